What follows belongs to an exercise in optimizing a design on an open flow for small area and a short achievable clock period; a production flow would make more cautious choices. RTL that was checked went through simulation tests only; none was proved equivalent to the original. The runs stand in the order in which they began. Some may have run side by side, so a run need not build on the results above it, and the first need not be the original design. Not every run is shown, and edits may drop behaviour that the tests do not exercise. Only the layout flow was run in runs 6, 8 to 11, 14 to 16, 19, 21, 25 to 27 and 31; the RTL was not checked for function there. Power is estimated from default activity; no workload was simulated.

## run.sh

```bash
#!/bin/bash
# synth_recipe.tcl (not shown) runs the flow's synth.tcl, then flattens the netlist and writes it again
# the make line also repeats each setting of config.mk as NAME=value (left out here)
make -C /OpenROAD-flow-scripts/flow DESIGN_CONFIG=/design/flow/config.mk WORK_HOME=/design/flow/orfs CLKGATE_MAP_FILE= SYNTH_SCRIPT=/design/flow/synth_recipe.tcl finish
```

## config.mk

```make
export PLATFORM = sky130hd
export DESIGN_NAME = FloatingPointMultiplierSingle
export DESIGN_NICKNAME = FloatingPointMultiplierSingle
export VERILOG_FILES = /design/flow/design.v
export SDC_FILE = /design/flow/constraint.sdc
export NUM_CORES = 4
export LEC_CHECK = 0
export CAP_MARGIN = 20
export CORE_MARGIN = 2
export CORE_UTILIZATION = 45
export SLEW_MARGIN = 20
```

## constraint.sdc

```tcl
create_clock -name core_clock -period 11.0 [get_ports {clk}]
set_input_delay 2.2000 -clock core_clock [delete_from_list [all_inputs] [get_ports {clk}]]
set_output_delay 2.2000 -clock core_clock [all_outputs]
set_load 0.01 [all_outputs]
```

## design.v

```verilog
module registerNbits #(parameter N = 32) (clk,reset,en, inp, out);
	input clk,reset,en;
	output reg [N-1:0] out;
	input [N-1:0] inp;
	always @(posedge clk)
		begin
			if (reset) 
				out <= 'b0;
			else if(en)
				out <= inp;
		end
endmodule
module FloatingPointMultiplierSingle (clk,reset,en,inputA,inputB,result, OF);
input clk,reset,en;
input [32-1:0] inputA, inputB;
output [32-1:0] result;
output OF;
wire [32-1:0] A_reg;
wire [32-1:0] B_reg;
wire [32-1:0] out;
registerNbits #(32) regA (clk,reset,en,inputA, A_reg);
registerNbits #(32) regB (clk,reset,en,inputB, B_reg);
FloatingPointMultiplier 
FloatingPointMultiplier_dut (
  .A (A_reg),
  . B (B_reg),
  .O (out),
  .OF  ( OF)
);
registerNbits #(32) outReg (clk,reset,en,out,result);
endmodule
module FloatingPointMultiplier (A, B, O, OF);
  input [31:0] A, B;
  output [31:0] O;
  output OF;
  wire [7:0] a_exponent;
  wire [23:0] a_mantissa;
  wire [7:0] b_exponent;
  wire [23:0] b_mantissa;
  wire isNormalised;
  wire [47:0] o_mantissa_normalised;
  wire [23:0] O_final_mantessa;
  wire o_sign;
  wire [7:0]  o_exponent; 
  wire o_carry_exponent;
  wire [47:0] o_mantissa;
  wire zf;
  wire inf;
  wire nan;
  wire a_sign;
  wire b_sign;
  assign a_sign = A[31];
  assign a_exponent = A[30:23]; 
  assign a_mantissa = {1'b1,A[22:0]};
  assign b_sign = B[31];
  assign b_exponent = B[30:23];
  assign b_mantissa = {1'b1,B[22:0]};
  assign round = |o_mantissa[22:0];
  assign o_mantissa = a_mantissa * b_mantissa;
  assign {o_carry_exponent,o_exponent} = a_exponent + b_exponent - 8'd127 + isNormalised;
  assign o_sign = A[31] ^ B[31];
  assign isNormalised = o_mantissa[47] ? 1'b1 : 1'b0;
  assign o_mantissa_normalised = isNormalised ? o_mantissa : o_mantissa << 1;
  assign O_final_mantessa = o_mantissa_normalised[46:24] + (o_mantissa_normalised[23] & round); 					 
  assign zf = ((a_mantissa[22:0] == 23'b0 && a_exponent==8'b0) || (b_mantissa[22:0] == 23'b0 && b_exponent==8'b0)) ? 1'b1 :  1'b0;
  assign inf = ((a_mantissa[22:0] == 23'b0 && a_exponent==8'hff) || (b_mantissa[22:0] == 23'b0 && b_exponent==8'hff)) ? 1'b1 :  1'b0;
  assign nan = (zf & inf)||((a_mantissa[22:0] != 23'b0 && a_exponent==8'hff) || (b_mantissa[22:0] != 23'b0 && b_exponent==8'hff)) ;
  assign O[31] = o_sign;
  assign O[30:23] = nan?8'hff:
         zf ? 0 :
         inf ? 8'hff:
         o_exponent;
  assign O[22:0] = nan ? 23'b1111_1111_1111_1111_1111_111:
         zf ? 0 :
         inf ? 23'b0:
         O_final_mantessa[22:0];
  assign OF = (inf|zf|nan)?0: o_carry_exponent;
endmodule
```

==> results of run 1 <==
worst max path at each step:
stage,endpoint,slack [ns]
2_1_floorplan,OF,0.03
3_3_place_gp,OF,-0.13
3_5_place_dp,OF,-0.22
4_1_cts,OF,0.05
5_1_grt,OF,0.03
6_report,OF,0.43
stage by stage:
| stage | TNS [ns] | power [uW] | instance area, sq um | instances |
|---|---|---|---|---|
| finish | 0 | 2810 | 27600 | 3673 |
| global route | 0 | 3070 | 27600 | 3673 |
| CTS | 0 | 2790 | 27300 | 3664 |
| detailed placement | -0.223 | 2410 | 27000 | 3648 |
| global placement | -0.129 | 2400 | 27000 | 3648 |
| floorplan | 0 | 1700 | 24300 | 2822 |
layer usage:
| metal | track usage | up-vias | wire length [microns] |
|---|---|---|---|
| li1 | - | 8969 | - |
| met1 | 0.346 | 9980 | 30400 |
| met2 | 0.453 | 560 | 35100 |
| met3 | 0.0515 | 145 | 4050 |
| met4 | 0.106 | 0 | 3080 |
| met5 | 0 | - | 0 |
state kept, by name (all words and copies together) (netlist names):
name and cells:
regB.out 32, outReg.out 32, regA.out 32
report_power, final:
| group | switching (uW) | internal (uW) | total, uW | leakage [uW] |
|---|---|---|---|---|
| Combinational | 1180 | 844 | 2020 | 0.0125 |
| Clock | 194 | 161 | 355 | 0.000143 |
| Sequential | 47.9 | 386 | 434 | 0.000808 |
| Total | 1420 | 1390 | 2810 | 0.0135 |
worst max-delay path: cells and delay by family (launching register included):
family          cells  cell delay [ns]
xor+xnor            1             0.15
flops               1             0.36
simple gates        6             1.02
compound gates     10             1.08
buf+inv            10             0.97
fa+ha+maj          10             4.37
synthesized netlist by cell type (all sizes together), types with 6 or more instances:
cell	number
a211o	6
a211oi	22
a21o	14
a21oi	72
a311oi	7
a31oi	11
and2	231
and3	13
and4	6
buf	27
clkbuf	129
dfxtp	96
fa	483
ha	190
inv	585
mux2i	76
nand2	355
nand3	26
nand4	20
nor2	165
nor3	30
nor4	27
o211ai	8
o21a	6
o21ai	61
o21bai	10
or2	7
or3	6
xnor2	33
xor2	18
cell families after synthesis:
family / synth area share
AOI/OAI and AO/OA: 0.0753
xor gates and xnor gates: 0.0187
adders and majority gates: 0.496
buffers and inverters: 0.118
DFF: 0.0792
muxes: 0.0318
and+or+nand+nor: 0.181
final cells by class:
cell class,instances,share of cell area
well taps,696,0.0315
inverters,588,0.0803
repair buffers,295,0.0935
multi-input cells,1982,0.712
clock inverters,7,0.00272
clock buffers,9,0.00816
flip-flops and latches,96,0.0719
what timing repair did:
item	CTS	global route
pin swaps	5	35
buffers inserted	0	9
gates resized for setup	25	67
endpoints found under the hold margin	0	0
setup endpoints to repair	1	1
gates cloned	0	0
==> results.json, run 1 <==
{
  "ir_drop_v": 0.000102,
  "drc": 0,
  "core_sq_um": 53600,
  "power_density_nw_per_um2": 102,
  "drt_iter0_drc": 1254,
  "synth_top_area_frac": 0.398,
  "endpoint_kind": "output pin",
  "mappedNetlistArea_sq_um": 24300,
  "fin_ws_ns": 0.432,
  "hp-class": "flop to flop",
  "cts_htree_levels": 3,
  "clockRootBuffer": "clkbuf_16",
  "drt_pre_antenna_iters": 5,
  "min_from": "outReg.out[7]",
  "timing.hold.ws_ns": 0.476,
  "period_share": 0.961,
  "finalSetupViolations": 0,
  "rows": 85,
  "wl_per_cell_microns": 19.8,
  "slew_viol_final": 0,
  "hold_buffers": 0,
  "grt-ovfl-total": 0,
  "die_w_microns": 236,
  "cp_max_fo": 7,
  "synth.avg_cell_area_sq_um": 8.60,
  "worst_path_largest_cell_delay_ns": 0.55,
  "startpoint_type": "flop",
  "grt_max_degree": 73,
  "yosys-top-cells-area": "fa_1 40%, ha_1 9.8%, inv_1 9.0%",
  "antenna_found_initial": 1,
  "antenna_left": 0,
  "worstMarginPinSlew_ns": 1.06,
  "crit_path_start": "regA.out[10]",
  "yosysWarnings": 2,
  "grt_pass1_vias": 21300,
  "dieArea_sq_um": 55800,
  "vias": 19700,
  "antenna_cells": 0,
  "io_pins": 100,
  "clock_latency_ns": 0.40,
  "synth.net_count": 3562,
  "synth.distinct_cells": 88,
  "synthArstFlopShare": 0,
  "num-nets-final": 3712,
  "multi_input_area_sq_um": 19700,
  "cp.required_ns": 8.80,
  "slew_headroom": 0.289,
  "max_cap_violations": 0,
  "cts.sinks": 96,
  "syn2layout_area_growth_pct": 13.7,
  "fin_skew_ns": 0.0217,
  "synth_edf_count": 0,
  "cp_data_arrival_time_ns": 8.37,
  "grtUsageTotal": 0.270,
  "place_ws_ns": -0.223,
  "hold_violations": 0,
  "final_cell_mix": "582 x inv_1, 481 x fa_1, 352 x nand2_1",
  "p_leak_uw": 0.0135,
  "regArea_sq_um": 1980,
  "cts_buffer_depth": 2,
  "hold_path_depth": 2,
  "worst_path_most_repeated_cell": "fa_1",
  "r2r.worst_path.cells": 31,
  "die_h_microns": 236,
  "ys_ff_latch": 96,
  "drive_above_1_share": 0.103,
  "grt_pass1_wl_microns": 116000,
  "grt_setup_unrepaired": "false",
  "hpwl_microns": 61500,
  "wl_microns": 72600,
  "seq_area_frac_synth": 0.0792,
  "yosys_most_used_dff": "dfxtp_1",
  "viasPerCell": 5.35,
  "r2r-start": "regA.out[5]",
  "crit_path_top_delay_cell": "fa_1",
  "start_util": 0.453,
  "fill_cells": 5153,
  "post-route-util": 0.515,
  "r2r-end": "outReg.out[22]",
  "fmax_mhz": 94.6,
  "final_common_cell": "inv_1",
  "rrSetupSlack_ns": 1.86,
  "cts_tree": "built",
  "min_to": "outReg.out[7]",
  "fin_crit_ns": 10.57,
  "synthCells": 2822,
  "gp_congestion": 0.918,
  "crit_type": "flop to output pin",
  "synth.largest_area_cell": "fa_1",
  "cts_buffers": 9,
  "status": "timing/DRC/antenna clean",
  "cts.reportedPaths.clkPinSlew_ns": 0.09,
  "io_buffers": 99
}
==> run 2: changes to the inputs <==
==> design.v (replaced) <==
module FloatingPointMultiplierSingle (clk,reset,en,inputA,inputB,result, OF);
input clk,reset,en;
input [31:0] inputA, inputB;
output reg [31:0] result;
output OF;
wire [31:0] A = inputA;
wire [31:0] B = inputB;
wire [23:0] ma = {1'b1, A[22:0]};
wire [23:0] mb = {1'b1, B[22:0]};
wire pp1 = ma[0] & mb[0];
wire pp2 = ma[0] & mb[1];
wire pp3 = ma[0] & mb[2];
wire pp4 = ma[0] & mb[3];
wire pp5 = ma[0] & mb[4];
wire pp6 = ma[0] & mb[5];
wire pp7 = ma[0] & mb[6];
wire pp8 = ma[0] & mb[7];
wire pp9 = ma[0] & mb[8];
wire pp10 = ma[0] & mb[9];
wire pp11 = ma[0] & mb[10];
wire pp12 = ma[0] & mb[11];
wire pp13 = ma[0] & mb[12];
wire pp14 = ma[0] & mb[13];
wire pp15 = ma[0] & mb[14];
wire pp16 = ma[0] & mb[15];
wire pp17 = ma[0] & mb[16];
wire pp18 = ma[0] & mb[17];
wire pp19 = ma[0] & mb[18];
wire pp20 = ma[0] & mb[19];
wire pp21 = ma[0] & mb[20];
wire pp22 = ma[0] & mb[21];
wire pp23 = ma[0] & mb[22];
wire pp24 = ma[1] & mb[0];
wire pp25 = ma[1] & mb[1];
wire pp26 = ma[1] & mb[2];
wire pp27 = ma[1] & mb[3];
wire pp28 = ma[1] & mb[4];
wire pp29 = ma[1] & mb[5];
wire pp30 = ma[1] & mb[6];
wire pp31 = ma[1] & mb[7];
wire pp32 = ma[1] & mb[8];
wire pp33 = ma[1] & mb[9];
wire pp34 = ma[1] & mb[10];
wire pp35 = ma[1] & mb[11];
wire pp36 = ma[1] & mb[12];
wire pp37 = ma[1] & mb[13];
wire pp38 = ma[1] & mb[14];
wire pp39 = ma[1] & mb[15];
wire pp40 = ma[1] & mb[16];
wire pp41 = ma[1] & mb[17];
wire pp42 = ma[1] & mb[18];
wire pp43 = ma[1] & mb[19];
wire pp44 = ma[1] & mb[20];
wire pp45 = ma[1] & mb[21];
wire pp46 = ma[1] & mb[22];
wire pp47 = ma[2] & mb[0];
wire pp48 = ma[2] & mb[1];
wire pp49 = ma[2] & mb[2];
wire pp50 = ma[2] & mb[3];
wire pp51 = ma[2] & mb[4];
wire pp52 = ma[2] & mb[5];
wire pp53 = ma[2] & mb[6];
wire pp54 = ma[2] & mb[7];
wire pp55 = ma[2] & mb[8];
wire pp56 = ma[2] & mb[9];
wire pp57 = ma[2] & mb[10];
wire pp58 = ma[2] & mb[11];
wire pp59 = ma[2] & mb[12];
wire pp60 = ma[2] & mb[13];
wire pp61 = ma[2] & mb[14];
wire pp62 = ma[2] & mb[15];
wire pp63 = ma[2] & mb[16];
wire pp64 = ma[2] & mb[17];
wire pp65 = ma[2] & mb[18];
wire pp66 = ma[2] & mb[19];
wire pp67 = ma[2] & mb[20];
wire pp68 = ma[2] & mb[21];
wire pp69 = ma[2] & mb[22];
wire pp70 = ma[3] & mb[0];
wire pp71 = ma[3] & mb[1];
wire pp72 = ma[3] & mb[2];
wire pp73 = ma[3] & mb[3];
wire pp74 = ma[3] & mb[4];
wire pp75 = ma[3] & mb[5];
wire pp76 = ma[3] & mb[6];
wire pp77 = ma[3] & mb[7];
wire pp78 = ma[3] & mb[8];
wire pp79 = ma[3] & mb[9];
wire pp80 = ma[3] & mb[10];
wire pp81 = ma[3] & mb[11];
wire pp82 = ma[3] & mb[12];
wire pp83 = ma[3] & mb[13];
wire pp84 = ma[3] & mb[14];
wire pp85 = ma[3] & mb[15];
wire pp86 = ma[3] & mb[16];
wire pp87 = ma[3] & mb[17];
wire pp88 = ma[3] & mb[18];
wire pp89 = ma[3] & mb[19];
wire pp90 = ma[3] & mb[20];
wire pp91 = ma[3] & mb[21];
wire pp92 = ma[3] & mb[22];
wire pp93 = ma[4] & mb[0];
wire pp94 = ma[4] & mb[1];
wire pp95 = ma[4] & mb[2];
wire pp96 = ma[4] & mb[3];
wire pp97 = ma[4] & mb[4];
wire pp98 = ma[4] & mb[5];
wire pp99 = ma[4] & mb[6];
wire pp100 = ma[4] & mb[7];
wire pp101 = ma[4] & mb[8];
wire pp102 = ma[4] & mb[9];
wire pp103 = ma[4] & mb[10];
wire pp104 = ma[4] & mb[11];
wire pp105 = ma[4] & mb[12];
wire pp106 = ma[4] & mb[13];
wire pp107 = ma[4] & mb[14];
wire pp108 = ma[4] & mb[15];
wire pp109 = ma[4] & mb[16];
wire pp110 = ma[4] & mb[17];
wire pp111 = ma[4] & mb[18];
wire pp112 = ma[4] & mb[19];
wire pp113 = ma[4] & mb[20];
wire pp114 = ma[4] & mb[21];
wire pp115 = ma[4] & mb[22];
wire pp116 = ma[5] & mb[0];
wire pp117 = ma[5] & mb[1];
wire pp118 = ma[5] & mb[2];
wire pp119 = ma[5] & mb[3];
wire pp120 = ma[5] & mb[4];
wire pp121 = ma[5] & mb[5];
wire pp122 = ma[5] & mb[6];
wire pp123 = ma[5] & mb[7];
wire pp124 = ma[5] & mb[8];
wire pp125 = ma[5] & mb[9];
wire pp126 = ma[5] & mb[10];
wire pp127 = ma[5] & mb[11];
wire pp128 = ma[5] & mb[12];
wire pp129 = ma[5] & mb[13];
wire pp130 = ma[5] & mb[14];
wire pp131 = ma[5] & mb[15];
wire pp132 = ma[5] & mb[16];
wire pp133 = ma[5] & mb[17];
wire pp134 = ma[5] & mb[18];
wire pp135 = ma[5] & mb[19];
wire pp136 = ma[5] & mb[20];
wire pp137 = ma[5] & mb[21];
wire pp138 = ma[5] & mb[22];
wire pp139 = ma[6] & mb[0];
wire pp140 = ma[6] & mb[1];
wire pp141 = ma[6] & mb[2];
wire pp142 = ma[6] & mb[3];
wire pp143 = ma[6] & mb[4];
wire pp144 = ma[6] & mb[5];
wire pp145 = ma[6] & mb[6];
wire pp146 = ma[6] & mb[7];
wire pp147 = ma[6] & mb[8];
wire pp148 = ma[6] & mb[9];
wire pp149 = ma[6] & mb[10];
wire pp150 = ma[6] & mb[11];
wire pp151 = ma[6] & mb[12];
wire pp152 = ma[6] & mb[13];
wire pp153 = ma[6] & mb[14];
wire pp154 = ma[6] & mb[15];
wire pp155 = ma[6] & mb[16];
wire pp156 = ma[6] & mb[17];
wire pp157 = ma[6] & mb[18];
wire pp158 = ma[6] & mb[19];
wire pp159 = ma[6] & mb[20];
wire pp160 = ma[6] & mb[21];
wire pp161 = ma[6] & mb[22];
wire pp162 = ma[7] & mb[0];
wire pp163 = ma[7] & mb[1];
wire pp164 = ma[7] & mb[2];
wire pp165 = ma[7] & mb[3];
wire pp166 = ma[7] & mb[4];
wire pp167 = ma[7] & mb[5];
wire pp168 = ma[7] & mb[6];
wire pp169 = ma[7] & mb[7];
wire pp170 = ma[7] & mb[8];
wire pp171 = ma[7] & mb[9];
wire pp172 = ma[7] & mb[10];
wire pp173 = ma[7] & mb[11];
wire pp174 = ma[7] & mb[12];
wire pp175 = ma[7] & mb[13];
wire pp176 = ma[7] & mb[14];
wire pp177 = ma[7] & mb[15];
wire pp178 = ma[7] & mb[16];
wire pp179 = ma[7] & mb[17];
wire pp180 = ma[7] & mb[18];
wire pp181 = ma[7] & mb[19];
wire pp182 = ma[7] & mb[20];
wire pp183 = ma[7] & mb[21];
wire pp184 = ma[7] & mb[22];
wire pp185 = ma[8] & mb[0];
wire pp186 = ma[8] & mb[1];
wire pp187 = ma[8] & mb[2];
wire pp188 = ma[8] & mb[3];
wire pp189 = ma[8] & mb[4];
wire pp190 = ma[8] & mb[5];
wire pp191 = ma[8] & mb[6];
wire pp192 = ma[8] & mb[7];
wire pp193 = ma[8] & mb[8];
wire pp194 = ma[8] & mb[9];
wire pp195 = ma[8] & mb[10];
wire pp196 = ma[8] & mb[11];
wire pp197 = ma[8] & mb[12];
wire pp198 = ma[8] & mb[13];
wire pp199 = ma[8] & mb[14];
wire pp200 = ma[8] & mb[15];
wire pp201 = ma[8] & mb[16];
wire pp202 = ma[8] & mb[17];
wire pp203 = ma[8] & mb[18];
wire pp204 = ma[8] & mb[19];
wire pp205 = ma[8] & mb[20];
wire pp206 = ma[8] & mb[21];
wire pp207 = ma[8] & mb[22];
wire pp208 = ma[9] & mb[0];
wire pp209 = ma[9] & mb[1];
wire pp210 = ma[9] & mb[2];
wire pp211 = ma[9] & mb[3];
wire pp212 = ma[9] & mb[4];
wire pp213 = ma[9] & mb[5];
wire pp214 = ma[9] & mb[6];
wire pp215 = ma[9] & mb[7];
wire pp216 = ma[9] & mb[8];
wire pp217 = ma[9] & mb[9];
wire pp218 = ma[9] & mb[10];
wire pp219 = ma[9] & mb[11];
wire pp220 = ma[9] & mb[12];
wire pp221 = ma[9] & mb[13];
wire pp222 = ma[9] & mb[14];
wire pp223 = ma[9] & mb[15];
wire pp224 = ma[9] & mb[16];
wire pp225 = ma[9] & mb[17];
wire pp226 = ma[9] & mb[18];
wire pp227 = ma[9] & mb[19];
wire pp228 = ma[9] & mb[20];
wire pp229 = ma[9] & mb[21];
wire pp230 = ma[9] & mb[22];
wire pp231 = ma[10] & mb[0];
wire pp232 = ma[10] & mb[1];
wire pp233 = ma[10] & mb[2];
wire pp234 = ma[10] & mb[3];
wire pp235 = ma[10] & mb[4];
wire pp236 = ma[10] & mb[5];
wire pp237 = ma[10] & mb[6];
wire pp238 = ma[10] & mb[7];
wire pp239 = ma[10] & mb[8];
wire pp240 = ma[10] & mb[9];
wire pp241 = ma[10] & mb[10];
wire pp242 = ma[10] & mb[11];
wire pp243 = ma[10] & mb[12];
wire pp244 = ma[10] & mb[13];
wire pp245 = ma[10] & mb[14];
wire pp246 = ma[10] & mb[15];
wire pp247 = ma[10] & mb[16];
wire pp248 = ma[10] & mb[17];
wire pp249 = ma[10] & mb[18];
wire pp250 = ma[10] & mb[19];
wire pp251 = ma[10] & mb[20];
wire pp252 = ma[10] & mb[21];
wire pp253 = ma[10] & mb[22];
wire pp254 = ma[11] & mb[0];
wire pp255 = ma[11] & mb[1];
wire pp256 = ma[11] & mb[2];
wire pp257 = ma[11] & mb[3];
wire pp258 = ma[11] & mb[4];
wire pp259 = ma[11] & mb[5];
wire pp260 = ma[11] & mb[6];
wire pp261 = ma[11] & mb[7];
wire pp262 = ma[11] & mb[8];
wire pp263 = ma[11] & mb[9];
wire pp264 = ma[11] & mb[10];
wire pp265 = ma[11] & mb[11];
wire pp266 = ma[11] & mb[12];
wire pp267 = ma[11] & mb[13];
wire pp268 = ma[11] & mb[14];
wire pp269 = ma[11] & mb[15];
wire pp270 = ma[11] & mb[16];
wire pp271 = ma[11] & mb[17];
wire pp272 = ma[11] & mb[18];
wire pp273 = ma[11] & mb[19];
wire pp274 = ma[11] & mb[20];
wire pp275 = ma[11] & mb[21];
wire pp276 = ma[11] & mb[22];
wire pp277 = ma[12] & mb[0];
wire pp278 = ma[12] & mb[1];
wire pp279 = ma[12] & mb[2];
wire pp280 = ma[12] & mb[3];
wire pp281 = ma[12] & mb[4];
wire pp282 = ma[12] & mb[5];
wire pp283 = ma[12] & mb[6];
wire pp284 = ma[12] & mb[7];
wire pp285 = ma[12] & mb[8];
wire pp286 = ma[12] & mb[9];
wire pp287 = ma[12] & mb[10];
wire pp288 = ma[12] & mb[11];
wire pp289 = ma[12] & mb[12];
wire pp290 = ma[12] & mb[13];
wire pp291 = ma[12] & mb[14];
wire pp292 = ma[12] & mb[15];
wire pp293 = ma[12] & mb[16];
wire pp294 = ma[12] & mb[17];
wire pp295 = ma[12] & mb[18];
wire pp296 = ma[12] & mb[19];
wire pp297 = ma[12] & mb[20];
wire pp298 = ma[12] & mb[21];
wire pp299 = ma[12] & mb[22];
wire pp300 = ma[13] & mb[0];
wire pp301 = ma[13] & mb[1];
wire pp302 = ma[13] & mb[2];
wire pp303 = ma[13] & mb[3];
wire pp304 = ma[13] & mb[4];
wire pp305 = ma[13] & mb[5];
wire pp306 = ma[13] & mb[6];
wire pp307 = ma[13] & mb[7];
wire pp308 = ma[13] & mb[8];
wire pp309 = ma[13] & mb[9];
wire pp310 = ma[13] & mb[10];
wire pp311 = ma[13] & mb[11];
wire pp312 = ma[13] & mb[12];
wire pp313 = ma[13] & mb[13];
wire pp314 = ma[13] & mb[14];
wire pp315 = ma[13] & mb[15];
wire pp316 = ma[13] & mb[16];
wire pp317 = ma[13] & mb[17];
wire pp318 = ma[13] & mb[18];
wire pp319 = ma[13] & mb[19];
wire pp320 = ma[13] & mb[20];
wire pp321 = ma[13] & mb[21];
wire pp322 = ma[13] & mb[22];
wire pp323 = ma[14] & mb[0];
wire pp324 = ma[14] & mb[1];
wire pp325 = ma[14] & mb[2];
wire pp326 = ma[14] & mb[3];
wire pp327 = ma[14] & mb[4];
wire pp328 = ma[14] & mb[5];
wire pp329 = ma[14] & mb[6];
wire pp330 = ma[14] & mb[7];
wire pp331 = ma[14] & mb[8];
wire pp332 = ma[14] & mb[9];
wire pp333 = ma[14] & mb[10];
wire pp334 = ma[14] & mb[11];
wire pp335 = ma[14] & mb[12];
wire pp336 = ma[14] & mb[13];
wire pp337 = ma[14] & mb[14];
wire pp338 = ma[14] & mb[15];
wire pp339 = ma[14] & mb[16];
wire pp340 = ma[14] & mb[17];
wire pp341 = ma[14] & mb[18];
wire pp342 = ma[14] & mb[19];
wire pp343 = ma[14] & mb[20];
wire pp344 = ma[14] & mb[21];
wire pp345 = ma[14] & mb[22];
wire pp346 = ma[15] & mb[0];
wire pp347 = ma[15] & mb[1];
wire pp348 = ma[15] & mb[2];
wire pp349 = ma[15] & mb[3];
wire pp350 = ma[15] & mb[4];
wire pp351 = ma[15] & mb[5];
wire pp352 = ma[15] & mb[6];
wire pp353 = ma[15] & mb[7];
wire pp354 = ma[15] & mb[8];
wire pp355 = ma[15] & mb[9];
wire pp356 = ma[15] & mb[10];
wire pp357 = ma[15] & mb[11];
wire pp358 = ma[15] & mb[12];
wire pp359 = ma[15] & mb[13];
wire pp360 = ma[15] & mb[14];
wire pp361 = ma[15] & mb[15];
wire pp362 = ma[15] & mb[16];
wire pp363 = ma[15] & mb[17];
wire pp364 = ma[15] & mb[18];
wire pp365 = ma[15] & mb[19];
wire pp366 = ma[15] & mb[20];
wire pp367 = ma[15] & mb[21];
wire pp368 = ma[15] & mb[22];
wire pp369 = ma[16] & mb[0];
wire pp370 = ma[16] & mb[1];
wire pp371 = ma[16] & mb[2];
wire pp372 = ma[16] & mb[3];
wire pp373 = ma[16] & mb[4];
wire pp374 = ma[16] & mb[5];
wire pp375 = ma[16] & mb[6];
wire pp376 = ma[16] & mb[7];
wire pp377 = ma[16] & mb[8];
wire pp378 = ma[16] & mb[9];
wire pp379 = ma[16] & mb[10];
wire pp380 = ma[16] & mb[11];
wire pp381 = ma[16] & mb[12];
wire pp382 = ma[16] & mb[13];
wire pp383 = ma[16] & mb[14];
wire pp384 = ma[16] & mb[15];
wire pp385 = ma[16] & mb[16];
wire pp386 = ma[16] & mb[17];
wire pp387 = ma[16] & mb[18];
wire pp388 = ma[16] & mb[19];
wire pp389 = ma[16] & mb[20];
wire pp390 = ma[16] & mb[21];
wire pp391 = ma[16] & mb[22];
wire pp392 = ma[17] & mb[0];
wire pp393 = ma[17] & mb[1];
wire pp394 = ma[17] & mb[2];
wire pp395 = ma[17] & mb[3];
wire pp396 = ma[17] & mb[4];
wire pp397 = ma[17] & mb[5];
wire pp398 = ma[17] & mb[6];
wire pp399 = ma[17] & mb[7];
wire pp400 = ma[17] & mb[8];
wire pp401 = ma[17] & mb[9];
wire pp402 = ma[17] & mb[10];
wire pp403 = ma[17] & mb[11];
wire pp404 = ma[17] & mb[12];
wire pp405 = ma[17] & mb[13];
wire pp406 = ma[17] & mb[14];
wire pp407 = ma[17] & mb[15];
wire pp408 = ma[17] & mb[16];
wire pp409 = ma[17] & mb[17];
wire pp410 = ma[17] & mb[18];
wire pp411 = ma[17] & mb[19];
wire pp412 = ma[17] & mb[20];
wire pp413 = ma[17] & mb[21];
wire pp414 = ma[17] & mb[22];
wire pp415 = ma[18] & mb[0];
wire pp416 = ma[18] & mb[1];
wire pp417 = ma[18] & mb[2];
wire pp418 = ma[18] & mb[3];
wire pp419 = ma[18] & mb[4];
wire pp420 = ma[18] & mb[5];
wire pp421 = ma[18] & mb[6];
wire pp422 = ma[18] & mb[7];
wire pp423 = ma[18] & mb[8];
wire pp424 = ma[18] & mb[9];
wire pp425 = ma[18] & mb[10];
wire pp426 = ma[18] & mb[11];
wire pp427 = ma[18] & mb[12];
wire pp428 = ma[18] & mb[13];
wire pp429 = ma[18] & mb[14];
wire pp430 = ma[18] & mb[15];
wire pp431 = ma[18] & mb[16];
wire pp432 = ma[18] & mb[17];
wire pp433 = ma[18] & mb[18];
wire pp434 = ma[18] & mb[19];
wire pp435 = ma[18] & mb[20];
wire pp436 = ma[18] & mb[21];
wire pp437 = ma[18] & mb[22];
wire pp438 = ma[19] & mb[0];
wire pp439 = ma[19] & mb[1];
wire pp440 = ma[19] & mb[2];
wire pp441 = ma[19] & mb[3];
wire pp442 = ma[19] & mb[4];
wire pp443 = ma[19] & mb[5];
wire pp444 = ma[19] & mb[6];
wire pp445 = ma[19] & mb[7];
wire pp446 = ma[19] & mb[8];
wire pp447 = ma[19] & mb[9];
wire pp448 = ma[19] & mb[10];
wire pp449 = ma[19] & mb[11];
wire pp450 = ma[19] & mb[12];
wire pp451 = ma[19] & mb[13];
wire pp452 = ma[19] & mb[14];
wire pp453 = ma[19] & mb[15];
wire pp454 = ma[19] & mb[16];
wire pp455 = ma[19] & mb[17];
wire pp456 = ma[19] & mb[18];
wire pp457 = ma[19] & mb[19];
wire pp458 = ma[19] & mb[20];
wire pp459 = ma[19] & mb[21];
wire pp460 = ma[19] & mb[22];
wire pp461 = ma[20] & mb[0];
wire pp462 = ma[20] & mb[1];
wire pp463 = ma[20] & mb[2];
wire pp464 = ma[20] & mb[3];
wire pp465 = ma[20] & mb[4];
wire pp466 = ma[20] & mb[5];
wire pp467 = ma[20] & mb[6];
wire pp468 = ma[20] & mb[7];
wire pp469 = ma[20] & mb[8];
wire pp470 = ma[20] & mb[9];
wire pp471 = ma[20] & mb[10];
wire pp472 = ma[20] & mb[11];
wire pp473 = ma[20] & mb[12];
wire pp474 = ma[20] & mb[13];
wire pp475 = ma[20] & mb[14];
wire pp476 = ma[20] & mb[15];
wire pp477 = ma[20] & mb[16];
wire pp478 = ma[20] & mb[17];
wire pp479 = ma[20] & mb[18];
wire pp480 = ma[20] & mb[19];
wire pp481 = ma[20] & mb[20];
wire pp482 = ma[20] & mb[21];
wire pp483 = ma[20] & mb[22];
wire pp484 = ma[21] & mb[0];
wire pp485 = ma[21] & mb[1];
wire pp486 = ma[21] & mb[2];
wire pp487 = ma[21] & mb[3];
wire pp488 = ma[21] & mb[4];
wire pp489 = ma[21] & mb[5];
wire pp490 = ma[21] & mb[6];
wire pp491 = ma[21] & mb[7];
wire pp492 = ma[21] & mb[8];
wire pp493 = ma[21] & mb[9];
wire pp494 = ma[21] & mb[10];
wire pp495 = ma[21] & mb[11];
wire pp496 = ma[21] & mb[12];
wire pp497 = ma[21] & mb[13];
wire pp498 = ma[21] & mb[14];
wire pp499 = ma[21] & mb[15];
wire pp500 = ma[21] & mb[16];
wire pp501 = ma[21] & mb[17];
wire pp502 = ma[21] & mb[18];
wire pp503 = ma[21] & mb[19];
wire pp504 = ma[21] & mb[20];
wire pp505 = ma[21] & mb[21];
wire pp506 = ma[21] & mb[22];
wire pp507 = ma[22] & mb[0];
wire pp508 = ma[22] & mb[1];
wire pp509 = ma[22] & mb[2];
wire pp510 = ma[22] & mb[3];
wire pp511 = ma[22] & mb[4];
wire pp512 = ma[22] & mb[5];
wire pp513 = ma[22] & mb[6];
wire pp514 = ma[22] & mb[7];
wire pp515 = ma[22] & mb[8];
wire pp516 = ma[22] & mb[9];
wire pp517 = ma[22] & mb[10];
wire pp518 = ma[22] & mb[11];
wire pp519 = ma[22] & mb[12];
wire pp520 = ma[22] & mb[13];
wire pp521 = ma[22] & mb[14];
wire pp522 = ma[22] & mb[15];
wire pp523 = ma[22] & mb[16];
wire pp524 = ma[22] & mb[17];
wire pp525 = ma[22] & mb[18];
wire pp526 = ma[22] & mb[19];
wire pp527 = ma[22] & mb[20];
wire pp528 = ma[22] & mb[21];
wire pp529 = ma[22] & mb[22];
wire s530 = pp3 ^ pp25;
wire c531 = pp3 & pp25;
wire s532 = pp4 ^ pp26 ^ pp48;
wire c533 = (pp4 & pp26) | (pp4 & pp48) | (pp26 & pp48);
wire s534 = pp70 ^ c531;
wire c535 = pp70 & c531;
wire s536 = pp5 ^ pp27 ^ pp49;
wire c537 = (pp5 & pp27) | (pp5 & pp49) | (pp27 & pp49);
wire s538 = pp71 ^ pp93 ^ c533;
wire c539 = (pp71 & pp93) | (pp71 & c533) | (pp93 & c533);
wire s540 = c535 ^ s536;
wire c541 = c535 & s536;
wire s542 = pp6 ^ pp28 ^ pp50;
wire c543 = (pp6 & pp28) | (pp6 & pp50) | (pp28 & pp50);
wire s544 = pp72 ^ pp94 ^ pp116;
wire c545 = (pp72 & pp94) | (pp72 & pp116) | (pp94 & pp116);
wire s546 = c537 ^ s542 ^ s544;
wire c547 = (c537 & s542) | (c537 & s544) | (s542 & s544);
wire s548 = c541 ^ c539;
wire c549 = c541 & c539;
wire s550 = pp7 ^ pp29 ^ pp51;
wire c551 = (pp7 & pp29) | (pp7 & pp51) | (pp29 & pp51);
wire s552 = pp73 ^ pp95 ^ pp117;
wire c553 = (pp73 & pp95) | (pp73 & pp117) | (pp95 & pp117);
wire s554 = pp139 ^ c543 ^ c545;
wire c555 = (pp139 & c543) | (pp139 & c545) | (c543 & c545);
wire s556 = s550 ^ s552 ^ c547;
wire c557 = (s550 & s552) | (s550 & c547) | (s552 & c547);
wire s558 = s554 ^ c549;
wire c559 = s554 & c549;
wire s560 = pp8 ^ pp30 ^ pp52;
wire c561 = (pp8 & pp30) | (pp8 & pp52) | (pp30 & pp52);
wire s562 = pp74 ^ pp96 ^ pp118;
wire c563 = (pp74 & pp96) | (pp74 & pp118) | (pp96 & pp118);
wire s564 = pp140 ^ pp162 ^ c551;
wire c565 = (pp140 & pp162) | (pp140 & c551) | (pp162 & c551);
wire s566 = c553 ^ s560 ^ s562;
wire c567 = (c553 & s560) | (c553 & s562) | (s560 & s562);
wire s568 = c555 ^ s564 ^ s566;
wire c569 = (c555 & s564) | (c555 & s566) | (s564 & s566);
wire s570 = c559 ^ c557;
wire c571 = c559 & c557;
wire s572 = pp9 ^ pp31 ^ pp53;
wire c573 = (pp9 & pp31) | (pp9 & pp53) | (pp31 & pp53);
wire s574 = pp75 ^ pp97 ^ pp119;
wire c575 = (pp75 & pp97) | (pp75 & pp119) | (pp97 & pp119);
wire s576 = pp141 ^ pp163 ^ pp185;
wire c577 = (pp141 & pp163) | (pp141 & pp185) | (pp163 & pp185);
wire s578 = c561 ^ c563 ^ s572;
wire c579 = (c561 & c563) | (c561 & s572) | (c563 & s572);
wire s580 = s574 ^ s576 ^ c565;
wire c581 = (s574 & s576) | (s574 & c565) | (s576 & c565);
wire s582 = c567 ^ s578 ^ s580;
wire c583 = (c567 & s578) | (c567 & s580) | (s578 & s580);
wire s584 = c569 ^ c571;
wire c585 = c569 & c571;
wire s586 = pp10 ^ pp32 ^ pp54;
wire c587 = (pp10 & pp32) | (pp10 & pp54) | (pp32 & pp54);
wire s588 = pp76 ^ pp98 ^ pp120;
wire c589 = (pp76 & pp98) | (pp76 & pp120) | (pp98 & pp120);
wire s590 = pp142 ^ pp164 ^ pp186;
wire c591 = (pp142 & pp164) | (pp142 & pp186) | (pp164 & pp186);
wire s592 = pp208 ^ c573 ^ c575;
wire c593 = (pp208 & c573) | (pp208 & c575) | (c573 & c575);
wire s594 = c577 ^ s586 ^ s588;
wire c595 = (c577 & s586) | (c577 & s588) | (s586 & s588);
wire s596 = s590 ^ c579 ^ s592;
wire c597 = (s590 & c579) | (s590 & s592) | (c579 & s592);
wire s598 = s594 ^ c581 ^ s596;
wire c599 = (s594 & c581) | (s594 & s596) | (c581 & s596);
wire s600 = c585 ^ c583;
wire c601 = c585 & c583;
wire s602 = pp11 ^ pp33 ^ pp55;
wire c603 = (pp11 & pp33) | (pp11 & pp55) | (pp33 & pp55);
wire s604 = pp77 ^ pp99 ^ pp121;
wire c605 = (pp77 & pp99) | (pp77 & pp121) | (pp99 & pp121);
wire s606 = pp143 ^ pp165 ^ pp187;
wire c607 = (pp143 & pp165) | (pp143 & pp187) | (pp165 & pp187);
wire s608 = pp209 ^ pp231 ^ c587;
wire c609 = (pp209 & pp231) | (pp209 & c587) | (pp231 & c587);
wire s610 = c589 ^ c591 ^ s602;
wire c611 = (c589 & c591) | (c589 & s602) | (c591 & s602);
wire s612 = s604 ^ s606 ^ c593;
wire c613 = (s604 & s606) | (s604 & c593) | (s606 & c593);
wire s614 = c595 ^ s608 ^ s610;
wire c615 = (c595 & s608) | (c595 & s610) | (s608 & s610);
wire s616 = c597 ^ s612 ^ s614;
wire c617 = (c597 & s612) | (c597 & s614) | (s612 & s614);
wire s618 = c599 ^ s616;
wire c619 = c599 & s616;
wire s620 = pp12 ^ pp34 ^ pp56;
wire c621 = (pp12 & pp34) | (pp12 & pp56) | (pp34 & pp56);
wire s622 = pp78 ^ pp100 ^ pp122;
wire c623 = (pp78 & pp100) | (pp78 & pp122) | (pp100 & pp122);
wire s624 = pp144 ^ pp166 ^ pp188;
wire c625 = (pp144 & pp166) | (pp144 & pp188) | (pp166 & pp188);
wire s626 = pp210 ^ pp232 ^ pp254;
wire c627 = (pp210 & pp232) | (pp210 & pp254) | (pp232 & pp254);
wire s628 = c603 ^ c605 ^ c607;
wire c629 = (c603 & c605) | (c603 & c607) | (c605 & c607);
wire s630 = s620 ^ s622 ^ s624;
wire c631 = (s620 & s622) | (s620 & s624) | (s622 & s624);
wire s632 = s626 ^ c609 ^ c611;
wire c633 = (s626 & c609) | (s626 & c611) | (c609 & c611);
wire s634 = s628 ^ s630 ^ c613;
wire c635 = (s628 & s630) | (s628 & c613) | (s630 & c613);
wire s636 = s632 ^ c615 ^ s634;
wire c637 = (s632 & c615) | (s632 & s634) | (c615 & s634);
wire s638 = c617 ^ c619;
wire c639 = c617 & c619;
wire s640 = pp13 ^ pp35 ^ pp57;
wire c641 = (pp13 & pp35) | (pp13 & pp57) | (pp35 & pp57);
wire s642 = pp79 ^ pp101 ^ pp123;
wire c643 = (pp79 & pp101) | (pp79 & pp123) | (pp101 & pp123);
wire s644 = pp145 ^ pp167 ^ pp189;
wire c645 = (pp145 & pp167) | (pp145 & pp189) | (pp167 & pp189);
wire s646 = pp211 ^ pp233 ^ pp255;
wire c647 = (pp211 & pp233) | (pp211 & pp255) | (pp233 & pp255);
wire s648 = pp277 ^ c621 ^ c623;
wire c649 = (pp277 & c621) | (pp277 & c623) | (c621 & c623);
wire s650 = c625 ^ c627 ^ s640;
wire c651 = (c625 & c627) | (c625 & s640) | (c627 & s640);
wire s652 = s642 ^ s644 ^ s646;
wire c653 = (s642 & s644) | (s642 & s646) | (s644 & s646);
wire s654 = c629 ^ c631 ^ s648;
wire c655 = (c629 & c631) | (c629 & s648) | (c631 & s648);
wire s656 = s650 ^ s652 ^ c633;
wire c657 = (s650 & s652) | (s650 & c633) | (s652 & c633);
wire s658 = s654 ^ c635 ^ s656;
wire c659 = (s654 & c635) | (s654 & s656) | (c635 & s656);
wire s660 = c637 ^ s658;
wire c661 = c637 & s658;
wire s662 = pp14 ^ pp36 ^ pp58;
wire c663 = (pp14 & pp36) | (pp14 & pp58) | (pp36 & pp58);
wire s664 = pp80 ^ pp102 ^ pp124;
wire c665 = (pp80 & pp102) | (pp80 & pp124) | (pp102 & pp124);
wire s666 = pp146 ^ pp168 ^ pp190;
wire c667 = (pp146 & pp168) | (pp146 & pp190) | (pp168 & pp190);
wire s668 = pp212 ^ pp234 ^ pp256;
wire c669 = (pp212 & pp234) | (pp212 & pp256) | (pp234 & pp256);
wire s670 = pp278 ^ pp300 ^ c641;
wire c671 = (pp278 & pp300) | (pp278 & c641) | (pp300 & c641);
wire s672 = c643 ^ c645 ^ c647;
wire c673 = (c643 & c645) | (c643 & c647) | (c645 & c647);
wire s674 = s662 ^ s664 ^ s666;
wire c675 = (s662 & s664) | (s662 & s666) | (s664 & s666);
wire s676 = s668 ^ c649 ^ c651;
wire c677 = (s668 & c649) | (s668 & c651) | (c649 & c651);
wire s678 = c653 ^ s670 ^ s672;
wire c679 = (c653 & s670) | (c653 & s672) | (s670 & s672);
wire s680 = s674 ^ c655 ^ s676;
wire c681 = (s674 & c655) | (s674 & s676) | (c655 & s676);
wire s682 = s678 ^ c657 ^ s680;
wire c683 = (s678 & c657) | (s678 & s680) | (c657 & s680);
wire s684 = c659 ^ s682;
wire c685 = c659 & s682;
wire s686 = pp15 ^ pp37 ^ pp59;
wire c687 = (pp15 & pp37) | (pp15 & pp59) | (pp37 & pp59);
wire s688 = pp81 ^ pp103 ^ pp125;
wire c689 = (pp81 & pp103) | (pp81 & pp125) | (pp103 & pp125);
wire s690 = pp147 ^ pp169 ^ pp191;
wire c691 = (pp147 & pp169) | (pp147 & pp191) | (pp169 & pp191);
wire s692 = pp213 ^ pp235 ^ pp257;
wire c693 = (pp213 & pp235) | (pp213 & pp257) | (pp235 & pp257);
wire s694 = pp279 ^ pp301 ^ pp323;
wire c695 = (pp279 & pp301) | (pp279 & pp323) | (pp301 & pp323);
wire s696 = c663 ^ c665 ^ c667;
wire c697 = (c663 & c665) | (c663 & c667) | (c665 & c667);
wire s698 = c669 ^ s686 ^ s688;
wire c699 = (c669 & s686) | (c669 & s688) | (s686 & s688);
wire s700 = s690 ^ s692 ^ s694;
wire c701 = (s690 & s692) | (s690 & s694) | (s692 & s694);
wire s702 = c671 ^ c673 ^ c675;
wire c703 = (c671 & c673) | (c671 & c675) | (c673 & c675);
wire s704 = s696 ^ s698 ^ s700;
wire c705 = (s696 & s698) | (s696 & s700) | (s698 & s700);
wire s706 = c677 ^ c679 ^ s702;
wire c707 = (c677 & c679) | (c677 & s702) | (c679 & s702);
wire s708 = s704 ^ c681 ^ s706;
wire c709 = (s704 & c681) | (s704 & s706) | (c681 & s706);
wire s710 = c683 ^ s708;
wire c711 = c683 & s708;
wire s712 = pp16 ^ pp38 ^ pp60;
wire c713 = (pp16 & pp38) | (pp16 & pp60) | (pp38 & pp60);
wire s714 = pp82 ^ pp104 ^ pp126;
wire c715 = (pp82 & pp104) | (pp82 & pp126) | (pp104 & pp126);
wire s716 = pp148 ^ pp170 ^ pp192;
wire c717 = (pp148 & pp170) | (pp148 & pp192) | (pp170 & pp192);
wire s718 = pp214 ^ pp236 ^ pp258;
wire c719 = (pp214 & pp236) | (pp214 & pp258) | (pp236 & pp258);
wire s720 = pp280 ^ pp302 ^ pp324;
wire c721 = (pp280 & pp302) | (pp280 & pp324) | (pp302 & pp324);
wire s722 = pp346 ^ c687 ^ c689;
wire c723 = (pp346 & c687) | (pp346 & c689) | (c687 & c689);
wire s724 = c691 ^ c693 ^ c695;
wire c725 = (c691 & c693) | (c691 & c695) | (c693 & c695);
wire s726 = s712 ^ s714 ^ s716;
wire c727 = (s712 & s714) | (s712 & s716) | (s714 & s716);
wire s728 = s718 ^ s720 ^ c697;
wire c729 = (s718 & s720) | (s718 & c697) | (s720 & c697);
wire s730 = c699 ^ c701 ^ s722;
wire c731 = (c699 & c701) | (c699 & s722) | (c701 & s722);
wire s732 = s724 ^ s726 ^ c703;
wire c733 = (s724 & s726) | (s724 & c703) | (s726 & c703);
wire s734 = s728 ^ s730 ^ c705;
wire c735 = (s728 & s730) | (s728 & c705) | (s730 & c705);
wire s736 = s732 ^ c707 ^ s734;
wire c737 = (s732 & c707) | (s732 & s734) | (c707 & s734);
wire s738 = c709 ^ s736;
wire c739 = c709 & s736;
wire s740 = pp17 ^ pp39 ^ pp61;
wire c741 = (pp17 & pp39) | (pp17 & pp61) | (pp39 & pp61);
wire s742 = pp83 ^ pp105 ^ pp127;
wire c743 = (pp83 & pp105) | (pp83 & pp127) | (pp105 & pp127);
wire s744 = pp149 ^ pp171 ^ pp193;
wire c745 = (pp149 & pp171) | (pp149 & pp193) | (pp171 & pp193);
wire s746 = pp215 ^ pp237 ^ pp259;
wire c747 = (pp215 & pp237) | (pp215 & pp259) | (pp237 & pp259);
wire s748 = pp281 ^ pp303 ^ pp325;
wire c749 = (pp281 & pp303) | (pp281 & pp325) | (pp303 & pp325);
wire s750 = pp347 ^ pp369 ^ c713;
wire c751 = (pp347 & pp369) | (pp347 & c713) | (pp369 & c713);
wire s752 = c715 ^ c717 ^ c719;
wire c753 = (c715 & c717) | (c715 & c719) | (c717 & c719);
wire s754 = c721 ^ s740 ^ s742;
wire c755 = (c721 & s740) | (c721 & s742) | (s740 & s742);
wire s756 = s744 ^ s746 ^ s748;
wire c757 = (s744 & s746) | (s744 & s748) | (s746 & s748);
wire s758 = c723 ^ c725 ^ c727;
wire c759 = (c723 & c725) | (c723 & c727) | (c725 & c727);
wire s760 = s750 ^ s752 ^ s754;
wire c761 = (s750 & s752) | (s750 & s754) | (s752 & s754);
wire s762 = s756 ^ c729 ^ c731;
wire c763 = (s756 & c729) | (s756 & c731) | (c729 & c731);
wire s764 = s758 ^ s760 ^ c733;
wire c765 = (s758 & s760) | (s758 & c733) | (s760 & c733);
wire s766 = s762 ^ c735 ^ s764;
wire c767 = (s762 & c735) | (s762 & s764) | (c735 & s764);
wire s768 = c737 ^ c739;
wire c769 = c737 & c739;
wire s770 = pp18 ^ pp40 ^ pp62;
wire c771 = (pp18 & pp40) | (pp18 & pp62) | (pp40 & pp62);
wire s772 = pp84 ^ pp106 ^ pp128;
wire c773 = (pp84 & pp106) | (pp84 & pp128) | (pp106 & pp128);
wire s774 = pp150 ^ pp172 ^ pp194;
wire c775 = (pp150 & pp172) | (pp150 & pp194) | (pp172 & pp194);
wire s776 = pp216 ^ pp238 ^ pp260;
wire c777 = (pp216 & pp238) | (pp216 & pp260) | (pp238 & pp260);
wire s778 = pp282 ^ pp304 ^ pp326;
wire c779 = (pp282 & pp304) | (pp282 & pp326) | (pp304 & pp326);
wire s780 = pp348 ^ pp370 ^ pp392;
wire c781 = (pp348 & pp370) | (pp348 & pp392) | (pp370 & pp392);
wire s782 = c741 ^ c743 ^ c745;
wire c783 = (c741 & c743) | (c741 & c745) | (c743 & c745);
wire s784 = c747 ^ c749 ^ s770;
wire c785 = (c747 & c749) | (c747 & s770) | (c749 & s770);
wire s786 = s772 ^ s774 ^ s776;
wire c787 = (s772 & s774) | (s772 & s776) | (s774 & s776);
wire s788 = s778 ^ s780 ^ c751;
wire c789 = (s778 & s780) | (s778 & c751) | (s780 & c751);
wire s790 = c753 ^ c755 ^ c757;
wire c791 = (c753 & c755) | (c753 & c757) | (c755 & c757);
wire s792 = s782 ^ s784 ^ s786;
wire c793 = (s782 & s784) | (s782 & s786) | (s784 & s786);
wire s794 = c759 ^ s788 ^ s790;
wire c795 = (c759 & s788) | (c759 & s790) | (s788 & s790);
wire s796 = c761 ^ s792 ^ c763;
wire c797 = (c761 & s792) | (c761 & c763) | (s792 & c763);
wire s798 = s794 ^ c765 ^ s796;
wire c799 = (s794 & c765) | (s794 & s796) | (c765 & s796);
wire s800 = c767 ^ s798;
wire c801 = c767 & s798;
wire s802 = pp19 ^ pp41 ^ pp63;
wire c803 = (pp19 & pp41) | (pp19 & pp63) | (pp41 & pp63);
wire s804 = pp85 ^ pp107 ^ pp129;
wire c805 = (pp85 & pp107) | (pp85 & pp129) | (pp107 & pp129);
wire s806 = pp151 ^ pp173 ^ pp195;
wire c807 = (pp151 & pp173) | (pp151 & pp195) | (pp173 & pp195);
wire s808 = pp217 ^ pp239 ^ pp261;
wire c809 = (pp217 & pp239) | (pp217 & pp261) | (pp239 & pp261);
wire s810 = pp283 ^ pp305 ^ pp327;
wire c811 = (pp283 & pp305) | (pp283 & pp327) | (pp305 & pp327);
wire s812 = pp349 ^ pp371 ^ pp393;
wire c813 = (pp349 & pp371) | (pp349 & pp393) | (pp371 & pp393);
wire s814 = pp415 ^ c771 ^ c773;
wire c815 = (pp415 & c771) | (pp415 & c773) | (c771 & c773);
wire s816 = c775 ^ c777 ^ c779;
wire c817 = (c775 & c777) | (c775 & c779) | (c777 & c779);
wire s818 = c781 ^ s802 ^ s804;
wire c819 = (c781 & s802) | (c781 & s804) | (s802 & s804);
wire s820 = s806 ^ s808 ^ s810;
wire c821 = (s806 & s808) | (s806 & s810) | (s808 & s810);
wire s822 = s812 ^ c783 ^ c785;
wire c823 = (s812 & c783) | (s812 & c785) | (c783 & c785);
wire s824 = c787 ^ s814 ^ s816;
wire c825 = (c787 & s814) | (c787 & s816) | (s814 & s816);
wire s826 = s818 ^ s820 ^ c789;
wire c827 = (s818 & s820) | (s818 & c789) | (s820 & c789);
wire s828 = c791 ^ s822 ^ s824;
wire c829 = (c791 & s822) | (c791 & s824) | (s822 & s824);
wire s830 = c793 ^ s826 ^ c795;
wire c831 = (c793 & s826) | (c793 & c795) | (s826 & c795);
wire s832 = s828 ^ c797 ^ s830;
wire c833 = (s828 & c797) | (s828 & s830) | (c797 & s830);
wire s834 = c799 ^ s832;
wire c835 = c799 & s832;
wire s836 = pp20 ^ pp42 ^ pp64;
wire c837 = (pp20 & pp42) | (pp20 & pp64) | (pp42 & pp64);
wire s838 = pp86 ^ pp108 ^ pp130;
wire c839 = (pp86 & pp108) | (pp86 & pp130) | (pp108 & pp130);
wire s840 = pp152 ^ pp174 ^ pp196;
wire c841 = (pp152 & pp174) | (pp152 & pp196) | (pp174 & pp196);
wire s842 = pp218 ^ pp240 ^ pp262;
wire c843 = (pp218 & pp240) | (pp218 & pp262) | (pp240 & pp262);
wire s844 = pp284 ^ pp306 ^ pp328;
wire c845 = (pp284 & pp306) | (pp284 & pp328) | (pp306 & pp328);
wire s846 = pp350 ^ pp372 ^ pp394;
wire c847 = (pp350 & pp372) | (pp350 & pp394) | (pp372 & pp394);
wire s848 = pp416 ^ pp438 ^ c803;
wire c849 = (pp416 & pp438) | (pp416 & c803) | (pp438 & c803);
wire s850 = c805 ^ c807 ^ c809;
wire c851 = (c805 & c807) | (c805 & c809) | (c807 & c809);
wire s852 = c811 ^ c813 ^ s836;
wire c853 = (c811 & c813) | (c811 & s836) | (c813 & s836);
wire s854 = s838 ^ s840 ^ s842;
wire c855 = (s838 & s840) | (s838 & s842) | (s840 & s842);
wire s856 = s844 ^ s846 ^ c815;
wire c857 = (s844 & s846) | (s844 & c815) | (s846 & c815);
wire s858 = c817 ^ c819 ^ c821;
wire c859 = (c817 & c819) | (c817 & c821) | (c819 & c821);
wire s860 = s848 ^ s850 ^ s852;
wire c861 = (s848 & s850) | (s848 & s852) | (s850 & s852);
wire s862 = s854 ^ c823 ^ c825;
wire c863 = (s854 & c823) | (s854 & c825) | (c823 & c825);
wire s864 = s856 ^ s858 ^ s860;
wire c865 = (s856 & s858) | (s856 & s860) | (s858 & s860);
wire s866 = c827 ^ s862 ^ c829;
wire c867 = (c827 & s862) | (c827 & c829) | (s862 & c829);
wire s868 = s864 ^ c831 ^ s866;
wire c869 = (s864 & c831) | (s864 & s866) | (c831 & s866);
wire s870 = c833 ^ s868;
wire c871 = c833 & s868;
wire s872 = pp21 ^ pp43 ^ pp65;
wire c873 = (pp21 & pp43) | (pp21 & pp65) | (pp43 & pp65);
wire s874 = pp87 ^ pp109 ^ pp131;
wire c875 = (pp87 & pp109) | (pp87 & pp131) | (pp109 & pp131);
wire s876 = pp153 ^ pp175 ^ pp197;
wire c877 = (pp153 & pp175) | (pp153 & pp197) | (pp175 & pp197);
wire s878 = pp219 ^ pp241 ^ pp263;
wire c879 = (pp219 & pp241) | (pp219 & pp263) | (pp241 & pp263);
wire s880 = pp285 ^ pp307 ^ pp329;
wire c881 = (pp285 & pp307) | (pp285 & pp329) | (pp307 & pp329);
wire s882 = pp351 ^ pp373 ^ pp395;
wire c883 = (pp351 & pp373) | (pp351 & pp395) | (pp373 & pp395);
wire s884 = pp417 ^ pp439 ^ pp461;
wire c885 = (pp417 & pp439) | (pp417 & pp461) | (pp439 & pp461);
wire s886 = c837 ^ c839 ^ c841;
wire c887 = (c837 & c839) | (c837 & c841) | (c839 & c841);
wire s888 = c843 ^ c845 ^ c847;
wire c889 = (c843 & c845) | (c843 & c847) | (c845 & c847);
wire s890 = s872 ^ s874 ^ s876;
wire c891 = (s872 & s874) | (s872 & s876) | (s874 & s876);
wire s892 = s878 ^ s880 ^ s882;
wire c893 = (s878 & s880) | (s878 & s882) | (s880 & s882);
wire s894 = s884 ^ c849 ^ c851;
wire c895 = (s884 & c849) | (s884 & c851) | (c849 & c851);
wire s896 = c853 ^ c855 ^ s886;
wire c897 = (c853 & c855) | (c853 & s886) | (c855 & s886);
wire s898 = s888 ^ s890 ^ s892;
wire c899 = (s888 & s890) | (s888 & s892) | (s890 & s892);
wire s900 = c857 ^ c859 ^ s894;
wire c901 = (c857 & c859) | (c857 & s894) | (c859 & s894);
wire s902 = s896 ^ c861 ^ s898;
wire c903 = (s896 & c861) | (s896 & s898) | (c861 & s898);
wire s904 = c863 ^ s900 ^ c865;
wire c905 = (c863 & s900) | (c863 & c865) | (s900 & c865);
wire s906 = s902 ^ c867 ^ s904;
wire c907 = (s902 & c867) | (s902 & s904) | (c867 & s904);
wire s908 = c869 ^ s906;
wire c909 = c869 & s906;
wire s910 = pp22 ^ pp44 ^ pp66;
wire c911 = (pp22 & pp44) | (pp22 & pp66) | (pp44 & pp66);
wire s912 = pp88 ^ pp110 ^ pp132;
wire c913 = (pp88 & pp110) | (pp88 & pp132) | (pp110 & pp132);
wire s914 = pp154 ^ pp176 ^ pp198;
wire c915 = (pp154 & pp176) | (pp154 & pp198) | (pp176 & pp198);
wire s916 = pp220 ^ pp242 ^ pp264;
wire c917 = (pp220 & pp242) | (pp220 & pp264) | (pp242 & pp264);
wire s918 = pp286 ^ pp308 ^ pp330;
wire c919 = (pp286 & pp308) | (pp286 & pp330) | (pp308 & pp330);
wire s920 = pp352 ^ pp374 ^ pp396;
wire c921 = (pp352 & pp374) | (pp352 & pp396) | (pp374 & pp396);
wire s922 = pp418 ^ pp440 ^ pp462;
wire c923 = (pp418 & pp440) | (pp418 & pp462) | (pp440 & pp462);
wire s924 = pp484 ^ c873 ^ c875;
wire c925 = (pp484 & c873) | (pp484 & c875) | (c873 & c875);
wire s926 = c877 ^ c879 ^ c881;
wire c927 = (c877 & c879) | (c877 & c881) | (c879 & c881);
wire s928 = c883 ^ c885 ^ s910;
wire c929 = (c883 & c885) | (c883 & s910) | (c885 & s910);
wire s930 = s912 ^ s914 ^ s916;
wire c931 = (s912 & s914) | (s912 & s916) | (s914 & s916);
wire s932 = s918 ^ s920 ^ s922;
wire c933 = (s918 & s920) | (s918 & s922) | (s920 & s922);
wire s934 = c887 ^ c889 ^ c891;
wire c935 = (c887 & c889) | (c887 & c891) | (c889 & c891);
wire s936 = c893 ^ s924 ^ s926;
wire c937 = (c893 & s924) | (c893 & s926) | (s924 & s926);
wire s938 = s928 ^ s930 ^ s932;
wire c939 = (s928 & s930) | (s928 & s932) | (s930 & s932);
wire s940 = c895 ^ c897 ^ s934;
wire c941 = (c895 & c897) | (c895 & s934) | (c897 & s934);
wire s942 = s936 ^ c899 ^ s938;
wire c943 = (s936 & c899) | (s936 & s938) | (c899 & s938);
wire s944 = c901 ^ c903 ^ s940;
wire c945 = (c901 & c903) | (c901 & s940) | (c903 & s940);
wire s946 = s942 ^ c905 ^ s944;
wire c947 = (s942 & c905) | (s942 & s944) | (c905 & s944);
wire s948 = c907 ^ s946;
wire c949 = c907 & s946;
wire s950 = pp23 ^ pp45 ^ pp67;
wire c951 = (pp23 & pp45) | (pp23 & pp67) | (pp45 & pp67);
wire s952 = pp89 ^ pp111 ^ pp133;
wire c953 = (pp89 & pp111) | (pp89 & pp133) | (pp111 & pp133);
wire s954 = pp155 ^ pp177 ^ pp199;
wire c955 = (pp155 & pp177) | (pp155 & pp199) | (pp177 & pp199);
wire s956 = pp221 ^ pp243 ^ pp265;
wire c957 = (pp221 & pp243) | (pp221 & pp265) | (pp243 & pp265);
wire s958 = pp287 ^ pp309 ^ pp331;
wire c959 = (pp287 & pp309) | (pp287 & pp331) | (pp309 & pp331);
wire s960 = pp353 ^ pp375 ^ pp397;
wire c961 = (pp353 & pp375) | (pp353 & pp397) | (pp375 & pp397);
wire s962 = pp419 ^ pp441 ^ pp463;
wire c963 = (pp419 & pp441) | (pp419 & pp463) | (pp441 & pp463);
wire s964 = pp485 ^ pp507 ^ c911;
wire c965 = (pp485 & pp507) | (pp485 & c911) | (pp507 & c911);
wire s966 = c913 ^ c915 ^ c917;
wire c967 = (c913 & c915) | (c913 & c917) | (c915 & c917);
wire s968 = c919 ^ c921 ^ c923;
wire c969 = (c919 & c921) | (c919 & c923) | (c921 & c923);
wire s970 = s950 ^ s952 ^ s954;
wire c971 = (s950 & s952) | (s950 & s954) | (s952 & s954);
wire s972 = s956 ^ s958 ^ s960;
wire c973 = (s956 & s958) | (s956 & s960) | (s958 & s960);
wire s974 = s962 ^ c925 ^ c927;
wire c975 = (s962 & c925) | (s962 & c927) | (c925 & c927);
wire s976 = c929 ^ c931 ^ c933;
wire c977 = (c929 & c931) | (c929 & c933) | (c931 & c933);
wire s978 = s964 ^ s966 ^ s968;
wire c979 = (s964 & s966) | (s964 & s968) | (s966 & s968);
wire s980 = s970 ^ s972 ^ c935;
wire c981 = (s970 & s972) | (s970 & c935) | (s972 & c935);
wire s982 = c937 ^ s974 ^ s976;
wire c983 = (c937 & s974) | (c937 & s976) | (s974 & s976);
wire s984 = s978 ^ c939 ^ s980;
wire c985 = (s978 & c939) | (s978 & s980) | (c939 & s980);
wire s986 = c941 ^ c943 ^ s982;
wire c987 = (c941 & c943) | (c941 & s982) | (c943 & s982);
wire s988 = c945 ^ s984 ^ s986;
wire c989 = (c945 & s984) | (c945 & s986) | (s984 & s986);
wire s990 = c947 ^ s988;
wire c991 = c947 & s988;
wire s992 = ma[0] ^ mb[0] ^ pp46;
wire c993 = (ma[0] & mb[0]) | (ma[0] & pp46) | (mb[0] & pp46);
wire s994 = pp68 ^ pp90 ^ pp112;
wire c995 = (pp68 & pp90) | (pp68 & pp112) | (pp90 & pp112);
wire s996 = pp134 ^ pp156 ^ pp178;
wire c997 = (pp134 & pp156) | (pp134 & pp178) | (pp156 & pp178);
wire s998 = pp200 ^ pp222 ^ pp244;
wire c999 = (pp200 & pp222) | (pp200 & pp244) | (pp222 & pp244);
wire s1000 = pp266 ^ pp288 ^ pp310;
wire c1001 = (pp266 & pp288) | (pp266 & pp310) | (pp288 & pp310);
wire s1002 = pp332 ^ pp354 ^ pp376;
wire c1003 = (pp332 & pp354) | (pp332 & pp376) | (pp354 & pp376);
wire s1004 = pp398 ^ pp420 ^ pp442;
wire c1005 = (pp398 & pp420) | (pp398 & pp442) | (pp420 & pp442);
wire s1006 = pp464 ^ pp486 ^ pp508;
wire c1007 = (pp464 & pp486) | (pp464 & pp508) | (pp486 & pp508);
wire s1008 = c951 ^ c953 ^ c955;
wire c1009 = (c951 & c953) | (c951 & c955) | (c953 & c955);
wire s1010 = c957 ^ c959 ^ c961;
wire c1011 = (c957 & c959) | (c957 & c961) | (c959 & c961);
wire s1012 = c963 ^ s992 ^ s994;
wire c1013 = (c963 & s992) | (c963 & s994) | (s992 & s994);
wire s1014 = s996 ^ s998 ^ s1000;
wire c1015 = (s996 & s998) | (s996 & s1000) | (s998 & s1000);
wire s1016 = s1002 ^ s1004 ^ s1006;
wire c1017 = (s1002 & s1004) | (s1002 & s1006) | (s1004 & s1006);
wire s1018 = c965 ^ c967 ^ c969;
wire c1019 = (c965 & c967) | (c965 & c969) | (c967 & c969);
wire s1020 = c971 ^ c973 ^ s1008;
wire c1021 = (c971 & c973) | (c971 & s1008) | (c973 & s1008);
wire s1022 = s1010 ^ s1012 ^ s1014;
wire c1023 = (s1010 & s1012) | (s1010 & s1014) | (s1012 & s1014);
wire s1024 = s1016 ^ c975 ^ c977;
wire c1025 = (s1016 & c975) | (s1016 & c977) | (c975 & c977);
wire s1026 = c979 ^ s1018 ^ s1020;
wire c1027 = (c979 & s1018) | (c979 & s1020) | (s1018 & s1020);
wire s1028 = s1022 ^ c981 ^ s1024;
wire c1029 = (s1022 & c981) | (s1022 & s1024) | (c981 & s1024);
wire s1030 = c983 ^ s1026 ^ c985;
wire c1031 = (c983 & s1026) | (c983 & c985) | (s1026 & c985);
wire s1032 = c987 ^ s1028 ^ s1030;
wire c1033 = (c987 & s1028) | (c987 & s1030) | (s1028 & s1030);
wire s1034 = c989 ^ c991;
wire c1035 = c989 & c991;
wire s1036 = ma[1] ^ mb[1] ^ pp69;
wire c1037 = (ma[1] & mb[1]) | (ma[1] & pp69) | (mb[1] & pp69);
wire s1038 = pp91 ^ pp113 ^ pp135;
wire c1039 = (pp91 & pp113) | (pp91 & pp135) | (pp113 & pp135);
wire s1040 = pp157 ^ pp179 ^ pp201;
wire c1041 = (pp157 & pp179) | (pp157 & pp201) | (pp179 & pp201);
wire s1042 = pp223 ^ pp245 ^ pp267;
wire c1043 = (pp223 & pp245) | (pp223 & pp267) | (pp245 & pp267);
wire s1044 = pp289 ^ pp311 ^ pp333;
wire c1045 = (pp289 & pp311) | (pp289 & pp333) | (pp311 & pp333);
wire s1046 = pp355 ^ pp377 ^ pp399;
wire c1047 = (pp355 & pp377) | (pp355 & pp399) | (pp377 & pp399);
wire s1048 = pp421 ^ pp443 ^ pp465;
wire c1049 = (pp421 & pp443) | (pp421 & pp465) | (pp443 & pp465);
wire s1050 = pp487 ^ pp509 ^ c993;
wire c1051 = (pp487 & pp509) | (pp487 & c993) | (pp509 & c993);
wire s1052 = c995 ^ c997 ^ c999;
wire c1053 = (c995 & c997) | (c995 & c999) | (c997 & c999);
wire s1054 = c1001 ^ c1003 ^ c1005;
wire c1055 = (c1001 & c1003) | (c1001 & c1005) | (c1003 & c1005);
wire s1056 = c1007 ^ s1036 ^ s1038;
wire c1057 = (c1007 & s1036) | (c1007 & s1038) | (s1036 & s1038);
wire s1058 = s1040 ^ s1042 ^ s1044;
wire c1059 = (s1040 & s1042) | (s1040 & s1044) | (s1042 & s1044);
wire s1060 = s1046 ^ s1048 ^ c1009;
wire c1061 = (s1046 & s1048) | (s1046 & c1009) | (s1048 & c1009);
wire s1062 = c1011 ^ c1013 ^ c1015;
wire c1063 = (c1011 & c1013) | (c1011 & c1015) | (c1013 & c1015);
wire s1064 = c1017 ^ s1050 ^ s1052;
wire c1065 = (c1017 & s1050) | (c1017 & s1052) | (s1050 & s1052);
wire s1066 = s1054 ^ s1056 ^ s1058;
wire c1067 = (s1054 & s1056) | (s1054 & s1058) | (s1056 & s1058);
wire s1068 = c1019 ^ c1021 ^ s1060;
wire c1069 = (c1019 & c1021) | (c1019 & s1060) | (c1021 & s1060);
wire s1070 = s1062 ^ s1064 ^ c1023;
wire c1071 = (s1062 & s1064) | (s1062 & c1023) | (s1064 & c1023);
wire s1072 = s1066 ^ c1025 ^ c1027;
wire c1073 = (s1066 & c1025) | (s1066 & c1027) | (c1025 & c1027);
wire s1074 = s1068 ^ s1070 ^ c1029;
wire c1075 = (s1068 & s1070) | (s1068 & c1029) | (s1070 & c1029);
wire s1076 = s1072 ^ c1031 ^ s1074;
wire c1077 = (s1072 & c1031) | (s1072 & s1074) | (c1031 & s1074);
wire s1078 = c1033 ^ s1076;
wire c1079 = c1033 & s1076;
wire s1080 = ma[2] ^ mb[2] ^ pp92;
wire c1081 = (ma[2] & mb[2]) | (ma[2] & pp92) | (mb[2] & pp92);
wire s1082 = pp114 ^ pp136 ^ pp158;
wire c1083 = (pp114 & pp136) | (pp114 & pp158) | (pp136 & pp158);
wire s1084 = pp180 ^ pp202 ^ pp224;
wire c1085 = (pp180 & pp202) | (pp180 & pp224) | (pp202 & pp224);
wire s1086 = pp246 ^ pp268 ^ pp290;
wire c1087 = (pp246 & pp268) | (pp246 & pp290) | (pp268 & pp290);
wire s1088 = pp312 ^ pp334 ^ pp356;
wire c1089 = (pp312 & pp334) | (pp312 & pp356) | (pp334 & pp356);
wire s1090 = pp378 ^ pp400 ^ pp422;
wire c1091 = (pp378 & pp400) | (pp378 & pp422) | (pp400 & pp422);
wire s1092 = pp444 ^ pp466 ^ pp488;
wire c1093 = (pp444 & pp466) | (pp444 & pp488) | (pp466 & pp488);
wire s1094 = pp510 ^ c1037 ^ c1039;
wire c1095 = (pp510 & c1037) | (pp510 & c1039) | (c1037 & c1039);
wire s1096 = c1041 ^ c1043 ^ c1045;
wire c1097 = (c1041 & c1043) | (c1041 & c1045) | (c1043 & c1045);
wire s1098 = c1047 ^ c1049 ^ s1080;
wire c1099 = (c1047 & c1049) | (c1047 & s1080) | (c1049 & s1080);
wire s1100 = s1082 ^ s1084 ^ s1086;
wire c1101 = (s1082 & s1084) | (s1082 & s1086) | (s1084 & s1086);
wire s1102 = s1088 ^ s1090 ^ s1092;
wire c1103 = (s1088 & s1090) | (s1088 & s1092) | (s1090 & s1092);
wire s1104 = c1051 ^ c1053 ^ c1055;
wire c1105 = (c1051 & c1053) | (c1051 & c1055) | (c1053 & c1055);
wire s1106 = c1057 ^ c1059 ^ s1094;
wire c1107 = (c1057 & c1059) | (c1057 & s1094) | (c1059 & s1094);
wire s1108 = s1096 ^ s1098 ^ s1100;
wire c1109 = (s1096 & s1098) | (s1096 & s1100) | (s1098 & s1100);
wire s1110 = s1102 ^ c1061 ^ c1063;
wire c1111 = (s1102 & c1061) | (s1102 & c1063) | (c1061 & c1063);
wire s1112 = c1065 ^ s1104 ^ s1106;
wire c1113 = (c1065 & s1104) | (c1065 & s1106) | (s1104 & s1106);
wire s1114 = c1067 ^ s1108 ^ c1069;
wire c1115 = (c1067 & s1108) | (c1067 & c1069) | (s1108 & c1069);
wire s1116 = s1110 ^ c1071 ^ s1112;
wire c1117 = (s1110 & c1071) | (s1110 & s1112) | (c1071 & s1112);
wire s1118 = c1073 ^ s1114 ^ s1116;
wire c1119 = (c1073 & s1114) | (c1073 & s1116) | (s1114 & s1116);
wire s1120 = c1075 ^ s1118 ^ c1077;
wire c1121 = (c1075 & s1118) | (c1075 & c1077) | (s1118 & c1077);
wire s1122 = ma[3] ^ mb[3] ^ pp115;
wire c1123 = (ma[3] & mb[3]) | (ma[3] & pp115) | (mb[3] & pp115);
wire s1124 = pp137 ^ pp159 ^ pp181;
wire c1125 = (pp137 & pp159) | (pp137 & pp181) | (pp159 & pp181);
wire s1126 = pp203 ^ pp225 ^ pp247;
wire c1127 = (pp203 & pp225) | (pp203 & pp247) | (pp225 & pp247);
wire s1128 = pp269 ^ pp291 ^ pp313;
wire c1129 = (pp269 & pp291) | (pp269 & pp313) | (pp291 & pp313);
wire s1130 = pp335 ^ pp357 ^ pp379;
wire c1131 = (pp335 & pp357) | (pp335 & pp379) | (pp357 & pp379);
wire s1132 = pp401 ^ pp423 ^ pp445;
wire c1133 = (pp401 & pp423) | (pp401 & pp445) | (pp423 & pp445);
wire s1134 = pp467 ^ pp489 ^ pp511;
wire c1135 = (pp467 & pp489) | (pp467 & pp511) | (pp489 & pp511);
wire s1136 = c1081 ^ c1083 ^ c1085;
wire c1137 = (c1081 & c1083) | (c1081 & c1085) | (c1083 & c1085);
wire s1138 = c1087 ^ c1089 ^ c1091;
wire c1139 = (c1087 & c1089) | (c1087 & c1091) | (c1089 & c1091);
wire s1140 = c1093 ^ s1122 ^ s1124;
wire c1141 = (c1093 & s1122) | (c1093 & s1124) | (s1122 & s1124);
wire s1142 = s1126 ^ s1128 ^ s1130;
wire c1143 = (s1126 & s1128) | (s1126 & s1130) | (s1128 & s1130);
wire s1144 = s1132 ^ s1134 ^ c1095;
wire c1145 = (s1132 & s1134) | (s1132 & c1095) | (s1134 & c1095);
wire s1146 = c1097 ^ c1099 ^ c1101;
wire c1147 = (c1097 & c1099) | (c1097 & c1101) | (c1099 & c1101);
wire s1148 = c1103 ^ s1136 ^ s1138;
wire c1149 = (c1103 & s1136) | (c1103 & s1138) | (s1136 & s1138);
wire s1150 = s1140 ^ s1142 ^ c1105;
wire c1151 = (s1140 & s1142) | (s1140 & c1105) | (s1142 & c1105);
wire s1152 = c1107 ^ s1144 ^ s1146;
wire c1153 = (c1107 & s1144) | (c1107 & s1146) | (s1144 & s1146);
wire s1154 = s1148 ^ c1109 ^ c1111;
wire c1155 = (s1148 & c1109) | (s1148 & c1111) | (c1109 & c1111);
wire s1156 = s1150 ^ c1113 ^ s1152;
wire c1157 = (s1150 & c1113) | (s1150 & s1152) | (c1113 & s1152);
wire s1158 = c1115 ^ s1154 ^ c1117;
wire c1159 = (c1115 & s1154) | (c1115 & c1117) | (s1154 & c1117);
wire s1160 = s1156 ^ c1119 ^ s1158;
wire c1161 = (s1156 & c1119) | (s1156 & s1158) | (c1119 & s1158);
wire s1162 = ma[4] ^ mb[4] ^ pp138;
wire c1163 = (ma[4] & mb[4]) | (ma[4] & pp138) | (mb[4] & pp138);
wire s1164 = pp160 ^ pp182 ^ pp204;
wire c1165 = (pp160 & pp182) | (pp160 & pp204) | (pp182 & pp204);
wire s1166 = pp226 ^ pp248 ^ pp270;
wire c1167 = (pp226 & pp248) | (pp226 & pp270) | (pp248 & pp270);
wire s1168 = pp292 ^ pp314 ^ pp336;
wire c1169 = (pp292 & pp314) | (pp292 & pp336) | (pp314 & pp336);
wire s1170 = pp358 ^ pp380 ^ pp402;
wire c1171 = (pp358 & pp380) | (pp358 & pp402) | (pp380 & pp402);
wire s1172 = pp424 ^ pp446 ^ pp468;
wire c1173 = (pp424 & pp446) | (pp424 & pp468) | (pp446 & pp468);
wire s1174 = pp490 ^ pp512 ^ c1123;
wire c1175 = (pp490 & pp512) | (pp490 & c1123) | (pp512 & c1123);
wire s1176 = c1125 ^ c1127 ^ c1129;
wire c1177 = (c1125 & c1127) | (c1125 & c1129) | (c1127 & c1129);
wire s1178 = c1131 ^ c1133 ^ c1135;
wire c1179 = (c1131 & c1133) | (c1131 & c1135) | (c1133 & c1135);
wire s1180 = s1162 ^ s1164 ^ s1166;
wire c1181 = (s1162 & s1164) | (s1162 & s1166) | (s1164 & s1166);
wire s1182 = s1168 ^ s1170 ^ s1172;
wire c1183 = (s1168 & s1170) | (s1168 & s1172) | (s1170 & s1172);
wire s1184 = c1137 ^ c1139 ^ c1141;
wire c1185 = (c1137 & c1139) | (c1137 & c1141) | (c1139 & c1141);
wire s1186 = c1143 ^ s1174 ^ s1176;
wire c1187 = (c1143 & s1174) | (c1143 & s1176) | (s1174 & s1176);
wire s1188 = s1178 ^ s1180 ^ s1182;
wire c1189 = (s1178 & s1180) | (s1178 & s1182) | (s1180 & s1182);
wire s1190 = c1145 ^ c1147 ^ c1149;
wire c1191 = (c1145 & c1147) | (c1145 & c1149) | (c1147 & c1149);
wire s1192 = s1184 ^ s1186 ^ s1188;
wire c1193 = (s1184 & s1186) | (s1184 & s1188) | (s1186 & s1188);
wire s1194 = c1151 ^ s1190 ^ c1153;
wire c1195 = (c1151 & s1190) | (c1151 & c1153) | (s1190 & c1153);
wire s1196 = s1192 ^ c1155 ^ c1157;
wire c1197 = (s1192 & c1155) | (s1192 & c1157) | (c1155 & c1157);
wire s1198 = s1194 ^ c1159 ^ s1196;
wire c1199 = (s1194 & c1159) | (s1194 & s1196) | (c1159 & s1196);
wire s1200 = ma[5] ^ mb[5] ^ pp161;
wire c1201 = (ma[5] & mb[5]) | (ma[5] & pp161) | (mb[5] & pp161);
wire s1202 = pp183 ^ pp205 ^ pp227;
wire c1203 = (pp183 & pp205) | (pp183 & pp227) | (pp205 & pp227);
wire s1204 = pp249 ^ pp271 ^ pp293;
wire c1205 = (pp249 & pp271) | (pp249 & pp293) | (pp271 & pp293);
wire s1206 = pp315 ^ pp337 ^ pp359;
wire c1207 = (pp315 & pp337) | (pp315 & pp359) | (pp337 & pp359);
wire s1208 = pp381 ^ pp403 ^ pp425;
wire c1209 = (pp381 & pp403) | (pp381 & pp425) | (pp403 & pp425);
wire s1210 = pp447 ^ pp469 ^ pp491;
wire c1211 = (pp447 & pp469) | (pp447 & pp491) | (pp469 & pp491);
wire s1212 = pp513 ^ c1163 ^ c1165;
wire c1213 = (pp513 & c1163) | (pp513 & c1165) | (c1163 & c1165);
wire s1214 = c1167 ^ c1169 ^ c1171;
wire c1215 = (c1167 & c1169) | (c1167 & c1171) | (c1169 & c1171);
wire s1216 = c1173 ^ s1200 ^ s1202;
wire c1217 = (c1173 & s1200) | (c1173 & s1202) | (s1200 & s1202);
wire s1218 = s1204 ^ s1206 ^ s1208;
wire c1219 = (s1204 & s1206) | (s1204 & s1208) | (s1206 & s1208);
wire s1220 = s1210 ^ c1175 ^ c1177;
wire c1221 = (s1210 & c1175) | (s1210 & c1177) | (c1175 & c1177);
wire s1222 = c1179 ^ c1181 ^ c1183;
wire c1223 = (c1179 & c1181) | (c1179 & c1183) | (c1181 & c1183);
wire s1224 = s1212 ^ s1214 ^ s1216;
wire c1225 = (s1212 & s1214) | (s1212 & s1216) | (s1214 & s1216);
wire s1226 = s1218 ^ c1185 ^ c1187;
wire c1227 = (s1218 & c1185) | (s1218 & c1187) | (c1185 & c1187);
wire s1228 = s1220 ^ s1222 ^ c1189;
wire c1229 = (s1220 & s1222) | (s1220 & c1189) | (s1222 & c1189);
wire s1230 = s1224 ^ c1191 ^ s1226;
wire c1231 = (s1224 & c1191) | (s1224 & s1226) | (c1191 & s1226);
wire s1232 = c1193 ^ s1228 ^ c1195;
wire c1233 = (c1193 & s1228) | (c1193 & c1195) | (s1228 & c1195);
wire s1234 = s1230 ^ c1197 ^ s1232;
wire c1235 = (s1230 & c1197) | (s1230 & s1232) | (c1197 & s1232);
wire s1236 = ma[6] ^ mb[6] ^ pp184;
wire c1237 = (ma[6] & mb[6]) | (ma[6] & pp184) | (mb[6] & pp184);
wire s1238 = pp206 ^ pp228 ^ pp250;
wire c1239 = (pp206 & pp228) | (pp206 & pp250) | (pp228 & pp250);
wire s1240 = pp272 ^ pp294 ^ pp316;
wire c1241 = (pp272 & pp294) | (pp272 & pp316) | (pp294 & pp316);
wire s1242 = pp338 ^ pp360 ^ pp382;
wire c1243 = (pp338 & pp360) | (pp338 & pp382) | (pp360 & pp382);
wire s1244 = pp404 ^ pp426 ^ pp448;
wire c1245 = (pp404 & pp426) | (pp404 & pp448) | (pp426 & pp448);
wire s1246 = pp470 ^ pp492 ^ pp514;
wire c1247 = (pp470 & pp492) | (pp470 & pp514) | (pp492 & pp514);
wire s1248 = c1201 ^ c1203 ^ c1205;
wire c1249 = (c1201 & c1203) | (c1201 & c1205) | (c1203 & c1205);
wire s1250 = c1207 ^ c1209 ^ c1211;
wire c1251 = (c1207 & c1209) | (c1207 & c1211) | (c1209 & c1211);
wire s1252 = s1236 ^ s1238 ^ s1240;
wire c1253 = (s1236 & s1238) | (s1236 & s1240) | (s1238 & s1240);
wire s1254 = s1242 ^ s1244 ^ s1246;
wire c1255 = (s1242 & s1244) | (s1242 & s1246) | (s1244 & s1246);
wire s1256 = c1213 ^ c1215 ^ c1217;
wire c1257 = (c1213 & c1215) | (c1213 & c1217) | (c1215 & c1217);
wire s1258 = c1219 ^ s1248 ^ s1250;
wire c1259 = (c1219 & s1248) | (c1219 & s1250) | (s1248 & s1250);
wire s1260 = s1252 ^ s1254 ^ c1221;
wire c1261 = (s1252 & s1254) | (s1252 & c1221) | (s1254 & c1221);
wire s1262 = c1223 ^ s1256 ^ s1258;
wire c1263 = (c1223 & s1256) | (c1223 & s1258) | (s1256 & s1258);
wire s1264 = c1225 ^ c1227 ^ s1260;
wire c1265 = (c1225 & c1227) | (c1225 & s1260) | (c1227 & s1260);
wire s1266 = c1229 ^ s1262 ^ c1231;
wire c1267 = (c1229 & s1262) | (c1229 & c1231) | (s1262 & c1231);
wire s1268 = s1264 ^ c1233 ^ s1266;
wire c1269 = (s1264 & c1233) | (s1264 & s1266) | (c1233 & s1266);
wire s1270 = ma[7] ^ mb[7] ^ pp207;
wire c1271 = (ma[7] & mb[7]) | (ma[7] & pp207) | (mb[7] & pp207);
wire s1272 = pp229 ^ pp251 ^ pp273;
wire c1273 = (pp229 & pp251) | (pp229 & pp273) | (pp251 & pp273);
wire s1274 = pp295 ^ pp317 ^ pp339;
wire c1275 = (pp295 & pp317) | (pp295 & pp339) | (pp317 & pp339);
wire s1276 = pp361 ^ pp383 ^ pp405;
wire c1277 = (pp361 & pp383) | (pp361 & pp405) | (pp383 & pp405);
wire s1278 = pp427 ^ pp449 ^ pp471;
wire c1279 = (pp427 & pp449) | (pp427 & pp471) | (pp449 & pp471);
wire s1280 = pp493 ^ pp515 ^ c1237;
wire c1281 = (pp493 & pp515) | (pp493 & c1237) | (pp515 & c1237);
wire s1282 = c1239 ^ c1241 ^ c1243;
wire c1283 = (c1239 & c1241) | (c1239 & c1243) | (c1241 & c1243);
wire s1284 = c1245 ^ c1247 ^ s1270;
wire c1285 = (c1245 & c1247) | (c1245 & s1270) | (c1247 & s1270);
wire s1286 = s1272 ^ s1274 ^ s1276;
wire c1287 = (s1272 & s1274) | (s1272 & s1276) | (s1274 & s1276);
wire s1288 = s1278 ^ c1249 ^ c1251;
wire c1289 = (s1278 & c1249) | (s1278 & c1251) | (c1249 & c1251);
wire s1290 = c1253 ^ c1255 ^ s1280;
wire c1291 = (c1253 & c1255) | (c1253 & s1280) | (c1255 & s1280);
wire s1292 = s1282 ^ s1284 ^ s1286;
wire c1293 = (s1282 & s1284) | (s1282 & s1286) | (s1284 & s1286);
wire s1294 = c1257 ^ c1259 ^ s1288;
wire c1295 = (c1257 & c1259) | (c1257 & s1288) | (c1259 & s1288);
wire s1296 = s1290 ^ s1292 ^ c1261;
wire c1297 = (s1290 & s1292) | (s1290 & c1261) | (s1292 & c1261);
wire s1298 = c1263 ^ s1294 ^ c1265;
wire c1299 = (c1263 & s1294) | (c1263 & c1265) | (s1294 & c1265);
wire s1300 = s1296 ^ c1267 ^ s1298;
wire c1301 = (s1296 & c1267) | (s1296 & s1298) | (c1267 & s1298);
wire s1302 = ma[8] ^ mb[8] ^ pp230;
wire c1303 = (ma[8] & mb[8]) | (ma[8] & pp230) | (mb[8] & pp230);
wire s1304 = pp252 ^ pp274 ^ pp296;
wire c1305 = (pp252 & pp274) | (pp252 & pp296) | (pp274 & pp296);
wire s1306 = pp318 ^ pp340 ^ pp362;
wire c1307 = (pp318 & pp340) | (pp318 & pp362) | (pp340 & pp362);
wire s1308 = pp384 ^ pp406 ^ pp428;
wire c1309 = (pp384 & pp406) | (pp384 & pp428) | (pp406 & pp428);
wire s1310 = pp450 ^ pp472 ^ pp494;
wire c1311 = (pp450 & pp472) | (pp450 & pp494) | (pp472 & pp494);
wire s1312 = pp516 ^ c1271 ^ c1273;
wire c1313 = (pp516 & c1271) | (pp516 & c1273) | (c1271 & c1273);
wire s1314 = c1275 ^ c1277 ^ c1279;
wire c1315 = (c1275 & c1277) | (c1275 & c1279) | (c1277 & c1279);
wire s1316 = s1302 ^ s1304 ^ s1306;
wire c1317 = (s1302 & s1304) | (s1302 & s1306) | (s1304 & s1306);
wire s1318 = s1308 ^ s1310 ^ c1281;
wire c1319 = (s1308 & s1310) | (s1308 & c1281) | (s1310 & c1281);
wire s1320 = c1283 ^ c1285 ^ c1287;
wire c1321 = (c1283 & c1285) | (c1283 & c1287) | (c1285 & c1287);
wire s1322 = s1312 ^ s1314 ^ s1316;
wire c1323 = (s1312 & s1314) | (s1312 & s1316) | (s1314 & s1316);
wire s1324 = c1289 ^ c1291 ^ s1318;
wire c1325 = (c1289 & c1291) | (c1289 & s1318) | (c1291 & s1318);
wire s1326 = s1320 ^ c1293 ^ s1322;
wire c1327 = (s1320 & c1293) | (s1320 & s1322) | (c1293 & s1322);
wire s1328 = c1295 ^ s1324 ^ s1326;
wire c1329 = (c1295 & s1324) | (c1295 & s1326) | (s1324 & s1326);
wire s1330 = c1297 ^ s1328 ^ c1299;
wire c1331 = (c1297 & s1328) | (c1297 & c1299) | (s1328 & c1299);
wire s1332 = ma[9] ^ mb[9] ^ pp253;
wire c1333 = (ma[9] & mb[9]) | (ma[9] & pp253) | (mb[9] & pp253);
wire s1334 = pp275 ^ pp297 ^ pp319;
wire c1335 = (pp275 & pp297) | (pp275 & pp319) | (pp297 & pp319);
wire s1336 = pp341 ^ pp363 ^ pp385;
wire c1337 = (pp341 & pp363) | (pp341 & pp385) | (pp363 & pp385);
wire s1338 = pp407 ^ pp429 ^ pp451;
wire c1339 = (pp407 & pp429) | (pp407 & pp451) | (pp429 & pp451);
wire s1340 = pp473 ^ pp495 ^ pp517;
wire c1341 = (pp473 & pp495) | (pp473 & pp517) | (pp495 & pp517);
wire s1342 = c1303 ^ c1305 ^ c1307;
wire c1343 = (c1303 & c1305) | (c1303 & c1307) | (c1305 & c1307);
wire s1344 = c1309 ^ c1311 ^ s1332;
wire c1345 = (c1309 & c1311) | (c1309 & s1332) | (c1311 & s1332);
wire s1346 = s1334 ^ s1336 ^ s1338;
wire c1347 = (s1334 & s1336) | (s1334 & s1338) | (s1336 & s1338);
wire s1348 = s1340 ^ c1313 ^ c1315;
wire c1349 = (s1340 & c1313) | (s1340 & c1315) | (c1313 & c1315);
wire s1350 = c1317 ^ s1342 ^ s1344;
wire c1351 = (c1317 & s1342) | (c1317 & s1344) | (s1342 & s1344);
wire s1352 = s1346 ^ c1319 ^ c1321;
wire c1353 = (s1346 & c1319) | (s1346 & c1321) | (c1319 & c1321);
wire s1354 = s1348 ^ c1323 ^ s1350;
wire c1355 = (s1348 & c1323) | (s1348 & s1350) | (c1323 & s1350);
wire s1356 = c1325 ^ s1352 ^ c1327;
wire c1357 = (c1325 & s1352) | (c1325 & c1327) | (s1352 & c1327);
wire s1358 = s1354 ^ c1329 ^ s1356;
wire c1359 = (s1354 & c1329) | (s1354 & s1356) | (c1329 & s1356);
wire s1360 = ma[10] ^ mb[10] ^ pp276;
wire c1361 = (ma[10] & mb[10]) | (ma[10] & pp276) | (mb[10] & pp276);
wire s1362 = pp298 ^ pp320 ^ pp342;
wire c1363 = (pp298 & pp320) | (pp298 & pp342) | (pp320 & pp342);
wire s1364 = pp364 ^ pp386 ^ pp408;
wire c1365 = (pp364 & pp386) | (pp364 & pp408) | (pp386 & pp408);
wire s1366 = pp430 ^ pp452 ^ pp474;
wire c1367 = (pp430 & pp452) | (pp430 & pp474) | (pp452 & pp474);
wire s1368 = pp496 ^ pp518 ^ c1333;
wire c1369 = (pp496 & pp518) | (pp496 & c1333) | (pp518 & c1333);
wire s1370 = c1335 ^ c1337 ^ c1339;
wire c1371 = (c1335 & c1337) | (c1335 & c1339) | (c1337 & c1339);
wire s1372 = c1341 ^ s1360 ^ s1362;
wire c1373 = (c1341 & s1360) | (c1341 & s1362) | (s1360 & s1362);
wire s1374 = s1364 ^ s1366 ^ c1343;
wire c1375 = (s1364 & s1366) | (s1364 & c1343) | (s1366 & c1343);
wire s1376 = c1345 ^ c1347 ^ s1368;
wire c1377 = (c1345 & c1347) | (c1345 & s1368) | (c1347 & s1368);
wire s1378 = s1370 ^ s1372 ^ c1349;
wire c1379 = (s1370 & s1372) | (s1370 & c1349) | (s1372 & c1349);
wire s1380 = s1374 ^ s1376 ^ c1351;
wire c1381 = (s1374 & s1376) | (s1374 & c1351) | (s1376 & c1351);
wire s1382 = c1353 ^ s1378 ^ c1355;
wire c1383 = (c1353 & s1378) | (c1353 & c1355) | (s1378 & c1355);
wire s1384 = s1380 ^ c1357 ^ s1382;
wire c1385 = (s1380 & c1357) | (s1380 & s1382) | (c1357 & s1382);
wire s1386 = ma[11] ^ mb[11] ^ pp299;
wire c1387 = (ma[11] & mb[11]) | (ma[11] & pp299) | (mb[11] & pp299);
wire s1388 = pp321 ^ pp343 ^ pp365;
wire c1389 = (pp321 & pp343) | (pp321 & pp365) | (pp343 & pp365);
wire s1390 = pp387 ^ pp409 ^ pp431;
wire c1391 = (pp387 & pp409) | (pp387 & pp431) | (pp409 & pp431);
wire s1392 = pp453 ^ pp475 ^ pp497;
wire c1393 = (pp453 & pp475) | (pp453 & pp497) | (pp475 & pp497);
wire s1394 = pp519 ^ c1361 ^ c1363;
wire c1395 = (pp519 & c1361) | (pp519 & c1363) | (c1361 & c1363);
wire s1396 = c1365 ^ c1367 ^ s1386;
wire c1397 = (c1365 & c1367) | (c1365 & s1386) | (c1367 & s1386);
wire s1398 = s1388 ^ s1390 ^ s1392;
wire c1399 = (s1388 & s1390) | (s1388 & s1392) | (s1390 & s1392);
wire s1400 = c1369 ^ c1371 ^ c1373;
wire c1401 = (c1369 & c1371) | (c1369 & c1373) | (c1371 & c1373);
wire s1402 = s1394 ^ s1396 ^ s1398;
wire c1403 = (s1394 & s1396) | (s1394 & s1398) | (s1396 & s1398);
wire s1404 = c1375 ^ c1377 ^ s1400;
wire c1405 = (c1375 & c1377) | (c1375 & s1400) | (c1377 & s1400);
wire s1406 = s1402 ^ c1379 ^ c1381;
wire c1407 = (s1402 & c1379) | (s1402 & c1381) | (c1379 & c1381);
wire s1408 = s1404 ^ c1383 ^ s1406;
wire c1409 = (s1404 & c1383) | (s1404 & s1406) | (c1383 & s1406);
wire s1410 = ma[12] ^ mb[12] ^ pp322;
wire c1411 = (ma[12] & mb[12]) | (ma[12] & pp322) | (mb[12] & pp322);
wire s1412 = pp344 ^ pp366 ^ pp388;
wire c1413 = (pp344 & pp366) | (pp344 & pp388) | (pp366 & pp388);
wire s1414 = pp410 ^ pp432 ^ pp454;
wire c1415 = (pp410 & pp432) | (pp410 & pp454) | (pp432 & pp454);
wire s1416 = pp476 ^ pp498 ^ pp520;
wire c1417 = (pp476 & pp498) | (pp476 & pp520) | (pp498 & pp520);
wire s1418 = c1387 ^ c1389 ^ c1391;
wire c1419 = (c1387 & c1389) | (c1387 & c1391) | (c1389 & c1391);
wire s1420 = c1393 ^ s1410 ^ s1412;
wire c1421 = (c1393 & s1410) | (c1393 & s1412) | (s1410 & s1412);
wire s1422 = s1414 ^ s1416 ^ c1395;
wire c1423 = (s1414 & s1416) | (s1414 & c1395) | (s1416 & c1395);
wire s1424 = c1397 ^ c1399 ^ s1418;
wire c1425 = (c1397 & c1399) | (c1397 & s1418) | (c1399 & s1418);
wire s1426 = s1420 ^ c1401 ^ s1422;
wire c1427 = (s1420 & c1401) | (s1420 & s1422) | (c1401 & s1422);
wire s1428 = s1424 ^ c1403 ^ c1405;
wire c1429 = (s1424 & c1403) | (s1424 & c1405) | (c1403 & c1405);
wire s1430 = s1426 ^ c1407 ^ s1428;
wire c1431 = (s1426 & c1407) | (s1426 & s1428) | (c1407 & s1428);
wire s1432 = ma[13] ^ mb[13] ^ pp345;
wire c1433 = (ma[13] & mb[13]) | (ma[13] & pp345) | (mb[13] & pp345);
wire s1434 = pp367 ^ pp389 ^ pp411;
wire c1435 = (pp367 & pp389) | (pp367 & pp411) | (pp389 & pp411);
wire s1436 = pp433 ^ pp455 ^ pp477;
wire c1437 = (pp433 & pp455) | (pp433 & pp477) | (pp455 & pp477);
wire s1438 = pp499 ^ pp521 ^ c1411;
wire c1439 = (pp499 & pp521) | (pp499 & c1411) | (pp521 & c1411);
wire s1440 = c1413 ^ c1415 ^ c1417;
wire c1441 = (c1413 & c1415) | (c1413 & c1417) | (c1415 & c1417);
wire s1442 = s1432 ^ s1434 ^ s1436;
wire c1443 = (s1432 & s1434) | (s1432 & s1436) | (s1434 & s1436);
wire s1444 = c1419 ^ c1421 ^ s1438;
wire c1445 = (c1419 & c1421) | (c1419 & s1438) | (c1421 & s1438);
wire s1446 = s1440 ^ s1442 ^ c1423;
wire c1447 = (s1440 & s1442) | (s1440 & c1423) | (s1442 & c1423);
wire s1448 = c1425 ^ s1444 ^ s1446;
wire c1449 = (c1425 & s1444) | (c1425 & s1446) | (s1444 & s1446);
wire s1450 = c1427 ^ c1429 ^ s1448;
wire c1451 = (c1427 & c1429) | (c1427 & s1448) | (c1429 & s1448);
wire s1452 = ma[14] ^ mb[14] ^ pp368;
wire c1453 = (ma[14] & mb[14]) | (ma[14] & pp368) | (mb[14] & pp368);
wire s1454 = pp390 ^ pp412 ^ pp434;
wire c1455 = (pp390 & pp412) | (pp390 & pp434) | (pp412 & pp434);
wire s1456 = pp456 ^ pp478 ^ pp500;
wire c1457 = (pp456 & pp478) | (pp456 & pp500) | (pp478 & pp500);
wire s1458 = pp522 ^ c1433 ^ c1435;
wire c1459 = (pp522 & c1433) | (pp522 & c1435) | (c1433 & c1435);
wire s1460 = c1437 ^ s1452 ^ s1454;
wire c1461 = (c1437 & s1452) | (c1437 & s1454) | (s1452 & s1454);
wire s1462 = s1456 ^ c1439 ^ c1441;
wire c1463 = (s1456 & c1439) | (s1456 & c1441) | (c1439 & c1441);
wire s1464 = c1443 ^ s1458 ^ s1460;
wire c1465 = (c1443 & s1458) | (c1443 & s1460) | (s1458 & s1460);
wire s1466 = c1445 ^ s1462 ^ s1464;
wire c1467 = (c1445 & s1462) | (c1445 & s1464) | (s1462 & s1464);
wire s1468 = c1447 ^ s1466 ^ c1449;
wire c1469 = (c1447 & s1466) | (c1447 & c1449) | (s1466 & c1449);
wire s1470 = ma[15] ^ mb[15] ^ pp391;
wire c1471 = (ma[15] & mb[15]) | (ma[15] & pp391) | (mb[15] & pp391);
wire s1472 = pp413 ^ pp435 ^ pp457;
wire c1473 = (pp413 & pp435) | (pp413 & pp457) | (pp435 & pp457);
wire s1474 = pp479 ^ pp501 ^ pp523;
wire c1475 = (pp479 & pp501) | (pp479 & pp523) | (pp501 & pp523);
wire s1476 = c1453 ^ c1455 ^ c1457;
wire c1477 = (c1453 & c1455) | (c1453 & c1457) | (c1455 & c1457);
wire s1478 = s1470 ^ s1472 ^ s1474;
wire c1479 = (s1470 & s1472) | (s1470 & s1474) | (s1472 & s1474);
wire s1480 = c1459 ^ c1461 ^ s1476;
wire c1481 = (c1459 & c1461) | (c1459 & s1476) | (c1461 & s1476);
wire s1482 = s1478 ^ c1463 ^ s1480;
wire c1483 = (s1478 & c1463) | (s1478 & s1480) | (c1463 & s1480);
wire s1484 = c1465 ^ c1467 ^ s1482;
wire c1485 = (c1465 & c1467) | (c1465 & s1482) | (c1467 & s1482);
wire s1486 = ma[16] ^ mb[16] ^ pp414;
wire c1487 = (ma[16] & mb[16]) | (ma[16] & pp414) | (mb[16] & pp414);
wire s1488 = pp436 ^ pp458 ^ pp480;
wire c1489 = (pp436 & pp458) | (pp436 & pp480) | (pp458 & pp480);
wire s1490 = pp502 ^ pp524 ^ c1471;
wire c1491 = (pp502 & pp524) | (pp502 & c1471) | (pp524 & c1471);
wire s1492 = c1473 ^ c1475 ^ s1486;
wire c1493 = (c1473 & c1475) | (c1473 & s1486) | (c1475 & s1486);
wire s1494 = s1488 ^ c1477 ^ c1479;
wire c1495 = (s1488 & c1477) | (s1488 & c1479) | (c1477 & c1479);
wire s1496 = s1490 ^ s1492 ^ c1481;
wire c1497 = (s1490 & s1492) | (s1490 & c1481) | (s1492 & c1481);
wire s1498 = s1494 ^ s1496 ^ c1483;
wire c1499 = (s1494 & s1496) | (s1494 & c1483) | (s1496 & c1483);
wire s1500 = ma[17] ^ mb[17] ^ pp437;
wire c1501 = (ma[17] & mb[17]) | (ma[17] & pp437) | (mb[17] & pp437);
wire s1502 = pp459 ^ pp481 ^ pp503;
wire c1503 = (pp459 & pp481) | (pp459 & pp503) | (pp481 & pp503);
wire s1504 = pp525 ^ c1487 ^ c1489;
wire c1505 = (pp525 & c1487) | (pp525 & c1489) | (c1487 & c1489);
wire s1506 = s1500 ^ s1502 ^ c1491;
wire c1507 = (s1500 & s1502) | (s1500 & c1491) | (s1502 & c1491);
wire s1508 = c1493 ^ s1504 ^ c1495;
wire c1509 = (c1493 & s1504) | (c1493 & c1495) | (s1504 & c1495);
wire s1510 = s1506 ^ c1497 ^ s1508;
wire c1511 = (s1506 & c1497) | (s1506 & s1508) | (c1497 & s1508);
wire s1512 = ma[18] ^ mb[18] ^ pp460;
wire c1513 = (ma[18] & mb[18]) | (ma[18] & pp460) | (mb[18] & pp460);
wire s1514 = pp482 ^ pp504 ^ pp526;
wire c1515 = (pp482 & pp504) | (pp482 & pp526) | (pp504 & pp526);
wire s1516 = c1501 ^ c1503 ^ s1512;
wire c1517 = (c1501 & c1503) | (c1501 & s1512) | (c1503 & s1512);
wire s1518 = s1514 ^ c1505 ^ s1516;
wire c1519 = (s1514 & c1505) | (s1514 & s1516) | (c1505 & s1516);
wire s1520 = c1507 ^ s1518 ^ c1509;
wire c1521 = (c1507 & s1518) | (c1507 & c1509) | (s1518 & c1509);
wire s1522 = ma[19] ^ mb[19] ^ pp483;
wire c1523 = (ma[19] & mb[19]) | (ma[19] & pp483) | (mb[19] & pp483);
wire s1524 = pp505 ^ pp527 ^ c1513;
wire c1525 = (pp505 & pp527) | (pp505 & c1513) | (pp527 & c1513);
wire s1526 = c1515 ^ s1522 ^ c1517;
wire c1527 = (c1515 & s1522) | (c1515 & c1517) | (s1522 & c1517);
wire s1528 = s1524 ^ s1526 ^ c1519;
wire c1529 = (s1524 & s1526) | (s1524 & c1519) | (s1526 & c1519);
wire s1530 = ma[20] ^ mb[20] ^ pp506;
wire c1531 = (ma[20] & mb[20]) | (ma[20] & pp506) | (mb[20] & pp506);
wire s1532 = pp528 ^ c1523 ^ s1530;
wire c1533 = (pp528 & c1523) | (pp528 & s1530) | (c1523 & s1530);
wire s1534 = c1525 ^ s1532 ^ c1527;
wire c1535 = (c1525 & s1532) | (c1525 & c1527) | (s1532 & c1527);
wire s1536 = ma[21] ^ mb[21] ^ pp529;
wire c1537 = (ma[21] & mb[21]) | (ma[21] & pp529) | (mb[21] & pp529);
wire s1538 = c1531 ^ s1536 ^ c1533;
wire c1539 = (c1531 & s1536) | (c1531 & c1533) | (s1536 & c1533);
wire s1540 = ma[22] ^ mb[22] ^ c1537;
wire c1541 = (ma[22] & mb[22]) | (ma[22] & c1537) | (mb[22] & c1537);
wire [31:0] row0 = {1'b0, 1'b1, c1539, c1535, c1529, c1521, c1511, c1499, c1485, c1469, c1451, c1431, c1409, c1385, c1359, c1331, c1301, c1269, c1235, c1199, c1161, c1121, c1079, c1035, s1032, c949, c909, c871, c835, c801, c769, s766};
wire [31:0] row1 = {1'b0, c1541, s1540, s1538, s1534, s1528, s1520, s1510, s1498, s1484, s1468, s1450, s1430, s1408, s1384, s1358, s1330, s1300, s1268, s1234, s1198, s1160, s1120, s1078, s1034, s990, s948, s908, s870, s834, s800, s768};
wire [15:0] low0 = {c711, c685, c661, c639, s636, c601, s598, s582, s568, s556, s546, s538, s532, pp47, pp2, pp1};
wire [15:0] low1 = {s738, s710, s684, s660, s638, s618, s600, s584, s570, s558, s548, s540, s534, s530, pp24, 1'b0};
wire [16:0] lowsum = low0 + low1;
wire cK = lowsum[16];
function [4:0] tz23; input [22:0] m; integer i; begin
  tz23 = 5'd23;
  for (i = 22; i >= 0; i = i - 1) if (m[i]) tz23 = i;
end endfunction
wire [5:0] tzsum = tz23(A[22:0]) + tz23(B[22:0]);
wire sticky = tzsum < 6'd23;
wire [8:0] e0 = {1'b0, A[30:23]} + {1'b0, B[30:23]} - 9'd127;
wire [8:0] e1 = e0 + 9'd1;
wire a_mz = A[22:0] == 23'd0, b_mz = B[22:0] == 23'd0;
wire a_ef = A[30:23] == 8'hff, b_ef = B[30:23] == 8'hff;
wire zf = (a_mz & A[30:23] == 8'h00) | (b_mz & B[30:23] == 8'h00);
wire inf = (a_mz & a_ef) | (b_mz & b_ef);
wire nan = (zf & inf) | (~a_mz & a_ef) | (~b_mz & b_ef);
wire [1:0] cls = nan ? 2'b10 : zf ? 2'b00 : inf ? 2'b01 : 2'b11;
reg [31:0] q_row0, q_row1;
reg q_cK, q_sticky, q_sign, q_of0, q_of1;
reg [7:0] q_e0;
reg [1:0] q_cls;
always @(posedge clk) begin
  if (reset) begin
    q_row0 <= 0; q_row1 <= 0; q_cK <= 1'b0; q_sticky <= 1'b0; q_sign <= 1'b0;
    q_of0 <= 1'b0; q_of1 <= 1'b0; q_e0 <= 8'd0; q_cls <= 2'b00;
  end else if (en) begin
    q_row0 <= row0; q_row1 <= row1; q_cK <= cK; q_sticky <= sticky;
    q_sign <= A[31] ^ B[31];
    q_of0 <= e0[8]; q_of1 <= e1[8]; q_e0 <= e0[7:0]; q_cls <= cls;
  end
end
wire [31:0] P = q_row0 + q_row1 + q_cK;   
wire n = P[31];
wire [22:0] m_hi = P[30:8] + (P[7] & q_sticky);
wire [22:0] m_lo = P[29:7] + P[6];
wire [22:0] mant = n ? m_hi : m_lo;
wire [7:0] expo = q_e0 + n;
wire normal = q_cls == 2'b11;
assign OF = normal & (n ? q_of1 : q_of0);
wire [31:0] O;
assign O[31] = q_sign;
assign O[30:23] = normal ? expo : (q_cls == 2'b00 ? 8'h00 : 8'hff);
assign O[22:0] = normal ? mant : (q_cls == 2'b10 ? 23'h7fffff : 23'h0);
always @(posedge clk) begin
  if (reset) result <= 32'd0;
  else if (en) result <= O;
end
endmodule
==> run 2 against run 1 <==
Still clean. Core utilization fell by 2.0 points. Register-to-register slack better by 4.7 ns. Sequential cell count grew 13. Global-route usage rose by 0.65 points. Cell count shrank 7.8%. First-iteration DRC count grew 7.2%. Total power grew 67%. Die area fell by 2.7%. Sequential share of layout area grew 1.3 points. Clock power down 5.6%. Setup slack improved by 3.0 ns. Highest routed layer unchanged.
==> results.json, run 2 <==
{
  "largest_reg_flops": 32,
  "seqPwrFrac": 0.114,
  "final_common_cell": "inv_1",
  "drt_iter0_drc": 1344,
  "cts_resized": 0,
  "gp_congestion": 0.917,
  "clockRootBuffer": "clkbuf_16",
  "wl_per_cell_microns": 21.5,
  "fin_skew_ns": 0.0178,
  "final_cell_mix": "534 x inv_1, 485 x fa_1, 329 x and2_1",
  "worstMarginPinSlew_ns": 0.975,
  "grtUsageTotal": 0.277,
  "synth.largest_area_cell": "fa_1",
  "antenna_found_initial": 1,
  "rrSetupSlack_ns": 6.52,
  "die_w_microns": 233,
  "switching_share": 0.518,
  "num-nets-final": 3368,
  "synth_edf_count": 0,
  "ir_drop_v": 0.000158,
  "status": "timing/DRC/antenna clean",
  "worst_path_largest_cell_delay_ns": 1.11,
  "crit_type": "input pin to flop",
  "core_sq_um": 51600,
  "cp_max_fo": 19,
  "grt_setup_unrepaired": "false",
  "fin_crit_ns": 7.58,
  "cts_buffer_depth": 2,
  "cp.required_ns": 11.24,
  "internal_power_uw": 2260,
  "mappedNetlistArea_sq_um": 23600,
  "synthCells": 2681,
  "grt_pass1_wl_microns": 114000,
  "seq_area_frac_synth": 0.0924,
  "switchingPower_uw": 2430,
  "r2r-start": "q_row0[12]",
  "yosysWarnings": 1,
  "synthArstFlopShare": 0,
  "ys_top_cells_by_count": "534 x inv_1, 485 x fa_1, 329 x and2_1",
  "grt_pass1_vias": 20000,
  "period_share": 0.689,
  "vias": 18800,
  "r2r-end": "result[30]",
  "io_pins": 100,
  "synth.net_count": 3349,
  "start_util": 0.457,
  "endpoint_kind": "flop",
  "grt_max_degree": 75,
  "synth_top_area_frac": 0.411,
  "yosysMostFrequentCell": "inv_1",
  "fmax_mhz": 132,
  "hold_buffers": 0,
  "worst_path_most_repeated_cell": "fa_1",
  "multi_input_area_sq_um": 18900,
  "top_regs": "result (32), q_row0 (31), q_row1 (31)",
  "hold_path_depth": 2,
  "synth.distinct_cells": 70,
  "finalSetupViolations": 0,
  "rows": 83,
  "fin_setup_tns_ns": 0,
  "drt_pre_antenna_iters": 5,
  "syn2layout_area_growth_pct": 8.27,
  "min_to": "result[5]",
  "power_uw": 4690,
  "hp-class": "flop to flop",
  "yosys_most_used_dff": "dfxtp_1",
  "io_buffers": 99,
  "crit_path_top_delay_cell": "clkdlybuf4s50_1",
  "grt-ovfl-total": 0,
  "yosys-top-cells-area": "fa_1 41%, dfxtp_1 9.2%, and2_1 8.7%",
  "hold_violations": 0,
  "drive_above_1_share": 0.0344,
  "cp_data_arrival_time_ns": 7.82,
  "dieArea_sq_um": 54300,
  "slew_headroom": 0.348,
  "comb_power_share": 0.815,
  "p_leak_uw": 0.0119,
  "antenna_cells": 0,
  "drc": 0,
  "cts.sinks": 109,
  "antenna_left": 0,
  "regArea_sq_um": 2180,
  "r2r.worst_path.cells": 15,
  "fill_cells": 4959,
  "power_density_nw_per_um2": 183,
  "viasPerCell": 5.55,
  "min_from": "result[5]",
  "cts_tree": "built",
  "place_inst": 3369,
  "critical_path.cell_chain": "clkdlybuf4s50_1 -> clkinv_1 -> nor2_1 -> fa_1 -> inv_1 -> fa_1 -> fa_1 -> fa_1 -> fa_1 -> fa_1 -> fa_1 -> inv_1 -> fa_1 -> mux2i_1 -> nor2_1",
  "wl_microns": 72600,
  "synth.avg_cell_area_sq_um": 8.81,
  "cts_buffers": 9,
  "cts_htree_levels": 3,
  "cts.reportedPaths.clkPinSlew_ns": 0.08,
  "stdcell_count": 3385,
  "largest_register": "result",
  "hpwl_microns": 52600,
  "startpoint_type": "input pin",
  "pwr-share-clk": 0.071,
  "die_h_microns": 233,
  "cts_setup_buffers": 0,
  "clock_latency_ns": 0.38,
  "ys_ff_latch": 109,
  "slew_viol_final": 0,
  "max_cap_violations": 0
}
## run 2: changes by cell type in the layout (fill, tap and decap cells not counted), sizes merged, moves of 6 or more
cell / delta
a21oi: +9
and2: +100
buf: -147
clkinv: +8
dfxtp: +13
ha: -74
inv: -49
nand2: -163
nand2b: +13
nand3: +6
nand4: +9
nor2: +20
o211ai: +9
o21ai: -14
## run 2: logic make-up after synthesis
group,count (synthesis),share of synthesized area
and+or+nand+nor,896,0.200
buffers and inverters,681,0.109
adders and majority gates,601,0.473
AOI/OAI and AO/OA,273,0.0771
DFF,109,0.0924
muxes,74,0.0314
xor gates and xnor gates,47,0.0178
## run 2: power groups by stage
stage | clock (uW) | sequential [uW] | combinational, uW
after floorplan | 0 | 528 | 2610
after global placement | 0 | 540 | 3690
after CTS | 344 | 533 | 3810
after global routing | 360 | 542 | 4350
final | 335 | 533 | 3820
after detailed placement | 0 | 541 | 3790
## run 2: layout make-up
class,instances,share of cell area
timing repair buffer,146,0.0520
clock inverter,7,0.00308
inverter,543,0.0797
tap,680,0.0333
clock buffer,9,0.00881
sequential,109,0.0854
multi-input combinational,1891,0.738
## run 2: worst max-delay path by stage
stage / startpoint / end / cells after the start
final: inputA[0] / q_row1[9] / 15
after global routing: inputA[0] / q_row1[7] / 15
after detailed placement: inputA[0] / q_row1[9] / 15
after floorplan: inputA[2] / q_cK / 16
after global placement: inputA[0] / q_row1[7] / 15
after CTS: inputA[0] / q_row1[9] / 15
## run 2: layer usage
metal	wire length (microns)	vias up	GRT usage	part of all wire
li1	-	8250	-	-
met1	30100	9554	0.366	0.41
met2	33900	799	0.461	0.47
met3	5950	170	0.0448	0.082
met4	2610	0	0.0961	0.036
met5	0	-	0	0
## run 2: critical path: cells and delay by family
kind | cells | cell delay, ns
adders and majority gates | 8 | 3.11
buffers and inverters | 4 | 1.96
and+or+nand+nor | 2 | 0.39
muxes | 1 | 0.14
## run 2: through the flow
| stage | worst slack, ns | utilization | area [sq um] | hold slack [ns] |
|---|---|---|---|---|
| 2_1_floorplan | 4.26 | - | 23600 | 0.441 |
| 4_1_cts | 3.49 | 0.495 | 25600 | 0.448 |
| 5_1_grt | 3.26 | 0.495 | 25600 | 0.468 |
| 6_report | 3.42 | 0.495 | 25600 | 0.444 |
| 3_5_place_dp | 3.10 | 0.489 | 25300 | 0.436 |
| 3_3_place_gp | 3.25 | 0.489 | 25300 | 0.437 |
==> run 3: changes to the inputs <==
--- a/config.mk
+++ b/config.mk
@@ -7,2 +7,3 @@
 export LEC_CHECK = 0
+export ABC_CLOCK_PERIOD_IN_PS = 4000
 export CAP_MARGIN = 20
==> run 3 against run 2 <==
Sequential power barely moved. Setup slack did not move. Still clean on timing, DRC and antenna. Combinational power barely moved. Largest cell class unchanged. Total power did not move. Global-route usage did not move. First-iteration DRC count did not move. Area after synthesis did not move. Sequential cell count did not move. Clock-buffer cell count did not move. Via count did not move. Register-to-register slack barely moved. Cell count did not move.
==> results.json, run 3 <==
{
  "status": "timing/DRC/antenna clean",
  "internal_power_uw": 2260,
  "grt_max_degree": 75,
  "switchingPower_uw": 2430,
  "start_util": 0.457,
  "synth.net_count": 3349,
  "antenna_found_initial": 1,
  "grt_setup_unrepaired": "false",
  "fin_setup_tns_ns": 0,
  "place_ws_ns": 3.10,
  "startpoint_type": "input pin",
  "syn2layout_area_growth_pct": 8.27,
  "fin_crit_ns": 7.58,
  "die_w_microns": 233,
  "cts_buffers": 9,
  "fmax_mhz": 132,
  "switching_share": 0.518,
  "yosysMostFrequentCell": "inv_1",
  "cp.required_ns": 11.24,
  "vias": 18800,
  "ys_ff_latch": 109,
  "largest_reg_flops": 32,
  "synthArstFlopShare": 0,
  "synth_edf_count": 0,
  "rows": 83,
  "top_regs": "result (32), q_row0 (31), q_row1 (31)",
  "hpwl_microns": 52600,
  "synthCells": 2681,
  "ir_drop_v": 0.000158,
  "cp_data_arrival_time_ns": 7.82,
  "final_cell_mix": "534 x inv_1, 485 x fa_1, 329 x and2_1",
  "cts_resized": 0,
  "grt-ovfl-total": 0,
  "wl_microns": 72600,
  "drt_pre_antenna_iters": 5,
  "synth.avg_cell_area_sq_um": 8.81,
  "hold_buffers": 0,
  "cts_tree": "built",
  "slew_headroom": 0.348,
  "synth_top_area_frac": 0.411,
  "slew_viol_final": 0,
  "cp_max_fo": 19,
  "cts_setup_buffers": 0,
  "period_share": 0.689,
  "p_leak_uw": 0.0119,
  "yosys-top-cells-area": "fa_1 41%, dfxtp_1 9.2%, and2_1 8.7%",
  "fill_cells": 4959,
  "gp_congestion": 0.917,
  "max_cap_violations": 0,
  "cts_htree_levels": 3,
  "synth.largest_area_cell": "fa_1",
  "crit_type": "input pin to flop",
  "power_density_nw_per_um2": 183,
  "worstMarginPinSlew_ns": 0.975,
  "crit_path_start": "inputA[0]",
  "comb_power_share": 0.815,
  "grt_pass1_vias": 20000,
  "finalSetupViolations": 0,
  "cts.reportedPaths.clkPinSlew_ns": 0.08,
  "hold_violations": 0,
  "synth.distinct_cells": 70,
  "cts.sinks": 109,
  "antenna_cells": 0,
  "grtUsageTotal": 0.277,
  "grt_pass1_wl_microns": 114000,
  "r2r-start": "q_row0[12]",
  "drc": 0,
  "largest_register": "result",
  "wl_per_cell_microns": 21.5,
  "power_uw": 4690,
  "mappedNetlistArea_sq_um": 23600,
  "seq_area_frac_synth": 0.0924,
  "viasPerCell": 5.55,
  "io_buffers": 99,
  "io_pins": 100,
  "min_from": "result[5]",
  "fin_skew_ns": 0.0178,
  "num-nets-final": 3368,
  "antenna_left": 0,
  "clock_latency_ns": 0.38,
  "final_common_cell": "inv_1",
  "die_h_microns": 233,
  "endpoint_kind": "flop",
  "core_sq_um": 51600,
  "fin_ws_ns": 3.42,
  "yosys_most_used_dff": "dfxtp_1",
  "ys_top_cells_by_count": "534 x inv_1, 485 x fa_1, 329 x and2_1",
  "hp-class": "flop to flop",
  "drive_above_1_share": 0.0344,
  "yosysWarnings": 1,
  "cts_buffer_depth": 2,
  "dieArea_sq_um": 54300,
  "drt_iter0_drc": 1344,
  "pwr-share-clk": 0.071,
  "seqPwrFrac": 0.114,
  "clockRootBuffer": "clkbuf_16"
}
-- run 3: critical path, stage by stage --
cell	delay, ns
clkdlybuf4s50_1	1.11
clkinv_1	0.72
nor2_1	0.34
fa_1	0.20
inv_1	0.06
fa_1	0.43
fa_1	0.42
fa_1	0.47
fa_1	0.40
fa_1	0.40
fa_1	0.39
inv_1	0.07
fa_1	0.40
mux2i_1	0.14
nor2_1	0.05
-- run 3: path summary, 6_finish.rpt --
path                     end  slack, ns  cells past startpoint
hold reg to reg    result[5]       0.44                      2
setup reg to reg  result[30]       6.52                     15
setup / recovery   q_row1[9]       3.42                     15
hold / removal     result[5]       0.44                      2
-- run 3: cell type report --
type	count	area (sq um)	share of cell area
inverter	543	2040	0.0797
tap	680	851	0.0333
clock buffer	9	225	0.00881
multi-input combinational	1891	18900	0.738
sequential	109	2180	0.0854
timing repair buffer	146	1330	0.0520
clock inverter	7	78.8	0.00308
-- run 3: kinds of logic (layout without fill, tap and decap cells) --
family,Yosys count,count (layout),share of synthesized area
buffers and inverters,681,705,0.109
AO/OA/AOI/OAI,273,273,0.0771
multiplexers,74,74,0.0314
XOR/XNOR,47,47,0.0178
flip-flops,109,109,0.0924
adder cells (fa/ha/maj),601,601,0.473
AND/OR/NAND/NOR,896,896,0.200
-- run 3: power by group through the flow --
stage,clock (uW),combinational (uW),sequential [uW]
floorplan,0,2610,528
global placement,0,3690,540
detailed placement,0,3790,541
CTS,344,3810,533
global route,360,4350,542
finish,335,3820,533
-- run 3: per-stage QoR --
stage	instances	cell area [sq um]	util	hold slack, ns
after global placement	3369	25300	0.489	0.437
final	3385	25600	0.495	0.444
after global routing	3385	25600	0.495	0.468
after detailed placement	3369	25300	0.489	0.436
after floorplan	2681	23600	-	0.441
after CTS	3385	25600	0.495	0.448
-- run 3: metal layers --
layer	part of all wire	vias to the layer above	GRT usage	routed length (microns)
met1	0.41	9554	0.366	30100
met2	0.47	799	0.461	33900
met3	0.082	170	0.0448	5950
met4	0.036	0	0.0961	2610
met5	0	-	0	0
li1	-	8250	-	-
==> run 4: changes to the inputs <==
--- a/config.mk
+++ b/config.mk
@@ -7,3 +7,2 @@
 export LEC_CHECK = 0
-export ABC_CLOCK_PERIOD_IN_PS = 4000
 export CAP_MARGIN = 20
@@ -11,2 +10,4 @@
 export CORE_UTILIZATION = 45
+export SETUP_SLACK_MARGIN = 4
 export SLEW_MARGIN = 20
+export TNS_END_PERCENT = 100
==> run 4 against run 3 <==
Global-route usage about the same. Synthesized cell count unchanged. Design area increased by 1.1%. Non-clock buffer count increased by 23. Clock skew increased by 0.00064 ns. Cell count increased by 0.68%. Maximum frequency increased by 9.5%. Via count increased by 0.79%. Total power increased by 0.34%. Clock-buffer cell count unchanged. Clock power about the same. Highest routed layer unchanged.
==> results.json, run 4 <==
{
  "status": "timing/DRC/antenna clean",
  "die_w_microns": 233,
  "worst_path_most_repeated_cell": "fa_1",
  "p_leak_uw": 0.0121,
  "hp-class": "flop to flop",
  "antenna_left": 0,
  "endpoint_kind": "flop",
  "fmax_mhz": 145,
  "cp.required_ns": 11.24,
  "cts_buffers": 9,
  "crit_path_top_delay_cell": "fa_1",
  "ys_top_cells_by_count": "534 x inv_1, 485 x fa_1, 329 x and2_1",
  "hold_buffers": 0,
  "largest_register": "result",
  "num-nets-final": 3391,
  "fin_ws_ns": 4.08,
  "hold_violations": 0,
  "synth_top_area_frac": 0.411,
  "crit_type": "input pin to flop",
  "viasPerCell": 5.55,
  "fin_crit_ns": 6.92,
  "die_h_microns": 233,
  "fill_cells": 4935,
  "gp_congestion": 0.917,
  "max_cap_violations": 0,
  "mappedNetlistArea_sq_um": 23600,
  "clock_latency_ns": 0.37,
  "start_util": 0.457,
  "wl_per_cell_microns": 21.5,
  "worst_path_largest_cell_delay_ns": 0.52,
  "top_regs": "result (32), q_row0 (31), q_row1 (31)",
  "vias": 18900,
  "grt_setup_unrepaired": "false",
  "largest_reg_flops": 32,
  "synthArstFlopShare": 0,
  "yosys_most_used_dff": "dfxtp_1",
  "synthCells": 2681,
  "wl_microns": 73200,
  "critical_path.cell_chain": "clkdlybuf4s50_1 -> buf_4 -> clkinvlp_4 -> nor2_1 -> fa_1 -> inv_1 -> fa_1 -> fa_1 -> fa_1 -> fa_1 -> fa_1 -> fa_1 -> inv_1 -> fa_1 -> mux2i_1 -> nor2_1",
  "synth_edf_count": 0,
  "slew_viol_final": 0,
  "cts_htree_levels": 3,
  "rows": 83,
  "cts_tree": "built",
  "grt_max_degree": 75,
  "antenna_found_initial": 1,
  "ir_drop_v": 0.000155,
  "grtUsageTotal": 0.277,
  "io_buffers": 99,
  "core_sq_um": 51600,
  "drive_above_1_share": 0.0480,
  "cts.reportedPaths.clkPinSlew_ns": 0.08,
  "drt_iter0_drc": 1384,
  "yosysMostFrequentCell": "inv_1",
  "fin_skew_ns": 0.0184,
  "finalSetupViolations": 0,
  "yosys-top-cells-area": "fa_1 41%, dfxtp_1 9.2%, and2_1 8.7%",
  "place_ws_ns": 3.10,
  "grt_pass1_vias": 20000,
  "ys_ff_latch": 109,
  "drc": 0,
  "clockRootBuffer": "clkbuf_16",
  "seq_area_frac_synth": 0.0924,
  "power_density_nw_per_um2": 182,
  "cp_data_arrival_time_ns": 7.16,
  "cts_buffer_depth": 2,
  "synth.avg_cell_area_sq_um": 8.81,
  "grt_pass1_wl_microns": 114000,
  "cts.sinks": 109,
  "syn2layout_area_growth_pct": 9.50,
  "io_pins": 100,
  "dieArea_sq_um": 54300,
  "synth.distinct_cells": 70,
  "period_share": 0.629,
  "final_common_cell": "inv_1",
  "yosysWarnings": 1,
  "fin_setup_tns_ns": 0,
  "drt_pre_antenna_iters": 6,
  "synth.largest_area_cell": "fa_1",
  "grt-ovfl-total": 0,
  "final_cell_mix": "528 x inv_1, 485 x fa_1, 329 x and2_1",
  "synth.net_count": 3349,
  "cp_max_fo": 21,
  "antenna_cells": 0,
  "hpwl_microns": 52600,
  "startpoint_type": "input pin",
  "slew_headroom": 0.349,
  "worstMarginPinSlew_ns": 0.976
}
run 4: cell types whose count changed in the layout (fill, tap and decap cells not counted), sizes merged:
cell and delta:
buf +22, clkinvlp +9, clkinv -6, clkdlybuf4s50 -5, dlygate4sd2 +3, inv -3
clkbuf +2, dlymetal6s2s +1
run 4: final timing paths:
path,start,endpoint,slack (ns),cells past startpoint
worst max-delay path,inputB[14],q_row1[9],4.08,16
worst min-delay path,result[5],result[5],0.44,2
worst min register to register,result[5],result[5],0.44,2
worst max register to register,q_row0[12],result[30],6.58,15
run 4: worst max-delay path, delay by kind of cell:
family / cells / cell delay, ns
adder cells (fa/ha/maj): 8 / 3.28
buffers and inverters: 5 / 1.27
AND/OR/NAND/NOR: 2 / 0.27
multiplexers: 1 / 0.14
run 4: kinds of logic (layout without fill, tap and decap cells):
| group | count (synthesis) | in the layout | share of synthesized area |
|---|---|---|---|
| flops | 109 | 109 | 0.0924 |
| xor+xnor | 47 | 47 | 0.0178 |
| simple gates | 896 | 896 | 0.200 |
| fa+ha+maj | 601 | 601 | 0.473 |
| mux | 74 | 74 | 0.0314 |
| compound gates | 273 | 273 | 0.0771 |
| buf+inv | 681 | 728 | 0.109 |
run 4: layer usage:
layer	global-route usage	share of wire
met5	0	0
met1	0.367	0.41
met4	0.0957	0.033
met3	0.0438	0.084
met2	0.461	0.47
run 4: layout make-up:
cell class	count	area, sq um	share of cell area
clock buffers	9	225	0.00871
clock inverters	7	78.8	0.00305
inverters	543	2080	0.0805
multi-input cells	1891	18900	0.729
flip-flops and latches	109	2180	0.0844
well taps	680	851	0.0329
repair buffers	169	1580	0.0609
run 4: where the power goes:
group	internal (uW)	switching (uW)	total, uW
clock network	162	173	335
logic	1620	2210	3830
registers	485	48.1	533
run 4: metrics by stage:
step           total power, uW  hold slack, ns  area [sq um]  cells  utilization
3_5_place_dp              4330           0.436         25300   3369        0.489
2_1_floorplan             3140           0.441         23600   2681            -
6_report                  4700           0.443         25900   3408        0.501
4_1_cts                   4690           0.448         25600   3385        0.495
5_1_grt                   5260           0.468         25900   3408        0.501
3_3_place_gp              4230           0.437         25300   3369        0.489
run 4: what timing repair did:
item | CTS | global route
endpoints found under the setup margin | 25 | 20
buffers inserted | 0 | 22
gates resized for setup | 9 | 32
cloned | 0 | 1
--- run 5: outline of the changes from run 4 ---
design.v: 1601 -> 995 lines; modules unchanged: 0
  FloatingPointMultiplierSingle: edited, 1601 -> 995 lines, shown in part
==> module FloatingPointMultiplierSingle as of run 5, first 36 of 995 lines <==
module FloatingPointMultiplierSingle (clk,reset,en,inputA,inputB,result, OF);
input clk,reset,en;
input [31:0] inputA, inputB;
output reg [31:0] result;
output OF;
wire [31:0] A = inputA;
wire [31:0] B = inputB;
wire [23:0] ma = {1'b1, A[22:0]};
wire [23:0] mb = {1'b1, B[22:0]};
wire [25:0] mbx = {2'b00, mb};
wire [24:0] max1 = {1'b0, ma};       
wire [24:0] max2 = {ma, 1'b0};       
wire one0 = mb[0] ^ 1'b0;
wire two0 = (mbx[1] & ~mb[0] & ~1'b0) | (~mbx[1] & mb[0] & 1'b0);
wire neg0 = mbx[1] & ~(mb[0] & 1'b0);
wire pp1 = ((one0 & max1[0]) | (two0 & max2[0])) ^ neg0;
wire pp2 = ((one0 & max1[1]) | (two0 & max2[1])) ^ neg0;
wire pp3 = ((one0 & max1[2]) | (two0 & max2[2])) ^ neg0;
wire pp4 = ((one0 & max1[3]) | (two0 & max2[3])) ^ neg0;
wire pp5 = ((one0 & max1[4]) | (two0 & max2[4])) ^ neg0;
wire pp6 = ((one0 & max1[5]) | (two0 & max2[5])) ^ neg0;
wire pp7 = ((one0 & max1[6]) | (two0 & max2[6])) ^ neg0;
wire pp8 = ((one0 & max1[7]) | (two0 & max2[7])) ^ neg0;
wire pp9 = ((one0 & max1[8]) | (two0 & max2[8])) ^ neg0;
wire pp10 = ((one0 & max1[9]) | (two0 & max2[9])) ^ neg0;
wire pp11 = ((one0 & max1[10]) | (two0 & max2[10])) ^ neg0;
wire pp12 = ((one0 & max1[11]) | (two0 & max2[11])) ^ neg0;
wire pp13 = ((one0 & max1[12]) | (two0 & max2[12])) ^ neg0;
wire pp14 = ((one0 & max1[13]) | (two0 & max2[13])) ^ neg0;
wire pp15 = ((one0 & max1[14]) | (two0 & max2[14])) ^ neg0;
wire pp16 = ((one0 & max1[15]) | (two0 & max2[15])) ^ neg0;
wire pp17 = ((one0 & max1[16]) | (two0 & max2[16])) ^ neg0;
wire pp18 = ((one0 & max1[17]) | (two0 & max2[17])) ^ neg0;
wire pp19 = ((one0 & max1[18]) | (two0 & max2[18])) ^ neg0;
wire pp20 = ((one0 & max1[19]) | (two0 & max2[19])) ^ neg0;
wire pp21 = ((one0 & max1[20]) | (two0 & max2[20])) ^ neg0;
==> run 5 against run 4 <==
Via count down 6.3%. Combinational power grew 16%. Core utilization down 0.60 points. Sequential power grew 4.3%. Design area decreased by 13%. Critical path type unchanged. Largest cell class unchanged. Critical endpoint is now q_row1[8]. Global-route usage fell by 0.58 points. Synthesized cell count is 10% lower.
==> results.json, run 5 <==
{
  "status": "timing/DRC/antenna clean",
  "ys_top_cells_by_count": "280 x xnor2_1, 263 x inv_1, 253 x fa_1",
  "ys_ff_latch": 111,
  "worst_path_most_repeated_cell": "fa_1",
  "seq_area_frac_synth": 0.107,
  "synthArstFlopShare": 0,
  "clockRootBuffer": "clkbuf_16",
  "synth_top_area_frac": 0.244,
  "yosys-top-cells-area": "fa_1 24%, xnor2_1 12%, dfxtp_1 11%",
  "switching_share": 0.509,
  "r2r-end": "result[6]",
  "synth_edf_count": 0,
  "timing.hold.ws_ns": 0.460,
  "num-nets-final": 2830,
  "fmax_mhz": 148,
  "drt_iter0_drc": 1682,
  "synth.avg_cell_area_sq_um": 8.61,
  "cp_data_arrival_time_ns": 7.00,
  "internal_power_uw": 2630,
  "grt_setup_unrepaired": "false",
  "max_cap_violations": 0,
  "fin_crit_ns": 6.74,
  "cts.reportedPaths.clkPinSlew_ns": 0.09,
  "synth.distinct_cells": 90,
  "seqPwrFrac": 0.104,
  "start_util": 0.457,
  "cts_buffer_depth": 2,
  "fin_ws_ns": 4.26,
  "mappedNetlistArea_sq_um": 20800,
  "cts_tree": "built",
  "viasPerCell": 5.94,
  "pwr-share-clk": 0.064,
  "synth.net_count": 2864,
  "cts.sinks": 111,
  "synth.largest_area_cell": "fa_1",
  "worst_path_largest_cell_delay_ns": 0.51,
  "top_regs": "q_row0 (32), q_row1 (32), result (32)",
  "io_pins": 100,
  "yosysWarnings": 1,
  "clock_latency_ns": 0.38,
  "drt_pre_antenna_iters": 6,
  "yosys_most_used_dff": "dfxtp_1",
  "startpoint_type": "input pin",
  "vias": 17700,
  "syn2layout_area_growth_pct": 8.33,
  "period_share": 0.612,
  "grt-ovfl-total": 0,
  "hold_buffers": 0,
  "yosysMostFrequentCell": "xnor2_1",
  "drive_above_1_share": 0.0553,
  "dpl_cell_area_sq_um": 22100,
  "min_from": "result[5]",
  "grt_pass1_vias": 18200,
  "critical_path.cell_chain": "clkdlybuf4s50_1 -> buf_6 -> ha_4 -> nor2b_4 -> buf_4 -> xor2_1 -> fa_1 -> fa_1 -> fa_1 -> fa_1 -> fa_1 -> inv_1 -> fa_1 -> mux2i_1 -> nor2_1",
  "finalSetupViolations": 0,
  "drc": 0,
  "crit_buf_inv": 4,
  "wl_microns": 64000,
  "dieArea_sq_um": 47900,
  "ir_drop_v": 0.000150,
  "cp_max_fo": 31,
  "place_inst": 2966,
  "r2r-start": "q_row0[0]",
  "grt_max_degree": 66,
  "io_buffers": 99,
  "die_w_microns": 219,
  "slew_viol_final": 0,
  "hold_path_depth": 1,
  "grt_pass1_wl_microns": 102000,
  "antenna_cells": 0,
  "p_leak_uw": 0.00942,
  "rows": 78,
  "antenna_found_initial": 1,
  "fin_setup_tns_ns": 0,
  "place_ws_ns": 3.17,
  "final_common_cell": "xnor2_1",
  "slew_headroom": 0.394,
  "wl_per_cell_microns": 21.5,
  "cts_htree_levels": 3,
  "critical-path-top-delay-family": "adder cells",
  "fin_skew_ns": 0.0147,
  "crit_type": "input pin to flop",
  "gp_congestion": 0.903,
  "final_cell_mix": "280 x xnor2_1, 262 x inv_1, 253 x fa_1",
  "crit_path_top_delay_cell": "fa_1",
  "rrSetupSlack_ns": 6.63,
  "cp.required_ns": 11.26,
  "core_sq_um": 45500,
  "switchingPower_uw": 2730,
  "grtUsageTotal": 0.271,
  "endpoint_kind": "flop",
  "synthCells": 2414,
  "final_area_sq_um": 22500,
  "comb_power_share": 0.833,
  "r2r.worst_path.cells": 13,
  "hpwl_microns": 45500,
  "power_density_nw_per_um2": 238,
  "worstMarginPinSlew_ns": 0.910,
  "min_to": "result[5]",
  "antenna_left": 0,
  "stdcell_count": 2985,
  "hp-class": "flop to flop",
  "hold_violations": 0,
  "die_h_microns": 219,
  "cts_buffers": 9
}
==> run 5: cell types whose count changed after synthesis, moves of 34 or more <==
| cell | previous run | this run |
|---|---|---|
| a22oi_1 | 0 | 241 |
| and2_1 | 329 | 14 |
| clkbuf_1 | 112 | 146 |
| fa_1 | 485 | 253 |
| inv_1 | 534 | 263 |
| nand2_1 | 192 | 124 |
| nor2_1 | 185 | 137 |
| xnor2_1 | 29 | 280 |
| xor2_1 | 17 | 73 |
==> run 5: cell type report <==
| class | instances | area [sq um] |
|---|---|---|
| clock buffers | 9 | 225 |
| multi-input cells | 1828 | 16800 |
| clock inverters | 7 | 85.1 |
| inverters | 271 | 1030 |
| fillers | 4423 | 23000 |
| repair inverters | 1 | 5.00 |
| flip-flops and latches | 111 | 2220 |
| repair buffers | 158 | 1420 |
| well taps | 600 | 751 |
==> run 5: what timing repair did <==
item,in CTS,in global routing
pin swaps,0,0
resized for setup,7,7
buffers inserted,0,2
endpoints found under the hold margin,0,0
setup endpoints to repair,30,17
cloned,1,0
==> run 5: routing by layer <==
metal	global-route usage	up-vias	part of all wire
met1	0.366	8564	0.43
met4	0.0923	0	0.029
li1	-	8098	-
met3	0.0561	156	0.095
met5	0	-	0
met2	0.432	905	0.45
==> run 5: worst max-delay path by stage <==
stage / startpoint / depth (start not counted) / endpoint / slack, ns
after floorplan: inputB[9] / 17 / q_row1[11] / 4.39
after global placement: inputB[9] / 16 / q_row1[11] / 3.28
after detailed placement: inputB[9] / 16 / q_row1[11] / 3.17
after CTS: inputB[3] / 16 / q_row1[11] / 4.06
after global routing: inputB[11] / 17 / q_row1[11] / 4.04
final: inputB[1] / 15 / q_row1[8] / 4.26
==> run 5: kinds of logic (layout without fill, tap and decap cells) <==
kind of cell | Yosys count | after routing | synth area share
compound gates | 569 | 569 | 0.193
xor+xnor | 353 | 353 | 0.149
fa+ha+maj | 383 | 383 | 0.322
buf+inv | 475 | 446 | 0.0879
flops | 111 | 111 | 0.107
mux | 78 | 78 | 0.0377
simple gates | 445 | 445 | 0.103
==> run 5: power by group through the flow <==
stage | logic, uW | clock network [uW] | registers [uW]
2_1_floorplan | 3280 | 0 | 549
3_3_place_gp | 4280 | 0 | 565
3_5_place_dp | 4430 | 0 | 565
4_1_cts | 4470 | 354 | 556
5_1_grt | 5150 | 369 | 566
6_report | 4460 | 341 | 556
==> run 5: per-stage QoR <==
step	total power, uW	util
floorplan	3830	-
global placement	4850	0.486
detailed placement	5000	0.486
CTS	5380	0.494
global route	6080	0.495
finish	5360	0.495
==> run 6: changes to the inputs <==
--- a/design.v
+++ b/design.v
@@ -980,5 +980,5 @@
 wire n = P[31];
-wire [22:0] m_hi = P[30:8] + (P[7] & q_sticky);
-wire [22:0] m_lo = P[29:7] + P[6];
-wire [22:0] mant = n ? m_hi : m_lo;
+wire [22:0] m_sel = n ? P[30:8] : P[29:7];
+wire m_inc = n ? (P[7] & q_sticky) : P[6];
+wire [22:0] mant = m_sel + m_inc;
 wire [7:0] expo = q_e0 + n;
==> flow/run.sh (new file) <==
#!/bin/bash
# Standard ORFS layout, except that Yosys's generic ABC pass before full-adder
# extraction is skipped (SYNTH_ARGS=-noabc), so the hand-written adder tree is
# mapped to full-adder cells without extra inverters. Registers are unchanged.
set -euo pipefail
bash standard.sh SYNTH_ARGS=-noabc finish > standard.log 2>&1
==> standard.sh (new file) <==
#!/bin/bash
# synth_recipe.tcl (not shown) runs the flow's synth.tcl, then flattens the netlist and writes it again
# the make line also repeats each setting of config.mk as NAME=value (left out here)
make -C /OpenROAD-flow-scripts/flow DESIGN_CONFIG=/design/flow/config.mk WORK_HOME=/design/flow/orfs CLKGATE_MAP_FILE= SYNTH_SCRIPT=/design/flow/synth_recipe.tcl "${@:-finish}"
--- a/config.mk
+++ b/config.mk
@@ -10,3 +10,3 @@
 export CORE_UTILIZATION = 45
-export SETUP_SLACK_MARGIN = 4
+export SETUP_SLACK_MARGIN = 5
 export SLEW_MARGIN = 20
removed: run.sh
==> run 6 against run 5 <==
First-iteration DRC count up 32%. Largest power group unchanged. Die area down 4.1%. Combinational power up about 10%. Sequential share of layout area down 0.92 points.
==> results.json, run 6 <==
{
  "io_pins": 100,
  "min_from": "result[4]",
  "cts.sinks": 111,
  "max_cap_violations": 0,
  "cp_max_fo": 5,
  "fmax_mhz": 166,
  "cp.required_ns": 11.23,
  "dieArea_sq_um": 46000,
  "r2r-end": "result[10]",
  "status": "timing/DRC/antenna clean",
  "synth.distinct_cells": 82,
  "antenna_found_initial": 0,
  "start_util": 0.453,
  "ys_ff_latch": 111,
  "synth-adder-area-share": 0.335,
  "synth.avg_cell_area_sq_um": 8.98,
  "cts_htree_levels": 3,
  "cts_buffer_depth": 2,
  "synth_compound_area_frac": 0.200,
  "synth_top_family_by_area": "adder cells",
  "fin_setup_tns_ns": 0,
  "startpoint_type": "input pin",
  "io_buffers": 99,
  "seqPwrFrac": 0.096,
  "yosys-top-cells-area": "fa_1 25%, xnor2_1 13%, dfxtp_1 11%",
  "synth-xor-area-share": 0.157,
  "clockRootBuffer": "clkbuf_16",
  "drt_pre_antenna_iters": 6,
  "core_sq_um": 43900,
  "gp_congestion": 0.913,
  "worstMarginPinSlew_ns": 0.909,
  "yosysWarnings": 1,
  "yosys.area_share.simple": 0.0966,
  "wl_per_cell_microns": 27.7,
  "ys_top_cells_by_count": "300 x xnor2_1, 253 x fa_1, 244 x a22oi_1",
  "die_w_microns": 214,
  "fill_cells": 3788,
  "hp-class": "flop to flop",
  "endpoint_kind": "flop",
  "num-nets-final": 2744,
  "cts_buffers": 9,
  "antenna_left": 0,
  "grtUsageTotal": 0.328,
  "synth.largest_area_cell": "fa_1",
  "post-route-util": 0.565,
  "ir_drop_v": 0.000184,
  "final_common_cell": "xnor2_1",
  "clock_latency_ns": 0.38,
  "grt_pass1_wl_microns": 115000,
  "power_density_nw_per_um2": 235,
  "period_share": 0.548,
  "grt_setup_unrepaired": "true",
  "vias": 18700,
  "cts.reportedPaths.clkPinSlew_ns": 0.09,
  "switchingPower_uw": 2860,
  "stdcell_count": 2893,
  "grt_pass1_vias": 18600,
  "yosysMostFrequentCell": "xnor2_1",
  "power_uw": 5820,
  "antenna_cells": 0,
  "pwr-share-clk": 0.062,
  "viasPerCell": 6.48,
  "synth.net_count": 2666,
  "finalSetupViolations": 0,
  "p_leak_uw": 0.00965,
  "hold_path_depth": 2,
  "rows": 77,
  "die_h_microns": 214,
  "grt_max_degree": 73,
  "synth_top_area_frac": 0.254,
  "place_ws_ns": 3.49,
  "fin_crit_ns": 6.02,
  "synth_edf_count": 0,
  "slew_headroom": 0.394,
  "synthCells": 2218,
  "hold_violations": 0,
  "crit_type": "input pin to flop",
  "seq_area_frac_synth": 0.112,
  "internal_power_uw": 2960,
  "syn2layout_area_growth_pct": 24.6,
  "drt_iter0_drc": 2216,
  "switching_share": 0.491,
  "min_to": "result[4]",
  "synthArstFlopShare": 0,
  "yosys_most_used_dff": "dfxtp_1",
  "comb_power_share": 0.843,
  "synth.area.mux_share": 0.0388,
  "r2r.worst_path.cells": 17,
  "multi_input_area_sq_um": 17400,
  "cts_tree": "built",
  "fin_ws_ns": 4.98,
  "rrSetupSlack_ns": 5.79,
  "slew_viol_final": 0,
  "grt-ovfl-total": 0,
  "top_regs": "q_row0 (32), q_row1 (32), result (32)",
  "place_inst": 2757,
  "cp_data_arrival_time_ns": 6.26,
  "hpwl_microns": 45900,
  "drc": 0,
  "drive_above_1_share": 0.178,
  "mappedNetlistArea_sq_um": 19900,
  "final_cell_mix": "291 x xnor2_1, 223 x a22oi_1, 175 x fa_1",
  "r2r-start": "q_row0[24]",
  "wl_microns": 80100,
  "regArea_sq_um": 2220,
  "fin_skew_ns": 0.0160
}
run 6: cell types whose count changed in the layout (fill, tap and decap cells not counted), moves of 17 or more:
cell,previous run,this run
fa_2,0,78
a22oi_2,0,21
clkdlybuf4s50_1,94,56
nor2_1,137,115
a22oi_1,241,223
xor2_1,73,56
inv_1,262,93
bufbuf_16,0,19
fa_1,253,175
a21oi_1,96,122
buf_12,0,51
run 6: area by class of cell:
class	instances	area share
repair inverters	10	0.00353
clock buffers	9	0.00908
inverters	110	0.0242
flip-flops and latches	111	0.0895
repair buffers	255	0.141
multi-input cells	1799	0.699
clock inverters	7	0.00378
well taps	592	0.0298
run 6: layer usage:
| layer | vias to the layer above | track usage | part of all wire |
|---|---|---|---|
| li1 | 7930 | - | - |
| met1 | 9057 | 0.406 | 0.37 |
| met5 | - | 0 | 0 |
| met3 | 414 | 0.0843 | 0.12 |
| met4 | 0 | 0.206 | 0.078 |
| met2 | 1336 | 0.510 | 0.43 |
run 6: what timing repair did:
action / in CTS / in global routing
endpoints found under the setup margin: 52 / 38
gates resized for setup: 327 / 152
cloned: 35 / 10
hold buffers: 0 / 0
setup buffers: 57 / 18
pin swaps: 32 / 93
run 6: worst max-delay path, cell delays in order:
cell and delay (ns):
buf_12 0.09, inv_4 0.03, or3_4 0.38, o21ai_4 0.09, buf_12 0.16, buf_4 0.11, buf_8 0.13, a22oi_1 0.09
xnor2_1 0.18, fa_2 0.40, fa_1 0.51, fa_2 0.37, fa_1 0.47, fa_2 0.61, ha_4 0.21, mux2i_1 0.15
nor2_1 0.06
run 6: cell families (layout without fill, tap and decap cells):
kind of cell    count (synthesis)  count (layout)
compound gates                577             578
fa+ha+maj                     381             381
mux                            77              77
simple gates                  405             405
flops                         111             111
xor+xnor                      358             358
buf+inv                       309             391
run 6: worst max path at each step:
stage / from / end / slack (ns) / cells after the start
finish: inputB[9] / q_row1[16] / 4.98 / 17
global route: inputB[9] / q_row1[16] / 4.90 / 17
CTS: inputB[21] / q_row1[11] / 4.96 / 15
detailed placement: inputB[9] / q_row1[11] / 3.49 / 12
global placement: inputB[9] / q_row1[11] / 3.56 / 12
floorplan: inputB[8] / q_cK / 4.89 / 15
run 6: through the flow:
step                instance area [sq um]  hold slack, ns
finish                              24800           0.471
global route                        24800           0.490
CTS                                 23900           0.471
detailed placement                  21300           0.457
floorplan                           20200           0.441
global placement                    21300           0.444
run 6: power by group through the flow:
stage	combinational [uW]	sequential (uW)	clock, uW
after floorplan	3190	544	0
after global placement	4290	562	0
after detailed placement	4410	563	0
after CTS	4600	555	370
after global routing	5420	564	384
final	4910	556	358
==> run 7: changes to the inputs <==
--- a/design.v
+++ b/design.v
@@ -980,5 +980,5 @@
 wire n = P[31];
-wire [22:0] m_sel = n ? P[30:8] : P[29:7];
-wire m_inc = n ? (P[7] & q_sticky) : P[6];
-wire [22:0] mant = m_sel + m_inc;
+wire [22:0] m_hi = P[30:8] + (P[7] & q_sticky);
+wire [22:0] m_lo = P[29:7] + P[6];
+wire [22:0] mant = n ? m_hi : m_lo;
 wire [7:0] expo = q_e0 + n;
--- a/config.mk
+++ b/config.mk
@@ -10,3 +10,3 @@
 export CORE_UTILIZATION = 45
-export SETUP_SLACK_MARGIN = 5
+export SETUP_SLACK_MARGIN = 4
 export SLEW_MARGIN = 20
==> run 7 against run 6 <==
Total power fell by 9.6%. Critical path depth fell by 1. Cell count is 3.6% lower. Design area down 12%. Global-route usage fell by 5.6 points. Clock skew grew 0.0057 ns. Die area up 1.1%. Synthesized cell count is 0.77% higher. Maximum frequency down 12%. First-iteration DRC count down 37%. Via count down 9.1%. Critical endpoint is now q_cK. Largest cell class unchanged.
==> results.json, run 7 <==
{
  "status": "timing/DRC/antenna clean",
  "wl_per_cell_microns": 22.7,
  "die_w_microns": 216,
  "die_h_microns": 216,
  "start_util": 0.455,
  "cts_tree": "built",
  "drc": 0,
  "mappedNetlistArea_sq_um": 20100,
  "fin_crit_ns": 6.84,
  "fin_setup_tns_ns": 0,
  "yosys_most_used_dff": "dfxtp_1",
  "finalSetupViolations": 0,
  "stdcell_count": 2790,
  "power_density_nw_per_um2": 241,
  "synthArstFlopShare": 0,
  "max_cap_violations": 0,
  "io_buffers": 99,
  "io_pins": 100,
  "hold_path_depth": 2,
  "clockRootBuffer": "clkbuf_16",
  "slew_headroom": 0.326,
  "synthCells": 2235,
  "drt_iter0_drc": 1397,
  "viasPerCell": 6.10,
  "grt_setup_unrepaired": "true",
  "cts.sinks": 111,
  "startpoint_type": "input pin",
  "antenna_cells": 0,
  "cp_data_arrival_time_ns": 7.10,
  "cts_buffers": 9,
  "yosysWarnings": 1,
  "cts_buffer_depth": 2,
  "wl_microns": 63400,
  "grt-ovfl-total": 0,
  "vias": 17000,
  "core_sq_um": 44200,
  "crit_type": "input pin to flop",
  "ys_ff_latch": 111,
  "synth.largest_area_cell": "fa_1",
  "synth_edf_count": 0,
  "antenna_left": 0,
  "rows": 77,
  "period_share": 0.622,
  "worstMarginPinSlew_ns": 1.01,
  "synth_top_area_frac": 0.252,
  "slew_viol_final": 0,
  "clock_latency_ns": 0.40,
  "grt_pass1_wl_microns": 98800,
  "antenna_found_initial": 0,
  "dieArea_sq_um": 46500,
  "place_inst": 2774,
  "syn2layout_area_growth_pct": 8.30,
  "fmax_mhz": 146,
  "synth.net_count": 2685,
  "num-nets-final": 2643,
  "synth.distinct_cells": 79,
  "drive_above_1_share": 0.0505,
  "ys_top_cells_by_count": "301 x xnor2_1, 253 x fa_1, 244 x a22oi_1",
  "top_regs": "q_row0 (32), q_row1 (32), result (32)",
  "hp-class": "flop to flop",
  "p_leak_uw": 0.00846,
  "hold_violations": 0,
  "seq_area_frac_synth": 0.110,
  "gp_congestion": 0.908,
  "rrSetupSlack_ns": 6.37,
  "grtUsageTotal": 0.271,
  "cp_max_fo": 25,
  "yosysMostFrequentCell": "xnor2_1",
  "grt_pass1_vias": 17400,
  "grt_max_degree": 68,
  "fin_skew_ns": 0.0217,
  "yosys-top-cells-area": "fa_1 25%, xnor2_1 13%, dfxtp_1 11%",
  "cts_htree_levels": 3,
  "r2r.worst_path.cells": 16,
  "final_common_cell": "xnor2_1",
  "synth.avg_cell_area_sq_um": 9.01,
  "cp.required_ns": 11.26,
  "hpwl_microns": 45600,
  "endpoint_kind": "flop",
  "final_cell_mix": "301 x xnor2_1, 253 x fa_1, 244 x a22oi_1",
  "ir_drop_v": 0.000149,
  "cts.reportedPaths.clkPinSlew_ns": 0.09,
  "hold_buffers": 0,
  "drt_pre_antenna_iters": 6
}
## run 7: changes by cell type after synthesis, moves of 6 or more
cell,previous run,this run
nand2_1,117,91
nand2b_1,21,33
nand4_1,11,23
a221oi_1,11,0
buf_1,41,50
buf_2,10,2
mux2i_1,76,83
nor2_1,116,123
nand3_1,28,22
## run 7: area by class of cell
cell class / count / area [sq um]
Inverter: 104 / 413
Clock inverter: 7 / 88.8
Timing Repair Buffer: 147 / 1350
Tap cell: 592 / 741
Multi-Input combinational cell: 1820 / 16800
Sequential cell: 111 / 2220
Clock buffer: 9 / 225
Fill cell: 4177 / 22400
## run 7: worst max-delay path, stage by stage
cell,delay (ns)
clkdlybuf4s50_1,0.58
ha_4,0.24
nand2b_1,0.22
inv_4,0.42
xnor2_1,0.18
fa_1,0.43
fa_1,0.40
fa_1,0.56
fa_1,0.42
ha_1,0.29
ha_1,0.29
a21o_1,0.18
a21oi_1,0.21
nand3b_1,0.12
a311oi_2,0.26
nor3_1,0.08
## run 7: final timing paths
| check | start | endpoint |
|---|---|---|
| worst max-delay path | inputB[5] | q_cK |
| worst min-delay path | result[10] | result[10] |
| worst max register to register | q_row0[0] | result[20] |
| worst min register to register | result[10] | result[10] |
## run 7: per-stage QoR
stage	utilization	hold WS, ns	total power, uW	setup WS [ns]	cell area [sq um]
finish	0.493	0.446	5260	4.16	21800
global route	0.493	0.465	5880	3.94	21800
CTS	0.492	0.448	5240	4.02	21800
detailed placement	0.484	0.434	4840	3.37	21400
global placement	0.484	0.433	4740	3.53	21400
floorplan	-	0.442	3670	4.37	20100
## run 7: routing by layer
| metal | share of wire | wire, microns | track usage |
|---|---|---|---|
| met2 | 0.45 | 28700 | 0.429 |
| met5 | 0 | 0 | 0 |
| met1 | 0.43 | 27600 | 0.368 |
| met3 | 0.073 | 4630 | 0.0427 |
| met4 | 0.039 | 2450 | 0.120 |
## run 7: repair_timing
action / in CTS / in global routing
gates resized for setup: 11 / 15
endpoints found under the hold margin: 0 / 0
setup endpoints to repair: 3 / 13
buffers inserted: 0 / 0
## run 7: kinds of logic after synthesis
| family | after synthesis | synth area share |
|---|---|---|
| adder cells (fa/ha/maj) | 383 | 0.332 |
| XOR/XNOR | 358 | 0.156 |
| AO/OA/AOI/OAI | 571 | 0.193 |
| multiplexers | 84 | 0.0418 |
| buffers and inverters | 304 | 0.0596 |
| AND/OR/NAND/NOR | 424 | 0.107 |
| flip-flops | 111 | 0.110 |
## run 7: power by group
group          total, uW  switching (uW)  internal [uW]
Clock                361             196            166
Sequential           548            47.2            501
Combinational       4350            2370           1990
==> run 8: changes to the inputs <==
--- a/design.v
+++ b/design.v
@@ -970,8 +970,11 @@
   if (reset) begin
-    q_row0 <= 0; q_row1 <= 0; q_cK <= 1'b0; q_sticky <= 1'b0; q_sign <= 1'b0;
-    q_of0 <= 1'b0; q_of1 <= 1'b0; q_e0 <= 8'd0; q_cls <= 2'b00;
+    q_sign <= 1'b0; q_cls <= 2'b00;
   end else if (en) begin
+    q_sign <= A[31] ^ B[31]; q_cls <= cls;
+  end
+end
+always @(posedge clk) begin
+  if (en) begin
     q_row0 <= row0; q_row1 <= row1; q_cK <= cK; q_sticky <= sticky;
-    q_sign <= A[31] ^ B[31];
-    q_of0 <= e0[8]; q_of1 <= e1[8]; q_e0 <= e0[7:0]; q_cls <= cls;
+    q_of0 <= e0[8]; q_of1 <= e1[8]; q_e0 <= e0[7:0];
   end
@@ -980,5 +983,5 @@
 wire n = P[31];
-wire [22:0] m_hi = P[30:8] + (P[7] & q_sticky);
-wire [22:0] m_lo = P[29:7] + P[6];
-wire [22:0] mant = n ? m_hi : m_lo;
+wire [22:0] m_sel = n ? P[30:8] : P[29:7];
+wire m_inc = n ? (P[7] & q_sticky) : P[6];
+wire [22:0] mant = m_sel + m_inc;
 wire [7:0] expo = q_e0 + n;
==> run 8 against run 7 <==
Largest power group unchanged. Highest routed layer is now met5. Wire length is 4.1% lower. Sequential share of layout area is 3.8 points higher. Still clean on timing, DRC and antenna. Total power is 29% higher.
==> results.json, run 8 <==
{
  "status": "timing/DRC/antenna clean",
  "io_buffers": 99,
  "viasPerCell": 6.09,
  "final_area_sq_um": 21400,
  "post-route-util": 0.495,
  "fill_cells": 4159,
  "slew_viol_final": 0,
  "dieArea_sq_um": 45500,
  "grt_max_degree": 66,
  "antenna_left": 0,
  "mappedNetlistArea_sq_um": 19700,
  "clockRootBuffer": "clkbuf_16",
  "start_util": 0.457,
  "cp.required_ns": 11.10,
  "finalSetupViolations": 0,
  "core_sq_um": 43200,
  "wl_per_cell_microns": 23.2,
  "place_ws_ns": 3.46,
  "die_h_microns": 213,
  "yosysMostFrequentCell": "xnor2_1",
  "synth.avg_cell_area_sq_um": 9.58,
  "dpl_cell_area_sq_um": 21000,
  "yosysWarnings": 1,
  "worstMarginPinSlew_ns": 0.927,
  "regArea_sq_um": 2980,
  "grtUsageTotal": 0.271,
  "period_share": 0.631,
  "synth_top_area_frac": 0.257,
  "cts.reportedPaths.clkPinSlew_ns": 0.07,
  "grt-ovfl-total": 0,
  "startpoint_type": "input pin",
  "synth.largest_area_cell": "fa_1",
  "grt_setup_unrepaired": "true",
  "hpwl_microns": 42900,
  "ys_top_cells_by_count": "288 x xnor2_1, 253 x fa_1, 244 x a22oi_1",
  "wl_microns": 60800,
  "crit_type": "input pin to flop",
  "fin_crit_ns": 6.94,
  "synth_edf_count": 76,
  "final_cell_mix": "288 x xnor2_1, 253 x fa_1, 244 x a22oi_1",
  "power_density_nw_per_um2": 318,
  "top_regs": "q_row0 (32), q_row1 (32), result (32)",
  "synth.distinct_cells": 89,
  "hp-class": "flop to flop",
  "cts_htree_levels": 3,
  "yosys-top-cells-area": "fa_1 26%, xnor2_1 13%, edfxtp_1 12%",
  "cts.sinks": 111,
  "io_pins": 100,
  "max_cap_violations": 0,
  "cts_buffers": 9,
  "ir_drop_v": 0.000180,
  "ys_ff_latch": 111,
  "grt_pass1_vias": 16500,
  "hold_buffers": 0,
  "drc": 0,
  "slew_headroom": 0.379,
  "stdcell_count": 2620,
  "min_from": "result[0]",
  "vias": 15900,
  "gp_congestion": 0.889,
  "grtUsageMet3": 0.0353,
  "fin_ws_ns": 4.06,
  "drive_above_1_share": 0.0585,
  "cp_max_fo": 25,
  "p_leak_uw": 0.00788,
  "clock_latency_ns": 0.37,
  "grt_use_met2": 0.454,
  "grt-busiest-layer": "met2",
  "fin_setup_tns_ns": 0,
  "rows": 76,
  "grt_pass1_wl_microns": 95100,
  "met1_usage": 0.356,
  "drt_iter0_drc": 1401,
  "cts_buffer_depth": 2,
  "fmax_mhz": 144,
  "drt_pre_antenna_iters": 6,
  "synthCells": 2060,
  "synthArstFlopShare": 0,
  "crit_path_start": "inputB[17]",
  "syn2layout_area_growth_pct": 8.23,
  "r2r-start": "q_row0[10]",
  "final_common_cell": "xnor2_1",
  "seq_area_frac_synth": 0.151,
  "fin_skew_ns": 0.0138,
  "cts_tree": "built",
  "place_inst": 2603,
  "num-nets-final": 2477,
  "die_w_microns": 213,
  "synth.net_count": 2508,
  "multi_input_area_sq_um": 15600,
  "antenna_found_initial": 2,
  "cp_data_arrival_time_ns": 7.04,
  "yosys_most_used_dff": "edfxtp_1",
  "hold_violations": 0,
  "endpoint_kind": "flop"
}
run 8: cell count changes after synthesis, sizes merged, moves of 10 or more:
cell / change
o211ai: -13
dfxtp: -76
buf: -10
mux2i: -65
edfxtp: +76
nor2: -58
xor2: +12
nand2: +17
xnor2: -12
nand2b: -12
run 8: cell families after synthesis:
logic type,after synthesis,synth area share
and+or+nand+nor,342,0.0875
muxes,21,0.0110
AOI/OAI and AO/OA,555,0.195
buffers and inverters,292,0.0575
xor gates and xnor gates,358,0.160
adders and majority gates,381,0.338
DFF,111,0.151
run 8: final timing paths:
path              cells after the start  slack, ns          to
hold reg to reg                       2       0.46   result[0]
hold / removal                        2       0.46   result[0]
setup reg to reg                     19       5.42  result[16]
setup / recovery                     11       4.06  q_row1[11]
run 8: cell type report:
type | count | share of cell area
diodes | 1 | 0.000117
clock buffers | 9 | 0.0105
flip-flops and latches | 111 | 0.140
repair buffers | 140 | 0.0606
multi-input cells | 1657 | 0.732
well taps | 585 | 0.0343
inverters | 110 | 0.0202
clock inverters | 7 | 0.00217
run 8: stage by stage:
stage               power [uW]  hold slack [ns]
CTS                       6790            0.467
floorplan                 4950            0.463
finish                    6800            0.463
detailed placement        6440            0.455
global placement          6280            0.453
global route              7530            0.492
run 8: routing by layer:
metal	share of wire	up-vias
met1	0.42	7891
met2	0.47	734
met4	0.038	2
met3	0.072	128
li1	-	7189
met5	0.00020	-
run 8: power breakdown:
group	internal, uW	total, uW	switching (uW)
logic	2330	5510	3180
registers	912	974	61.7
clock network	155	318	164
run 8: timing repair:
item | CTS | global route
gates resized for setup | 6 | 15
setup endpoints to repair | 4 | 14
buffers inserted | 0 | 0
run 8: critical path, stage by stage:
cell	delay, ns
clkdlybuf4s50_1	0.57
ha_2	0.26
nand2b_1	0.21
inv_2	0.70
xnor2_1	0.23
fa_1	0.47
fa_1	0.46
fa_1	0.49
fa_1	0.48
fa_1	0.46
fa_1	0.48
==> run 9: changes to the inputs <==
==> flow/run.sh (replaced) <==
#!/bin/bash
# Standard ORFS layout with two changes: Yosys's generic ABC pass before
# full-adder extraction is skipped (SYNTH_ARGS=-noabc), so the hand-written
# adder tree maps to full-adder cells without extra inverters; and the port
# buffers are buf_4 cells instead of the default delay-buffer choice.
# Registers are unchanged. ORFS writes each tool's log under orfs/logs.
set -euo pipefail
bash standard.sh SYNTH_ARGS=-noabc "BUFFER_PORTS_ARGS=-buffer_cell sky130_fd_sc_hd__buf_4" finish > standard.log 2>&1
==> run 9 against run 8 <==
Critical endpoint is now q_cK. Global-route usage down 0.13 points. Still clean on timing, DRC and antenna. Sequential cell count unchanged. Via count up 0.34%. Critical path depth up 4. Sequential power about the same.
==> results.json, run 9 <==
{
  "status": "timing/DRC/antenna clean",
  "clockRootBuffer": "clkbuf_16",
  "grt_max_degree": 51,
  "grtUsageTotal": 0.270,
  "worst_path_largest_cell_delay_ns": 1.00,
  "rrSetupSlack_ns": 5.42,
  "cp-endpoint": "q_cK",
  "cts_buffers": 9,
  "crit_type": "input pin to flop",
  "max_cap_violations": 0,
  "cp_data_arrival_time_ns": 6.83,
  "ys_ff_latch": 111,
  "fmax_mhz": 149,
  "worst_path_most_repeated_cell": "ha_1",
  "fin_crit_ns": 6.70,
  "cp_max_fo": 24,
  "r2r-end": "result[16]",
  "rows": 76,
  "cts.reportedPaths.clkPinSlew_ns": 0.08,
  "period_share": 0.609,
  "ir_drop_v": 0.000187,
  "synth_top_area_frac": 0.257,
  "antenna_found_initial": 1,
  "synth.net_count": 2508,
  "hold_violations": 0,
  "synth.distinct_cells": 89,
  "cts_buffer_depth": 2,
  "ys_top_cells_by_count": "288 x xnor2_1, 253 x fa_1, 244 x a22oi_1",
  "grt_setup_unrepaired": "false",
  "core_sq_um": 43200,
  "drt_pre_antenna_iters": 6,
  "start_util": 0.457,
  "timing.hold.ws_ns": 0.468,
  "r2r-start": "q_row1[10]",
  "wl_per_cell_microns": 23.4,
  "crit_path_top_delay_cell": "ha_1",
  "die_w_microns": 213,
  "min_from": "result[0]",
  "synth_edf_count": 76,
  "cp.required_ns": 11.13,
  "num-nets-final": 2454,
  "worstMarginPinSlew_ns": 1.08,
  "seq_area_frac_synth": 0.151,
  "grt-ovfl-total": 0,
  "dieArea_sq_um": 45500,
  "syn2layout_area_growth_pct": 6.30,
  "fill_cells": 4109,
  "p_leak_uw": 0.00792,
  "final_common_cell": "xnor2_1",
  "power_uw": 6860,
  "cts.sinks": 111,
  "synth.largest_area_cell": "fa_1",
  "power_density_nw_per_um2": 327,
  "mappedNetlistArea_sq_um": 19700,
  "drc": 0,
  "hpwl_microns": 42700,
  "grt_pass1_wl_microns": 94400,
  "yosysMostFrequentCell": "xnor2_1",
  "yosysWarnings": 1,
  "viasPerCell": 6.16,
  "gp_congestion": 0.890,
  "cts_htree_levels": 3,
  "antenna_left": 0,
  "fin_skew_ns": 0.0128,
  "drive_above_1_share": 0.0940,
  "startpoint_type": "input pin",
  "critical_path.cell_chain": "buf_4 -> ha_1 -> a22oi_1 -> xnor2_1 -> fa_1 -> fa_1 -> fa_1 -> ha_1 -> ha_1 -> ha_1 -> a21o_1 -> a21o_1 -> a21oi_1 -> nand2_1 -> o21a_1",
  "slew_viol_final": 0,
  "yosys-top-cells-area": "fa_1 26%, xnor2_1 13%, edfxtp_1 12%",
  "yosys_most_used_dff": "edfxtp_1",
  "io_buffers": 99,
  "drt_iter0_drc": 1455,
  "vias": 16000,
  "die_h_microns": 213,
  "clock_latency_ns": 0.37,
  "top_regs": "q_row0 (32), q_row1 (32), result (32)",
  "cts_setup_buffers": 0,
  "grt_pass1_vias": 16300,
  "synth.avg_cell_area_sq_um": 9.58,
  "synthCells": 2060,
  "cts_tree": "built",
  "hp-class": "flop to flop",
  "endpoint_kind": "flop",
  "io_pins": 100,
  "slew_headroom": 0.278,
  "fin_setup_tns_ns": 0,
  "r2r.worst_path.cells": 19,
  "synthArstFlopShare": 0,
  "finalSetupViolations": 0,
  "wl_microns": 60900,
  "crit_path_start": "inputB[7]",
  "final_cell_mix": "288 x xnor2_1, 253 x fa_1, 244 x a22oi_1"
}
-- run 9: per-stage QoR --
stage               utilization  setup slack [ns]  area, sq um  instances
CTS                       0.486              4.22        21000       2596
detailed placement        0.478              3.82        20600       2580
finish                    0.486              4.30        21000       2597
floorplan                     -              4.50        19700       2060
global route              0.486              4.14        21000       2596
global placement          0.478              3.87        20600       2580
-- run 9: timing repair --
action	CTS	global route
hold buffers	0	0
setup endpoints to repair	0	1
gates resized for setup	0	1
-- run 9: cells by family after synthesis --
| kind of cell | after synthesis | synth area share |
|---|---|---|
| multiplexers | 21 | 0.0110 |
| buffers and inverters | 292 | 0.0575 |
| adder cells (fa/ha/maj) | 381 | 0.338 |
| flip-flops | 111 | 0.151 |
| AND/OR/NAND/NOR | 342 | 0.0875 |
| AO/OA/AOI/OAI | 555 | 0.195 |
| XOR/XNOR | 358 | 0.160 |
-- run 9: final cells by class --
cell class	instances	area [sq um]	area share
multi-input cells	1657	15600	0.745
flip-flops and latches	111	2980	0.142
repair buffers	117	878	0.0419
well taps	585	732	0.0349
inverters	110	415	0.0198
clock buffers	9	225	0.0107
clock inverters	7	104	0.00495
diodes	1	2.50	0.000119
-- run 9: worst max-delay path, delay by kind of cell --
family	cells	cell delay, ns
adders and majority gates	7	3.24
buffers and inverters	1	0.14
and+or+nand+nor	1	0.07
xor gates and xnor gates	1	0.20
AOI/OAI and AO/OA	5	0.94
-- run 9: worst min path at each step --
stage / cells after the start / slack, ns / to
after global routing: 2 / 0.49 / result[0]
after global placement: 2 / 0.45 / result[1]
after floorplan: 2 / 0.46 / q_sign
after CTS: 2 / 0.47 / result[0]
final: 2 / 0.47 / result[0]
after detailed placement: 2 / 0.46 / result[0]
-- run 9: routing by layer --
layer	vias up	share of wire	global-route usage
met3	134	0.081	0.0391
met2	768	0.47	0.444
met4	0	0.033	0.105
met5	-	0	0
li1	7129	-	-
met1	7967	0.42	0.361
-- run 9: power by group --
group / internal, uW / switching, uW
Sequential: 912 / 61.8
Clock: 203 / 166
Combinational: 2320 / 3190
Total: 3440 / 3420
==> run 10: changes to the inputs <==
--- a/config.mk
+++ b/config.mk
@@ -10,3 +10,3 @@
 export CORE_UTILIZATION = 45
-export SETUP_SLACK_MARGIN = 4
+export SETUP_SLACK_MARGIN = 4.5
 export SLEW_MARGIN = 20
==> run 10 against run 9 <==
Highest routed layer unchanged. Via count up 0.38%. Wire length grew 1.2%. Still clean. Synthesized cell count stayed put. Combinational power hardly changed. Setup slack better by 0.36 ns. Critical endpoint unchanged. Core utilization about the same.
==> results.json, run 10 <==
{
  "cp_max_fo": 24,
  "grt_pass1_wl_microns": 95600,
  "dieArea_sq_um": 45500,
  "crit_type": "input pin to flop",
  "period_share": 0.576,
  "antenna_cells": 0,
  "grtUsageTotal": 0.275,
  "wl_microns": 61600,
  "die_h_microns": 213,
  "worstMarginPinSlew_ns": 0.916,
  "hp-class": "flop to flop",
  "ys_ff_latch": 111,
  "fin_skew_ns": 0.0139,
  "fill_cells": 4130,
  "grt-ovfl-total": 0,
  "antenna_left": 0,
  "cts_tree": "built",
  "pwr-share-clk": 0.047,
  "cp.required_ns": 11.14,
  "drt_iter0_drc": 1462,
  "seq_area_frac_synth": 0.151,
  "fin_setup_tns_ns": 0,
  "grt_setup_unrepaired": "false",
  "cts.sinks": 111,
  "fmax_mhz": 158,
  "synth_top_area_frac": 0.257,
  "ys_top_cells_by_count": "288 x xnor2_1, 253 x fa_1, 244 x a22oi_1",
  "grt_pass1_vias": 16700,
  "synth_edf_count": 76,
  "hpwl_microns": 43100,
  "start_util": 0.457,
  "mappedNetlistArea_sq_um": 19700,
  "yosys_most_used_dff": "edfxtp_1",
  "hold_violations": 0,
  "drc": 0,
  "top_regs": "q_row0 (32), q_row1 (32), result (32)",
  "cts_buffer_depth": 2,
  "grt_max_degree": 53,
  "switching_share": 0.503,
  "rows": 76,
  "drive_above_1_share": 0.0959,
  "endpoint_kind": "flop",
  "yosys-top-cells-area": "fa_1 26%, xnor2_1 13%, edfxtp_1 12%",
  "cp_data_arrival_time_ns": 6.48,
  "cts.reportedPaths.clkPinSlew_ns": 0.09,
  "p_leak_uw": 0.00790,
  "internal_power_uw": 3400,
  "switchingPower_uw": 3440,
  "finalSetupViolations": 0,
  "io_buffers": 99,
  "wl_per_cell_microns": 23.7,
  "clock_latency_ns": 0.38,
  "syn2layout_area_growth_pct": 6.27,
  "synthCells": 2060,
  "cts_buffers": 9,
  "viasPerCell": 6.18,
  "fin_ws_ns": 4.66,
  "final_cell_mix": "288 x xnor2_1, 253 x fa_1, 244 x a22oi_1",
  "synth.avg_cell_area_sq_um": 9.58,
  "ir_drop_v": 0.000145,
  "core_sq_um": 43200,
  "place_ws_ns": 3.83,
  "seqPwrFrac": 0.142,
  "stdcell_count": 2597,
  "max_cap_violations": 0,
  "status": "timing/DRC/antenna clean",
  "synth.net_count": 2508,
  "final_common_cell": "xnor2_1",
  "synthArstFlopShare": 0,
  "place_inst": 2581,
  "drt_pre_antenna_iters": 6,
  "synth.distinct_cells": 89,
  "die_w_microns": 213,
  "yosysMostFrequentCell": "xnor2_1",
  "slew_headroom": 0.387,
  "slew_viol_final": 0,
  "synth.largest_area_cell": "fa_1",
  "power_uw": 6830,
  "yosysWarnings": 1,
  "antenna_found_initial": 0,
  "num-nets-final": 2455,
  "power_density_nw_per_um2": 326,
  "clockRootBuffer": "clkbuf_16",
  "io_pins": 100,
  "gp_congestion": 0.884,
  "comb_power_share": 0.811,
  "startpoint_type": "input pin",
  "cts_setup_buffers": 0,
  "vias": 16100,
  "cts_htree_levels": 3,
  "fin_crit_ns": 6.34
}
[run 10: cell counts after synthesis]
No cell type changed its count.
[run 10: metal layers]
metal  global-route usage  part of all wire  vias to the layer above
met4                0.108             0.032                        0
li1                     -                 -                     7154
met1                0.363              0.42                     7987
met2                0.455              0.47                      782
met3               0.0429             0.083                      135
met5                    0                 0                        -
[run 10: stage by stage]
step	hold WS [ns]	utilization	area, sq um
CTS	0.468	0.485	20900
global route	0.495	0.486	21000
finish	0.469	0.486	21000
detailed placement	0.457	0.478	20600
floorplan	0.463	-	19700
global placement	0.454	0.478	20600
[run 10: cell families (layout without fill, tap and decap cells)]
group                      after synthesis  count (layout)  share of synthesized area
muxes                                   21              21                     0.0110
xor gates and xnor gates               358             358                      0.160
and+or+nand+nor                        342             342                     0.0875
adders and majority gates              381             381                      0.338
AOI/OAI and AO/OA                      555             555                      0.195
buffers and inverters                  292             244                     0.0575
DFF                                    111             111                      0.151
[run 10: what timing repair did]
item | in CTS | in global routing
setup endpoints to repair | 9 | 10
endpoints found under the hold margin | 0 | 0
resized for setup | 7 | 18
hold buffers | 0 | 0
[run 10: worst paths after layout]
path           endpoint  slack (ns)        from  cells past startpoint
max                q_cK        4.66   inputB[5]                     15
min          result[24]        0.47  result[24]                      2
max reg2reg  result[12]        5.42  q_row0[16]                     19
min reg2reg  result[24]        0.47  result[24]                      2
[run 10: critical path, cell delays in order]
cell and delay (ns):
buf_4 0.14, ha_2 0.72, a22oi_1 0.22, xnor2_1 0.19
fa_1 0.49, fa_1 0.57, fa_1 0.42, ha_1 0.20
ha_1 0.27, ha_1 0.30, a21o_1 0.16, a21o_1 0.17
a21oi_1 0.17, nand2_1 0.07, o21a_1 0.18
[run 10: final cells by class]
cell class,count,area [sq um],area share
multi-input combinational,1657,15600,0.746
inverter,110,440,0.0210
clock inverter,7,55.1,0.00263
clock buffer,9,225,0.0107
tap,585,732,0.0349
timing repair buffer,118,890,0.0424
sequential,111,2980,0.142
[run 10: power groups by stage]
stage	Sequential (uW)	Clock [uW]	Combinational (uW)
floorplan	966	0	3980
global placement	981	0	5330
detailed placement	982	0	5480
CTS	973	332	5510
global route	985	345	6240
finish	971	322	5540
--- run 11: outline of the changes from run 10 ---
design.v: 998 -> 1029 lines; modules unchanged: 0
  FloatingPointMultiplierSingle: edited, 998 -> 1029 lines, shown in part
==> module FloatingPointMultiplierSingle as of run 11, first 36 of 1029 lines <==
module FloatingPointMultiplierSingle (clk,reset,en,inputA,inputB,result, OF);
input clk,reset,en;
input [31:0] inputA, inputB;
output reg [31:0] result;
output OF;
wire [31:0] A = inputA;
wire [31:0] B = inputB;
wire [23:0] ma = {1'b1, A[22:0]};
wire [23:0] mb = {1'b1, B[22:0]};
wire [25:0] mbx = {2'b00, mb};
wire [24:0] max1 = {1'b0, ma};       
wire [24:0] max2 = {ma, 1'b0};       
wire one0 = mb[0] ^ 1'b0;
wire two0 = (mbx[1] & ~mb[0] & ~1'b0) | (~mbx[1] & mb[0] & 1'b0);
wire neg0 = mbx[1] & ~(mb[0] & 1'b0);
wire pp1 = ((one0 & max1[0]) | (two0 & max2[0])) ^ neg0;
wire pp2 = ((one0 & max1[1]) | (two0 & max2[1])) ^ neg0;
wire pp3 = ((one0 & max1[2]) | (two0 & max2[2])) ^ neg0;
wire pp4 = ((one0 & max1[3]) | (two0 & max2[3])) ^ neg0;
wire pp5 = ((one0 & max1[4]) | (two0 & max2[4])) ^ neg0;
wire pp6 = ((one0 & max1[5]) | (two0 & max2[5])) ^ neg0;
wire pp7 = ((one0 & max1[6]) | (two0 & max2[6])) ^ neg0;
wire pp8 = ((one0 & max1[7]) | (two0 & max2[7])) ^ neg0;
wire pp9 = ((one0 & max1[8]) | (two0 & max2[8])) ^ neg0;
wire pp10 = ((one0 & max1[9]) | (two0 & max2[9])) ^ neg0;
wire pp11 = ((one0 & max1[10]) | (two0 & max2[10])) ^ neg0;
wire pp12 = ((one0 & max1[11]) | (two0 & max2[11])) ^ neg0;
wire pp13 = ((one0 & max1[12]) | (two0 & max2[12])) ^ neg0;
wire pp14 = ((one0 & max1[13]) | (two0 & max2[13])) ^ neg0;
wire pp15 = ((one0 & max1[14]) | (two0 & max2[14])) ^ neg0;
wire pp16 = ((one0 & max1[15]) | (two0 & max2[15])) ^ neg0;
wire pp17 = ((one0 & max1[16]) | (two0 & max2[16])) ^ neg0;
wire pp18 = ((one0 & max1[17]) | (two0 & max2[17])) ^ neg0;
wire pp19 = ((one0 & max1[18]) | (two0 & max2[18])) ^ neg0;
wire pp20 = ((one0 & max1[19]) | (two0 & max2[19])) ^ neg0;
wire pp21 = ((one0 & max1[20]) | (two0 & max2[20])) ^ neg0;
--- a/config.mk
+++ b/config.mk
@@ -10,3 +10,3 @@
 export CORE_UTILIZATION = 45
-export SETUP_SLACK_MARGIN = 4.5
+export SETUP_SLACK_MARGIN = 4
 export SLEW_MARGIN = 20
==> run 11 against run 10 <==
Global-route usage decreased by 1.3 points. Synthesized cell count increased by 0.19%. Maximum frequency decreased by 3.6%. Largest power group unchanged. Design area increased by 2.8%. Register-to-register slack got worse by 0.49 ns. First-iteration DRC count increased by 0.96%. Sequential power decreased by 3.0%. Still clean.
==> results.json, run 11 <==
{
  "status": "timing/DRC/antenna clean",
  "wl_per_cell_microns": 22.9,
  "grtUsageTotal": 0.262,
  "final_cell_mix": "280 x xnor2_1, 252 x fa_1, 243 x a22oi_1",
  "critical_path.cell_chain": "buf_4 -> ha_1 -> a22oi_1 -> xnor2_1 -> fa_1 -> fa_1 -> fa_1 -> fa_1 -> ha_1 -> ha_1 -> a2111oi_0 -> a21oi_1",
  "ys_ff_latch": 117,
  "ir_drop_v": 0.000186,
  "grt_pass1_wl_microns": 95300,
  "power_uw": 7580,
  "final_common_cell": "xnor2_1",
  "cts_buffer_depth": 2,
  "seq_area_frac_synth": 0.158,
  "synthCells": 2064,
  "rows": 77,
  "antenna_found_initial": 2,
  "num-nets-final": 2492,
  "cp-endpoint": "q_cK",
  "synthArstFlopShare": 0,
  "fin_setup_tns_ns": 0,
  "fin_crit_ns": 6.58,
  "grt-ovfl-total": 0,
  "antenna_left": 0,
  "cts_buffers": 17,
  "wl_microns": 60200,
  "cp_max_fo": 44,
  "worstMarginPinSlew_ns": 1.18,
  "yosys-top-cells-area": "fa_1 25%, edfxtp_1 12%, xnor2_1 12%",
  "dieArea_sq_um": 46200,
  "cts.sinks": 117,
  "drt_pre_antenna_iters": 6,
  "place_ws_ns": 4.06,
  "cts.reportedPaths.clkPinSlew_ns": 0.06,
  "crit_buf_inv": 1,
  "hp-class": "flop to flop",
  "yosysWarnings": 1,
  "finalSetupViolations": 0,
  "power_density_nw_per_um2": 352,
  "grt_setup_unrepaired": "false",
  "drc": 0,
  "antenna_cells": 0,
  "synth.distinct_cells": 89,
  "slew_headroom": 0.217,
  "largest_reg_flops": 70,
  "p_leak_uw": 0.00822,
  "synth.avg_cell_area_sq_um": 9.70,
  "rrSetupSlack_ns": 4.93,
  "io_pins": 100,
  "clock_latency_ns": 0.43,
  "die_w_microns": 215,
  "worst_path_largest_cell_delay_ns": 0.78,
  "viasPerCell": 6.10,
  "fin_ws_ns": 4.42,
  "die_h_microns": 215,
  "timing.hold.ws_ns": 0.462,
  "cp.required_ns": 11.17,
  "cts_setup_buffers": 0,
  "start_util": 0.455,
  "cts_htree_levels": 4,
  "yosysMostFrequentCell": "xnor2_1",
  "fill_cells": 4156,
  "stdcell_count": 2634,
  "crit_path_top_delay_cell": "ha_1",
  "synth_edf_count": 82,
  "fin_skew_ns": 0.0115,
  "hold_violations": 0,
  "synth.net_count": 2526,
  "mappedNetlistArea_sq_um": 20000,
  "ys_top_cells_by_count": "280 x xnor2_1, 252 x fa_1, 243 x a22oi_1",
  "yosys_most_used_dff": "edfxtp_1",
  "crit_type": "input pin to flop",
  "drive_above_1_share": 0.103,
  "core_sq_um": 44000,
  "cp_data_arrival_time_ns": 6.75,
  "io_buffers": 99,
  "largest_register": "q_pp",
  "drt_iter0_drc": 1476,
  "worst_path_most_repeated_cell": "fa_1",
  "hpwl_microns": 42900,
  "cts_tree": "built",
  "clockRootBuffer": "clkbuf_16",
  "slew_viol_final": 0,
  "synth.largest_area_cell": "fa_1",
  "r2r.worst_path.cells": 18,
  "synth_top_area_frac": 0.252,
  "grt_pass1_vias": 16800,
  "endpoint_kind": "flop",
  "syn2layout_area_growth_pct": 7.62,
  "fmax_mhz": 152,
  "r2r-end": "result[21]",
  "max_cap_violations": 0,
  "period_share": 0.598,
  "r2r-start": "q_pp[22]",
  "gp_congestion": 0.898,
  "place_inst": 2603,
  "top_regs": "q_pp (70), result (32), q_e0 (8)",
  "startpoint_type": "input pin",
  "critical-path-top-delay-family": "adder cells",
  "vias": 16100,
  "grt_max_degree": 72,
  "crit_path_start": "inputB[1]",
  "critical_path_depth": 12
}
[run 11: cell types whose count changed in the layout (fill, tap and decap cells not counted), moves of 6 or more]
cell       change
inv_4         -10
inv_2         +11
ha_1          +20
clkbuf_16      +8
mux2i_1       -10
xnor2_1        -8
edfxtp_1       +6
[run 11: layout make-up]
type	instances	area (sq um)	area share
multi-input cells	1661	15700	0.730
clock inverters	14	161	0.00749
repair buffers	122	916	0.0425
flip-flops and latches	117	3160	0.147
inverters	111	419	0.0195
clock buffers	17	425	0.0197
well taps	592	741	0.0344
[run 11: stage by stage]
stage               cell area (sq um)  utilization
detailed placement              21000        0.476
global route                    21500        0.489
global placement                21000        0.476
CTS                             21500        0.489
finish                          21500        0.489
floorplan                       20000            -
[run 11: worst min-delay path by stage]
stage          cells after the start    endpoint  startpoint
2_1_floorplan                      2      q_sign      q_sign
3_3_place_gp                       2  result[24]  result[24]
3_5_place_dp                       2  result[24]  result[24]
4_1_cts                            2  result[24]  result[24]
5_1_grt                            2   result[0]   result[0]
6_report                           2  result[24]  result[24]
[run 11: cells by family after synthesis]
logic type	count (synthesis)	synth area share
AO/OA/AOI/OAI	564	0.197
XOR/XNOR	350	0.154
adder cells (fa/ha/maj)	395	0.341
buffers and inverters	286	0.0571
flip-flops	117	0.158
multiplexers	7	0.00350
AND/OR/NAND/NOR	345	0.0889
[run 11: power by group]
group	total (uW)	leakage [uW]	internal, uW	switching [uW]
registers	942	0.00109	877	64.8
logic	6080	0.00687	2400	3670
clock network	557	0.000268	352	205
[run 11: per-layer routing]
metal  vias up  global-route usage  share of wire  wire, microns
li1       7236                   -              -              -
met1      7937               0.350           0.43          25900
met2       768               0.419           0.45          27400
met3       139              0.0495          0.079           4740
met4         0               0.107          0.037           2240
met5         -                   0              0              0
[run 11: tightest hold or removal path, delay by kind of cell (launching register included)]
family / cells / cell delay [ns]
AND/OR/NAND/NOR: 1 / 0.06
flip-flops: 1 / 0.30
AO/OA/AOI/OAI: 1 / 0.05
[run 11: timing repair]
action	in CTS	in global routing
setup endpoints to repair	0	2
hold buffers	0	0
resized for setup	0	3
--- run 12: outline of the changes from run 11 ---
design.v: 1029 -> 1153 lines; modules unchanged: 0
  FloatingPointMultiplierSingle: edited, 1029 -> 1153 lines, shown in part
==> module FloatingPointMultiplierSingle as of run 12, first 36 of 1153 lines <==
module FloatingPointMultiplierSingle (clk,reset,en,inputA,inputB,result, OF);
input clk,reset,en;
input [31:0] inputA, inputB;
output reg [31:0] result;
output OF;
wire [31:0] A = inputA;
wire [31:0] B = inputB;
wire [23:0] ma = {1'b1, A[22:0]};
wire [23:0] mb = {1'b1, B[22:0]};
wire [25:0] mbx = {2'b00, mb};
wire [24:0] max1 = {1'b0, ma};       
wire [24:0] max2 = {ma, 1'b0};       
wire one0 = mb[0] ^ 1'b0;
wire two0 = (mbx[1] & ~mb[0] & ~1'b0) | (~mbx[1] & mb[0] & 1'b0);
wire neg0 = mbx[1] & ~(mb[0] & 1'b0);
wire pp1 = ((one0 & max1[0]) | (two0 & max2[0])) ^ neg0;
wire pp2 = ((one0 & max1[1]) | (two0 & max2[1])) ^ neg0;
wire pp3 = ((one0 & max1[2]) | (two0 & max2[2])) ^ neg0;
wire pp4 = ((one0 & max1[3]) | (two0 & max2[3])) ^ neg0;
wire pp5 = ((one0 & max1[4]) | (two0 & max2[4])) ^ neg0;
wire pp6 = ((one0 & max1[5]) | (two0 & max2[5])) ^ neg0;
wire pp7 = ((one0 & max1[6]) | (two0 & max2[6])) ^ neg0;
wire pp8 = ((one0 & max1[7]) | (two0 & max2[7])) ^ neg0;
wire pp9 = ((one0 & max1[8]) | (two0 & max2[8])) ^ neg0;
wire pp10 = ((one0 & max1[9]) | (two0 & max2[9])) ^ neg0;
wire pp11 = ((one0 & max1[10]) | (two0 & max2[10])) ^ neg0;
wire pp12 = ((one0 & max1[11]) | (two0 & max2[11])) ^ neg0;
wire pp13 = ((one0 & max1[12]) | (two0 & max2[12])) ^ neg0;
wire pp14 = ((one0 & max1[13]) | (two0 & max2[13])) ^ neg0;
wire pp15 = ((one0 & max1[14]) | (two0 & max2[14])) ^ neg0;
wire pp16 = ((one0 & max1[15]) | (two0 & max2[15])) ^ neg0;
wire pp17 = ((one0 & max1[16]) | (two0 & max2[16])) ^ neg0;
wire pp18 = ((one0 & max1[17]) | (two0 & max2[17])) ^ neg0;
wire pp19 = ((one0 & max1[18]) | (two0 & max2[18])) ^ neg0;
wire pp20 = ((one0 & max1[19]) | (two0 & max2[19])) ^ neg0;
wire pp21 = ((one0 & max1[20]) | (two0 & max2[20])) ^ neg0;
--- a/config.mk
+++ b/config.mk
@@ -10,3 +10,3 @@
 export CORE_UTILIZATION = 45
-export SETUP_SLACK_MARGIN = 4
+export SETUP_SLACK_MARGIN = 5
 export SLEW_MARGIN = 20
==> run 12 against run 11 <==
Still clean. Design area shrank 1.2%. Sequential cell count shrank 6. Setup slack gained 0.55 ns. Sequential power grew 5.9%. Global-route usage grew 0.71 points. Total power shrank 14%. Via count shrank 4.3%. Synthesized cell count shrank 7.5%. Register-to-register slack gained 0.62 ns. Clock skew grew 0.0022 ns.
==> results.json, run 12 <==
{
  "grt-ovfl-total": 0,
  "hold_buffers": 0,
  "viasPerCell": 6.30,
  "ir_drop_v": 0.000204,
  "start_util": 0.455,
  "drive_above_1_share": 0.153,
  "finalSetupViolations": 0,
  "cp_max_fo": 8,
  "fin_skew_ns": 0.0137,
  "hp-class": "flop to flop",
  "crit_type": "input pin to flop",
  "final_cell_mix": "257 x xnor2_1, 238 x a22oi_1, 223 x fa_1",
  "grtUsageTotal": 0.269,
  "ys_top_cells_by_count": "265 x fa_1, 264 x xnor2_1, 243 x a22oi_1",
  "io_pins": 100,
  "endpoint_kind": "flop",
  "final_common_cell": "xnor2_1",
  "clock_latency_ns": 0.36,
  "cts.reportedPaths.clkPinSlew_ns": 0.07,
  "drc": 0,
  "max_cap_violations": 0,
  "synth.area.mux_share": 0.0154,
  "wl_microns": 60000,
  "die_h_microns": 209,
  "yosysMostFrequentCell": "fa_1",
  "synth.distinct_cells": 76,
  "grt_pass1_vias": 15900,
  "yosys_most_used_dff": "edfxtp_1",
  "synth.largest_area_cell": "fa_1",
  "antenna_cells": 0,
  "fill_cells": 3734,
  "cts_buffers": 9,
  "yosys-top-cells-area": "fa_1 28%, xnor2_1 12%, edfxtp_1 12%",
  "rrSetupSlack_ns": 5.55,
  "synth_compound_area_frac": 0.190,
  "timing.hold.ws_ns": 0.464,
  "gp_congestion": 0.886,
  "worstMarginPinSlew_ns": 0.909,
  "drt_pre_antenna_iters": 6,
  "grt_max_degree": 58,
  "largest_register": "q_pp",
  "synth_edf_count": 76,
  "syn2layout_area_growth_pct": 12.0,
  "slew_viol_final": 0,
  "seq_area_frac_synth": 0.157,
  "crit_path_start": "inputB[3]",
  "io_buffers": 99,
  "synthCells": 1909,
  "ys_ff_latch": 111,
  "startpoint_type": "input pin",
  "synthArstFlopShare": 0,
  "largest_reg_flops": 64,
  "cp.required_ns": 11.10,
  "yosys.area_share.simple": 0.0731,
  "hold_violations": 0,
  "fmax_mhz": 166,
  "cts_htree_levels": 3,
  "synth-adder-area-share": 0.363,
  "fin_crit_ns": 6.03,
  "synth.avg_cell_area_sq_um": 9.95,
  "num-nets-final": 2359,
  "cts_buffer_depth": 2,
  "p_leak_uw": 0.00820,
  "r2r.worst_path.cells": 21,
  "status": "timing/DRC/antenna clean",
  "power_density_nw_per_um2": 305,
  "top_regs": "q_pp (64), result (32), q_e0 (8)",
  "fin_setup_tns_ns": 0,
  "die_w_microns": 209,
  "core_sq_um": 41800,
  "grt_setup_unrepaired": "true",
  "antenna_left": 0,
  "grt_pass1_wl_microns": 91700,
  "cp_data_arrival_time_ns": 6.12,
  "synth_top_area_frac": 0.279,
  "dieArea_sq_um": 43900,
  "vias": 15400,
  "synth_top_family_by_area": "adder cells",
  "cts_tree": "built",
  "period_share": 0.548,
  "r2r-end": "result[20]",
  "cts.sinks": 111,
  "mappedNetlistArea_sq_um": 19000,
  "rows": 75,
  "yosysWarnings": 1,
  "synth-xor-area-share": 0.147,
  "cp-endpoint": "q_pp[17]",
  "antenna_found_initial": 0,
  "r2r-start": "q_pp[0]",
  "slew_headroom": 0.394,
  "wl_per_cell_microns": 24.6,
  "drt_iter0_drc": 1432,
  "hpwl_microns": 40200,
  "clockRootBuffer": "clkbuf_16",
  "synth.net_count": 2368
}
## run 12: cell count changes in the layout (fill, tap and decap cells not counted), moves of 13 or more
cell,delta
a21oi_1,-55
fa_2,+42
fa_1,-29
ha_1,-28
xnor2_1,-23
a22o_1,+22
o21ai_0,-21
mux2i_1,+20
nand2_1,-16
nor2_1,-16
xor2_1,-15
a21o_1,+14
buf_6,+13
## run 12: kinds of logic after synthesis
| group | after synthesis |
|---|---|
| simple gates | 278 |
| fa+ha+maj | 392 |
| compound gates | 506 |
| flops | 111 |
| xor+xnor | 318 |
| buf+inv | 275 |
| mux | 29 |
## run 12: what timing repair did
action | in CTS | in global routing
endpoints found under the setup margin | 39 | 26
cloned | 2 | 6
setup buffers | 4 | 19
pin swaps | 9 | 50
gates resized for setup | 66 | 66
## run 12: layer usage
metal / vias to the layer above / GRT usage / share of wire
met5: - / 0 / 0
met1: 7682 / 0.369 / 0.42
met2: 839 / 0.438 / 0.46
met3: 125 / 0.0401 / 0.088
li1: 6742 / - / -
met4: 0 / 0.0927 / 0.031
## run 12: metrics by stage
stage          cells  area [sq um]  total power [uW]  setup WS, ns   util
2_1_floorplan   1909         19200              4510          4.67      -
3_3_place_gp    2397         20000              5690          3.87  0.479
3_5_place_dp    2397         20000              5870          3.74  0.479
4_1_cts         2419         20700              6350          4.95  0.496
5_1_grt         2444         21300              7230          4.89  0.510
6_report        2444         21300              6500          4.97  0.510
## run 12: report_power, final
part           internal [uW]  total, uW  switching [uW]
clock                    186        357             171
sequential               914        998            83.6
combinational           2330       5140            2810
total                   3430       6500            3070
## run 12: worst min-delay path by stage
stage / start / to / slack [ns] / depth (start not counted)
floorplan: q_sign / q_sign / 0.46 / 2
global placement: result[6] / result[6] / 0.45 / 1
detailed placement: result[24] / result[24] / 0.45 / 2
CTS: result[24] / result[24] / 0.47 / 2
global route: result[0] / result[0] / 0.48 / 2
finish: result[24] / result[24] / 0.46 / 2
## run 12: cell type report
type | instances | area, sq um | share of cell area
clock buffers | 9 | 225 | 0.0106
clock inverters | 7 | 100 | 0.00470
inverters | 105 | 541 | 0.0254
multi-input cells | 1525 | 15400 | 0.725
flip-flops and latches | 111 | 2980 | 0.140
well taps | 539 | 674 | 0.0317
repair buffers | 146 | 1310 | 0.0616
repair inverters | 2 | 17.5 | 0.000823
## run 12: worst max-delay path: stages
cell and delay (ns):
buf_12 0.10, inv_1 0.05, or3_4 0.40, o21ai_4 0.08
buf_12 0.15, buf_6 0.12, a22oi_1 0.08, xnor2_1 0.26
fa_2 0.54, fa_2 0.43, fa_2 0.37, fa_2 0.39
fa_1 0.52, fa_2 0.42
==> run 13: changes to the inputs <==
--- a/config.mk
+++ b/config.mk
@@ -10,3 +10,3 @@
 export CORE_UTILIZATION = 45
-export SETUP_SLACK_MARGIN = 5
+export SETUP_SLACK_MARGIN = 4.5
 export SLEW_MARGIN = 20
==> run 13 against run 12 <==
Clock power fell by 6.2%. Via count fell by 1.7%. Setup slack got worse by 0.30 ns. Highest routed layer is now met5.
==> results.json, run 13 <==
{
  "status": "timing/DRC/antenna clean",
  "synth_top_area_frac": 0.279,
  "worstMarginPinSlew_ns": 0.887,
  "power_uw": 6190,
  "fin_skew_ns": 0.0157,
  "ys_ff_latch": 111,
  "dieArea_sq_um": 43900,
  "antenna_found_initial": 1,
  "grt_pass1_vias": 15600,
  "timing.hold.ws_ns": 0.464,
  "startpoint_type": "input pin",
  "dpl_cell_area_sq_um": 19900,
  "crit_path_top_delay_cell": "nor2b_2",
  "clock_latency_ns": 0.37,
  "comb_power_share": 0.785,
  "synth.largest_area_cell": "fa_1",
  "grt_max_degree": 54,
  "grt_setup_unrepaired": "false",
  "period_share": 0.575,
  "max_cap_violations": 0,
  "yosysWarnings": 1,
  "vias": 15100,
  "ys_top_cells_by_count": "265 x fa_1, 264 x xnor2_1, 243 x a22oi_1",
  "switching_share": 0.479,
  "synth.avg_cell_area_sq_um": 9.95,
  "p_leak_uw": 0.00792,
  "critical_path.cell_chain": "buf_4 -> nor2b_2 -> buf_4 -> o21bai_1 -> fa_1 -> fa_1 -> fa_1 -> fa_1 -> fa_1 -> fa_1",
  "cp_data_arrival_time_ns": 6.44,
  "die_h_microns": 209,
  "stdcell_count": 2416,
  "wl_per_cell_microns": 23.5,
  "rows": 75,
  "io_buffers": 99,
  "hold_buffers": 0,
  "internal_power_uw": 3220,
  "cts.sinks": 111,
  "grt-ovfl-total": 0,
  "crit_type": "input pin to flop",
  "place_inst": 2399,
  "r2r.worst_path.cells": 21,
  "drive_above_1_share": 0.0986,
  "fill_cells": 3846,
  "drt_iter0_drc": 1311,
  "antenna_cells": 0,
  "clockRootBuffer": "clkbuf_16",
  "synth.distinct_cells": 76,
  "switchingPower_uw": 2970,
  "ir_drop_v": 0.000162,
  "fin_crit_ns": 6.33,
  "viasPerCell": 6.26,
  "crit_buf_inv": 2,
  "hpwl_microns": 39700,
  "final_cell_mix": "264 x xnor2_1, 264 x fa_1, 243 x a22oi_1",
  "power_density_nw_per_um2": 304,
  "fin_setup_tns_ns": 0,
  "grtUsageTotal": 0.260,
  "worst_path_largest_cell_delay_ns": 0.57,
  "grt_pass1_wl_microns": 88900,
  "critical_path_depth": 10,
  "seq_area_frac_synth": 0.157,
  "worst_path_most_repeated_cell": "fa_1",
  "yosysMostFrequentCell": "fa_1",
  "cp.required_ns": 11.11,
  "synth.net_count": 2368,
  "antenna_left": 0,
  "synth_edf_count": 76,
  "cts_htree_levels": 3,
  "hp-class": "flop to flop",
  "gp_congestion": 0.883,
  "start_util": 0.455,
  "cts_buffers": 9,
  "synthArstFlopShare": 0,
  "syn2layout_area_growth_pct": 7.07,
  "cts_setup_buffers": 0,
  "top_regs": "q_pp (64), result (32), q_e0 (8)",
  "hold_violations": 0,
  "yosys-top-cells-area": "fa_1 28%, xnor2_1 12%, edfxtp_1 12%",
  "endpoint_kind": "flop",
  "fmax_mhz": 158,
  "die_w_microns": 209,
  "seqPwrFrac": 0.161,
  "drc": 0,
  "critical-path-top-delay-family": "adder cells",
  "hold_path_depth": 2,
  "cp_max_fo": 30,
  "synthCells": 1909,
  "finalSetupViolations": 0,
  "final_area_sq_um": 20300,
  "core_sq_um": 41800,
  "pwr-share-clk": 0.054,
  "largest_register": "q_pp",
  "drt_pre_antenna_iters": 6,
  "cts_buffer_depth": 2,
  "slew_viol_final": 0,
  "wl_microns": 56700,
  "cts.reportedPaths.clkPinSlew_ns": 0.08,
  "slew_headroom": 0.409,
  "mappedNetlistArea_sq_um": 19000,
  "io_pins": 100,
  "largest_reg_flops": 64,
  "cts_tree": "built",
  "yosys_most_used_dff": "edfxtp_1",
  "num-nets-final": 2331
}
run 13: changes by cell type in the layout (fill, tap and decap cells not counted), sizes merged:
cell    delta
inv        +2
o21ai      -1
clkbuf     -4
buf       -20
bufinv     -4
nor2       -1
run 13: layout make-up:
type | count | area, sq um | share of cell area
multi-input combinational | 1523 | 15000 | 0.738
sequential | 111 | 2980 | 0.147
timing repair buffer | 122 | 950 | 0.0467
tap | 539 | 674 | 0.0332
inverter | 105 | 422 | 0.0207
clock buffer | 9 | 225 | 0.0111
clock inverter | 7 | 70.1 | 0.00345
run 13: path summary, 6_finish.rpt:
path                                  from  slack [ns]         end
worst min register to register  result[23]        0.46  result[23]
worst max register to register     q_pp[0]        5.48  result[20]
worst min-delay path            result[23]        0.46  result[23]
worst max-delay path             inputB[0]        4.67    q_pp[23]
run 13: logic make-up (layout without fill, tap and decap cells):
| group | Yosys count | count (layout) | synth area share |
|---|---|---|---|
| and+or+nand+nor | 278 | 278 | 0.0731 |
| DFF | 111 | 111 | 0.157 |
| AOI/OAI and AO/OA | 506 | 506 | 0.190 |
| xor gates and xnor gates | 318 | 318 | 0.147 |
| buffers and inverters | 275 | 243 | 0.0548 |
| muxes | 29 | 29 | 0.0154 |
| adders and majority gates | 392 | 392 | 0.363 |
run 13: worst register-to-register path, delay by kind of cell (launching register included):
kind	cells	cell delay (ns)
AND/OR/NAND/NOR	5	1.19
XOR/XNOR	1	0.43
adder cells (fa/ha/maj)	2	0.67
flip-flops	1	0.37
AO/OA/AOI/OAI	13	2.79
run 13: repair_timing:
action,4_1_cts,5_1_grt
endpoints found under the setup margin,2,6
resized for setup,5,27
pin swaps,0,2
gates cloned,0,1
run 13: power by group through the flow:
stage	registers (uW)	logic [uW]	clock network, uW
6_report	996	4860	335
5_1_grt	1010	5530	359
4_1_cts	999	4850	345
3_5_place_dp	1010	4810	0
3_3_place_gp	1010	4640	0
2_1_floorplan	991	3450	0
run 13: layer usage:
layer,vias to the layer above,wire [microns],global-route usage
li1,6674,-,-
met1,7542,23900,0.353
met2,789,25700,0.410
met3,121,5150,0.0516
met4,2,1910,0.104
met5,-,13,0
run 13: through the flow:
stage	worst slack, ns	util
floorplan	4.50	-
global placement	3.91	0.478
detailed placement	3.90	0.478
CTS	4.49	0.485
global route	4.51	0.487
finish	4.67	0.487
==> run 14: changes to the inputs <==
--- a/design.v
+++ b/design.v
@@ -14,3 +14,3 @@
 wire two0 = (mbx[1] & ~mb[0] & ~1'b0) | (~mbx[1] & mb[0] & 1'b0);
-wire neg0 = mbx[1] & ~(mb[0] & 1'b0);
+wire neg0 = mbx[1] & (one0 | ~mb[0]);
 wire pp1 = ((one0 & max1[0]) | (two0 & max2[0])) ^ neg0;
@@ -42,3 +42,3 @@
 wire two1 = (mbx[3] & ~mb[2] & ~mb[1]) | (~mbx[3] & mb[2] & mb[1]);
-wire neg1 = mbx[3] & ~(mb[2] & mb[1]);
+wire neg1 = mbx[3] & (one1 | ~mb[2]);
 wire pp26 = ((one1 & max1[0]) | (two1 & max2[0])) ^ neg1;
@@ -70,3 +70,3 @@
 wire two2 = (mbx[5] & ~mb[4] & ~mb[3]) | (~mbx[5] & mb[4] & mb[3]);
-wire neg2 = mbx[5] & ~(mb[4] & mb[3]);
+wire neg2 = mbx[5] & (one2 | ~mb[4]);
 wire pp51 = ((one2 & max1[0]) | (two2 & max2[0])) ^ neg2;
@@ -98,3 +98,3 @@
 wire two3 = (mbx[7] & ~mb[6] & ~mb[5]) | (~mbx[7] & mb[6] & mb[5]);
-wire neg3 = mbx[7] & ~(mb[6] & mb[5]);
+wire neg3 = mbx[7] & (one3 | ~mb[6]);
 wire pp76 = ((one3 & max1[0]) | (two3 & max2[0])) ^ neg3;
@@ -126,3 +126,3 @@
 wire two4 = (mbx[9] & ~mb[8] & ~mb[7]) | (~mbx[9] & mb[8] & mb[7]);
-wire neg4 = mbx[9] & ~(mb[8] & mb[7]);
+wire neg4 = mbx[9] & (one4 | ~mb[8]);
 wire pp101 = ((one4 & max1[0]) | (two4 & max2[0])) ^ neg4;
@@ -154,3 +154,3 @@
 wire two5 = (mbx[11] & ~mb[10] & ~mb[9]) | (~mbx[11] & mb[10] & mb[9]);
-wire neg5 = mbx[11] & ~(mb[10] & mb[9]);
+wire neg5 = mbx[11] & (one5 | ~mb[10]);
 wire pp126 = ((one5 & max1[0]) | (two5 & max2[0])) ^ neg5;
@@ -182,3 +182,3 @@
 wire two6 = (mbx[13] & ~mb[12] & ~mb[11]) | (~mbx[13] & mb[12] & mb[11]);
-wire neg6 = mbx[13] & ~(mb[12] & mb[11]);
+wire neg6 = mbx[13] & (one6 | ~mb[12]);
 wire pp151 = ((one6 & max1[0]) | (two6 & max2[0])) ^ neg6;
@@ -210,3 +210,3 @@
 wire two7 = (mbx[15] & ~mb[14] & ~mb[13]) | (~mbx[15] & mb[14] & mb[13]);
-wire neg7 = mbx[15] & ~(mb[14] & mb[13]);
+wire neg7 = mbx[15] & (one7 | ~mb[14]);
 wire pp176 = ((one7 & max1[0]) | (two7 & max2[0])) ^ neg7;
@@ -238,3 +238,3 @@
 wire two8 = (mbx[17] & ~mb[16] & ~mb[15]) | (~mbx[17] & mb[16] & mb[15]);
-wire neg8 = mbx[17] & ~(mb[16] & mb[15]);
+wire neg8 = mbx[17] & (one8 | ~mb[16]);
 wire pp201 = ((one8 & max1[0]) | (two8 & max2[0])) ^ neg8;
@@ -266,3 +266,3 @@
 wire two9 = (mbx[19] & ~mb[18] & ~mb[17]) | (~mbx[19] & mb[18] & mb[17]);
-wire neg9 = mbx[19] & ~(mb[18] & mb[17]);
+wire neg9 = mbx[19] & (one9 | ~mb[18]);
 wire pp226 = ((one9 & max1[0]) | (two9 & max2[0])) ^ neg9;
@@ -294,3 +294,3 @@
 wire two10 = (mbx[21] & ~mb[20] & ~mb[19]) | (~mbx[21] & mb[20] & mb[19]);
-wire neg10 = mbx[21] & ~(mb[20] & mb[19]);
+wire neg10 = mbx[21] & (one10 | ~mb[20]);
 wire pp251 = ((one10 & max1[0]) | (two10 & max2[0])) ^ neg10;
@@ -322,3 +322,3 @@
 wire two11 = (mbx[23] & ~mb[22] & ~mb[21]) | (~mbx[23] & mb[22] & mb[21]);
-wire neg11 = mbx[23] & ~(mb[22] & mb[21]);
+wire neg11 = mbx[23] & (one11 | ~mb[22]);
 wire pp276 = ((one11 & max1[0]) | (two11 & max2[0])) ^ neg11;
--- a/config.mk
+++ b/config.mk
@@ -10,3 +10,3 @@
 export CORE_UTILIZATION = 45
-export SETUP_SLACK_MARGIN = 4.5
+export SETUP_SLACK_MARGIN = 5
 export SLEW_MARGIN = 20
==> run 14 against run 13 <==
Largest cell class unchanged. Design area up 5.1%. Hold slack better by 0.0039 ns. Core utilization up 2.0 points. Maximum frequency up 4.6%. Still clean.
==> results.json, run 14 <==
{
  "status": "timing/DRC/antenna clean",
  "vias": 16000,
  "core_sq_um": 42100,
  "synth-adder-area-share": 0.358,
  "num-nets-final": 2403,
  "antenna_found_initial": 0,
  "dieArea_sq_um": 44500,
  "final_area_sq_um": 21400,
  "synth_edf_count": 76,
  "yosysMostFrequentCell": "xnor2_1",
  "clock_latency_ns": 0.37,
  "grt_setup_unrepaired": "true",
  "cp_data_arrival_time_ns": 6.17,
  "yosys-top-cells-area": "fa_1 28%, xnor2_1 13%, edfxtp_1 12%",
  "cp.required_ns": 11.12,
  "drc": 0,
  "comb_power_share": 0.799,
  "rows": 75,
  "drt_iter0_drc": 1725,
  "die_h_microns": 211,
  "max_cap_violations": 0,
  "hp-class": "flop to flop",
  "grt_pass1_vias": 16600,
  "syn2layout_area_growth_pct": 10.9,
  "switching_share": 0.489,
  "ys_ff_latch": 111,
  "p_leak_uw": 0.00816,
  "synth_compound_area_frac": 0.192,
  "final_cell_mix": "291 x xnor2_1, 248 x fa_1, 240 x a22oi_1",
  "start_util": 0.457,
  "ir_drop_v": 0.000190,
  "cp_max_fo": 24,
  "cts.reportedPaths.clkPinSlew_ns": 0.09,
  "grt_max_degree": 67,
  "worst_path_largest_cell_delay_ns": 0.54,
  "slew_headroom": 0.328,
  "worstMarginPinSlew_ns": 1.00,
  "crit_buf_inv": 2,
  "crit_path_top_delay_cell": "xor2_1",
  "synthCells": 1957,
  "synth_top_family_by_area": "adder cells",
  "wl_microns": 62200,
  "grt_pass1_wl_microns": 94800,
  "viasPerCell": 6.43,
  "fill_cells": 3866,
  "internal_power_uw": 3420,
  "startpoint_type": "input pin",
  "die_w_microns": 211,
  "ys_top_cells_by_count": "292 x xnor2_1, 265 x fa_1, 243 x a22oi_1",
  "wl_per_cell_microns": 25.0,
  "top_regs": "q_pp (64), result (32), q_e0 (8)",
  "critical_path.cell_chain": "buf_4 -> ha_1 -> buf_6 -> nand2_1 -> xor2_1 -> fa_1 -> fa_1 -> fa_1 -> ha_1 -> ha_1 -> and4_4 -> a21oi_2 -> o311ai_4",
  "fin_crit_ns": 6.05,
  "critical-path-top-delay-family": "adder cells",
  "fin_skew_ns": 0.0139,
  "rrSetupSlack_ns": 5.62,
  "synth.area.mux_share": 0.0163,
  "seqPwrFrac": 0.149,
  "hold_violations": 0,
  "synth-xor-area-share": 0.147,
  "yosys_most_used_dff": "edfxtp_1",
  "drt_pre_antenna_iters": 7,
  "yosysWarnings": 1,
  "hold_buffers": 0,
  "synth.largest_area_cell": "fa_1",
  "synth_top_area_frac": 0.275,
  "multi_input_area_sq_um": 15600,
  "crit_type": "input pin to flop",
  "pwr-share-clk": 0.051,
  "cts_tree": "built",
  "gp_congestion": 0.872,
  "synthArstFlopShare": 0,
  "grt-ovfl-total": 0,
  "synth.avg_cell_area_sq_um": 9.85,
  "slew_viol_final": 0,
  "finalSetupViolations": 0,
  "antenna_left": 0,
  "drive_above_1_share": 0.127,
  "synth.distinct_cells": 73,
  "cts_htree_levels": 3,
  "grtUsageTotal": 0.276,
  "fmax_mhz": 165,
  "io_buffers": 99,
  "cts_buffer_depth": 2,
  "cts_buffers": 9,
  "endpoint_kind": "flop",
  "mappedNetlistArea_sq_um": 19300,
  "clockRootBuffer": "clkbuf_16",
  "period_share": 0.550,
  "dpl_cell_area_sq_um": 20200,
  "seq_area_frac_synth": 0.155,
  "cts.sinks": 111,
  "final_common_cell": "xnor2_1",
  "synth.net_count": 2416,
  "largest_register": "q_pp",
  "power_density_nw_per_um2": 313,
  "antenna_cells": 0,
  "regArea_sq_um": 2980,
  "fin_setup_tns_ns": 0,
  "switchingPower_uw": 3270,
  "io_pins": 100,
  "largest_reg_flops": 64,
  "hpwl_microns": 40800,
  "yosys.area_share.simple": 0.0789
}
run 14: tightest hold or removal path: cells and delay by family, from the launching register on:
kind            cells  cell delay, ns
flops               1            0.31
simple gates        1            0.06
compound gates      1            0.05
run 14: repair_timing:
action	in CTS	in global routing
endpoints found under the hold margin	0	0
buffers inserted	8	11
resized for setup	71	66
gates cloned	3	5
endpoints found under the setup margin	34	19
pin swaps	12	20
run 14: cell type report:
type,count,area share
Clock buffer,9,0.0105
Clock inverter,7,0.00439
Sequential cell,111,0.140
Timing Repair inverter,5,0.00205
Timing Repair Buffer,141,0.0577
Multi-Input combinational cell,1574,0.728
Tap cell,539,0.0316
Inverter,102,0.0264
run 14: final timing paths:
check / cells after the start / endpoint / from
max: 13 / q_cK / inputB[13]
max reg2reg: 18 / result[19] / q_pp[8]
min reg2reg: 2 / result[26] / result[26]
min: 2 / result[26] / result[26]
run 14: metrics by stage:
step                      hold WS (ns)  setup WS (ns)   util  instances  power [uW]
final                            0.468           4.95  0.507       2488        6690
after global routing             0.489           4.88  0.507       2488        7450
after CTS                        0.472           4.99  0.498       2472        6450
after detailed placement         0.460           3.93  0.480       2445        6040
after global placement           0.453           3.97  0.480       2445        5880
after floorplan                  0.463           4.74      -       1957        4610
run 14: metal layers:
metal / up-vias / routed length [microns] / track usage
met1: 7911 / 24600 / 0.361
met3: 186 / 6660 / 0.0589
met5: - / 0 / 0.00779
met4: 0 / 2790 / 0.116
li1: 6921 / - / -
met2: 982 / 28100 / 0.444
run 14: power groups by stage:
stage	Sequential [uW]	Combinational, uW	Clock (uW)
final	999	5350	343
after global routing	1020	6060	368
after CTS	1000	5090	353
after detailed placement	1010	5020	0
after global placement	1010	4870	0
after floorplan	992	3610	0
run 14: cell families (layout without fill, tap and decap cells):
group / count (synthesis) / in the layout
XOR/XNOR: 323 / 323
AND/OR/NAND/NOR: 307 / 307
multiplexers: 31 / 31
AO/OA/AOI/OAI: 520 / 521
flip-flops: 111 / 111
buffers and inverters: 273 / 264
adder cells (fa/ha/maj): 392 / 392
==> run 15: changes to the inputs <==
--- a/config.mk
+++ b/config.mk
@@ -9,3 +9,4 @@
 export CORE_MARGIN = 2
-export CORE_UTILIZATION = 45
+export CORE_UTILIZATION = 60
+export PLACE_DENSITY = 0.7
 export SETUP_SLACK_MARGIN = 5
==> run 15 against run 14 <==
Critical path depth increased by 1. Clock-buffer cell count increased by 4. Sequential cell count did not move. Via count grew 1.5%. Core utilization rose by 16 points.
==> results.json, run 15 <==
{
  "status": "timing/DRC/antenna clean",
  "ys_ff_latch": 111,
  "synth_top_area_frac": 0.275,
  "synth_edf_count": 76,
  "cp-endpoint": "q_cK",
  "fin_setup_tns_ns": 0,
  "ys_top_cells_by_count": "292 x xnor2_1, 265 x fa_1, 243 x a22oi_1",
  "grt_setup_unrepaired": "true",
  "yosysMostFrequentCell": "xnor2_1",
  "worstMarginPinSlew_ns": 0.989,
  "cts.sinks": 111,
  "met1_usage": 0.453,
  "final_cell_mix": "291 x xnor2_1, 245 x fa_1, 240 x a22oi_1",
  "cts.reportedPaths.clkPinSlew_ns": 0.07,
  "grt-ovfl-total": 0,
  "rows": 65,
  "cts_buffers": 9,
  "grt_pass1_vias": 16400,
  "final_common_cell": "xnor2_1",
  "synth.avg_cell_area_sq_um": 9.85,
  "slew_viol_final": 0,
  "grtUsageTotal": 0.355,
  "drc": 0,
  "wl_per_cell_microns": 25.8,
  "startpoint_type": "input pin",
  "synthArstFlopShare": 0,
  "critical-path-top-delay-family": "adder cells",
  "antenna_left": 0,
  "yosys_most_used_dff": "edfxtp_1",
  "antenna_found_initial": 0,
  "ir_drop_v": 0.000200,
  "yosys-top-cells-area": "fa_1 28%, xnor2_1 13%, edfxtp_1 12%",
  "cts_tree": "built",
  "p_leak_uw": 0.00814,
  "vias": 16200,
  "r2r-end": "result[19]",
  "place_ws_ns": 3.96,
  "synth.distinct_cells": 73,
  "io_buffers": 99,
  "worst_path_largest_cell_delay_ns": 0.57,
  "grt_pass1_wl_microns": 91600,
  "crit_path_top_delay_cell": "fa_1",
  "fin_crit_ns": 6.01,
  "die_w_microns": 183,
  "r2r.worst_path.cells": 18,
  "top_regs": "q_pp (64), result (32), q_e0 (8)",
  "largest_register": "q_pp",
  "cp_data_arrival_time_ns": 6.10,
  "grtUsageMet3": 0.0961,
  "drt_pre_antenna_iters": 6,
  "crit_buf_inv": 2,
  "rrSetupSlack_ns": 5.76,
  "critical_path_depth": 14,
  "largest_reg_flops": 64,
  "max_cap_violations": 0,
  "endpoint_kind": "flop",
  "hold_buffers": 0,
  "r2r-start": "q_pp[8]",
  "power_uw": 6740,
  "grt_use_met2": 0.559,
  "drive_above_1_share": 0.129,
  "critical_path.cell_chain": "buf_4 -> ha_4 -> nand2b_2 -> inv_16 -> xnor2_1 -> fa_1 -> fa_2 -> fa_1 -> fa_1 -> ha_1 -> ha_1 -> and4_4 -> a21oi_2 -> o311ai_4",
  "synthCells": 1957,
  "synth.net_count": 2416,
  "cts_buffer_depth": 2,
  "gp_congestion": 0.914,
  "wl_microns": 60700,
  "core_sq_um": 31600,
  "timing.hold.ws_ns": 0.464,
  "mappedNetlistArea_sq_um": 19300,
  "slew_headroom": 0.341,
  "grt-busiest-layer": "met2",
  "fin_skew_ns": 0.00968,
  "num-nets-final": 2401,
  "period_share": 0.546,
  "clock_latency_ns": 0.36,
  "yosysWarnings": 1,
  "worst_path_most_repeated_cell": "fa_1",
  "power_density_nw_per_um2": 317,
  "seq_area_frac_synth": 0.155,
  "fmax_mhz": 166,
  "finalSetupViolations": 0,
  "hp-class": "flop to flop",
  "cp_max_fo": 13,
  "io_pins": 100,
  "hold_violations": 0,
  "clockRootBuffer": "clkbuf_16",
  "fin_ws_ns": 4.99,
  "crit_path_start": "inputB[7]",
  "start_util": 0.609,
  "post-route-util": 0.671,
  "syn2layout_area_growth_pct": 10.2,
  "grt_max_degree": 75,
  "hpwl_microns": 38900,
  "dieArea_sq_um": 33600,
  "synth.largest_area_cell": "fa_1",
  "die_h_microns": 183,
  "crit_type": "input pin to flop",
  "cts_htree_levels": 3,
  "viasPerCell": 6.91,
  "cp.required_ns": 11.10,
  "drt_iter0_drc": 2028
}
-- run 15: stage by stage --
| step | area [sq um] | cells |
|---|---|---|
| after global routing | 21200 | 2349 |
| final | 21200 | 2350 |
| after global placement | 20100 | 2307 |
| after detailed placement | 20100 | 2307 |
| after floorplan | 19400 | 1957 |
| after CTS | 20800 | 2331 |
-- run 15: timing repair --
| item | 4_1_cts | 5_1_grt |
|---|---|---|
| setup endpoints to repair | 37 | 19 |
| gates cloned | 5 | 6 |
| resized for setup | 69 | 85 |
| pin swaps | 4 | 26 |
| setup buffers | 3 | 12 |
-- run 15: tightest hold or removal path, delay by kind of cell (launching register included) --
| family | cells | cell delay [ns] |
|---|---|---|
| DFF | 1 | 0.31 |
| and+or+nand+nor | 1 | 0.06 |
| AOI/OAI and AO/OA | 1 | 0.05 |
-- run 15: area by class of cell --
type | instances | area [sq um]
clock inverter | 3 | 26.3
multi-input combinational | 1574 | 15600
inverter | 102 | 586
antenna | 1 | 2.50
timing repair buffer | 137 | 1210
tap | 402 | 503
timing repair inverter | 7 | 61.3
sequential | 111 | 2980
clock buffer | 13 | 262
fill | 2513 | 10400
-- run 15: power by group --
part,internal (uW),total (uW),switching (uW)
clock,169,321,152
sequential,915,1000,86.9
combinational,2380,5420,3040
-- run 15: how the worst min path moves through the flow --
stage / depth (start not counted) / endpoint / startpoint
finish: 2 / result[23] / result[23]
global route: 2 / result[28] / result[28]
CTS: 2 / result[23] / result[23]
detailed placement: 2 / result[23] / result[23]
global placement: 2 / result[23] / result[23]
floorplan: 2 / q_sign / q_sign
-- run 15: layer usage --
layer,up-vias,share of wire
met5,-,0
met3,257,0.13
met1,7865,0.37
li1,6906,-
met4,0,0.054
met2,1204,0.45
-- run 15: kinds of logic (layout without fill, tap and decap cells) --
kind of cell             Yosys count  in the layout  synth area share
AO/OA/AOI/OAI                    520            521             0.192
other                              0              1                 0
flip-flops                       111            111             0.155
AND/OR/NAND/NOR                  307            307            0.0789
multiplexers                      31             31            0.0163
adder cells (fa/ha/maj)          392            392             0.358
buffers and inverters            273            262            0.0537
XOR/XNOR                         323            323             0.147
--- run 16: outline of the changes from run 15 ---
design.v: 1153 -> 1187 lines; modules unchanged: 0
  FloatingPointMultiplierSingle: edited, 1153 -> 1187 lines, shown in part
==> module FloatingPointMultiplierSingle as of run 16, first 36 of 1187 lines <==
module FloatingPointMultiplierSingle (clk,reset,en,inputA,inputB,result, OF);
input clk,reset,en;
input [31:0] inputA, inputB;
output reg [31:0] result;
output OF;
wire [31:0] A = inputA;
wire [31:0] B = inputB;
wire [23:0] ma = {1'b1, A[22:0]};
wire [23:0] mb = {1'b1, B[22:0]};
wire [25:0] mbx = {2'b00, mb};
wire [24:0] max1 = {1'b0, ma};       
wire [24:0] max2 = {ma, 1'b0};       
wire one0 = mb[0] ^ 1'b0;
wire two0 = (mbx[1] & ~mb[0] & ~1'b0) | (~mbx[1] & mb[0] & 1'b0);
wire neg0 = mbx[1] & (one0 | ~mb[0]);
wire pp1 = ((one0 & max1[0]) | (two0 & max2[0])) ^ neg0;
wire pp2 = ((one0 & max1[1]) | (two0 & max2[1])) ^ neg0;
wire pp3 = ((one0 & max1[2]) | (two0 & max2[2])) ^ neg0;
wire pp4 = ((one0 & max1[3]) | (two0 & max2[3])) ^ neg0;
wire pp5 = ((one0 & max1[4]) | (two0 & max2[4])) ^ neg0;
wire pp6 = ((one0 & max1[5]) | (two0 & max2[5])) ^ neg0;
wire pp7 = ((one0 & max1[6]) | (two0 & max2[6])) ^ neg0;
wire pp8 = ((one0 & max1[7]) | (two0 & max2[7])) ^ neg0;
wire pp9 = ((one0 & max1[8]) | (two0 & max2[8])) ^ neg0;
wire pp10 = ((one0 & max1[9]) | (two0 & max2[9])) ^ neg0;
wire pp11 = ((one0 & max1[10]) | (two0 & max2[10])) ^ neg0;
wire pp12 = ((one0 & max1[11]) | (two0 & max2[11])) ^ neg0;
wire pp13 = ((one0 & max1[12]) | (two0 & max2[12])) ^ neg0;
wire pp14 = ((one0 & max1[13]) | (two0 & max2[13])) ^ neg0;
wire pp15 = ((one0 & max1[14]) | (two0 & max2[14])) ^ neg0;
wire pp16 = ((one0 & max1[15]) | (two0 & max2[15])) ^ neg0;
wire pp17 = ((one0 & max1[16]) | (two0 & max2[16])) ^ neg0;
wire pp18 = ((one0 & max1[17]) | (two0 & max2[17])) ^ neg0;
wire pp19 = ((one0 & max1[18]) | (two0 & max2[18])) ^ neg0;
wire pp20 = ((one0 & max1[19]) | (two0 & max2[19])) ^ neg0;
wire pp21 = ((one0 & max1[20]) | (two0 & max2[20])) ^ neg0;
--- a/config.mk
+++ b/config.mk
@@ -9,4 +9,3 @@
 export CORE_MARGIN = 2
-export CORE_UTILIZATION = 60
-export PLACE_DENSITY = 0.7
+export CORE_UTILIZATION = 45
 export SETUP_SLACK_MARGIN = 5
==> run 16 against run 15 <==
Via count down 6.0%. Clock skew rose by 0.0012 ns. Area after synthesis up 1.7%. Sequential cell count up 16. First-iteration DRC count shrank 34%. Sequential share of layout area is 2.0 points higher. Clock power is 65% higher. Design area grew 1.6%.
==> results.json, run 16 <==
{
  "antenna_cells": 0,
  "fill_cells": 3947,
  "syn2layout_area_growth_pct": 10.1,
  "hold_violations": 0,
  "seqPwrFrac": 0.136,
  "die_w_microns": 213,
  "grt_pass1_vias": 15700,
  "fmax_mhz": 169,
  "period_share": 0.537,
  "grt_max_degree": 82,
  "viasPerCell": 6.03,
  "cts_tree": "built",
  "ys_ff_latch": 127,
  "io_buffers": 99,
  "max_cap_violations": 0,
  "seq_area_frac_synth": 0.177,
  "synthArstFlopShare": 0,
  "crit_path_start": "inputB[19]",
  "ir_drop_v": 0.000237,
  "yosys.area_share.simple": 0.0711,
  "timing.hold.ws_ns": 0.446,
  "cp-endpoint": "q_pp[32]",
  "largest_register": "q_pp",
  "hpwl_microns": 39900,
  "synth.net_count": 2418,
  "synth_edf_count": 92,
  "synth_top_area_frac": 0.270,
  "num-nets-final": 2405,
  "place_ws_ns": 3.91,
  "cp.required_ns": 11.18,
  "yosysMostFrequentCell": "xnor2_1",
  "synth.distinct_cells": 76,
  "drc": 0,
  "startpoint_type": "input pin",
  "gp_congestion": 0.895,
  "yosys-top-cells-area": "fa_1 27%, edfxtp_1 14%, xnor2_1 13%",
  "hp-class": "flop to flop",
  "fin_skew_ns": 0.0109,
  "top_regs": "q_pp (80), result (32), q_e0 (8)",
  "grtUsageTotal": 0.256,
  "r2r-end": "result[18]",
  "synth.avg_cell_area_sq_um": 10.1,
  "comb_power_share": 0.794,
  "r2r.worst_path.cells": 23,
  "worst_path_largest_cell_delay_ns": 0.72,
  "pwr-share-clk": 0.070,
  "grt-ovfl-total": 0,
  "wl_per_cell_microns": 22.6,
  "status": "timing/DRC/antenna clean",
  "switching_share": 0.499,
  "post-route-util": 0.501,
  "antenna_found_initial": 0,
  "antenna_left": 0,
  "fin_ws_ns": 5.10,
  "yosys_most_used_dff": "edfxtp_1",
  "final_cell_mix": "294 x xnor2_1, 260 x fa_1, 241 x a22oi_1",
  "grt_setup_unrepaired": "false",
  "synth_top_family_by_area": "adder cells",
  "ys_top_cells_by_count": "294 x xnor2_1, 264 x fa_1, 242 x a22oi_1",
  "synth-xor-area-share": 0.155,
  "start_util": 0.455,
  "wl_microns": 57100,
  "cp_data_arrival_time_ns": 6.08,
  "mappedNetlistArea_sq_um": 19600,
  "synth.largest_area_cell": "fa_1",
  "grt_pass1_wl_microns": 88800,
  "core_sq_um": 43100,
  "switchingPower_uw": 3760,
  "worst_path_most_repeated_cell": "fa_1",
  "synth_compound_area_frac": 0.178,
  "crit_type": "input pin to flop",
  "clockRootBuffer": "clkbuf_16",
  "final_common_cell": "xnor2_1",
  "cts_buffers": 17,
  "internal_power_uw": 3780,
  "cts_buffer_depth": 2,
  "rows": 76,
  "vias": 15300,
  "largest_reg_flops": 80,
  "finalSetupViolations": 0,
  "fin_crit_ns": 5.90,
  "cts.reportedPaths.clkPinSlew_ns": 0.06,
  "synth.area.mux_share": 0.00549,
  "slew_headroom": 0.365,
  "rrSetupSlack_ns": 5.48,
  "yosysWarnings": 1,
  "worstMarginPinSlew_ns": 0.949,
  "crit_path_top_delay_cell": "inv_2",
  "endpoint_kind": "flop",
  "dieArea_sq_um": 45200,
  "fin_setup_tns_ns": 0,
  "cp_max_fo": 25,
  "p_leak_uw": 0.00834,
  "cts.sinks": 127,
  "power_density_nw_per_um2": 349,
  "place_inst": 2483,
  "clock_latency_ns": 0.44,
  "stdcell_count": 2528,
  "r2r-start": "q_pp[12]",
  "drive_above_1_share": 0.116,
  "drt_pre_antenna_iters": 6,
  "slew_viol_final": 0,
  "critical_path.cell_chain": "buf_4 -> ha_1 -> nand2b_1 -> inv_2 -> xnor2_1 -> fa_1 -> fa_1 -> fa_1 -> fa_1 -> fa_1",
  "cts_htree_levels": 4,
  "die_h_microns": 213,
  "drt_iter0_drc": 1344,
  "synth-adder-area-share": 0.362,
  "synthCells": 1943,
  "io_pins": 100
}
[run 16: metal layers]
layer / track usage / part of all wire
met1: 0.349 / 0.42
met2: 0.404 / 0.46
met3: 0.0446 / 0.087
met4: 0.106 / 0.028
met5: 0 / 0
[run 16: power groups by stage]
stage | logic (uW) | clock network [uW] | registers (uW)
floorplan | 4370 | 0 | 1020
global placement | 5720 | 0 | 1030
detailed placement | 5880 | 0 | 1030
CTS | 5930 | 543 | 1030
global route | 6770 | 563 | 1050
finish | 5980 | 531 | 1020
[run 16: repair_timing]
action                                  CTS  global route
endpoints found under the setup margin   12            16
buffers inserted                          2             7
hold buffers                              0             0
gates resized for setup                  13            40
gates cloned                              1             3
pin swaps                                 1             6
[run 16: kinds of logic after synthesis]
family                     count (synthesis)
muxes                                     10
and+or+nand+nor                          283
xor gates and xnor gates                 343
buffers and inverters                    272
AOI/OAI and AO/OA                        500
DFF                                      127
adders and majority gates                408
[run 16: worst min path at each step]
| stage | cells after the start | start | slack, ns | endpoint |
|---|---|---|---|---|
| global route | 2 | result[8] | 0.47 | result[8] |
| floorplan | 2 | q_sign | 0.46 | q_sign |
| finish | 2 | result[17] | 0.45 | result[17] |
| detailed placement | 2 | result[17] | 0.44 | result[17] |
| global placement | 2 | result[17] | 0.44 | result[17] |
| CTS | 2 | result[17] | 0.45 | result[17] |
[run 16: layout make-up]
class                      count  area, sq um  area share
clock buffer                  22          497      0.0230
clock inverter                10         73.8     0.00342
inverter                     106          457      0.0212
multi-input combinational   1545        15300       0.707
sequential                   127         3460       0.160
tap                          585          732      0.0339
timing repair buffer         133         1100      0.0509
[run 16: through the flow]
stage	total power [uW]	instance area, sq um
after global placement	6750	20700
after CTS	7500	21300
final	7540	21600
after global routing	8380	21600
after floorplan	5390	19700
after detailed placement	6910	20700
[run 16: worst max-delay path: cells and delay by family]
| kind | cells | cell delay [ns] |
|---|---|---|
| adder cells (fa/ha/maj) | 6 | 2.48 |
| AND/OR/NAND/NOR | 1 | 0.29 |
| buffers and inverters | 2 | 0.87 |
| XOR/XNOR | 1 | 0.22 |
==> run 17: changes to the inputs <==
--- a/design.v
+++ b/design.v
@@ -508,20 +508,20 @@
 wire c460 = (s455 & c440) | (s455 & s457) | (c440 & s457);
-wire s461 = pp20 ^ pp43 ^ pp66;
-wire c462 = (pp20 & pp43) | (pp20 & pp66) | (pp43 & pp66);
-wire s463 = pp89 ^ pp112 ^ pp135;
-wire c464 = (pp89 & pp112) | (pp89 & pp135) | (pp112 & pp135);
-wire s465 = pp158 ^ pp181 ^ pp204;
-wire c466 = (pp158 & pp181) | (pp158 & pp204) | (pp181 & pp204);
-wire s467 = pp227 ^ c446 ^ c448;
-wire c468 = (pp227 & c446) | (pp227 & c448) | (c446 & c448);
-wire s469 = c450 ^ s461 ^ s463;
-wire c470 = (c450 & s461) | (c450 & s463) | (s461 & s463);
-wire s471 = s465 ^ c452 ^ s467;
-wire c472 = (s465 & c452) | (s465 & s467) | (c452 & s467);
-wire s473 = c454 ^ s469 ^ c456;
-wire c474 = (c454 & s469) | (c454 & c456) | (s469 & c456);
-wire s475 = c458 ^ s471;
-wire c476 = c458 & s471;
-wire s477 = s475 ^ s473;
-wire c478 = s475 & s473;
+wire s461 = c442 ^ s459;
+wire c462 = c442 & s459;
+wire s463 = pp20 ^ pp43 ^ pp66;
+wire c464 = (pp20 & pp43) | (pp20 & pp66) | (pp43 & pp66);
+wire s465 = pp89 ^ pp112 ^ pp135;
+wire c466 = (pp89 & pp112) | (pp89 & pp135) | (pp112 & pp135);
+wire s467 = pp158 ^ pp181 ^ pp204;
+wire c468 = (pp158 & pp181) | (pp158 & pp204) | (pp181 & pp204);
+wire s469 = pp227 ^ c446 ^ c448;
+wire c470 = (pp227 & c446) | (pp227 & c448) | (c446 & c448);
+wire s471 = c450 ^ s463 ^ s465;
+wire c472 = (c450 & s463) | (c450 & s465) | (s463 & s465);
+wire s473 = s467 ^ c452 ^ s469;
+wire c474 = (s467 & c452) | (s467 & s469) | (c452 & s469);
+wire s475 = c454 ^ s471 ^ c456;
+wire c476 = (c454 & s471) | (c454 & c456) | (s471 & c456);
+wire s477 = c458 ^ s473 ^ s475;
+wire c478 = (c458 & s473) | (c458 & s475) | (s473 & s475);
 wire s479 = neg10 ^ pp21 ^ pp44;
@@ -534,12 +534,12 @@
 wire c486 = (pp205 & pp228) | (pp205 & pp251) | (pp228 & pp251);
-wire s487 = c462 ^ c464 ^ c466;
-wire c488 = (c462 & c464) | (c462 & c466) | (c464 & c466);
+wire s487 = c464 ^ c466 ^ c468;
+wire c488 = (c464 & c466) | (c464 & c468) | (c466 & c468);
 wire s489 = s479 ^ s481 ^ s483;
 wire c490 = (s479 & s481) | (s479 & s483) | (s481 & s483);
-wire s491 = s485 ^ c468 ^ s487;
-wire c492 = (s485 & c468) | (s485 & s487) | (c468 & s487);
-wire s493 = c470 ^ s489 ^ c472;
-wire c494 = (c470 & s489) | (c470 & c472) | (s489 & c472);
-wire s495 = s491 ^ c476 ^ c474;
-wire c496 = (s491 & c476) | (s491 & c474) | (c476 & c474);
+wire s491 = s485 ^ c470 ^ s487;
+wire c492 = (s485 & c470) | (s485 & s487) | (c470 & s487);
+wire s493 = c472 ^ s489 ^ c474;
+wire c494 = (c472 & s489) | (c472 & c474) | (s489 & c474);
+wire s495 = s491 ^ c476 ^ s493;
+wire c496 = (s491 & c476) | (s491 & s493) | (c476 & s493);
 wire s497 = pp22 ^ pp45 ^ pp68;
@@ -560,4 +560,4 @@
 wire c512 = (c490 & s507) | (c490 & c492) | (s507 & c492);
-wire s513 = s509 ^ c494;
-wire c514 = s509 & c494;
+wire s513 = s509 ^ c494 ^ s511;
+wire c514 = (s509 & c494) | (s509 & s511) | (c494 & s511);
 wire s515 = neg11 ^ pp23 ^ pp46;
@@ -580,4 +580,4 @@
 wire c532 = (s525 & s527) | (s525 & c510) | (s527 & c510);
-wire s533 = s529 ^ c512;
-wire c534 = s529 & c512;
+wire s533 = s529 ^ c512 ^ s531;
+wire c534 = (s529 & c512) | (s529 & s531) | (c512 & s531);
 wire s535 = pp24 ^ pp47 ^ pp70;
@@ -600,4 +600,4 @@
 wire c552 = (c528 & s547) | (c528 & c530) | (s547 & c530);
-wire s553 = s549 ^ c532;
-wire c554 = s549 & c532;
+wire s553 = s549 ^ c532 ^ s551;
+wire c554 = (s549 & c532) | (s549 & s551) | (c532 & s551);
 wire s555 = ma[0] ^ pp25 ^ pp48;
@@ -642,4 +642,4 @@
 wire c594 = (s587 & s589) | (s587 & c570) | (s589 & c570);
-wire s595 = s591 ^ c572;
-wire c596 = s591 & c572;
+wire s595 = s591 ^ c572 ^ s593;
+wire c596 = (s591 & c572) | (s591 & s593) | (c572 & s593);
 wire s597 = 1'b1 ^ ma[2] ^ pp50;
@@ -666,255 +666,257 @@
 wire c618 = s613 & c594;
-wire s619 = ma[3] ^ ~neg1 ^ pp74;
-wire c620 = (ma[3] & ~neg1) | (ma[3] & pp74) | (~neg1 & pp74);
-wire s621 = pp97 ^ pp120 ^ pp143;
-wire c622 = (pp97 & pp120) | (pp97 & pp143) | (pp120 & pp143);
-wire s623 = pp166 ^ pp189 ^ pp212;
-wire c624 = (pp166 & pp189) | (pp166 & pp212) | (pp189 & pp212);
-wire s625 = pp235 ^ pp258 ^ pp281;
-wire c626 = (pp235 & pp258) | (pp235 & pp281) | (pp258 & pp281);
-wire s627 = c598 ^ c600 ^ c602;
-wire c628 = (c598 & c600) | (c598 & c602) | (c600 & c602);
-wire s629 = c604 ^ s619 ^ s621;
-wire c630 = (c604 & s619) | (c604 & s621) | (s619 & s621);
-wire s631 = s623 ^ s625 ^ c606;
-wire c632 = (s623 & s625) | (s623 & c606) | (s625 & c606);
-wire s633 = s627 ^ c608 ^ c610;
-wire c634 = (s627 & c608) | (s627 & c610) | (c608 & c610);
-wire s635 = s629 ^ s631 ^ c612;
-wire c636 = (s629 & s631) | (s629 & c612) | (s631 & c612);
-wire s637 = c614 ^ s633 ^ c616;
-wire c638 = (c614 & s633) | (c614 & c616) | (s633 & c616);
-wire s639 = 1'b1 ^ ma[4] ^ pp75;
-wire c640 = (1'b1 & ma[4]) | (1'b1 & pp75) | (ma[4] & pp75);
-wire s641 = pp98 ^ pp121 ^ pp144;
-wire c642 = (pp98 & pp121) | (pp98 & pp144) | (pp121 & pp144);
-wire s643 = pp167 ^ pp190 ^ pp213;
-wire c644 = (pp167 & pp190) | (pp167 & pp213) | (pp190 & pp213);
-wire s645 = pp236 ^ pp259 ^ pp282;
-wire c646 = (pp236 & pp259) | (pp236 & pp282) | (pp259 & pp282);
-wire s647 = c620 ^ c622 ^ c624;
-wire c648 = (c620 & c622) | (c620 & c624) | (c622 & c624);
-wire s649 = c626 ^ s639 ^ s641;
-wire c650 = (c626 & s639) | (c626 & s641) | (s639 & s641);
-wire s651 = s643 ^ s645 ^ c628;
-wire c652 = (s643 & s645) | (s643 & c628) | (s645 & c628);
-wire s653 = s647 ^ c630 ^ s649;
-wire c654 = (s647 & c630) | (s647 & s649) | (c630 & s649);
-wire s655 = c632 ^ s651 ^ c634;
-wire c656 = (c632 & s651) | (c632 & c634) | (s651 & c634);
-wire s657 = s653 ^ c636;
-wire c658 = s653 & c636;
-wire s659 = ma[5] ^ ~neg2 ^ pp99;
-wire c660 = (ma[5] & ~neg2) | (ma[5] & pp99) | (~neg2 & pp99);
-wire s661 = pp122 ^ pp145 ^ pp168;
-wire c662 = (pp122 & pp145) | (pp122 & pp168) | (pp145 & pp168);
-wire s663 = pp191 ^ pp214 ^ pp237;
-wire c664 = (pp191 & pp214) | (pp191 & pp237) | (pp214 & pp237);
-wire s665 = pp260 ^ pp283 ^ c640;
-wire c666 = (pp260 & pp283) | (pp260 & c640) | (pp283 & c640);
-wire s667 = c642 ^ c644 ^ c646;
-wire c668 = (c642 & c644) | (c642 & c646) | (c644 & c646);
-wire s669 = s659 ^ s661 ^ s663;
-wire c670 = (s659 & s661) | (s659 & s663) | (s661 & s663);
-wire s671 = c648 ^ s665 ^ s667;
-wire c672 = (c648 & s665) | (c648 & s667) | (s665 & s667);
-wire s673 = c650 ^ s669 ^ c652;
-wire c674 = (c650 & s669) | (c650 & c652) | (s669 & c652);
-wire s675 = c654 ^ s671 ^ c656;
-wire c676 = (c654 & s671) | (c654 & c656) | (s671 & c656);
-wire s677 = 1'b1 ^ ma[6] ^ pp100;
-wire c678 = (1'b1 & ma[6]) | (1'b1 & pp100) | (ma[6] & pp100);
-wire s679 = pp123 ^ pp146 ^ pp169;
-wire c680 = (pp123 & pp146) | (pp123 & pp169) | (pp146 & pp169);
-wire s681 = pp192 ^ pp215 ^ pp238;
-wire c682 = (pp192 & pp215) | (pp192 & pp238) | (pp215 & pp238);
-wire s683 = pp261 ^ pp284 ^ c660;
-wire c684 = (pp261 & pp284) | (pp261 & c660) | (pp284 & c660);
-wire s685 = c662 ^ c664 ^ s677;
-wire c686 = (c662 & c664) | (c662 & s677) | (c664 & s677);
-wire s687 = s679 ^ s681 ^ c666;
-wire c688 = (s679 & s681) | (s679 & c666) | (s681 & c666);
-wire s689 = c668 ^ s683 ^ c670;
-wire c690 = (c668 & s683) | (c668 & c670) | (s683 & c670);
-wire s691 = s685 ^ s687 ^ c672;
-wire c692 = (s685 & s687) | (s685 & c672) | (s687 & c672);
-wire s693 = s689 ^ c674;
-wire c694 = s689 & c674;
-wire s695 = ma[7] ^ ~neg3 ^ pp124;
-wire c696 = (ma[7] & ~neg3) | (ma[7] & pp124) | (~neg3 & pp124);
-wire s697 = pp147 ^ pp170 ^ pp193;
-wire c698 = (pp147 & pp170) | (pp147 & pp193) | (pp170 & pp193);
-wire s699 = pp216 ^ pp239 ^ pp262;
-wire c700 = (pp216 & pp239) | (pp216 & pp262) | (pp239 & pp262);
-wire s701 = pp285 ^ c678 ^ c680;
-wire c702 = (pp285 & c678) | (pp285 & c680) | (c678 & c680);
-wire s703 = c682 ^ s695 ^ s697;
-wire c704 = (c682 & s695) | (c682 & s697) | (s695 & s697);
-wire s705 = s699 ^ c684 ^ s701;
-wire c706 = (s699 & c684) | (s699 & s701) | (c684 & s701);
-wire s707 = c686 ^ s703 ^ c688;
-wire c708 = (c686 & s703) | (c686 & c688) | (s703 & c688);
-wire s709 = c690 ^ s705 ^ c692;
-wire c710 = (c690 & s705) | (c690 & c692) | (s705 & c692);
-wire s711 = 1'b1 ^ ma[8] ^ pp125;
-wire c712 = (1'b1 & ma[8]) | (1'b1 & pp125) | (ma[8] & pp125);
-wire s713 = pp148 ^ pp171 ^ pp194;
-wire c714 = (pp148 & pp171) | (pp148 & pp194) | (pp171 & pp194);
-wire s715 = pp217 ^ pp240 ^ pp263;
-wire c716 = (pp217 & pp240) | (pp217 & pp263) | (pp240 & pp263);
-wire s717 = pp286 ^ c696 ^ c698;
-wire c718 = (pp286 & c696) | (pp286 & c698) | (c696 & c698);
-wire s719 = c700 ^ s711 ^ s713;
-wire c720 = (c700 & s711) | (c700 & s713) | (s711 & s713);
-wire s721 = s715 ^ c702 ^ s717;
-wire c722 = (s715 & c702) | (s715 & s717) | (c702 & s717);
-wire s723 = c704 ^ s719 ^ c706;
-wire c724 = (c704 & s719) | (c704 & c706) | (s719 & c706);
-wire s725 = s721 ^ c708;
-wire c726 = s721 & c708;
-wire s727 = ma[9] ^ ~neg4 ^ pp149;
-wire c728 = (ma[9] & ~neg4) | (ma[9] & pp149) | (~neg4 & pp149);
-wire s729 = pp172 ^ pp195 ^ pp218;
-wire c730 = (pp172 & pp195) | (pp172 & pp218) | (pp195 & pp218);
-wire s731 = pp241 ^ pp264 ^ pp287;
-wire c732 = (pp241 & pp264) | (pp241 & pp287) | (pp264 & pp287);
-wire s733 = c712 ^ c714 ^ c716;
-wire c734 = (c712 & c714) | (c712 & c716) | (c714 & c716);
-wire s735 = s727 ^ s729 ^ s731;
-wire c736 = (s727 & s729) | (s727 & s731) | (s729 & s731);
-wire s737 = c718 ^ s733 ^ c720;
-wire c738 = (c718 & s733) | (c718 & c720) | (s733 & c720);
-wire s739 = s735 ^ c722 ^ s737;
-wire c740 = (s735 & c722) | (s735 & s737) | (c722 & s737);
-wire s741 = c724 ^ s739;
-wire c742 = c724 & s739;
-wire s743 = 1'b1 ^ ma[10] ^ pp150;
-wire c744 = (1'b1 & ma[10]) | (1'b1 & pp150) | (ma[10] & pp150);
-wire s745 = pp173 ^ pp196 ^ pp219;
-wire c746 = (pp173 & pp196) | (pp173 & pp219) | (pp196 & pp219);
-wire s747 = pp242 ^ pp265 ^ pp288;
-wire c748 = (pp242 & pp265) | (pp242 & pp288) | (pp265 & pp288);
-wire s749 = c728 ^ c730 ^ c732;
-wire c750 = (c728 & c730) | (c728 & c732) | (c730 & c732);
-wire s751 = s743 ^ s745 ^ s747;
-wire c752 = (s743 & s745) | (s743 & s747) | (s745 & s747);
-wire s753 = c734 ^ s749 ^ c736;
-wire c754 = (c734 & s749) | (c734 & c736) | (s749 & c736);
-wire s755 = s751 ^ c738 ^ s753;
-wire c756 = (s751 & c738) | (s751 & s753) | (c738 & s753);
-wire s757 = c740 ^ s755;
-wire c758 = c740 & s755;
-wire s759 = ma[11] ^ ~neg5 ^ pp174;
-wire c760 = (ma[11] & ~neg5) | (ma[11] & pp174) | (~neg5 & pp174);
-wire s761 = pp197 ^ pp220 ^ pp243;
-wire c762 = (pp197 & pp220) | (pp197 & pp243) | (pp220 & pp243);
-wire s763 = pp266 ^ pp289 ^ c744;
-wire c764 = (pp266 & pp289) | (pp266 & c744) | (pp289 & c744);
-wire s765 = c746 ^ c748 ^ s759;
-wire c766 = (c746 & c748) | (c746 & s759) | (c748 & s759);
-wire s767 = s761 ^ c750 ^ s763;
-wire c768 = (s761 & c750) | (s761 & s763) | (c750 & s763);
-wire s769 = c752 ^ s765 ^ c754;
-wire c770 = (c752 & s765) | (c752 & c754) | (s765 & c754);
-wire s771 = s767 ^ c756;
-wire c772 = s767 & c756;
-wire s773 = 1'b1 ^ ma[12] ^ pp175;
-wire c774 = (1'b1 & ma[12]) | (1'b1 & pp175) | (ma[12] & pp175);
-wire s775 = pp198 ^ pp221 ^ pp244;
-wire c776 = (pp198 & pp221) | (pp198 & pp244) | (pp221 & pp244);
-wire s777 = pp267 ^ pp290 ^ c760;
-wire c778 = (pp267 & pp290) | (pp267 & c760) | (pp290 & c760);
-wire s779 = c762 ^ s773 ^ s775;
-wire c780 = (c762 & s773) | (c762 & s775) | (s773 & s775);
-wire s781 = c764 ^ s777 ^ c766;
-wire c782 = (c764 & s777) | (c764 & c766) | (s777 & c766);
-wire s783 = s779 ^ c768 ^ s781;
-wire c784 = (s779 & c768) | (s779 & s781) | (c768 & s781);
-wire s785 = c770 ^ s783;
-wire c786 = c770 & s783;
-wire s787 = ma[13] ^ ~neg6 ^ pp199;
-wire c788 = (ma[13] & ~neg6) | (ma[13] & pp199) | (~neg6 & pp199);
-wire s789 = pp222 ^ pp245 ^ pp268;
-wire c790 = (pp222 & pp245) | (pp222 & pp268) | (pp245 & pp268);
-wire s791 = pp291 ^ c774 ^ c776;
-wire c792 = (pp291 & c774) | (pp291 & c776) | (c774 & c776);
-wire s793 = s787 ^ s789 ^ c778;
-wire c794 = (s787 & s789) | (s787 & c778) | (s789 & c778);
-wire s795 = s791 ^ c780 ^ s793;
-wire c796 = (s791 & c780) | (s791 & s793) | (c780 & s793);
-wire s797 = c782 ^ s795;
-wire c798 = c782 & s795;
-wire s799 = 1'b1 ^ ma[14] ^ pp200;
-wire c800 = (1'b1 & ma[14]) | (1'b1 & pp200) | (ma[14] & pp200);
-wire s801 = pp223 ^ pp246 ^ pp269;
-wire c802 = (pp223 & pp246) | (pp223 & pp269) | (pp246 & pp269);
-wire s803 = pp292 ^ c788 ^ c790;
-wire c804 = (pp292 & c788) | (pp292 & c790) | (c788 & c790);
-wire s805 = s799 ^ s801 ^ c792;
-wire c806 = (s799 & s801) | (s799 & c792) | (s801 & c792);
-wire s807 = s803 ^ c794 ^ s805;
-wire c808 = (s803 & c794) | (s803 & s805) | (c794 & s805);
-wire s809 = c796 ^ s807;
-wire c810 = c796 & s807;
-wire s811 = ma[15] ^ ~neg7 ^ pp224;
-wire c812 = (ma[15] & ~neg7) | (ma[15] & pp224) | (~neg7 & pp224);
-wire s813 = pp247 ^ pp270 ^ pp293;
-wire c814 = (pp247 & pp270) | (pp247 & pp293) | (pp270 & pp293);
-wire s815 = c800 ^ c802 ^ s811;
-wire c816 = (c800 & c802) | (c800 & s811) | (c802 & s811);
-wire s817 = s813 ^ c804 ^ s815;
-wire c818 = (s813 & c804) | (s813 & s815) | (c804 & s815);
-wire s819 = c806 ^ s817;
-wire c820 = c806 & s817;
-wire s821 = s819 ^ c808;
-wire c822 = s819 & c808;
-wire s823 = 1'b1 ^ ma[16] ^ pp225;
-wire c824 = (1'b1 & ma[16]) | (1'b1 & pp225) | (ma[16] & pp225);
-wire s825 = pp248 ^ pp271 ^ pp294;
-wire c826 = (pp248 & pp271) | (pp248 & pp294) | (pp271 & pp294);
-wire s827 = c812 ^ c814 ^ s823;
-wire c828 = (c812 & c814) | (c812 & s823) | (c814 & s823);
-wire s829 = s825 ^ c816 ^ s827;
-wire c830 = (s825 & c816) | (s825 & s827) | (c816 & s827);
-wire s831 = c818 ^ s829 ^ c820;
-wire c832 = (c818 & s829) | (c818 & c820) | (s829 & c820);
-wire s833 = ma[17] ^ ~neg8 ^ pp249;
-wire c834 = (ma[17] & ~neg8) | (ma[17] & pp249) | (~neg8 & pp249);
-wire s835 = pp272 ^ pp295 ^ c824;
-wire c836 = (pp272 & pp295) | (pp272 & c824) | (pp295 & c824);
-wire s837 = c826 ^ s833 ^ s835;
-wire c838 = (c826 & s833) | (c826 & s835) | (s833 & s835);
-wire s839 = c828 ^ c830 ^ s837;
-wire c840 = (c828 & c830) | (c828 & s837) | (c830 & s837);
-wire s841 = 1'b1 ^ ma[18] ^ pp250;
-wire c842 = (1'b1 & ma[18]) | (1'b1 & pp250) | (ma[18] & pp250);
-wire s843 = pp273 ^ pp296 ^ c834;
-wire c844 = (pp273 & pp296) | (pp273 & c834) | (pp296 & c834);
-wire s845 = s841 ^ c836 ^ s843;
-wire c846 = (s841 & c836) | (s841 & s843) | (c836 & s843);
-wire s847 = c838 ^ s845;
-wire c848 = c838 & s845;
-wire s849 = ma[19] ^ ~neg9 ^ pp274;
-wire c850 = (ma[19] & ~neg9) | (ma[19] & pp274) | (~neg9 & pp274);
-wire s851 = pp297 ^ c842 ^ s849;
-wire c852 = (pp297 & c842) | (pp297 & s849) | (c842 & s849);
-wire s853 = c844 ^ s851 ^ c846;
-wire c854 = (c844 & s851) | (c844 & c846) | (s851 & c846);
-wire s855 = 1'b1 ^ ma[20] ^ pp275;
-wire c856 = (1'b1 & ma[20]) | (1'b1 & pp275) | (ma[20] & pp275);
-wire s857 = pp298 ^ c850 ^ s855;
-wire c858 = (pp298 & c850) | (pp298 & s855) | (c850 & s855);
-wire s859 = c852 ^ s857;
-wire c860 = c852 & s857;
-wire s861 = ma[21] ^ ~neg10 ^ pp299;
-wire c862 = (ma[21] & ~neg10) | (ma[21] & pp299) | (~neg10 & pp299);
-wire s863 = c856 ^ s861 ^ c858;
-wire c864 = (c856 & s861) | (c856 & c858) | (s861 & c858);
-wire s865 = 1'b1 ^ ma[22] ^ pp300;
-wire c866 = (1'b1 & ma[22]) | (1'b1 & pp300) | (ma[22] & pp300);
-wire s867 = c862 ^ s865;
-wire c868 = c862 & s865;
-wire s869 = ma[23] ^ ~neg11 ^ c866;
-wire c870 = (ma[23] & ~neg11) | (ma[23] & c866) | (~neg11 & c866);
-wire [79:0] pp_bits = {s869, c868, s867, c864, s863, c860, s859, c854, s853, c848, s847, c840, s839, c832, s831, c822, s821, c810, s809, c798, s797, c786, c784, s785, c772, s771, c758, s769, s757, c742, s741, c726, s725, c710, s723, s709, c694, s707, s693, c676, s691, s675, c658, s673, s657, c638, s655, s637, c618, s635, s617, c596, s615, s595, c574, s593, s573, c554, s571, s553, c534, s551, s533, c514, s531, s513, c496, s511, s495, c478, s493, s477, c460, s459, c444, c442, s443, c428, s427, c412};
+wire s619 = s615 ^ s617;
+wire c620 = s615 & s617;
+wire s621 = ma[3] ^ ~neg1 ^ pp74;
+wire c622 = (ma[3] & ~neg1) | (ma[3] & pp74) | (~neg1 & pp74);
+wire s623 = pp97 ^ pp120 ^ pp143;
+wire c624 = (pp97 & pp120) | (pp97 & pp143) | (pp120 & pp143);
+wire s625 = pp166 ^ pp189 ^ pp212;
+wire c626 = (pp166 & pp189) | (pp166 & pp212) | (pp189 & pp212);
+wire s627 = pp235 ^ pp258 ^ pp281;
+wire c628 = (pp235 & pp258) | (pp235 & pp281) | (pp258 & pp281);
+wire s629 = c598 ^ c600 ^ c602;
+wire c630 = (c598 & c600) | (c598 & c602) | (c600 & c602);
+wire s631 = c604 ^ s621 ^ s623;
+wire c632 = (c604 & s621) | (c604 & s623) | (s621 & s623);
+wire s633 = s625 ^ s627 ^ c606;
+wire c634 = (s625 & s627) | (s625 & c606) | (s627 & c606);
+wire s635 = s629 ^ c608 ^ c610;
+wire c636 = (s629 & c608) | (s629 & c610) | (c608 & c610);
+wire s637 = s631 ^ s633 ^ c612;
+wire c638 = (s631 & s633) | (s631 & c612) | (s633 & c612);
+wire s639 = c614 ^ s635 ^ c616;
+wire c640 = (c614 & s635) | (c614 & c616) | (s635 & c616);
+wire s641 = s637 ^ c618;
+wire c642 = s637 & c618;
+wire s643 = 1'b1 ^ ma[4] ^ pp75;
+wire c644 = (1'b1 & ma[4]) | (1'b1 & pp75) | (ma[4] & pp75);
+wire s645 = pp98 ^ pp121 ^ pp144;
+wire c646 = (pp98 & pp121) | (pp98 & pp144) | (pp121 & pp144);
+wire s647 = pp167 ^ pp190 ^ pp213;
+wire c648 = (pp167 & pp190) | (pp167 & pp213) | (pp190 & pp213);
+wire s649 = pp236 ^ pp259 ^ pp282;
+wire c650 = (pp236 & pp259) | (pp236 & pp282) | (pp259 & pp282);
+wire s651 = c622 ^ c624 ^ c626;
+wire c652 = (c622 & c624) | (c622 & c626) | (c624 & c626);
+wire s653 = c628 ^ s643 ^ s645;
+wire c654 = (c628 & s643) | (c628 & s645) | (s643 & s645);
+wire s655 = s647 ^ s649 ^ c630;
+wire c656 = (s647 & s649) | (s647 & c630) | (s649 & c630);
+wire s657 = s651 ^ c632 ^ s653;
+wire c658 = (s651 & c632) | (s651 & s653) | (c632 & s653);
+wire s659 = c634 ^ s655 ^ c636;
+wire c660 = (c634 & s655) | (c634 & c636) | (s655 & c636);
+wire s661 = s657 ^ c638 ^ s659;
+wire c662 = (s657 & c638) | (s657 & s659) | (c638 & s659);
+wire s663 = ma[5] ^ ~neg2 ^ pp99;
+wire c664 = (ma[5] & ~neg2) | (ma[5] & pp99) | (~neg2 & pp99);
+wire s665 = pp122 ^ pp145 ^ pp168;
+wire c666 = (pp122 & pp145) | (pp122 & pp168) | (pp145 & pp168);
+wire s667 = pp191 ^ pp214 ^ pp237;
+wire c668 = (pp191 & pp214) | (pp191 & pp237) | (pp214 & pp237);
+wire s669 = pp260 ^ pp283 ^ c644;
+wire c670 = (pp260 & pp283) | (pp260 & c644) | (pp283 & c644);
+wire s671 = c646 ^ c648 ^ c650;
+wire c672 = (c646 & c648) | (c646 & c650) | (c648 & c650);
+wire s673 = s663 ^ s665 ^ s667;
+wire c674 = (s663 & s665) | (s663 & s667) | (s665 & s667);
+wire s675 = c652 ^ s669 ^ s671;
+wire c676 = (c652 & s669) | (c652 & s671) | (s669 & s671);
+wire s677 = c654 ^ s673 ^ c656;
+wire c678 = (c654 & s673) | (c654 & c656) | (s673 & c656);
+wire s679 = c658 ^ s675 ^ c660;
+wire c680 = (c658 & s675) | (c658 & c660) | (s675 & c660);
+wire s681 = 1'b1 ^ ma[6] ^ pp100;
+wire c682 = (1'b1 & ma[6]) | (1'b1 & pp100) | (ma[6] & pp100);
+wire s683 = pp123 ^ pp146 ^ pp169;
+wire c684 = (pp123 & pp146) | (pp123 & pp169) | (pp146 & pp169);
+wire s685 = pp192 ^ pp215 ^ pp238;
+wire c686 = (pp192 & pp215) | (pp192 & pp238) | (pp215 & pp238);
+wire s687 = pp261 ^ pp284 ^ c664;
+wire c688 = (pp261 & pp284) | (pp261 & c664) | (pp284 & c664);
+wire s689 = c666 ^ c668 ^ s681;
+wire c690 = (c666 & c668) | (c666 & s681) | (c668 & s681);
+wire s691 = s683 ^ s685 ^ c670;
+wire c692 = (s683 & s685) | (s683 & c670) | (s685 & c670);
+wire s693 = c672 ^ s687 ^ c674;
+wire c694 = (c672 & s687) | (c672 & c674) | (s687 & c674);
+wire s695 = s689 ^ s691 ^ c676;
+wire c696 = (s689 & s691) | (s689 & c676) | (s691 & c676);
+wire s697 = s693 ^ c678 ^ s695;
+wire c698 = (s693 & c678) | (s693 & s695) | (c678 & s695);
+wire s699 = ma[7] ^ ~neg3 ^ pp124;
+wire c700 = (ma[7] & ~neg3) | (ma[7] & pp124) | (~neg3 & pp124);
+wire s701 = pp147 ^ pp170 ^ pp193;
+wire c702 = (pp147 & pp170) | (pp147 & pp193) | (pp170 & pp193);
+wire s703 = pp216 ^ pp239 ^ pp262;
+wire c704 = (pp216 & pp239) | (pp216 & pp262) | (pp239 & pp262);
+wire s705 = pp285 ^ c682 ^ c684;
+wire c706 = (pp285 & c682) | (pp285 & c684) | (c682 & c684);
+wire s707 = c686 ^ s699 ^ s701;
+wire c708 = (c686 & s699) | (c686 & s701) | (s699 & s701);
+wire s709 = s703 ^ c688 ^ s705;
+wire c710 = (s703 & c688) | (s703 & s705) | (c688 & s705);
+wire s711 = c690 ^ s707 ^ c692;
+wire c712 = (c690 & s707) | (c690 & c692) | (s707 & c692);
+wire s713 = c694 ^ s709 ^ c696;
+wire c714 = (c694 & s709) | (c694 & c696) | (s709 & c696);
+wire s715 = 1'b1 ^ ma[8] ^ pp125;
+wire c716 = (1'b1 & ma[8]) | (1'b1 & pp125) | (ma[8] & pp125);
+wire s717 = pp148 ^ pp171 ^ pp194;
+wire c718 = (pp148 & pp171) | (pp148 & pp194) | (pp171 & pp194);
+wire s719 = pp217 ^ pp240 ^ pp263;
+wire c720 = (pp217 & pp240) | (pp217 & pp263) | (pp240 & pp263);
+wire s721 = pp286 ^ c700 ^ c702;
+wire c722 = (pp286 & c700) | (pp286 & c702) | (c700 & c702);
+wire s723 = c704 ^ s715 ^ s717;
+wire c724 = (c704 & s715) | (c704 & s717) | (s715 & s717);
+wire s725 = s719 ^ c706 ^ s721;
+wire c726 = (s719 & c706) | (s719 & s721) | (c706 & s721);
+wire s727 = c708 ^ s723 ^ c710;
+wire c728 = (c708 & s723) | (c708 & c710) | (s723 & c710);
+wire s729 = s725 ^ c712 ^ s727;
+wire c730 = (s725 & c712) | (s725 & s727) | (c712 & s727);
+wire s731 = ma[9] ^ ~neg4 ^ pp149;
+wire c732 = (ma[9] & ~neg4) | (ma[9] & pp149) | (~neg4 & pp149);
+wire s733 = pp172 ^ pp195 ^ pp218;
+wire c734 = (pp172 & pp195) | (pp172 & pp218) | (pp195 & pp218);
+wire s735 = pp241 ^ pp264 ^ pp287;
+wire c736 = (pp241 & pp264) | (pp241 & pp287) | (pp264 & pp287);
+wire s737 = c716 ^ c718 ^ c720;
+wire c738 = (c716 & c718) | (c716 & c720) | (c718 & c720);
+wire s739 = s731 ^ s733 ^ s735;
+wire c740 = (s731 & s733) | (s731 & s735) | (s733 & s735);
+wire s741 = c722 ^ s737 ^ c724;
+wire c742 = (c722 & s737) | (c722 & c724) | (s737 & c724);
+wire s743 = s739 ^ c726 ^ s741;
+wire c744 = (s739 & c726) | (s739 & s741) | (c726 & s741);
+wire s745 = c728 ^ s743;
+wire c746 = c728 & s743;
+wire s747 = 1'b1 ^ ma[10] ^ pp150;
+wire c748 = (1'b1 & ma[10]) | (1'b1 & pp150) | (ma[10] & pp150);
+wire s749 = pp173 ^ pp196 ^ pp219;
+wire c750 = (pp173 & pp196) | (pp173 & pp219) | (pp196 & pp219);
+wire s751 = pp242 ^ pp265 ^ pp288;
+wire c752 = (pp242 & pp265) | (pp242 & pp288) | (pp265 & pp288);
+wire s753 = c732 ^ c734 ^ c736;
+wire c754 = (c732 & c734) | (c732 & c736) | (c734 & c736);
+wire s755 = s747 ^ s749 ^ s751;
+wire c756 = (s747 & s749) | (s747 & s751) | (s749 & s751);
+wire s757 = c738 ^ s753 ^ c740;
+wire c758 = (c738 & s753) | (c738 & c740) | (s753 & c740);
+wire s759 = s755 ^ c742 ^ s757;
+wire c760 = (s755 & c742) | (s755 & s757) | (c742 & s757);
+wire s761 = c744 ^ s759;
+wire c762 = c744 & s759;
+wire s763 = ma[11] ^ ~neg5 ^ pp174;
+wire c764 = (ma[11] & ~neg5) | (ma[11] & pp174) | (~neg5 & pp174);
+wire s765 = pp197 ^ pp220 ^ pp243;
+wire c766 = (pp197 & pp220) | (pp197 & pp243) | (pp220 & pp243);
+wire s767 = pp266 ^ pp289 ^ c748;
+wire c768 = (pp266 & pp289) | (pp266 & c748) | (pp289 & c748);
+wire s769 = c750 ^ c752 ^ s763;
+wire c770 = (c750 & c752) | (c750 & s763) | (c752 & s763);
+wire s771 = s765 ^ c754 ^ s767;
+wire c772 = (s765 & c754) | (s765 & s767) | (c754 & s767);
+wire s773 = c756 ^ s769 ^ c758;
+wire c774 = (c756 & s769) | (c756 & c758) | (s769 & c758);
+wire s775 = s771 ^ c760 ^ s773;
+wire c776 = (s771 & c760) | (s771 & s773) | (c760 & s773);
+wire s777 = 1'b1 ^ ma[12] ^ pp175;
+wire c778 = (1'b1 & ma[12]) | (1'b1 & pp175) | (ma[12] & pp175);
+wire s779 = pp198 ^ pp221 ^ pp244;
+wire c780 = (pp198 & pp221) | (pp198 & pp244) | (pp221 & pp244);
+wire s781 = pp267 ^ pp290 ^ c764;
+wire c782 = (pp267 & pp290) | (pp267 & c764) | (pp290 & c764);
+wire s783 = c766 ^ s777 ^ s779;
+wire c784 = (c766 & s777) | (c766 & s779) | (s777 & s779);
+wire s785 = c768 ^ s781 ^ c770;
+wire c786 = (c768 & s781) | (c768 & c770) | (s781 & c770);
+wire s787 = s783 ^ c772 ^ s785;
+wire c788 = (s783 & c772) | (s783 & s785) | (c772 & s785);
+wire s789 = c774 ^ s787;
+wire c790 = c774 & s787;
+wire s791 = ma[13] ^ ~neg6 ^ pp199;
+wire c792 = (ma[13] & ~neg6) | (ma[13] & pp199) | (~neg6 & pp199);
+wire s793 = pp222 ^ pp245 ^ pp268;
+wire c794 = (pp222 & pp245) | (pp222 & pp268) | (pp245 & pp268);
+wire s795 = pp291 ^ c778 ^ c780;
+wire c796 = (pp291 & c778) | (pp291 & c780) | (c778 & c780);
+wire s797 = s791 ^ s793 ^ c782;
+wire c798 = (s791 & s793) | (s791 & c782) | (s793 & c782);
+wire s799 = s795 ^ c784 ^ s797;
+wire c800 = (s795 & c784) | (s795 & s797) | (c784 & s797);
+wire s801 = c786 ^ s799 ^ c788;
+wire c802 = (c786 & s799) | (c786 & c788) | (s799 & c788);
+wire s803 = 1'b1 ^ ma[14] ^ pp200;
+wire c804 = (1'b1 & ma[14]) | (1'b1 & pp200) | (ma[14] & pp200);
+wire s805 = pp223 ^ pp246 ^ pp269;
+wire c806 = (pp223 & pp246) | (pp223 & pp269) | (pp246 & pp269);
+wire s807 = pp292 ^ c792 ^ c794;
+wire c808 = (pp292 & c792) | (pp292 & c794) | (c792 & c794);
+wire s809 = s803 ^ s805 ^ c796;
+wire c810 = (s803 & s805) | (s803 & c796) | (s805 & c796);
+wire s811 = s807 ^ c798 ^ s809;
+wire c812 = (s807 & c798) | (s807 & s809) | (c798 & s809);
+wire s813 = c800 ^ s811;
+wire c814 = c800 & s811;
+wire s815 = ma[15] ^ ~neg7 ^ pp224;
+wire c816 = (ma[15] & ~neg7) | (ma[15] & pp224) | (~neg7 & pp224);
+wire s817 = pp247 ^ pp270 ^ pp293;
+wire c818 = (pp247 & pp270) | (pp247 & pp293) | (pp270 & pp293);
+wire s819 = c804 ^ c806 ^ s815;
+wire c820 = (c804 & c806) | (c804 & s815) | (c806 & s815);
+wire s821 = s817 ^ c808 ^ s819;
+wire c822 = (s817 & c808) | (s817 & s819) | (c808 & s819);
+wire s823 = c810 ^ s821 ^ c812;
+wire c824 = (c810 & s821) | (c810 & c812) | (s821 & c812);
+wire s825 = 1'b1 ^ ma[16] ^ pp225;
+wire c826 = (1'b1 & ma[16]) | (1'b1 & pp225) | (ma[16] & pp225);
+wire s827 = pp248 ^ pp271 ^ pp294;
+wire c828 = (pp248 & pp271) | (pp248 & pp294) | (pp271 & pp294);
+wire s829 = c816 ^ c818 ^ s825;
+wire c830 = (c816 & c818) | (c816 & s825) | (c818 & s825);
+wire s831 = s827 ^ c820 ^ s829;
+wire c832 = (s827 & c820) | (s827 & s829) | (c820 & s829);
+wire s833 = c822 ^ s831;
+wire c834 = c822 & s831;
+wire s835 = ma[17] ^ ~neg8 ^ pp249;
+wire c836 = (ma[17] & ~neg8) | (ma[17] & pp249) | (~neg8 & pp249);
+wire s837 = pp272 ^ pp295 ^ c826;
+wire c838 = (pp272 & pp295) | (pp272 & c826) | (pp295 & c826);
+wire s839 = c828 ^ s835 ^ s837;
+wire c840 = (c828 & s835) | (c828 & s837) | (s835 & s837);
+wire s841 = c830 ^ c832 ^ s839;
+wire c842 = (c830 & c832) | (c830 & s839) | (c832 & s839);
+wire s843 = 1'b1 ^ ma[18] ^ pp250;
+wire c844 = (1'b1 & ma[18]) | (1'b1 & pp250) | (ma[18] & pp250);
+wire s845 = pp273 ^ pp296 ^ c836;
+wire c846 = (pp273 & pp296) | (pp273 & c836) | (pp296 & c836);
+wire s847 = s843 ^ c838 ^ s845;
+wire c848 = (s843 & c838) | (s843 & s845) | (c838 & s845);
+wire s849 = c840 ^ s847;
+wire c850 = c840 & s847;
+wire s851 = ma[19] ^ ~neg9 ^ pp274;
+wire c852 = (ma[19] & ~neg9) | (ma[19] & pp274) | (~neg9 & pp274);
+wire s853 = pp297 ^ c844 ^ s851;
+wire c854 = (pp297 & c844) | (pp297 & s851) | (c844 & s851);
+wire s855 = c846 ^ s853 ^ c848;
+wire c856 = (c846 & s853) | (c846 & c848) | (s853 & c848);
+wire s857 = 1'b1 ^ ma[20] ^ pp275;
+wire c858 = (1'b1 & ma[20]) | (1'b1 & pp275) | (ma[20] & pp275);
+wire s859 = pp298 ^ c852 ^ s857;
+wire c860 = (pp298 & c852) | (pp298 & s857) | (c852 & s857);
+wire s861 = c854 ^ s859;
+wire c862 = c854 & s859;
+wire s863 = ma[21] ^ ~neg10 ^ pp299;
+wire c864 = (ma[21] & ~neg10) | (ma[21] & pp299) | (~neg10 & pp299);
+wire s865 = c858 ^ s863 ^ c860;
+wire c866 = (c858 & s863) | (c858 & c860) | (s863 & c860);
+wire s867 = 1'b1 ^ ma[22] ^ pp300;
+wire c868 = (1'b1 & ma[22]) | (1'b1 & pp300) | (ma[22] & pp300);
+wire s869 = c864 ^ s867;
+wire c870 = c864 & s867;
+wire s871 = ma[23] ^ ~neg11 ^ c868;
+wire c872 = (ma[23] & ~neg11) | (ma[23] & c868) | (~neg11 & c868);
+wire [69:0] pp_bits = {s871, c870, s869, c866, s865, c862, s861, c856, s855, c850, s849, c842, s841, c834, s833, c824, s823, c814, s813, c802, s801, c790, s789, c776, s775, c762, s761, c746, s745, c730, s729, c714, s713, c698, s711, s697, c680, s679, c662, s677, s661, c640, c642, s641, s639, c620, s619, c596, s595, c574, s573, c554, s571, s553, c534, s533, c514, s513, c496, s495, c478, s477, c462, c460, s461, c444, s443, c428, s427, c412};
 wire [15:0] low0 = {c398, c384, s381, c360, c350, s347, s337, c324, s321, s315, s309, s305, c302, pp26, pp2, pp1};
@@ -937,3 +939,3 @@
 wire [1:0] cls = nan ? 2'b10 : zf ? 2'b00 : inf ? 2'b01 : 2'b11;
-reg [79:0] q_pp;
+reg [69:0] q_pp;
 reg q_cK, q_sticky, q_sign, q_of0, q_of1;
@@ -954,64 +956,62 @@
 end
-wire s871 = q_pp[4] ^ q_pp[5];
-wire c872 = q_pp[4] & q_pp[5];
-wire s873 = q_pp[7] ^ q_pp[8];
-wire c874 = q_pp[7] & q_pp[8];
-wire s875 = q_pp[9] ^ q_pp[10] ^ q_pp[11];
-wire c876 = (q_pp[9] & q_pp[10]) | (q_pp[9] & q_pp[11]) | (q_pp[10] & q_pp[11]);
-wire s877 = q_pp[12] ^ q_pp[13] ^ q_pp[14];
-wire c878 = (q_pp[12] & q_pp[13]) | (q_pp[12] & q_pp[14]) | (q_pp[13] & q_pp[14]);
-wire s879 = q_pp[15] ^ q_pp[16] ^ q_pp[17];
-wire c880 = (q_pp[15] & q_pp[16]) | (q_pp[15] & q_pp[17]) | (q_pp[16] & q_pp[17]);
-wire s881 = q_pp[18] ^ q_pp[19] ^ q_pp[20];
-wire c882 = (q_pp[18] & q_pp[19]) | (q_pp[18] & q_pp[20]) | (q_pp[19] & q_pp[20]);
-wire s883 = q_pp[21] ^ q_pp[22] ^ q_pp[23];
-wire c884 = (q_pp[21] & q_pp[22]) | (q_pp[21] & q_pp[23]) | (q_pp[22] & q_pp[23]);
-wire s885 = q_pp[24] ^ q_pp[25] ^ q_pp[26];
-wire c886 = (q_pp[24] & q_pp[25]) | (q_pp[24] & q_pp[26]) | (q_pp[25] & q_pp[26]);
-wire s887 = q_pp[27] ^ q_pp[28] ^ q_pp[29];
-wire c888 = (q_pp[27] & q_pp[28]) | (q_pp[27] & q_pp[29]) | (q_pp[28] & q_pp[29]);
-wire s889 = q_pp[30] ^ q_pp[31] ^ q_pp[32];
-wire c890 = (q_pp[30] & q_pp[31]) | (q_pp[30] & q_pp[32]) | (q_pp[31] & q_pp[32]);
-wire s891 = q_pp[33] ^ q_pp[34] ^ q_pp[35];
-wire c892 = (q_pp[33] & q_pp[34]) | (q_pp[33] & q_pp[35]) | (q_pp[34] & q_pp[35]);
-wire s893 = q_pp[36] ^ q_pp[37] ^ q_pp[38];
-wire c894 = (q_pp[36] & q_pp[37]) | (q_pp[36] & q_pp[38]) | (q_pp[37] & q_pp[38]);
-wire s895 = q_pp[39] ^ q_pp[40] ^ q_pp[41];
-wire c896 = (q_pp[39] & q_pp[40]) | (q_pp[39] & q_pp[41]) | (q_pp[40] & q_pp[41]);
-wire s897 = q_pp[42] ^ q_pp[43] ^ q_pp[44];
-wire c898 = (q_pp[42] & q_pp[43]) | (q_pp[42] & q_pp[44]) | (q_pp[43] & q_pp[44]);
-wire s899 = q_pp[45] ^ q_pp[46] ^ q_pp[47];
-wire c900 = (q_pp[45] & q_pp[46]) | (q_pp[45] & q_pp[47]) | (q_pp[46] & q_pp[47]);
-wire s901 = q_pp[48] ^ q_pp[49];
-wire c902 = q_pp[48] & q_pp[49];
-wire s903 = q_pp[50] ^ q_pp[51];
-wire c904 = q_pp[50] & q_pp[51];
-wire s905 = q_pp[52] ^ q_pp[53] ^ q_pp[54];
-wire c906 = (q_pp[52] & q_pp[53]) | (q_pp[52] & q_pp[54]) | (q_pp[53] & q_pp[54]);
-wire s907 = q_pp[55] ^ q_pp[56];
-wire c908 = q_pp[55] & q_pp[56];
-wire s909 = q_pp[57] ^ q_pp[58] ^ q_pp[59];
-wire c910 = (q_pp[57] & q_pp[58]) | (q_pp[57] & q_pp[59]) | (q_pp[58] & q_pp[59]);
-wire s911 = q_pp[60] ^ q_pp[61];
-wire c912 = q_pp[60] & q_pp[61];
-wire s913 = q_pp[62] ^ q_pp[63];
-wire c914 = q_pp[62] & q_pp[63];
-wire s915 = q_pp[64] ^ q_pp[65];
-wire c916 = q_pp[64] & q_pp[65];
-wire s917 = q_pp[66] ^ q_pp[67];
-wire c918 = q_pp[66] & q_pp[67];
-wire s919 = q_pp[68] ^ q_pp[69];
-wire c920 = q_pp[68] & q_pp[69];
-wire s921 = q_pp[70] ^ q_pp[71];
-wire c922 = q_pp[70] & q_pp[71];
-wire s923 = q_pp[72] ^ q_pp[73];
-wire c924 = q_pp[72] & q_pp[73];
-wire s925 = q_pp[74] ^ q_pp[75];
-wire c926 = q_pp[74] & q_pp[75];
-wire s927 = q_pp[76] ^ q_pp[77];
-wire c928 = q_pp[76] & q_pp[77];
-wire s929 = q_pp[78] ^ q_pp[79];
-wire c930 = q_pp[78] & q_pp[79];
-wire [31:0] row0 = {c928, c926, c924, c922, c920, c918, c916, c914, c912, c910, c908, c906, c904, c902, c900, c898, c896, c894, c892, c890, c888, c886, c884, c882, c880, c878, c876, c874, c872, q_pp[6], q_pp[2], q_pp[0]};
-wire [31:0] row1 = {s929, s927, s925, s923, s921, s919, s917, s915, s913, s911, s909, s907, s905, s903, s901, s899, s897, s895, s893, s891, s889, s887, s885, s883, s881, s879, s877, s875, s873, s871, q_pp[3], q_pp[1]};
+wire s873 = q_pp[6] ^ q_pp[7];
+wire c874 = q_pp[6] & q_pp[7];
+wire s875 = q_pp[9] ^ q_pp[10];
+wire c876 = q_pp[9] & q_pp[10];
+wire s877 = q_pp[11] ^ q_pp[12];
+wire c878 = q_pp[11] & q_pp[12];
+wire s879 = q_pp[13] ^ q_pp[14];
+wire c880 = q_pp[13] & q_pp[14];
+wire s881 = q_pp[15] ^ q_pp[16];
+wire c882 = q_pp[15] & q_pp[16];
+wire s883 = q_pp[17] ^ q_pp[18] ^ q_pp[19];
+wire c884 = (q_pp[17] & q_pp[18]) | (q_pp[17] & q_pp[19]) | (q_pp[18] & q_pp[19]);
+wire s885 = q_pp[20] ^ q_pp[21];
+wire c886 = q_pp[20] & q_pp[21];
+wire s887 = q_pp[22] ^ q_pp[23];
+wire c888 = q_pp[22] & q_pp[23];
+wire s889 = q_pp[24] ^ q_pp[25] ^ q_pp[26];
+wire c890 = (q_pp[24] & q_pp[25]) | (q_pp[24] & q_pp[26]) | (q_pp[25] & q_pp[26]);
+wire s891 = q_pp[27] ^ q_pp[28] ^ q_pp[29];
+wire c892 = (q_pp[27] & q_pp[28]) | (q_pp[27] & q_pp[29]) | (q_pp[28] & q_pp[29]);
+wire s893 = q_pp[30] ^ q_pp[31] ^ q_pp[32];
+wire c894 = (q_pp[30] & q_pp[31]) | (q_pp[30] & q_pp[32]) | (q_pp[31] & q_pp[32]);
+wire s895 = q_pp[33] ^ q_pp[34];
+wire c896 = q_pp[33] & q_pp[34];
+wire s897 = q_pp[35] ^ q_pp[36] ^ q_pp[37];
+wire c898 = (q_pp[35] & q_pp[36]) | (q_pp[35] & q_pp[37]) | (q_pp[36] & q_pp[37]);
+wire s899 = q_pp[38] ^ q_pp[39];
+wire c900 = q_pp[38] & q_pp[39];
+wire s901 = q_pp[40] ^ q_pp[41];
+wire c902 = q_pp[40] & q_pp[41];
+wire s903 = q_pp[42] ^ q_pp[43];
+wire c904 = q_pp[42] & q_pp[43];
+wire s905 = q_pp[44] ^ q_pp[45];
+wire c906 = q_pp[44] & q_pp[45];
+wire s907 = q_pp[46] ^ q_pp[47];
+wire c908 = q_pp[46] & q_pp[47];
+wire s909 = q_pp[48] ^ q_pp[49];
+wire c910 = q_pp[48] & q_pp[49];
+wire s911 = q_pp[50] ^ q_pp[51];
+wire c912 = q_pp[50] & q_pp[51];
+wire s913 = q_pp[52] ^ q_pp[53];
+wire c914 = q_pp[52] & q_pp[53];
+wire s915 = q_pp[54] ^ q_pp[55];
+wire c916 = q_pp[54] & q_pp[55];
+wire s917 = q_pp[56] ^ q_pp[57];
+wire c918 = q_pp[56] & q_pp[57];
+wire s919 = q_pp[58] ^ q_pp[59];
+wire c920 = q_pp[58] & q_pp[59];
+wire s921 = q_pp[60] ^ q_pp[61];
+wire c922 = q_pp[60] & q_pp[61];
+wire s923 = q_pp[62] ^ q_pp[63];
+wire c924 = q_pp[62] & q_pp[63];
+wire s925 = q_pp[64] ^ q_pp[65];
+wire c926 = q_pp[64] & q_pp[65];
+wire s927 = q_pp[66] ^ q_pp[67];
+wire c928 = q_pp[66] & q_pp[67];
+wire s929 = q_pp[68] ^ q_pp[69];
+wire c930 = q_pp[68] & q_pp[69];
+wire [31:0] row0 = {c928, c926, c924, c922, c920, c918, c916, c914, c912, c910, c908, c906, c904, c902, c900, c898, c896, c894, c892, c890, c888, c886, c884, c882, c880, c878, c876, c874, q_pp[8], q_pp[4], q_pp[2], q_pp[0]};
+wire [31:0] row1 = {s929, s927, s925, s923, s921, s919, s917, s915, s913, s911, s909, s907, s905, s903, s901, s899, s897, s895, s893, s891, s889, s887, s885, s883, s881, s879, s877, s875, s873, q_pp[5], q_pp[3], q_pp[1]};
 wire [31:0] ag = row0 & row1;
==> run 17 against run 16 <==
Clock power increased by 6.6%. Still clean. Largest cell class unchanged. First-iteration DRC count shrank 2.2%. Wire length rose by 4.8%. Sequential share of layout area shrank 1.3 points. Core utilization hardly changed. Non-clock buffer count rose by 3. Sequential cell count decreased by 10. Register-to-register slack got worse by 0.15 ns.
==> results.json, run 17 <==
{
  "num-nets-final": 2420,
  "regArea_sq_um": 3160,
  "clockRootBuffer": "clkbuf_16",
  "yosys_most_used_dff": "edfxtp_1",
  "cp.required_ns": 11.17,
  "antenna_found_initial": 0,
  "mappedNetlistArea_sq_um": 19400,
  "io_buffers": 99,
  "ys_ff_latch": 117,
  "r2r-start": "q_pp[17]",
  "cts.reportedPaths.clkPinSlew_ns": 0.06,
  "synthArstFlopShare": 0,
  "wl_microns": 59900,
  "r2r.worst_path.cells": 19,
  "grtUsageTotal": 0.269,
  "final_cell_mix": "293 x xnor2_1, 255 x fa_1, 242 x a22oi_1",
  "io_pins": 100,
  "largest_reg_flops": 70,
  "synth_top_area_frac": 0.272,
  "status": "timing/DRC/antenna clean",
  "p_leak_uw": 0.00833,
  "yosys-top-cells-area": "fa_1 27%, xnor2_1 13%, edfxtp_1 13%",
  "fin_skew_ns": 0.0156,
  "cts_htree_levels": 4,
  "multi_input_area_sq_um": 15500,
  "hold_buffers": 0,
  "grt-ovfl-total": 0,
  "ir_drop_v": 0.000211,
  "fmax_mhz": 170,
  "synthCells": 1953,
  "startpoint_type": "input pin",
  "synth.avg_cell_area_sq_um": 9.96,
  "hpwl_microns": 41600,
  "grt_pass1_wl_microns": 91900,
  "gp_congestion": 0.890,
  "ys_top_cells_by_count": "294 x xnor2_1, 264 x fa_1, 243 x a22oi_1",
  "period_share": 0.536,
  "yosysWarnings": 1,
  "seq_area_frac_synth": 0.163,
  "core_sq_um": 42900,
  "cts_tree": "built",
  "rrSetupSlack_ns": 5.33,
  "syn2layout_area_growth_pct": 10.6,
  "wl_per_cell_microns": 23.5,
  "max_cap_violations": 0,
  "drt_pre_antenna_iters": 7,
  "viasPerCell": 6.15,
  "antenna_cells": 0,
  "min_from": "result[10]",
  "grt_max_degree": 77,
  "fin_crit_ns": 5.90,
  "final_common_cell": "xnor2_1",
  "synth.largest_area_cell": "fa_1",
  "synth.distinct_cells": 68,
  "cts.sinks": 117,
  "rows": 76,
  "cp_data_arrival_time_ns": 6.07,
  "timing.hold.ws_ns": 0.457,
  "grt_pass1_vias": 15900,
  "hold_path_depth": 2,
  "antenna_left": 0,
  "endpoint_kind": "flop",
  "stdcell_count": 2543,
  "die_h_microns": 212,
  "r2r-end": "result[21]",
  "crit_path_start": "inputB[17]",
  "drc": 0,
  "hp-class": "flop to flop",
  "place_inst": 2494,
  "slew_viol_final": 0,
  "crit_type": "input pin to flop",
  "dieArea_sq_um": 44900,
  "fill_cells": 3922,
  "top_regs": "q_pp (70), result (32), q_e0 (8)",
  "cts_buffer_depth": 2,
  "finalSetupViolations": 0,
  "hold_violations": 0,
  "largest_register": "q_pp",
  "worstMarginPinSlew_ns": 0.993,
  "grt_setup_unrepaired": "true",
  "slew_headroom": 0.338,
  "yosysMostFrequentCell": "xnor2_1",
  "die_w_microns": 212,
  "start_util": 0.453,
  "min_to": "result[10]",
  "drive_above_1_share": 0.116,
  "power_density_nw_per_um2": 340,
  "vias": 15600,
  "cts_buffers": 17,
  "cp_max_fo": 25,
  "synth_edf_count": 82,
  "drt_iter0_drc": 1314,
  "synth.net_count": 2428,
  "fin_setup_tns_ns": 0,
  "clock_latency_ns": 0.44
}
-- run 17: changes by cell type in the layout (fill, tap and decap cells not counted), moves of 8 or more --
cell / previous run / this run
mux2i_1: 6 / 28
a22o_1: 6 / 23
xor2_1: 43 / 30
nand2_1: 109 / 97
edfxtp_1: 92 / 82
o21ai_1: 19 / 10
o21ai_0: 41 / 33
-- run 17: what timing repair did --
| action | CTS | global route |
|---|---|---|
| endpoints found under the setup margin | 20 | 20 |
| cloned | 3 | 1 |
| endpoints found under the hold margin | 0 | 0 |
| pin swaps | 3 | 12 |
| gates resized for setup | 23 | 41 |
| setup buffers | 6 | 7 |
-- run 17: critical path, stage by stage --
cell and delay [ns]:
buf_4 0.14, ha_1 0.18, nand2b_1 0.21, inv_2 0.67, xnor2_1 0.23, fa_1 0.54, fa_1 0.40, fa_1 0.56
fa_1 0.43, fa_1 0.49
-- run 17: how the worst max path moves through the flow --
stage | endpoint | slack, ns
2_1_floorplan | q_cK | 4.75
3_3_place_gp | q_cK | 4.07
3_5_place_dp | q_cK | 3.95
4_1_cts | q_cK | 4.98
5_1_grt | q_cK | 4.99
6_report | q_pp[45] | 5.10
-- run 17: final cells by class --
cell class | instances | area share
clock buffers | 18 | 0.0210
repair inverters | 1 | 0.000407
repair buffers | 136 | 0.0490
inverters | 105 | 0.0218
multi-input cells | 1567 | 0.719
clock inverters | 14 | 0.00716
flip-flops and latches | 117 | 0.147
well taps | 585 | 0.0341
-- run 17: logic make-up (layout without fill, tap and decap cells) --
logic type / after synthesis / count (layout) / synth area share
AOI/OAI and AO/OA: 513 / 514 / 0.185
xor gates and xnor gates: 325 / 325 / 0.146
adders and majority gates: 408 / 408 / 0.365
buffers and inverters: 271 / 274 / 0.0524
DFF: 117 / 117 / 0.163
muxes: 28 / 28 / 0.0144
and+or+nand+nor: 291 / 292 / 0.0747
-- run 17: per-layer routing --
metal,wire [microns],global-route usage,vias to the layer above
li1,-,-,6930
met1,24500,0.355,7742
met2,27700,0.434,849
met3,5610,0.0568,122
met4,2060,0.105,0
met5,0,0,-
-- run 17: through the flow --
stage / setup WS [ns] / area (sq um) / power [uW] / utilization
2_1_floorplan: 4.75 / 19500 / 4910 / -
3_3_place_gp: 4.07 / 20500 / 6340 / 0.477
3_5_place_dp: 3.95 / 20500 / 6500 / 0.477
4_1_cts: 4.98 / 21200 / 7130 / 0.495
5_1_grt: 4.99 / 21500 / 8120 / 0.501
6_report: 5.10 / 21500 / 7310 / 0.501
-- run 17: power by group --
| part | total (uW) | switching, uW | internal [uW] |
|---|---|---|---|
| Sequential | 959 | 69.8 | 889 |
| Combinational | 5790 | 3370 | 2420 |
| Clock | 566 | 249 | 317 |
| Total | 7310 | 3680 | 3630 |
==> run 18: changes to the inputs <==
==> flow/run.sh (replaced) <==
#!/bin/bash
# Standard ORFS layout with two changes: Yosys's generic ABC pass before
# full-adder extraction is skipped (SYNTH_ARGS=-noabc), so the hand-written
# adder tree maps to full-adder cells without extra inverters; and the port
# buffers are buf_1 cells instead of the default delay-buffer choice.
# Registers are unchanged. ORFS writes each tool's log under orfs/logs.
set -euo pipefail
bash standard.sh SYNTH_ARGS=-noabc "BUFFER_PORTS_ARGS=-buffer_cell sky130_fd_sc_hd__buf_1" finish > standard.log 2>&1
--- a/config.mk
+++ b/config.mk
@@ -10,2 +10,3 @@
 export CORE_UTILIZATION = 45
+export CTS_BUF_LIST = sky130_fd_sc_hd__clkbuf_4 sky130_fd_sc_hd__clkbuf_8
 export SETUP_SLACK_MARGIN = 5
==> run 18 against run 17 <==
First-iteration DRC count is 23% higher. Register-to-register slack better by 0.08 ns. Hold slack improved by 0.0057 ns. Critical path type unchanged. Critical endpoint is now q_cK.
==> results.json, run 18 <==
{
  "status": "timing/DRC/antenna clean",
  "grt_max_degree": 73,
  "ys_top_cells_by_count": "294 x xnor2_1, 264 x fa_1, 243 x a22oi_1",
  "num-nets-final": 2437,
  "fin_skew_ns": 0.0232,
  "drc": 0,
  "internal_power_uw": 3450,
  "fin_setup_tns_ns": 0,
  "clock_latency_ns": 0.47,
  "finalSetupViolations": 0,
  "drt_iter0_drc": 1610,
  "cts_htree_levels": 4,
  "rows": 76,
  "startpoint_type": "input pin",
  "synth.net_count": 2428,
  "cp_max_fo": 24,
  "io_buffers": 99,
  "antenna_cells": 0,
  "largest_register": "q_pp",
  "clockRootBuffer": "clkbuf_8",
  "viasPerCell": 6.14,
  "slew_viol_final": 0,
  "cts_buffer_depth": 2,
  "synth.largest_area_cell": "fa_1",
  "ys_ff_latch": 117,
  "synth.avg_cell_area_sq_um": 9.96,
  "fmax_mhz": 169,
  "wl_per_cell_microns": 23.1,
  "pwr-share-clk": 0.064,
  "ir_drop_v": 0.000216,
  "synth_top_area_frac": 0.272,
  "core_sq_um": 42900,
  "final_common_cell": "xnor2_1",
  "synthArstFlopShare": 0,
  "top_regs": "q_pp (70), result (32), q_e0 (8)",
  "yosysMostFrequentCell": "xnor2_1",
  "drt_pre_antenna_iters": 6,
  "cts.reportedPaths.clkPinSlew_ns": 0.09,
  "die_h_microns": 212,
  "cts_buffers": 17,
  "yosys-top-cells-area": "fa_1 27%, xnor2_1 13%, edfxtp_1 13%",
  "met1_usage": 0.357,
  "antenna_found_initial": 0,
  "max_cap_violations": 0,
  "grt-ovfl-total": 0,
  "switchingPower_uw": 3570,
  "synth_edf_count": 82,
  "worstMarginPinSlew_ns": 0.905,
  "grt_use_met2": 0.429,
  "seqPwrFrac": 0.137,
  "start_util": 0.453,
  "slew_headroom": 0.397,
  "grtUsageMet3": 0.0510,
  "hold_violations": 0,
  "hpwl_microns": 41300,
  "place_inst": 2517,
  "cp.required_ns": 11.20,
  "mappedNetlistArea_sq_um": 19400,
  "grt_pass1_vias": 16300,
  "vias": 15700,
  "synth.distinct_cells": 68,
  "power_density_nw_per_um2": 333,
  "io_pins": 100,
  "power_uw": 7010,
  "comb_power_share": 0.799,
  "dieArea_sq_um": 44900,
  "stdcell_count": 2560,
  "fin_crit_ns": 5.93,
  "yosys_most_used_dff": "edfxtp_1",
  "period_share": 0.539,
  "grt_pass1_wl_microns": 92500,
  "synthCells": 1953,
  "timing.hold.ws_ns": 0.463,
  "yosysWarnings": 1,
  "cts_tree": "built",
  "cts.sinks": 117,
  "cp_data_arrival_time_ns": 6.13,
  "hp-class": "flop to flop",
  "seq_area_frac_synth": 0.163,
  "final_cell_mix": "294 x xnor2_1, 257 x fa_1, 243 x a22oi_1",
  "p_leak_uw": 0.00801,
  "endpoint_kind": "flop",
  "hold_buffers": 0,
  "largest_reg_flops": 70,
  "grt_setup_unrepaired": "true",
  "wl_microns": 59000,
  "drive_above_1_share": 0.0724,
  "gp_congestion": 0.855,
  "syn2layout_area_growth_pct": 8.31,
  "crit_type": "input pin to flop",
  "grtUsageTotal": 0.268,
  "switching_share": 0.509,
  "antenna_left": 0,
  "die_w_microns": 212,
  "grt-busiest-layer": "met2"
}
==> run 18: cell counts after synthesis <==
Identical to the previous run, type by type.
==> run 18: what timing repair did <==
item                                    in CTS  in global routing
resized for setup                           24                 47
gates cloned                                 3                  0
pin swaps                                    2                 11
buffers inserted                             4                  4
endpoints found under the setup margin       7                 17
==> run 18: final timing paths <==
check             startpoint          to  slack, ns  cells after the start
setup / recovery   inputB[5]        q_cK       5.07                     14
hold / removal     result[4]   result[4]       0.46                      2
setup reg to reg    q_pp[17]  result[21]       5.41                     19
hold reg to reg    result[4]   result[4]       0.46                      2
==> run 18: final cells by class <==
type                       count  area, sq um
clock buffer                  17          234
clock inverter                15          204
fill                        4005        21800
inverter                     105          483
multi-input combinational   1566        15400
sequential                   117         3160
tap                          585          732
timing repair buffer         155          885
==> run 18: kinds of logic (layout without fill, tap and decap cells) <==
family,after synthesis,count (layout),share of synthesized area
fa+ha+maj,408,408,0.365
flops,117,117,0.163
simple gates,291,292,0.0747
buf+inv,271,292,0.0524
compound gates,513,513,0.185
xor+xnor,325,325,0.146
mux,28,28,0.0144
==> run 18: worst max-delay path, cell delays in order <==
cell and delay (ns):
buf_2 0.16, ha_1 0.30, buf_4 0.30, a22oi_1 0.16
xnor2_1 0.29, fa_2 0.51, fa_1 0.55, fa_1 0.42
ha_1 0.19, ha_1 0.28, ha_1 0.31, and4_1 0.22
a21oi_1 0.14, o211ai_1 0.09
==> run 18: power groups by stage <==
stage               Clock (uW)  Sequential (uW)  Combinational, uW
CTS                        466              962               5520
detailed placement           0              972               5470
global route               484              978               6330
global placement             0              966               5340
floorplan                    0              957               3950
finish                     451              960               5600
==> run 18: metal layers <==
layer	routed length, microns	share of wire
met1	24800	0.42
met2	26600	0.45
met3	5290	0.090
met4	2290	0.039
met5	0	0
==> run 18: through the flow <==
stage | cell area [sq um] | util | worst slack (ns)
after CTS | 20900 | 0.487 | 4.90
final | 21100 | 0.491 | 5.07
after global routing | 21100 | 0.491 | 4.98
after detailed placement | 20300 | 0.473 | 4.09
after global placement | 20300 | 0.473 | 4.11
after floorplan | 19500 | - | 4.75
==> run 19: changes to the inputs <==
--- a/design.v
+++ b/design.v
@@ -925,8 +925,5 @@
 wire cK = lowsum[16];    
-function [4:0] tz23; input [22:0] m; integer i; begin
-  tz23 = 5'd23;
-  for (i = 22; i >= 0; i = i - 1) if (m[i]) tz23 = i;
-end endfunction
-wire [5:0] tzsum = tz23(A[22:0]) + tz23(B[22:0]);
-wire sticky = tzsum < 6'd23;
+wire [15:0] lowp = low0 ^ low1;
+wire [15:0] lowo = low0 | low1;
+wire lowzero = ~lowp[0] & (lowp[15:1] == lowo[14:0]);
 wire [8:0] e0 = {1'b0, A[30:23]} + {1'b0, B[30:23]} - 9'd127;
@@ -940,3 +937,3 @@
 reg [69:0] q_pp;
-reg q_cK, q_sticky, q_sign, q_of0, q_of1;
+reg q_cK, q_lowzero, q_sign, q_of0, q_of1;
 reg [7:0] q_e0;
@@ -952,3 +949,3 @@
   if (en) begin
-    q_pp <= pp_bits; q_cK <= cK; q_sticky <= sticky;
+    q_pp <= pp_bits; q_cK <= cK; q_lowzero <= lowzero;
     q_of0 <= e0[8]; q_of1 <= e1[8]; q_e0 <= e0[7:0];
@@ -1136,3 +1133,5 @@
 wire [22:0] m_sel = n ? P[30:8] : P[29:7];
-wire m_inc = n ? (P[7] & q_sticky) : P[6];
+wire hizero = (ap[0] == q_cK) & (ap[6:1] == (ag[5:0] | ap[5:0]));
+wire sticky = ~(q_lowzero & hizero);    
+wire m_inc = n ? (P[7] & sticky) : P[6];
 wire Ap1045 = m_sel[1] & m_sel[0];
==> flow/run.sh (replaced) <==
#!/bin/bash
# Standard ORFS layout with two changes: Yosys's generic ABC pass before
# full-adder extraction is skipped (SYNTH_ARGS=-noabc), so the hand-written
# adder tree maps to full-adder cells without extra inverters; and the port
# buffers are buf_2 cells instead of the default delay-buffer choice.
# Registers are unchanged. ORFS writes each tool's log under orfs/logs.
set -euo pipefail
bash standard.sh SYNTH_ARGS=-noabc "BUFFER_PORTS_ARGS=-buffer_cell sky130_fd_sc_hd__buf_2" finish > standard.log 2>&1
==> run 19 against run 18 <==
First-iteration DRC count shrank 7.3%. Hold slack got worse by 0.0033 ns. Maximum frequency increased by 0.16%. Clock power decreased by 16%. Clock-buffer cell count grew 6. Synthesized cell count increased by 0.51%. Design area increased by 3.5%. Critical path depth shrank 1. Critical path type unchanged. Critical endpoint is now q_lowzero.
==> results.json, run 19 <==
{
  "switching_share": 0.506,
  "synth_edf_count": 82,
  "grt_pass1_vias": 16100,
  "cts_buffer_depth": 2,
  "final_cell_mix": "296 x xnor2_1, 256 x fa_1, 241 x a22oi_1",
  "p_leak_uw": 0.00862,
  "start_util": 0.457,
  "synth.net_count": 2453,
  "ir_drop_v": 0.000212,
  "yosysWarnings": 1,
  "period_share": 0.538,
  "hold_violations": 0,
  "r2r-start": "q_pp[0]",
  "r2r-end": "result[22]",
  "drt_pre_antenna_iters": 6,
  "cts_buffers": 17,
  "io_pins": 100,
  "core_sq_um": 43300,
  "synth_top_area_frac": 0.267,
  "antenna_cells": 0,
  "final_common_cell": "xnor2_1",
  "fin_setup_tns_ns": 0,
  "r2r.worst_path.cells": 18,
  "seq_area_frac_synth": 0.160,
  "min_to": "result[24]",
  "slew_viol_final": 0,
  "viasPerCell": 6.21,
  "grtUsageTotal": 0.267,
  "worstMarginPinSlew_ns": 0.892,
  "cts_htree_levels": 4,
  "clock_latency_ns": 0.45,
  "vias": 15900,
  "fin_ws_ns": 5.08,
  "synth.avg_cell_area_sq_um": 10.1,
  "hp-class": "flop to flop",
  "hold_path_depth": 2,
  "seqPwrFrac": 0.125,
  "crit_type": "input pin to flop",
  "switchingPower_uw": 3900,
  "cts.reportedPaths.clkPinSlew_ns": 0.08,
  "clockRootBuffer": "clkbuf_8",
  "gp_congestion": 0.864,
  "hpwl_microns": 42100,
  "grt-ovfl-total": 0,
  "grt_setup_unrepaired": "true",
  "max_cap_violations": 0,
  "rrSetupSlack_ns": 5.48,
  "pwr-share-clk": 0.049,
  "antenna_left": 0,
  "cts.sinks": 117,
  "fin_skew_ns": 0.0153,
  "drc": 0,
  "fin_crit_ns": 5.92,
  "power_density_nw_per_um2": 354,
  "largest_reg_flops": 70,
  "die_h_microns": 214,
  "yosysMostFrequentCell": "xnor2_1",
  "slew_headroom": 0.405,
  "synthArstFlopShare": 0,
  "top_regs": "q_pp (70), result (32), q_e0 (8)",
  "wl_per_cell_microns": 24.0,
  "rows": 76,
  "internal_power_uw": 3810,
  "yosys_most_used_dff": "edfxtp_1",
  "largest_register": "q_pp",
  "mappedNetlistArea_sq_um": 19800,
  "cts_tree": "built",
  "yosys-top-cells-area": "fa_1 27%, xnor2_1 13%, edfxtp_1 12%",
  "place_ws_ns": 3.77,
  "status": "timing/DRC/antenna clean",
  "cp.required_ns": 11.31,
  "cp_max_fo": 27,
  "hold_buffers": 0,
  "min_from": "result[24]",
  "dieArea_sq_um": 45600,
  "antenna_found_initial": 0,
  "grt_max_degree": 73,
  "endpoint_kind": "flop",
  "num-nets-final": 2457,
  "grt_pass1_wl_microns": 92700,
  "die_w_microns": 214,
  "drt_iter0_drc": 1493,
  "synth.largest_area_cell": "fa_1",
  "fmax_mhz": 169,
  "cp_data_arrival_time_ns": 6.23,
  "syn2layout_area_growth_pct": 10.2,
  "drive_above_1_share": 0.137,
  "ys_ff_latch": 117,
  "comb_power_share": 0.826,
  "ys_top_cells_by_count": "298 x xnor2_1, 264 x fa_1, 244 x a22oi_1",
  "wl_microns": 61400,
  "finalSetupViolations": 0,
  "startpoint_type": "input pin",
  "synthCells": 1963,
  "io_buffers": 99,
  "synth.distinct_cells": 75
}
-- run 19: kinds of logic (layout without fill, tap and decap cells) --
logic type,Yosys count,count (layout),share of synthesized area
AOI/OAI and AO/OA,487,487,0.178
and+or+nand+nor,265,265,0.0680
muxes,31,31,0.0165
DFF,117,117,0.160
adders and majority gates,423,423,0.368
buffers and inverters,305,322,0.0609
xor gates and xnor gates,335,335,0.149
-- run 19: final cells by class --
cell class / instances / area [sq um]
clock buffers: 23 / 292
fillers: 3964 / 21500
repair inverters: 3 / 26.3
repair buffers: 146 / 1090
clock inverters: 9 / 78.8
flip-flops and latches: 117 / 3160
inverters: 141 / 673
well taps: 585 / 732
multi-input cells: 1541 / 15700
-- run 19: how the worst max path moves through the flow --
stage / slack, ns / startpoint / to / depth (start not counted)
final: 5.08 / inputA[9] / q_lowzero / 13
after floorplan: 4.99 / inputB[1] / q_lowzero / 14
after CTS: 4.99 / inputB[13] / q_lowzero / 16
after global routing: 4.95 / inputA[9] / q_lowzero / 13
after global placement: 3.95 / inputB[1] / q_lowzero / 16
after detailed placement: 3.77 / inputB[1] / q_lowzero / 14
-- run 19: what timing repair did --
| action | CTS | global route |
|---|---|---|
| buffers inserted | 7 | 16 |
| resized for setup | 61 | 66 |
| setup endpoints to repair | 41 | 13 |
| cloned | 4 | 4 |
| pin swaps | 5 | 16 |
-- run 19: per-layer routing --
metal	track usage	routed length, microns
met5	0	0
met2	0.435	28500
met3	0.0567	6070
met1	0.349	24700
met4	0.104	2190
-- run 19: worst max-delay path, cell delays in order --
cell	delay (ns)
buf_2	0.63
a22oi_1	0.22
xnor2_1	0.20
fa_1	0.41
fa_2	0.41
fa_1	0.55
fa_1	0.41
ha_1	0.29
ha_1	0.31
xnor2_1	0.14
nor4_1	0.18
nand3_1	0.13
a21oi_2	0.13
-- run 19: power groups by stage --
stage / registers (uW) / clock network, uW / logic [uW]
global route: 980 / 406 / 7090
finish: 962 / 377 / 6370
floorplan: 960 / 0 / 4550
CTS: 963 / 389 / 6180
detailed placement: 973 / 0 / 6080
global placement: 968 / 0 / 5950
-- run 19: per-stage QoR --
stage	total power (uW)	utilization	hold WS (ns)	cells	area [sq um]
6_report	7710	0.504	0.459	2565	21800
5_1_grt	8480	0.504	0.471	2565	21800
2_1_floorplan	5510	-	0.463	1963	20000
3_5_place_dp	7060	0.475	0.450	2502	20600
3_3_place_gp	6910	0.475	0.445	2502	20600
4_1_cts	7540	0.492	0.461	2545	21300
==> run 20: changes to the inputs <==
--- a/design.v
+++ b/design.v
@@ -925,5 +925,8 @@
 wire cK = lowsum[16];    
-wire [15:0] lowp = low0 ^ low1;
-wire [15:0] lowo = low0 | low1;
-wire lowzero = ~lowp[0] & (lowp[15:1] == lowo[14:0]);
+function [4:0] tz23; input [22:0] m; integer i; begin
+  tz23 = 5'd23;
+  for (i = 22; i >= 0; i = i - 1) if (m[i]) tz23 = i;
+end endfunction
+wire [5:0] tzsum = tz23(A[22:0]) + tz23(B[22:0]);
+wire sticky = tzsum < 6'd23;
 wire [8:0] e0 = {1'b0, A[30:23]} + {1'b0, B[30:23]} - 9'd127;
@@ -937,3 +940,3 @@
 reg [69:0] q_pp;
-reg q_cK, q_lowzero, q_sign, q_of0, q_of1;
+reg q_cK, q_sticky, q_sign, q_of0, q_of1;
 reg [7:0] q_e0;
@@ -949,3 +952,3 @@
   if (en) begin
-    q_pp <= pp_bits; q_cK <= cK; q_lowzero <= lowzero;
+    q_pp <= pp_bits; q_cK <= cK; q_sticky <= sticky;
     q_of0 <= e0[8]; q_of1 <= e1[8]; q_e0 <= e0[7:0];
@@ -1133,5 +1136,3 @@
 wire [22:0] m_sel = n ? P[30:8] : P[29:7];
-wire hizero = (ap[0] == q_cK) & (ap[6:1] == (ag[5:0] | ap[5:0]));
-wire sticky = ~(q_lowzero & hizero);    
-wire m_inc = n ? (P[7] & sticky) : P[6];
+wire m_inc = n ? (P[7] & q_sticky) : P[6];
 wire Ap1045 = m_sel[1] & m_sel[0];
--- a/config.mk
+++ b/config.mk
@@ -10,3 +10,5 @@
 export CORE_UTILIZATION = 45
-export CTS_BUF_LIST = sky130_fd_sc_hd__clkbuf_4 sky130_fd_sc_hd__clkbuf_8
+export CTS_BUF_LIST = sky130_fd_sc_hd__clkbuf_8 sky130_fd_sc_hd__clkbuf_16
+export CTS_CLUSTER_DIAMETER = 150
+export CTS_CLUSTER_SIZE = 30
 export SETUP_SLACK_MARGIN = 5
==> run 20 against run 19 <==
Design area decreased by 2.7%. Area after synthesis decreased by 1.7%. Clock power increased by 46%. Clock-buffer cell count decreased by 6. Sequential power decreased by 0.5%. Non-clock buffer count decreased by 5. Synthesized cell count decreased by 0.51%.
==> results.json, run 20 <==
{
  "status": "timing/DRC/antenna clean",
  "cts.sinks": 117,
  "syn2layout_area_growth_pct": 9.09,
  "rows": 76,
  "synth.largest_area_cell": "fa_1",
  "cts_htree_levels": 4,
  "drt_iter0_drc": 1520,
  "crit_path_top_delay_cell": "fa_1",
  "synthCells": 1953,
  "cts.reportedPaths.clkPinSlew_ns": 0.07,
  "critical-path-top-delay-family": "adder cells",
  "grt_pass1_wl_microns": 92600,
  "die_h_microns": 212,
  "dieArea_sq_um": 44900,
  "grt-ovfl-total": 0,
  "cts_buffers": 17,
  "start_util": 0.453,
  "crit_type": "input pin to flop",
  "num-nets-final": 2423,
  "clock_latency_ns": 0.43,
  "grt_max_degree": 77,
  "io_buffers": 99,
  "synth.net_count": 2428,
  "vias": 15500,
  "p_leak_uw": 0.00828,
  "cp.required_ns": 11.27,
  "final_cell_mix": "294 x xnor2_1, 258 x fa_1, 243 x a22oi_1",
  "seq_area_frac_synth": 0.163,
  "max_cap_violations": 0,
  "comb_power_share": 0.792,
  "switching_share": 0.505,
  "synth_edf_count": 82,
  "internal_power_uw": 3580,
  "drc": 0,
  "die_w_microns": 212,
  "hp-class": "flop to flop",
  "critical_path.cell_chain": "buf_4 -> inv_1 -> or3_4 -> o21ai_4 -> buf_12 -> a22oi_1 -> xnor2_1 -> fa_2 -> fa_2 -> fa_1 -> fa_1 -> ha_1 -> ha_4 -> and4_4 -> o211ai_1 -> o211ai_1",
  "viasPerCell": 6.09,
  "cts_buffer_depth": 2,
  "synth_top_area_frac": 0.272,
  "power_density_nw_per_um2": 341,
  "final_area_sq_um": 21200,
  "cp_data_arrival_time_ns": 6.29,
  "hpwl_microns": 41100,
  "fill_cells": 3975,
  "grtUsageTotal": 0.268,
  "dpl_cell_area_sq_um": 20300,
  "top_regs": "q_pp (70), result (32), q_e0 (8)",
  "period_share": 0.547,
  "grt_pass1_vias": 16100,
  "yosys_most_used_dff": "edfxtp_1",
  "synth.distinct_cells": 68,
  "wl_microns": 59000,
  "yosys-top-cells-area": "fa_1 27%, xnor2_1 13%, edfxtp_1 13%",
  "drt_pre_antenna_iters": 5,
  "crit_buf_inv": 3,
  "ys_top_cells_by_count": "294 x xnor2_1, 264 x fa_1, 243 x a22oi_1",
  "fmax_mhz": 166,
  "antenna_cells": 0,
  "hold_violations": 0,
  "largest_reg_flops": 70,
  "seqPwrFrac": 0.132,
  "pwr-share-clk": 0.076,
  "largest_register": "q_pp",
  "clockRootBuffer": "clkbuf_16",
  "yosysWarnings": 1,
  "fin_crit_ns": 6.02,
  "fin_setup_tns_ns": 0,
  "synth.avg_cell_area_sq_um": 9.96,
  "io_pins": 100,
  "core_sq_um": 42900,
  "wl_per_cell_microns": 23.2,
  "mappedNetlistArea_sq_um": 19400,
  "switchingPower_uw": 3650,
  "slew_viol_final": 0,
  "cp_max_fo": 8,
  "grt_setup_unrepaired": "true",
  "timing.hold.ws_ns": 0.452,
  "worstMarginPinSlew_ns": 1.00,
  "cts_tree": "built",
  "ir_drop_v": 0.000217,
  "fin_skew_ns": 0.0138,
  "endpoint_kind": "flop",
  "final_common_cell": "xnor2_1",
  "gp_congestion": 0.867,
  "antenna_left": 0,
  "slew_headroom": 0.331,
  "finalSetupViolations": 0,
  "startpoint_type": "input pin",
  "yosysMostFrequentCell": "xnor2_1",
  "antenna_found_initial": 0,
  "worst_path_largest_cell_delay_ns": 0.56,
  "synthArstFlopShare": 0,
  "drive_above_1_share": 0.111,
  "ys_ff_latch": 117
}
-- run 20: kinds of logic after synthesis --
kind of cell,after synthesis,synth area share
muxes,28,0.0144
buffers and inverters,271,0.0524
and+or+nand+nor,291,0.0747
adders and majority gates,408,0.365
AOI/OAI and AO/OA,513,0.185
DFF,117,0.163
xor gates and xnor gates,325,0.146
-- run 20: power by group through the flow --
stage               clock, uW  sequential, uW  combinational [uW]
finish                    549             957                5730
global route              578             976                6460
CTS                       561             959                5590
detailed placement          0             968                5490
global placement            0             963                5360
floorplan                   0             957                3950
-- run 20: stage by stage --
stage | utilization | cells | worst slack, ns | power [uW]
finish | 0.495 | 2546 | 4.98 | 7240
global route | 0.495 | 2546 | 4.83 | 8010
CTS | 0.493 | 2545 | 5.01 | 7110
detailed placement | 0.473 | 2500 | 3.93 | 6460
global placement | 0.473 | 2500 | 3.99 | 6330
floorplan | - | 1953 | 4.75 | 4910
-- run 20: layer usage --
metal | up-vias | track usage | share of wire
met1 | 7673 | 0.360 | 0.42
met5 | - | 0 | 0
met3 | 135 | 0.0464 | 0.083
met2 | 766 | 0.429 | 0.46
li1 | 6926 | - | -
met4 | 0 | 0.113 | 0.037
-- run 20: final timing paths --
check / startpoint / endpoint / slack, ns / cells past startpoint
max: inputB[3] / q_cK / 4.98 / 16
min: result[12] / result[12] / 0.45 / 2
max reg2reg: q_pp[17] / result[21] / 5.30 / 19
min reg2reg: result[12] / result[12] / 0.45 / 2
-- run 20: cell type report --
cell class | count | area, sq um | share of cell area
Inverter | 105 | 440 | 0.0208
Clock inverter | 15 | 153 | 0.00720
Tap cell | 585 | 732 | 0.0345
Sequential cell | 117 | 3160 | 0.149
Clock buffer | 17 | 425 | 0.0201
Timing Repair Buffer | 141 | 911 | 0.0429
Multi-Input combinational cell | 1566 | 15400 | 0.725
-- run 20: repair_timing --
item / in CTS / in global routing
pin swaps: 7 / 6
setup endpoints to repair: 22 / 11
setup buffers: 10 / 0
hold buffers: 0 / 0
gates resized for setup: 39 / 15
cloned: 3 / 1
-- run 20: worst reg2reg max path, stage by stage, from the launching register on --
cell and delay (ns):
edfxtp_1 0.40, fa_1 0.50, ha_1 0.36, nand3_1 0.14, o32ai_1 0.10, a21oi_1 0.35, nand2_1 0.17, a21bo_2 0.26
a21o_1 0.17, a21o_1 0.18, fa_1 0.41, xnor2_1 0.22, or3_1 0.37, or3_4 0.43, nor3_4 0.23, and3_1 0.26
and3_1 0.20, o21ai_0 0.12, o41ai_1 0.54, o32ai_1 0.15
==> run 21: changes to the inputs <==
--- a/design.v
+++ b/design.v
@@ -1178,9 +1178,10 @@
 assign OF = normal & (n ? q_of1 : q_of0);
+wire [1:0] r_cls = reset ? 2'b00 : q_cls;
+wire r_normal = r_cls == 2'b11;
 wire [31:0] O;
-assign O[31] = q_sign;
-assign O[30:23] = normal ? expo : (q_cls == 2'b00 ? 8'h00 : 8'hff);
-assign O[22:0] = normal ? mant : (q_cls == 2'b10 ? 23'h7fffff : 23'h0);
+assign O[31] = q_sign & ~reset;
+assign O[30:23] = r_normal ? expo : (r_cls == 2'b00 ? 8'h00 : 8'hff);
+assign O[22:0] = r_normal ? mant : (r_cls == 2'b10 ? 23'h7fffff : 23'h0);
 always @(posedge clk) begin
-  if (reset) result <= 32'd0;
-  else if (en) result <= O;
+  if (en | reset) result <= O;
 end
--- a/config.mk
+++ b/config.mk
@@ -10,5 +10,3 @@
 export CORE_UTILIZATION = 45
-export CTS_BUF_LIST = sky130_fd_sc_hd__clkbuf_8 sky130_fd_sc_hd__clkbuf_16
-export CTS_CLUSTER_DIAMETER = 150
-export CTS_CLUSTER_SIZE = 30
+export CTS_BUF_LIST = sky130_fd_sc_hd__clkbuf_4 sky130_fd_sc_hd__clkbuf_8
 export SETUP_SLACK_MARGIN = 5
==> run 21 against run 20 <==
Still clean. Core utilization decreased by 0.12 points. Clock power decreased by 23%. Total power decreased by 2.2%. First-iteration DRC count decreased by 23%. Critical path depth decreased by 6. Combinational power decreased by 0.9%. Sequential cell count unchanged. Sequential share of layout area increased by 1.5 points. Non-clock buffer count decreased by 6. Clock skew increased by 0.018 ns. Largest power group unchanged. Highest routed layer unchanged.
==> results.json, run 21 <==
{
  "synth-adder-area-share": 0.364,
  "power_uw": 7080,
  "hold_buffers": 0,
  "cts_buffers": 17,
  "synth_edf_count": 114,
  "dieArea_sq_um": 44900,
  "clock_latency_ns": 0.48,
  "hold_path_depth": 2,
  "crit_path_top_delay_cell": "inv_2",
  "finalSetupViolations": 0,
  "min_to": "q_sign",
  "min_from": "q_sign",
  "endpoint_kind": "flop",
  "power_density_nw_per_um2": 334,
  "rrSetupSlack_ns": 5.73,
  "startpoint_type": "input pin",
  "io_pins": 100,
  "drc": 0,
  "critical-path-top-delay-family": "adder cells",
  "ys_ff_latch": 117,
  "antenna_left": 0,
  "cp_data_arrival_time_ns": 6.11,
  "crit_buf_inv": 2,
  "cts.reportedPaths.clkPinSlew_ns": 0.10,
  "worst_path_largest_cell_delay_ns": 0.65,
  "grtUsageTotal": 0.261,
  "synth.area.mux_share": 0.0124,
  "core_sq_um": 42900,
  "fin_crit_ns": 5.91,
  "worstMarginPinSlew_ns": 1.06,
  "wl_microns": 57500,
  "vias": 15100,
  "syn2layout_area_growth_pct": 8.79,
  "met1Wirelength_microns": 23700,
  "grt-ovfl-total": 0,
  "r2r-start": "q_pp[17]",
  "final_common_cell": "xnor2_1",
  "rows": 76,
  "place_ws_ns": 3.91,
  "synth.avg_cell_area_sq_um": 10.3,
  "synth-xor-area-share": 0.143,
  "top_regs": "q_pp (70), result (32), q_e0 (8)",
  "gp_congestion": 0.866,
  "synth_top_family_by_area": "adder cells",
  "mappedNetlistArea_sq_um": 19400,
  "ys_top_cells_by_count": "281 x xnor2_1, 264 x fa_1, 242 x a22oi_1",
  "hp-class": "flop to flop",
  "grt_pass1_vias": 15800,
  "maxUsedRoutingLayer": "met4",
  "crit_type": "input pin to flop",
  "slew_headroom": 0.289,
  "synth.distinct_cells": 76,
  "status": "timing/DRC/antenna clean",
  "yosysWarnings": 1,
  "start_util": 0.454,
  "fin_setup_tns_ns": 0,
  "period_share": 0.537,
  "cts_buffer_depth": 2,
  "synthCells": 1888,
  "drt_pre_antenna_iters": 6,
  "synth_top_area_frac": 0.272,
  "die_w_microns": 212,
  "die_h_microns": 212,
  "synthArstFlopShare": 0,
  "largest_reg_flops": 70,
  "fin_skew_ns": 0.0318,
  "antenna_found_initial": 0,
  "antenna_cells": 0,
  "yosys.area_share.simple": 0.0713,
  "fmax_mhz": 169,
  "drive_above_1_share": 0.122,
  "num-nets-final": 2358,
  "grt_pass1_wl_microns": 89200,
  "drt_iter0_drc": 1163,
  "slew_viol_final": 0,
  "hold_violations": 0,
  "met3_length_microns": 5210,
  "grt_setup_unrepaired": "true",
  "synth.net_count": 2363,
  "cts_tree": "built",
  "largest_register": "q_pp",
  "max_cap_violations": 0,
  "fin_ws_ns": 5.09,
  "viasPerCell": 6.07,
  "yosys_most_used_dff": "edfxtp_1",
  "seq_area_frac_synth": 0.179,
  "wl_per_cell_microns": 23.2,
  "cts.sinks": 117,
  "r2r-end": "result[14]",
  "cts_htree_levels": 4,
  "hpwl_microns": 40000,
  "worst_path_most_repeated_cell": "fa_1",
  "ir_drop_v": 0.000276,
  "cp.required_ns": 11.19,
  "grt_max_degree": 70,
  "synth_compound_area_frac": 0.177,
  "yosysMostFrequentCell": "xnor2_1",
  "wl_met2_microns": 26300,
  "p_leak_uw": 0.00824,
  "final_cell_mix": "281 x xnor2_1, 262 x fa_1, 242 x a22oi_1",
  "fill_cells": 3931,
  "cp_max_fo": 25,
  "io_buffers": 99,
  "synth.largest_area_cell": "fa_1",
  "yosys-top-cells-area": "fa_1 27%, edfxtp_1 18%, xnor2_1 13%",
  "regArea_sq_um": 3480,
  "multi_input_area_sq_um": 15200,
  "r2r.worst_path.cells": 18,
  "clockRootBuffer": "clkbuf_8",
  "critical_path.cell_chain": "buf_2 -> ha_1 -> nand2b_1 -> inv_2 -> xnor2_1 -> fa_1 -> fa_1 -> fa_1 -> fa_1 -> fa_1"
}
==> run 21: cell count changes after synthesis, sizes merged, moves of 7 or more <==
| cell | delta |
|---|---|
| nand2 | -12 |
| nand4 | +7 |
| edfxtp | +32 |
| a22o | -10 |
| o211ai | -8 |
| dfxtp | -32 |
| nand3 | -11 |
| xnor2 | -13 |
==> run 21: repair_timing <==
| item | in CTS | in global routing |
|---|---|---|
| pin swaps | 6 | 5 |
| endpoints found under the setup margin | 23 | 15 |
| setup buffers | 8 | 5 |
| gates resized for setup | 29 | 44 |
| cloned | 3 | 1 |
==> run 21: where the power goes <==
part / switching (uW) / total (uW) / internal [uW]
Sequential: 59.9 / 974 / 914
Clock: 213 / 425 / 212
Combinational: 3280 / 5680 / 2400
==> run 21: worst register-to-register path, delay by kind of cell (launching register included) <==
kind	cells	cell delay [ns]
AO/OA/AOI/OAI	8	1.69
flip-flops	1	0.40
XOR/XNOR	1	0.25
adder cells (fa/ha/maj)	3	1.23
AND/OR/NAND/NOR	6	1.44
==> run 21: cells by family after synthesis <==
kind of cell,count (synthesis)
AO/OA/AOI/OAI,484
adder cells (fa/ha/maj),408
XOR/XNOR,318
AND/OR/NAND/NOR,270
buffers and inverters,267
flip-flops,117
multiplexers,24
==> run 21: worst max-delay path by stage <==
stage / end / start / depth (start not counted)
after floorplan: q_cK / inputB[5] / 13
after global placement: q_cK / inputB[1] / 13
after global routing: OF / q_pp[17] / 14
after detailed placement: q_cK / inputB[1] / 13
final: q_pp[45] / inputB[19] / 10
after CTS: OF / q_pp[30] / 12
==> run 21: area by class of cell <==
class	count	area share
Tap cell	585	0.0346
Clock buffer	17	0.0111
Sequential cell	117	0.165
Multi-Input combinational cell	1507	0.717
Inverter	104	0.0247
Timing Repair Buffer	135	0.0391
Timing Repair inverter	1	0.000414
Clock inverter	15	0.00857
==> run 21: layer usage <==
layer | vias to the layer above | GRT usage
li1 | 6684 | -
met1 | 7483 | 0.339
met2 | 767 | 0.415
met3 | 131 | 0.0549
met4 | 0 | 0.125
met5 | - | 0
==> run 21: metrics by stage <==
step                      hold slack, ns  cell area, sq um  std cells  utilization
after floorplan                    0.454             19600       1888            -
after global placement             0.470             20300       2432        0.473
after detailed placement           0.489             20300       2432        0.473
after CTS                          0.499             20900       2475        0.488
after global routing               0.551             21200       2481        0.493
final                              0.495             21200       2481        0.493
==> run 22: changes to the inputs <==
--- a/design.v
+++ b/design.v
@@ -1178,10 +1178,9 @@
 assign OF = normal & (n ? q_of1 : q_of0);
-wire [1:0] r_cls = reset ? 2'b00 : q_cls;
-wire r_normal = r_cls == 2'b11;
 wire [31:0] O;
-assign O[31] = q_sign & ~reset;
-assign O[30:23] = r_normal ? expo : (r_cls == 2'b00 ? 8'h00 : 8'hff);
-assign O[22:0] = r_normal ? mant : (r_cls == 2'b10 ? 23'h7fffff : 23'h0);
+assign O[31] = q_sign;
+assign O[30:23] = normal ? expo : (q_cls == 2'b00 ? 8'h00 : 8'hff);
+assign O[22:0] = normal ? mant : (q_cls == 2'b10 ? 23'h7fffff : 23'h0);
 always @(posedge clk) begin
-  if (en | reset) result <= O;
+  if (reset) result <= 32'd0;
+  else if (en) result <= O;
 end
==> run 22 against run 21 <==
Hold slack got worse by 0.038 ns. Maximum frequency increased by 0.52%. Core utilization decreased by 0.11 points. Total power increased by 0.83%. Sequential cell count unchanged. Register-to-register slack got worse by 0.38 ns. Synthesized cell count increased by 3.4%. Largest cell class unchanged. Design area decreased by 0.23%. Cell count increased by 2.7%. Clock power decreased by 6.8%.
==> results.json, run 22 <==
{
  "status": "timing/DRC/antenna clean",
  "slew_viol_final": 0,
  "viasPerCell": 6.11,
  "fin_setup_tns_ns": 0,
  "synth.avg_cell_area_sq_um": 9.96,
  "rows": 76,
  "crit_path_top_delay_cell": "fa_1",
  "mappedNetlistArea_sq_um": 19400,
  "wl_per_cell_microns": 23.1,
  "cts_htree_levels": 4,
  "final_cell_mix": "294 x xnor2_1, 256 x fa_1, 243 x a22oi_1",
  "ys_top_cells_by_count": "294 x xnor2_1, 264 x fa_1, 243 x a22oi_1",
  "cts_buffer_depth": 2,
  "seq_area_frac_synth": 0.163,
  "gp_congestion": 0.867,
  "synth.net_count": 2428,
  "cts_buffers": 17,
  "critical_path.cell_chain": "buf_4 -> inv_1 -> or3_4 -> o21ai_4 -> buf_4 -> buf_2 -> a22oi_1 -> xnor2_1 -> fa_1 -> fa_1 -> fa_1 -> fa_1 -> fa_1",
  "drc": 0,
  "antenna_left": 0,
  "synthArstFlopShare": 0,
  "dieArea_sq_um": 44900,
  "fin_skew_ns": 0.0238,
  "synth_compound_area_frac": 0.185,
  "slew_headroom": 0.341,
  "yosys-top-cells-area": "fa_1 27%, xnor2_1 13%, edfxtp_1 13%",
  "final_area_sq_um": 21100,
  "core_sq_um": 42900,
  "antenna_found_initial": 0,
  "io_buffers": 99,
  "cp.required_ns": 11.20,
  "synth-xor-area-share": 0.146,
  "start_util": 0.453,
  "yosysWarnings": 1,
  "synth_top_family_by_area": "adder cells",
  "dpl_cell_area_sq_um": 20300,
  "drt_iter0_drc": 1553,
  "syn2layout_area_growth_pct": 8.58,
  "drive_above_1_share": 0.116,
  "place_ws_ns": 3.93,
  "grt_max_degree": 77,
  "fill_cells": 3990,
  "clock_latency_ns": 0.47,
  "synth-adder-area-share": 0.365,
  "fin_crit_ns": 5.88,
  "synthCells": 1953,
  "ir_drop_v": 0.000217,
  "io_pins": 100,
  "grt_setup_unrepaired": "false",
  "largest_reg_flops": 70,
  "cts.reportedPaths.clkPinSlew_ns": 0.08,
  "fin_ws_ns": 5.12,
  "antenna_cells": 0,
  "ys_ff_latch": 117,
  "yosys.area_share.simple": 0.0747,
  "place_inst": 2500,
  "hold_violations": 0,
  "grt_pass1_vias": 16000,
  "cts.sinks": 117,
  "grtUsageTotal": 0.267,
  "fmax_mhz": 170,
  "synth.largest_area_cell": "fa_1",
  "die_w_microns": 212,
  "grt_pass1_wl_microns": 92200,
  "worst_path_most_repeated_cell": "fa_1",
  "top_regs": "q_pp (70), result (32), q_e0 (8)",
  "worstMarginPinSlew_ns": 0.988,
  "endpoint_kind": "flop",
  "cp_data_arrival_time_ns": 6.08,
  "max_cap_violations": 0,
  "die_h_microns": 212,
  "cts_tree": "built",
  "cp_max_fo": 12,
  "hp-class": "flop to flop",
  "power_density_nw_per_um2": 338,
  "p_leak_uw": 0.00821,
  "period_share": 0.535,
  "clockRootBuffer": "clkbuf_8",
  "drt_pre_antenna_iters": 6,
  "grt-ovfl-total": 0,
  "yosys_most_used_dff": "edfxtp_1",
  "final_common_cell": "xnor2_1",
  "vias": 15600,
  "startpoint_type": "input pin",
  "yosysMostFrequentCell": "xnor2_1",
  "num-nets-final": 2425,
  "crit_type": "input pin to flop",
  "hpwl_microns": 41100,
  "finalSetupViolations": 0,
  "synth.distinct_cells": 68,
  "largest_register": "q_pp",
  "stdcell_count": 2548,
  "synth_edf_count": 82,
  "synth.area.mux_share": 0.0144,
  "worst_path_largest_cell_delay_ns": 0.57,
  "wl_microns": 58900,
  "synth_top_area_frac": 0.272
}
## run 22: worst paths after layout
check	from	slack, ns	depth (start not counted)	to
min reg2reg	result[1]	0.46	1	result[1]
max	inputB[9]	5.12	13	q_pp[34]
max reg2reg	q_pp[30]	5.35	18	result[20]
min	result[1]	0.46	1	result[1]
## run 22: what timing repair did
action / 4_1_cts / 5_1_grt
pin swaps: 3 / 16
endpoints found under the hold margin: 0 / 0
endpoints found under the setup margin: 12 / 19
resized for setup: 26 / 42
cloned: 3 / 1
hold buffers: 0 / 0
buffers inserted: 9 / 3
## run 22: metrics by stage
stage                     hold WS (ns)  power (uW)   util
final                            0.458        7140  0.492
after CTS                        0.462        6950  0.487
after global placement           0.442        6330  0.473
after detailed placement         0.441        6460  0.473
after floorplan                  0.463        4910      -
after global routing             0.474        7920  0.492
## run 22: logic make-up after synthesis
family / count (synthesis)
buffers and inverters: 271
multiplexers: 28
flip-flops: 117
AO/OA/AOI/OAI: 513
adder cells (fa/ha/maj): 408
XOR/XNOR: 325
AND/OR/NAND/NOR: 291
## run 22: critical path: cells and delay by family
family	cells	cell delay, ns
fa+ha+maj	5	2.36
compound gates	2	0.21
simple gates	1	0.39
xor+xnor	1	0.18
buf+inv	4	0.72
## run 22: layer usage
layer / up-vias / routed length [microns] / GRT usage
met3: 126 / 4980 / 0.0448
met5: - / 0 / 0
li1: 6928 / - / -
met2: 831 / 26900 / 0.428
met4: 0 / 2150 / 0.106
met1: 7677 / 24800 / 0.361
## run 22: final cells by class
type	count	area (sq um)	area share
clock inverter	15	153	0.00723
inverter	105	440	0.0209
tap	585	732	0.0347
timing repair buffer	143	955	0.0452
multi-input combinational	1566	15400	0.731
clock buffer	17	234	0.0111
sequential	117	3160	0.150
## run 22: power by group
group / total [uW] / switching [uW] / internal, uW
Clock: 396 / 226 / 170
Sequential: 955 / 67.4 / 888
Combinational: 5790 / 3350 / 2440
==> run 23: changes to the inputs <==
--- a/flow/run.sh
+++ b/flow/run.sh
@@ -5,4 +5,5 @@
 # buffers are buf_2 cells instead of the default delay-buffer choice.
+# The timing repair aims for 5.6 ns of setup slack (SETUP_SLACK_MARGIN).
 # Registers are unchanged. ORFS writes each tool's log under orfs/logs.
 set -euo pipefail
-bash standard.sh SYNTH_ARGS=-noabc "BUFFER_PORTS_ARGS=-buffer_cell sky130_fd_sc_hd__buf_2" finish > standard.log 2>&1
+bash standard.sh SYNTH_ARGS=-noabc "BUFFER_PORTS_ARGS=-buffer_cell sky130_fd_sc_hd__buf_2" SETUP_SLACK_MARGIN=5.6 finish > standard.log 2>&1
==> run 23 against run 22 <==
Area after synthesis is the same. Setup slack better by 0.070 ns. Cell count grew 2.5%. Wire length rose by 7.7%. Hold slack got worse by 0.0036 ns. First-iteration DRC count grew 1.2%. Critical endpoint is now q_cK.
==> results.json, run 23 <==
{
  "synth.avg_cell_area_sq_um": 9.96,
  "cts_htree_levels": 4,
  "start_util": 0.453,
  "synth.distinct_cells": 68,
  "synth_edf_count": 82,
  "worstMarginPinSlew_ns": 1.07,
  "power_density_nw_per_um2": 343,
  "cts_tree": "built",
  "io_pins": 100,
  "fill_cells": 3785,
  "ys_top_cells_by_count": "294 x xnor2_1, 264 x fa_1, 243 x a22oi_1",
  "io_buffers": 99,
  "cts_buffers": 17,
  "dieArea_sq_um": 44900,
  "cts.reportedPaths.clkPinSlew_ns": 0.10,
  "wl_microns": 63500,
  "grt-ovfl-total": 0,
  "hpwl_microns": 41800,
  "clock_latency_ns": 0.47,
  "cts.sinks": 117,
  "endpoint_kind": "flop",
  "ys_ff_latch": 117,
  "wl_per_cell_microns": 24.3,
  "max_cap_violations": 0,
  "core_sq_um": 42900,
  "rows": 76,
  "antenna_found_initial": 0,
  "hold_violations": 0,
  "top_regs": "q_pp (70), result (32), q_e0 (8)",
  "num-nets-final": 2487,
  "hold_buffers": 0,
  "post-route-util": 0.542,
  "cp_max_fo": 5,
  "largest_register": "q_pp",
  "cts_buffer_depth": 2,
  "place_inst": 2506,
  "grt_setup_unrepaired": "true",
  "regArea_sq_um": 3160,
  "die_h_microns": 212,
  "synth.largest_area_cell": "fa_1",
  "cp.required_ns": 11.31,
  "power_uw": 7980,
  "seq_area_frac_synth": 0.163,
  "fin_ws_ns": 5.19,
  "die_w_microns": 212,
  "drive_above_1_share": 0.248,
  "fin_setup_tns_ns": 0,
  "hp-class": "flop to flop",
  "slew_viol_final": 0,
  "grt_max_degree": 74,
  "period_share": 0.528,
  "fmax_mhz": 172,
  "clockRootBuffer": "clkbuf_8",
  "slew_headroom": 0.282,
  "vias": 16200,
  "drc": 0,
  "final_cell_mix": "279 x xnor2_1, 223 x a22oi_1, 135 x fa_1",
  "antenna_left": 0,
  "r2r.worst_path.cells": 21,
  "syn2layout_area_growth_pct": 19.4,
  "crit_type": "input pin to flop",
  "viasPerCell": 6.19,
  "drt_iter0_drc": 1571,
  "cp_data_arrival_time_ns": 6.12,
  "fin_crit_ns": 5.81,
  "hold_path_depth": 2,
  "synthArstFlopShare": 0,
  "grt_pass1_vias": 16500,
  "status": "timing/DRC/antenna clean",
  "synth.net_count": 2428,
  "grt_pass1_wl_microns": 96900,
  "p_leak_uw": 0.00883,
  "final_common_cell": "xnor2_1",
  "yosys-top-cells-area": "fa_1 27%, xnor2_1 13%, edfxtp_1 13%",
  "ir_drop_v": 0.000238,
  "synth_top_area_frac": 0.272,
  "startpoint_type": "input pin",
  "largest_reg_flops": 70,
  "yosysWarnings": 1,
  "multi_input_area_sq_um": 16400,
  "gp_congestion": 0.863,
  "synthCells": 1953,
  "mappedNetlistArea_sq_um": 19400,
  "drt_pre_antenna_iters": 6,
  "yosys_most_used_dff": "edfxtp_1",
  "fin_skew_ns": 0.0174,
  "place_ws_ns": 4.06,
  "yosysMostFrequentCell": "xnor2_1",
  "finalSetupViolations": 0,
  "grtUsageTotal": 0.282,
  "stdcell_count": 2611
}
-- run 23: cell counts after synthesis --
No cell type changed its count.
-- run 23: routing by layer --
| layer | part of all wire | global-route usage | up-vias |
|---|---|---|---|
| met5 | 0 | 0 | - |
| met4 | 0.045 | 0.114 | 0 |
| met3 | 0.091 | 0.0571 | 171 |
| met2 | 0.46 | 0.453 | 841 |
| met1 | 0.40 | 0.374 | 8086 |
| li1 | - | - | 7056 |
-- run 23: area by class of cell --
cell class | instances | area share
clock buffers | 17 | 0.0101
clock inverters | 15 | 0.00652
diodes | 1 | 0.000108
repair buffers | 201 | 0.0845
well taps | 585 | 0.0315
flip-flops and latches | 117 | 0.136
multi-input cells | 1566 | 0.706
inverters | 105 | 0.0240
repair inverters | 4 | 0.00151
-- run 23: kinds of logic after synthesis --
kind of cell	Yosys count	share of synthesized area
muxes	28	0.0144
xor gates and xnor gates	325	0.146
AOI/OAI and AO/OA	513	0.185
and+or+nand+nor	291	0.0747
DFF	117	0.163
adders and majority gates	408	0.365
buffers and inverters	271	0.0524
-- run 23: critical path, stage by stage --
cell	delay, ns
buf_12	0.09
inv_6	0.03
or3_4	0.39
o21ai_4	0.11
buf_12	0.15
a22oi_2	0.07
xnor2_2	0.18
fa_2	0.39
fa_1	0.47
fa_1	0.53
fa_1	0.56
ha_4	0.22
ha_4	0.26
and4_4	0.20
o211ai_1	0.08
o211ai_1	0.20
-- run 23: timing repair --
action	CTS	global route
setup endpoints to repair	61	48
hold endpoints to repair	0	0
gates cloned	12	4
pin swaps	68	96
setup buffers	33	23
gates resized for setup	184	115
-- run 23: path summary, 6_finish.rpt --
check	from	endpoint	slack, ns
setup / recovery	inputB[3]	q_cK	5.19
setup reg to reg	q_pp[17]	result[22]	5.84
hold / removal	result[10]	result[10]	0.45
hold reg to reg	result[10]	result[10]	0.45
-- run 23: through the flow --
step	hold WS, ns	instance area (sq um)
global placement	0.446	20700
finish	0.454	23200
floorplan	0.463	20000
CTS	0.463	22500
global route	0.483	23200
detailed placement	0.442	20700
-- run 23: power breakdown --
part | total, uW | internal, uW | switching, uW
Clock | 390 | 171 | 219
Sequential | 959 | 889 | 70.1
Combinational | 6630 | 2960 | 3660
Total | 7980 | 4020 | 3950
==> run 24: changes to the inputs <==
==> flow/run.sh (replaced) <==
#!/bin/bash
# Standard ORFS layout with two changes: Yosys's generic ABC pass before
# full-adder extraction is skipped (SYNTH_ARGS=-noabc), so the hand-written
# adder tree maps to full-adder cells without extra inverters; and the port
# buffers are buf_2 cells instead of the default delay-buffer choice.
# The timing repair aims for 5.3 ns of setup slack (SETUP_SLACK_MARGIN).
# Registers are unchanged. ORFS writes each tool's log under orfs/logs.
set -euo pipefail
bash standard.sh SYNTH_ARGS=-noabc "BUFFER_PORTS_ARGS=-buffer_cell sky130_fd_sc_hd__buf_2" SETUP_SLACK_MARGIN=5.3 finish > standard.log 2>&1
==> run 24 against run 23 <==
Clock-buffer cell count unchanged. Total power decreased by 9.6%. Via count decreased by 3.5%. Hold slack improved by 0.0038 ns. First-iteration DRC count decreased by 6.9%. Setup slack got worse by 0.067 ns. Design area decreased by 7.2%. Critical path type unchanged. Highest routed layer unchanged.
==> results.json, run 24 <==
{
  "synth.largest_area_cell": "fa_1",
  "synth.avg_cell_area_sq_um": 9.96,
  "yosys-top-cells-area": "fa_1 27%, xnor2_1 13%, edfxtp_1 13%",
  "antenna_found_initial": 1,
  "power_density_nw_per_um2": 334,
  "r2r.worst_path.cells": 20,
  "rows": 76,
  "seq_area_frac_synth": 0.163,
  "clock_latency_ns": 0.48,
  "wl_per_cell_microns": 22.9,
  "drt_pre_antenna_iters": 6,
  "grt_pass1_vias": 16200,
  "cp_max_fo": 5,
  "slew_viol_final": 0,
  "worst_path_most_repeated_cell": "fa_1",
  "viasPerCell": 6.11,
  "endpoint_kind": "flop",
  "yosys_most_used_dff": "edfxtp_1",
  "fmax_mhz": 170,
  "fin_crit_ns": 5.88,
  "fin_setup_tns_ns": 0,
  "crit_path_start": "inputB[3]",
  "max_cap_violations": 0,
  "vias": 15600,
  "cp_data_arrival_time_ns": 6.19,
  "grt_setup_unrepaired": "true",
  "syn2layout_area_growth_pct": 10.8,
  "final_common_cell": "xnor2_1",
  "worst_path_largest_cell_delay_ns": 0.58,
  "grtUsageTotal": 0.266,
  "hp-class": "flop to flop",
  "crit_type": "input pin to flop",
  "gp_congestion": 0.870,
  "cp.required_ns": 11.31,
  "grt-ovfl-total": 0,
  "synthCells": 1953,
  "dieArea_sq_um": 44900,
  "cts.reportedPaths.clkPinSlew_ns": 0.09,
  "largest_register": "q_pp",
  "final_cell_mix": "292 x xnor2_1, 240 x a22oi_1, 226 x fa_1",
  "p_leak_uw": 0.00830,
  "crit_path_top_delay_cell": "fa_1",
  "rrSetupSlack_ns": 5.58,
  "r2r-end": "result[22]",
  "cts_tree": "built",
  "finalSetupViolations": 0,
  "num-nets-final": 2425,
  "largest_reg_flops": 70,
  "startpoint_type": "input pin",
  "wl_microns": 58400,
  "final_area_sq_um": 21500,
  "hold_buffers": 0,
  "synth_edf_count": 82,
  "core_sq_um": 42900,
  "worstMarginPinSlew_ns": 1.09,
  "cts_htree_levels": 4,
  "clockRootBuffer": "clkbuf_8",
  "antenna_left": 0,
  "drive_above_1_share": 0.141,
  "cts_buffers": 17,
  "power_uw": 7210,
  "period_share": 0.534,
  "yosysWarnings": 1,
  "synth.net_count": 2428,
  "io_pins": 100,
  "status": "timing/DRC/antenna clean",
  "r2r-start": "q_pp[17]",
  "critical_path.cell_chain": "buf_12 -> inv_6 -> or3_4 -> o21ai_4 -> buf_12 -> a22oi_2 -> xnor2_2 -> fa_2 -> fa_1 -> fa_1 -> fa_1 -> ha_4 -> ha_4 -> and4_4 -> o211ai_1 -> o211ai_1",
  "yosysMostFrequentCell": "xnor2_1",
  "fin_skew_ns": 0.0196,
  "top_regs": "q_pp (70), result (32), q_e0 (8)",
  "grt_pass1_wl_microns": 92000,
  "place_inst": 2499,
  "min_to": "result[12]",
  "hold_path_depth": 2,
  "dpl_cell_area_sq_um": 20300,
  "drt_iter0_drc": 1462,
  "stdcell_count": 2549,
  "cts.sinks": 117,
  "hold_violations": 0,
  "ir_drop_v": 0.000230,
  "synth_top_area_frac": 0.272,
  "ys_ff_latch": 117,
  "drc": 0,
  "grt_max_degree": 74,
  "die_w_microns": 212,
  "die_h_microns": 212,
  "min_from": "result[12]",
  "cts_buffer_depth": 2,
  "mappedNetlistArea_sq_um": 19400,
  "synth.distinct_cells": 68,
  "hpwl_microns": 41000,
  "synthArstFlopShare": 0,
  "start_util": 0.453,
  "ys_top_cells_by_count": "294 x xnor2_1, 264 x fa_1, 243 x a22oi_1",
  "slew_headroom": 0.267,
  "io_buffers": 99
}
-- run 24: what timing repair did --
action,in CTS,in global routing
endpoints found under the setup margin,42,34
pin swaps,18,48
endpoints found under the hold margin,0,0
gates cloned,4,1
buffers inserted,9,3
gates resized for setup,83,68
-- run 24: metrics by stage --
step           utilization  hold WS [ns]  setup slack, ns
5_1_grt              0.502         0.487             5.08
3_5_place_dp         0.473         0.444             3.93
2_1_floorplan            -         0.463             4.75
3_3_place_gp         0.473         0.447             4.02
4_1_cts              0.495         0.464             5.18
6_report             0.502         0.458             5.12
-- run 24: logic make-up (layout without fill, tap and decap cells) --
group | count (synthesis) | count (layout) | synth area share
multiplexers | 28 | 28 | 0.0144
flip-flops | 117 | 117 | 0.163
AO/OA/AOI/OAI | 513 | 513 | 0.185
AND/OR/NAND/NOR | 291 | 292 | 0.0747
other | 0 | 1 | 0
buffers and inverters | 271 | 280 | 0.0524
adder cells (fa/ha/maj) | 408 | 408 | 0.365
XOR/XNOR | 325 | 325 | 0.146
-- run 24: final cells by class --
class / count / area (sq um)
Antenna cell: 1 / 2.50
Clock buffer: 17 / 234
Clock inverter: 15 / 159
Fill cell: 3940 / 21300
Inverter: 105 / 546
Multi-Input combinational cell: 1566 / 15700
Sequential cell: 117 / 3160
Tap cell: 585 / 732
Timing Repair Buffer: 143 / 1050
-- run 24: report_power, final --
part	switching [uW]	leakage, uW	total, uW	internal [uW]
clock network	218	0.000202	388	170
logic	3380	0.00701	5870	2490
registers	65.5	0.00109	953	888
-- run 24: how the worst max path moves through the flow --
stage	slack, ns	cells past startpoint	endpoint
floorplan	4.75	15	q_cK
global placement	4.02	13	q_cK
detailed placement	3.93	13	q_cK
CTS	5.18	15	q_cK
global route	5.08	16	q_cK
finish	5.12	16	q_cK
-- run 24: per-layer routing --
metal	track usage	routed length (microns)	vias up
met5	0	0	-
met3	0.0559	5050	96
met4	0.0896	1330	0
li1	-	-	6926
met2	0.435	27600	767
met1	0.351	24500	7793
-- run 24: critical path, delay by kind of cell --
family	cells	cell delay, ns
adder cells (fa/ha/maj)	6	2.45
XOR/XNOR	1	0.20
AND/OR/NAND/NOR	2	0.61
buffers and inverters	3	0.27
AO/OA/AOI/OAI	4	0.45
--- run 25: outline of the changes from run 24 ---
design.v: 1187 -> 1184 lines; modules unchanged: 0
  FloatingPointMultiplierSingle: edited, 1187 -> 1184 lines, shown in part
==> module FloatingPointMultiplierSingle, changes in run 25, first 48 of 1310 lines <==
@@ -358,4 +358,4 @@
 wire c310 = (pp6 & pp29) | (pp6 & pp52) | (pp29 & pp52);
-wire s311 = c306 ^ c308;
-wire c312 = c306 & c308;
+wire s311 = c308 ^ c306;
+wire c312 = c308 & c306;
 wire s313 = neg3 ^ pp7 ^ pp30;
@@ -370,4 +370,4 @@
 wire c322 = (pp77 & c314) | (pp77 & s319) | (c314 & s319);
-wire s323 = c316 ^ c318;
-wire c324 = c316 & c318;
+wire s323 = c318 ^ c316;
+wire c324 = c318 & c316;
 wire s325 = neg4 ^ pp9 ^ pp32;
@@ -384,6 +384,6 @@
 wire c336 = (pp79 & pp102) | (pp79 & c326) | (pp102 & c326);
-wire s337 = c328 ^ s333 ^ s335;
-wire c338 = (c328 & s333) | (c328 & s335) | (s333 & s335);
-wire s339 = c330 ^ c332;
-wire c340 = c330 & c332;
+wire s337 = c328 ^ s333 ^ c330;
+wire c338 = (c328 & s333) | (c328 & c330) | (s333 & c330);
+wire s339 = s335 ^ c332;
+wire c340 = s335 & c332;
 wire s341 = neg5 ^ pp11 ^ pp34;
@@ -416,4 +416,4 @@
 wire c368 = (c354 & s361) | (c354 & s363) | (s361 & s363);
-wire s369 = s365 ^ c356 ^ s367;
-wire c370 = (s365 & c356) | (s365 & s367) | (c356 & s367);
+wire s369 = c356 ^ s365 ^ s367;
+wire c370 = (c356 & s365) | (c356 & s367) | (s365 & s367);
 wire s371 = c358 ^ s369;
@@ -428,4 +428,4 @@
 wire c380 = (s373 & s375) | (s373 & c366) | (s375 & c366);
-wire s381 = s377 ^ c368 ^ s379;
-wire c382 = (s377 & c368) | (s377 & s379) | (c368 & s379);
+wire s381 = c368 ^ s377 ^ s379;
+wire c382 = (c368 & s377) | (c368 & s379) | (s377 & s379);
 wire s383 = c370 ^ c372;
@@ -454,4 +454,4 @@
 wire c406 = (c388 & c390) | (c388 & s399) | (c390 & s399);
-wire s407 = s401 ^ s403 ^ c392;
-wire c408 = (s401 & s403) | (s401 & c392) | (s403 & c392);
+wire s407 = s401 ^ c392 ^ s403;
+wire c408 = (s401 & c392) | (s401 & s403) | (c392 & s403);
 wire s409 = s405 ^ c394 ^ s407;
@@ -470,4 +470,4 @@
 wire c422 = (s413 & s415) | (s413 & s417) | (s415 & s417);
==> flow/run.sh (replaced) <==
#!/bin/bash
# Standard ORFS layout with two changes: Yosys's generic ABC pass before
# full-adder extraction is skipped (SYNTH_ARGS=-noabc), so the hand-written
# adder tree maps to full-adder cells without extra inverters; and the port
# buffers are buf_2 cells instead of the default delay-buffer choice.
# Registers are unchanged. ORFS writes each tool's log under orfs/logs.
set -euo pipefail
bash standard.sh SYNTH_ARGS=-noabc "BUFFER_PORTS_ARGS=-buffer_cell sky130_fd_sc_hd__buf_2" finish > standard.log 2>&1
==> run 25 against run 24 <==
Still clean. Combinational power fell by 3%. Synthesized cell count fell by 3.1%. Area after synthesis barely moved. Setup slack got worse by 0.044 ns. Sequential cell count fell by 1. Sequential power rose by 0.8%. Clock-buffer cell count did not move. Global-route usage fell by 0.54 points. Hold slack improved by 0.041 ns. Via count fell by 3.7%. Largest cell class unchanged. Largest power group unchanged. Highest routed layer unchanged.
==> results.json, run 25 <==
{
  "status": "timing/DRC/antenna clean",
  "finalSetupViolations": 0,
  "dpl_cell_area_sq_um": 20300,
  "syn2layout_area_growth_pct": 8.53,
  "io_buffers": 99,
  "cp.required_ns": 8.80,
  "ys_ff_latch": 116,
  "synth_compound_area_frac": 0.173,
  "synth.largest_area_cell": "fa_1",
  "synth_edf_count": 113,
  "hold_violations": 0,
  "fill_cells": 3911,
  "rows": 76,
  "drt_pre_antenna_iters": 5,
  "final_common_cell": "xnor2_1",
  "wl_per_cell_microns": 23.1,
  "core_sq_um": 42900,
  "synth.area.mux_share": 0.00811,
  "largest_reg_flops": 69,
  "largest_register": "q_pp",
  "stdcell_count": 2484,
  "mappedNetlistArea_sq_um": 19400,
  "yosysWarnings": 1,
  "fin_setup_tns_ns": 0,
  "io_pins": 100,
  "yosys.area_share.simple": 0.0705,
  "viasPerCell": 6.04,
  "final_area_sq_um": 21100,
  "cts_tree": "built",
  "gp_congestion": 0.858,
  "endpoint_kind": "output pin",
  "grt-ovfl-total": 0,
  "die_h_microns": 212,
  "grt_setup_unrepaired": "true",
  "synth-adder-area-share": 0.363,
  "wl_microns": 57400,
  "yosys_most_used_dff": "edfxtp_1",
  "place_inst": 2437,
  "p_leak_uw": 0.00815,
  "synth-xor-area-share": 0.156,
  "drt_iter0_drc": 1364,
  "antenna_left": 0,
  "cts.reportedPaths.clkPinSlew_ns": 0.09,
  "worstMarginPinSlew_ns": 0.870,
  "die_w_microns": 212,
  "clock_latency_ns": 0.47,
  "yosys-top-cells-area": "fa_1 27%, edfxtp_1 17%, xnor2_1 13%",
  "synthCells": 1892,
  "power_density_nw_per_um2": 336,
  "cts.sinks": 116,
  "slew_headroom": 0.420,
  "clockRootBuffer": "clkbuf_8",
  "cp_data_arrival_time_ns": 3.72,
  "synthArstFlopShare": 0,
  "ir_drop_v": 0.000188,
  "synth.distinct_cells": 72,
  "hp-class": "flop to flop",
  "drive_above_1_share": 0.123,
  "synth_top_family_by_area": "adder cells",
  "ys_top_cells_by_count": "296 x xnor2_1, 264 x fa_1, 243 x a22oi_1",
  "power_uw": 7090,
  "startpoint_type": "flop",
  "hpwl_microns": 39800,
  "grt_max_degree": 69,
  "synth.avg_cell_area_sq_um": 10.3,
  "cts_htree_levels": 4,
  "synth_top_area_frac": 0.272,
  "num-nets-final": 2358,
  "grtUsageTotal": 0.261,
  "fmax_mhz": 169,
  "rrSetupSlack_ns": 5.30,
  "drc": 0,
  "regArea_sq_um": 3450,
  "fin_skew_ns": 0.0212,
  "cts_buffers": 17,
  "dieArea_sq_um": 44900,
  "final_cell_mix": "296 x xnor2_1, 259 x fa_1, 241 x a22oi_1",
  "antenna_found_initial": 1,
  "multi_input_area_sq_um": 15200,
  "grt_pass1_wl_microns": 89500,
  "slew_viol_final": 0,
  "top_regs": "q_pp (69), result (32), q_e0 (8)",
  "yosysMostFrequentCell": "xnor2_1",
  "max_cap_violations": 0,
  "crit_type": "flop to output pin",
  "synth.net_count": 2365,
  "start_util": 0.453,
  "cp_max_fo": 23,
  "cts_buffer_depth": 2,
  "vias": 15000,
  "period_share": 0.538,
  "seq_area_frac_synth": 0.178,
  "grt_pass1_vias": 15800,
  "fin_crit_ns": 5.92
}
[run 25: cell types whose count changed in the layout (fill, tap and decap cells not counted), moves of 9 or more]
cell and change:
a22o_1 -23, dfxtp_1 -32, edfxtp_1 +31, fa_1 +33
fa_2 -33, mux2i_1 -19, nand2_1 -11, nand3_1 -9
o211ai_1 -13, xor2_1 +17
[run 25: layer usage]
metal  part of all wire  routed length (microns)  track usage
met5                  0                        0            0
met2               0.47                    27100        0.426
met4              0.034                     1960        0.111
met3              0.080                     4600       0.0463
met1               0.41                    23800        0.341
[run 25: logic make-up after synthesis]
kind of cell,after synthesis
AOI/OAI and AO/OA,485
DFF,116
xor gates and xnor gates,345
buffers and inverters,263
muxes,14
and+or+nand+nor,263
adders and majority gates,406
[run 25: path summary, 6_finish.rpt]
kind	endpoint	cells after the start	startpoint
max	OF	15	q_pp[36]
min	q_sign	2	q_sign
max reg2reg	result[21]	18	q_pp[17]
min reg2reg	q_sign	2	q_sign
[run 25: worst max-delay path: stages (launching register included)]
cell	delay, ns
edfxtp_1	0.40
fa_1	0.62
ha_1	0.26
nand2_1	0.07
nor2_1	0.05
and4b_2	0.29
a2111oi_4	0.41
buf_4	0.18
nand4_1	0.11
nand2_2	0.18
buf_12	0.17
inv_1	0.08
buf_12	0.16
nand2_1	0.08
a21oi_2	0.05
buf_2	0.14
[run 25: where the power goes]
| group | switching [uW] | internal, uW | total (uW) |
|---|---|---|---|
| registers | 57.7 | 903 | 961 |
| clock network | 208 | 211 | 419 |
| logic | 3270 | 2440 | 5710 |
| total | 3540 | 3550 | 7090 |
[run 25: cell type report]
cell class | instances | share of cell area
Multi-Input combinational cell | 1514 | 0.721
Sequential cell | 116 | 0.164
Timing Repair Buffer | 133 | 0.0409
Tap cell | 585 | 0.0347
Inverter | 103 | 0.0196
Clock buffer | 17 | 0.0111
Clock inverter | 15 | 0.00866
Antenna cell | 1 | 0.000119
[run 25: per-stage QoR]
stage / util / worst slack [ns] / hold slack (ns)
floorplan: - / 4.94 / 0.454
global placement: 0.472 / 3.87 / 0.469
detailed placement: 0.472 / 3.87 / 0.493
CTS: 0.485 / 4.97 / 0.505
global route: 0.492 / 4.87 / 0.543
finish: 0.492 / 5.08 / 0.499
[run 25: timing repair]
action	in CTS	in global routing
hold buffers	0	0
gates resized for setup	23	41
pin swaps	3	10
endpoints found under the setup margin	35	30
cloned	1	2
setup buffers	4	7
==> run 26: too many edits to list; what changed since run 25 <==
design.v: 1184 -> 1202 lines; modules unchanged: 0
  FloatingPointMultiplierSingle: edited, 1184 -> 1202 lines, shown in part
==> module FloatingPointMultiplierSingle as of run 26, first 36 of 1202 lines <==
module FloatingPointMultiplierSingle (clk,reset,en,inputA,inputB,result, OF);
input clk,reset,en;
input [31:0] inputA, inputB;
output reg [31:0] result;
output OF;
wire [31:0] A = inputA;
wire [31:0] B = inputB;
wire [23:0] ma = {1'b1, A[22:0]};
wire [23:0] mb = {1'b1, B[22:0]};
wire [25:0] mbx = {2'b00, mb};
wire [24:0] max1 = {1'b0, ma};       
wire [24:0] max2 = {ma, 1'b0};       
wire one0 = mb[0] ^ 1'b0;
wire two0 = (mbx[1] & ~mb[0] & ~1'b0) | (~mbx[1] & mb[0] & 1'b0);
wire neg0 = mbx[1] & (one0 | ~mb[0]);
wire pp1 = ((one0 & max1[0]) | (two0 & max2[0])) ^ neg0;
wire pp2 = ((one0 & max1[1]) | (two0 & max2[1])) ^ neg0;
wire pp3 = ((one0 & max1[2]) | (two0 & max2[2])) ^ neg0;
wire pp4 = ((one0 & max1[3]) | (two0 & max2[3])) ^ neg0;
wire pp5 = ((one0 & max1[4]) | (two0 & max2[4])) ^ neg0;
wire pp6 = ((one0 & max1[5]) | (two0 & max2[5])) ^ neg0;
wire pp7 = ((one0 & max1[6]) | (two0 & max2[6])) ^ neg0;
wire pp8 = ((one0 & max1[7]) | (two0 & max2[7])) ^ neg0;
wire pp9 = ((one0 & max1[8]) | (two0 & max2[8])) ^ neg0;
wire pp10 = ((one0 & max1[9]) | (two0 & max2[9])) ^ neg0;
wire pp11 = ((one0 & max1[10]) | (two0 & max2[10])) ^ neg0;
wire pp12 = ((one0 & max1[11]) | (two0 & max2[11])) ^ neg0;
wire pp13 = ((one0 & max1[12]) | (two0 & max2[12])) ^ neg0;
wire pp14 = ((one0 & max1[13]) | (two0 & max2[13])) ^ neg0;
wire pp15 = ((one0 & max1[14]) | (two0 & max2[14])) ^ neg0;
wire pp16 = ((one0 & max1[15]) | (two0 & max2[15])) ^ neg0;
wire pp17 = ((one0 & max1[16]) | (two0 & max2[16])) ^ neg0;
wire pp18 = ((one0 & max1[17]) | (two0 & max2[17])) ^ neg0;
wire pp19 = ((one0 & max1[18]) | (two0 & max2[18])) ^ neg0;
wire pp20 = ((one0 & max1[19]) | (two0 & max2[19])) ^ neg0;
wire pp21 = ((one0 & max1[20]) | (two0 & max2[20])) ^ neg0;
==> run 26 against run 25 <==
Still clean on timing, DRC and antenna. Maximum frequency fell by 0.79%. Register-to-register slack improved by 0.18 ns. Sequential cell count fell by 1. Combinational power barely moved. First-iteration DRC count rose by 30%. Global-route usage rose by 1.0 points.
==> results.json, run 26 <==
{
  "status": "timing/DRC/antenna clean",
  "drc": 0,
  "gp_congestion": 0.882,
  "cp_data_arrival_time_ns": 6.16,
  "min_from": "q_sign",
  "antenna_found_initial": 0,
  "antenna_left": 0,
  "fin_setup_tns_ns": 0,
  "hold_path_depth": 2,
  "io_buffers": 99,
  "seqPwrFrac": 0.143,
  "synth.net_count": 2373,
  "yosysMostFrequentCell": "xnor2_1",
  "crit_type": "input pin to flop",
  "yosys_most_used_dff": "edfxtp_1",
  "synthArstFlopShare": 0,
  "rows": 76,
  "comb_power_share": 0.801,
  "num-nets-final": 2385,
  "power_uw": 7110,
  "rrSetupSlack_ns": 5.48,
  "fin_crit_ns": 5.97,
  "hold_violations": 0,
  "switchingPower_uw": 3540,
  "min_to": "q_sign",
  "r2r-end": "result[21]",
  "mappedNetlistArea_sq_um": 19500,
  "drt_pre_antenna_iters": 6,
  "die_w_microns": 212,
  "dieArea_sq_um": 45000,
  "top_regs": "q_pp (68), result (32), q_e0 (8)",
  "final_common_cell": "xnor2_1",
  "r2r-start": "q_pp[0]",
  "synth_top_area_frac": 0.271,
  "grtUsageTotal": 0.271,
  "synth.distinct_cells": 67,
  "vias": 15600,
  "internal_power_uw": 3570,
  "syn2layout_area_growth_pct": 10.5,
  "grt-ovfl-total": 0,
  "io_pins": 100,
  "finalSetupViolations": 0,
  "power_density_nw_per_um2": 330,
  "worstMarginPinSlew_ns": 0.814,
  "synth_edf_count": 112,
  "startpoint_type": "input pin",
  "ir_drop_v": 0.000205,
  "drt_iter0_drc": 1775,
  "critical_path.cell_chain": "buf_2 -> inv_1 -> nand3_1 -> o21ai_0 -> fa_1 -> fa_1 -> fa_1 -> fa_1 -> fa_1 -> ha_1",
  "hp-class": "flop to flop",
  "fin_skew_ns": 0.0227,
  "wl_per_cell_microns": 25.1,
  "cts.reportedPaths.clkPinSlew_ns": 0.08,
  "yosysWarnings": 1,
  "cts_htree_levels": 4,
  "yosys-top-cells-area": "fa_1 27%, edfxtp_1 17%, xnor2_1 13%",
  "synth.largest_area_cell": "fa_1",
  "seq_area_frac_synth": 0.176,
  "grt_pass1_wl_microns": 92900,
  "grt_setup_unrepaired": "true",
  "grt_pass1_vias": 16000,
  "cts_buffer_depth": 2,
  "synthCells": 1891,
  "die_h_microns": 212,
  "crit_path_top_delay_cell": "fa_1",
  "core_sq_um": 42900,
  "largest_register": "q_pp",
  "clock_latency_ns": 0.47,
  "cts_tree": "built",
  "switching_share": 0.498,
  "worst_path_most_repeated_cell": "fa_1",
  "period_share": 0.543,
  "drive_above_1_share": 0.132,
  "cts_buffers": 17,
  "r2r.worst_path.cells": 19,
  "cp_max_fo": 26,
  "start_util": 0.454,
  "cp.required_ns": 11.20,
  "clockRootBuffer": "clkbuf_8",
  "cts.sinks": 115,
  "hold_buffers": 0,
  "wl_microns": 62800,
  "endpoint_kind": "flop",
  "ys_top_cells_by_count": "287 x xnor2_1, 264 x fa_1, 242 x a22oi_1",
  "final_cell_mix": "286 x xnor2_1, 258 x fa_1, 241 x a22oi_1",
  "fmax_mhz": 168,
  "antenna_cells": 0,
  "worst_path_largest_cell_delay_ns": 0.59,
  "largest_reg_flops": 68,
  "hpwl_microns": 39700,
  "viasPerCell": 6.24,
  "synth.avg_cell_area_sq_um": 10.3,
  "ys_ff_latch": 115,
  "pwr-share-clk": 0.056,
  "slew_headroom": 0.457,
  "slew_viol_final": 0,
  "grt_max_degree": 65,
  "fill_cells": 3886,
  "p_leak_uw": 0.00846,
  "max_cap_violations": 0
}
==> run 26: cell count changes after synthesis, moves of 6 or more <==
cell,previous run,this run
a21oi_1,90,55
mux2i_1,9,34
a22o_1,0,22
clkbuf_1,127,109
buf_1,31,48
nand3_1,16,29
a21o_1,26,17
ha_1,142,151
o21ai_0,43,34
xnor2_1,296,287
xor2_1,47,38
and3_1,5,11
nor4_1,16,22
==> run 26: metrics by stage <==
step / hold slack (ns) / area [sq um] / util / cells / worst slack, ns
2_1_floorplan: 0.459 / 19700 / - / 1891 / 4.93
3_3_place_gp: 0.469 / 20300 / 0.474 / 2432 / 3.62
3_5_place_dp: 0.482 / 20300 / 0.474 / 2432 / 3.56
4_1_cts: 0.497 / 21100 / 0.491 / 2476 / 4.98
5_1_grt: 0.524 / 21500 / 0.502 / 2501 / 4.97
6_report: 0.490 / 21500 / 0.502 / 2501 / 5.03
==> run 26: cell families after synthesis <==
group,Yosys count,share of synthesized area
AOI/OAI and AO/OA,453,0.166
adders and majority gates,415,0.368
xor gates and xnor gates,325,0.146
and+or+nand+nor,282,0.0742
buffers and inverters,266,0.0518
DFF,115,0.176
muxes,35,0.0181
==> run 26: worst max path at each step <==
stage                          start        to  slack, ns  depth (start not counted)
after floorplan            inputB[1]      q_cK       4.93                         14
after global placement     inputB[1]      q_cK       3.62                         16
after detailed placement   inputB[1]      q_cK       3.56                         16
after CTS                 inputB[15]  q_pp[20]       4.98                         10
after global routing       inputB[5]      q_cK       4.97                         16
final                     inputA[22]  q_pp[20]       5.03                         10
==> run 26: final cells by class <==
class	count	area (sq um)	share of cell area
repair buffers	144	1000	0.0466
flip-flops and latches	115	3420	0.159
inverters	105	552	0.0256
clock inverters	14	154	0.00715
repair inverters	6	55.1	0.00256
well taps	585	732	0.0340
multi-input cells	1514	15400	0.714
clock buffers	18	241	0.0112
==> run 26: repair_timing <==
action                                  CTS  global route
gates cloned                              4             9
resized for setup                        46            75
setup buffers                             8            16
endpoints found under the setup margin   46            24
pin swaps                                 5            14
==> run 26: worst max-delay path, delay by kind of cell <==
kind / cells / cell delay [ns]
fa+ha+maj: 6 / 2.74
buf+inv: 2 / 0.88
compound gates: 1 / 0.19
simple gates: 1 / 0.14
==> run 26: power by group through the flow <==
stage / registers, uW / logic (uW) / clock network (uW)
after global placement: 1030 / 5340 / 0
after detailed placement: 1030 / 5490 / 0
after floorplan: 1020 / 4030 / 0
final: 1010 / 5690 / 400
after CTS: 1020 / 5600 / 411
after global routing: 1030 / 6450 / 428
==> run 26: per-layer routing <==
metal | track usage | up-vias | share of wire
met2 | 0.429 | 968 | 0.44
met5 | 0 | - | 0
met1 | 0.352 | 7670 | 0.40
met3 | 0.0644 | 214 | 0.11
li1 | - | 6761 | -
met4 | 0.124 | 0 | 0.047
==> run 27: too many edits to list; what changed since run 26 <==
design.v: 1202 -> 1186 lines; modules unchanged: 0
  FloatingPointMultiplierSingle: edited, 1202 -> 1186 lines, shown in part
==> module FloatingPointMultiplierSingle, changes in run 27, first 48 of 1348 lines <==
@@ -358,4 +358,4 @@
 wire c310 = (pp6 & pp29) | (pp6 & pp52) | (pp29 & pp52);
-wire s311 = c308 ^ c306;
-wire c312 = c308 & c306;
+wire s311 = c306 ^ c308;
+wire c312 = c306 & c308;
 wire s313 = neg3 ^ pp7 ^ pp30;
@@ -370,4 +370,4 @@
 wire c322 = (pp77 & c314) | (pp77 & s319) | (c314 & s319);
-wire s323 = c318 ^ c316;
-wire c324 = c318 & c316;
+wire s323 = c316 ^ c318;
+wire c324 = c316 & c318;
 wire s325 = neg4 ^ pp9 ^ pp32;
@@ -384,6 +384,6 @@
 wire c336 = (pp79 & pp102) | (pp79 & c326) | (pp102 & c326);
-wire s337 = c328 ^ s333 ^ c330;
-wire c338 = (c328 & s333) | (c328 & c330) | (s333 & c330);
-wire s339 = s335 ^ c332;
-wire c340 = s335 & c332;
+wire s337 = c328 ^ s333 ^ s335;
+wire c338 = (c328 & s333) | (c328 & s335) | (s333 & s335);
+wire s339 = c330 ^ c332;
+wire c340 = c330 & c332;
 wire s341 = neg5 ^ pp11 ^ pp34;
@@ -416,4 +416,4 @@
 wire c368 = (c354 & s361) | (c354 & s363) | (s361 & s363);
-wire s369 = c356 ^ s365 ^ s367;
-wire c370 = (c356 & s365) | (c356 & s367) | (s365 & s367);
+wire s369 = s365 ^ c356 ^ s367;
+wire c370 = (s365 & c356) | (s365 & s367) | (c356 & s367);
 wire s371 = c358 ^ s369;
@@ -428,4 +428,4 @@
 wire c380 = (s373 & s375) | (s373 & c366) | (s375 & c366);
-wire s381 = c368 ^ s377 ^ s379;
-wire c382 = (c368 & s377) | (c368 & s379) | (s377 & s379);
+wire s381 = s377 ^ c368 ^ s379;
+wire c382 = (s377 & c368) | (s377 & s379) | (c368 & s379);
 wire s383 = c370 ^ c372;
@@ -454,4 +454,4 @@
 wire c406 = (c388 & c390) | (c388 & s399) | (c390 & s399);
-wire s407 = s401 ^ c392 ^ s403;
-wire c408 = (s401 & c392) | (s401 & s403) | (c392 & s403);
+wire s407 = s401 ^ s403 ^ c392;
+wire c408 = (s401 & s403) | (s401 & c392) | (s403 & c392);
 wire s409 = s405 ^ c394 ^ s407;
@@ -470,4 +470,4 @@
 wire c422 = (s413 & s415) | (s413 & s417) | (s415 & s417);
==> run 27 against run 26 <==
Hold slack got worse by 0.030 ns. Maximum frequency increased by 0.81%. Setup slack gained 0.048 ns. First-iteration DRC count is 8.2% lower. Critical path type unchanged. Largest power group unchanged.
==> results.json, run 27 <==
{
  "hold_violations": 0,
  "grt_use_met2": 0.440,
  "die_h_microns": 211,
  "vias": 15400,
  "crit_path_top_delay_cell": "fa_1",
  "startpoint_type": "input pin",
  "cp.required_ns": 11.23,
  "wl_microns": 60600,
  "antenna_left": 0,
  "finalSetupViolations": 0,
  "synth_top_area_frac": 0.274,
  "yosysMostFrequentCell": "xnor2_1",
  "grtUsageTotal": 0.277,
  "final_common_cell": "xnor2_1",
  "grtUsageMet3": 0.0641,
  "seqPwrFrac": 0.132,
  "slew_viol_final": 0,
  "met1_usage": 0.374,
  "synth.largest_area_cell": "fa_1",
  "stdcell_count": 2473,
  "cts_buffer_depth": 2,
  "die_w_microns": 211,
  "ys_ff_latch": 116,
  "top_regs": "q_pp (70), result (32), q_e0 (8)",
  "grt_pass1_wl_microns": 93600,
  "fill_cells": 3869,
  "ir_drop_v": 0.000260,
  "num-nets-final": 2392,
  "synth.distinct_cells": 83,
  "cts_tree": "built",
  "synthCells": 1929,
  "cp_data_arrival_time_ns": 6.15,
  "fin_skew_ns": 0.0289,
  "gp_congestion": 0.858,
  "clockRootBuffer": "clkbuf_8",
  "post-route-util": 0.498,
  "regArea_sq_um": 3130,
  "largest_register": "q_pp",
  "yosys_most_used_dff": "edfxtp_1",
  "drive_above_1_share": 0.128,
  "endpoint_kind": "flop",
  "dpl_cell_area_sq_um": 20100,
  "status": "timing/DRC/antenna clean",
  "cts.reportedPaths.clkPinSlew_ns": 0.08,
  "internal_power_uw": 3590,
  "cts_buffers": 17,
  "pwr-share-clk": 0.069,
  "viasPerCell": 6.23,
  "max_cap_violations": 0,
  "rows": 75,
  "worst_path_largest_cell_delay_ns": 0.57,
  "mappedNetlistArea_sq_um": 19300,
  "worst_path_most_repeated_cell": "fa_1",
  "synth.net_count": 2404,
  "io_pins": 100,
  "fin_setup_tns_ns": 0,
  "fmax_mhz": 169,
  "antenna_found_initial": 5,
  "crit_type": "input pin to flop",
  "yosys-top-cells-area": "fa_1 27%, xnor2_1 13%, edfxtp_1 13%",
  "fin_crit_ns": 5.92,
  "yosysWarnings": 1,
  "worstMarginPinSlew_ns": 1.13,
  "clock_latency_ns": 0.48,
  "cp_max_fo": 24,
  "grt-ovfl-total": 0,
  "switching_share": 0.499,
  "hpwl_microns": 42400,
  "synth_edf_count": 81,
  "comb_power_share": 0.799,
  "power_density_nw_per_um2": 342,
  "start_util": 0.459,
  "period_share": 0.538,
  "core_sq_um": 42100,
  "hp-class": "flop to flop",
  "synthArstFlopShare": 0,
  "grt_pass1_vias": 15800,
  "syn2layout_area_growth_pct": 8.55,
  "seq_area_frac_synth": 0.162,
  "ys_top_cells_by_count": "285 x xnor2_1, 264 x fa_1, 242 x a22oi_1",
  "grt_setup_unrepaired": "true",
  "drt_pre_antenna_iters": 7,
  "slew_headroom": 0.239,
  "hold_buffers": 0,
  "final_cell_mix": "285 x xnor2_1, 257 x fa_1, 242 x a22oi_1",
  "synth.avg_cell_area_sq_um": 10.0,
  "grt-busiest-layer": "met2",
  "cts_htree_levels": 4,
  "dieArea_sq_um": 44600,
  "place_inst": 2427,
  "critical_path.cell_chain": "buf_2 -> nor2_1 -> nand2_1 -> o21ai_2 -> buf_4 -> a22oi_1 -> xnor2_1 -> fa_1 -> fa_2 -> fa_1 -> fa_1 -> ha_1 -> ha_1 -> a21o_1 -> a21oi_2 -> o41ai_2",
  "final_area_sq_um": 21000,
  "io_buffers": 99,
  "wl_per_cell_microns": 24.5,
  "switchingPower_uw": 3570,
  "drc": 0,
  "cts.sinks": 116,
  "multi_input_area_sq_um": 15400,
  "p_leak_uw": 0.00822,
  "drt_iter0_drc": 1630,
  "grt_max_degree": 59,
  "largest_reg_flops": 70
}
run 27: stage by stage:
stage	hold slack [ns]	worst slack (ns)	total power (uW)
final	0.460	5.08	7170
after global routing	0.482	4.97	7880
after detailed placement	0.449	3.87	6390
after floorplan	0.463	4.87	4850
after CTS	0.462	4.98	6990
after global placement	0.438	3.91	6300
run 27: kinds of logic after synthesis:
kind of cell               after synthesis  share of synthesized area
AOI/OAI and AO/OA                      491                      0.177
xor gates and xnor gates               343                      0.158
adders and majority gates              408                      0.367
muxes                                   16                    0.00939
and+or+nand+nor                        285                     0.0748
buffers and inverters                  270                     0.0526
DFF                                    116                      0.162
run 27: what timing repair did:
action,in CTS,in global routing
cloned,2,0
gates resized for setup,29,46
pin swaps,3,12
endpoints found under the setup margin,28,6
setup buffers,3,5
run 27: final timing paths:
path | start | to | slack (ns) | cells past startpoint
hold / removal | result[17] | result[17] | 0.46 | 2
setup / recovery | inputB[5] | q_cK | 5.08 | 16
hold reg to reg | result[17] | result[17] | 0.46 | 2
setup reg to reg | q_pp[9] | result[21] | 5.38 | 21
run 27: power groups by stage:
| stage | Combinational (uW) | Sequential, uW | Clock, uW |
|---|---|---|---|
| after CTS | 5530 | 947 | 511 |
| after global placement | 5350 | 952 | 0 |
| after global routing | 6390 | 965 | 529 |
| after detailed placement | 5430 | 956 | 0 |
| final | 5720 | 946 | 497 |
| after floorplan | 3900 | 942 | 0 |
run 27: cell type report:
class	instances	area share
diodes	4	0.000477
clock buffers	24	0.0149
clock inverters	8	0.00823
inverters	106	0.0223
multi-input cells	1544	0.735
flip-flops and latches	116	0.149
well taps	539	0.0322
repair buffers	132	0.0377
run 27: metal layers:
metal	wire length (microns)	share of wire
met2	27300	0.45
met1	25700	0.42
met4	1760	0.029
met3	5840	0.096
met5	23	0.00038
run 27: critical path, delay by kind of cell:
kind / cells / cell delay [ns]
AND/OR/NAND/NOR: 2 / 0.17
adder cells (fa/ha/maj): 6 / 2.44
AO/OA/AOI/OAI: 5 / 0.61
XOR/XNOR: 1 / 0.20
buffers and inverters: 2 / 0.51
==> run 28: changes to the inputs <==
--- a/design.v
+++ b/design.v
@@ -925,8 +925,52 @@
 wire cK = lowsum[16];    
-function [4:0] tz23; input [22:0] m; integer i; begin
-  tz23 = 5'd23;
-  for (i = 22; i >= 0; i = i - 1) if (m[i]) tz23 = i;
-end endfunction
-wire [5:0] tzsum = tz23(A[22:0]) + tz23(B[22:0]);
-wire sticky = tzsum < 6'd23;
+wire po931 = B[1] | B[0];
+wire po932 = B[3] | B[2];
+wire po933 = B[5] | B[4];
+wire po934 = B[7] | B[6];
+wire po935 = B[9] | B[8];
+wire po936 = B[11] | B[10];
+wire po937 = B[13] | B[12];
+wire po938 = B[15] | B[14];
+wire po939 = B[17] | B[16];
+wire po940 = B[19] | B[18];
+wire po941 = B[21] | B[20];
+wire po942 = B[2] | po931;
+wire po943 = po932 | po931;
+wire po944 = B[6] | po933;
+wire po945 = po934 | po933;
+wire po946 = B[10] | po935;
+wire po947 = po936 | po935;
+wire po948 = B[14] | po937;
+wire po949 = po938 | po937;
+wire po950 = B[18] | po939;
+wire po951 = po940 | po939;
+wire po952 = B[22] | po941;
+wire po953 = B[4] | po943;
+wire po954 = po933 | po943;
+wire po955 = po944 | po943;
+wire po956 = po945 | po943;
+wire po957 = B[12] | po947;
+wire po958 = po937 | po947;
+wire po959 = po948 | po947;
+wire po960 = po949 | po947;
+wire po961 = B[20] | po951;
+wire po962 = po941 | po951;
+wire po963 = po952 | po951;
+wire po964 = B[8] | po956;
+wire po965 = po935 | po956;
+wire po966 = po946 | po956;
+wire po967 = po947 | po956;
+wire po968 = po957 | po956;
+wire po969 = po958 | po956;
+wire po970 = po959 | po956;
+wire po971 = po960 | po956;
+wire po972 = B[16] | po971;
+wire po973 = po939 | po971;
+wire po974 = po950 | po971;
+wire po975 = po951 | po971;
+wire po976 = po961 | po971;
+wire po977 = po962 | po971;
+wire po978 = po963 | po971;
+wire [22:0] preB = {po978, po977, po976, po975, po974, po973, po972, po971, po970, po969, po968, po967, po966, po965, po964, po956, po955, po954, po953, po943, po942, po931, B[0]};    
+wire sticky = |(A[22:0] & {preB[0], preB[1], preB[2], preB[3], preB[4], preB[5], preB[6], preB[7], preB[8], preB[9], preB[10], preB[11], preB[12], preB[13], preB[14], preB[15], preB[16], preB[17], preB[18], preB[19], preB[20], preB[21], preB[22]});
 wire [8:0] e0 = {1'b0, A[30:23]} + {1'b0, B[30:23]} - 9'd127;
@@ -1017,117 +1061,117 @@
 wire [31:0] ap = row0 ^ row1;
-wire G931 = ag[0] | (ap[0] & q_cK);
-wire Pg932 = ap[0] & 1'b0;
-wire G933 = ag[2] | (ap[2] & ag[1]);
-wire Pg934 = ap[2] & ap[1];
-wire G935 = ag[4] | (ap[4] & ag[3]);
-wire Pg936 = ap[4] & ap[3];
-wire G937 = ag[6] | (ap[6] & ag[5]);
-wire Pg938 = ap[6] & ap[5];
-wire G939 = ag[8] | (ap[8] & ag[7]);
-wire Pg940 = ap[8] & ap[7];
-wire G941 = ag[10] | (ap[10] & ag[9]);
-wire Pg942 = ap[10] & ap[9];
-wire G943 = ag[12] | (ap[12] & ag[11]);
-wire Pg944 = ap[12] & ap[11];
-wire G945 = ag[14] | (ap[14] & ag[13]);
-wire Pg946 = ap[14] & ap[13];
-wire G947 = ag[16] | (ap[16] & ag[15]);
-wire Pg948 = ap[16] & ap[15];
-wire G949 = ag[18] | (ap[18] & ag[17]);
-wire Pg950 = ap[18] & ap[17];
-wire G951 = ag[20] | (ap[20] & ag[19]);
-wire Pg952 = ap[20] & ap[19];
-wire G953 = ag[22] | (ap[22] & ag[21]);
-wire Pg954 = ap[22] & ap[21];
-wire G955 = ag[24] | (ap[24] & ag[23]);
-wire Pg956 = ap[24] & ap[23];
-wire G957 = ag[26] | (ap[26] & ag[25]);
-wire Pg958 = ap[26] & ap[25];
-wire G959 = ag[28] | (ap[28] & ag[27]);
-wire Pg960 = ap[28] & ap[27];
-wire G961 = ag[30] | (ap[30] & ag[29]);
-wire Pg962 = ap[30] & ap[29];
-wire G963 = G933 | (Pg934 & G931);
-wire Pg964 = Pg934 & Pg932;
-wire G965 = G937 | (Pg938 & G935);
-wire Pg966 = Pg938 & Pg936;
-wire G967 = G941 | (Pg942 & G939);
-wire Pg968 = Pg942 & Pg940;
-wire G969 = G945 | (Pg946 & G943);
-wire Pg970 = Pg946 & Pg944;
-wire G971 = G949 | (Pg950 & G947);
-wire Pg972 = Pg950 & Pg948;
-wire G973 = G953 | (Pg954 & G951);
-wire Pg974 = Pg954 & Pg952;
-wire G975 = G957 | (Pg958 & G955);
-wire Pg976 = Pg958 & Pg956;
-wire G977 = G961 | (Pg962 & G959);
-wire Pg978 = Pg962 & Pg960;
-wire G979 = G965 | (Pg966 & G963);
-wire Pg980 = Pg966 & Pg964;
-wire G981 = G969 | (Pg970 & G967);
-wire Pg982 = Pg970 & Pg968;
-wire G983 = G973 | (Pg974 & G971);
-wire Pg984 = Pg974 & Pg972;
-wire G985 = G977 | (Pg978 & G975);
-wire Pg986 = Pg978 & Pg976;
-wire G987 = G981 | (Pg982 & G979);
-wire Pg988 = Pg982 & Pg980;
-wire G989 = G985 | (Pg986 & G983);
-wire Pg990 = Pg986 & Pg984;
-wire G991 = G989 | (Pg990 & G987);
-wire Pg992 = Pg990 & Pg988;
-wire G993 = G983 | (Pg984 & G987);
-wire Pg994 = Pg984 & Pg988;
-wire G995 = G967 | (Pg968 & G979);
-wire Pg996 = Pg968 & Pg980;
-wire G997 = G971 | (Pg972 & G987);
-wire Pg998 = Pg972 & Pg988;
-wire G999 = G975 | (Pg976 & G993);
-wire Pg1000 = Pg976 & Pg994;
-wire G1001 = G935 | (Pg936 & G963);
-wire Pg1002 = Pg936 & Pg964;
-wire G1003 = G939 | (Pg940 & G979);
-wire Pg1004 = Pg940 & Pg980;
-wire G1005 = G943 | (Pg944 & G995);
-wire Pg1006 = Pg944 & Pg996;
-wire G1007 = G947 | (Pg948 & G987);
-wire Pg1008 = Pg948 & Pg988;
-wire G1009 = G951 | (Pg952 & G997);
-wire Pg1010 = Pg952 & Pg998;
-wire G1011 = G955 | (Pg956 & G993);
-wire Pg1012 = Pg956 & Pg994;
-wire G1013 = G959 | (Pg960 & G999);
-wire Pg1014 = Pg960 & Pg1000;
-wire G1015 = ag[1] | (ap[1] & G931);
-wire Pg1016 = ap[1] & Pg932;
-wire G1017 = ag[3] | (ap[3] & G963);
-wire Pg1018 = ap[3] & Pg964;
-wire G1019 = ag[5] | (ap[5] & G1001);
-wire Pg1020 = ap[5] & Pg1002;
-wire G1021 = ag[7] | (ap[7] & G979);
-wire Pg1022 = ap[7] & Pg980;
-wire G1023 = ag[9] | (ap[9] & G1003);
-wire Pg1024 = ap[9] & Pg1004;
-wire G1025 = ag[11] | (ap[11] & G995);
-wire Pg1026 = ap[11] & Pg996;
-wire G1027 = ag[13] | (ap[13] & G1005);
-wire Pg1028 = ap[13] & Pg1006;
-wire G1029 = ag[15] | (ap[15] & G987);
-wire Pg1030 = ap[15] & Pg988;
-wire G1031 = ag[17] | (ap[17] & G1007);
-wire Pg1032 = ap[17] & Pg1008;
-wire G1033 = ag[19] | (ap[19] & G997);
-wire Pg1034 = ap[19] & Pg998;
-wire G1035 = ag[21] | (ap[21] & G1009);
-wire Pg1036 = ap[21] & Pg1010;
-wire G1037 = ag[23] | (ap[23] & G993);
-wire Pg1038 = ap[23] & Pg994;
-wire G1039 = ag[25] | (ap[25] & G1011);
-wire Pg1040 = ap[25] & Pg1012;
-wire G1041 = ag[27] | (ap[27] & G999);
-wire Pg1042 = ap[27] & Pg1000;
-wire G1043 = ag[29] | (ap[29] & G1013);
-wire Pg1044 = ap[29] & Pg1014;
-wire [31:0] carry = {G991, G1043, G1013, G1041, G999, G1039, G1011, G1037, G993, G1035, G1009, G1033, G997, G1031, G1007, G1029, G987, G1027, G1005, G1025, G995, G1023, G1003, G1021, G979, G1019, G1001, G1017, G963, G1015, G931, q_cK};
+wire G979 = ag[0] | (ap[0] & q_cK);
+wire Pg980 = ap[0] & 1'b0;
+wire G981 = ag[2] | (ap[2] & ag[1]);
+wire Pg982 = ap[2] & ap[1];
+wire G983 = ag[4] | (ap[4] & ag[3]);
+wire Pg984 = ap[4] & ap[3];
+wire G985 = ag[6] | (ap[6] & ag[5]);
+wire Pg986 = ap[6] & ap[5];
+wire G987 = ag[8] | (ap[8] & ag[7]);
+wire Pg988 = ap[8] & ap[7];
+wire G989 = ag[10] | (ap[10] & ag[9]);
+wire Pg990 = ap[10] & ap[9];
+wire G991 = ag[12] | (ap[12] & ag[11]);
+wire Pg992 = ap[12] & ap[11];
+wire G993 = ag[14] | (ap[14] & ag[13]);
+wire Pg994 = ap[14] & ap[13];
+wire G995 = ag[16] | (ap[16] & ag[15]);
+wire Pg996 = ap[16] & ap[15];
+wire G997 = ag[18] | (ap[18] & ag[17]);
+wire Pg998 = ap[18] & ap[17];
+wire G999 = ag[20] | (ap[20] & ag[19]);
+wire Pg1000 = ap[20] & ap[19];
+wire G1001 = ag[22] | (ap[22] & ag[21]);
+wire Pg1002 = ap[22] & ap[21];
+wire G1003 = ag[24] | (ap[24] & ag[23]);
+wire Pg1004 = ap[24] & ap[23];
+wire G1005 = ag[26] | (ap[26] & ag[25]);
+wire Pg1006 = ap[26] & ap[25];
+wire G1007 = ag[28] | (ap[28] & ag[27]);
+wire Pg1008 = ap[28] & ap[27];
+wire G1009 = ag[30] | (ap[30] & ag[29]);
+wire Pg1010 = ap[30] & ap[29];
+wire G1011 = G981 | (Pg982 & G979);
+wire Pg1012 = Pg982 & Pg980;
+wire G1013 = G985 | (Pg986 & G983);
+wire Pg1014 = Pg986 & Pg984;
+wire G1015 = G989 | (Pg990 & G987);
+wire Pg1016 = Pg990 & Pg988;
+wire G1017 = G993 | (Pg994 & G991);
+wire Pg1018 = Pg994 & Pg992;
+wire G1019 = G997 | (Pg998 & G995);
+wire Pg1020 = Pg998 & Pg996;
+wire G1021 = G1001 | (Pg1002 & G999);
+wire Pg1022 = Pg1002 & Pg1000;
+wire G1023 = G1005 | (Pg1006 & G1003);
+wire Pg1024 = Pg1006 & Pg1004;
+wire G1025 = G1009 | (Pg1010 & G1007);
+wire Pg1026 = Pg1010 & Pg1008;
+wire G1027 = G1013 | (Pg1014 & G1011);
+wire Pg1028 = Pg1014 & Pg1012;
+wire G1029 = G1017 | (Pg1018 & G1015);
+wire Pg1030 = Pg1018 & Pg1016;
+wire G1031 = G1021 | (Pg1022 & G1019);
+wire Pg1032 = Pg1022 & Pg1020;
+wire G1033 = G1025 | (Pg1026 & G1023);
+wire Pg1034 = Pg1026 & Pg1024;
+wire G1035 = G1029 | (Pg1030 & G1027);
+wire Pg1036 = Pg1030 & Pg1028;
+wire G1037 = G1033 | (Pg1034 & G1031);
+wire Pg1038 = Pg1034 & Pg1032;
+wire G1039 = G1037 | (Pg1038 & G1035);
+wire Pg1040 = Pg1038 & Pg1036;
+wire G1041 = G1031 | (Pg1032 & G1035);
+wire Pg1042 = Pg1032 & Pg1036;
+wire G1043 = G1015 | (Pg1016 & G1027);
+wire Pg1044 = Pg1016 & Pg1028;
+wire G1045 = G1019 | (Pg1020 & G1035);
+wire Pg1046 = Pg1020 & Pg1036;
+wire G1047 = G1023 | (Pg1024 & G1041);
+wire Pg1048 = Pg1024 & Pg1042;
+wire G1049 = G983 | (Pg984 & G1011);
+wire Pg1050 = Pg984 & Pg1012;
+wire G1051 = G987 | (Pg988 & G1027);
+wire Pg1052 = Pg988 & Pg1028;
+wire G1053 = G991 | (Pg992 & G1043);
+wire Pg1054 = Pg992 & Pg1044;
+wire G1055 = G995 | (Pg996 & G1035);
+wire Pg1056 = Pg996 & Pg1036;
+wire G1057 = G999 | (Pg1000 & G1045);
+wire Pg1058 = Pg1000 & Pg1046;
+wire G1059 = G1003 | (Pg1004 & G1041);
+wire Pg1060 = Pg1004 & Pg1042;
+wire G1061 = G1007 | (Pg1008 & G1047);
+wire Pg1062 = Pg1008 & Pg1048;
+wire G1063 = ag[1] | (ap[1] & G979);
+wire Pg1064 = ap[1] & Pg980;
+wire G1065 = ag[3] | (ap[3] & G1011);
+wire Pg1066 = ap[3] & Pg1012;
+wire G1067 = ag[5] | (ap[5] & G1049);
+wire Pg1068 = ap[5] & Pg1050;
+wire G1069 = ag[7] | (ap[7] & G1027);
+wire Pg1070 = ap[7] & Pg1028;
+wire G1071 = ag[9] | (ap[9] & G1051);
+wire Pg1072 = ap[9] & Pg1052;
+wire G1073 = ag[11] | (ap[11] & G1043);
+wire Pg1074 = ap[11] & Pg1044;
+wire G1075 = ag[13] | (ap[13] & G1053);
+wire Pg1076 = ap[13] & Pg1054;
+wire G1077 = ag[15] | (ap[15] & G1035);
+wire Pg1078 = ap[15] & Pg1036;
+wire G1079 = ag[17] | (ap[17] & G1055);
+wire Pg1080 = ap[17] & Pg1056;
+wire G1081 = ag[19] | (ap[19] & G1045);
+wire Pg1082 = ap[19] & Pg1046;
+wire G1083 = ag[21] | (ap[21] & G1057);
+wire Pg1084 = ap[21] & Pg1058;
+wire G1085 = ag[23] | (ap[23] & G1041);
+wire Pg1086 = ap[23] & Pg1042;
+wire G1087 = ag[25] | (ap[25] & G1059);
+wire Pg1088 = ap[25] & Pg1060;
+wire G1089 = ag[27] | (ap[27] & G1047);
+wire Pg1090 = ap[27] & Pg1048;
+wire G1091 = ag[29] | (ap[29] & G1061);
+wire Pg1092 = ap[29] & Pg1062;
+wire [31:0] carry = {G1039, G1091, G1061, G1089, G1047, G1087, G1059, G1085, G1041, G1083, G1057, G1081, G1045, G1079, G1055, G1077, G1035, G1075, G1053, G1073, G1043, G1071, G1051, G1069, G1027, G1067, G1049, G1065, G1011, G1063, G979, q_cK};
 wire [31:0] P = ap ^ carry;   
@@ -1136,39 +1180,39 @@
 wire m_inc = n ? (P[7] & q_sticky) : P[6];
-wire Ap1045 = m_sel[1] & m_sel[0];
-wire Ap1046 = m_sel[3] & m_sel[2];
-wire Ap1047 = m_sel[5] & m_sel[4];
-wire Ap1048 = m_sel[7] & m_sel[6];
-wire Ap1049 = m_sel[9] & m_sel[8];
-wire Ap1050 = m_sel[11] & m_sel[10];
-wire Ap1051 = m_sel[13] & m_sel[12];
-wire Ap1052 = m_sel[15] & m_sel[14];
-wire Ap1053 = m_sel[17] & m_sel[16];
-wire Ap1054 = m_sel[19] & m_sel[18];
-wire Ap1055 = m_sel[21] & m_sel[20];
-wire Ap1056 = Ap1046 & Ap1045;
-wire Ap1057 = Ap1048 & Ap1047;
-wire Ap1058 = Ap1050 & Ap1049;
-wire Ap1059 = Ap1052 & Ap1051;
-wire Ap1060 = Ap1054 & Ap1053;
-wire Ap1061 = Ap1057 & Ap1056;
-wire Ap1062 = Ap1059 & Ap1058;
-wire Ap1063 = Ap1062 & Ap1061;
-wire Ap1064 = Ap1058 & Ap1061;
-wire Ap1065 = Ap1060 & Ap1063;
-wire Ap1066 = Ap1047 & Ap1056;
-wire Ap1067 = Ap1049 & Ap1061;
-wire Ap1068 = Ap1051 & Ap1064;
-wire Ap1069 = Ap1053 & Ap1063;
-wire Ap1070 = Ap1055 & Ap1065;
-wire Ap1071 = m_sel[2] & Ap1045;
-wire Ap1072 = m_sel[4] & Ap1056;
-wire Ap1073 = m_sel[6] & Ap1066;
-wire Ap1074 = m_sel[8] & Ap1061;
-wire Ap1075 = m_sel[10] & Ap1067;
-wire Ap1076 = m_sel[12] & Ap1064;
-wire Ap1077 = m_sel[14] & Ap1068;
-wire Ap1078 = m_sel[16] & Ap1063;
-wire Ap1079 = m_sel[18] & Ap1069;
-wire Ap1080 = m_sel[20] & Ap1065;
-wire [22:0] ones = {Ap1070, Ap1080, Ap1065, Ap1079, Ap1069, Ap1078, Ap1063, Ap1077, Ap1068, Ap1076, Ap1064, Ap1075, Ap1067, Ap1074, Ap1061, Ap1073, Ap1066, Ap1072, Ap1056, Ap1071, Ap1045, m_sel[0], 1'b1};
+wire Ap1093 = m_sel[1] & m_sel[0];
+wire Ap1094 = m_sel[3] & m_sel[2];
+wire Ap1095 = m_sel[5] & m_sel[4];
+wire Ap1096 = m_sel[7] & m_sel[6];
+wire Ap1097 = m_sel[9] & m_sel[8];
+wire Ap1098 = m_sel[11] & m_sel[10];
+wire Ap1099 = m_sel[13] & m_sel[12];
+wire Ap1100 = m_sel[15] & m_sel[14];
+wire Ap1101 = m_sel[17] & m_sel[16];
+wire Ap1102 = m_sel[19] & m_sel[18];
+wire Ap1103 = m_sel[21] & m_sel[20];
+wire Ap1104 = Ap1094 & Ap1093;
+wire Ap1105 = Ap1096 & Ap1095;
+wire Ap1106 = Ap1098 & Ap1097;
+wire Ap1107 = Ap1100 & Ap1099;
+wire Ap1108 = Ap1102 & Ap1101;
+wire Ap1109 = Ap1105 & Ap1104;
+wire Ap1110 = Ap1107 & Ap1106;
+wire Ap1111 = Ap1110 & Ap1109;
+wire Ap1112 = Ap1106 & Ap1109;
+wire Ap1113 = Ap1108 & Ap1111;
+wire Ap1114 = Ap1095 & Ap1104;
+wire Ap1115 = Ap1097 & Ap1109;
+wire Ap1116 = Ap1099 & Ap1112;
+wire Ap1117 = Ap1101 & Ap1111;
+wire Ap1118 = Ap1103 & Ap1113;
+wire Ap1119 = m_sel[2] & Ap1093;
+wire Ap1120 = m_sel[4] & Ap1104;
+wire Ap1121 = m_sel[6] & Ap1114;
+wire Ap1122 = m_sel[8] & Ap1109;
+wire Ap1123 = m_sel[10] & Ap1115;
+wire Ap1124 = m_sel[12] & Ap1112;
+wire Ap1125 = m_sel[14] & Ap1116;
+wire Ap1126 = m_sel[16] & Ap1111;
+wire Ap1127 = m_sel[18] & Ap1117;
+wire Ap1128 = m_sel[20] & Ap1113;
+wire [22:0] ones = {Ap1118, Ap1128, Ap1113, Ap1127, Ap1117, Ap1126, Ap1111, Ap1125, Ap1116, Ap1124, Ap1112, Ap1123, Ap1115, Ap1122, Ap1109, Ap1121, Ap1114, Ap1120, Ap1104, Ap1119, Ap1093, m_sel[0], 1'b1};
 wire [22:0] mant = m_sel ^ ({23{m_inc}} & ones);
==> run 28 against run 27 <==
Still clean on timing, DRC and antenna. Setup slack gained 0.0055 ns. Clock power shrank 21%. Area after synthesis shrank 1.8%. Hold slack lost 0.0089 ns. Combinational power shrank 7.5%. Global-route usage shrank 1.3 points. Largest power group unchanged. Highest routed layer is now met4.
==> results.json, run 28 <==
{
  "die_w_microns": 209,
  "synthArstFlopShare": 0,
  "grt-ovfl-total": 0,
  "synth.net_count": 2337,
  "synth.largest_area_cell": "fa_1",
  "cts_htree_levels": 4,
  "critical_path.cell_chain": "fa_1 -> ha_1 -> and4_1 -> and4_1 -> o311ai_4 -> a21oi_1 -> nor3_2 -> xnor2_2 -> buf_12 -> inv_8 -> nand4_1 -> xor2_1 -> nor2_1 -> buf_2",
  "vias": 14800,
  "antenna_found_initial": 0,
  "startpoint_type": "flop",
  "drive_above_1_share": 0.108,
  "fin_crit_ns": 5.92,
  "cts_buffer_depth": 2,
  "gp_congestion": 0.902,
  "yosys-top-cells-area": "fa_1 28%, xnor2_1 13%, edfxtp_1 13%",
  "ir_drop_v": 0.000256,
  "antenna_cells": 0,
  "dieArea_sq_um": 43800,
  "clock_latency_ns": 0.48,
  "largest_reg_flops": 70,
  "io_pins": 100,
  "clockRootBuffer": "clkbuf_8",
  "synth_top_area_frac": 0.278,
  "yosysWarnings": 1,
  "grt_max_degree": 70,
  "crit_type": "flop to output pin",
  "grt_pass1_vias": 15300,
  "yosys_most_used_dff": "edfxtp_1",
  "seq_area_frac_synth": 0.165,
  "num-nets-final": 2310,
  "cts.sinks": 116,
  "synthCells": 1868,
  "yosysMostFrequentCell": "xnor2_1",
  "fin_setup_tns_ns": 0,
  "cts_tree": "built",
  "slew_headroom": 0.424,
  "top_regs": "q_pp (70), result (32), q_e0 (8)",
  "core_sq_um": 41800,
  "max_cap_violations": 0,
  "final_cell_mix": "283 x xnor2_1, 263 x fa_1, 242 x a22oi_1",
  "cp.required_ns": 8.80,
  "finalSetupViolations": 0,
  "largest_register": "q_pp",
  "hpwl_microns": 39400,
  "slew_viol_final": 0,
  "final_area_sq_um": 20300,
  "cts.reportedPaths.clkPinSlew_ns": 0.08,
  "ys_top_cells_by_count": "284 x xnor2_1, 263 x fa_1, 243 x a22oi_1",
  "worstMarginPinSlew_ns": 0.864,
  "wl_per_cell_microns": 23.6,
  "grt_pass1_wl_microns": 89100,
  "worst_path_largest_cell_delay_ns": 0.55,
  "grt_setup_unrepaired": "true",
  "synth.distinct_cells": 73,
  "fmax_mhz": 169,
  "die_h_microns": 209,
  "cts_buffers": 17,
  "cp_data_arrival_time_ns": 3.72,
  "mappedNetlistArea_sq_um": 19000,
  "synth_edf_count": 81,
  "start_util": 0.454,
  "power_uw": 6640,
  "drc": 0,
  "antenna_left": 0,
  "place_ws_ns": 4.06,
  "fin_ws_ns": 5.08,
  "syn2layout_area_growth_pct": 6.96,
  "power_density_nw_per_um2": 327,
  "fin_skew_ns": 0.0169,
  "hp-class": "flop to flop",
  "crit_path_top_delay_cell": "fa_1",
  "fill_cells": 3888,
  "drt_iter0_drc": 1323,
  "final_common_cell": "xnor2_1",
  "synth.avg_cell_area_sq_um": 10.2,
  "worst_path_most_repeated_cell": "and4_1",
  "endpoint_kind": "output pin",
  "status": "timing/DRC/antenna clean",
  "drt_pre_antenna_iters": 6,
  "viasPerCell": 6.19,
  "p_leak_uw": 0.00789,
  "rows": 75,
  "grtUsageTotal": 0.264,
  "cp_max_fo": 35,
  "hold_buffers": 0,
  "timing.hold.ws_ns": 0.451,
  "dpl_cell_area_sq_um": 19700,
  "io_buffers": 99,
  "hold_violations": 0,
  "ys_ff_latch": 116,
  "period_share": 0.538,
  "wl_microns": 56400
}
[run 28: cell types whose count changed in the layout (fill, tap and decap cells not counted), sizes merged, moves of 18 or more]
| cell | change |
|---|---|
| nor2 | +24 |
| a22o | +24 |
| mux2i | +18 |
| a21oi | -21 |
| xor2 | -27 |
| o21ai | -22 |
| nand2 | -35 |
[run 28: per-layer routing]
metal  GRT usage  routed length, microns
met1       0.354                   24400
met3      0.0522                    4690
met5           0                       0
met2       0.427                   26000
met4      0.0914                    1370
[run 28: where the power goes]
group / leakage (uW) / internal [uW] / switching [uW]
sequential: 0.00108 / 884 / 69.4
clock: 0.000195 / 184 / 207
combinational: 0.00661 / 2250 / 3040
[run 28: final timing paths]
path                   from         end  slack, ns  cells past startpoint
setup / recovery   q_pp[30]          OF       5.08                     14
hold / removal    result[7]   result[7]       0.45                      2
setup reg to reg    q_pp[9]  result[20]       5.41                     20
hold reg to reg   result[7]   result[7]       0.45                      2
[run 28: kinds of logic after synthesis]
| kind of cell | count (synthesis) | synth area share |
|---|---|---|
| xor gates and xnor gates | 316 | 0.146 |
| AOI/OAI and AO/OA | 471 | 0.178 |
| and+or+nand+nor | 268 | 0.0714 |
| adders and majority gates | 402 | 0.369 |
| buffers and inverters | 261 | 0.0518 |
| DFF | 116 | 0.165 |
| muxes | 34 | 0.0180 |
[run 28: through the flow]
step,std cells,util
after global placement,2359,0.472
after CTS,2392,0.483
final,2393,0.486
after detailed placement,2359,0.472
after global routing,2393,0.486
after floorplan,1868,-
[run 28: cell type report]
| type | instances | area [sq um] | area share |
|---|---|---|---|
| clock buffers | 17 | 234 | 0.0115 |
| flip-flops and latches | 116 | 3130 | 0.154 |
| repair buffers | 118 | 668 | 0.0329 |
| multi-input cells | 1492 | 15000 | 0.740 |
| inverters | 96 | 427 | 0.0210 |
| clock inverters | 15 | 146 | 0.00721 |
| well taps | 539 | 674 | 0.0332 |
[run 28: timing repair]
| item | in CTS | in global routing |
|---|---|---|
| endpoints found under the setup margin | 19 | 32 |
| gates resized for setup | 18 | 30 |
| pin swaps | 1 | 2 |
| setup buffers | 0 | 1 |
| cloned | 1 | 0 |
[run 28: critical path, delay by kind of cell, from the launching register on]
| family | cells | cell delay [ns] |
|---|---|---|
| XOR/XNOR | 2 | 0.29 |
| buffers and inverters | 3 | 0.47 |
| AO/OA/AOI/OAI | 2 | 0.34 |
| AND/OR/NAND/NOR | 5 | 0.81 |
| adder cells (fa/ha/maj) | 2 | 0.89 |
| flip-flops | 1 | 0.40 |
==> run 29: changes to the inputs <==
--- a/config.mk
+++ b/config.mk
@@ -11,3 +11,3 @@
 export CTS_BUF_LIST = sky130_fd_sc_hd__clkbuf_4 sky130_fd_sc_hd__clkbuf_8
-export SETUP_SLACK_MARGIN = 5
+export SETUP_SLACK_MARGIN = 4.7
 export SLEW_MARGIN = 20
==> run 29 against run 28 <==
Maximum frequency is 4.1% lower. Clock skew up 0.0033 ns. Non-clock buffer count is 2 higher. Die area stayed put. Cell count hardly changed. Critical endpoint is now q_pp[23].
==> results.json, run 29 <==
{
  "grt-ovfl-total": 0,
  "endpoint_kind": "flop",
  "slew_headroom": 0.221,
  "vias": 14800,
  "cts_buffer_depth": 2,
  "worst_path_most_repeated_cell": "fa_1",
  "viasPerCell": 6.18,
  "wl_microns": 56800,
  "synthArstFlopShare": 0,
  "multi_input_area_sq_um": 14900,
  "startpoint_type": "input pin",
  "yosys_most_used_dff": "edfxtp_1",
  "crit_type": "input pin to flop",
  "core_sq_um": 41800,
  "worst_path_largest_cell_delay_ns": 1.10,
  "rows": 75,
  "cp_max_fo": 24,
  "crit_path_start": "inputB[19]",
  "drt_iter0_drc": 1417,
  "power_density_nw_per_um2": 328,
  "clock_latency_ns": 0.47,
  "critical-path-top-delay-family": "adder cells",
  "power_uw": 6600,
  "start_util": 0.454,
  "seqPwrFrac": 0.144,
  "fin_skew_ns": 0.0202,
  "yosysMostFrequentCell": "xnor2_1",
  "ys_ff_latch": 116,
  "synth_top_area_frac": 0.278,
  "io_buffers": 99,
  "synth_edf_count": 81,
  "max_cap_violations": 0,
  "yosys-top-cells-area": "fa_1 28%, xnor2_1 13%, edfxtp_1 13%",
  "grt_pass1_vias": 15400,
  "synth.distinct_cells": 73,
  "grtUsageTotal": 0.264,
  "clockRootBuffer": "clkbuf_8",
  "grt_max_degree": 67,
  "post-route-util": 0.482,
  "synth.avg_cell_area_sq_um": 10.2,
  "num-nets-final": 2311,
  "largest_register": "q_pp",
  "dieArea_sq_um": 43800,
  "antenna_cells": 0,
  "cts_tree": "built",
  "hpwl_microns": 39800,
  "fin_setup_tns_ns": 0,
  "drive_above_1_share": 0.104,
  "min_from": "result[7]",
  "p_leak_uw": 0.00785,
  "worstMarginPinSlew_ns": 1.17,
  "switching_share": 0.501,
  "synth.largest_area_cell": "fa_1",
  "final_area_sq_um": 20100,
  "grt_pass1_wl_microns": 89200,
  "cts_buffers": 17,
  "fmax_mhz": 162,
  "fill_cells": 3926,
  "final_common_cell": "xnor2_1",
  "synth.net_count": 2337,
  "drt_pre_antenna_iters": 6,
  "status": "timing/DRC/antenna clean",
  "crit_buf_inv": 1,
  "drc": 0,
  "hold_buffers": 0,
  "cp.required_ns": 11.22,
  "cts.sinks": 116,
  "antenna_found_initial": 0,
  "yosysWarnings": 1,
  "pwr-share-clk": 0.061,
  "gp_congestion": 0.931,
  "rrSetupSlack_ns": 5.24,
  "slew_viol_final": 0,
  "fin_ws_ns": 4.84,
  "finalSetupViolations": 0,
  "ir_drop_v": 0.000185,
  "die_h_microns": 209,
  "final_cell_mix": "284 x xnor2_1, 263 x fa_1, 243 x a22oi_1",
  "top_regs": "q_pp (70), result (32), q_e0 (8)",
  "fin_crit_ns": 6.16,
  "regArea_sq_um": 3130,
  "r2r-start": "q_pp[17]",
  "syn2layout_area_growth_pct": 6.17,
  "switchingPower_uw": 3310,
  "wl_per_cell_microns": 23.7,
  "comb_power_share": 0.795,
  "largest_reg_flops": 70,
  "mappedNetlistArea_sq_um": 19000,
  "cts_htree_levels": 4,
  "dpl_cell_area_sq_um": 19700,
  "wl_met2_microns": 26400,
  "grt_setup_unrepaired": "true",
  "place_ws_ns": 3.96,
  "synthCells": 1868,
  "met3_length_microns": 4730,
  "cts.reportedPaths.clkPinSlew_ns": 0.08,
  "met1Wirelength_microns": 24200,
  "seq_area_frac_synth": 0.165,
  "cp_data_arrival_time_ns": 6.38,
  "antenna_left": 0,
  "period_share": 0.560,
  "internal_power_uw": 3290,
  "die_w_microns": 209,
  "maxUsedRoutingLayer": "met4",
  "crit_path_top_delay_cell": "ha_1",
  "hold_violations": 0,
  "io_pins": 100,
  "ys_top_cells_by_count": "284 x xnor2_1, 263 x fa_1, 243 x a22oi_1",
  "critical_path.cell_chain": "buf_2 -> ha_1 -> a22oi_1 -> xnor2_1 -> fa_1 -> fa_1 -> fa_1 -> fa_1 -> ha_1 -> ha_1",
  "hp-class": "flop to flop"
}
[run 29: cell types whose count changed in the layout (fill, tap and decap cells not counted), sizes merged]
| cell | delta |
|---|---|
| clkinv | -2 |
| buf | +2 |
| clkinvlp | +1 |
| bufinv | -1 |
| o21ai | -1 |
| inv | +2 |
[run 29: logic make-up (layout without fill, tap and decap cells)]
logic type      after synthesis  in the layout  share of synthesized area
compound gates              471            471                      0.178
buf+inv                     261            248                     0.0518
simple gates                268            268                     0.0714
xor+xnor                    316            316                      0.146
fa+ha+maj                   402            402                      0.369
mux                          34             34                     0.0180
flops                       116            116                      0.165
[run 29: power groups by stage]
stage / registers, uW / logic [uW] / clock network [uW]
after detailed placement: 962 / 5160 / 0
after global placement: 959 / 5000 / 0
after CTS: 953 / 5210 / 414
final: 951 / 5240 / 404
after global routing: 969 / 5940 / 433
after floorplan: 952 / 3750 / 0
[run 29: area by class of cell]
cell class,count,share of cell area
well taps,539,0.0335
inverters,96,0.0186
clock buffers,17,0.0116
repair buffers,120,0.0329
clock inverters,15,0.00808
multi-input cells,1491,0.740
flip-flops and latches,116,0.156
[run 29: metrics by stage]
step | instances | hold slack (ns)
3_3_place_gp | 2362 | 0.441
2_1_floorplan | 1868 | 0.463
4_1_cts | 2394 | 0.471
5_1_grt | 2394 | 0.490
6_report | 2394 | 0.461
3_5_place_dp | 2362 | 0.452
[run 29: metal layers]
metal / vias up / global-route usage
met5: - / 0
met4: 0 / 0.0887
met3: 96 / 0.0521
met2: 684 / 0.428
met1: 7458 / 0.354
li1: 6549 / -
[run 29: path summary, 6_finish.rpt]
kind | cells past startpoint | to
worst max-delay path | 10 | q_pp[23]
worst min-delay path | 2 | result[7]
worst max register to register | 21 | result[21]
worst min register to register | 2 | result[7]
[run 29: worst min-delay path: cells and delay by family, from the launching register on]
kind / cells / cell delay, ns
compound gates: 1 / 0.05
flops: 1 / 0.33
simple gates: 1 / 0.04
[run 29: repair_timing]
action                     CTS  global route
setup buffers                0             0
gates cloned                 0             0
setup endpoints to repair    2             5
resized for setup            3            17
==> run 30: changes to the inputs <==
--- a/config.mk
+++ b/config.mk
@@ -10,4 +10,4 @@
 export CORE_UTILIZATION = 45
-export CTS_BUF_LIST = sky130_fd_sc_hd__clkbuf_4 sky130_fd_sc_hd__clkbuf_8
-export SETUP_SLACK_MARGIN = 4.7
+export CTS_BUF_LIST = sky130_fd_sc_hd__clkbuf_4
+export SETUP_SLACK_MARGIN = 5
 export SLEW_MARGIN = 20
==> run 30 against run 29 <==
Sequential share of layout area is 0.18 points lower. Critical endpoint unchanged. Critical path type unchanged. Combinational power rose by 6.5%. Global-route usage about the same. Setup slack improved by 0.26 ns. Largest cell class unchanged. Critical path depth up 1. Area after synthesis did not move. Core utilization up 0.55 points. Hold slack got worse by 0.0011 ns.
==> results.json, run 30 <==
{
  "status": "timing/DRC/antenna clean",
  "worst_path_largest_cell_delay_ns": 0.71,
  "endpoint_kind": "flop",
  "cp_data_arrival_time_ns": 6.27,
  "final_cell_mix": "283 x xnor2_1, 260 x fa_1, 242 x a22oi_1",
  "synth.net_count": 2337,
  "max_cap_violations": 0,
  "cts_tree": "built",
  "cts_htree_levels": 4,
  "grt_pass1_vias": 15400,
  "p_leak_uw": 0.00792,
  "cts_buffer_depth": 2,
  "hp-class": "flop to flop",
  "drc": 0,
  "start_util": 0.454,
  "largest_reg_flops": 70,
  "synthArstFlopShare": 0,
  "gp_congestion": 0.902,
  "yosys_most_used_dff": "edfxtp_1",
  "power_density_nw_per_um2": 336,
  "final_area_sq_um": 20400,
  "dieArea_sq_um": 43800,
  "grt-ovfl-total": 0,
  "period_share": 0.537,
  "slew_viol_final": 0,
  "syn2layout_area_growth_pct": 7.39,
  "grtUsageTotal": 0.263,
  "stdcell_count": 2407,
  "hold_path_depth": 2,
  "cts.sinks": 116,
  "crit_path_top_delay_cell": "inv_2",
  "core_sq_um": 41800,
  "ys_ff_latch": 116,
  "yosysWarnings": 1,
  "slew_headroom": 0.389,
  "synth_top_area_frac": 0.278,
  "viasPerCell": 6.19,
  "io_buffers": 99,
  "hold_buffers": 0,
  "synth_edf_count": 81,
  "antenna_left": 0,
  "cp.required_ns": 11.37,
  "drt_pre_antenna_iters": 5,
  "critical_path.cell_chain": "buf_2 -> ha_1 -> nand2b_1 -> inv_2 -> xnor2_1 -> fa_1 -> fa_1 -> fa_1 -> fa_1 -> ha_1 -> ha_1",
  "grt_max_degree": 70,
  "cp_max_fo": 25,
  "antenna_found_initial": 1,
  "wl_microns": 56800,
  "synth.largest_area_cell": "fa_1",
  "hold_violations": 0,
  "fill_cells": 3880,
  "worst_path_most_repeated_cell": "fa_1",
  "top_regs": "q_pp (70), result (32), q_e0 (8)",
  "startpoint_type": "input pin",
  "die_h_microns": 209,
  "clockRootBuffer": "clkbuf_4",
  "place_inst": 2359,
  "grt_setup_unrepaired": "true",
  "grt_pass1_wl_microns": 89100,
  "cts.reportedPaths.clkPinSlew_ns": 0.11,
  "dpl_cell_area_sq_um": 19700,
  "cts_buffers": 17,
  "fin_crit_ns": 5.91,
  "vias": 14900,
  "fmax_mhz": 169,
  "yosysMostFrequentCell": "xnor2_1",
  "ys_top_cells_by_count": "284 x xnor2_1, 263 x fa_1, 243 x a22oi_1",
  "synthCells": 1868,
  "synth.avg_cell_area_sq_um": 10.2,
  "ir_drop_v": 0.000216,
  "drive_above_1_share": 0.123,
  "num-nets-final": 2323,
  "fin_setup_tns_ns": 0,
  "drt_iter0_drc": 1381,
  "finalSetupViolations": 0,
  "hpwl_microns": 39400,
  "largest_register": "q_pp",
  "worstMarginPinSlew_ns": 0.915,
  "synth.distinct_cells": 73,
  "crit_type": "input pin to flop",
  "r2r.worst_path.cells": 21,
  "post-route-util": 0.488,
  "yosys-top-cells-area": "fa_1 28%, xnor2_1 13%, edfxtp_1 13%",
  "die_w_microns": 209,
  "wl_per_cell_microns": 23.6,
  "fin_skew_ns": 0.0240,
  "seq_area_frac_synth": 0.165,
  "mappedNetlistArea_sq_um": 19000,
  "io_pins": 100,
  "clock_latency_ns": 0.61,
  "final_common_cell": "xnor2_1",
  "rows": 75
}
[run 30: cell counts after synthesis]
Identical to the previous run, type by type.
[run 30: kinds of logic (layout without fill, tap and decap cells)]
logic type	after synthesis	in the layout	synth area share
xor+xnor	316	316	0.146
simple gates	268	268	0.0714
compound gates	471	472	0.178
flops	116	116	0.165
fa+ha+maj	402	402	0.369
mux	34	34	0.0180
buf+inv	261	259	0.0518
other cells	0	1	0
[run 30: what timing repair did]
action	4_1_cts	5_1_grt
buffers inserted	1	11
cloned	1	2
endpoints found under the hold margin	0	0
gates resized for setup	27	24
endpoints found under the setup margin	10	9
pin swaps	5	10
[run 30: per-layer routing]
layer,GRT usage,vias up,share of wire
met1,0.352,7456,0.43
met4,0.0958,0,0.029
li1,-,6595,-
met3,0.0503,110,0.086
met2,0.428,741,0.46
met5,0,-,0
[run 30: final timing paths]
kind | slack, ns | endpoint | start
hold / removal | 0.46 | result[7] | result[7]
hold reg to reg | 0.46 | result[7] | result[7]
setup reg to reg | 5.49 | result[21] | q_pp[17]
setup / recovery | 5.09 | q_pp[23] | inputB[17]
[run 30: through the flow]
stage	hold slack [ns]	worst slack, ns	power (uW)
floorplan	0.463	5.02	4720
CTS	0.467	4.98	6680
detailed placement	0.440	4.06	6140
global route	0.497	4.92	7590
global placement	0.442	4.17	5990
finish	0.460	5.09	6850
[run 30: area by class of cell]
class / count / area, sq um / area share
multi-input combinational: 1492 / 15100 / 0.741
clock inverter: 15 / 146 / 0.00719
sequential: 116 / 3130 / 0.154
timing repair buffer: 131 / 798 / 0.0392
antenna: 1 / 2.50 / 0.000123
tap: 539 / 674 / 0.0331
clock buffer: 17 / 128 / 0.00626
inverter: 96 / 394 / 0.0193
[run 30: power by group]
group / leakage, uW / switching, uW / internal [uW]
logic: 0.00669 / 3130 / 2450
registers: 0.00108 / 70.8 / 883
clock network: 0.000151 / 196 / 118
[run 30: worst max-delay path: cells and delay by family]
kind                     cells  cell delay [ns]
AND/OR/NAND/NOR              1             0.29
adder cells (fa/ha/maj)      7             2.67
XOR/XNOR                     1             0.20
buffers and inverters        2             0.89
==> run 31: changes to the inputs <==
--- a/design.v
+++ b/design.v
@@ -920,7 +920,7 @@
 wire c872 = (ma[23] & ~neg11) | (ma[23] & c868) | (~neg11 & c868);
-wire [69:0] pp_bits = {s871, c870, s869, c866, s865, c862, s861, c856, s855, c850, s849, c842, s841, c834, s833, c824, s823, c814, s813, c802, s801, c790, s789, c776, s775, c762, s761, c746, s745, c730, s729, c714, s713, c698, s711, s697, c680, s679, c662, s677, s661, c640, c642, s641, s639, c620, s619, c596, s595, c574, s573, c554, s571, s553, c534, s533, c514, s513, c496, s495, c478, s477, c462, c460, s461, c444, s443, c428, s427, c412};
-wire [15:0] low0 = {c398, c384, s381, c360, c350, s347, s337, c324, s321, s315, s309, s305, c302, pp26, pp2, pp1};
-wire [15:0] low1 = {s411, s397, s383, s371, s359, s349, s339, s331, s323, s317, s311, s307, s303, s301, 1'b0, neg0};
-wire [16:0] lowsum = low0 + low1;
-wire cK = lowsum[16];    
+wire [73:0] pp_bits = {s871, c870, s869, c866, s865, c862, s861, c856, s855, c850, s849, c842, s841, c834, s833, c824, s823, c814, s813, c802, s801, c790, s789, c776, s775, c762, s761, c746, s745, c730, s729, c714, s713, c698, s711, s697, c680, s679, c662, s677, s661, c640, c642, s641, s639, c620, s619, c596, s595, c574, s573, c554, s571, s553, c534, s533, c514, s513, c496, s495, c478, s477, c462, c460, s461, c444, s443, c428, s427, c412, s411, c398, s397, c384};
+wire [13:0] low0 = {s381, c360, c350, s347, s337, c324, s321, s315, s309, s305, c302, pp26, pp2, pp1};
+wire [13:0] low1 = {s383, s371, s359, s349, s339, s331, s323, s317, s311, s307, s303, s301, 1'b0, neg0};
+wire [14:0] lowsum = low0 + low1;
+wire cK = lowsum[14];    
 wire po931 = B[1] | B[0];
@@ -982,3 +982,3 @@
 wire [1:0] cls = nan ? 2'b10 : zf ? 2'b00 : inf ? 2'b01 : 2'b11;
-reg [69:0] q_pp;
+reg [73:0] q_pp;
 reg q_cK, q_sticky, q_sign, q_of0;
@@ -999,64 +999,64 @@
 end
-wire s873 = q_pp[6] ^ q_pp[7];
-wire c874 = q_pp[6] & q_pp[7];
-wire s875 = q_pp[9] ^ q_pp[10];
-wire c876 = q_pp[9] & q_pp[10];
-wire s877 = q_pp[11] ^ q_pp[12];
-wire c878 = q_pp[11] & q_pp[12];
-wire s879 = q_pp[13] ^ q_pp[14];
-wire c880 = q_pp[13] & q_pp[14];
-wire s881 = q_pp[15] ^ q_pp[16];
-wire c882 = q_pp[15] & q_pp[16];
-wire s883 = q_pp[17] ^ q_pp[18] ^ q_pp[19];
-wire c884 = (q_pp[17] & q_pp[18]) | (q_pp[17] & q_pp[19]) | (q_pp[18] & q_pp[19]);
-wire s885 = q_pp[20] ^ q_pp[21];
-wire c886 = q_pp[20] & q_pp[21];
-wire s887 = q_pp[22] ^ q_pp[23];
-wire c888 = q_pp[22] & q_pp[23];
-wire s889 = q_pp[24] ^ q_pp[25] ^ q_pp[26];
-wire c890 = (q_pp[24] & q_pp[25]) | (q_pp[24] & q_pp[26]) | (q_pp[25] & q_pp[26]);
-wire s891 = q_pp[27] ^ q_pp[28] ^ q_pp[29];
-wire c892 = (q_pp[27] & q_pp[28]) | (q_pp[27] & q_pp[29]) | (q_pp[28] & q_pp[29]);
-wire s893 = q_pp[30] ^ q_pp[31] ^ q_pp[32];
-wire c894 = (q_pp[30] & q_pp[31]) | (q_pp[30] & q_pp[32]) | (q_pp[31] & q_pp[32]);
-wire s895 = q_pp[33] ^ q_pp[34];
-wire c896 = q_pp[33] & q_pp[34];
-wire s897 = q_pp[35] ^ q_pp[36] ^ q_pp[37];
-wire c898 = (q_pp[35] & q_pp[36]) | (q_pp[35] & q_pp[37]) | (q_pp[36] & q_pp[37]);
-wire s899 = q_pp[38] ^ q_pp[39];
-wire c900 = q_pp[38] & q_pp[39];
-wire s901 = q_pp[40] ^ q_pp[41];
-wire c902 = q_pp[40] & q_pp[41];
-wire s903 = q_pp[42] ^ q_pp[43];
-wire c904 = q_pp[42] & q_pp[43];
-wire s905 = q_pp[44] ^ q_pp[45];
-wire c906 = q_pp[44] & q_pp[45];
-wire s907 = q_pp[46] ^ q_pp[47];
-wire c908 = q_pp[46] & q_pp[47];
-wire s909 = q_pp[48] ^ q_pp[49];
-wire c910 = q_pp[48] & q_pp[49];
-wire s911 = q_pp[50] ^ q_pp[51];
-wire c912 = q_pp[50] & q_pp[51];
-wire s913 = q_pp[52] ^ q_pp[53];
-wire c914 = q_pp[52] & q_pp[53];
-wire s915 = q_pp[54] ^ q_pp[55];
-wire c916 = q_pp[54] & q_pp[55];
-wire s917 = q_pp[56] ^ q_pp[57];
-wire c918 = q_pp[56] & q_pp[57];
-wire s919 = q_pp[58] ^ q_pp[59];
-wire c920 = q_pp[58] & q_pp[59];
-wire s921 = q_pp[60] ^ q_pp[61];
-wire c922 = q_pp[60] & q_pp[61];
-wire s923 = q_pp[62] ^ q_pp[63];
-wire c924 = q_pp[62] & q_pp[63];
-wire s925 = q_pp[64] ^ q_pp[65];
-wire c926 = q_pp[64] & q_pp[65];
-wire s927 = q_pp[66] ^ q_pp[67];
-wire c928 = q_pp[66] & q_pp[67];
-wire s929 = q_pp[68] ^ q_pp[69];
-wire c930 = q_pp[68] & q_pp[69];
-wire [31:0] row0 = {c928, c926, c924, c922, c920, c918, c916, c914, c912, c910, c908, c906, c904, c902, c900, c898, c896, c894, c892, c890, c888, c886, c884, c882, c880, c878, c876, c874, q_pp[8], q_pp[4], q_pp[2], q_pp[0]};
-wire [31:0] row1 = {s929, s927, s925, s923, s921, s919, s917, s915, s913, s911, s909, s907, s905, s903, s901, s899, s897, s895, s893, s891, s889, s887, s885, s883, s881, s879, s877, s875, s873, q_pp[5], q_pp[3], q_pp[1]};
-wire [31:0] ag = row0 & row1;
-wire [31:0] ap = row0 ^ row1;
+wire s873 = q_pp[10] ^ q_pp[11];
+wire c874 = q_pp[10] & q_pp[11];
+wire s875 = q_pp[13] ^ q_pp[14];
+wire c876 = q_pp[13] & q_pp[14];
+wire s877 = q_pp[15] ^ q_pp[16];
+wire c878 = q_pp[15] & q_pp[16];
+wire s879 = q_pp[17] ^ q_pp[18];
+wire c880 = q_pp[17] & q_pp[18];
+wire s881 = q_pp[19] ^ q_pp[20];
+wire c882 = q_pp[19] & q_pp[20];
+wire s883 = q_pp[21] ^ q_pp[22] ^ q_pp[23];
+wire c884 = (q_pp[21] & q_pp[22]) | (q_pp[21] & q_pp[23]) | (q_pp[22] & q_pp[23]);
+wire s885 = q_pp[24] ^ q_pp[25];
+wire c886 = q_pp[24] & q_pp[25];
+wire s887 = q_pp[26] ^ q_pp[27];
+wire c888 = q_pp[26] & q_pp[27];
+wire s889 = q_pp[28] ^ q_pp[29] ^ q_pp[30];
+wire c890 = (q_pp[28] & q_pp[29]) | (q_pp[28] & q_pp[30]) | (q_pp[29] & q_pp[30]);
+wire s891 = q_pp[31] ^ q_pp[32] ^ q_pp[33];
+wire c892 = (q_pp[31] & q_pp[32]) | (q_pp[31] & q_pp[33]) | (q_pp[32] & q_pp[33]);
+wire s893 = q_pp[34] ^ q_pp[35] ^ q_pp[36];
+wire c894 = (q_pp[34] & q_pp[35]) | (q_pp[34] & q_pp[36]) | (q_pp[35] & q_pp[36]);
+wire s895 = q_pp[37] ^ q_pp[38];
+wire c896 = q_pp[37] & q_pp[38];
+wire s897 = q_pp[39] ^ q_pp[40] ^ q_pp[41];
+wire c898 = (q_pp[39] & q_pp[40]) | (q_pp[39] & q_pp[41]) | (q_pp[40] & q_pp[41]);
+wire s899 = q_pp[42] ^ q_pp[43];
+wire c900 = q_pp[42] & q_pp[43];
+wire s901 = q_pp[44] ^ q_pp[45];
+wire c902 = q_pp[44] & q_pp[45];
+wire s903 = q_pp[46] ^ q_pp[47];
+wire c904 = q_pp[46] & q_pp[47];
+wire s905 = q_pp[48] ^ q_pp[49];
+wire c906 = q_pp[48] & q_pp[49];
+wire s907 = q_pp[50] ^ q_pp[51];
+wire c908 = q_pp[50] & q_pp[51];
+wire s909 = q_pp[52] ^ q_pp[53];
+wire c910 = q_pp[52] & q_pp[53];
+wire s911 = q_pp[54] ^ q_pp[55];
+wire c912 = q_pp[54] & q_pp[55];
+wire s913 = q_pp[56] ^ q_pp[57];
+wire c914 = q_pp[56] & q_pp[57];
+wire s915 = q_pp[58] ^ q_pp[59];
+wire c916 = q_pp[58] & q_pp[59];
+wire s917 = q_pp[60] ^ q_pp[61];
+wire c918 = q_pp[60] & q_pp[61];
+wire s919 = q_pp[62] ^ q_pp[63];
+wire c920 = q_pp[62] & q_pp[63];
+wire s921 = q_pp[64] ^ q_pp[65];
+wire c922 = q_pp[64] & q_pp[65];
+wire s923 = q_pp[66] ^ q_pp[67];
+wire c924 = q_pp[66] & q_pp[67];
+wire s925 = q_pp[68] ^ q_pp[69];
+wire c926 = q_pp[68] & q_pp[69];
+wire s927 = q_pp[70] ^ q_pp[71];
+wire c928 = q_pp[70] & q_pp[71];
+wire s929 = q_pp[72] ^ q_pp[73];
+wire c930 = q_pp[72] & q_pp[73];
+wire [33:0] row0 = {c928, c926, c924, c922, c920, c918, c916, c914, c912, c910, c908, c906, c904, c902, c900, c898, c896, c894, c892, c890, c888, c886, c884, c882, c880, c878, c876, c874, q_pp[12], q_pp[8], q_pp[6], q_pp[4], q_pp[2], q_pp[0]};
+wire [33:0] row1 = {s929, s927, s925, s923, s921, s919, s917, s915, s913, s911, s909, s907, s905, s903, s901, s899, s897, s895, s893, s891, s889, s887, s885, s883, s881, s879, s877, s875, s873, q_pp[9], q_pp[7], q_pp[5], q_pp[3], q_pp[1]};
+wire [33:0] ag = row0 & row1;
+wire [33:0] ap = row0 ^ row1;
 wire G979 = ag[0] | (ap[0] & q_cK);
@@ -1093,126 +1093,132 @@
 wire Pg1010 = ap[30] & ap[29];
-wire G1011 = G981 | (Pg982 & G979);
-wire Pg1012 = Pg982 & Pg980;
-wire G1013 = G985 | (Pg986 & G983);
-wire Pg1014 = Pg986 & Pg984;
-wire G1015 = G989 | (Pg990 & G987);
-wire Pg1016 = Pg990 & Pg988;
-wire G1017 = G993 | (Pg994 & G991);
-wire Pg1018 = Pg994 & Pg992;
-wire G1019 = G997 | (Pg998 & G995);
-wire Pg1020 = Pg998 & Pg996;
-wire G1021 = G1001 | (Pg1002 & G999);
-wire Pg1022 = Pg1002 & Pg1000;
-wire G1023 = G1005 | (Pg1006 & G1003);
-wire Pg1024 = Pg1006 & Pg1004;
-wire G1025 = G1009 | (Pg1010 & G1007);
-wire Pg1026 = Pg1010 & Pg1008;
-wire G1027 = G1013 | (Pg1014 & G1011);
-wire Pg1028 = Pg1014 & Pg1012;
-wire G1029 = G1017 | (Pg1018 & G1015);
-wire Pg1030 = Pg1018 & Pg1016;
-wire G1031 = G1021 | (Pg1022 & G1019);
-wire Pg1032 = Pg1022 & Pg1020;
-wire G1033 = G1025 | (Pg1026 & G1023);
-wire Pg1034 = Pg1026 & Pg1024;
-wire G1035 = G1029 | (Pg1030 & G1027);
-wire Pg1036 = Pg1030 & Pg1028;
-wire G1037 = G1033 | (Pg1034 & G1031);
-wire Pg1038 = Pg1034 & Pg1032;
-wire G1039 = G1037 | (Pg1038 & G1035);
-wire Pg1040 = Pg1038 & Pg1036;
-wire G1041 = G1031 | (Pg1032 & G1035);
-wire Pg1042 = Pg1032 & Pg1036;
-wire G1043 = G1015 | (Pg1016 & G1027);
-wire Pg1044 = Pg1016 & Pg1028;
-wire G1045 = G1019 | (Pg1020 & G1035);
-wire Pg1046 = Pg1020 & Pg1036;
-wire G1047 = G1023 | (Pg1024 & G1041);
-wire Pg1048 = Pg1024 & Pg1042;
-wire G1049 = G983 | (Pg984 & G1011);
-wire Pg1050 = Pg984 & Pg1012;
-wire G1051 = G987 | (Pg988 & G1027);
-wire Pg1052 = Pg988 & Pg1028;
-wire G1053 = G991 | (Pg992 & G1043);
-wire Pg1054 = Pg992 & Pg1044;
-wire G1055 = G995 | (Pg996 & G1035);
-wire Pg1056 = Pg996 & Pg1036;
-wire G1057 = G999 | (Pg1000 & G1045);
-wire Pg1058 = Pg1000 & Pg1046;
-wire G1059 = G1003 | (Pg1004 & G1041);
-wire Pg1060 = Pg1004 & Pg1042;
-wire G1061 = G1007 | (Pg1008 & G1047);
-wire Pg1062 = Pg1008 & Pg1048;
-wire G1063 = ag[1] | (ap[1] & G979);
-wire Pg1064 = ap[1] & Pg980;
-wire G1065 = ag[3] | (ap[3] & G1011);
-wire Pg1066 = ap[3] & Pg1012;
-wire G1067 = ag[5] | (ap[5] & G1049);
-wire Pg1068 = ap[5] & Pg1050;
-wire G1069 = ag[7] | (ap[7] & G1027);
-wire Pg1070 = ap[7] & Pg1028;
-wire G1071 = ag[9] | (ap[9] & G1051);
-wire Pg1072 = ap[9] & Pg1052;
-wire G1073 = ag[11] | (ap[11] & G1043);
-wire Pg1074 = ap[11] & Pg1044;
-wire G1075 = ag[13] | (ap[13] & G1053);
-wire Pg1076 = ap[13] & Pg1054;
-wire G1077 = ag[15] | (ap[15] & G1035);
-wire Pg1078 = ap[15] & Pg1036;
-wire G1079 = ag[17] | (ap[17] & G1055);
-wire Pg1080 = ap[17] & Pg1056;
-wire G1081 = ag[19] | (ap[19] & G1045);
-wire Pg1082 = ap[19] & Pg1046;
-wire G1083 = ag[21] | (ap[21] & G1057);
-wire Pg1084 = ap[21] & Pg1058;
-wire G1085 = ag[23] | (ap[23] & G1041);
-wire Pg1086 = ap[23] & Pg1042;
-wire G1087 = ag[25] | (ap[25] & G1059);
-wire Pg1088 = ap[25] & Pg1060;
-wire G1089 = ag[27] | (ap[27] & G1047);
-wire Pg1090 = ap[27] & Pg1048;
-wire G1091 = ag[29] | (ap[29] & G1061);
-wire Pg1092 = ap[29] & Pg1062;
-wire [31:0] carry = {G1039, G1091, G1061, G1089, G1047, G1087, G1059, G1085, G1041, G1083, G1057, G1081, G1045, G1079, G1055, G1077, G1035, G1075, G1053, G1073, G1043, G1071, G1051, G1069, G1027, G1067, G1049, G1065, G1011, G1063, G979, q_cK};
-wire [31:0] P = ap ^ carry;   
-wire n = P[31];
-wire [22:0] m_sel = n ? P[30:8] : P[29:7];
-wire m_inc = n ? (P[7] & q_sticky) : P[6];
-wire Ap1093 = m_sel[1] & m_sel[0];
-wire Ap1094 = m_sel[3] & m_sel[2];
-wire Ap1095 = m_sel[5] & m_sel[4];
-wire Ap1096 = m_sel[7] & m_sel[6];
-wire Ap1097 = m_sel[9] & m_sel[8];
-wire Ap1098 = m_sel[11] & m_sel[10];
-wire Ap1099 = m_sel[13] & m_sel[12];
-wire Ap1100 = m_sel[15] & m_sel[14];
-wire Ap1101 = m_sel[17] & m_sel[16];
-wire Ap1102 = m_sel[19] & m_sel[18];
-wire Ap1103 = m_sel[21] & m_sel[20];
-wire Ap1104 = Ap1094 & Ap1093;
-wire Ap1105 = Ap1096 & Ap1095;
-wire Ap1106 = Ap1098 & Ap1097;
-wire Ap1107 = Ap1100 & Ap1099;
-wire Ap1108 = Ap1102 & Ap1101;
-wire Ap1109 = Ap1105 & Ap1104;
-wire Ap1110 = Ap1107 & Ap1106;
-wire Ap1111 = Ap1110 & Ap1109;
-wire Ap1112 = Ap1106 & Ap1109;
-wire Ap1113 = Ap1108 & Ap1111;
-wire Ap1114 = Ap1095 & Ap1104;
-wire Ap1115 = Ap1097 & Ap1109;
-wire Ap1116 = Ap1099 & Ap1112;
-wire Ap1117 = Ap1101 & Ap1111;
-wire Ap1118 = Ap1103 & Ap1113;
-wire Ap1119 = m_sel[2] & Ap1093;
-wire Ap1120 = m_sel[4] & Ap1104;
-wire Ap1121 = m_sel[6] & Ap1114;
-wire Ap1122 = m_sel[8] & Ap1109;
-wire Ap1123 = m_sel[10] & Ap1115;
-wire Ap1124 = m_sel[12] & Ap1112;
-wire Ap1125 = m_sel[14] & Ap1116;
-wire Ap1126 = m_sel[16] & Ap1111;
-wire Ap1127 = m_sel[18] & Ap1117;
-wire Ap1128 = m_sel[20] & Ap1113;
-wire [22:0] ones = {Ap1118, Ap1128, Ap1113, Ap1127, Ap1117, Ap1126, Ap1111, Ap1125, Ap1116, Ap1124, Ap1112, Ap1123, Ap1115, Ap1122, Ap1109, Ap1121, Ap1114, Ap1120, Ap1104, Ap1119, Ap1093, m_sel[0], 1'b1};
+wire G1011 = ag[32] | (ap[32] & ag[31]);
+wire Pg1012 = ap[32] & ap[31];
+wire G1013 = G981 | (Pg982 & G979);
+wire Pg1014 = Pg982 & Pg980;
+wire G1015 = G985 | (Pg986 & G983);
+wire Pg1016 = Pg986 & Pg984;
+wire G1017 = G989 | (Pg990 & G987);
+wire Pg1018 = Pg990 & Pg988;
+wire G1019 = G993 | (Pg994 & G991);
+wire Pg1020 = Pg994 & Pg992;
+wire G1021 = G997 | (Pg998 & G995);
+wire Pg1022 = Pg998 & Pg996;
+wire G1023 = G1001 | (Pg1002 & G999);
+wire Pg1024 = Pg1002 & Pg1000;
+wire G1025 = G1005 | (Pg1006 & G1003);
+wire Pg1026 = Pg1006 & Pg1004;
+wire G1027 = G1009 | (Pg1010 & G1007);
+wire Pg1028 = Pg1010 & Pg1008;
+wire G1029 = G1015 | (Pg1016 & G1013);
+wire Pg1030 = Pg1016 & Pg1014;
+wire G1031 = G1019 | (Pg1020 & G1017);
+wire Pg1032 = Pg1020 & Pg1018;
+wire G1033 = G1023 | (Pg1024 & G1021);
+wire Pg1034 = Pg1024 & Pg1022;
+wire G1035 = G1027 | (Pg1028 & G1025);
+wire Pg1036 = Pg1028 & Pg1026;
+wire G1037 = G1031 | (Pg1032 & G1029);
+wire Pg1038 = Pg1032 & Pg1030;
+wire G1039 = G1035 | (Pg1036 & G1033);
+wire Pg1040 = Pg1036 & Pg1034;
+wire G1041 = G1039 | (Pg1040 & G1037);
+wire Pg1042 = Pg1040 & Pg1038;
+wire G1043 = G1033 | (Pg1034 & G1037);
+wire Pg1044 = Pg1034 & Pg1038;
+wire G1045 = G1017 | (Pg1018 & G1029);
+wire Pg1046 = Pg1018 & Pg1030;
+wire G1047 = G1021 | (Pg1022 & G1037);
+wire Pg1048 = Pg1022 & Pg1038;
+wire G1049 = G1025 | (Pg1026 & G1043);
+wire Pg1050 = Pg1026 & Pg1044;
+wire G1051 = G983 | (Pg984 & G1013);
+wire Pg1052 = Pg984 & Pg1014;
+wire G1053 = G987 | (Pg988 & G1029);
+wire Pg1054 = Pg988 & Pg1030;
+wire G1055 = G991 | (Pg992 & G1045);
+wire Pg1056 = Pg992 & Pg1046;
+wire G1057 = G995 | (Pg996 & G1037);
+wire Pg1058 = Pg996 & Pg1038;
+wire G1059 = G999 | (Pg1000 & G1047);
+wire Pg1060 = Pg1000 & Pg1048;
+wire G1061 = G1003 | (Pg1004 & G1043);
+wire Pg1062 = Pg1004 & Pg1044;
+wire G1063 = G1007 | (Pg1008 & G1049);
+wire Pg1064 = Pg1008 & Pg1050;
+wire G1065 = G1011 | (Pg1012 & G1041);
+wire Pg1066 = Pg1012 & Pg1042;
+wire G1067 = ag[1] | (ap[1] & G979);
+wire Pg1068 = ap[1] & Pg980;
+wire G1069 = ag[3] | (ap[3] & G1013);
+wire Pg1070 = ap[3] & Pg1014;
+wire G1071 = ag[5] | (ap[5] & G1051);
+wire Pg1072 = ap[5] & Pg1052;
+wire G1073 = ag[7] | (ap[7] & G1029);
+wire Pg1074 = ap[7] & Pg1030;
+wire G1075 = ag[9] | (ap[9] & G1053);
+wire Pg1076 = ap[9] & Pg1054;
+wire G1077 = ag[11] | (ap[11] & G1045);
+wire Pg1078 = ap[11] & Pg1046;
+wire G1079 = ag[13] | (ap[13] & G1055);
+wire Pg1080 = ap[13] & Pg1056;
+wire G1081 = ag[15] | (ap[15] & G1037);
+wire Pg1082 = ap[15] & Pg1038;
+wire G1083 = ag[17] | (ap[17] & G1057);
+wire Pg1084 = ap[17] & Pg1058;
+wire G1085 = ag[19] | (ap[19] & G1047);
+wire Pg1086 = ap[19] & Pg1048;
+wire G1087 = ag[21] | (ap[21] & G1059);
+wire Pg1088 = ap[21] & Pg1060;
+wire G1089 = ag[23] | (ap[23] & G1043);
+wire Pg1090 = ap[23] & Pg1044;
+wire G1091 = ag[25] | (ap[25] & G1061);
+wire Pg1092 = ap[25] & Pg1062;
+wire G1093 = ag[27] | (ap[27] & G1049);
+wire Pg1094 = ap[27] & Pg1050;
+wire G1095 = ag[29] | (ap[29] & G1063);
+wire Pg1096 = ap[29] & Pg1064;
+wire G1097 = ag[31] | (ap[31] & G1041);
+wire Pg1098 = ap[31] & Pg1042;
+wire [33:0] carry = {G1065, G1097, G1041, G1095, G1063, G1093, G1049, G1091, G1061, G1089, G1043, G1087, G1059, G1085, G1047, G1083, G1057, G1081, G1037, G1079, G1055, G1077, G1045, G1075, G1053, G1073, G1029, G1071, G1051, G1069, G1013, G1067, G979, q_cK};
+wire [33:0] P = ap ^ carry;   
+wire n = P[33];
+wire [22:0] m_sel = n ? P[32:10] : P[31:9];
+wire m_inc = n ? (P[9] & q_sticky) : P[8];
+wire Ap1099 = m_sel[1] & m_sel[0];
+wire Ap1100 = m_sel[3] & m_sel[2];
+wire Ap1101 = m_sel[5] & m_sel[4];
+wire Ap1102 = m_sel[7] & m_sel[6];
+wire Ap1103 = m_sel[9] & m_sel[8];
+wire Ap1104 = m_sel[11] & m_sel[10];
+wire Ap1105 = m_sel[13] & m_sel[12];
+wire Ap1106 = m_sel[15] & m_sel[14];
+wire Ap1107 = m_sel[17] & m_sel[16];
+wire Ap1108 = m_sel[19] & m_sel[18];
+wire Ap1109 = m_sel[21] & m_sel[20];
+wire Ap1110 = Ap1100 & Ap1099;
+wire Ap1111 = Ap1102 & Ap1101;
+wire Ap1112 = Ap1104 & Ap1103;
+wire Ap1113 = Ap1106 & Ap1105;
+wire Ap1114 = Ap1108 & Ap1107;
+wire Ap1115 = Ap1111 & Ap1110;
+wire Ap1116 = Ap1113 & Ap1112;
+wire Ap1117 = Ap1116 & Ap1115;
+wire Ap1118 = Ap1112 & Ap1115;
+wire Ap1119 = Ap1114 & Ap1117;
+wire Ap1120 = Ap1101 & Ap1110;
+wire Ap1121 = Ap1103 & Ap1115;
+wire Ap1122 = Ap1105 & Ap1118;
+wire Ap1123 = Ap1107 & Ap1117;
+wire Ap1124 = Ap1109 & Ap1119;
+wire Ap1125 = m_sel[2] & Ap1099;
+wire Ap1126 = m_sel[4] & Ap1110;
+wire Ap1127 = m_sel[6] & Ap1120;
+wire Ap1128 = m_sel[8] & Ap1115;
+wire Ap1129 = m_sel[10] & Ap1121;
+wire Ap1130 = m_sel[12] & Ap1118;
+wire Ap1131 = m_sel[14] & Ap1122;
+wire Ap1132 = m_sel[16] & Ap1117;
+wire Ap1133 = m_sel[18] & Ap1123;
+wire Ap1134 = m_sel[20] & Ap1119;
+wire [22:0] ones = {Ap1124, Ap1134, Ap1119, Ap1133, Ap1123, Ap1132, Ap1117, Ap1131, Ap1122, Ap1130, Ap1118, Ap1129, Ap1121, Ap1128, Ap1115, Ap1127, Ap1120, Ap1126, Ap1110, Ap1125, Ap1099, m_sel[0], 1'b1};
 wire [22:0] mant = m_sel ^ ({23{m_inc}} & ones);
--- a/config.mk
+++ b/config.mk
@@ -10,3 +10,3 @@
 export CORE_UTILIZATION = 45
-export CTS_BUF_LIST = sky130_fd_sc_hd__clkbuf_4
+export CTS_BUF_LIST = sky130_fd_sc_hd__clkbuf_4 sky130_fd_sc_hd__clkbuf_8
 export SETUP_SLACK_MARGIN = 5
==> run 31 against run 30 <==
Still clean. Sequential power is 4.4% higher. Total power is 2.5% higher. Synthesized cell count is 1.7% higher. Clock power is 33% higher. Highest routed layer unchanged.
==> results.json, run 31 <==
{
  "io_pins": 100,
  "mappedNetlistArea_sq_um": 19300,
  "worstMarginPinSlew_ns": 0.901,
  "ir_drop_v": 0.000185,
  "cp_data_arrival_time_ns": 6.17,
  "grt-ovfl-total": 0,
  "clock_latency_ns": 0.49,
  "grt_max_degree": 65,
  "startpoint_type": "input pin",
  "syn2layout_area_growth_pct": 7.58,
  "max_cap_violations": 0,
  "drt_iter0_drc": 1434,
  "synth-xor-area-share": 0.147,
  "grt_pass1_wl_microns": 91200,
  "cp.required_ns": 11.21,
  "final_cell_mix": "289 x xnor2_1, 261 x fa_1, 242 x a22oi_1",
  "crit_type": "input pin to flop",
  "drive_above_1_share": 0.115,
  "hold_violations": 0,
  "hp-class": "flop to flop",
  "regArea_sq_um": 3250,
  "ys_ff_latch": 120,
  "multi_input_area_sq_um": 15200,
  "hold_buffers": 0,
  "grtUsageTotal": 0.267,
  "r2r.worst_path.cells": 21,
  "yosys.area_share.simple": 0.0725,
  "fin_crit_ns": 5.96,
  "clockRootBuffer": "clkbuf_8",
  "cp_max_fo": 25,
  "hpwl_microns": 40000,
  "status": "timing/DRC/antenna clean",
  "synth.area.mux_share": 0.0157,
  "power_uw": 7020,
  "cts_tree": "built",
  "finalSetupViolations": 0,
  "synth_top_family_by_area": "adder cells",
  "wl_per_cell_microns": 24.2,
  "synth-adder-area-share": 0.364,
  "top_regs": "q_pp (74), result (32), q_e0 (8)",
  "hold_path_depth": 1,
  "period_share": 0.542,
  "slew_headroom": 0.398,
  "yosys-top-cells-area": "fa_1 27%, edfxtp_1 13%, xnor2_1 13%",
  "synthCells": 1899,
  "vias": 15200,
  "die_w_microns": 211,
  "fin_setup_tns_ns": 0,
  "synth.avg_cell_area_sq_um": 10.1,
  "fin_skew_ns": 0.0244,
  "dieArea_sq_um": 44500,
  "core_sq_um": 42100,
  "largest_reg_flops": 74,
  "grt_setup_unrepaired": "true",
  "antenna_found_initial": 1,
  "synth.distinct_cells": 77,
  "yosysMostFrequentCell": "xnor2_1",
  "power_density_nw_per_um2": 339,
  "cts.sinks": 120,
  "cts_htree_levels": 4,
  "yosys_most_used_dff": "edfxtp_1",
  "wl_microns": 58900,
  "synth_compound_area_frac": 0.181,
  "final_common_cell": "xnor2_1",
  "die_h_microns": 211,
  "num-nets-final": 2351,
  "slew_viol_final": 0,
  "ys_top_cells_by_count": "289 x xnor2_1, 263 x fa_1, 242 x a22oi_1",
  "synth_edf_count": 85,
  "start_util": 0.457,
  "fmax_mhz": 168,
  "antenna_left": 0,
  "synth.net_count": 2368,
  "cts_buffers": 17,
  "drt_pre_antenna_iters": 6,
  "post-route-util": 0.492,
  "rows": 75,
  "fill_cells": 3859,
  "largest_register": "q_pp",
  "seq_area_frac_synth": 0.169,
  "cts_buffer_depth": 2,
  "synth_top_area_frac": 0.273,
  "drc": 0,
  "io_buffers": 99,
  "yosysWarnings": 1,
  "endpoint_kind": "flop",
  "grt_pass1_vias": 15700,
  "synth.largest_area_cell": "fa_1",
  "gp_congestion": 0.884,
  "cts.reportedPaths.clkPinSlew_ns": 0.09,
  "synthArstFlopShare": 0,
  "p_leak_uw": 0.00798,
  "viasPerCell": 6.24
}
[run 31: changes by cell type in the layout (fill, tap and decap cells not counted), sizes merged, moves of 6 or more]
| cell | delta |
|---|---|
| a21oi | +11 |
| nand3 | +10 |
| nand2 | +7 |
| nand2b | -6 |
[run 31: cell families (layout without fill, tap and decap cells)]
| group | after synthesis | count (layout) |
|---|---|---|
| compound gates | 483 | 484 |
| fa+ha+maj | 402 | 402 |
| xor+xnor | 323 | 323 |
| simple gates | 281 | 281 |
| flops | 120 | 120 |
| buf+inv | 260 | 255 |
| mux | 30 | 30 |
| other cells | 0 | 1 |
[run 31: cell type report]
cell class | instances | share of cell area
Timing Repair Buffer | 128 | 0.0364
Multi-Input combinational cell | 1520 | 0.735
Sequential cell | 120 | 0.157
Clock inverter | 15 | 0.00797
Clock buffer | 17 | 0.0113
Inverter | 95 | 0.0197
Tap cell | 539 | 0.0326
Antenna cell | 1 | 0.000121
[run 31: power by group]
part / internal (uW) / switching [uW] / leakage (uW)
Combinational: 2410 / 3190 / 0.00666
Sequential: 921 / 74.9 / 0.00112
Clock: 206 / 214 / 0.000199
[run 31: per-layer routing]
metal / vias up / track usage / routed length, microns
met2: 800 / 0.437 / 26900
li1: 6712 / - / -
met4: 0 / 0.101 / 1840
met5: - / 0 / 0
met3: 130 / 0.0514 / 5080
met1: 7562 / 0.353 / 25100
[run 31: what timing repair did]
item,CTS,global route
gates cloned,1,1
buffers inserted,1,8
pin swaps,3,7
hold endpoints to repair,0,0
endpoints found under the setup margin,47,24
resized for setup,31,28
[run 31: path summary, 6_finish.rpt]
check / startpoint / to / slack, ns
worst max-delay path: inputB[19] / q_pp[38] / 5.04
worst min register to register: result[6] / result[6] / 0.46
worst min-delay path: result[6] / result[6] / 0.46
worst max register to register: q_pp[13] / result[22] / 5.42
[run 31: critical path: stages]
cell and delay [ns]:
buf_2 0.17, ha_1 0.20, nand2b_1 0.25, inv_2 0.71
xnor2_1 0.21, fa_1 0.47, fa_1 0.48, fa_1 0.43
fa_1 0.57, fa_1 0.44
[run 31: per-stage QoR]
stage	hold slack, ns	instance area (sq um)	instances	setup WS (ns)
after global routing	0.473	20700	2435	4.93
after CTS	0.458	20500	2425	4.95
final	0.460	20700	2435	5.04
after global placement	0.430	19900	2391	3.98
after floorplan	0.463	19300	1899	5.00
after detailed placement	0.436	19900	2391	3.93

-- re-timing with driven ports --
In the flow no input, the clock included, has a driving cell. The finished layouts below were timed again as built, in two steps.
Step 1, drivers: a clkbuf_16 drives clk and a buf_2 each remaining input, both assumed.
Step 2 moves the port delays by t, midway between the first and last clock arrival at a register: inputs arrive t later, outputs are due t later. That takes back most of the time a late clock gives input paths.
Three values: ideal ports, drivers, drivers and shift; two values: the first two.
run | t (ns) | setup WS [ns] | latest minus earliest clock arrival (ns)
run 1 | 0.443 | 0.432 / 0.379 / 0.822 | 0.022 / 0.022
run 2 | 0.414 | 3.419 / 3.445 / 3.031 | 0.018 / 0.018
run 3 | 0.414 | 3.419 / 3.445 / 3.031 | 0.018 / 0.018
run 4 | 0.413 | 4.080 / 4.104 / 3.690 | 0.019 / 0.019
run 5 | 0.430 | 4.264 / 4.296 / 3.865 | 0.014 / 0.015
run 6 | 0.427 | 4.977 / 4.967 / 4.540 | 0.016 / 0.016
run 7 | 0.440 | 4.160 / 4.188 / 3.748 | 0.021 / 0.022
run 8 | 0.415 | 4.060 / 4.084 / 3.668 | 0.016 / 0.017
run 9 | 0.417 | 4.302 / 4.331 / 3.914 | 0.014 / 0.015
run 10 | 0.414 | 4.663 / 4.690 / 4.276 | 0.020 / 0.019
run 11 | 0.472 | 4.425 / 4.447 / 3.975 | 0.018 / 0.018
run 12 | 0.408 | 4.974 / 4.959 / 4.551 | 0.018 / 0.018
run 13 | 0.407 | 4.672 / 4.695 / 4.288 | 0.017 / 0.017
run 14 | 0.410 | 4.953 / 4.960 / 4.550 | 0.014 / 0.014
run 15 | 0.402 | 4.994 / 4.999 / 4.597 | 0.010 / 0.010
run 16 | 0.489 | 5.098 / 5.127 / 4.637 | 0.012 / 0.011
run 17 | 0.483 | 5.102 / 5.132 / 4.649 | 0.015 / 0.016
run 18 | 0.502 | 5.071 / 5.093 / 4.591 | 0.026 / 0.026
run 19 | 0.481 | 5.080 / 5.088 / 4.606 | 0.020 / 0.019
run 20 | 0.476 | 4.979 / 5.003 / 4.527 | 0.014 / 0.014
run 21 | 0.512 | 5.089 / 5.098 / 4.605 | 0.039 / 0.039
run 22 | 0.506 | 5.120 / 5.136 / 4.630 | 0.026 / 0.026
run 23 | 0.508 | 5.190 / 5.168 / 4.660 | 0.023 / 0.022
run 24 | 0.520 | 5.123 / 5.108 / 4.588 | 0.020 / 0.019
run 25 | 0.504 | 5.079 / 5.033 / 4.613 | 0.022 / 0.023
run 26 | 0.499 | 5.032 / 5.052 / 4.553 | 0.030 / 0.030
run 27 | 0.522 | 5.079 / 5.112 / 4.591 | 0.029 / 0.029
run 28 | 0.528 | 5.085 / 5.033 / 4.618 | 0.020 / 0.020
run 29 | 0.514 | 4.835 / 4.854 / 4.349 | 0.023 / 0.023
run 30 | 0.645 | 5.094 / 5.077 / 4.479 | 0.024 / 0.024
run 31 | 0.518 | 5.039 / 5.062 / 4.544 | 0.034 / 0.034
After both steps setup and hold are still met in every run listed. For run 30, which loses most, drivers alone change the setup slack by -0.017 ns; drivers and shift together by -0.615 ns.
